This is an optimization exercise on Yosys and OpenROAD, whose aim is small area, a short achievable clock period and few clock cycles per item, not a production implementation.
At most, simulation tests tie the RTL to the original design; equivalence was not proved.
The runs stand in the order in which they began. Some may have run side by side, so a run need not build on the results above it, and the first need not be the original design.
Some runs may be left out. An edit can pass the tests and still lose a function that they never use.
No functional check of the RTL was part of runs 1 to 11, 20, 22, 25, 29, 32, 36, 38 and 39.
Power and IR drop assume default switching activity.

<file path="design.v">
module tag (
   input          clk,
   input          csel,
   input          ssel,
   input  [237:0] b,
   input  [237:0] a,
   input  [135:0] y,
   input  [135:0] x,
   input  [6:0]   e,
   output [6:0]   u
);
   reg q1_0_0;
   reg q1_0_1;
   reg q1_0_2;
   reg q1_0_3;
   reg q1_0_4;
   reg q1_0_5;
   reg q1_0_6;
   reg q1_0_7;
   reg q1_1_0;
   reg q1_1_1;
   reg q1_1_2;
   reg q1_1_3;
   reg q1_1_4;
   reg q1_1_5;
   reg q1_1_6;
   reg q1_1_7;
   reg q1_2_0;
   reg q1_2_1;
   reg q1_2_2;
   reg q1_2_3;
   reg q1_2_4;
   reg q1_2_5;
   reg q1_2_6;
   reg q1_2_7;
   reg q1_3_0;
   reg q1_3_1;
   reg q1_3_2;
   reg q1_3_3;
   reg q1_3_4;
   reg q1_3_5;
   reg q1_3_6;
   reg q1_3_7;
   reg q1_4_0;
   reg q1_4_1;
   reg q1_4_2;
   reg q1_4_3;
   reg q1_4_4;
   reg q1_4_5;
   reg q1_4_6;
   reg q1_4_7;
   reg q1_5_0;
   reg q1_5_1;
   reg q1_5_2;
   reg q1_5_3;
   reg q1_5_4;
   reg q1_5_5;
   reg q1_5_6;
   reg q1_5_7;
   reg q1_6_0;
   reg q1_6_1;
   reg q1_6_2;
   reg q1_6_3;
   reg q1_6_4;
   reg q1_6_5;
   reg q1_6_6;
   reg q1_6_7;
   reg [6:0] ur;
   wire [6:0] c0 = csel ? a[6:0] : b[6:0];
   wire [3:0] k0 = ssel ? x[3:0] : y[3:0];
   wire [6:0] r0a = k0[0] ? {c0[5:0], c0[6]} : c0;
   wire [6:0] r0b = k0[1] ? {r0a[4:0], r0a[6:5]} : r0a;
   wire [6:0] r0c = k0[2] ? {r0b[2:0], r0b[6:3]} : r0b;
   wire [6:0] t0 = r0c ^ {7{k0[3]}};
   wire [6:0] c1 = csel ? a[13:7] : b[13:7];
   wire [3:0] k1 = ssel ? x[7:4] : y[7:4];
   wire [6:0] r1a = k1[0] ? {c1[5:0], c1[6]} : c1;
   wire [6:0] r1b = k1[1] ? {r1a[4:0], r1a[6:5]} : r1a;
   wire [6:0] r1c = k1[2] ? {r1b[2:0], r1b[6:3]} : r1b;
   wire [6:0] t1 = r1c ^ {7{k1[3]}};
   wire [6:0] c2 = csel ? a[20:14] : b[20:14];
   wire [3:0] k2 = ssel ? x[11:8] : y[11:8];
   wire [6:0] r2a = k2[0] ? {c2[5:0], c2[6]} : c2;
   wire [6:0] r2b = k2[1] ? {r2a[4:0], r2a[6:5]} : r2a;
   wire [6:0] r2c = k2[2] ? {r2b[2:0], r2b[6:3]} : r2b;
   wire [6:0] t2 = r2c ^ {7{k2[3]}};
   wire [6:0] c3 = csel ? a[27:21] : b[27:21];
   wire [3:0] k3 = ssel ? x[15:12] : y[15:12];
   wire [6:0] r3a = k3[0] ? {c3[5:0], c3[6]} : c3;
   wire [6:0] r3b = k3[1] ? {r3a[4:0], r3a[6:5]} : r3a;
   wire [6:0] r3c = k3[2] ? {r3b[2:0], r3b[6:3]} : r3b;
   wire [6:0] t3 = r3c ^ {7{k3[3]}};
   wire [6:0] c4 = csel ? a[34:28] : b[34:28];
   wire [3:0] k4 = ssel ? x[19:16] : y[19:16];
   wire [6:0] r4a = k4[0] ? {c4[5:0], c4[6]} : c4;
   wire [6:0] r4b = k4[1] ? {r4a[4:0], r4a[6:5]} : r4a;
   wire [6:0] r4c = k4[2] ? {r4b[2:0], r4b[6:3]} : r4b;
   wire [6:0] t4 = r4c ^ {7{k4[3]}};
   wire [6:0] c5 = csel ? a[41:35] : b[41:35];
   wire [3:0] k5 = ssel ? x[23:20] : y[23:20];
   wire [6:0] r5a = k5[0] ? {c5[5:0], c5[6]} : c5;
   wire [6:0] r5b = k5[1] ? {r5a[4:0], r5a[6:5]} : r5a;
   wire [6:0] r5c = k5[2] ? {r5b[2:0], r5b[6:3]} : r5b;
   wire [6:0] t5 = r5c ^ {7{k5[3]}};
   wire [6:0] c6 = csel ? a[48:42] : b[48:42];
   wire [3:0] k6 = ssel ? x[27:24] : y[27:24];
   wire [6:0] r6a = k6[0] ? {c6[5:0], c6[6]} : c6;
   wire [6:0] r6b = k6[1] ? {r6a[4:0], r6a[6:5]} : r6a;
   wire [6:0] r6c = k6[2] ? {r6b[2:0], r6b[6:3]} : r6b;
   wire [6:0] t6 = r6c ^ {7{k6[3]}};
   wire [6:0] c7 = csel ? a[55:49] : b[55:49];
   wire [3:0] k7 = ssel ? x[31:28] : y[31:28];
   wire [6:0] r7a = k7[0] ? {c7[5:0], c7[6]} : c7;
   wire [6:0] r7b = k7[1] ? {r7a[4:0], r7a[6:5]} : r7a;
   wire [6:0] r7c = k7[2] ? {r7b[2:0], r7b[6:3]} : r7b;
   wire [6:0] t7 = r7c ^ {7{k7[3]}};
   wire [6:0] c8 = csel ? a[62:56] : b[62:56];
   wire [3:0] k8 = ssel ? x[35:32] : y[35:32];
   wire [6:0] r8a = k8[0] ? {c8[5:0], c8[6]} : c8;
   wire [6:0] r8b = k8[1] ? {r8a[4:0], r8a[6:5]} : r8a;
   wire [6:0] r8c = k8[2] ? {r8b[2:0], r8b[6:3]} : r8b;
   wire [6:0] t8 = r8c ^ {7{k8[3]}};
   wire [6:0] c9 = csel ? a[69:63] : b[69:63];
   wire [3:0] k9 = ssel ? x[39:36] : y[39:36];
   wire [6:0] r9a = k9[0] ? {c9[5:0], c9[6]} : c9;
   wire [6:0] r9b = k9[1] ? {r9a[4:0], r9a[6:5]} : r9a;
   wire [6:0] r9c = k9[2] ? {r9b[2:0], r9b[6:3]} : r9b;
   wire [6:0] t9 = r9c ^ {7{k9[3]}};
   wire [6:0] c10 = csel ? a[76:70] : b[76:70];
   wire [3:0] k10 = ssel ? x[43:40] : y[43:40];
   wire [6:0] r10a = k10[0] ? {c10[5:0], c10[6]} : c10;
   wire [6:0] r10b = k10[1] ? {r10a[4:0], r10a[6:5]} : r10a;
   wire [6:0] r10c = k10[2] ? {r10b[2:0], r10b[6:3]} : r10b;
   wire [6:0] t10 = r10c ^ {7{k10[3]}};
   wire [6:0] c11 = csel ? a[83:77] : b[83:77];
   wire [3:0] k11 = ssel ? x[47:44] : y[47:44];
   wire [6:0] r11a = k11[0] ? {c11[5:0], c11[6]} : c11;
   wire [6:0] r11b = k11[1] ? {r11a[4:0], r11a[6:5]} : r11a;
   wire [6:0] r11c = k11[2] ? {r11b[2:0], r11b[6:3]} : r11b;
   wire [6:0] t11 = r11c ^ {7{k11[3]}};
   wire [6:0] c12 = csel ? a[90:84] : b[90:84];
   wire [3:0] k12 = ssel ? x[51:48] : y[51:48];
   wire [6:0] r12a = k12[0] ? {c12[5:0], c12[6]} : c12;
   wire [6:0] r12b = k12[1] ? {r12a[4:0], r12a[6:5]} : r12a;
   wire [6:0] r12c = k12[2] ? {r12b[2:0], r12b[6:3]} : r12b;
   wire [6:0] t12 = r12c ^ {7{k12[3]}};
   wire [6:0] c13 = csel ? a[97:91] : b[97:91];
   wire [3:0] k13 = ssel ? x[55:52] : y[55:52];
   wire [6:0] r13a = k13[0] ? {c13[5:0], c13[6]} : c13;
   wire [6:0] r13b = k13[1] ? {r13a[4:0], r13a[6:5]} : r13a;
   wire [6:0] r13c = k13[2] ? {r13b[2:0], r13b[6:3]} : r13b;
   wire [6:0] t13 = r13c ^ {7{k13[3]}};
   wire [6:0] c14 = csel ? a[104:98] : b[104:98];
   wire [3:0] k14 = ssel ? x[59:56] : y[59:56];
   wire [6:0] r14a = k14[0] ? {c14[5:0], c14[6]} : c14;
   wire [6:0] r14b = k14[1] ? {r14a[4:0], r14a[6:5]} : r14a;
   wire [6:0] r14c = k14[2] ? {r14b[2:0], r14b[6:3]} : r14b;
   wire [6:0] t14 = r14c ^ {7{k14[3]}};
   wire [6:0] c15 = csel ? a[111:105] : b[111:105];
   wire [3:0] k15 = ssel ? x[63:60] : y[63:60];
   wire [6:0] r15a = k15[0] ? {c15[5:0], c15[6]} : c15;
   wire [6:0] r15b = k15[1] ? {r15a[4:0], r15a[6:5]} : r15a;
   wire [6:0] r15c = k15[2] ? {r15b[2:0], r15b[6:3]} : r15b;
   wire [6:0] t15 = r15c ^ {7{k15[3]}};
   wire [6:0] c16 = csel ? a[118:112] : b[118:112];
   wire [3:0] k16 = ssel ? x[67:64] : y[67:64];
   wire [6:0] r16a = k16[0] ? {c16[5:0], c16[6]} : c16;
   wire [6:0] r16b = k16[1] ? {r16a[4:0], r16a[6:5]} : r16a;
   wire [6:0] r16c = k16[2] ? {r16b[2:0], r16b[6:3]} : r16b;
   wire [6:0] t16 = r16c ^ {7{k16[3]}};
   wire [6:0] c17 = csel ? a[125:119] : b[125:119];
   wire [3:0] k17 = ssel ? x[71:68] : y[71:68];
   wire [6:0] r17a = k17[0] ? {c17[5:0], c17[6]} : c17;
   wire [6:0] r17b = k17[1] ? {r17a[4:0], r17a[6:5]} : r17a;
   wire [6:0] r17c = k17[2] ? {r17b[2:0], r17b[6:3]} : r17b;
   wire [6:0] t17 = r17c ^ {7{k17[3]}};
   wire [6:0] c18 = csel ? a[132:126] : b[132:126];
   wire [3:0] k18 = ssel ? x[75:72] : y[75:72];
   wire [6:0] r18a = k18[0] ? {c18[5:0], c18[6]} : c18;
   wire [6:0] r18b = k18[1] ? {r18a[4:0], r18a[6:5]} : r18a;
   wire [6:0] r18c = k18[2] ? {r18b[2:0], r18b[6:3]} : r18b;
   wire [6:0] t18 = r18c ^ {7{k18[3]}};
   wire [6:0] c19 = csel ? a[139:133] : b[139:133];
   wire [3:0] k19 = ssel ? x[79:76] : y[79:76];
   wire [6:0] r19a = k19[0] ? {c19[5:0], c19[6]} : c19;
   wire [6:0] r19b = k19[1] ? {r19a[4:0], r19a[6:5]} : r19a;
   wire [6:0] r19c = k19[2] ? {r19b[2:0], r19b[6:3]} : r19b;
   wire [6:0] t19 = r19c ^ {7{k19[3]}};
   wire [6:0] c20 = csel ? a[146:140] : b[146:140];
   wire [3:0] k20 = ssel ? x[83:80] : y[83:80];
   wire [6:0] r20a = k20[0] ? {c20[5:0], c20[6]} : c20;
   wire [6:0] r20b = k20[1] ? {r20a[4:0], r20a[6:5]} : r20a;
   wire [6:0] r20c = k20[2] ? {r20b[2:0], r20b[6:3]} : r20b;
   wire [6:0] t20 = r20c ^ {7{k20[3]}};
   wire [6:0] c21 = csel ? a[153:147] : b[153:147];
   wire [3:0] k21 = ssel ? x[87:84] : y[87:84];
   wire [6:0] r21a = k21[0] ? {c21[5:0], c21[6]} : c21;
   wire [6:0] r21b = k21[1] ? {r21a[4:0], r21a[6:5]} : r21a;
   wire [6:0] r21c = k21[2] ? {r21b[2:0], r21b[6:3]} : r21b;
   wire [6:0] t21 = r21c ^ {7{k21[3]}};
   wire [6:0] c22 = csel ? a[160:154] : b[160:154];
   wire [3:0] k22 = ssel ? x[91:88] : y[91:88];
   wire [6:0] r22a = k22[0] ? {c22[5:0], c22[6]} : c22;
   wire [6:0] r22b = k22[1] ? {r22a[4:0], r22a[6:5]} : r22a;
   wire [6:0] r22c = k22[2] ? {r22b[2:0], r22b[6:3]} : r22b;
   wire [6:0] t22 = r22c ^ {7{k22[3]}};
   wire [6:0] c23 = csel ? a[167:161] : b[167:161];
   wire [3:0] k23 = ssel ? x[95:92] : y[95:92];
   wire [6:0] r23a = k23[0] ? {c23[5:0], c23[6]} : c23;
   wire [6:0] r23b = k23[1] ? {r23a[4:0], r23a[6:5]} : r23a;
   wire [6:0] r23c = k23[2] ? {r23b[2:0], r23b[6:3]} : r23b;
   wire [6:0] t23 = r23c ^ {7{k23[3]}};
   wire [6:0] c24 = csel ? a[174:168] : b[174:168];
   wire [3:0] k24 = ssel ? x[99:96] : y[99:96];
   wire [6:0] r24a = k24[0] ? {c24[5:0], c24[6]} : c24;
   wire [6:0] r24b = k24[1] ? {r24a[4:0], r24a[6:5]} : r24a;
   wire [6:0] r24c = k24[2] ? {r24b[2:0], r24b[6:3]} : r24b;
   wire [6:0] t24 = r24c ^ {7{k24[3]}};
   wire [6:0] c25 = csel ? a[181:175] : b[181:175];
   wire [3:0] k25 = ssel ? x[103:100] : y[103:100];
   wire [6:0] r25a = k25[0] ? {c25[5:0], c25[6]} : c25;
   wire [6:0] r25b = k25[1] ? {r25a[4:0], r25a[6:5]} : r25a;
   wire [6:0] r25c = k25[2] ? {r25b[2:0], r25b[6:3]} : r25b;
   wire [6:0] t25 = r25c ^ {7{k25[3]}};
   wire [6:0] c26 = csel ? a[188:182] : b[188:182];
   wire [3:0] k26 = ssel ? x[107:104] : y[107:104];
   wire [6:0] r26a = k26[0] ? {c26[5:0], c26[6]} : c26;
   wire [6:0] r26b = k26[1] ? {r26a[4:0], r26a[6:5]} : r26a;
   wire [6:0] r26c = k26[2] ? {r26b[2:0], r26b[6:3]} : r26b;
   wire [6:0] t26 = r26c ^ {7{k26[3]}};
   wire [6:0] c27 = csel ? a[195:189] : b[195:189];
   wire [3:0] k27 = ssel ? x[111:108] : y[111:108];
   wire [6:0] r27a = k27[0] ? {c27[5:0], c27[6]} : c27;
   wire [6:0] r27b = k27[1] ? {r27a[4:0], r27a[6:5]} : r27a;
   wire [6:0] r27c = k27[2] ? {r27b[2:0], r27b[6:3]} : r27b;
   wire [6:0] t27 = r27c ^ {7{k27[3]}};
   wire [6:0] c28 = csel ? a[202:196] : b[202:196];
   wire [3:0] k28 = ssel ? x[115:112] : y[115:112];
   wire [6:0] r28a = k28[0] ? {c28[5:0], c28[6]} : c28;
   wire [6:0] r28b = k28[1] ? {r28a[4:0], r28a[6:5]} : r28a;
   wire [6:0] r28c = k28[2] ? {r28b[2:0], r28b[6:3]} : r28b;
   wire [6:0] t28 = r28c ^ {7{k28[3]}};
   wire [6:0] c29 = csel ? a[209:203] : b[209:203];
   wire [3:0] k29 = ssel ? x[119:116] : y[119:116];
   wire [6:0] r29a = k29[0] ? {c29[5:0], c29[6]} : c29;
   wire [6:0] r29b = k29[1] ? {r29a[4:0], r29a[6:5]} : r29a;
   wire [6:0] r29c = k29[2] ? {r29b[2:0], r29b[6:3]} : r29b;
   wire [6:0] t29 = r29c ^ {7{k29[3]}};
   wire [6:0] c30 = csel ? a[216:210] : b[216:210];
   wire [3:0] k30 = ssel ? x[123:120] : y[123:120];
   wire [6:0] r30a = k30[0] ? {c30[5:0], c30[6]} : c30;
   wire [6:0] r30b = k30[1] ? {r30a[4:0], r30a[6:5]} : r30a;
   wire [6:0] r30c = k30[2] ? {r30b[2:0], r30b[6:3]} : r30b;
   wire [6:0] t30 = r30c ^ {7{k30[3]}};
   wire [6:0] c31 = csel ? a[223:217] : b[223:217];
   wire [3:0] k31 = ssel ? x[127:124] : y[127:124];
   wire [6:0] r31a = k31[0] ? {c31[5:0], c31[6]} : c31;
   wire [6:0] r31b = k31[1] ? {r31a[4:0], r31a[6:5]} : r31a;
   wire [6:0] r31c = k31[2] ? {r31b[2:0], r31b[6:3]} : r31b;
   wire [6:0] t31 = r31c ^ {7{k31[3]}};
   wire [6:0] c32 = csel ? a[230:224] : b[230:224];
   wire [3:0] k32 = ssel ? x[131:128] : y[131:128];
   wire [6:0] r32a = k32[0] ? {c32[5:0], c32[6]} : c32;
   wire [6:0] r32b = k32[1] ? {r32a[4:0], r32a[6:5]} : r32a;
   wire [6:0] r32c = k32[2] ? {r32b[2:0], r32b[6:3]} : r32b;
   wire [6:0] t32 = r32c ^ {7{k32[3]}};
   wire [6:0] c33 = csel ? a[237:231] : b[237:231];
   wire [3:0] k33 = ssel ? x[135:132] : y[135:132];
   wire [6:0] r33a = k33[0] ? {c33[5:0], c33[6]} : c33;
   wire [6:0] r33b = k33[1] ? {r33a[4:0], r33a[6:5]} : r33a;
   wire [6:0] r33c = k33[2] ? {r33b[2:0], r33b[6:3]} : r33b;
   wire [6:0] t33 = r33c ^ {7{k33[3]}};
   wire s1_0_0 = t0[0] ^ t1[0] ^ t2[0];
   wire o1_0_0 = (t0[0] & t1[0]) | (t0[0] & t2[0]) | (t1[0] & t2[0]);
   wire s1_0_1 = t3[0] ^ t4[0] ^ t5[0];
   wire o1_0_1 = (t3[0] & t4[0]) | (t3[0] & t5[0]) | (t4[0] & t5[0]);
   wire s1_0_2 = t6[0] ^ t7[0] ^ t8[0];
   wire o1_0_2 = (t6[0] & t7[0]) | (t6[0] & t8[0]) | (t7[0] & t8[0]);
   wire s1_0_3 = t9[0] ^ t10[0] ^ t11[0];
   wire o1_0_3 = (t9[0] & t10[0]) | (t9[0] & t11[0]) | (t10[0] & t11[0]);
   wire s1_0_4 = t12[0] ^ t13[0] ^ t14[0];
   wire o1_0_4 = (t12[0] & t13[0]) | (t12[0] & t14[0]) | (t13[0] & t14[0]);
   wire s1_0_5 = t15[0] ^ t16[0] ^ t17[0];
   wire o1_0_5 = (t15[0] & t16[0]) | (t15[0] & t17[0]) | (t16[0] & t17[0]);
   wire s1_0_6 = t18[0] ^ t19[0] ^ t20[0];
   wire o1_0_6 = (t18[0] & t19[0]) | (t18[0] & t20[0]) | (t19[0] & t20[0]);
   wire s1_0_7 = t21[0] ^ t22[0] ^ t23[0];
   wire o1_0_7 = (t21[0] & t22[0]) | (t21[0] & t23[0]) | (t22[0] & t23[0]);
   wire s1_0_8 = t24[0] ^ t25[0] ^ t26[0];
   wire o1_0_8 = (t24[0] & t25[0]) | (t24[0] & t26[0]) | (t25[0] & t26[0]);
   wire s1_0_9 = t27[0] ^ t28[0] ^ t29[0];
   wire o1_0_9 = (t27[0] & t28[0]) | (t27[0] & t29[0]) | (t28[0] & t29[0]);
   wire s1_0_10 = t30[0] ^ t31[0] ^ t32[0];
   wire o1_0_10 = (t30[0] & t31[0]) | (t30[0] & t32[0]) | (t31[0] & t32[0]);
   wire s1_1_0 = t0[1] ^ t1[1] ^ t2[1];
   wire o1_1_0 = (t0[1] & t1[1]) | (t0[1] & t2[1]) | (t1[1] & t2[1]);
   wire s1_1_1 = t3[1] ^ t4[1] ^ t5[1];
   wire o1_1_1 = (t3[1] & t4[1]) | (t3[1] & t5[1]) | (t4[1] & t5[1]);
   wire s1_1_2 = t6[1] ^ t7[1] ^ t8[1];
   wire o1_1_2 = (t6[1] & t7[1]) | (t6[1] & t8[1]) | (t7[1] & t8[1]);
   wire s1_1_3 = t9[1] ^ t10[1] ^ t11[1];
   wire o1_1_3 = (t9[1] & t10[1]) | (t9[1] & t11[1]) | (t10[1] & t11[1]);
   wire s1_1_4 = t12[1] ^ t13[1] ^ t14[1];
   wire o1_1_4 = (t12[1] & t13[1]) | (t12[1] & t14[1]) | (t13[1] & t14[1]);
   wire s1_1_5 = t15[1] ^ t16[1] ^ t17[1];
   wire o1_1_5 = (t15[1] & t16[1]) | (t15[1] & t17[1]) | (t16[1] & t17[1]);
   wire s1_1_6 = t18[1] ^ t19[1] ^ t20[1];
   wire o1_1_6 = (t18[1] & t19[1]) | (t18[1] & t20[1]) | (t19[1] & t20[1]);
   wire s1_1_7 = t21[1] ^ t22[1] ^ t23[1];
   wire o1_1_7 = (t21[1] & t22[1]) | (t21[1] & t23[1]) | (t22[1] & t23[1]);
   wire s1_1_8 = t24[1] ^ t25[1] ^ t26[1];
   wire o1_1_8 = (t24[1] & t25[1]) | (t24[1] & t26[1]) | (t25[1] & t26[1]);
   wire s1_1_9 = t27[1] ^ t28[1] ^ t29[1];
   wire o1_1_9 = (t27[1] & t28[1]) | (t27[1] & t29[1]) | (t28[1] & t29[1]);
   wire s1_1_10 = t30[1] ^ t31[1] ^ t32[1];
   wire o1_1_10 = (t30[1] & t31[1]) | (t30[1] & t32[1]) | (t31[1] & t32[1]);
   wire s1_2_0 = t0[2] ^ t1[2] ^ t2[2];
   wire o1_2_0 = (t0[2] & t1[2]) | (t0[2] & t2[2]) | (t1[2] & t2[2]);
   wire s1_2_1 = t3[2] ^ t4[2] ^ t5[2];
   wire o1_2_1 = (t3[2] & t4[2]) | (t3[2] & t5[2]) | (t4[2] & t5[2]);
   wire s1_2_2 = t6[2] ^ t7[2] ^ t8[2];
   wire o1_2_2 = (t6[2] & t7[2]) | (t6[2] & t8[2]) | (t7[2] & t8[2]);
   wire s1_2_3 = t9[2] ^ t10[2] ^ t11[2];
   wire o1_2_3 = (t9[2] & t10[2]) | (t9[2] & t11[2]) | (t10[2] & t11[2]);
   wire s1_2_4 = t12[2] ^ t13[2] ^ t14[2];
   wire o1_2_4 = (t12[2] & t13[2]) | (t12[2] & t14[2]) | (t13[2] & t14[2]);
   wire s1_2_5 = t15[2] ^ t16[2] ^ t17[2];
   wire o1_2_5 = (t15[2] & t16[2]) | (t15[2] & t17[2]) | (t16[2] & t17[2]);
   wire s1_2_6 = t18[2] ^ t19[2] ^ t20[2];
   wire o1_2_6 = (t18[2] & t19[2]) | (t18[2] & t20[2]) | (t19[2] & t20[2]);
   wire s1_2_7 = t21[2] ^ t22[2] ^ t23[2];
   wire o1_2_7 = (t21[2] & t22[2]) | (t21[2] & t23[2]) | (t22[2] & t23[2]);
   wire s1_2_8 = t24[2] ^ t25[2] ^ t26[2];
   wire o1_2_8 = (t24[2] & t25[2]) | (t24[2] & t26[2]) | (t25[2] & t26[2]);
   wire s1_2_9 = t27[2] ^ t28[2] ^ t29[2];
   wire o1_2_9 = (t27[2] & t28[2]) | (t27[2] & t29[2]) | (t28[2] & t29[2]);
   wire s1_2_10 = t30[2] ^ t31[2] ^ t32[2];
   wire o1_2_10 = (t30[2] & t31[2]) | (t30[2] & t32[2]) | (t31[2] & t32[2]);
   wire s1_3_0 = t0[3] ^ t1[3] ^ t2[3];
   wire o1_3_0 = (t0[3] & t1[3]) | (t0[3] & t2[3]) | (t1[3] & t2[3]);
   wire s1_3_1 = t3[3] ^ t4[3] ^ t5[3];
   wire o1_3_1 = (t3[3] & t4[3]) | (t3[3] & t5[3]) | (t4[3] & t5[3]);
   wire s1_3_2 = t6[3] ^ t7[3] ^ t8[3];
   wire o1_3_2 = (t6[3] & t7[3]) | (t6[3] & t8[3]) | (t7[3] & t8[3]);
   wire s1_3_3 = t9[3] ^ t10[3] ^ t11[3];
   wire o1_3_3 = (t9[3] & t10[3]) | (t9[3] & t11[3]) | (t10[3] & t11[3]);
   wire s1_3_4 = t12[3] ^ t13[3] ^ t14[3];
   wire o1_3_4 = (t12[3] & t13[3]) | (t12[3] & t14[3]) | (t13[3] & t14[3]);
   wire s1_3_5 = t15[3] ^ t16[3] ^ t17[3];
   wire o1_3_5 = (t15[3] & t16[3]) | (t15[3] & t17[3]) | (t16[3] & t17[3]);
   wire s1_3_6 = t18[3] ^ t19[3] ^ t20[3];
   wire o1_3_6 = (t18[3] & t19[3]) | (t18[3] & t20[3]) | (t19[3] & t20[3]);
   wire s1_3_7 = t21[3] ^ t22[3] ^ t23[3];
   wire o1_3_7 = (t21[3] & t22[3]) | (t21[3] & t23[3]) | (t22[3] & t23[3]);
   wire s1_3_8 = t24[3] ^ t25[3] ^ t26[3];
   wire o1_3_8 = (t24[3] & t25[3]) | (t24[3] & t26[3]) | (t25[3] & t26[3]);
   wire s1_3_9 = t27[3] ^ t28[3] ^ t29[3];
   wire o1_3_9 = (t27[3] & t28[3]) | (t27[3] & t29[3]) | (t28[3] & t29[3]);
   wire s1_3_10 = t30[3] ^ t31[3] ^ t32[3];
   wire o1_3_10 = (t30[3] & t31[3]) | (t30[3] & t32[3]) | (t31[3] & t32[3]);
   wire s1_4_0 = t0[4] ^ t1[4] ^ t2[4];
   wire o1_4_0 = (t0[4] & t1[4]) | (t0[4] & t2[4]) | (t1[4] & t2[4]);
   wire s1_4_1 = t3[4] ^ t4[4] ^ t5[4];
   wire o1_4_1 = (t3[4] & t4[4]) | (t3[4] & t5[4]) | (t4[4] & t5[4]);
   wire s1_4_2 = t6[4] ^ t7[4] ^ t8[4];
   wire o1_4_2 = (t6[4] & t7[4]) | (t6[4] & t8[4]) | (t7[4] & t8[4]);
   wire s1_4_3 = t9[4] ^ t10[4] ^ t11[4];
   wire o1_4_3 = (t9[4] & t10[4]) | (t9[4] & t11[4]) | (t10[4] & t11[4]);
   wire s1_4_4 = t12[4] ^ t13[4] ^ t14[4];
   wire o1_4_4 = (t12[4] & t13[4]) | (t12[4] & t14[4]) | (t13[4] & t14[4]);
   wire s1_4_5 = t15[4] ^ t16[4] ^ t17[4];
   wire o1_4_5 = (t15[4] & t16[4]) | (t15[4] & t17[4]) | (t16[4] & t17[4]);
   wire s1_4_6 = t18[4] ^ t19[4] ^ t20[4];
   wire o1_4_6 = (t18[4] & t19[4]) | (t18[4] & t20[4]) | (t19[4] & t20[4]);
   wire s1_4_7 = t21[4] ^ t22[4] ^ t23[4];
   wire o1_4_7 = (t21[4] & t22[4]) | (t21[4] & t23[4]) | (t22[4] & t23[4]);
   wire s1_4_8 = t24[4] ^ t25[4] ^ t26[4];
   wire o1_4_8 = (t24[4] & t25[4]) | (t24[4] & t26[4]) | (t25[4] & t26[4]);
   wire s1_4_9 = t27[4] ^ t28[4] ^ t29[4];
   wire o1_4_9 = (t27[4] & t28[4]) | (t27[4] & t29[4]) | (t28[4] & t29[4]);
   wire s1_4_10 = t30[4] ^ t31[4] ^ t32[4];
   wire o1_4_10 = (t30[4] & t31[4]) | (t30[4] & t32[4]) | (t31[4] & t32[4]);
   wire s1_5_0 = t0[5] ^ t1[5] ^ t2[5];
   wire o1_5_0 = (t0[5] & t1[5]) | (t0[5] & t2[5]) | (t1[5] & t2[5]);
   wire s1_5_1 = t3[5] ^ t4[5] ^ t5[5];
   wire o1_5_1 = (t3[5] & t4[5]) | (t3[5] & t5[5]) | (t4[5] & t5[5]);
   wire s1_5_2 = t6[5] ^ t7[5] ^ t8[5];
   wire o1_5_2 = (t6[5] & t7[5]) | (t6[5] & t8[5]) | (t7[5] & t8[5]);
   wire s1_5_3 = t9[5] ^ t10[5] ^ t11[5];
   wire o1_5_3 = (t9[5] & t10[5]) | (t9[5] & t11[5]) | (t10[5] & t11[5]);
   wire s1_5_4 = t12[5] ^ t13[5] ^ t14[5];
   wire o1_5_4 = (t12[5] & t13[5]) | (t12[5] & t14[5]) | (t13[5] & t14[5]);
   wire s1_5_5 = t15[5] ^ t16[5] ^ t17[5];
   wire o1_5_5 = (t15[5] & t16[5]) | (t15[5] & t17[5]) | (t16[5] & t17[5]);
   wire s1_5_6 = t18[5] ^ t19[5] ^ t20[5];
   wire o1_5_6 = (t18[5] & t19[5]) | (t18[5] & t20[5]) | (t19[5] & t20[5]);
   wire s1_5_7 = t21[5] ^ t22[5] ^ t23[5];
   wire o1_5_7 = (t21[5] & t22[5]) | (t21[5] & t23[5]) | (t22[5] & t23[5]);
   wire s1_5_8 = t24[5] ^ t25[5] ^ t26[5];
   wire o1_5_8 = (t24[5] & t25[5]) | (t24[5] & t26[5]) | (t25[5] & t26[5]);
   wire s1_5_9 = t27[5] ^ t28[5] ^ t29[5];
   wire o1_5_9 = (t27[5] & t28[5]) | (t27[5] & t29[5]) | (t28[5] & t29[5]);
   wire s1_5_10 = t30[5] ^ t31[5] ^ t32[5];
   wire o1_5_10 = (t30[5] & t31[5]) | (t30[5] & t32[5]) | (t31[5] & t32[5]);
   wire s1_6_0 = t0[6] ^ t1[6] ^ t2[6];
   wire o1_6_0 = (t0[6] & t1[6]) | (t0[6] & t2[6]) | (t1[6] & t2[6]);
   wire s1_6_1 = t3[6] ^ t4[6] ^ t5[6];
   wire o1_6_1 = (t3[6] & t4[6]) | (t3[6] & t5[6]) | (t4[6] & t5[6]);
   wire s1_6_2 = t6[6] ^ t7[6] ^ t8[6];
   wire o1_6_2 = (t6[6] & t7[6]) | (t6[6] & t8[6]) | (t7[6] & t8[6]);
   wire s1_6_3 = t9[6] ^ t10[6] ^ t11[6];
   wire o1_6_3 = (t9[6] & t10[6]) | (t9[6] & t11[6]) | (t10[6] & t11[6]);
   wire s1_6_4 = t12[6] ^ t13[6] ^ t14[6];
   wire o1_6_4 = (t12[6] & t13[6]) | (t12[6] & t14[6]) | (t13[6] & t14[6]);
   wire s1_6_5 = t15[6] ^ t16[6] ^ t17[6];
   wire o1_6_5 = (t15[6] & t16[6]) | (t15[6] & t17[6]) | (t16[6] & t17[6]);
   wire s1_6_6 = t18[6] ^ t19[6] ^ t20[6];
   wire o1_6_6 = (t18[6] & t19[6]) | (t18[6] & t20[6]) | (t19[6] & t20[6]);
   wire s1_6_7 = t21[6] ^ t22[6] ^ t23[6];
   wire o1_6_7 = (t21[6] & t22[6]) | (t21[6] & t23[6]) | (t22[6] & t23[6]);
   wire s1_6_8 = t24[6] ^ t25[6] ^ t26[6];
   wire o1_6_8 = (t24[6] & t25[6]) | (t24[6] & t26[6]) | (t25[6] & t26[6]);
   wire s1_6_9 = t27[6] ^ t28[6] ^ t29[6];
   wire o1_6_9 = (t27[6] & t28[6]) | (t27[6] & t29[6]) | (t28[6] & t29[6]);
   wire s1_6_10 = t30[6] ^ t31[6] ^ t32[6];
   wire o1_6_10 = (t30[6] & t31[6]) | (t30[6] & t32[6]) | (t31[6] & t32[6]);
   wire s2_0_0 = s1_0_0 ^ s1_0_1 ^ s1_0_2;
   wire o2_0_0 = (s1_0_0 & s1_0_1) | (s1_0_0 & s1_0_2) | (s1_0_1 & s1_0_2);
   wire s2_0_1 = s1_0_3 ^ s1_0_4 ^ s1_0_5;
   wire o2_0_1 = (s1_0_3 & s1_0_4) | (s1_0_3 & s1_0_5) | (s1_0_4 & s1_0_5);
   wire s2_0_2 = s1_0_6 ^ s1_0_7 ^ s1_0_8;
   wire o2_0_2 = (s1_0_6 & s1_0_7) | (s1_0_6 & s1_0_8) | (s1_0_7 & s1_0_8);
   wire s2_0_3 = s1_0_9 ^ s1_0_10 ^ t33[0];
   wire o2_0_3 = (s1_0_9 & s1_0_10) | (s1_0_9 & t33[0]) | (s1_0_10 & t33[0]);
   wire s2_0_4 = e[0] ^ o1_6_0 ^ o1_6_1;
   wire o2_0_4 = (e[0] & o1_6_0) | (e[0] & o1_6_1) | (o1_6_0 & o1_6_1);
   wire s2_0_5 = o1_6_2 ^ o1_6_3 ^ o1_6_4;
   wire o2_0_5 = (o1_6_2 & o1_6_3) | (o1_6_2 & o1_6_4) | (o1_6_3 & o1_6_4);
   wire s2_0_6 = o1_6_5 ^ o1_6_6 ^ o1_6_7;
   wire o2_0_6 = (o1_6_5 & o1_6_6) | (o1_6_5 & o1_6_7) | (o1_6_6 & o1_6_7);
   wire s2_0_7 = o1_6_8 ^ o1_6_9 ^ o1_6_10;
   wire o2_0_7 = (o1_6_8 & o1_6_9) | (o1_6_8 & o1_6_10) | (o1_6_9 & o1_6_10);
   wire s2_1_0 = o1_0_0 ^ o1_0_1 ^ o1_0_2;
   wire o2_1_0 = (o1_0_0 & o1_0_1) | (o1_0_0 & o1_0_2) | (o1_0_1 & o1_0_2);
   wire s2_1_1 = o1_0_3 ^ o1_0_4 ^ o1_0_5;
   wire o2_1_1 = (o1_0_3 & o1_0_4) | (o1_0_3 & o1_0_5) | (o1_0_4 & o1_0_5);
   wire s2_1_2 = o1_0_6 ^ o1_0_7 ^ o1_0_8;
   wire o2_1_2 = (o1_0_6 & o1_0_7) | (o1_0_6 & o1_0_8) | (o1_0_7 & o1_0_8);
   wire s2_1_3 = o1_0_9 ^ o1_0_10 ^ s1_1_0;
   wire o2_1_3 = (o1_0_9 & o1_0_10) | (o1_0_9 & s1_1_0) | (o1_0_10 & s1_1_0);
   wire s2_1_4 = s1_1_1 ^ s1_1_2 ^ s1_1_3;
   wire o2_1_4 = (s1_1_1 & s1_1_2) | (s1_1_1 & s1_1_3) | (s1_1_2 & s1_1_3);
   wire s2_1_5 = s1_1_4 ^ s1_1_5 ^ s1_1_6;
   wire o2_1_5 = (s1_1_4 & s1_1_5) | (s1_1_4 & s1_1_6) | (s1_1_5 & s1_1_6);
   wire s2_1_6 = s1_1_7 ^ s1_1_8 ^ s1_1_9;
   wire o2_1_6 = (s1_1_7 & s1_1_8) | (s1_1_7 & s1_1_9) | (s1_1_8 & s1_1_9);
   wire s2_1_7 = s1_1_10 ^ t33[1] ^ e[1];
   wire o2_1_7 = (s1_1_10 & t33[1]) | (s1_1_10 & e[1]) | (t33[1] & e[1]);
   wire s2_2_0 = o1_1_0 ^ o1_1_1 ^ o1_1_2;
   wire o2_2_0 = (o1_1_0 & o1_1_1) | (o1_1_0 & o1_1_2) | (o1_1_1 & o1_1_2);
   wire s2_2_1 = o1_1_3 ^ o1_1_4 ^ o1_1_5;
   wire o2_2_1 = (o1_1_3 & o1_1_4) | (o1_1_3 & o1_1_5) | (o1_1_4 & o1_1_5);
   wire s2_2_2 = o1_1_6 ^ o1_1_7 ^ o1_1_8;
   wire o2_2_2 = (o1_1_6 & o1_1_7) | (o1_1_6 & o1_1_8) | (o1_1_7 & o1_1_8);
   wire s2_2_3 = o1_1_9 ^ o1_1_10 ^ s1_2_0;
   wire o2_2_3 = (o1_1_9 & o1_1_10) | (o1_1_9 & s1_2_0) | (o1_1_10 & s1_2_0);
   wire s2_2_4 = s1_2_1 ^ s1_2_2 ^ s1_2_3;
   wire o2_2_4 = (s1_2_1 & s1_2_2) | (s1_2_1 & s1_2_3) | (s1_2_2 & s1_2_3);
   wire s2_2_5 = s1_2_4 ^ s1_2_5 ^ s1_2_6;
   wire o2_2_5 = (s1_2_4 & s1_2_5) | (s1_2_4 & s1_2_6) | (s1_2_5 & s1_2_6);
   wire s2_2_6 = s1_2_7 ^ s1_2_8 ^ s1_2_9;
   wire o2_2_6 = (s1_2_7 & s1_2_8) | (s1_2_7 & s1_2_9) | (s1_2_8 & s1_2_9);
   wire s2_2_7 = s1_2_10 ^ t33[2] ^ e[2];
   wire o2_2_7 = (s1_2_10 & t33[2]) | (s1_2_10 & e[2]) | (t33[2] & e[2]);
   wire s2_3_0 = o1_2_0 ^ o1_2_1 ^ o1_2_2;
   wire o2_3_0 = (o1_2_0 & o1_2_1) | (o1_2_0 & o1_2_2) | (o1_2_1 & o1_2_2);
   wire s2_3_1 = o1_2_3 ^ o1_2_4 ^ o1_2_5;
   wire o2_3_1 = (o1_2_3 & o1_2_4) | (o1_2_3 & o1_2_5) | (o1_2_4 & o1_2_5);
   wire s2_3_2 = o1_2_6 ^ o1_2_7 ^ o1_2_8;
   wire o2_3_2 = (o1_2_6 & o1_2_7) | (o1_2_6 & o1_2_8) | (o1_2_7 & o1_2_8);
   wire s2_3_3 = o1_2_9 ^ o1_2_10 ^ s1_3_0;
   wire o2_3_3 = (o1_2_9 & o1_2_10) | (o1_2_9 & s1_3_0) | (o1_2_10 & s1_3_0);
   wire s2_3_4 = s1_3_1 ^ s1_3_2 ^ s1_3_3;
   wire o2_3_4 = (s1_3_1 & s1_3_2) | (s1_3_1 & s1_3_3) | (s1_3_2 & s1_3_3);
   wire s2_3_5 = s1_3_4 ^ s1_3_5 ^ s1_3_6;
   wire o2_3_5 = (s1_3_4 & s1_3_5) | (s1_3_4 & s1_3_6) | (s1_3_5 & s1_3_6);
   wire s2_3_6 = s1_3_7 ^ s1_3_8 ^ s1_3_9;
   wire o2_3_6 = (s1_3_7 & s1_3_8) | (s1_3_7 & s1_3_9) | (s1_3_8 & s1_3_9);
   wire s2_3_7 = s1_3_10 ^ t33[3] ^ e[3];
   wire o2_3_7 = (s1_3_10 & t33[3]) | (s1_3_10 & e[3]) | (t33[3] & e[3]);
   wire s2_4_0 = o1_3_0 ^ o1_3_1 ^ o1_3_2;
   wire o2_4_0 = (o1_3_0 & o1_3_1) | (o1_3_0 & o1_3_2) | (o1_3_1 & o1_3_2);
   wire s2_4_1 = o1_3_3 ^ o1_3_4 ^ o1_3_5;
   wire o2_4_1 = (o1_3_3 & o1_3_4) | (o1_3_3 & o1_3_5) | (o1_3_4 & o1_3_5);
   wire s2_4_2 = o1_3_6 ^ o1_3_7 ^ o1_3_8;
   wire o2_4_2 = (o1_3_6 & o1_3_7) | (o1_3_6 & o1_3_8) | (o1_3_7 & o1_3_8);
   wire s2_4_3 = o1_3_9 ^ o1_3_10 ^ s1_4_0;
   wire o2_4_3 = (o1_3_9 & o1_3_10) | (o1_3_9 & s1_4_0) | (o1_3_10 & s1_4_0);
   wire s2_4_4 = s1_4_1 ^ s1_4_2 ^ s1_4_3;
   wire o2_4_4 = (s1_4_1 & s1_4_2) | (s1_4_1 & s1_4_3) | (s1_4_2 & s1_4_3);
   wire s2_4_5 = s1_4_4 ^ s1_4_5 ^ s1_4_6;
   wire o2_4_5 = (s1_4_4 & s1_4_5) | (s1_4_4 & s1_4_6) | (s1_4_5 & s1_4_6);
   wire s2_4_6 = s1_4_7 ^ s1_4_8 ^ s1_4_9;
   wire o2_4_6 = (s1_4_7 & s1_4_8) | (s1_4_7 & s1_4_9) | (s1_4_8 & s1_4_9);
   wire s2_4_7 = s1_4_10 ^ t33[4] ^ e[4];
   wire o2_4_7 = (s1_4_10 & t33[4]) | (s1_4_10 & e[4]) | (t33[4] & e[4]);
   wire s2_5_0 = o1_4_0 ^ o1_4_1 ^ o1_4_2;
   wire o2_5_0 = (o1_4_0 & o1_4_1) | (o1_4_0 & o1_4_2) | (o1_4_1 & o1_4_2);
   wire s2_5_1 = o1_4_3 ^ o1_4_4 ^ o1_4_5;
   wire o2_5_1 = (o1_4_3 & o1_4_4) | (o1_4_3 & o1_4_5) | (o1_4_4 & o1_4_5);
   wire s2_5_2 = o1_4_6 ^ o1_4_7 ^ o1_4_8;
   wire o2_5_2 = (o1_4_6 & o1_4_7) | (o1_4_6 & o1_4_8) | (o1_4_7 & o1_4_8);
   wire s2_5_3 = o1_4_9 ^ o1_4_10 ^ s1_5_0;
   wire o2_5_3 = (o1_4_9 & o1_4_10) | (o1_4_9 & s1_5_0) | (o1_4_10 & s1_5_0);
   wire s2_5_4 = s1_5_1 ^ s1_5_2 ^ s1_5_3;
   wire o2_5_4 = (s1_5_1 & s1_5_2) | (s1_5_1 & s1_5_3) | (s1_5_2 & s1_5_3);
   wire s2_5_5 = s1_5_4 ^ s1_5_5 ^ s1_5_6;
   wire o2_5_5 = (s1_5_4 & s1_5_5) | (s1_5_4 & s1_5_6) | (s1_5_5 & s1_5_6);
   wire s2_5_6 = s1_5_7 ^ s1_5_8 ^ s1_5_9;
   wire o2_5_6 = (s1_5_7 & s1_5_8) | (s1_5_7 & s1_5_9) | (s1_5_8 & s1_5_9);
   wire s2_5_7 = s1_5_10 ^ t33[5] ^ e[5];
   wire o2_5_7 = (s1_5_10 & t33[5]) | (s1_5_10 & e[5]) | (t33[5] & e[5]);
   wire s2_6_0 = o1_5_0 ^ o1_5_1 ^ o1_5_2;
   wire o2_6_0 = (o1_5_0 & o1_5_1) | (o1_5_0 & o1_5_2) | (o1_5_1 & o1_5_2);
   wire s2_6_1 = o1_5_3 ^ o1_5_4 ^ o1_5_5;
   wire o2_6_1 = (o1_5_3 & o1_5_4) | (o1_5_3 & o1_5_5) | (o1_5_4 & o1_5_5);
   wire s2_6_2 = o1_5_6 ^ o1_5_7 ^ o1_5_8;
   wire o2_6_2 = (o1_5_6 & o1_5_7) | (o1_5_6 & o1_5_8) | (o1_5_7 & o1_5_8);
   wire s2_6_3 = o1_5_9 ^ o1_5_10 ^ s1_6_0;
   wire o2_6_3 = (o1_5_9 & o1_5_10) | (o1_5_9 & s1_6_0) | (o1_5_10 & s1_6_0);
   wire s2_6_4 = s1_6_1 ^ s1_6_2 ^ s1_6_3;
   wire o2_6_4 = (s1_6_1 & s1_6_2) | (s1_6_1 & s1_6_3) | (s1_6_2 & s1_6_3);
   wire s2_6_5 = s1_6_4 ^ s1_6_5 ^ s1_6_6;
   wire o2_6_5 = (s1_6_4 & s1_6_5) | (s1_6_4 & s1_6_6) | (s1_6_5 & s1_6_6);
   wire s2_6_6 = s1_6_7 ^ s1_6_8 ^ s1_6_9;
   wire o2_6_6 = (s1_6_7 & s1_6_8) | (s1_6_7 & s1_6_9) | (s1_6_8 & s1_6_9);
   wire s2_6_7 = s1_6_10 ^ t33[6] ^ e[6];
   wire o2_6_7 = (s1_6_10 & t33[6]) | (s1_6_10 & e[6]) | (t33[6] & e[6]);
   wire s3_0_0 = s2_0_0 ^ s2_0_1 ^ s2_0_2;
   wire o3_0_0 = (s2_0_0 & s2_0_1) | (s2_0_0 & s2_0_2) | (s2_0_1 & s2_0_2);
   wire s3_0_1 = s2_0_3 ^ s2_0_4 ^ s2_0_5;
   wire o3_0_1 = (s2_0_3 & s2_0_4) | (s2_0_3 & s2_0_5) | (s2_0_4 & s2_0_5);
   wire s3_0_2 = s2_0_6 ^ s2_0_7 ^ o2_6_0;
   wire o3_0_2 = (s2_0_6 & s2_0_7) | (s2_0_6 & o2_6_0) | (s2_0_7 & o2_6_0);
   wire s3_0_3 = o2_6_1 ^ o2_6_2 ^ o2_6_3;
   wire o3_0_3 = (o2_6_1 & o2_6_2) | (o2_6_1 & o2_6_3) | (o2_6_2 & o2_6_3);
   wire s3_0_4 = o2_6_4 ^ o2_6_5 ^ o2_6_6;
   wire o3_0_4 = (o2_6_4 & o2_6_5) | (o2_6_4 & o2_6_6) | (o2_6_5 & o2_6_6);
   wire s3_1_0 = o2_0_0 ^ o2_0_1 ^ o2_0_2;
   wire o3_1_0 = (o2_0_0 & o2_0_1) | (o2_0_0 & o2_0_2) | (o2_0_1 & o2_0_2);
   wire s3_1_1 = o2_0_3 ^ o2_0_4 ^ o2_0_5;
   wire o3_1_1 = (o2_0_3 & o2_0_4) | (o2_0_3 & o2_0_5) | (o2_0_4 & o2_0_5);
   wire s3_1_2 = o2_0_6 ^ o2_0_7 ^ s2_1_0;
   wire o3_1_2 = (o2_0_6 & o2_0_7) | (o2_0_6 & s2_1_0) | (o2_0_7 & s2_1_0);
   wire s3_1_3 = s2_1_1 ^ s2_1_2 ^ s2_1_3;
   wire o3_1_3 = (s2_1_1 & s2_1_2) | (s2_1_1 & s2_1_3) | (s2_1_2 & s2_1_3);
   wire s3_1_4 = s2_1_4 ^ s2_1_5 ^ s2_1_6;
   wire o3_1_4 = (s2_1_4 & s2_1_5) | (s2_1_4 & s2_1_6) | (s2_1_5 & s2_1_6);
   wire s3_2_0 = o2_1_0 ^ o2_1_1 ^ o2_1_2;
   wire o3_2_0 = (o2_1_0 & o2_1_1) | (o2_1_0 & o2_1_2) | (o2_1_1 & o2_1_2);
   wire s3_2_1 = o2_1_3 ^ o2_1_4 ^ o2_1_5;
   wire o3_2_1 = (o2_1_3 & o2_1_4) | (o2_1_3 & o2_1_5) | (o2_1_4 & o2_1_5);
   wire s3_2_2 = o2_1_6 ^ o2_1_7 ^ s2_2_0;
   wire o3_2_2 = (o2_1_6 & o2_1_7) | (o2_1_6 & s2_2_0) | (o2_1_7 & s2_2_0);
   wire s3_2_3 = s2_2_1 ^ s2_2_2 ^ s2_2_3;
   wire o3_2_3 = (s2_2_1 & s2_2_2) | (s2_2_1 & s2_2_3) | (s2_2_2 & s2_2_3);
   wire s3_2_4 = s2_2_4 ^ s2_2_5 ^ s2_2_6;
   wire o3_2_4 = (s2_2_4 & s2_2_5) | (s2_2_4 & s2_2_6) | (s2_2_5 & s2_2_6);
   wire s3_3_0 = o2_2_0 ^ o2_2_1 ^ o2_2_2;
   wire o3_3_0 = (o2_2_0 & o2_2_1) | (o2_2_0 & o2_2_2) | (o2_2_1 & o2_2_2);
   wire s3_3_1 = o2_2_3 ^ o2_2_4 ^ o2_2_5;
   wire o3_3_1 = (o2_2_3 & o2_2_4) | (o2_2_3 & o2_2_5) | (o2_2_4 & o2_2_5);
   wire s3_3_2 = o2_2_6 ^ o2_2_7 ^ s2_3_0;
   wire o3_3_2 = (o2_2_6 & o2_2_7) | (o2_2_6 & s2_3_0) | (o2_2_7 & s2_3_0);
   wire s3_3_3 = s2_3_1 ^ s2_3_2 ^ s2_3_3;
   wire o3_3_3 = (s2_3_1 & s2_3_2) | (s2_3_1 & s2_3_3) | (s2_3_2 & s2_3_3);
   wire s3_3_4 = s2_3_4 ^ s2_3_5 ^ s2_3_6;
   wire o3_3_4 = (s2_3_4 & s2_3_5) | (s2_3_4 & s2_3_6) | (s2_3_5 & s2_3_6);
   wire s3_4_0 = o2_3_0 ^ o2_3_1 ^ o2_3_2;
   wire o3_4_0 = (o2_3_0 & o2_3_1) | (o2_3_0 & o2_3_2) | (o2_3_1 & o2_3_2);
   wire s3_4_1 = o2_3_3 ^ o2_3_4 ^ o2_3_5;
   wire o3_4_1 = (o2_3_3 & o2_3_4) | (o2_3_3 & o2_3_5) | (o2_3_4 & o2_3_5);
   wire s3_4_2 = o2_3_6 ^ o2_3_7 ^ s2_4_0;
   wire o3_4_2 = (o2_3_6 & o2_3_7) | (o2_3_6 & s2_4_0) | (o2_3_7 & s2_4_0);
   wire s3_4_3 = s2_4_1 ^ s2_4_2 ^ s2_4_3;
   wire o3_4_3 = (s2_4_1 & s2_4_2) | (s2_4_1 & s2_4_3) | (s2_4_2 & s2_4_3);
   wire s3_4_4 = s2_4_4 ^ s2_4_5 ^ s2_4_6;
   wire o3_4_4 = (s2_4_4 & s2_4_5) | (s2_4_4 & s2_4_6) | (s2_4_5 & s2_4_6);
   wire s3_5_0 = o2_4_0 ^ o2_4_1 ^ o2_4_2;
   wire o3_5_0 = (o2_4_0 & o2_4_1) | (o2_4_0 & o2_4_2) | (o2_4_1 & o2_4_2);
   wire s3_5_1 = o2_4_3 ^ o2_4_4 ^ o2_4_5;
   wire o3_5_1 = (o2_4_3 & o2_4_4) | (o2_4_3 & o2_4_5) | (o2_4_4 & o2_4_5);
   wire s3_5_2 = o2_4_6 ^ o2_4_7 ^ s2_5_0;
   wire o3_5_2 = (o2_4_6 & o2_4_7) | (o2_4_6 & s2_5_0) | (o2_4_7 & s2_5_0);
   wire s3_5_3 = s2_5_1 ^ s2_5_2 ^ s2_5_3;
   wire o3_5_3 = (s2_5_1 & s2_5_2) | (s2_5_1 & s2_5_3) | (s2_5_2 & s2_5_3);
   wire s3_5_4 = s2_5_4 ^ s2_5_5 ^ s2_5_6;
   wire o3_5_4 = (s2_5_4 & s2_5_5) | (s2_5_4 & s2_5_6) | (s2_5_5 & s2_5_6);
   wire s3_6_0 = o2_5_0 ^ o2_5_1 ^ o2_5_2;
   wire o3_6_0 = (o2_5_0 & o2_5_1) | (o2_5_0 & o2_5_2) | (o2_5_1 & o2_5_2);
   wire s3_6_1 = o2_5_3 ^ o2_5_4 ^ o2_5_5;
   wire o3_6_1 = (o2_5_3 & o2_5_4) | (o2_5_3 & o2_5_5) | (o2_5_4 & o2_5_5);
   wire s3_6_2 = o2_5_6 ^ o2_5_7 ^ s2_6_0;
   wire o3_6_2 = (o2_5_6 & o2_5_7) | (o2_5_6 & s2_6_0) | (o2_5_7 & s2_6_0);
   wire s3_6_3 = s2_6_1 ^ s2_6_2 ^ s2_6_3;
   wire o3_6_3 = (s2_6_1 & s2_6_2) | (s2_6_1 & s2_6_3) | (s2_6_2 & s2_6_3);
   wire s3_6_4 = s2_6_4 ^ s2_6_5 ^ s2_6_6;
   wire o3_6_4 = (s2_6_4 & s2_6_5) | (s2_6_4 & s2_6_6) | (s2_6_5 & s2_6_6);
   wire s4_0_0 = s3_0_0 ^ s3_0_1 ^ s3_0_2;
   wire o4_0_0 = (s3_0_0 & s3_0_1) | (s3_0_0 & s3_0_2) | (s3_0_1 & s3_0_2);
   wire s4_0_1 = s3_0_3 ^ s3_0_4 ^ o2_6_7;
   wire o4_0_1 = (s3_0_3 & s3_0_4) | (s3_0_3 & o2_6_7) | (s3_0_4 & o2_6_7);
   wire s4_0_2 = o3_6_0 ^ o3_6_1 ^ o3_6_2;
   wire o4_0_2 = (o3_6_0 & o3_6_1) | (o3_6_0 & o3_6_2) | (o3_6_1 & o3_6_2);
   wire s4_1_0 = o3_0_0 ^ o3_0_1 ^ o3_0_2;
   wire o4_1_0 = (o3_0_0 & o3_0_1) | (o3_0_0 & o3_0_2) | (o3_0_1 & o3_0_2);
   wire s4_1_1 = o3_0_3 ^ o3_0_4 ^ s3_1_0;
   wire o4_1_1 = (o3_0_3 & o3_0_4) | (o3_0_3 & s3_1_0) | (o3_0_4 & s3_1_0);
   wire s4_1_2 = s3_1_1 ^ s3_1_2 ^ s3_1_3;
   wire o4_1_2 = (s3_1_1 & s3_1_2) | (s3_1_1 & s3_1_3) | (s3_1_2 & s3_1_3);
   wire s4_2_0 = o3_1_0 ^ o3_1_1 ^ o3_1_2;
   wire o4_2_0 = (o3_1_0 & o3_1_1) | (o3_1_0 & o3_1_2) | (o3_1_1 & o3_1_2);
   wire s4_2_1 = o3_1_3 ^ o3_1_4 ^ s3_2_0;
   wire o4_2_1 = (o3_1_3 & o3_1_4) | (o3_1_3 & s3_2_0) | (o3_1_4 & s3_2_0);
   wire s4_2_2 = s3_2_1 ^ s3_2_2 ^ s3_2_3;
   wire o4_2_2 = (s3_2_1 & s3_2_2) | (s3_2_1 & s3_2_3) | (s3_2_2 & s3_2_3);
   wire s4_3_0 = o3_2_0 ^ o3_2_1 ^ o3_2_2;
   wire o4_3_0 = (o3_2_0 & o3_2_1) | (o3_2_0 & o3_2_2) | (o3_2_1 & o3_2_2);
   wire s4_3_1 = o3_2_3 ^ o3_2_4 ^ s3_3_0;
   wire o4_3_1 = (o3_2_3 & o3_2_4) | (o3_2_3 & s3_3_0) | (o3_2_4 & s3_3_0);
   wire s4_3_2 = s3_3_1 ^ s3_3_2 ^ s3_3_3;
   wire o4_3_2 = (s3_3_1 & s3_3_2) | (s3_3_1 & s3_3_3) | (s3_3_2 & s3_3_3);
   wire s4_4_0 = o3_3_0 ^ o3_3_1 ^ o3_3_2;
   wire o4_4_0 = (o3_3_0 & o3_3_1) | (o3_3_0 & o3_3_2) | (o3_3_1 & o3_3_2);
   wire s4_4_1 = o3_3_3 ^ o3_3_4 ^ s3_4_0;
   wire o4_4_1 = (o3_3_3 & o3_3_4) | (o3_3_3 & s3_4_0) | (o3_3_4 & s3_4_0);
   wire s4_4_2 = s3_4_1 ^ s3_4_2 ^ s3_4_3;
   wire o4_4_2 = (s3_4_1 & s3_4_2) | (s3_4_1 & s3_4_3) | (s3_4_2 & s3_4_3);
   wire s4_5_0 = o3_4_0 ^ o3_4_1 ^ o3_4_2;
   wire o4_5_0 = (o3_4_0 & o3_4_1) | (o3_4_0 & o3_4_2) | (o3_4_1 & o3_4_2);
   wire s4_5_1 = o3_4_3 ^ o3_4_4 ^ s3_5_0;
   wire o4_5_1 = (o3_4_3 & o3_4_4) | (o3_4_3 & s3_5_0) | (o3_4_4 & s3_5_0);
   wire s4_5_2 = s3_5_1 ^ s3_5_2 ^ s3_5_3;
   wire o4_5_2 = (s3_5_1 & s3_5_2) | (s3_5_1 & s3_5_3) | (s3_5_2 & s3_5_3);
   wire s4_6_0 = o3_5_0 ^ o3_5_1 ^ o3_5_2;
   wire o4_6_0 = (o3_5_0 & o3_5_1) | (o3_5_0 & o3_5_2) | (o3_5_1 & o3_5_2);
   wire s4_6_1 = o3_5_3 ^ o3_5_4 ^ s3_6_0;
   wire o4_6_1 = (o3_5_3 & o3_5_4) | (o3_5_3 & s3_6_0) | (o3_5_4 & s3_6_0);
   wire s4_6_2 = s3_6_1 ^ s3_6_2 ^ s3_6_3;
   wire o4_6_2 = (s3_6_1 & s3_6_2) | (s3_6_1 & s3_6_3) | (s3_6_2 & s3_6_3);
   wire s5_0_0 = q1_0_0 ^ q1_0_1 ^ q1_0_2;
   wire o5_0_0 = (q1_0_0 & q1_0_1) | (q1_0_0 & q1_0_2) | (q1_0_1 & q1_0_2);
   wire s5_0_1 = q1_0_3 ^ q1_0_4 ^ q1_0_5;
   wire o5_0_1 = (q1_0_3 & q1_0_4) | (q1_0_3 & q1_0_5) | (q1_0_4 & q1_0_5);
   wire s5_1_0 = q1_1_0 ^ q1_1_1 ^ q1_1_2;
   wire o5_1_0 = (q1_1_0 & q1_1_1) | (q1_1_0 & q1_1_2) | (q1_1_1 & q1_1_2);
   wire s5_1_1 = q1_1_3 ^ q1_1_4 ^ q1_1_5;
   wire o5_1_1 = (q1_1_3 & q1_1_4) | (q1_1_3 & q1_1_5) | (q1_1_4 & q1_1_5);
   wire s5_2_0 = q1_2_0 ^ q1_2_1 ^ q1_2_2;
   wire o5_2_0 = (q1_2_0 & q1_2_1) | (q1_2_0 & q1_2_2) | (q1_2_1 & q1_2_2);
   wire s5_2_1 = q1_2_3 ^ q1_2_4 ^ q1_2_5;
   wire o5_2_1 = (q1_2_3 & q1_2_4) | (q1_2_3 & q1_2_5) | (q1_2_4 & q1_2_5);
   wire s5_3_0 = q1_3_0 ^ q1_3_1 ^ q1_3_2;
   wire o5_3_0 = (q1_3_0 & q1_3_1) | (q1_3_0 & q1_3_2) | (q1_3_1 & q1_3_2);
   wire s5_3_1 = q1_3_3 ^ q1_3_4 ^ q1_3_5;
   wire o5_3_1 = (q1_3_3 & q1_3_4) | (q1_3_3 & q1_3_5) | (q1_3_4 & q1_3_5);
   wire s5_4_0 = q1_4_0 ^ q1_4_1 ^ q1_4_2;
   wire o5_4_0 = (q1_4_0 & q1_4_1) | (q1_4_0 & q1_4_2) | (q1_4_1 & q1_4_2);
   wire s5_4_1 = q1_4_3 ^ q1_4_4 ^ q1_4_5;
   wire o5_4_1 = (q1_4_3 & q1_4_4) | (q1_4_3 & q1_4_5) | (q1_4_4 & q1_4_5);
   wire s5_5_0 = q1_5_0 ^ q1_5_1 ^ q1_5_2;
   wire o5_5_0 = (q1_5_0 & q1_5_1) | (q1_5_0 & q1_5_2) | (q1_5_1 & q1_5_2);
   wire s5_5_1 = q1_5_3 ^ q1_5_4 ^ q1_5_5;
   wire o5_5_1 = (q1_5_3 & q1_5_4) | (q1_5_3 & q1_5_5) | (q1_5_4 & q1_5_5);
   wire s5_6_0 = q1_6_0 ^ q1_6_1 ^ q1_6_2;
   wire o5_6_0 = (q1_6_0 & q1_6_1) | (q1_6_0 & q1_6_2) | (q1_6_1 & q1_6_2);
   wire s5_6_1 = q1_6_3 ^ q1_6_4 ^ q1_6_5;
   wire o5_6_1 = (q1_6_3 & q1_6_4) | (q1_6_3 & q1_6_5) | (q1_6_4 & q1_6_5);
   wire s6_0_0 = s5_0_0 ^ s5_0_1 ^ q1_0_6;
   wire o6_0_0 = (s5_0_0 & s5_0_1) | (s5_0_0 & q1_0_6) | (s5_0_1 & q1_0_6);
   wire s6_0_1 = q1_0_7 ^ o5_6_0 ^ o5_6_1;
   wire o6_0_1 = (q1_0_7 & o5_6_0) | (q1_0_7 & o5_6_1) | (o5_6_0 & o5_6_1);
   wire s6_1_0 = o5_0_0 ^ o5_0_1 ^ s5_1_0;
   wire o6_1_0 = (o5_0_0 & o5_0_1) | (o5_0_0 & s5_1_0) | (o5_0_1 & s5_1_0);
   wire s6_1_1 = s5_1_1 ^ q1_1_6 ^ q1_1_7;
   wire o6_1_1 = (s5_1_1 & q1_1_6) | (s5_1_1 & q1_1_7) | (q1_1_6 & q1_1_7);
   wire s6_2_0 = o5_1_0 ^ o5_1_1 ^ s5_2_0;
   wire o6_2_0 = (o5_1_0 & o5_1_1) | (o5_1_0 & s5_2_0) | (o5_1_1 & s5_2_0);
   wire s6_2_1 = s5_2_1 ^ q1_2_6 ^ q1_2_7;
   wire o6_2_1 = (s5_2_1 & q1_2_6) | (s5_2_1 & q1_2_7) | (q1_2_6 & q1_2_7);
   wire s6_3_0 = o5_2_0 ^ o5_2_1 ^ s5_3_0;
   wire o6_3_0 = (o5_2_0 & o5_2_1) | (o5_2_0 & s5_3_0) | (o5_2_1 & s5_3_0);
   wire s6_3_1 = s5_3_1 ^ q1_3_6 ^ q1_3_7;
   wire o6_3_1 = (s5_3_1 & q1_3_6) | (s5_3_1 & q1_3_7) | (q1_3_6 & q1_3_7);
   wire s6_4_0 = o5_3_0 ^ o5_3_1 ^ s5_4_0;
   wire o6_4_0 = (o5_3_0 & o5_3_1) | (o5_3_0 & s5_4_0) | (o5_3_1 & s5_4_0);
   wire s6_4_1 = s5_4_1 ^ q1_4_6 ^ q1_4_7;
   wire o6_4_1 = (s5_4_1 & q1_4_6) | (s5_4_1 & q1_4_7) | (q1_4_6 & q1_4_7);
   wire s6_5_0 = o5_4_0 ^ o5_4_1 ^ s5_5_0;
   wire o6_5_0 = (o5_4_0 & o5_4_1) | (o5_4_0 & s5_5_0) | (o5_4_1 & s5_5_0);
   wire s6_5_1 = s5_5_1 ^ q1_5_6 ^ q1_5_7;
   wire o6_5_1 = (s5_5_1 & q1_5_6) | (s5_5_1 & q1_5_7) | (q1_5_6 & q1_5_7);
   wire s6_6_0 = o5_5_0 ^ o5_5_1 ^ s5_6_0;
   wire o6_6_0 = (o5_5_0 & o5_5_1) | (o5_5_0 & s5_6_0) | (o5_5_1 & s5_6_0);
   wire s6_6_1 = s5_6_1 ^ q1_6_6 ^ q1_6_7;
   wire o6_6_1 = (s5_6_1 & q1_6_6) | (s5_6_1 & q1_6_7) | (q1_6_6 & q1_6_7);
   wire s7_0_0 = s6_0_0 ^ s6_0_1 ^ o6_6_0;
   wire o7_0_0 = (s6_0_0 & s6_0_1) | (s6_0_0 & o6_6_0) | (s6_0_1 & o6_6_0);
   wire s7_1_0 = o6_0_0 ^ o6_0_1 ^ s6_1_0;
   wire o7_1_0 = (o6_0_0 & o6_0_1) | (o6_0_0 & s6_1_0) | (o6_0_1 & s6_1_0);
   wire s7_2_0 = o6_1_0 ^ o6_1_1 ^ s6_2_0;
   wire o7_2_0 = (o6_1_0 & o6_1_1) | (o6_1_0 & s6_2_0) | (o6_1_1 & s6_2_0);
   wire s7_3_0 = o6_2_0 ^ o6_2_1 ^ s6_3_0;
   wire o7_3_0 = (o6_2_0 & o6_2_1) | (o6_2_0 & s6_3_0) | (o6_2_1 & s6_3_0);
   wire s7_4_0 = o6_3_0 ^ o6_3_1 ^ s6_4_0;
   wire o7_4_0 = (o6_3_0 & o6_3_1) | (o6_3_0 & s6_4_0) | (o6_3_1 & s6_4_0);
   wire s7_5_0 = o6_4_0 ^ o6_4_1 ^ s6_5_0;
   wire o7_5_0 = (o6_4_0 & o6_4_1) | (o6_4_0 & s6_5_0) | (o6_4_1 & s6_5_0);
   wire s7_6_0 = o6_5_0 ^ o6_5_1 ^ s6_6_0;
   wire o7_6_0 = (o6_5_0 & o6_5_1) | (o6_5_0 & s6_6_0) | (o6_5_1 & s6_6_0);
   wire s8_0_0 = s7_0_0 ^ o6_6_1 ^ o7_6_0;
   wire o8_0_0 = (s7_0_0 & o6_6_1) | (s7_0_0 & o7_6_0) | (o6_6_1 & o7_6_0);
   wire s8_1_0 = o7_0_0 ^ s7_1_0 ^ s6_1_1;
   wire o8_1_0 = (o7_0_0 & s7_1_0) | (o7_0_0 & s6_1_1) | (s7_1_0 & s6_1_1);
   wire s8_2_0 = o7_1_0 ^ s7_2_0 ^ s6_2_1;
   wire o8_2_0 = (o7_1_0 & s7_2_0) | (o7_1_0 & s6_2_1) | (s7_2_0 & s6_2_1);
   wire s8_3_0 = o7_2_0 ^ s7_3_0 ^ s6_3_1;
   wire o8_3_0 = (o7_2_0 & s7_3_0) | (o7_2_0 & s6_3_1) | (s7_3_0 & s6_3_1);
   wire s8_4_0 = o7_3_0 ^ s7_4_0 ^ s6_4_1;
   wire o8_4_0 = (o7_3_0 & s7_4_0) | (o7_3_0 & s6_4_1) | (s7_4_0 & s6_4_1);
   wire s8_5_0 = o7_4_0 ^ s7_5_0 ^ s6_5_1;
   wire o8_5_0 = (o7_4_0 & s7_5_0) | (o7_4_0 & s6_5_1) | (s7_5_0 & s6_5_1);
   wire s8_6_0 = o7_5_0 ^ s7_6_0 ^ s6_6_1;
   wire o8_6_0 = (o7_5_0 & s7_6_0) | (o7_5_0 & s6_6_1) | (s7_6_0 & s6_6_1);
   wire [6:0] fa_ = {o8_5_0, o8_4_0, o8_3_0, o8_2_0, o8_1_0, o8_0_0, s8_0_0};
   wire [6:0] fb_ = {s8_6_0, s8_5_0, s8_4_0, s8_3_0, s8_2_0, s8_1_0, o8_6_0};
   wire [7:0] fs_ = {1'b0, fa_} + {1'b0, fb_};
   wire [6:0] u_sum = fs_[6:0] + {6'd0, fs_[7]};
   assign u = ur;
   always @(posedge clk) begin
      q1_0_0 <= s4_0_0;
      q1_0_1 <= s4_0_1;
      q1_0_2 <= s4_0_2;
      q1_0_3 <= o3_6_3;
      q1_0_4 <= o3_6_4;
      q1_0_5 <= o4_6_0;
      q1_0_6 <= o4_6_1;
      q1_0_7 <= o4_6_2;
      q1_1_0 <= o4_0_0;
      q1_1_1 <= o4_0_1;
      q1_1_2 <= o4_0_2;
      q1_1_3 <= s4_1_0;
      q1_1_4 <= s4_1_1;
      q1_1_5 <= s4_1_2;
      q1_1_6 <= s3_1_4;
      q1_1_7 <= s2_1_7;
      q1_2_0 <= o4_1_0;
      q1_2_1 <= o4_1_1;
      q1_2_2 <= o4_1_2;
      q1_2_3 <= s4_2_0;
      q1_2_4 <= s4_2_1;
      q1_2_5 <= s4_2_2;
      q1_2_6 <= s3_2_4;
      q1_2_7 <= s2_2_7;
      q1_3_0 <= o4_2_0;
      q1_3_1 <= o4_2_1;
      q1_3_2 <= o4_2_2;
      q1_3_3 <= s4_3_0;
      q1_3_4 <= s4_3_1;
      q1_3_5 <= s4_3_2;
      q1_3_6 <= s3_3_4;
      q1_3_7 <= s2_3_7;
      q1_4_0 <= o4_3_0;
      q1_4_1 <= o4_3_1;
      q1_4_2 <= o4_3_2;
      q1_4_3 <= s4_4_0;
      q1_4_4 <= s4_4_1;
      q1_4_5 <= s4_4_2;
      q1_4_6 <= s3_4_4;
      q1_4_7 <= s2_4_7;
      q1_5_0 <= o4_4_0;
      q1_5_1 <= o4_4_1;
      q1_5_2 <= o4_4_2;
      q1_5_3 <= s4_5_0;
      q1_5_4 <= s4_5_1;
      q1_5_5 <= s4_5_2;
      q1_5_6 <= s3_5_4;
      q1_5_7 <= s2_5_7;
      q1_6_0 <= o4_5_0;
      q1_6_1 <= o4_5_1;
      q1_6_2 <= o4_5_2;
      q1_6_3 <= s4_6_0;
      q1_6_4 <= s4_6_1;
      q1_6_5 <= s4_6_2;
      q1_6_6 <= s3_6_4;
      q1_6_7 <= s2_6_7;
      ur[0] <= u_sum[0];
      ur[1] <= u_sum[1];
      ur[2] <= u_sum[2];
      ur[3] <= u_sum[3];
      ur[4] <= u_sum[4];
      ur[5] <= u_sum[5];
      ur[6] <= u_sum[6];
   end
endmodule
module rsdp_tag (
   input          clk,
   input          rst,
   input          start,
   input          csel,
   input          ssel,
   input  [237:0] b,
   input  [237:0] a,
   input  [135:0] y,
   input  [135:0] x,
   input  [6:0]   e,
   output         ready,
   output         done,
   output [6:0]   u
);
   reg [1:0] vld;
   assign ready = 1'b1;
   assign done  = vld[1];
   tag core (
      .clk(clk), .csel(csel), .ssel(ssel),
      .b(b), .a(a), .y(y), .x(x), .e(e), .u(u)
   );
   always @(posedge clk) begin
      if (rst)
         vld <= 2'd0;
      else
         vld <= {vld[0:0], start};
   end
endmodule
</file>
<file path="run.sh">
#!/bin/bash
# synth_recipe.tcl (not shown) runs the flow's synth.tcl, then flattens the netlist and writes it again
# the make line also repeats each setting of config.mk as NAME=value (left out here)
make -C /OpenROAD-flow-scripts/flow DESIGN_CONFIG=/design/flow/config.mk WORK_HOME=/design/flow/orfs CLKGATE_MAP_FILE= SYNTH_SCRIPT=/design/flow/synth_recipe.tcl finish
</file>
<file path="config.mk">
export PLATFORM = sky130hd
export DESIGN_NAME = rsdp_tag
export DESIGN_NICKNAME = rsdp_tag
export VERILOG_FILES = /design/flow/design.v
export SDC_FILE = /design/flow/constraint.sdc
export NUM_CORES = 4
export LEC_CHECK = 0
export CAP_MARGIN = 20
export CORE_MARGIN = 2
export CORE_UTILIZATION = 35
export SLEW_MARGIN = 20
</file>
<file path="constraint.sdc">
create_clock -name core_clock -period 8.0 [get_ports {clk}]
set_input_delay 1.6000 -clock core_clock [delete_from_list [all_inputs] [get_ports {clk}]]
set_output_delay 1.6000 -clock core_clock [all_outputs]
set_load 0.01 [all_outputs]
</file>
==> results of run 1 <==
[through the flow]
step           worst slack, ps  utilization
4_1_cts                   1600        0.475
3_5_place_dp              1240        0.471
2_1_floorplan             2510            -
5_1_grt                   1220        0.476
3_3_place_gp              1310        0.471
6_report                  1580        0.476
[path summary, 6_finish.rpt]
check | to | slack [ps] | depth (start not counted)
max | core.q1_4_5 | 1580 | 13
min | vld[1] | 430 | 1
max reg2reg | core.ur[6] | 3040 | 20
min reg2reg | vld[1] | 430 | 1
[layout by cell type (no fill, tap or decap), drive strengths merged, types with 89 or more instances in the layout]
master and instances:
xor2 89, o2bb2ai 95, nor2 108, xnor2 156, fa 232, clkdlybuf4s50 765, mux2 231, o22ai 126
a221oi 160, mux2i 412, inv 358
[where the power goes]
part | total [mW] | leakage [nW] | internal (mW) | switching [mW]
logic | 12.7 | 13.2 | 5.53 | 7.20
registers | 0.859 | 0.548 | 0.777 | 0.0823
clock network | 0.444 | 0.158 | 0.276 | 0.168
[cell families after synthesis]
group	count (synthesis)	share of synthesized area
compound gates	801	0.254
other cells	1	0.000146
xor+xnor	245	0.0834
mux	643	0.270
flops	65	0.0506
simple gates	399	0.0797
buf+inv	459	0.0775
fa+ha+maj	241	0.185
[layout make-up]
| cell class | count | area share |
|---|---|---|
| clock inverter | 7 | 0.00292 |
| timing repair buffer | 804 | 0.232 |
| sequential | 65 | 0.0375 |
| clock buffer | 9 | 0.00650 |
| inverter | 356 | 0.0386 |
| tap | 959 | 0.0346 |
| multi-input combinational | 2330 | 0.648 |
| antenna | 10 | 0.000722 |
[routing by layer]
layer / global-route usage / wire length, microns / vias to the layer above
met2: 0.478 / 53200 / 1065
met1: 0.354 / 44900 / 12410
met4: 0.0491 / 2030 / 22
li1: - / - / 12123
met3: 0.0372 / 6870 / 123
met5: 0 / 148 / -
==> flow_summary.json, run 1 <==
{
  "status": "finished clean",
  "placed_cell_area_sq_mm": 0.0343,
  "tritoncts": "built",
  "fillCellCount": 6986,
  "globalRouteTotalUtil": 0.271,
  "peakVddDrop_uv": 1550,
  "relSlewSlack": 0.304,
  "cts_inserted_buffers": 9,
  "critPathMaxFanout": 105,
  "finalPower_mw": 14.0,
  "ys.flop_type": "dfxtp_1",
  "cts_setup_buffers": 0,
  "cpMostUsedCell": "fa_1",
  "synth_seq_cells": 65,
  "dieArea_sq_mm": 0.0757,
  "slew_violations": 0,
  "critPathTopFamily": "adder cells",
  "syn_area_per_cell_sq_um": 9.02,
  "path_clk_slew_ps": 60,
  "vias": 25743,
  "end_kind": "flop",
  "h-tree-depth": 3,
  "drv_cap": 0,
  "port_buffers": 767,
  "netlist_top_cells_area": "fa_1 18%, mux2i_1 14%, mux2_2 10%, xnor2_1 5.3%, inv_1 5.2%",
  "hpwl_mm": 94.7,
  "setup_violations": 0,
  "synthTopCellsByCount": "358 x mux2i_1, 356 x inv_1, 232 x fa_1",
  "crit_start": "ssel",
  "stdcell_area_sq_mm": 0.0347,
  "worst_pin_slew_ps": 1010,
  "drive_above_1_share": 0.114,
  "min-delay-start": "vld[0]",
  "slowest_stage": "buf_4",
  "dr.pass1.iters": 6,
  "clkSinkCount": 65,
  "overflow": 0,
  "drcViolationCount": 0,
  "netlist_area_sq_mm": 0.0257,
  "rsz0062_at_grt": "false",
  "cp-start-kind": "input pin",
  "p_leak_nw": 13.9,
  "dp_cells": 4513,
  "hold_violations": 0,
  "whs_ps": 435,
  "yosysTopAreaCell": "fa_1",
  "path_cells": "buf_8 -> buf_4 -> buf_4 -> nand2_1 -> o2bb2ai_1 -> a221oi_1 -> o221ai_1 -> xor2_1 -> fa_1 -> fa_1 -> fa_1 -> inv_1 -> fa_1",
  "fmax_ghz": 0.156,
  "coreArea_sq_mm": 0.0728,
  "ys_types": 60,
  "wire_per_inst_microns": 23.6,
  "fin_nets": 4567,
  "synth_most_common_cell": "mux2i_1",
  "hold_buffers": 0,
  "cp_slowest_stage_delay_ps": 650,
  "root_buffer": "clkbuf_16",
  "top_register": "core.ur",
  "ant_nets": 0,
  "multiInputGateArea_sq_mm": 0.0224,
  "clk_path_buf_depth": 2,
  "clock_skew_ps": 12.6,
  "fin_tns_setup_ps": 0,
  "synth_top_cell_area_share": 0.180,
  "drtIter0Drc": 2071,
  "die_height_microns": 275,
  "largest_register_ffs": 7,
  "grt_pass1_wl_mm": 156,
  "yosys_warnings": 2,
  "final-seq-area_sq_mm": 0.00130,
  "chipWidth_microns": 275,
  "pwr_density_cell_mw_per_mm2": 405,
  "hp-class": "flop to flop",
  "instances_no_fill": 4540,
  "grt_max_degree": 106,
  "synth_edf_count": 0,
  "finalCritPeriodShare": 0.803,
  "syn_nets": 3855,
  "postRouteWirelength_mm": 107,
  "syn_to_final_growth_pct": 34.7,
  "antenna_found_initial": 21,
  "clkLatencyLatePin_ps": 360,
  "initial_utilization": 0.353,
  "crit_type": "input pin to flop",
  "viasPerCell": 5.67,
  "layout_min_cycle_time_ps": 6420,
  "ys_seq_area_frac": 0.0506,
  "num_io_pins": 769,
  "grt_pass1_vias": 25074,
  "reg2reg_from": "core.q1_2_2",
  "reg_top3": "core.ur (7), vld (2)",
  "syn_inst": 2854,
  "worstPathRequired_ps": 8240,
  "post_cts_resized": 0,
  "rows": 99,
  "place_congestion": 0.973,
  "synthArstFlopShare": 0,
  "cp_num_buf_inv": 4,
  "arrival_ps": 6660
}
==> run 2: too many edits to list; what changed since run 1 <==
design.v: 834 -> 932 lines; modules unchanged: 0
  tag: edited, 805 -> 903 lines, not shown
  rsdp_tag: edited, 29 -> 29 lines
==> module rsdp_tag, changes in run 2 <==
@@ -14,7 +14,7 @@
    output [6:0]   u
 );
-   reg [1:0] vld;
+   reg [2:0] vld;
    assign ready = 1'b1;
-   assign done  = vld[1];
+   assign done  = vld[2];
    tag core (
       .clk(clk), .csel(csel), .ssel(ssel),
@@ -23,7 +23,7 @@
    always @(posedge clk) begin
       if (rst)
-         vld <= 2'd0;
+         vld <= 3'd0;
       else
-         vld <= {vld[0:0], start};
+         vld <= {vld[1:0], start};
    end
 endmodule
==> flow_summary.json, run 2 <==
{
  "reg2reg_from": "core.q2_1_2",
  "die_height_microns": 280,
  "vias": 26560,
  "arrival_ps": 6240,
  "viasPerCell": 5.68,
  "crit_type": "input pin to flop",
  "worstPathRequired_ps": 8290,
  "power.internal_mw": 4.86,
  "port_buffers": 767,
  "synthArstFlopShare": 0,
  "path_cells": "buf_8 -> buf_4 -> mux2i_2 -> mux2i_1 -> o22ai_1 -> a221oi_1 -> xnor2_1 -> fa_1 -> inv_1 -> fa_1 -> fa_1",
  "layout_common_cells": "765 x clkdlybuf4s50_1, 340 x mux2i_1, 274 x inv_1",
  "clkSinkCount": 115,
  "holdPathEnd": "vld[2]",
  "post_cts_resized": 0,
  "fmax_ghz": 0.168,
  "drcViolationCount": 0,
  "relSlewSlack": 0.253,
  "wire_per_inst_microns": 23.9,
  "grt_pass1_wl_mm": 163,
  "end_kind": "flop",
  "syn_inst": 2957,
  "cpMostUsedCell": "fa_1",
  "rr_worst_depth": 14,
  "ant_nets": 0,
  "tritoncts": "built",
  "synth_top_cell_area_share": 0.174,
  "dp_cells": 4628,
  "ys.flop_type": "dfxtp_1",
  "hold_path_depth": 1,
  "layout_min_cycle_time_ps": 5950,
  "power_switching_mw": 4.69,
  "syn_nets": 3958,
  "num_io_pins": 769,
  "cp_slowest_stage_delay_ps": 710,
  "fin_nets": 4670,
  "clock_power_share": 0.082,
  "pwr_density_cell_mw_per_mm2": 266,
  "place_congestion": 0.976,
  "hold_violations": 0,
  "chipWidth_microns": 280,
  "synth_seq_cells": 115,
  "clk_path_buf_depth": 2,
  "rows": 101,
  "hold_buffers": 0,
  "initial_utilization": 0.353,
  "ys_seq_area_frac": 0.0862,
  "drtIter0Drc": 2168,
  "path_clk_slew_ps": 50,
  "comb_power_share": 0.790,
  "postRouteWirelength_mm": 112,
  "critPathMaxFanout": 118,
  "grt_pass1_vias": 25928,
  "cp-start-kind": "input pin",
  "globalRouteTotalUtil": 0.273,
  "syn_area_per_cell_sq_um": 9.04,
  "finalCritPeriodShare": 0.744,
  "root_buffer": "clkbuf_16",
  "rsz0062_at_grt": "false",
  "hpwl_mm": 98.4,
  "dr.pass1.iters": 8,
  "peakVddDrop_uv": 319,
  "hp-class": "flop to flop",
  "top_register": "core.ur",
  "coreArea_sq_mm": 0.0757,
  "slowest_stage": "mux2i_2",
  "syn_to_final_growth_pct": 34.4,
  "yosysTopAreaCell": "fa_1",
  "fin_tns_setup_ps": 0,
  "cts_setup_buffers": 0,
  "yosys_warnings": 2,
  "p_leak_nw": 14.2,
  "ys_types": 68,
  "synthTopCellsByCount": "346 x mux2i_1, 274 x inv_1, 232 x fa_1",
  "h-tree-depth": 4,
  "instances_no_fill": 4676,
  "swShare": 0.491,
  "status": "finished clean",
  "worst_pin_slew_ps": 1100,
  "cts_inserted_buffers": 17,
  "dieArea_sq_mm": 0.0786,
  "clock_skew_ps": 9.70,
  "clkLatencyLatePin_ps": 410,
  "reg2reg_to": "core.ur[6]",
  "synth_edf_count": 0,
  "netlist_top_cells_area": "fa_1 17%, mux2i_1 13%, mux2_2 8.9%, dfxtp_1 8.6%, xnor2_1 4.9%",
  "antenna_found_initial": 14,
  "p_seq_frac": 0.129,
  "drv_cap": 0,
  "synth_most_common_cell": "mux2i_1",
  "slew_violations": 0,
  "min-delay-start": "vld[1]",
  "layout_commonest_cell": "clkdlybuf4s50_1",
  "largest_register_ffs": 7,
  "netlist_area_sq_mm": 0.0267,
  "overflow": 0,
  "rrSetupSlack_ps": 4140,
  "grt_max_degree": 119,
  "setup_violations": 0,
  "reg_top3": "core.ur (7), vld (3)",
  "drive_above_1_share": 0.112
}
==> run 2: worst max path at each step <==
stage	from	endpoint	slack, ps	cells after the start
finish	ssel	core.q1_1_9	2050	11
detailed placement	ssel	core.q1_1_9	1620	11
global placement	ssel	core.q1_3_9	1700	11
floorplan	ssel	core.q1_3_9	3010	11
CTS	ssel	core.q1_1_9	2060	11
global route	ssel	core.q1_4_9	1760	11
==> run 2: worst max-delay path: cells and delay by family <==
kind | cells | cell delay [ps]
xor gates and xnor gates | 1 | 220
adders and majority gates | 3 | 1540
AOI/OAI and AO/OA | 2 | 480
buffers and inverters | 3 | 1190
muxes | 2 | 1090
==> run 2: stage by stage <==
| step | area [sq um] | hold WS [ps] | setup WS [ps] | total power, mW | utilization |
|---|---|---|---|---|---|
| after CTS | 35800 | 451 | 2060 | 9.62 | 0.474 |
| after floorplan | 26700 | 414 | 3010 | 5.97 | - |
| after detailed placement | 35200 | 435 | 1620 | 8.76 | 0.466 |
| final | 35900 | 446 | 2050 | 9.55 | 0.474 |
| after global routing | 35900 | 467 | 1760 | 10.6 | 0.474 |
| after global placement | 35200 | 422 | 1700 | 8.60 | 0.465 |
==> run 2: logic make-up after synthesis <==
| family | synth area share |
|---|---|
| flip-flops | 0.0862 |
| AND/OR/NAND/NOR | 0.116 |
| XOR/XNOR | 0.0803 |
| adder cells (fa/ha/maj) | 0.178 |
| buffers and inverters | 0.0622 |
| multiplexers | 0.244 |
| other | 0.000140 |
| AO/OA/AOI/OAI | 0.233 |
==> run 2: layout make-up <==
class | instances | area (sq um)
fillers | 7286 | 39800
multi-input cells | 2466 | 22800
repair buffers | 795 | 7920
flip-flops and latches | 115 | 2300
well taps | 978 | 1220
inverters | 274 | 1030
clock buffers | 20 | 457
clock inverters | 12 | 155
diodes | 16 | 40.0
==> run 2: routing by layer <==
layer	up-vias	track usage	wire, microns
met4	4	0.0458	1600
met2	1036	0.481	56000
met1	12883	0.362	48600
met3	95	0.0292	5540
li1	12542	-	-
met5	-	0	21
==> run 2: power by group through the flow <==
stage	clock, mW	sequential, mW	combinational, mW
5_1_grt	0.817	1.26	8.49
6_report	0.780	1.23	7.54
2_1_floorplan	0	1.20	4.77
3_5_place_dp	0	1.24	7.52
4_1_cts	0.789	1.23	7.60
3_3_place_gp	0	1.24	7.37
==> run 3, diff against run 2 <==
--- a/design.v
+++ b/design.v
@@ -87,32 +87,4 @@
    reg q1_6_9;
    reg q1_6_10;
-   reg q2_0_0;
-   reg q2_0_1;
-   reg q2_0_2;
-   reg q2_0_3;
-   reg q2_1_0;
-   reg q2_1_1;
-   reg q2_1_2;
-   reg q2_1_3;
-   reg q2_2_0;
-   reg q2_2_1;
-   reg q2_2_2;
-   reg q2_2_3;
-   reg q2_3_0;
-   reg q2_3_1;
-   reg q2_3_2;
-   reg q2_3_3;
-   reg q2_4_0;
-   reg q2_4_1;
-   reg q2_4_2;
-   reg q2_4_3;
-   reg q2_5_0;
-   reg q2_5_1;
-   reg q2_5_2;
-   reg q2_5_3;
-   reg q2_6_0;
-   reg q2_6_1;
-   reg q2_6_2;
-   reg q2_6_3;
    reg [6:0] ur;
    wire [6:0] c0 = csel ? a[6:0] : b[6:0];
@@ -754,36 +726,54 @@
    wire s6_6_1 = s5_6_1 ^ q1_6_9 ^ q1_6_10;
    wire o6_6_1 = (s5_6_1 & q1_6_9) | (s5_6_1 & q1_6_10) | (q1_6_9 & q1_6_10);
-   wire s7_0_0 = q2_0_0 ^ q2_0_1 ^ q2_0_2;
-   wire o7_0_0 = (q2_0_0 & q2_0_1) | (q2_0_0 & q2_0_2) | (q2_0_1 & q2_0_2);
-   wire s7_1_0 = q2_1_0 ^ q2_1_1 ^ q2_1_2;
-   wire o7_1_0 = (q2_1_0 & q2_1_1) | (q2_1_0 & q2_1_2) | (q2_1_1 & q2_1_2);
-   wire s7_2_0 = q2_2_0 ^ q2_2_1 ^ q2_2_2;
-   wire o7_2_0 = (q2_2_0 & q2_2_1) | (q2_2_0 & q2_2_2) | (q2_2_1 & q2_2_2);
-   wire s7_3_0 = q2_3_0 ^ q2_3_1 ^ q2_3_2;
-   wire o7_3_0 = (q2_3_0 & q2_3_1) | (q2_3_0 & q2_3_2) | (q2_3_1 & q2_3_2);
-   wire s7_4_0 = q2_4_0 ^ q2_4_1 ^ q2_4_2;
-   wire o7_4_0 = (q2_4_0 & q2_4_1) | (q2_4_0 & q2_4_2) | (q2_4_1 & q2_4_2);
-   wire s7_5_0 = q2_5_0 ^ q2_5_1 ^ q2_5_2;
-   wire o7_5_0 = (q2_5_0 & q2_5_1) | (q2_5_0 & q2_5_2) | (q2_5_1 & q2_5_2);
-   wire s7_6_0 = q2_6_0 ^ q2_6_1 ^ q2_6_2;
-   wire o7_6_0 = (q2_6_0 & q2_6_1) | (q2_6_0 & q2_6_2) | (q2_6_1 & q2_6_2);
-   wire s8_0_0 = s7_0_0 ^ q2_0_3 ^ o7_6_0;
-   wire o8_0_0 = (s7_0_0 & q2_0_3) | (s7_0_0 & o7_6_0) | (q2_0_3 & o7_6_0);
-   wire s8_1_0 = o7_0_0 ^ s7_1_0 ^ q2_1_3;
-   wire o8_1_0 = (o7_0_0 & s7_1_0) | (o7_0_0 & q2_1_3) | (s7_1_0 & q2_1_3);
-   wire s8_2_0 = o7_1_0 ^ s7_2_0 ^ q2_2_3;
-   wire o8_2_0 = (o7_1_0 & s7_2_0) | (o7_1_0 & q2_2_3) | (s7_2_0 & q2_2_3);
-   wire s8_3_0 = o7_2_0 ^ s7_3_0 ^ q2_3_3;
-   wire o8_3_0 = (o7_2_0 & s7_3_0) | (o7_2_0 & q2_3_3) | (s7_3_0 & q2_3_3);
-   wire s8_4_0 = o7_3_0 ^ s7_4_0 ^ q2_4_3;
-   wire o8_4_0 = (o7_3_0 & s7_4_0) | (o7_3_0 & q2_4_3) | (s7_4_0 & q2_4_3);
-   wire s8_5_0 = o7_4_0 ^ s7_5_0 ^ q2_5_3;
-   wire o8_5_0 = (o7_4_0 & s7_5_0) | (o7_4_0 & q2_5_3) | (s7_5_0 & q2_5_3);
-   wire s8_6_0 = o7_5_0 ^ s7_6_0 ^ q2_6_3;
-   wire o8_6_0 = (o7_5_0 & s7_6_0) | (o7_5_0 & q2_6_3) | (s7_6_0 & q2_6_3);
-   wire [6:0] fa_ = {o8_5_0, o8_4_0, o8_3_0, o8_2_0, o8_1_0, o8_0_0, s8_0_0};
-   wire [6:0] fb_ = {s8_6_0, s8_5_0, s8_4_0, s8_3_0, s8_2_0, s8_1_0, o8_6_0};
-   wire [7:0] fs_ = {1'b0, fa_} + {1'b0, fb_};
-   wire [6:0] u_sum = fs_[6:0] + {6'd0, fs_[7]};
+   wire s7_0_0 = s6_0_0 ^ s6_0_1 ^ o6_6_0;
+   wire o7_0_0 = (s6_0_0 & s6_0_1) | (s6_0_0 & o6_6_0) | (s6_0_1 & o6_6_0);
+   wire s7_1_0 = o6_0_0 ^ o6_0_1 ^ s6_1_0;
+   wire o7_1_0 = (o6_0_0 & o6_0_1) | (o6_0_0 & s6_1_0) | (o6_0_1 & s6_1_0);
+   wire s7_2_0 = o6_1_0 ^ o6_1_1 ^ s6_2_0;
+   wire o7_2_0 = (o6_1_0 & o6_1_1) | (o6_1_0 & s6_2_0) | (o6_1_1 & s6_2_0);
+   wire s7_3_0 = o6_2_0 ^ o6_2_1 ^ s6_3_0;
+   wire o7_3_0 = (o6_2_0 & o6_2_1) | (o6_2_0 & s6_3_0) | (o6_2_1 & s6_3_0);
+   wire s7_4_0 = o6_3_0 ^ o6_3_1 ^ s6_4_0;
+   wire o7_4_0 = (o6_3_0 & o6_3_1) | (o6_3_0 & s6_4_0) | (o6_3_1 & s6_4_0);
+   wire s7_5_0 = o6_4_0 ^ o6_4_1 ^ s6_5_0;
+   wire o7_5_0 = (o6_4_0 & o6_4_1) | (o6_4_0 & s6_5_0) | (o6_4_1 & s6_5_0);
+   wire s7_6_0 = o6_5_0 ^ o6_5_1 ^ s6_6_0;
+   wire o7_6_0 = (o6_5_0 & o6_5_1) | (o6_5_0 & s6_6_0) | (o6_5_1 & s6_6_0);
+   wire s8_0_0 = s7_0_0 ^ o6_6_1 ^ o7_6_0;
+   wire o8_0_0 = (s7_0_0 & o6_6_1) | (s7_0_0 & o7_6_0) | (o6_6_1 & o7_6_0);
+   wire s8_1_0 = o7_0_0 ^ s7_1_0 ^ s6_1_1;
+   wire o8_1_0 = (o7_0_0 & s7_1_0) | (o7_0_0 & s6_1_1) | (s7_1_0 & s6_1_1);
+   wire s8_2_0 = o7_1_0 ^ s7_2_0 ^ s6_2_1;
+   wire o8_2_0 = (o7_1_0 & s7_2_0) | (o7_1_0 & s6_2_1) | (s7_2_0 & s6_2_1);
+   wire s8_3_0 = o7_2_0 ^ s7_3_0 ^ s6_3_1;
+   wire o8_3_0 = (o7_2_0 & s7_3_0) | (o7_2_0 & s6_3_1) | (s7_3_0 & s6_3_1);
+   wire s8_4_0 = o7_3_0 ^ s7_4_0 ^ s6_4_1;
+   wire o8_4_0 = (o7_3_0 & s7_4_0) | (o7_3_0 & s6_4_1) | (s7_4_0 & s6_4_1);
+   wire s8_5_0 = o7_4_0 ^ s7_5_0 ^ s6_5_1;
+   wire o8_5_0 = (o7_4_0 & s7_5_0) | (o7_4_0 & s6_5_1) | (s7_5_0 & s6_5_1);
+   wire s8_6_0 = o7_5_0 ^ s7_6_0 ^ s6_6_1;
+   wire o8_6_0 = (o7_5_0 & s7_6_0) | (o7_5_0 & s6_6_1) | (s7_6_0 & s6_6_1);
+   wire g0_ = s8_0_0 & o8_6_0;
+   wire p0_ = s8_0_0 ^ o8_6_0;
+   wire g1_ = o8_0_0 & s8_1_0;
+   wire p1_ = o8_0_0 ^ s8_1_0;
+   wire g2_ = o8_1_0 & s8_2_0;
+   wire p2_ = o8_1_0 ^ s8_2_0;
+   wire g3_ = o8_2_0 & s8_3_0;
+   wire p3_ = o8_2_0 ^ s8_3_0;
+   wire g4_ = o8_3_0 & s8_4_0;
+   wire p4_ = o8_3_0 ^ s8_4_0;
+   wire g5_ = o8_4_0 & s8_5_0;
+   wire p5_ = o8_4_0 ^ s8_5_0;
+   wire g6_ = o8_5_0 & s8_6_0;
+   wire p6_ = o8_5_0 ^ s8_6_0;
+   wire cy0_ = (g6_) | (p6_ & g5_) | (p6_ & p5_ & g4_) | (p6_ & p5_ & p4_ & g3_) | (p6_ & p5_ & p4_ & p3_ & g2_) | (p6_ & p5_ & p4_ & p3_ & p2_ & g1_) | (p6_ & p5_ & p4_ & p3_ & p2_ & p1_ & g0_);
+   wire cy1_ = (g0_) | (p0_ & g6_) | (p0_ & p6_ & g5_) | (p0_ & p6_ & p5_ & g4_) | (p0_ & p6_ & p5_ & p4_ & g3_) | (p0_ & p6_ & p5_ & p4_ & p3_ & g2_) | (p0_ & p6_ & p5_ & p4_ & p3_ & p2_ & g1_);
+   wire cy2_ = (g1_) | (p1_ & g0_) | (p1_ & p0_ & g6_) | (p1_ & p0_ & p6_ & g5_) | (p1_ & p0_ & p6_ & p5_ & g4_) | (p1_ & p0_ & p6_ & p5_ & p4_ & g3_) | (p1_ & p0_ & p6_ & p5_ & p4_ & p3_ & g2_);
+   wire cy3_ = (g2_) | (p2_ & g1_) | (p2_ & p1_ & g0_) | (p2_ & p1_ & p0_ & g6_) | (p2_ & p1_ & p0_ & p6_ & g5_) | (p2_ & p1_ & p0_ & p6_ & p5_ & g4_) | (p2_ & p1_ & p0_ & p6_ & p5_ & p4_ & g3_);
+   wire cy4_ = (g3_) | (p3_ & g2_) | (p3_ & p2_ & g1_) | (p3_ & p2_ & p1_ & g0_) | (p3_ & p2_ & p1_ & p0_ & g6_) | (p3_ & p2_ & p1_ & p0_ & p6_ & g5_) | (p3_ & p2_ & p1_ & p0_ & p6_ & p5_ & g4_);
+   wire cy5_ = (g4_) | (p4_ & g3_) | (p4_ & p3_ & g2_) | (p4_ & p3_ & p2_ & g1_) | (p4_ & p3_ & p2_ & p1_ & g0_) | (p4_ & p3_ & p2_ & p1_ & p0_ & g6_) | (p4_ & p3_ & p2_ & p1_ & p0_ & p6_ & g5_);
+   wire cy6_ = (g5_) | (p5_ & g4_) | (p5_ & p4_ & g3_) | (p5_ & p4_ & p3_ & g2_) | (p5_ & p4_ & p3_ & p2_ & g1_) | (p5_ & p4_ & p3_ & p2_ & p1_ & g0_) | (p5_ & p4_ & p3_ & p2_ & p1_ & p0_ & g6_);
+   wire [6:0] u_sum = {p6_ ^ cy6_, p5_ ^ cy5_, p4_ ^ cy4_, p3_ ^ cy3_, p2_ ^ cy2_, p1_ ^ cy1_, p0_ ^ cy0_};
    assign u = ur;
    always @(posedge clk) begin
@@ -865,32 +855,4 @@
       q1_6_9 <= s3_6_4;
       q1_6_10 <= s2_6_7;
-      q2_0_0 <= s6_0_0;
-      q2_0_1 <= s6_0_1;
-      q2_0_2 <= o6_6_0;
-      q2_0_3 <= o6_6_1;
-      q2_1_0 <= o6_0_0;
-      q2_1_1 <= o6_0_1;
-      q2_1_2 <= s6_1_0;
-      q2_1_3 <= s6_1_1;
-      q2_2_0 <= o6_1_0;
-      q2_2_1 <= o6_1_1;
-      q2_2_2 <= s6_2_0;
-      q2_2_3 <= s6_2_1;
-      q2_3_0 <= o6_2_0;
-      q2_3_1 <= o6_2_1;
-      q2_3_2 <= s6_3_0;
-      q2_3_3 <= s6_3_1;
-      q2_4_0 <= o6_3_0;
-      q2_4_1 <= o6_3_1;
-      q2_4_2 <= s6_4_0;
-      q2_4_3 <= s6_4_1;
-      q2_5_0 <= o6_4_0;
-      q2_5_1 <= o6_4_1;
-      q2_5_2 <= s6_5_0;
-      q2_5_3 <= s6_5_1;
-      q2_6_0 <= o6_5_0;
-      q2_6_1 <= o6_5_1;
-      q2_6_2 <= s6_6_0;
-      q2_6_3 <= s6_6_1;
       ur[0] <= u_sum[0];
       ur[1] <= u_sum[1];
@@ -917,7 +879,7 @@
    output [6:0]   u
 );
-   reg [2:0] vld;
+   reg [1:0] vld;
    assign ready = 1'b1;
-   assign done  = vld[2];
+   assign done  = vld[1];
    tag core (
       .clk(clk), .csel(csel), .ssel(ssel),
@@ -926,7 +888,7 @@
    always @(posedge clk) begin
       if (rst)
-         vld <= 3'd0;
+         vld <= 2'd0;
       else
-         vld <= {vld[1:0], start};
+         vld <= {vld[0:0], start};
    end
 endmodule
==> flow/run.sh (new file) <==
#!/bin/bash
# Standard ORFS layout (standard.sh, unchanged synthesis), with the
# port buffers that global placement inserts made from buf_1 cells instead of
# the default delay buffers. Every input and output port still gets a buffer.
set -euo pipefail
export BUFFER_PORTS_ARGS="-buffer_cell sky130_fd_sc_hd__buf_1"
bash standard.sh > orfs_make.log 2>&1
==> standard.sh (new file) <==
#!/bin/bash
# synth_recipe.tcl (not shown) runs the flow's synth.tcl, then flattens the netlist and writes it again
# the make line also repeats each setting of config.mk as NAME=value (left out here)
make -C /OpenROAD-flow-scripts/flow DESIGN_CONFIG=/design/flow/config.mk WORK_HOME=/design/flow/orfs CLKGATE_MAP_FILE= SYNTH_SCRIPT=/design/flow/synth_recipe.tcl "${@:-finish}"
removed: run.sh
==> flow_summary.json, run 3 <==
{
  "status": "finished clean",
  "syn_to_final_growth_pct": 15.2,
  "overflow": 0,
  "clkLatencyLatePin_ps": 350,
  "synth_top_cell_area_share": 0.169,
  "yosys_warnings": 2,
  "path_clk_slew_ps": 70,
  "finalPower_mw": 19.1,
  "whs_ps": 438,
  "fillCellCount": 7973,
  "drv_cap": 0,
  "min-delay-start": "vld[0]",
  "h-tree-depth": 3,
  "wire_per_inst_microns": 23.6,
  "grt_pass1_wl_mm": 167,
  "p_leak_nw": 12.1,
  "fin_ws_ps": 2160,
  "ys_seq_area_frac": 0.0629,
  "rrSetupSlack_ps": 3480,
  "viasPerCell": 5.72,
  "coreArea_sq_mm": 0.0775,
  "reg_top3": "core.ur (7), vld (2)",
  "pre_cts_slack_ps": 1790,
  "globalRouteTotalUtil": 0.270,
  "synthArstFlopShare": 0,
  "rsz0062_at_grt": "false",
  "cp-start-kind": "input pin",
  "layout_min_cycle_time_ps": 5840,
  "hold_violations": 0,
  "yosysTopAreaCell": "fa_1",
  "layout_commonest_cell": "buf_1",
  "synth_seq_cells": 86,
  "holdPathEnd": "vld[1]",
  "drcViolationCount": 0,
  "clock_skew_ps": 10.3,
  "hp-class": "flop to flop",
  "die_height_microns": 284,
  "peakVddDrop_uv": 2490,
  "setup_violations": 0,
  "ant_nets": 0,
  "finalCritPeriodShare": 0.730,
  "relSlewSlack": 0.297,
  "hold_buffers": 0,
  "grt_max_degree": 107,
  "ys.flop_type": "dfxtp_1",
  "tritoncts": "built",
  "initial_utilization": 0.353,
  "ys_types": 74,
  "arrival_ps": 6070,
  "dieArea_sq_mm": 0.0805,
  "postRouteWirelength_mm": 114,
  "syn_inst": 3052,
  "clkSinkCount": 86,
  "crit_type": "input pin to flop",
  "drive_above_1_share": 0.137,
  "drtIter0Drc": 2196,
  "worst_pin_slew_ps": 1030,
  "layout_common_cells": "765 x buf_1, 286 x mux2_2, 277 x inv_1",
  "grt_pass1_vias": 26806,
  "pwr_density_cell_mw_per_mm2": 606,
  "clk_path_buf_depth": 2,
  "syn_area_per_cell_sq_um": 8.97,
  "hold_path_depth": 1,
  "root_buffer": "clkbuf_16",
  "chipWidth_microns": 284,
  "worstPathRequired_ps": 8230,
  "cts_inserted_buffers": 9,
  "vias": 27540,
  "synthTopCellsByCount": "286 x mux2_2, 277 x inv_1, 259 x mux2i_1",
  "slew_violations": 0,
  "reg2reg_from": "core.q1_0_2",
  "dr.pass1.iters": 5,
  "port_buffers": 767,
  "synth_edf_count": 0,
  "critPathMaxFanout": 106,
  "rr_worst_depth": 13,
  "fmax_ghz": 0.171,
  "fin_tns_setup_ps": 0,
  "antenna_found_initial": 13,
  "hpwl_mm": 100,
  "cts_setup_buffers": 0,
  "fin_nets": 4757,
  "place_congestion": 0.951,
  "netlist_area_sq_mm": 0.0274,
  "rows": 102,
  "fin_util": 0.407,
  "syn_nets": 4056,
  "end_kind": "flop",
  "num_io_pins": 769,
  "synth_most_common_cell": "mux2_2",
  "reg2reg_to": "core.ur[3]",
  "post_cts_resized": 0,
  "netlist_top_cells_area": "fa_1 17%, mux2_2 12%, mux2i_1 9.5%, dfxtp_1 6.3%, xnor2_1 5.8%",
  "top_register": "core.ur",
  "largest_register_ffs": 7
}
-- run 3: critical path, stage by stage --
cell and delay, ps:
clkbuf_4 670, buf_12 470, mux2i_2 560, mux2i_1 360, o22ai_1 110, a221oi_1 310, xnor2_1 240, fa_1 590
inv_1 60, fa_1 500, fa_1 480
-- run 3: cell type report --
type	instances	area, sq um	area share
diodes	15	37.5	0.00119
clock buffers	10	239	0.00758
clock inverters	5	41.3	0.00131
multi-input cells	2577	24000	0.760
inverters	277	1040	0.0330
flip-flops and latches	86	1720	0.0546
repair buffers	802	3190	0.101
well taps	1040	1300	0.0413
-- run 3: power by group --
part	internal (mW)	total, mW	leakage (nW)	switching [mW]
clock network	0.222	0.426	0.137	0.204
logic	7.41	17.6	11.3	10.2
registers	0.942	1.05	0.725	0.112
-- run 3: kinds of logic (layout without fill, tap and decap cells) --
group | after synthesis | in the layout | share of synthesized area
AO/OA/AOI/OAI | 855 | 855 | 0.246
XOR/XNOR | 245 | 245 | 0.0784
adder cells (fa/ha/maj) | 244 | 244 | 0.175
buffers and inverters | 389 | 1094 | 0.0622
flip-flops | 86 | 86 | 0.0629
multiplexers | 613 | 613 | 0.248
other | 1 | 16 | 0.000137
AND/OR/NAND/NOR | 619 | 619 | 0.127
-- run 3: how the worst max path moves through the flow --
stage / start / to / slack (ps) / depth (start not counted)
finish: ssel / core.q1_3_9 / 2160 / 11
global route: ssel / core.q1_2_9 / 1970 / 11
CTS: ssel / core.q1_0_0 / 2160 / 11
detailed placement: ssel / core.q1_4_9 / 1790 / 10
floorplan: csel / core.q1_3_9 / 3100 / 11
global placement: ssel / core.q1_6_9 / 1770 / 10
-- run 3: metrics by stage --
stage / std cells / cell area, sq um
after floorplan: 3052 / 27400
after global placement: 4782 / 31200
after detailed placement: 4782 / 31200
after CTS: 4797 / 31500
after global routing: 4804 / 31500
final: 4812 / 31500
-- run 3: layer usage --
layer  track usage  part of all wire  vias up  wire [microns]
met5             0           0.00046        -              52
met4        0.0657             0.027        8            3030
met3        0.0342             0.063      127            7110
met2         0.465              0.48     1267           54300
met1         0.356              0.43    13283           49200
li1              -                 -    12855               -
--- run 4: outline of the changes from run 3 ---
design.v: 894 -> 1160 lines; modules unchanged: 0
  tag: edited, 865 -> 1131 lines, not shown
  rsdp_tag: edited, 29 -> 29 lines
==> module rsdp_tag, changes in run 4 <==
@@ -14,7 +14,7 @@
    output [6:0]   u
 );
-   reg [1:0] vld;
+   reg [2:0] vld;
    assign ready = 1'b1;
-   assign done  = vld[1];
+   assign done  = vld[2];
    tag core (
       .clk(clk), .csel(csel), .ssel(ssel),
@@ -23,7 +23,7 @@
    always @(posedge clk) begin
       if (rst)
-         vld <= 2'd0;
+         vld <= 3'd0;
       else
-         vld <= {vld[0:0], start};
+         vld <= {vld[1:0], start};
    end
 endmodule
==> flow_summary.json, run 4 <==
{
  "syn_nets": 4055,
  "holdPathEnd": "vld[2]",
  "rrSetupSlack_ps": 4510,
  "h-tree-depth": 1,
  "num_io_pins": 769,
  "ys_seq_area_frac": 0.150,
  "netlist_top_cells_area": "fa_1 16%, dfxtp_1 15%, mux2i_1 11%, mux2_2 8.5%, xor2_1 4.8%",
  "rr_worst_depth": 11,
  "reg_top3": "core.ur (7), vld (3)",
  "overflow": 0,
  "drv_cap": 0,
  "synth_top_cell_area_share": 0.158,
  "fin_tns_setup_ps": 0,
  "hold_violations": 0,
  "cts_setup_buffers": 0,
  "coreArea_sq_mm": 0.0833,
  "globalRouteTotalUtil": 0.250,
  "synth_most_common_cell": "mux2i_1",
  "critPathMaxFanout": 129,
  "crit_type": "input pin to flop",
  "rows": 106,
  "port_buffers": 767,
  "syn_area_per_cell_sq_um": 9.60,
  "peakVddDrop_uv": 804,
  "grt_pass1_wl_mm": 164,
  "syn_to_final_growth_pct": 16.1,
  "synthArstFlopShare": 0,
  "yosysTopAreaCell": "fa_1",
  "finalCritPeriodShare": 0.612,
  "die_height_microns": 293,
  "fin_nets": 4763,
  "chipWidth_microns": 293,
  "worst_pin_slew_ps": 948,
  "hp-class": "flop to flop",
  "ys_types": 68,
  "layout_min_cycle_time_ps": 4900,
  "slowest_stage": "mux2i_4",
  "cts_inserted_buffers": 26,
  "clock_skew_ps": 23.9,
  "status": "finished clean",
  "slew_violations": 0,
  "top_register": "core.ur",
  "viasPerCell": 5.62,
  "clkLatencyLatePin_ps": 570,
  "root_buffer": "clkbuf_16",
  "clkSinkCount": 220,
  "place_congestion": 1.01,
  "syn_inst": 3051,
  "hold_path_depth": 1,
  "antenna_found_initial": 15,
  "rsz0062_at_grt": "false",
  "synth_edf_count": 0,
  "fin_util": 0.408,
  "ys.flop_type": "dfxtp_1",
  "drtIter0Drc": 2075,
  "post_cts_resized": 0,
  "grt_max_degree": 130,
  "relSlewSlack": 0.350,
  "dieArea_sq_mm": 0.0860,
  "wire_per_inst_microns": 23.2,
  "initial_utilization": 0.352,
  "min-delay-start": "vld[1]",
  "end_kind": "flop",
  "hpwl_mm": 97.2,
  "cp_slowest_stage_delay_ps": 600,
  "path_clk_slew_ps": 70,
  "synth_seq_cells": 220,
  "postRouteWirelength_mm": 113,
  "netlist_area_sq_mm": 0.0293,
  "cp-start-kind": "input pin",
  "hold_buffers": 0,
  "drcViolationCount": 0,
  "setup_violations": 0,
  "arrival_ps": 5330,
  "grt_pass1_vias": 26442,
  "worstPathRequired_ps": 8430,
  "vias": 27375,
  "path_cells": "clkbuf_4 -> buf_12 -> mux2i_4 -> mux2i_1 -> o2bb2ai_1 -> a221oi_2 -> xor2_1 -> fa_1",
  "synthTopCellsByCount": "324 x mux2i_1, 265 x inv_1, 231 x fa_1",
  "layout_commonest_cell": "buf_1",
  "reg2reg_to": "core.ur[4]",
  "tritoncts": "built",
  "layout_common_cells": "765 x buf_1, 318 x mux2i_1, 265 x inv_1",
  "clk_path_buf_depth": 3,
  "yosys_warnings": 2,
  "reg2reg_from": "core.q2_0_2",
  "pwr_density_cell_mw_per_mm2": 399,
  "drive_above_1_share": 0.120,
  "largest_register_ffs": 7,
  "dr.pass1.iters": 8,
  "p_leak_nw": 13.2,
  "fmax_ghz": 0.204,
  "ant_nets": 0
}
-- run 4: cell types whose count changed in the layout (fill, tap and decap cells not counted), sizes merged, moves of 45 or more --
cell	delta
dfxtp	+134
o21ai	-107
nor2	-105
a21oi	+101
xnor2	-98
xor2	+98
mux2	-71
nand2	+71
mux2i	+67
or2	-61
and3b	-50
nor3b	-47
o2111ai	-45
-- run 4: worst max-delay path by stage --
stage                     from           end
after floorplan           ssel  core.q1_5_11
after global placement    ssel   core.q1_0_4
after detailed placement  ssel  core.q1_3_19
after CTS                 ssel  core.q1_3_19
after global routing      ssel   core.q1_0_8
final                     ssel   core.q1_0_4
-- run 4: layout make-up --
cell class | count | area [sq um]
Fill cell | 8348 | 49300
Multi-Input combinational cell | 2461 | 23200
Sequential cell | 220 | 4400
Timing Repair Buffer | 782 | 3060
Tap cell | 1080 | 1350
Inverter | 268 | 1010
Clock buffer | 31 | 699
Clock inverter | 16 | 263
Antenna cell | 14 | 35.0
-- run 4: stage by stage --
stage | power (mW) | instances | area [sq um] | setup WS [ps] | hold slack, ps
CTS | 13.7 | 4858 | 34000 | 3190 | 444
global placement | 12.1 | 4811 | 33000 | 2640 | 417
global route | 15.1 | 4865 | 34000 | 2990 | 451
floorplan | 9.11 | 3051 | 29300 | 4090 | 414
detailed placement | 12.2 | 4811 | 33000 | 2580 | 427
finish | 13.6 | 4872 | 34000 | 3100 | 440
-- run 4: kinds of logic after synthesis --
group                      count (synthesis)  synth area share
AOI/OAI and AO/OA                        841             0.226
other                                      1          0.000128
muxes                                    609             0.230
buffers and inverters                    370            0.0585
DFF                                      220             0.150
adders and majority gates                244             0.163
and+or+nand+nor                          521            0.0975
xor gates and xnor gates                 245            0.0733
-- run 4: layer usage --
metal	vias to the layer above	routed length, microns	track usage	part of all wire
li1	12871	-	-	-
met1	13247	49000	0.328	0.43
met2	1109	55100	0.438	0.49
met3	142	6210	0.0293	0.055
met4	6	2780	0.0586	0.025
met5	-	37	0	0.00033
-- run 4: critical path, delay by kind of cell --
family,cells,cell delay (ps)
buffers and inverters,2,1100
xor gates and xnor gates,1,490
AOI/OAI and AO/OA,2,250
adders and majority gates,1,490
muxes,2,1140
-- run 4: power by group --
group / switching [mW] / internal [mW]
combinational: 5.71 / 4.22
sequential: 0.421 / 1.85
clock: 0.534 / 0.823
total: 6.67 / 6.90
## Run 5: large edit since run 4, in outline
design.v: 1160 -> 894 lines; modules unchanged: 0
  tag: edited, 1131 -> 865 lines, not shown
  rsdp_tag: edited, 29 -> 29 lines
==> module rsdp_tag, changes in run 5 <==
@@ -14,7 +14,7 @@
    output [6:0]   u
 );
-   reg [2:0] vld;
+   reg [1:0] vld;
    assign ready = 1'b1;
-   assign done  = vld[2];
+   assign done  = vld[1];
    tag core (
       .clk(clk), .csel(csel), .ssel(ssel),
@@ -23,7 +23,7 @@
    always @(posedge clk) begin
       if (rst)
-         vld <= 3'd0;
+         vld <= 2'd0;
       else
-         vld <= {vld[1:0], start};
+         vld <= {vld[0:0], start};
    end
 endmodule
--- a/config.mk
+++ b/config.mk
@@ -8,4 +8,4 @@
 export CAP_MARGIN = 20
 export CORE_MARGIN = 2
-export CORE_UTILIZATION = 35
+export CORE_UTILIZATION = 55
 export SLEW_MARGIN = 20
==> flow_summary.json, run 5 <==
{
  "status": "stopped before the end",
  "stop_stage": "3_2_place_iop",
  "first-error": "[ERROR PPL-0024] Number of IO pins (769) exceeds maximum number of available positions (730). Increase the die perimeter from 813.96um to 1045.84um.",
  "synth_most_common_cell": "mux2i_1",
  "syn_inst": 2037,
  "syn_area_per_cell_sq_um": 10.7,
  "ys.flop_type": "dfxtp_1",
  "netlist_top_cells_area": "mux2i_1 43%, fa_1 21%, xor2_1 8.7%, dfxtp_1 7.9%, mux2_2 4.1%",
  "die_height_microns": 203,
  "yosys_warnings": 2,
  "syn_nets": 3041,
  "yosysTopAreaCell": "mux2i_1",
  "synth_seq_cells": 86,
  "synth_top_cell_area_share": 0.428,
  "synth_edf_count": 0,
  "synthTopCellsByCount": "935 x mux2i_1, 231 x fa_1, 228 x inv_1",
  "chipWidth_microns": 203,
  "initial_utilization": 0.553,
  "netlist_area_sq_mm": 0.0219,
  "rows": 73,
  "ys_types": 32,
  "synthArstFlopShare": 0,
  "ys_seq_area_frac": 0.0787
}
## run 5: changes by cell type after synthesis, moves of 49 or more
cell / delta
xnor2_1: -56
mux2_2: -142
nand2_1: -108
mux2i_1: +611
a221oi_1: -98
xor2_1: +56
a21oi_1: -155
dfxtp_1: -134
o2bb2ai_1: -68
nor2_1: -91
o22ai_1: -125
and2_1: -49
## run 5: kinds of logic after synthesis
kind of cell,Yosys count,synth area share
simple gates,12,0.00274
mux,1088,0.527
flops,86,0.0787
xor+xnor,245,0.0980
compound gates,25,0.00720
buf+inv,336,0.0671
other cells,1,0.000171
fa+ha+maj,244,0.219
==> run 6: too many edits to list; what changed since run 5 <==
design.v: 894 -> 1160 lines; modules unchanged: 0
  tag: edited, 865 -> 1131 lines, not shown
  rsdp_tag: edited, 29 -> 29 lines
==> module rsdp_tag, changes in run 6 <==
@@ -14,7 +14,7 @@
    output [6:0]   u
 );
-   reg [1:0] vld;
+   reg [2:0] vld;
    assign ready = 1'b1;
-   assign done  = vld[1];
+   assign done  = vld[2];
    tag core (
       .clk(clk), .csel(csel), .ssel(ssel),
@@ -23,7 +23,7 @@
    always @(posedge clk) begin
       if (rst)
-         vld <= 2'd0;
+         vld <= 3'd0;
       else
-         vld <= {vld[0:0], start};
+         vld <= {vld[1:0], start};
    end
 endmodule
==> flow_summary.json, run 6 <==
{
  "tritoncts": "built",
  "cp_slowest_stage_delay_ps": 510,
  "viasPerCell": 5.29,
  "reg2reg_to": "core.ur[4]",
  "slowest_stage": "mux2i_4",
  "crit_start": "ssel",
  "netlist_top_cells_area": "mux2i_1 39%, fa_1 19%, dfxtp_1 18%, xnor2_1 8.7%, mux2i_4 3.1%",
  "top_register": "core.ur",
  "critPathMaxFanout": 75,
  "place_congestion": 0.937,
  "reg2reg_from": "core.q2_0_4",
  "drv_cap": 0,
  "synth_most_common_cell": "mux2i_1",
  "fmax_ghz": 0.234,
  "yosys_warnings": 2,
  "status": "finished clean",
  "ys_types": 30,
  "h-tree-depth": 1,
  "globalRouteTotalUtil": 0.317,
  "p_seq_frac": 0.174,
  "worst_pin_slew_ps": 919,
  "rrSetupSlack_ps": 4440,
  "synth_edf_count": 0,
  "synthTopCellsByCount": "952 x mux2i_1, 243 x xnor2_1, 231 x fa_1",
  "drtIter0Drc": 804,
  "cts_setup_buffers": 0,
  "synth_seq_cells": 220,
  "cp-start-kind": "input pin",
  "ys_seq_area_frac": 0.180,
  "antenna_found_initial": 25,
  "swShare": 0.486,
  "slew_violations": 0,
  "layout_common_cells": "952 x mux2i_1, 765 x buf_1, 243 x xnor2_1",
  "die_height_microns": 215,
  "pwr_density_cell_mw_per_mm2": 463,
  "overflow": 0,
  "hold_buffers": 0,
  "crit_type": "input pin to flop",
  "rr_worst_depth": 11,
  "hp-class": "flop to flop",
  "grt_max_degree": 102,
  "syn_area_per_cell_sq_um": 11.5,
  "coreArea_sq_mm": 0.0440,
  "syn_to_final_growth_pct": 15.8,
  "grt_pass1_vias": 19604,
  "relSlewSlack": 0.387,
  "vias": 18195,
  "end_kind": "flop",
  "cp_num_buf_inv": 2,
  "port_buffers": 767,
  "clkSinkCount": 220,
  "netlist_area_sq_mm": 0.0244,
  "fin_nets": 3830,
  "post_cts_resized": 0,
  "num_io_pins": 769,
  "drcViolationCount": 0,
  "cpMostUsedCell": "mux2i_1",
  "synth_top_cell_area_share": 0.390,
  "comb_power_share": 0.748,
  "chipWidth_microns": 215,
  "ant_nets": 0,
  "drive_above_1_share": 0.0624,
  "path_cells": "clkbuf_4 -> buf_12 -> mux2i_4 -> xnor2_1 -> mux2i_1 -> mux2i_1 -> mux2i_1 -> fa_1",
  "whs_ps": 450,
  "clkLatencyLatePin_ps": 530,
  "cp.depth": 8,
  "peakVddDrop_uv": 686,
  "arrival_ps": 4680,
  "clock_power_share": 0.077,
  "rows": 77,
  "critPathTopFamily": "multiplexers",
  "syn_inst": 2129,
  "synthArstFlopShare": 0,
  "initial_utilization": 0.554,
  "layout_commonest_cell": "mux2i_1",
  "syn_nets": 3133,
  "layout_min_cycle_time_ps": 4270,
  "largest_register_ffs": 7,
  "worstPathRequired_ps": 8410,
  "wire_per_inst_microns": 21.6,
  "root_buffer": "clkbuf_16",
  "fin_util": 0.642,
  "clk_path_buf_depth": 3,
  "path_clk_slew_ps": 60,
  "power_switching_mw": 6.36,
  "crit_path_end": "core.q1_5_18",
  "postRouteWirelength_mm": 74.4,
  "fin_tns_setup_ps": 0,
  "reg_top3": "core.ur (7), vld (3)",
  "dr.pass1.iters": 5,
  "power.internal_mw": 6.74,
  "rsz0062_at_grt": "false",
  "setup_violations": 0,
  "hold_violations": 0,
  "clock_skew_ps": 27.6,
  "grt_pass1_wl_mm": 112,
  "finalCritPeriodShare": 0.534,
  "hpwl_mm": 66.8,
  "p_leak_nw": 12.8,
  "cts_inserted_buffers": 23,
  "dieArea_sq_mm": 0.0461,
  "ys.flop_type": "dfxtp_1",
  "yosysTopAreaCell": "mux2i_1"
}
[run 6: changes by cell type after synthesis, moves of 4 or more]
cell / before / now
buf_1: 5 / 11
buf_2: 67 / 76
buf_4: 11 / 4
clkbuf_1: 7 / 3
clkbuf_2: 10 / 0
dfxtp_1: 86 / 220
inv_1: 228 / 193
mux2_2: 80 / 57
mux2i_1: 935 / 952
mux2i_2: 41 / 45
xnor2_1: 27 / 243
xor2_1: 218 / 2
[run 6: worst min path at each step]
stage / end / slack (ps) / startpoint / cells after the start
2_1_floorplan: vld[1] / 410 / vld[0] / 1
3_3_place_gp: vld[2] / 430 / vld[1] / 1
3_5_place_dp: vld[1] / 440 / vld[0] / 1
4_1_cts: vld[1] / 450 / vld[0] / 1
5_1_grt: vld[1] / 460 / vld[0] / 1
6_report: vld[1] / 450 / vld[0] / 1
[run 6: layer usage]
metal | routed length (microns) | track usage | vias up
met3 | 4250 | 0.0431 | 78
met1 | 32200 | 0.419 | 8848
li1 | - | - | 8702
met4 | 1480 | 0.0537 | 8
met2 | 36400 | 0.561 | 559
met5 | 49 | 0 | -
[run 6: cell families (layout without fill, tap and decap cells)]
kind of cell / after synthesis / in the layout / synth area share
AOI/OAI and AO/OA: 27 / 27 / 0.00687
adders and majority gates: 244 / 244 / 0.196
xor gates and xnor gates: 245 / 245 / 0.0879
buffers and inverters: 294 / 1003 / 0.0529
other: 1 / 13 / 0.000154
muxes: 1088 / 1088 / 0.473
and+or+nand+nor: 10 / 10 / 0.00215
DFF: 220 / 220 / 0.180
[run 6: worst register-to-register path, cell delays in order, from the launching register on]
cell and delay, ps:
dfxtp_1 390, fa_1 480, fa_1 520, inv_1 50, fa_1 530, inv_1 60, ha_1 370, a21o_1 210
a221o_1 370, a21o_1 180, a21oi_1 170, xnor2_1 130
[run 6: power groups by stage]
stage,combinational (mW),sequential (mW),clock [mW]
floorplan,7.12,2.09,0
global placement,9.66,2.31,0
detailed placement,9.77,2.30,0
CTS,9.82,2.28,1.03
global route,11.2,2.32,1.07
finish,9.80,2.28,1.02
[run 6: area by class of cell]
type | instances | area [sq um]
multi-input combinational | 1615 | 18700
fill | 3690 | 15800
sequential | 220 | 4400
timing repair buffer | 773 | 2970
tap | 592 | 741
inverter | 193 | 724
clock buffer | 28 | 604
clock inverter | 9 | 91.3
antenna | 12 | 30.0
[run 6: per-stage QoR]
step                cell area, sq um  power (mW)  setup WS (ps)  std cells
floorplan                      24400        9.21           4360       2129
global placement               27600        12.0           3350       3393
detailed placement             27600        12.1           3270       3393
CTS                            28200        13.1           3830       3430
global route                   28300        14.6           3600       3434
finish                         28300        13.1           3730       3442
## Run 7: large edit since run 6, in outline
design.v: 1160 -> 1286 lines; modules unchanged: 1
  tag: edited, 1131 -> 1257 lines, not shown
--- a/config.mk
+++ b/config.mk
@@ -8,4 +8,4 @@
 export CAP_MARGIN = 20
 export CORE_MARGIN = 2
-export CORE_UTILIZATION = 55
+export CORE_UTILIZATION = 35
 export SLEW_MARGIN = 20
==> flow_summary.json, run 7 <==
{
  "path_clk_slew_ps": 60,
  "rr_worst_depth": 8,
  "syn_to_final_growth_pct": 18.0,
  "status": "finished clean",
  "clk_path_buf_depth": 3,
  "clock_power_share": 0.104,
  "hold_path_depth": 1,
  "hp-class": "flop to flop",
  "yosys.area_share.simple": 0.00315,
  "finalCritPeriodShare": 0.482,
  "crit_start": "core.q1_0_26",
  "layout_min_cycle_time_ps": 3860,
  "syn_area_per_cell_sq_um": 11.2,
  "rows": 101,
  "crit_type": "flop to flop",
  "grt_max_degree": 98,
  "worstPathRequired_ps": 8410,
  "fillCellCount": 7476,
  "power.internal_mw": 8.43,
  "dieArea_sq_mm": 0.0782,
  "comb_power_share": 0.748,
  "overflow": 0,
  "ys_types": 30,
  "grt_pass1_vias": 19702,
  "synth_most_common_cell": "mux2i_1",
  "fin_nets": 4068,
  "hold_violations": 0,
  "hpwl_mm": 66.3,
  "yosysTopAreaCell": "mux2i_1",
  "clock_skew_ps": 24.3,
  "rsz0062_at_grt": "false",
  "postRouteWirelength_mm": 74.6,
  "p_leak_nw": 14.5,
  "antenna_found_initial": 2,
  "slowest_stage": "fa_1",
  "p_seq_frac": 0.148,
  "coreArea_sq_mm": 0.0756,
  "route.met3.wl_mm": 3.10,
  "viasPerCell": 4.53,
  "root_buffer": "clkbuf_16",
  "yosys_warnings": 2,
  "path_cells": "fa_1 -> inv_1 -> fa_1 -> fa_1 -> inv_1 -> fa_1 -> fa_1 -> fa_1",
  "reg2reg_to": "core.q2_0_0",
  "clkSinkCount": 283,
  "met1_length_mm": 32.2,
  "wire_per_inst_microns": 18.3,
  "cpMostUsedCell": "fa_1",
  "dr.pass1.iters": 4,
  "drtIter0Drc": 540,
  "post_cts_resized": 0,
  "fin_ws_ps": 4140,
  "setup_violations": 0,
  "fin_tns_setup_ps": 0,
  "syn_inst": 2375,
  "peakVddDrop_uv": 729,
  "relSlewSlack": 0.414,
  "netlist_top_cells_area": "mux2i_1 36%, dfxtp_1 21%, fa_1 17%, xnor2_1 8.0%, mux2i_4 5.4%",
  "reg2reg_from": "core.q1_0_26",
  "power_switching_mw": 7.98,
  "wl_met2_mm": 37.6,
  "h-tree-depth": 2,
  "pre_cts_slack_ps": 3690,
  "synth_xor_area_frac": 0.0807,
  "cp_slowest_stage_delay_ps": 650,
  "reg_top3": "core.ur (7), vld (3)",
  "cp-start-kind": "flop",
  "synth_edf_count": 0,
  "post_synth_fa_ha_maj_area_fraction": 0.177,
  "clkLatencyLatePin_ps": 540,
  "initial_utilization": 0.352,
  "pwr_density_cell_mw_per_mm2": 523,
  "drv_cap": 0,
  "port_buffers": 767,
  "globalRouteTotalUtil": 0.186,
  "drcViolationCount": 0,
  "ant_nets": 0,
  "layout_commonest_cell": "mux2i_1",
  "largest_register_ffs": 7,
  "rrSetupSlack_ps": 4140,
  "end_kind": "flop",
  "cts_setup_buffers": 0,
  "place_congestion": 0.843,
  "chipWidth_microns": 280,
  "synth_top_family_by_area": "multiplexers",
  "netlist_area_sq_mm": 0.0266,
  "ys_seq_area_frac": 0.213,
  "ys.flop_type": "dfxtp_1",
  "synthArstFlopShare": 0,
  "syn_nets": 3373,
  "cts_inserted_buffers": 35,
  "fmax_ghz": 0.259,
  "swShare": 0.486,
  "top_layer": "met5",
  "muxShareOfSynthArea": 0.444,
  "num_io_pins": 769,
  "worst_pin_slew_ps": 880,
  "synth_top_cell_area_share": 0.359,
  "die_height_microns": 280,
  "top_register": "core.ur",
  "critPathMaxFanout": 1,
  "synthTopCellsByCount": "952 x mux2i_1, 371 x inv_1, 283 x dfxtp_1",
  "tritoncts": "built",
  "hold_buffers": 0,
  "grt_pass1_wl_mm": 110,
  "layout_common_cells": "952 x mux2i_1, 765 x buf_1, 371 x inv_1",
  "arrival_ps": 4270,
  "drive_above_1_share": 0.0653,
  "synth-compound-area-share": 0.00480,
  "placed_cell_area_sq_mm": 0.0301,
  "slew_violations": 0,
  "stdcell_area_sq_mm": 0.0314,
  "crit_path_end": "core.q2_0_0",
  "synth_seq_cells": 283,
  "vias": 18473
}
-- run 7: kinds of logic (layout without fill, tap and decap cells) --
kind of cell / after synthesis / count (layout)
compound gates: 20 / 20
xor+xnor: 245 / 245
fa+ha+maj: 238 / 238
buf+inv: 485 / 1204
flops: 283 / 283
mux: 1088 / 1088
other cells: 1 / 3
simple gates: 15 / 15
-- run 7: worst max-delay path, delay by kind of cell (launching register included) --
family                     cells  cell delay, ps
adders and majority gates      6            3260
buffers and inverters          2             140
DFF                            1             330
-- run 7: metrics by stage --
stage                      util  total power [mW]  instances  hold WS, ps
final                     0.415              16.4       4074          440
after detailed placement  0.399              14.9       4011          438
after floorplan               -              11.0       2375          414
after global placement    0.399              14.6       4011          416
after CTS                 0.415              16.7       4072          452
after global routing      0.415              18.5       4073          465
-- run 7: how the worst min path moves through the flow --
stage	slack, ps	startpoint	to
floorplan	410	vld[0]	vld[1]
global placement	420	vld[0]	vld[1]
detailed placement	440	vld[0]	vld[1]
CTS	450	vld[0]	vld[1]
global route	470	vld[1]	vld[2]
finish	440	vld[0]	vld[1]
-- run 7: final cells by class --
| class | instances | area, sq um | share of cell area |
|---|---|---|---|
| Antenna cell | 2 | 5.00 | 0.000160 |
| Clock buffer | 40 | 925 | 0.0295 |
| Clock inverter | 21 | 313 | 0.00997 |
| Inverter | 371 | 1390 | 0.0444 |
| Multi-Input combinational cell | 1607 | 18900 | 0.601 |
| Sequential cell | 283 | 5670 | 0.181 |
| Tap cell | 978 | 1220 | 0.0390 |
| Timing Repair Buffer | 772 | 2970 | 0.0948 |
-- run 7: layer usage --
metal / GRT usage / vias up
met5: 0 / -
met4: 0.0465 / 2
met3: 0.0238 / 74
met2: 0.334 / 437
met1: 0.235 / 8703
li1: - / 9257
-- run 7: power groups by stage --
stage	Combinational, mW	Clock [mW]	Sequential, mW
after detailed placement	12.4	0	2.46
after floorplan	8.56	0	2.39
after global routing	14.2	1.82	2.48
after global placement	12.1	0	2.46
final	12.3	1.70	2.42
after CTS	12.5	1.76	2.44
==> run 8, diff against run 7 <==
--- a/config.mk
+++ b/config.mk
@@ -9,3 +9,4 @@
 export CORE_MARGIN = 2
 export CORE_UTILIZATION = 35
+export SETUP_SLACK_MARGIN = 4.5
 export SLEW_MARGIN = 20
==> flow_summary.json, run 8 <==
{
  "finalPower_mw": 17.4,
  "yosys_warnings": 2,
  "instances_no_fill": 4076,
  "antenna_found_initial": 4,
  "fin_nets": 4067,
  "drive_above_1_share": 0.124,
  "cp-start-kind": "flop",
  "rrSetupSlack_ps": 4310,
  "clkLatencyLatePin_ps": 550,
  "globalRouteTotalUtil": 0.185,
  "synth_edf_count": 0,
  "viasPerCell": 4.53,
  "path_clk_slew_ps": 60,
  "top_layer": "met4",
  "vias": 18463,
  "tritoncts": "built",
  "drtIter0Drc": 572,
  "postRouteWirelength_mm": 74.3,
  "p_leak_nw": 14.3,
  "layout_min_cycle_time_ps": 3690,
  "ys_seq_area_frac": 0.213,
  "synthArstFlopShare": 0,
  "slew_violations": 0,
  "top_register": "core.ur",
  "end_kind": "flop",
  "grt_max_degree": 106,
  "largest_register_ffs": 7,
  "netlist_top_cells_area": "mux2i_1 36%, dfxtp_1 21%, fa_1 17%, xnor2_1 8.0%, mux2i_4 5.4%",
  "fin_tns_setup_ps": 0,
  "syn_inst": 2375,
  "worst_pin_slew_ps": 1000,
  "ys.flop_type": "dfxtp_1",
  "grt_pass1_vias": 19565,
  "clk_path_buf_depth": 3,
  "pwr_density_cell_mw_per_mm2": 553,
  "wire_per_inst_microns": 18.2,
  "die_height_microns": 280,
  "layout_common_cells": "952 x mux2i_1, 765 x buf_1, 297 x inv_1",
  "finalCritPeriodShare": 0.462,
  "netlist_area_sq_mm": 0.0266,
  "dieArea_sq_mm": 0.0782,
  "synth_top_cell_area_share": 0.359,
  "initial_utilization": 0.352,
  "synthTopCellsByCount": "952 x mux2i_1, 371 x inv_1, 283 x dfxtp_1",
  "layout_commonest_cell": "mux2i_1",
  "overflow": 0,
  "peakVddDrop_uv": 718,
  "reg2reg_from": "core.q1_2_25",
  "cts_inserted_buffers": 34,
  "crit_path_end": "core.q2_3_3",
  "syn_nets": 3373,
  "ys_types": 30,
  "place_congestion": 0.872,
  "reg_top3": "core.ur (7), vld (3)",
  "arrival_ps": 4190,
  "grt_pass1_wl_mm": 110,
  "crit_type": "flop to flop",
  "cts_setup_buffers": 0,
  "hold_violations": 0,
  "dp_cells": 4011,
  "port_buffers": 767,
  "route.met3.wl_mm": 2.82,
  "setup_violations": 0,
  "coreArea_sq_mm": 0.0756,
  "hpwl_mm": 65.9,
  "synth_most_common_cell": "mux2i_1",
  "met1_length_mm": 32.6,
  "chipWidth_microns": 280,
  "wl_met2_mm": 37.1,
  "status": "finished clean",
  "rows": 101,
  "ant_nets": 0,
  "root_buffer": "clkbuf_16",
  "syn_to_final_growth_pct": 18.6,
  "reg2reg_to": "core.q2_3_3",
  "fmax_ghz": 0.271,
  "rsz0062_at_grt": "true",
  "h-tree-depth": 2,
  "hp-class": "flop to flop",
  "clkSinkCount": 283,
  "rr_worst_depth": 10,
  "synth_seq_cells": 283,
  "clock_skew_ps": 27.8,
  "drv_cap": 0,
  "syn_area_per_cell_sq_um": 11.2,
  "num_io_pins": 769,
  "relSlewSlack": 0.330,
  "worstPathRequired_ps": 8500,
  "drcViolationCount": 0,
  "critPathMaxFanout": 1,
  "yosysTopAreaCell": "mux2i_1",
  "crit_start": "core.q1_2_25",
  "dr.pass1.iters": 4
}
[run 8: cell counts after synthesis]
No cell type changed its count.
[run 8: stage by stage]
stage | setup slack, ps | hold slack, ps | util | instance area [sq um]
CTS | 4320 | 443 | 0.416 | 31400
finish | 4310 | 439 | 0.417 | 31500
floorplan | 4510 | 414 | - | 26600
detailed placement | 3760 | 436 | 0.399 | 30100
global placement | 3750 | 420 | 0.399 | 30100
global route | 4250 | 463 | 0.417 | 31500
[run 8: area by class of cell]
| cell class | count | area, sq um |
|---|---|---|
| Multi-Input combinational cell | 1607 | 19100 |
| Clock inverter | 19 | 186 |
| Inverter | 371 | 1390 |
| Fill cell | 7470 | 44100 |
| Clock buffer | 42 | 942 |
| Sequential cell | 283 | 5710 |
| Timing Repair Buffer | 772 | 2990 |
| Antenna cell | 4 | 10.0 |
| Tap cell | 978 | 1220 |
[run 8: power breakdown]
group / switching (mW) / internal, mW
Combinational: 7.55 / 5.88
Sequential: 0.218 / 2.23
Clock: 0.658 / 0.888
[run 8: worst min path at each step]
stage / startpoint / endpoint / slack, ps / cells past startpoint
final: vld[0] / vld[1] / 440 / 1
after global routing: vld[0] / vld[1] / 460 / 1
after CTS: vld[0] / vld[1] / 440 / 1
after detailed placement: vld[0] / vld[1] / 440 / 1
after global placement: vld[0] / vld[1] / 420 / 1
after floorplan: vld[0] / vld[1] / 410 / 1
[run 8: cells by family after synthesis]
logic type	count (synthesis)	share of synthesized area
fa+ha+maj	238	0.177
mux	1088	0.444
compound gates	20	0.00480
buf+inv	485	0.0772
flops	283	0.213
other cells	1	0.000141
simple gates	15	0.00315
xor+xnor	245	0.0807
[run 8: what timing repair did]
item,CTS,global route
resized for setup,108,76
hold buffers,0,0
gates cloned,0,0
endpoints found under the setup margin,45,28
pin swaps,42,51
[run 8: critical path: stages (launching register included)]
cell and delay, ps:
dfxtp_2 320, fa_2 610, inv_2 70, fa_2 620, inv_2 50, fa_2 340, fa_1 520, inv_2 40
fa_2 540, inv_2 40, fa_2 500
[run 8: per-layer routing]
metal	up-vias	GRT usage
li1	9249	-
met1	8689	0.234
met2	446	0.329
met3	79	0.0240
met4	0	0.0502
met5	-	0
==> run 9, diff against run 8 <==
--- a/design.v
+++ b/design.v
@@ -259,28 +259,42 @@
    reg q2_0_2;
    reg q2_0_3;
+   reg q2_0_4;
+   reg q2_0_5;
    reg q2_1_0;
    reg q2_1_1;
    reg q2_1_2;
    reg q2_1_3;
+   reg q2_1_4;
+   reg q2_1_5;
    reg q2_2_0;
    reg q2_2_1;
    reg q2_2_2;
    reg q2_2_3;
+   reg q2_2_4;
+   reg q2_2_5;
    reg q2_3_0;
    reg q2_3_1;
    reg q2_3_2;
    reg q2_3_3;
+   reg q2_3_4;
+   reg q2_3_5;
    reg q2_4_0;
    reg q2_4_1;
    reg q2_4_2;
    reg q2_4_3;
+   reg q2_4_4;
+   reg q2_4_5;
    reg q2_5_0;
    reg q2_5_1;
    reg q2_5_2;
    reg q2_5_3;
+   reg q2_5_4;
+   reg q2_5_5;
    reg q2_6_0;
    reg q2_6_1;
    reg q2_6_2;
    reg q2_6_3;
+   reg q2_6_4;
+   reg q2_6_5;
    reg [6:0] ur;
    wire [6:0] c0 = csel ? a[6:0] : b[6:0];
@@ -894,60 +908,60 @@
    wire s5_6_1 = s4_6_0 ^ s4_6_1 ^ s4_6_2;
    wire o5_6_1 = (s4_6_0 & s4_6_1) | (s4_6_0 & s4_6_2) | (s4_6_1 & s4_6_2);
-   wire s6_0_0 = s5_0_0 ^ s5_0_1 ^ o4_6_1;
-   wire o6_0_0 = (s5_0_0 & s5_0_1) | (s5_0_0 & o4_6_1) | (s5_0_1 & o4_6_1);
-   wire s6_0_1 = o4_6_2 ^ o5_6_0 ^ o5_6_1;
-   wire o6_0_1 = (o4_6_2 & o5_6_0) | (o4_6_2 & o5_6_1) | (o5_6_0 & o5_6_1);
-   wire s6_1_0 = o5_0_0 ^ o5_0_1 ^ s5_1_0;
-   wire o6_1_0 = (o5_0_0 & o5_0_1) | (o5_0_0 & s5_1_0) | (o5_0_1 & s5_1_0);
-   wire s6_1_1 = s5_1_1 ^ s3_1_4 ^ s2_1_7;
-   wire o6_1_1 = (s5_1_1 & s3_1_4) | (s5_1_1 & s2_1_7) | (s3_1_4 & s2_1_7);
-   wire s6_2_0 = o5_1_0 ^ o5_1_1 ^ s5_2_0;
-   wire o6_2_0 = (o5_1_0 & o5_1_1) | (o5_1_0 & s5_2_0) | (o5_1_1 & s5_2_0);
-   wire s6_2_1 = s5_2_1 ^ s3_2_4 ^ s2_2_7;
-   wire o6_2_1 = (s5_2_1 & s3_2_4) | (s5_2_1 & s2_2_7) | (s3_2_4 & s2_2_7);
-   wire s6_3_0 = o5_2_0 ^ o5_2_1 ^ s5_3_0;
-   wire o6_3_0 = (o5_2_0 & o5_2_1) | (o5_2_0 & s5_3_0) | (o5_2_1 & s5_3_0);
-   wire s6_3_1 = s5_3_1 ^ s3_3_4 ^ s2_3_7;
-   wire o6_3_1 = (s5_3_1 & s3_3_4) | (s5_3_1 & s2_3_7) | (s3_3_4 & s2_3_7);
-   wire s6_4_0 = o5_3_0 ^ o5_3_1 ^ s5_4_0;
-   wire o6_4_0 = (o5_3_0 & o5_3_1) | (o5_3_0 & s5_4_0) | (o5_3_1 & s5_4_0);
-   wire s6_4_1 = s5_4_1 ^ s3_4_4 ^ s2_4_7;
-   wire o6_4_1 = (s5_4_1 & s3_4_4) | (s5_4_1 & s2_4_7) | (s3_4_4 & s2_4_7);
-   wire s6_5_0 = o5_4_0 ^ o5_4_1 ^ s5_5_0;
-   wire o6_5_0 = (o5_4_0 & o5_4_1) | (o5_4_0 & s5_5_0) | (o5_4_1 & s5_5_0);
-   wire s6_5_1 = s5_5_1 ^ s3_5_4 ^ s2_5_7;
-   wire o6_5_1 = (s5_5_1 & s3_5_4) | (s5_5_1 & s2_5_7) | (s3_5_4 & s2_5_7);
-   wire s6_6_0 = o5_5_0 ^ o5_5_1 ^ s5_6_0;
-   wire o6_6_0 = (o5_5_0 & o5_5_1) | (o5_5_0 & s5_6_0) | (o5_5_1 & s5_6_0);
-   wire s6_6_1 = s5_6_1 ^ s3_6_4 ^ s2_6_7;
-   wire o6_6_1 = (s5_6_1 & s3_6_4) | (s5_6_1 & s2_6_7) | (s3_6_4 & s2_6_7);
-   wire s7_0_0 = q2_0_0 ^ q2_0_1 ^ q2_0_2;
-   wire o7_0_0 = (q2_0_0 & q2_0_1) | (q2_0_0 & q2_0_2) | (q2_0_1 & q2_0_2);
-   wire s7_1_0 = q2_1_0 ^ q2_1_1 ^ q2_1_2;
-   wire o7_1_0 = (q2_1_0 & q2_1_1) | (q2_1_0 & q2_1_2) | (q2_1_1 & q2_1_2);
-   wire s7_2_0 = q2_2_0 ^ q2_2_1 ^ q2_2_2;
-   wire o7_2_0 = (q2_2_0 & q2_2_1) | (q2_2_0 & q2_2_2) | (q2_2_1 & q2_2_2);
-   wire s7_3_0 = q2_3_0 ^ q2_3_1 ^ q2_3_2;
-   wire o7_3_0 = (q2_3_0 & q2_3_1) | (q2_3_0 & q2_3_2) | (q2_3_1 & q2_3_2);
-   wire s7_4_0 = q2_4_0 ^ q2_4_1 ^ q2_4_2;
-   wire o7_4_0 = (q2_4_0 & q2_4_1) | (q2_4_0 & q2_4_2) | (q2_4_1 & q2_4_2);
-   wire s7_5_0 = q2_5_0 ^ q2_5_1 ^ q2_5_2;
-   wire o7_5_0 = (q2_5_0 & q2_5_1) | (q2_5_0 & q2_5_2) | (q2_5_1 & q2_5_2);
-   wire s7_6_0 = q2_6_0 ^ q2_6_1 ^ q2_6_2;
-   wire o7_6_0 = (q2_6_0 & q2_6_1) | (q2_6_0 & q2_6_2) | (q2_6_1 & q2_6_2);
-   wire s8_0_0 = s7_0_0 ^ q2_0_3 ^ o7_6_0;
-   wire o8_0_0 = (s7_0_0 & q2_0_3) | (s7_0_0 & o7_6_0) | (q2_0_3 & o7_6_0);
-   wire s8_1_0 = o7_0_0 ^ s7_1_0 ^ q2_1_3;
-   wire o8_1_0 = (o7_0_0 & s7_1_0) | (o7_0_0 & q2_1_3) | (s7_1_0 & q2_1_3);
-   wire s8_2_0 = o7_1_0 ^ s7_2_0 ^ q2_2_3;
-   wire o8_2_0 = (o7_1_0 & s7_2_0) | (o7_1_0 & q2_2_3) | (s7_2_0 & q2_2_3);
-   wire s8_3_0 = o7_2_0 ^ s7_3_0 ^ q2_3_3;
-   wire o8_3_0 = (o7_2_0 & s7_3_0) | (o7_2_0 & q2_3_3) | (s7_3_0 & q2_3_3);
-   wire s8_4_0 = o7_3_0 ^ s7_4_0 ^ q2_4_3;
-   wire o8_4_0 = (o7_3_0 & s7_4_0) | (o7_3_0 & q2_4_3) | (s7_4_0 & q2_4_3);
-   wire s8_5_0 = o7_4_0 ^ s7_5_0 ^ q2_5_3;
-   wire o8_5_0 = (o7_4_0 & s7_5_0) | (o7_4_0 & q2_5_3) | (s7_5_0 & q2_5_3);
-   wire s8_6_0 = o7_5_0 ^ s7_6_0 ^ q2_6_3;
-   wire o8_6_0 = (o7_5_0 & s7_6_0) | (o7_5_0 & q2_6_3) | (s7_6_0 & q2_6_3);
+   wire s6_0_0 = q2_0_0 ^ q2_0_1 ^ q2_0_2;
+   wire o6_0_0 = (q2_0_0 & q2_0_1) | (q2_0_0 & q2_0_2) | (q2_0_1 & q2_0_2);
+   wire s6_0_1 = q2_0_3 ^ q2_0_4 ^ q2_0_5;
+   wire o6_0_1 = (q2_0_3 & q2_0_4) | (q2_0_3 & q2_0_5) | (q2_0_4 & q2_0_5);
+   wire s6_1_0 = q2_1_0 ^ q2_1_1 ^ q2_1_2;
+   wire o6_1_0 = (q2_1_0 & q2_1_1) | (q2_1_0 & q2_1_2) | (q2_1_1 & q2_1_2);
+   wire s6_1_1 = q2_1_3 ^ q2_1_4 ^ q2_1_5;
+   wire o6_1_1 = (q2_1_3 & q2_1_4) | (q2_1_3 & q2_1_5) | (q2_1_4 & q2_1_5);
+   wire s6_2_0 = q2_2_0 ^ q2_2_1 ^ q2_2_2;
+   wire o6_2_0 = (q2_2_0 & q2_2_1) | (q2_2_0 & q2_2_2) | (q2_2_1 & q2_2_2);
+   wire s6_2_1 = q2_2_3 ^ q2_2_4 ^ q2_2_5;
+   wire o6_2_1 = (q2_2_3 & q2_2_4) | (q2_2_3 & q2_2_5) | (q2_2_4 & q2_2_5);
+   wire s6_3_0 = q2_3_0 ^ q2_3_1 ^ q2_3_2;
+   wire o6_3_0 = (q2_3_0 & q2_3_1) | (q2_3_0 & q2_3_2) | (q2_3_1 & q2_3_2);
+   wire s6_3_1 = q2_3_3 ^ q2_3_4 ^ q2_3_5;
+   wire o6_3_1 = (q2_3_3 & q2_3_4) | (q2_3_3 & q2_3_5) | (q2_3_4 & q2_3_5);
+   wire s6_4_0 = q2_4_0 ^ q2_4_1 ^ q2_4_2;
+   wire o6_4_0 = (q2_4_0 & q2_4_1) | (q2_4_0 & q2_4_2) | (q2_4_1 & q2_4_2);
+   wire s6_4_1 = q2_4_3 ^ q2_4_4 ^ q2_4_5;
+   wire o6_4_1 = (q2_4_3 & q2_4_4) | (q2_4_3 & q2_4_5) | (q2_4_4 & q2_4_5);
+   wire s6_5_0 = q2_5_0 ^ q2_5_1 ^ q2_5_2;
+   wire o6_5_0 = (q2_5_0 & q2_5_1) | (q2_5_0 & q2_5_2) | (q2_5_1 & q2_5_2);
+   wire s6_5_1 = q2_5_3 ^ q2_5_4 ^ q2_5_5;
+   wire o6_5_1 = (q2_5_3 & q2_5_4) | (q2_5_3 & q2_5_5) | (q2_5_4 & q2_5_5);
+   wire s6_6_0 = q2_6_0 ^ q2_6_1 ^ q2_6_2;
+   wire o6_6_0 = (q2_6_0 & q2_6_1) | (q2_6_0 & q2_6_2) | (q2_6_1 & q2_6_2);
+   wire s6_6_1 = q2_6_3 ^ q2_6_4 ^ q2_6_5;
+   wire o6_6_1 = (q2_6_3 & q2_6_4) | (q2_6_3 & q2_6_5) | (q2_6_4 & q2_6_5);
+   wire s7_0_0 = s6_0_0 ^ s6_0_1 ^ o6_6_0;
+   wire o7_0_0 = (s6_0_0 & s6_0_1) | (s6_0_0 & o6_6_0) | (s6_0_1 & o6_6_0);
+   wire s7_1_0 = o6_0_0 ^ o6_0_1 ^ s6_1_0;
+   wire o7_1_0 = (o6_0_0 & o6_0_1) | (o6_0_0 & s6_1_0) | (o6_0_1 & s6_1_0);
+   wire s7_2_0 = o6_1_0 ^ o6_1_1 ^ s6_2_0;
+   wire o7_2_0 = (o6_1_0 & o6_1_1) | (o6_1_0 & s6_2_0) | (o6_1_1 & s6_2_0);
+   wire s7_3_0 = o6_2_0 ^ o6_2_1 ^ s6_3_0;
+   wire o7_3_0 = (o6_2_0 & o6_2_1) | (o6_2_0 & s6_3_0) | (o6_2_1 & s6_3_0);
+   wire s7_4_0 = o6_3_0 ^ o6_3_1 ^ s6_4_0;
+   wire o7_4_0 = (o6_3_0 & o6_3_1) | (o6_3_0 & s6_4_0) | (o6_3_1 & s6_4_0);
+   wire s7_5_0 = o6_4_0 ^ o6_4_1 ^ s6_5_0;
+   wire o7_5_0 = (o6_4_0 & o6_4_1) | (o6_4_0 & s6_5_0) | (o6_4_1 & s6_5_0);
+   wire s7_6_0 = o6_5_0 ^ o6_5_1 ^ s6_6_0;
+   wire o7_6_0 = (o6_5_0 & o6_5_1) | (o6_5_0 & s6_6_0) | (o6_5_1 & s6_6_0);
+   wire s8_0_0 = s7_0_0 ^ o6_6_1 ^ o7_6_0;
+   wire o8_0_0 = (s7_0_0 & o6_6_1) | (s7_0_0 & o7_6_0) | (o6_6_1 & o7_6_0);
+   wire s8_1_0 = o7_0_0 ^ s7_1_0 ^ s6_1_1;
+   wire o8_1_0 = (o7_0_0 & s7_1_0) | (o7_0_0 & s6_1_1) | (s7_1_0 & s6_1_1);
+   wire s8_2_0 = o7_1_0 ^ s7_2_0 ^ s6_2_1;
+   wire o8_2_0 = (o7_1_0 & s7_2_0) | (o7_1_0 & s6_2_1) | (s7_2_0 & s6_2_1);
+   wire s8_3_0 = o7_2_0 ^ s7_3_0 ^ s6_3_1;
+   wire o8_3_0 = (o7_2_0 & s7_3_0) | (o7_2_0 & s6_3_1) | (s7_3_0 & s6_3_1);
+   wire s8_4_0 = o7_3_0 ^ s7_4_0 ^ s6_4_1;
+   wire o8_4_0 = (o7_3_0 & s7_4_0) | (o7_3_0 & s6_4_1) | (s7_4_0 & s6_4_1);
+   wire s8_5_0 = o7_4_0 ^ s7_5_0 ^ s6_5_1;
+   wire o8_5_0 = (o7_4_0 & s7_5_0) | (o7_4_0 & s6_5_1) | (s7_5_0 & s6_5_1);
+   wire s8_6_0 = o7_5_0 ^ s7_6_0 ^ s6_6_1;
+   wire o8_6_0 = (o7_5_0 & s7_6_0) | (o7_5_0 & s6_6_1) | (s7_6_0 & s6_6_1);
    wire g0_ = s8_0_0 & o8_6_0;
    wire p0_ = s8_0_0 ^ o8_6_0;
@@ -1219,32 +1233,46 @@
       q1_6_33 <= t33[6];
       q1_6_34 <= e[6];
-      q2_0_0 <= s6_0_0;
-      q2_0_1 <= s6_0_1;
-      q2_0_2 <= o6_6_0;
-      q2_0_3 <= o6_6_1;
-      q2_1_0 <= o6_0_0;
-      q2_1_1 <= o6_0_1;
-      q2_1_2 <= s6_1_0;
-      q2_1_3 <= s6_1_1;
-      q2_2_0 <= o6_1_0;
-      q2_2_1 <= o6_1_1;
-      q2_2_2 <= s6_2_0;
-      q2_2_3 <= s6_2_1;
-      q2_3_0 <= o6_2_0;
-      q2_3_1 <= o6_2_1;
-      q2_3_2 <= s6_3_0;
-      q2_3_3 <= s6_3_1;
-      q2_4_0 <= o6_3_0;
-      q2_4_1 <= o6_3_1;
-      q2_4_2 <= s6_4_0;
-      q2_4_3 <= s6_4_1;
-      q2_5_0 <= o6_4_0;
-      q2_5_1 <= o6_4_1;
-      q2_5_2 <= s6_5_0;
-      q2_5_3 <= s6_5_1;
-      q2_6_0 <= o6_5_0;
-      q2_6_1 <= o6_5_1;
-      q2_6_2 <= s6_6_0;
-      q2_6_3 <= s6_6_1;
+      q2_0_0 <= s5_0_0;
+      q2_0_1 <= s5_0_1;
+      q2_0_2 <= o4_6_1;
+      q2_0_3 <= o4_6_2;
+      q2_0_4 <= o5_6_0;
+      q2_0_5 <= o5_6_1;
+      q2_1_0 <= o5_0_0;
+      q2_1_1 <= o5_0_1;
+      q2_1_2 <= s5_1_0;
+      q2_1_3 <= s5_1_1;
+      q2_1_4 <= s3_1_4;
+      q2_1_5 <= s2_1_7;
+      q2_2_0 <= o5_1_0;
+      q2_2_1 <= o5_1_1;
+      q2_2_2 <= s5_2_0;
+      q2_2_3 <= s5_2_1;
+      q2_2_4 <= s3_2_4;
+      q2_2_5 <= s2_2_7;
+      q2_3_0 <= o5_2_0;
+      q2_3_1 <= o5_2_1;
+      q2_3_2 <= s5_3_0;
+      q2_3_3 <= s5_3_1;
+      q2_3_4 <= s3_3_4;
+      q2_3_5 <= s2_3_7;
+      q2_4_0 <= o5_3_0;
+      q2_4_1 <= o5_3_1;
+      q2_4_2 <= s5_4_0;
+      q2_4_3 <= s5_4_1;
+      q2_4_4 <= s3_4_4;
+      q2_4_5 <= s2_4_7;
+      q2_5_0 <= o5_4_0;
+      q2_5_1 <= o5_4_1;
+      q2_5_2 <= s5_5_0;
+      q2_5_3 <= s5_5_1;
+      q2_5_4 <= s3_5_4;
+      q2_5_5 <= s2_5_7;
+      q2_6_0 <= o5_5_0;
+      q2_6_1 <= o5_5_1;
+      q2_6_2 <= s5_6_0;
+      q2_6_3 <= s5_6_1;
+      q2_6_4 <= s3_6_4;
+      q2_6_5 <= s2_6_7;
       ur[0] <= u_sum[0];
       ur[1] <= u_sum[1];
==> flow_summary.json, run 9 <==
{
  "status": "finished clean",
  "syn_inst": 2350,
  "p_seq_frac": 0.157,
  "cts_inserted_buffers": 38,
  "grt_max_degree": 108,
  "ant_nets": 0,
  "whs_ps": 440,
  "ys.flop_type": "dfxtp_1",
  "hpwl_mm": 69.1,
  "h-tree-depth": 2,
  "arrival_ps": 3890,
  "place_congestion": 0.890,
  "synth_most_common_cell": "mux2i_1",
  "power.internal_mw": 8.40,
  "drive_above_1_share": 0.0673,
  "netlist_area_sq_mm": 0.0268,
  "grt_pass1_vias": 19924,
  "fin_nets": 4053,
  "syn_to_final_growth_pct": 18.2,
  "path_clk_slew_ps": 60,
  "power_switching_mw": 7.65,
  "fin_tns_setup_ps": 0,
  "wire_per_inst_microns": 19.5,
  "rows": 101,
  "fillCellCount": 7458,
  "top_register": "core.ur",
  "netlist_top_cells_area": "mux2i_1 36%, dfxtp_1 22%, fa_1 17%, xnor2_1 8.0%, mux2i_4 5.4%",
  "chipWidth_microns": 281,
  "port_buffers": 767,
  "p_leak_nw": 14.4,
  "grt_pass1_wl_mm": 114,
  "crit_type": "input pin to flop",
  "end_kind": "flop",
  "cts_setup_buffers": 0,
  "syn_nets": 3354,
  "vias": 18675,
  "postRouteWirelength_mm": 79.1,
  "layout_commonest_cell": "mux2i_1",
  "drtIter0Drc": 578,
  "hold_path_depth": 1,
  "cp-start-kind": "input pin",
  "worst_pin_slew_ps": 958,
  "synthArstFlopShare": 0,
  "cp_slowest_stage_delay_ps": 520,
  "ys_types": 32,
  "synth_edf_count": 0,
  "cpMostUsedCell": "mux2i_1",
  "antenna_found_initial": 5,
  "slew_violations": 0,
  "grt_use_met3": 0.0197,
  "dr.pass1.iters": 5,
  "worstPathRequired_ps": 8400,
  "yosysTopAreaCell": "mux2i_1",
  "path_cells": "clkbuf_4 -> buf_12 -> mux2i_4 -> xnor2_1 -> mux2i_1 -> mux2i_1 -> mux2i_1",
  "comb_power_share": 0.735,
  "initial_utilization": 0.353,
  "fin_util": 0.417,
  "clkLatencyLatePin_ps": 550,
  "clock_skew_ps": 18.8,
  "clk_path_buf_depth": 3,
  "overflow": 0,
  "ys_seq_area_frac": 0.222,
  "peakVddDrop_uv": 806,
  "viasPerCell": 4.61,
  "clock_power_share": 0.109,
  "tritoncts": "built",
  "fmax_ghz": 0.287,
  "rr_worst_depth": 11,
  "hold_violations": 0,
  "swShare": 0.477,
  "num_io_pins": 769,
  "slowest_stage": "mux2i_4",
  "reg_top3": "core.ur (7), vld (3)",
  "drv_cap": 0,
  "synth_top_cell_area_share": 0.356,
  "syn_area_per_cell_sq_um": 11.4,
  "synthTopCellsByCount": "952 x mux2i_1, 322 x inv_1, 297 x dfxtp_1",
  "critPathMaxFanout": 72,
  "setup_violations": 0,
  "clkSinkCount": 297,
  "grt_use_met2": 0.349,
  "layout_common_cells": "952 x mux2i_1, 765 x buf_1, 322 x inv_1",
  "dieArea_sq_mm": 0.0787,
  "top_usage_layer": "met2",
  "synth_seq_cells": 297,
  "layout_min_cycle_time_ps": 3490,
  "coreArea_sq_mm": 0.0758,
  "largest_register_ffs": 7,
  "hp-class": "flop to flop",
  "globalRouteTotalUtil": 0.193,
  "root_buffer": "clkbuf_16",
  "die_height_microns": 281,
  "met1_usage": 0.247,
  "relSlewSlack": 0.361,
  "finalCritPeriodShare": 0.436,
  "pwr_density_cell_mw_per_mm2": 507,
  "drcViolationCount": 0,
  "yosys_warnings": 2,
  "rsz0062_at_grt": "false"
}
[run 9: final cells by class]
| type | instances | area [sq um] | area share |
|---|---|---|---|
| clock buffers | 48 | 1060 | 0.0335 |
| well taps | 978 | 1220 | 0.0387 |
| inverters | 322 | 1210 | 0.0382 |
| clock inverters | 18 | 216 | 0.00684 |
| diodes | 2 | 5.00 | 0.000158 |
| repair buffers | 772 | 3010 | 0.0951 |
| multi-input cells | 1618 | 19000 | 0.600 |
| flip-flops and latches | 297 | 5950 | 0.188 |
[run 9: path summary, 6_finish.rpt]
kind | slack, ps | from | to
max | 4510 | ssel | core.q1_2_26
min | 440 | vld[1] | vld[2]
max reg2reg | 4600 | core.q2_0_2 | core.ur[4]
min reg2reg | 440 | vld[1] | vld[2]
[run 9: worst max-delay path, delay by kind of cell]
family / cells / cell delay, ps
buffers and inverters: 2 / 670
XOR/XNOR: 1 / 230
multiplexers: 4 / 1040
[run 9: power groups by stage]
stage	clock network [mW]	logic (mW)	registers (mW)
final	1.74	11.8	2.51
after detailed placement	0	11.8	2.54
after global routing	1.86	13.5	2.57
after global placement	0	11.6	2.55
after CTS	1.80	11.9	2.52
after floorplan	0	8.22	2.45
[run 9: metrics by stage]
stage	cells	total power [mW]	worst slack, ps	area, sq um
final	4055	16.0	4510	31600
after global routing	4055	17.9	4460	31600
after CTS	4052	16.2	4510	31600
after detailed placement	3986	14.3	3940	30300
after global placement	3986	14.2	3950	30300
after floorplan	2350	10.7	4790	26800
[run 9: kinds of logic (layout without fill, tap and decap cells)]
group / count (synthesis) / after routing / synth area share
buf+inv: 435 / 1160 / 0.0696
flops: 297 / 297 / 0.222
mux: 1088 / 1088 / 0.440
simple gates: 12 / 12 / 0.00252
compound gates: 28 / 28 / 0.00640
fa+ha+maj: 244 / 244 / 0.179
xor+xnor: 245 / 245 / 0.0801
other cells: 1 / 3 / 0.000140
[run 9: routing by layer]
layer | routed length [microns] | vias up
met5 | 13 | -
met1 | 34400 | 8932
met2 | 40300 | 436
met3 | 2900 | 66
li1 | - | 9239
met4 | 1440 | 2
[run 9: timing repair]
| action | CTS | global route |
|---|---|---|
| hold buffers | 0 | 0 |
| setup endpoints to repair | 0 | 150 |
| gates resized for setup | 0 | 7 |
==> run 10, diff against run 9 <==
--- a/config.mk
+++ b/config.mk
@@ -9,4 +9,4 @@
 export CORE_MARGIN = 2
 export CORE_UTILIZATION = 35
-export SETUP_SLACK_MARGIN = 4.5
+export SETUP_SLACK_MARGIN = 5
 export SLEW_MARGIN = 20
==> flow_summary.json, run 10 <==
{
  "worstPathRequired_ps": 8440,
  "layout_commonest_cell": "mux2i_1",
  "globalRouteTotalUtil": 0.196,
  "hold_violations": 0,
  "pwr_density_cell_mw_per_mm2": 592,
  "end_kind": "flop",
  "wire_per_inst_microns": 20.0,
  "dieArea_sq_mm": 0.0787,
  "worst_pin_slew_ps": 684,
  "fin_tns_setup_ps": 0,
  "peakVddDrop_uv": 1050,
  "cp_slowest_stage_delay_ps": 570,
  "syn_inst": 2350,
  "cp-start-kind": "flop",
  "h-tree-depth": 2,
  "syn_to_final_growth_pct": 22.3,
  "reg2reg_to": "core.ur[5]",
  "chipWidth_microns": 281,
  "stdcell_area_sq_mm": 0.0327,
  "status": "finished clean",
  "grt_pass1_wl_mm": 115,
  "hpwl_mm": 68.4,
  "rrSetupSlack_ps": 4760,
  "netlist_area_sq_mm": 0.0268,
  "drv_cap": 0,
  "slowest_stage": "fa_1",
  "reg_top3": "core.ur (7), vld (3)",
  "critPathTopFamily": "adder cells",
  "arrival_ps": 3670,
  "coreArea_sq_mm": 0.0758,
  "cp_num_buf_inv": 2,
  "antenna_found_initial": 4,
  "clock_skew_ps": 19.3,
  "holdPathEnd": "vld[2]",
  "placed_cell_area_sq_mm": 0.0303,
  "fmax_ghz": 0.309,
  "netlist_top_cells_area": "mux2i_1 36%, dfxtp_1 22%, fa_1 17%, xnor2_1 8.0%, mux2i_4 5.4%",
  "path_cells": "inv_1 -> fa_1 -> fa_2 -> fa_1 -> inv_1 -> ha_4 -> a21o_1 -> a21oi_2 -> nor2_1 -> or3_4 -> xnor2_2",
  "synth_top_cell_area_share": 0.356,
  "critPathMaxFanout": 5,
  "rsz0062_at_grt": "true",
  "initial_utilization": 0.353,
  "drive_above_1_share": 0.146,
  "vias": 18832,
  "synth_most_common_cell": "mux2i_1",
  "pre_cts_slack_ps": 3750,
  "clkSinkCount": 297,
  "min-delay-start": "vld[1]",
  "grt_pass1_vias": 19552,
  "synth_seq_cells": 297,
  "viasPerCell": 4.60,
  "synthArstFlopShare": 0,
  "port_buffers": 767,
  "finalPower_mw": 19.4,
  "fin_ws_ps": 4760,
  "finalCritPeriodShare": 0.404,
  "yosys_warnings": 2,
  "drtIter0Drc": 720,
  "layout_common_cells": "950 x mux2i_1, 765 x buf_1, 264 x dfxtp_1",
  "largest_register_ffs": 7,
  "whs_ps": 439,
  "root_buffer": "clkbuf_16",
  "reg2reg_from": "core.q2_5_0",
  "tritoncts": "built",
  "die_height_microns": 281,
  "setup_violations": 0,
  "synthTopCellsByCount": "952 x mux2i_1, 322 x inv_1, 297 x dfxtp_1",
  "ys_seq_area_frac": 0.222,
  "rr_worst_depth": 11,
  "ys.flop_type": "dfxtp_1",
  "crit_type": "flop to flop",
  "rows": 101,
  "dr.pass1.iters": 4,
  "syn_area_per_cell_sq_um": 11.4,
  "grt_max_degree": 54,
  "clkLatencyLatePin_ps": 550,
  "fin_nets": 4087,
  "top_register": "core.ur",
  "overflow": 0,
  "path_clk_slew_ps": 60,
  "num_io_pins": 769,
  "syn_nets": 3354,
  "hold_path_depth": 1,
  "drcViolationCount": 0,
  "hp-class": "flop to flop",
  "relSlewSlack": 0.535,
  "p_leak_nw": 14.7,
  "clk_path_buf_depth": 3,
  "postRouteWirelength_mm": 81.9,
  "slew_violations": 0,
  "cts_inserted_buffers": 37,
  "ant_nets": 0,
  "synth_edf_count": 0,
  "ys_types": 32,
  "layout_min_cycle_time_ps": 3240,
  "yosysTopAreaCell": "mux2i_1",
  "place_congestion": 0.857
}
==> run 10: cell counts after synthesis <==
No cell type changed its count.
==> run 10: cells by family (layout without fill, tap and decap cells) <==
group / after synthesis / in the layout / synth area share
flops: 297 / 297 / 0.222
compound gates: 28 / 28 / 0.00640
buf+inv: 435 / 1196 / 0.0696
mux: 1088 / 1088 / 0.440
xor+xnor: 245 / 245 / 0.0801
fa+ha+maj: 244 / 244 / 0.179
other cells: 1 / 3 / 0.000140
simple gates: 12 / 12 / 0.00252
==> run 10: worst max path at each step <==
stage	start	depth (start not counted)	endpoint
after CTS	core.q1_0_32	9	core.q2_0_0
after global placement	csel	7	core.q1_1_25
after global routing	core.q2_6_1	11	core.ur[5]
final	core.q2_5_0	11	core.ur[5]
after floorplan	core.q2_2_0	12	core.ur[5]
after detailed placement	csel	7	core.q1_2_18
==> run 10: area by class of cell <==
type,instances,area [sq um]
flip-flops and latches,297,5990
repair buffers,807,3520
clock inverters,14,290
well taps,978,1220
clock buffers,53,1120
fillers,7333,43100
inverters,322,1210
multi-input cells,1618,19400
diodes,2,5.00
==> run 10: through the flow <==
stage               utilization  instances
floorplan                     -       2350
global placement          0.400       3988
detailed placement        0.400       3988
CTS                       0.426       4070
global route              0.432       4091
finish                    0.432       4091
==> run 10: routing by layer <==
layer,wire length [microns],vias to the layer above,global-route usage,part of all wire
met4,1650,4,0.0428,0.020
met3,3600,91,0.0269,0.044
met5,27,-,0,0.00033
met1,36100,8914,0.253,0.44
met2,40500,502,0.346,0.49
li1,-,9321,-,-
==> run 10: what timing repair did <==
item | in CTS | in global routing
cloned | 4 | 6
pin swaps | 89 | 53
setup buffers | 11 | 13
endpoints found under the setup margin | 271 | 215
hold buffers | 0 | 0
resized for setup | 149 | 82
==> run 10: power breakdown <==
group	switching [mW]	leakage (nW)	internal (mW)	total, mW
sequential	0.258	2.51	2.27	2.53
clock	0.672	0.682	1.23	1.91
combinational	7.94	11.5	7.01	15.0
total	8.87	14.7	10.5	19.4
==> run 10: worst reg2reg max path, stage by stage, from the launching register on <==
cell	delay, ps
dfxtp_1	310
inv_1	60
fa_1	570
fa_2	460
fa_1	520
inv_1	100
ha_4	190
a21o_1	180
a21oi_2	160
nor2_1	50
or3_4	380
xnor2_2	150
--- run 11: outline of the changes from run 10 ---
design.v: 1314 -> 1290 lines; modules unchanged: 1
  tag: edited, 1285 -> 1257 lines, not shown
  fa3: new, 4 lines
==> module fa3 as of run 11 <==
module fa3 (input x, input y, input z, output s, output c);
   assign s = x ^ y ^ z;
   assign c = (x & y) | (x & z) | (y & z);
endmodule
--- a/config.mk
+++ b/config.mk
@@ -11,2 +11,4 @@
 export SETUP_SLACK_MARGIN = 5
 export SLEW_MARGIN = 20
+export SYNTH_HIERARCHICAL = 1
+export SYNTH_MINIMUM_KEEP_SIZE = 0
==> flow_summary.json, run 11 <==
{
  "clk_path_buf_depth": 3,
  "fin_tns_setup_ps": 0,
  "globalRouteTotalUtil": 0.221,
  "ys_types": 31,
  "layout_common_cells": "941 x mux2i_1, 765 x buf_1, 266 x dfxtp_1",
  "comb_power_share": 0.758,
  "cp-start-kind": "flop",
  "h-tree-depth": 2,
  "reg_top3": "core.ur (7), vld (3)",
  "rr_worst_depth": 6,
  "ys.flop_type": "dfxtp_1",
  "clock_skew_ps": 25.9,
  "place_congestion": 0.919,
  "tritoncts": "built",
  "hold_path_depth": 1,
  "status": "finished clean",
  "grt_max_degree": 64,
  "dr.pass1.iters": 4,
  "netlist_area_sq_mm": 0.0253,
  "arrival_ps": 4010,
  "hp-class": "flop to flop",
  "syn_nets": 3024,
  "largest_register_ffs": 7,
  "grt_pass1_vias": 19682,
  "p_leak_nw": 12.9,
  "port_buffers": 767,
  "worst_pin_slew_ps": 733,
  "hpwl_mm": 72.4,
  "num_io_pins": 769,
  "hold_violations": 0,
  "dieArea_sq_mm": 0.0745,
  "drcViolationCount": 0,
  "syn_area_per_cell_sq_um": 12.5,
  "power_switching_mw": 7.87,
  "clock_power_share": 0.098,
  "p_seq_frac": 0.144,
  "layout_commonest_cell": "mux2i_1",
  "drive_above_1_share": 0.144,
  "drv_cap": 0,
  "path_clk_slew_ps": 60,
  "antenna_cells": 0,
  "synthArstFlopShare": 0,
  "finalCritPeriodShare": 0.450,
  "synth_seq_cells": 283,
  "end_kind": "flop",
  "grt_pass1_wl_mm": 123,
  "swShare": 0.448,
  "crit_type": "flop to flop",
  "die_height_microns": 273,
  "drtIter0Drc": 749,
  "layout_min_cycle_time_ps": 3600,
  "vias": 18125,
  "cts_inserted_buffers": 36,
  "coreArea_sq_mm": 0.0715,
  "finalPower_mw": 17.5,
  "viasPerCell": 4.85,
  "relSlewSlack": 0.502,
  "ys_seq_area_frac": 0.224,
  "syn_inst": 2020,
  "hold_buffers": 0,
  "critPathMaxFanout": 1,
  "overflow": 0,
  "chipWidth_microns": 273,
  "rows": 98,
  "rrSetupSlack_ps": 4400,
  "slew_violations": 0,
  "peakVddDrop_uv": 710,
  "wire_per_inst_microns": 23.3,
  "netlist_top_cells_area": "mux2i_1 38%, dfxtp_1 22%, fa_1 18%, xnor2_1 8.4%, mux2i_4 5.7%",
  "root_buffer": "clkbuf_16",
  "worstPathRequired_ps": 8410,
  "clkSinkCount": 283,
  "clkLatencyLatePin_ps": 540,
  "postRouteWirelength_mm": 87.1,
  "ant_nets": 0,
  "synth_most_common_cell": "mux2i_1",
  "initial_utilization": 0.354,
  "power.internal_mw": 9.68,
  "synthTopCellsByCount": "952 x mux2i_1, 283 x dfxtp_1, 242 x xnor2_1",
  "yosys_warnings": 8,
  "synth_edf_count": 0,
  "syn_to_final_growth_pct": 23.4,
  "top_register": "core.ur",
  "rsz0062_at_grt": "true",
  "setup_violations": 0,
  "fmax_ghz": 0.278,
  "synth_top_cell_area_share": 0.376,
  "antenna_found_initial": 1,
  "pwr_density_cell_mw_per_mm2": 562,
  "yosysTopAreaCell": "mux2i_1",
  "fin_nets": 3763
}
run 11: modules after synthesis (local to each module, per instance):
| module | cells inside | times used | flops+latches | cell area [sq um] |
|---|---|---|---|---|
| tag | 1781 | 1 | 280 | 20600 |
| rsdp_tag | 8 | 1 | 3 | 90.1 |
| fa3 | 1 | 231 | 0 | 20.0 |
run 11: layout make-up:
type	count	area (sq um)
fill	6798	40200
multi-input combinational	1620	19300
sequential	283	5690
timing repair buffer	816	3760
tap	950	1190
clock buffer	40	957
clock inverter	26	320
inverter	2	7.51
run 11: power groups by stage:
| stage | clock network [mW] | logic, mW | registers [mW] |
|---|---|---|---|
| floorplan | 0 | 8.64 | 2.46 |
| global placement | 0 | 12.9 | 2.56 |
| detailed placement | 0 | 13.0 | 2.56 |
| CTS | 1.77 | 13.5 | 2.54 |
| global route | 1.82 | 15.0 | 2.58 |
| finish | 1.72 | 13.3 | 2.53 |
run 11: worst paths after layout:
kind	startpoint	endpoint
max	core.q1_3_2	core.q2_3_3
max reg2reg	core.q1_3_2	core.q2_3_3
min reg2reg	vld[0]	vld[1]
min	vld[0]	vld[1]
run 11: timing repair:
| action | 4_1_cts | 5_1_grt |
|---|---|---|
| gates cloned | 8 | 6 |
| endpoints found under the hold margin | 0 | 0 |
| pin swaps | 36 | 7 |
| endpoints found under the setup margin | 266 | 231 |
| gates resized for setup | 66 | 23 |
| setup buffers | 17 | 13 |
run 11: layer usage:
metal	wire length, microns	GRT usage	part of all wire	vias up
li1	-	-	-	8653
met1	38200	0.281	0.44	8983
met2	45200	0.408	0.52	422
met3	2880	0.0257	0.033	65
met4	855	0.0286	0.0098	2
met5	13	0	0.00015	-
run 11: kinds of logic after synthesis:
family / count (synthesis) / synth area share
AO/OA/AOI/OAI: 31 / 0.00751
buffers and inverters: 117 / 0.0264
XOR/XNOR: 245 / 0.0848
AND/OR/NAND/NOR: 11 / 0.00237
multiplexers: 1088 / 0.466
other: 1 / 0.000148
flip-flops: 283 / 0.224
adder cells (fa/ha/maj): 244 / 0.189
run 11: worst max-delay path, stage by stage (launching register included):
cell and delay (ps):
dfxtp_2 320, fa_2 640, fa_2 500, fa_1 540
fa_2 470, fa_2 580, fa_1 410
run 11: metrics by stage:
| stage | utilization | cells | hold WS (ps) | setup slack [ps] | instance area [sq um] |
|---|---|---|---|---|---|
| finish | 0.437 | 3737 | 452 | 4400 | 31200 |
| global route | 0.437 | 3737 | 469 | 4350 | 31200 |
| CTS | 0.433 | 3718 | 455 | 4380 | 31000 |
| detailed placement | 0.406 | 3627 | 441 | 3370 | 29000 |
| global placement | 0.406 | 3627 | 425 | 3620 | 29000 |
| floorplan | - | 2020 | 414 | 4700 | 25600 |
==> run 12, diff against run 11 <==
--- a/design.v
+++ b/design.v
@@ -259,28 +259,42 @@
    reg q2_0_2;
    reg q2_0_3;
+   reg q2_0_4;
+   reg q2_0_5;
    reg q2_1_0;
    reg q2_1_1;
    reg q2_1_2;
    reg q2_1_3;
+   reg q2_1_4;
+   reg q2_1_5;
    reg q2_2_0;
    reg q2_2_1;
    reg q2_2_2;
    reg q2_2_3;
+   reg q2_2_4;
+   reg q2_2_5;
    reg q2_3_0;
    reg q2_3_1;
    reg q2_3_2;
    reg q2_3_3;
+   reg q2_3_4;
+   reg q2_3_5;
    reg q2_4_0;
    reg q2_4_1;
    reg q2_4_2;
    reg q2_4_3;
+   reg q2_4_4;
+   reg q2_4_5;
    reg q2_5_0;
    reg q2_5_1;
    reg q2_5_2;
    reg q2_5_3;
+   reg q2_5_4;
+   reg q2_5_5;
    reg q2_6_0;
    reg q2_6_1;
    reg q2_6_2;
    reg q2_6_3;
+   reg q2_6_4;
+   reg q2_6_5;
    reg [6:0] ur;
    wire [6:0] c0 = csel ? a[6:0] : b[6:0];
@@ -895,59 +909,59 @@
    fa3 us5_6_1 (.x(s4_6_0), .y(s4_6_1), .z(s4_6_2), .s(s5_6_1), .c(o5_6_1));
    wire s6_0_0, o6_0_0;
-   fa3 us6_0_0 (.x(s5_0_0), .y(s5_0_1), .z(o4_6_1), .s(s6_0_0), .c(o6_0_0));
+   fa3 us6_0_0 (.x(q2_0_0), .y(q2_0_1), .z(q2_0_2), .s(s6_0_0), .c(o6_0_0));
    wire s6_0_1, o6_0_1;
-   fa3 us6_0_1 (.x(o4_6_2), .y(o5_6_0), .z(o5_6_1), .s(s6_0_1), .c(o6_0_1));
+   fa3 us6_0_1 (.x(q2_0_3), .y(q2_0_4), .z(q2_0_5), .s(s6_0_1), .c(o6_0_1));
    wire s6_1_0, o6_1_0;
-   fa3 us6_1_0 (.x(o5_0_0), .y(o5_0_1), .z(s5_1_0), .s(s6_1_0), .c(o6_1_0));
+   fa3 us6_1_0 (.x(q2_1_0), .y(q2_1_1), .z(q2_1_2), .s(s6_1_0), .c(o6_1_0));
    wire s6_1_1, o6_1_1;
-   fa3 us6_1_1 (.x(s5_1_1), .y(s3_1_4), .z(s2_1_7), .s(s6_1_1), .c(o6_1_1));
+   fa3 us6_1_1 (.x(q2_1_3), .y(q2_1_4), .z(q2_1_5), .s(s6_1_1), .c(o6_1_1));
    wire s6_2_0, o6_2_0;
-   fa3 us6_2_0 (.x(o5_1_0), .y(o5_1_1), .z(s5_2_0), .s(s6_2_0), .c(o6_2_0));
+   fa3 us6_2_0 (.x(q2_2_0), .y(q2_2_1), .z(q2_2_2), .s(s6_2_0), .c(o6_2_0));
    wire s6_2_1, o6_2_1;
-   fa3 us6_2_1 (.x(s5_2_1), .y(s3_2_4), .z(s2_2_7), .s(s6_2_1), .c(o6_2_1));
+   fa3 us6_2_1 (.x(q2_2_3), .y(q2_2_4), .z(q2_2_5), .s(s6_2_1), .c(o6_2_1));
    wire s6_3_0, o6_3_0;
-   fa3 us6_3_0 (.x(o5_2_0), .y(o5_2_1), .z(s5_3_0), .s(s6_3_0), .c(o6_3_0));
+   fa3 us6_3_0 (.x(q2_3_0), .y(q2_3_1), .z(q2_3_2), .s(s6_3_0), .c(o6_3_0));
    wire s6_3_1, o6_3_1;
-   fa3 us6_3_1 (.x(s5_3_1), .y(s3_3_4), .z(s2_3_7), .s(s6_3_1), .c(o6_3_1));
+   fa3 us6_3_1 (.x(q2_3_3), .y(q2_3_4), .z(q2_3_5), .s(s6_3_1), .c(o6_3_1));
    wire s6_4_0, o6_4_0;
-   fa3 us6_4_0 (.x(o5_3_0), .y(o5_3_1), .z(s5_4_0), .s(s6_4_0), .c(o6_4_0));
+   fa3 us6_4_0 (.x(q2_4_0), .y(q2_4_1), .z(q2_4_2), .s(s6_4_0), .c(o6_4_0));
    wire s6_4_1, o6_4_1;
-   fa3 us6_4_1 (.x(s5_4_1), .y(s3_4_4), .z(s2_4_7), .s(s6_4_1), .c(o6_4_1));
+   fa3 us6_4_1 (.x(q2_4_3), .y(q2_4_4), .z(q2_4_5), .s(s6_4_1), .c(o6_4_1));
    wire s6_5_0, o6_5_0;
-   fa3 us6_5_0 (.x(o5_4_0), .y(o5_4_1), .z(s5_5_0), .s(s6_5_0), .c(o6_5_0));
+   fa3 us6_5_0 (.x(q2_5_0), .y(q2_5_1), .z(q2_5_2), .s(s6_5_0), .c(o6_5_0));
    wire s6_5_1, o6_5_1;
-   fa3 us6_5_1 (.x(s5_5_1), .y(s3_5_4), .z(s2_5_7), .s(s6_5_1), .c(o6_5_1));
+   fa3 us6_5_1 (.x(q2_5_3), .y(q2_5_4), .z(q2_5_5), .s(s6_5_1), .c(o6_5_1));
    wire s6_6_0, o6_6_0;
-   fa3 us6_6_0 (.x(o5_5_0), .y(o5_5_1), .z(s5_6_0), .s(s6_6_0), .c(o6_6_0));
+   fa3 us6_6_0 (.x(q2_6_0), .y(q2_6_1), .z(q2_6_2), .s(s6_6_0), .c(o6_6_0));
    wire s6_6_1, o6_6_1;
-   fa3 us6_6_1 (.x(s5_6_1), .y(s3_6_4), .z(s2_6_7), .s(s6_6_1), .c(o6_6_1));
+   fa3 us6_6_1 (.x(q2_6_3), .y(q2_6_4), .z(q2_6_5), .s(s6_6_1), .c(o6_6_1));
    wire s7_0_0, o7_0_0;
-   fa3 us7_0_0 (.x(q2_0_0), .y(q2_0_1), .z(q2_0_2), .s(s7_0_0), .c(o7_0_0));
+   fa3 us7_0_0 (.x(s6_0_0), .y(s6_0_1), .z(o6_6_0), .s(s7_0_0), .c(o7_0_0));
    wire s7_1_0, o7_1_0;
-   fa3 us7_1_0 (.x(q2_1_0), .y(q2_1_1), .z(q2_1_2), .s(s7_1_0), .c(o7_1_0));
+   fa3 us7_1_0 (.x(o6_0_0), .y(o6_0_1), .z(s6_1_0), .s(s7_1_0), .c(o7_1_0));
    wire s7_2_0, o7_2_0;
-   fa3 us7_2_0 (.x(q2_2_0), .y(q2_2_1), .z(q2_2_2), .s(s7_2_0), .c(o7_2_0));
+   fa3 us7_2_0 (.x(o6_1_0), .y(o6_1_1), .z(s6_2_0), .s(s7_2_0), .c(o7_2_0));
    wire s7_3_0, o7_3_0;
-   fa3 us7_3_0 (.x(q2_3_0), .y(q2_3_1), .z(q2_3_2), .s(s7_3_0), .c(o7_3_0));
+   fa3 us7_3_0 (.x(o6_2_0), .y(o6_2_1), .z(s6_3_0), .s(s7_3_0), .c(o7_3_0));
    wire s7_4_0, o7_4_0;
-   fa3 us7_4_0 (.x(q2_4_0), .y(q2_4_1), .z(q2_4_2), .s(s7_4_0), .c(o7_4_0));
+   fa3 us7_4_0 (.x(o6_3_0), .y(o6_3_1), .z(s6_4_0), .s(s7_4_0), .c(o7_4_0));
    wire s7_5_0, o7_5_0;
-   fa3 us7_5_0 (.x(q2_5_0), .y(q2_5_1), .z(q2_5_2), .s(s7_5_0), .c(o7_5_0));
+   fa3 us7_5_0 (.x(o6_4_0), .y(o6_4_1), .z(s6_5_0), .s(s7_5_0), .c(o7_5_0));
    wire s7_6_0, o7_6_0;
-   fa3 us7_6_0 (.x(q2_6_0), .y(q2_6_1), .z(q2_6_2), .s(s7_6_0), .c(o7_6_0));
+   fa3 us7_6_0 (.x(o6_5_0), .y(o6_5_1), .z(s6_6_0), .s(s7_6_0), .c(o7_6_0));
    wire s8_0_0, o8_0_0;
-   fa3 us8_0_0 (.x(s7_0_0), .y(q2_0_3), .z(o7_6_0), .s(s8_0_0), .c(o8_0_0));
+   fa3 us8_0_0 (.x(s7_0_0), .y(o6_6_1), .z(o7_6_0), .s(s8_0_0), .c(o8_0_0));
    wire s8_1_0, o8_1_0;
-   fa3 us8_1_0 (.x(o7_0_0), .y(s7_1_0), .z(q2_1_3), .s(s8_1_0), .c(o8_1_0));
+   fa3 us8_1_0 (.x(o7_0_0), .y(s7_1_0), .z(s6_1_1), .s(s8_1_0), .c(o8_1_0));
    wire s8_2_0, o8_2_0;
-   fa3 us8_2_0 (.x(o7_1_0), .y(s7_2_0), .z(q2_2_3), .s(s8_2_0), .c(o8_2_0));
+   fa3 us8_2_0 (.x(o7_1_0), .y(s7_2_0), .z(s6_2_1), .s(s8_2_0), .c(o8_2_0));
    wire s8_3_0, o8_3_0;
-   fa3 us8_3_0 (.x(o7_2_0), .y(s7_3_0), .z(q2_3_3), .s(s8_3_0), .c(o8_3_0));
+   fa3 us8_3_0 (.x(o7_2_0), .y(s7_3_0), .z(s6_3_1), .s(s8_3_0), .c(o8_3_0));
    wire s8_4_0, o8_4_0;
-   fa3 us8_4_0 (.x(o7_3_0), .y(s7_4_0), .z(q2_4_3), .s(s8_4_0), .c(o8_4_0));
+   fa3 us8_4_0 (.x(o7_3_0), .y(s7_4_0), .z(s6_4_1), .s(s8_4_0), .c(o8_4_0));
    wire s8_5_0, o8_5_0;
-   fa3 us8_5_0 (.x(o7_4_0), .y(s7_5_0), .z(q2_5_3), .s(s8_5_0), .c(o8_5_0));
+   fa3 us8_5_0 (.x(o7_4_0), .y(s7_5_0), .z(s6_5_1), .s(s8_5_0), .c(o8_5_0));
    wire s8_6_0, o8_6_0;
-   fa3 us8_6_0 (.x(o7_5_0), .y(s7_6_0), .z(q2_6_3), .s(s8_6_0), .c(o8_6_0));
+   fa3 us8_6_0 (.x(o7_5_0), .y(s7_6_0), .z(s6_6_1), .s(s8_6_0), .c(o8_6_0));
    wire g0_ = s8_0_0 & o8_6_0;
    wire p0_ = s8_0_0 ^ o8_6_0;
@@ -1219,32 +1233,46 @@
       q1_6_33 <= t33[6];
       q1_6_34 <= e[6];
-      q2_0_0 <= s6_0_0;
-      q2_0_1 <= s6_0_1;
-      q2_0_2 <= o6_6_0;
-      q2_0_3 <= o6_6_1;
-      q2_1_0 <= o6_0_0;
-      q2_1_1 <= o6_0_1;
-      q2_1_2 <= s6_1_0;
-      q2_1_3 <= s6_1_1;
-      q2_2_0 <= o6_1_0;
-      q2_2_1 <= o6_1_1;
-      q2_2_2 <= s6_2_0;
-      q2_2_3 <= s6_2_1;
-      q2_3_0 <= o6_2_0;
-      q2_3_1 <= o6_2_1;
-      q2_3_2 <= s6_3_0;
-      q2_3_3 <= s6_3_1;
-      q2_4_0 <= o6_3_0;
-      q2_4_1 <= o6_3_1;
-      q2_4_2 <= s6_4_0;
-      q2_4_3 <= s6_4_1;
-      q2_5_0 <= o6_4_0;
-      q2_5_1 <= o6_4_1;
-      q2_5_2 <= s6_5_0;
-      q2_5_3 <= s6_5_1;
-      q2_6_0 <= o6_5_0;
-      q2_6_1 <= o6_5_1;
-      q2_6_2 <= s6_6_0;
-      q2_6_3 <= s6_6_1;
+      q2_0_0 <= s5_0_0;
+      q2_0_1 <= s5_0_1;
+      q2_0_2 <= o4_6_1;
+      q2_0_3 <= o4_6_2;
+      q2_0_4 <= o5_6_0;
+      q2_0_5 <= o5_6_1;
+      q2_1_0 <= o5_0_0;
+      q2_1_1 <= o5_0_1;
+      q2_1_2 <= s5_1_0;
+      q2_1_3 <= s5_1_1;
+      q2_1_4 <= s3_1_4;
+      q2_1_5 <= s2_1_7;
+      q2_2_0 <= o5_1_0;
+      q2_2_1 <= o5_1_1;
+      q2_2_2 <= s5_2_0;
+      q2_2_3 <= s5_2_1;
+      q2_2_4 <= s3_2_4;
+      q2_2_5 <= s2_2_7;
+      q2_3_0 <= o5_2_0;
+      q2_3_1 <= o5_2_1;
+      q2_3_2 <= s5_3_0;
+      q2_3_3 <= s5_3_1;
+      q2_3_4 <= s3_3_4;
+      q2_3_5 <= s2_3_7;
+      q2_4_0 <= o5_3_0;
+      q2_4_1 <= o5_3_1;
+      q2_4_2 <= s5_4_0;
+      q2_4_3 <= s5_4_1;
+      q2_4_4 <= s3_4_4;
+      q2_4_5 <= s2_4_7;
+      q2_5_0 <= o5_4_0;
+      q2_5_1 <= o5_4_1;
+      q2_5_2 <= s5_5_0;
+      q2_5_3 <= s5_5_1;
+      q2_5_4 <= s3_5_4;
+      q2_5_5 <= s2_5_7;
+      q2_6_0 <= o5_5_0;
+      q2_6_1 <= o5_5_1;
+      q2_6_2 <= s5_6_0;
+      q2_6_3 <= s5_6_1;
+      q2_6_4 <= s3_6_4;
+      q2_6_5 <= s2_6_7;
       ur[0] <= u_sum[0];
       ur[1] <= u_sum[1];
==> flow_summary.json, run 12 <==
{
  "rsz0062_at_grt": "true",
  "synthArstFlopShare": 0,
  "layout_commonest_cell": "mux2i_1",
  "num_io_pins": 769,
  "place_congestion": 0.964,
  "root_buffer": "clkbuf_16",
  "fin_nets": 3758,
  "synth_top_cell_area_share": 0.372,
  "clkLatencyLatePin_ps": 540,
  "hp-class": "flop to flop",
  "path_cells": "fa_2 -> fa_2 -> fa_1 -> fa_1 -> fa_2",
  "chipWidth_microns": 274,
  "viasPerCell": 4.87,
  "dp_cells": 3649,
  "yosys_warnings": 8,
  "fin_ws_ps": 4840,
  "drive_above_1_share": 0.127,
  "clkSinkCount": 297,
  "layout_min_cycle_time_ps": 3160,
  "finalCritPeriodShare": 0.395,
  "tritoncts": "built",
  "synth_most_common_cell": "mux2i_1",
  "h-tree-depth": 2,
  "hold_violations": 0,
  "clk_path_buf_depth": 3,
  "slowest_stage": "fa_2",
  "critPathMaxFanout": 1,
  "wire_per_inst_microns": 23.6,
  "worstPathRequired_ps": 8390,
  "dieArea_sq_mm": 0.0753,
  "ant_nets": 0,
  "hpwl_mm": 73.3,
  "cp-start-kind": "flop",
  "drtIter0Drc": 691,
  "synth_edf_count": 0,
  "synth_seq_cells": 297,
  "ys_types": 31,
  "die_height_microns": 274,
  "layout_common_cells": "947 x mux2i_1, 765 x buf_1, 284 x dfxtp_1",
  "cts_inserted_buffers": 38,
  "syn_nets": 3038,
  "worst_pin_slew_ps": 610,
  "syn_inst": 2034,
  "cp_slowest_stage_delay_ps": 620,
  "arrival_ps": 3540,
  "syn_to_final_growth_pct": 22.8,
  "initial_utilization": 0.352,
  "port_buffers": 767,
  "reg_top3": "core.ur (7), vld (3)",
  "largest_register_ffs": 7,
  "instances_no_fill": 3745,
  "cpMostUsedCell": "fa_2",
  "pwr_density_cell_mw_per_mm2": 588,
  "netlist_top_cells_area": "mux2i_1 37%, dfxtp_1 23%, fa_1 18%, xnor2_1 8.3%, mux2i_4 5.6%",
  "coreArea_sq_mm": 0.0727,
  "dr.pass1.iters": 5,
  "antenna_found_initial": 2,
  "end_kind": "flop",
  "netlist_area_sq_mm": 0.0256,
  "crit_type": "flop to flop",
  "fin_tns_setup_ps": 0,
  "drv_cap": 0,
  "slew_violations": 0,
  "overflow": 0,
  "status": "finished clean",
  "hold_buffers": 0,
  "globalRouteTotalUtil": 0.220,
  "syn_area_per_cell_sq_um": 12.6,
  "path_clk_slew_ps": 60,
  "grt_pass1_wl_mm": 122,
  "yosysTopAreaCell": "mux2i_1",
  "pre_cts_slack_ps": 3730,
  "p_leak_nw": 13.0,
  "clock_skew_ps": 26.2,
  "peakVddDrop_uv": 859,
  "grt_max_degree": 61,
  "grt_pass1_vias": 19959,
  "rows": 99,
  "relSlewSlack": 0.585,
  "fmax_ghz": 0.317,
  "postRouteWirelength_mm": 88.4,
  "top_register": "core.ur",
  "ys_seq_area_frac": 0.232,
  "synthTopCellsByCount": "952 x mux2i_1, 297 x dfxtp_1, 242 x xnor2_1",
  "drcViolationCount": 0,
  "setup_violations": 0,
  "vias": 18220,
  "ys.flop_type": "dfxtp_1"
}
run 12: cell count changes in the layout (fill, tap and decap cells not counted), moves of 7 or more:
cell / change
buf_4: -13
dfxtp_1: +18
ha_4: +7
a21oi_2: +8
a21oi_1: -8
fa_1: +40
ha_1: -8
fa_2: -40
run 12: final timing paths:
check | end | cells after the start | slack, ps | start
worst max-delay path | core.q2_5_3 | 5 | 4840 | core.q1_5_2
worst min-delay path | vld[1] | 1 | 450 | vld[0]
worst max register to register | core.q2_5_3 | 5 | 4840 | core.q1_5_2
worst min register to register | vld[1] | 1 | 450 | vld[0]
run 12: per-layer routing:
metal,track usage,wire (microns),vias to the layer above,part of all wire
met5,0,13,-,0.00015
met4,0.0589,2110,2,0.024
met1,0.277,37800,8977,0.43
met3,0.0327,3710,97,0.042
met2,0.391,44800,488,0.51
li1,-,-,8656,-
run 12: worst max-delay path: cells and delay by family, from the launching register on:
family | cells | cell delay [ps]
fa+ha+maj | 5 | 2630
flops | 1 | 370
run 12: kinds of logic after synthesis:
logic type,after synthesis,synth area share
other,1,0.000147
and+or+nand+nor,11,0.00235
xor gates and xnor gates,245,0.0838
muxes,1088,0.461
DFF,297,0.232
adders and majority gates,244,0.187
buffers and inverters,117,0.0262
AOI/OAI and AO/OA,31,0.00743
run 12: modules after synthesis (local to each module, per instance):
module	cells	times used	area (sq um)
rsdp_tag	8	1	90.1
fa3	1	231	20.0
tag	1795	1	20900
run 12: report_power, final:
part	leakage [nW]	switching, mW	total [mW]	internal, mW
clock network	0.705	0.695	1.95	1.25
registers	2.51	0.317	2.58	2.26
logic	9.81	7.25	13.9	6.69
total	13.0	8.26	18.5	10.2
run 12: what timing repair did:
item / CTS / global route
cloned: 5 / 8
pin swaps: 62 / 62
buffers inserted: 9 / 2
endpoints found under the setup margin: 270 / 247
gates resized for setup: 89 / 48
run 12: final cells by class:
class / count / area [sq um]
Inverter: 2 / 7.51
Tap cell: 959 / 1200
Clock inverter: 21 / 335
Fill cell: 6850 / 41300
Clock buffer: 49 / 1120
Multi-Input combinational cell: 1620 / 19300
Antenna cell: 2 / 5.00
Sequential cell: 297 / 5960
Timing Repair Buffer: 795 / 3470
run 12: metrics by stage:
stage                     power [mW]  hold slack, ps  instance area (sq um)  utilization
final                           18.5             449                  31400        0.432
after global placement          14.5             432                  29100        0.401
after global routing            20.1             460                  31400        0.432
after detailed placement        14.7             437                  29100        0.401
after CTS                       18.0             447                  31100        0.428
after floorplan                 10.7             414                  25700            -
Testbench counts for the RTL of run 12, summed over its fixed seeds: cycles 536, tags 512.
==> run 13, diff against run 12 <==
--- a/config.mk
+++ b/config.mk
@@ -9,4 +9,7 @@
 export CORE_MARGIN = 2
 export CORE_UTILIZATION = 35
+export CTS_BUF_LIST = sky130_fd_sc_hd__clkbuf_8 sky130_fd_sc_hd__clkbuf_16
+export CTS_CLUSTER_DIAMETER = 60
+export CTS_CLUSTER_SIZE = 20
 export SETUP_SLACK_MARGIN = 5
 export SLEW_MARGIN = 20
==> flow_summary.json, run 13 <==
{
  "status": "finished clean",
  "fmax_ghz": 0.318,
  "drive_above_1_share": 0.137,
  "h-tree-depth": 2,
  "syn_inst": 2034,
  "overflow": 0,
  "ant_nets": 0,
  "place_congestion": 0.964,
  "tritoncts": "built",
  "syn_to_final_growth_pct": 23.0,
  "antenna_found_initial": 2,
  "worst_pin_slew_ps": 612,
  "dp_cells": 3649,
  "end_kind": "flop",
  "hold_violations": 0,
  "route.met3.wl_mm": 3.69,
  "instances_no_fill": 3759,
  "path_clk_slew_ps": 70,
  "ys_seq_area_frac": 0.232,
  "critPathMaxFanout": 1,
  "chipWidth_microns": 274,
  "num_io_pins": 769,
  "yosysTopAreaCell": "mux2i_1",
  "drtIter0Drc": 704,
  "p_leak_nw": 13.0,
  "cts_inserted_buffers": 34,
  "cp-start-kind": "flop",
  "clock_skew_ps": 20.1,
  "top_layer": "met5",
  "wire_per_inst_microns": 23.3,
  "slew_violations": 0,
  "layout_min_cycle_time_ps": 3140,
  "top_register": "core.ur",
  "viasPerCell": 4.88,
  "ys.flop_type": "dfxtp_1",
  "netlist_top_cells_area": "mux2i_1 37%, dfxtp_1 23%, fa_1 18%, xnor2_1 8.3%, mux2i_4 5.6%",
  "grt_pass1_wl_mm": 121,
  "largest_register_ffs": 7,
  "dr.pass1.iters": 4,
  "peakVddDrop_uv": 834,
  "initial_utilization": 0.352,
  "vias": 18330,
  "synth_most_common_cell": "mux2i_1",
  "fin_tns_setup_ps": 0,
  "worstPathRequired_ps": 8480,
  "stdcell_area_sq_mm": 0.0315,
  "netlist_area_sq_mm": 0.0256,
  "synthArstFlopShare": 0,
  "arrival_ps": 3630,
  "clkSinkCount": 297,
  "hp-class": "flop to flop",
  "ys_types": 31,
  "fin_ws_ps": 4860,
  "globalRouteTotalUtil": 0.219,
  "relSlewSlack": 0.584,
  "wl_met2_mm": 44.6,
  "fin_nets": 3777,
  "synthTopCellsByCount": "952 x mux2i_1, 297 x dfxtp_1, 242 x xnor2_1",
  "syn_nets": 3038,
  "pwr_density_cell_mw_per_mm2": 603,
  "yosys_warnings": 8,
  "grt_pass1_vias": 19865,
  "syn_area_per_cell_sq_um": 12.6,
  "coreArea_sq_mm": 0.0727,
  "reg_top3": "core.ur (7), vld (3)",
  "postRouteWirelength_mm": 87.5,
  "synth_seq_cells": 297,
  "fin_util": 0.433,
  "met1_length_mm": 37.0,
  "cp_slowest_stage_delay_ps": 620,
  "die_height_microns": 274,
  "slowest_stage": "fa_2",
  "cp_num_buf_inv": 0,
  "dieArea_sq_mm": 0.0753,
  "placed_cell_area_sq_mm": 0.0291,
  "rows": 99,
  "layout_commonest_cell": "mux2i_1",
  "layout_common_cells": "945 x mux2i_1, 765 x buf_1, 283 x dfxtp_1",
  "synth_top_cell_area_share": 0.372,
  "clkLatencyLatePin_ps": 550,
  "setup_violations": 0,
  "root_buffer": "clkbuf_16",
  "drcViolationCount": 0,
  "critPathTopFamily": "adder cells",
  "grt_max_degree": 61,
  "cpMostUsedCell": "fa_2",
  "rsz0062_at_grt": "true",
  "hpwl_mm": 73.3,
  "clk_path_buf_depth": 3,
  "crit_type": "flop to flop",
  "path_cells": "fa_2 -> fa_2 -> fa_2 -> fa_2 -> fa_2",
  "finalCritPeriodShare": 0.393,
  "synth_edf_count": 0,
  "drv_cap": 0,
  "pre_cts_slack_ps": 3730,
  "port_buffers": 767
}
## run 13: cell count changes in the layout (fill, tap and decap cells not counted), moves of 5 or more
cell	before	now
buf_4	8	24
fa_1	152	143
fa_2	79	88
buf_12	3	11
clkbuf_16	49	41
bufinv_16	8	1
clkbuf_8	6	0
inv_12	0	5
## run 13: kinds of logic (layout without fill, tap and decap cells)
| group | after synthesis | in the layout | share of synthesized area |
|---|---|---|---|
| flip-flops | 297 | 297 | 0.232 |
| adder cells (fa/ha/maj) | 244 | 244 | 0.187 |
| AO/OA/AOI/OAI | 31 | 31 | 0.00743 |
| other | 1 | 3 | 0.000147 |
| XOR/XNOR | 245 | 245 | 0.0838 |
| AND/OR/NAND/NOR | 11 | 11 | 0.00235 |
| multiplexers | 1088 | 1088 | 0.461 |
| buffers and inverters | 117 | 881 | 0.0262 |
## run 13: repair_timing
item,CTS,global route
pin swaps,59,69
setup buffers,10,26
gates resized for setup,92,63
hold buffers,0,0
endpoints found under the setup margin,270,246
gates cloned,5,6
## run 13: power by group
group | switching [mW] | total, mW | leakage [nW] | internal, mW
registers | 0.318 | 2.58 | 2.51 | 2.26
clock network | 0.752 | 1.65 | 0.588 | 0.896
logic | 7.52 | 14.8 | 9.93 | 7.24
total | 8.59 | 19.0 | 13.0 | 10.4
## run 13: final timing paths
| path | end | start | slack (ps) | cells past startpoint |
|---|---|---|---|---|
| min | vld[1] | vld[0] | 450 | 1 |
| max reg2reg | core.q2_0_0 | core.q1_0_16 | 4860 | 5 |
| min reg2reg | vld[1] | vld[0] | 450 | 1 |
| max | core.q2_0_0 | core.q1_0_16 | 4860 | 5 |
## run 13: per-module statistics from Yosys, one instance, submodules excluded
module / copies in the design / cell area, sq um / cells inside
tag: 1 / 20900 / 1795
rsdp_tag: 1 / 90.1 / 8
fa3: 231 / 20.0 / 1
## run 13: cell type report
cell class / instances / area (sq um)
diodes: 2 / 5.00
clock buffers: 35 / 876
clock inverters: 26 / 327
fillers: 6859 / 41200
inverters: 2 / 10.0
multi-input cells: 1620 / 19400
flip-flops and latches: 297 / 5960
well taps: 959 / 1200
repair buffers: 818 / 3710
## run 13: routing by layer
layer,GRT usage,up-vias
met3,0.0362,100
met2,0.389,469
li1,-,8692
met5,0,-
met1,0.273,9067
met4,0.0568,2
## run 13: per-stage QoR
stage	hold slack (ps)	total power, mW
2_1_floorplan	414	10.7
5_1_grt	460	20.6
6_report	449	19.0
3_5_place_dp	437	14.7
3_3_place_gp	432	14.5
4_1_cts	446	17.8
==> run 14, diff against run 13 <==
==> flow/run.sh (replaced) <==
#!/bin/bash
# Standard ORFS layout (standard.sh, unchanged synthesis), except:
# - the port buffers that global placement inserts are buf_1 cells instead of
#   the default delay buffers (every input and output port still gets one);
# - clock tree synthesis uses clkbuf_8 leaf buffers, clusters of up to 20
#   sinks and no dummy loads, which makes a smaller clock tree.
set -euo pipefail
export BUFFER_PORTS_ARGS="-buffer_cell sky130_fd_sc_hd__buf_1"
export CTS_ARGS="-sink_clustering_enable -repair_clock_nets -dont_use_dummy_load -buf_list {sky130_fd_sc_hd__clkbuf_8 sky130_fd_sc_hd__clkbuf_16} -sink_clustering_size 20 -sink_clustering_max_diameter 60"
bash standard.sh > orfs_make.log 2>&1
--- a/config.mk
+++ b/config.mk
@@ -9,7 +9,4 @@
 export CORE_MARGIN = 2
 export CORE_UTILIZATION = 35
-export CTS_BUF_LIST = sky130_fd_sc_hd__clkbuf_8 sky130_fd_sc_hd__clkbuf_16
-export CTS_CLUSTER_DIAMETER = 60
-export CTS_CLUSTER_SIZE = 20
 export SETUP_SLACK_MARGIN = 5
 export SLEW_MARGIN = 20
==> flow_summary.json, run 14 <==
{
  "initial_utilization": 0.352,
  "hold_buffers": 0,
  "coreArea_sq_mm": 0.0727,
  "grt_pass1_vias": 19845,
  "cts_inserted_buffers": 34,
  "tritoncts": "built",
  "min-delay-start": "vld[0]",
  "ys_seq_area_frac": 0.232,
  "path_cells": "fa_2 -> fa_2 -> fa_2 -> fa_2 -> fa_2",
  "ys_types": 31,
  "h-tree-depth": 2,
  "clk_path_buf_depth": 3,
  "layout_common_cells": "944 x mux2i_1, 765 x buf_1, 282 x dfxtp_1",
  "wire_per_inst_microns": 23.6,
  "end_kind": "flop",
  "cpMostUsedCell": "fa_2",
  "layout_commonest_cell": "mux2i_1",
  "fillCellCount": 6905,
  "instances_no_fill": 3727,
  "hold_violations": 0,
  "syn_area_per_cell_sq_um": 12.6,
  "port_buffers": 767,
  "finalPower_mw": 18.2,
  "globalRouteTotalUtil": 0.221,
  "synth_seq_cells": 297,
  "hpwl_mm": 73.3,
  "post_synth_fa_ha_maj_area_fraction": 0.187,
  "slowest_stage": "fa_2",
  "die_height_microns": 274,
  "layout_min_cycle_time_ps": 3120,
  "drtIter0Drc": 690,
  "relSlewSlack": 0.588,
  "slew_violations": 0,
  "netlist_area_sq_mm": 0.0256,
  "postRouteWirelength_mm": 87.9,
  "synth_top_family_by_area": "multiplexers",
  "finalCritPeriodShare": 0.390,
  "fin_tns_setup_ps": 0,
  "drcViolationCount": 0,
  "crit_type": "flop to flop",
  "drive_above_1_share": 0.128,
  "clkSinkCount": 297,
  "path_clk_slew_ps": 70,
  "dr.pass1.iters": 4,
  "chipWidth_microns": 274,
  "pwr_density_cell_mw_per_mm2": 583,
  "p_leak_nw": 12.9,
  "ant_nets": 0,
  "synthTopCellsByCount": "952 x mux2i_1, 297 x dfxtp_1, 242 x xnor2_1",
  "synth_top_cell_area_share": 0.372,
  "largest_register_ffs": 7,
  "synth_edf_count": 0,
  "netlist_top_cells_area": "mux2i_1 37%, dfxtp_1 23%, fa_1 18%, xnor2_1 8.3%, mux2i_4 5.6%",
  "yosys.area_share.simple": 0.00235,
  "fin_nets": 3772,
  "multiInputGateArea_sq_mm": 0.0194,
  "reg2reg_to": "core.q2_5_3",
  "num_io_pins": 769,
  "rsz0062_at_grt": "true",
  "fin_ws_ps": 4880,
  "hp-class": "flop to flop",
  "syn_to_final_growth_pct": 21.6,
  "pre_cts_slack_ps": 3730,
  "synth_most_common_cell": "mux2i_1",
  "whs_ps": 445,
  "peakVddDrop_uv": 890,
  "vias": 18284,
  "syn_nets": 3038,
  "yosysTopAreaCell": "mux2i_1",
  "rr_worst_depth": 5,
  "antenna_found_initial": 2,
  "cp-start-kind": "flop",
  "rrSetupSlack_ps": 4880,
  "cp_slowest_stage_delay_ps": 630,
  "ys.flop_type": "dfxtp_1",
  "dieArea_sq_mm": 0.0753,
  "dp_cells": 3649,
  "muxShareOfSynthArea": 0.461,
  "reg2reg_from": "core.q1_5_0",
  "viasPerCell": 4.91,
  "synthArstFlopShare": 0,
  "root_buffer": "clkbuf_16",
  "syn_inst": 2034,
  "top_register": "core.ur",
  "worstPathRequired_ps": 8390,
  "final-seq-area_sq_mm": 0.00596,
  "place_congestion": 0.964,
  "grt_pass1_wl_mm": 122,
  "setup_violations": 0,
  "arrival_ps": 3510,
  "clkLatencyLatePin_ps": 540,
  "synth-compound-area-share": 0.00743,
  "hold_path_depth": 1,
  "holdPathEnd": "vld[1]",
  "clock_skew_ps": 54.4,
  "rows": 99,
  "critPathMaxFanout": 1,
  "grt_max_degree": 60,
  "reg_top3": "core.ur (7), vld (3)",
  "drv_cap": 0,
  "status": "finished clean",
  "synth_xor_area_frac": 0.0838,
  "overflow": 0,
  "worst_pin_slew_ps": 606,
  "fmax_ghz": 0.321,
  "yosys_warnings": 8
}
-- run 14: cell counts after synthesis --
Identical to the previous run, type by type.
-- run 14: cells by family after synthesis --
| kind of cell | Yosys count |
|---|---|
| muxes | 1088 |
| DFF | 297 |
| xor gates and xnor gates | 245 |
| adders and majority gates | 244 |
| buffers and inverters | 117 |
| AOI/OAI and AO/OA | 31 |
| and+or+nand+nor | 11 |
| other | 1 |
-- run 14: critical path, delay by kind of cell (launching register included) --
kind,cells,cell delay [ps]
adder cells (fa/ha/maj),5,2630
flip-flops,1,350
-- run 14: worst max-delay path by stage --
stage / startpoint / end
2_1_floorplan: csel / core.q1_0_14
3_3_place_gp: csel / core.q1_4_21
3_5_place_dp: ssel / core.q1_3_23
4_1_cts: core.q1_5_1 / core.q2_5_3
5_1_grt: core.q1_0_30 / core.q2_0_0
6_report: core.q1_5_0 / core.q2_5_3
-- run 14: per-layer routing --
metal  track usage  up-vias  part of all wire
li1              -     8659                 -
met1         0.278     9052              0.42
met2         0.392      470              0.51
met3        0.0339      101             0.042
met4        0.0579        2             0.025
met5             0        -           0.00015
-- run 14: final cells by class --
type | instances | share of cell area
tap | 959 | 0.0386
sequential | 297 | 0.192
multi-input combinational | 1620 | 0.623
inverter | 2 | 0.000322
antenna | 2 | 0.000161
timing repair buffer | 813 | 0.119
clock buffer | 34 | 0.0273
-- run 14: where the power goes --
group / switching [mW] / total, mW / internal [mW]
combinational: 7.39 / 14.3 / 6.89
sequential: 0.319 / 2.58 / 2.27
clock: 0.559 / 1.30 / 0.742
-- run 14: through the flow --
stage / area (sq um) / utilization
after floorplan: 25700 / -
after global placement: 29100 / 0.401
after detailed placement: 29100 / 0.401
after CTS: 30700 / 0.422
after global routing: 31100 / 0.428
final: 31100 / 0.428
-- run 14: Yosys stat by module (local to each module, per instance) --
module    area [sq um]  cells inside
fa3               20.0             1
rsdp_tag          90.1             8
tag              20900          1795
-- run 14: timing repair --
action	in CTS	in global routing
buffers inserted	13	17
resized for setup	99	58
endpoints found under the setup margin	270	238
pin swaps	72	62
gates cloned	7	5
==> run 15, diff against run 14 <==
==> flow/run.sh (replaced) <==
#!/bin/bash
# Standard ORFS layout (standard.sh, unchanged synthesis), except:
# - the port buffers that global placement inserts are buf_1 cells instead of
#   the default delay buffers (every input and output port still gets one);
# - clock tree synthesis uses clkbuf_8 leaf buffers, clusters of up to 24
#   sinks and no dummy loads, which makes a smaller clock tree.
set -euo pipefail
export BUFFER_PORTS_ARGS="-buffer_cell sky130_fd_sc_hd__buf_1"
export CTS_ARGS="-sink_clustering_enable -repair_clock_nets -dont_use_dummy_load -buf_list {sky130_fd_sc_hd__clkbuf_8} -sink_clustering_size 24 -sink_clustering_max_diameter 50"
bash standard.sh > orfs_make.log 2>&1
==> flow_summary.json, run 15 <==
{
  "status": "finished clean",
  "tritoncts": "built",
  "holdPathEnd": "vld[1]",
  "stdcell_area_sq_mm": 0.0308,
  "power.internal_mw": 9.53,
  "pwr_density_cell_mw_per_mm2": 573,
  "hold_violations": 0,
  "viasPerCell": 4.89,
  "comb_power_share": 0.798,
  "drcViolationCount": 0,
  "rrSetupSlack_ps": 4890,
  "hpwl_mm": 73.3,
  "synth_most_common_cell": "mux2i_1",
  "critPathMaxFanout": 1,
  "worstPathRequired_ps": 8460,
  "overflow": 0,
  "relSlewSlack": 0.588,
  "synthTopCellsByCount": "952 x mux2i_1, 297 x dfxtp_1, 242 x xnor2_1",
  "dr.pass1.iters": 5,
  "setup_violations": 0,
  "cpMostUsedCell": "fa_2",
  "drv_cap": 0,
  "chipWidth_microns": 274,
  "hp-class": "flop to flop",
  "drive_above_1_share": 0.131,
  "p_seq_frac": 0.146,
  "dieArea_sq_mm": 0.0753,
  "slowest_stage": "fa_2",
  "ys_types": 31,
  "syn_inst": 2034,
  "hold_buffers": 0,
  "arrival_ps": 3580,
  "wire_per_inst_microns": 23.4,
  "place_congestion": 0.964,
  "hold_path_depth": 1,
  "netlist_area_sq_mm": 0.0256,
  "path_clk_slew_ps": 90,
  "coreArea_sq_mm": 0.0727,
  "top_register": "core.ur",
  "netlist_top_cells_area": "mux2i_1 37%, dfxtp_1 23%, fa_1 18%, xnor2_1 8.3%, mux2i_4 5.6%",
  "cp_slowest_stage_delay_ps": 620,
  "cp-start-kind": "flop",
  "reg_top3": "core.ur (7), vld (3)",
  "globalRouteTotalUtil": 0.218,
  "clkSinkCount": 297,
  "syn_area_per_cell_sq_um": 12.6,
  "worst_pin_slew_ps": 607,
  "swShare": 0.460,
  "grt_pass1_vias": 19914,
  "reg2reg_to": "core.q2_0_0",
  "placed_cell_area_sq_mm": 0.0291,
  "yosysTopAreaCell": "mux2i_1",
  "path_cells": "fa_2 -> fa_2 -> fa_2 -> fa_2 -> fa_1",
  "clock_power_share": 0.056,
  "rr_worst_depth": 5,
  "num_io_pins": 769,
  "ys_seq_area_frac": 0.232,
  "layout_min_cycle_time_ps": 3110,
  "synth_top_cell_area_share": 0.372,
  "ys.flop_type": "dfxtp_1",
  "finalCritPeriodShare": 0.389,
  "layout_common_cells": "944 x mux2i_1, 765 x buf_1, 280 x dfxtp_1",
  "end_kind": "flop",
  "root_buffer": "clkbuf_8",
  "ant_nets": 0,
  "grt_max_degree": 61,
  "fin_tns_setup_ps": 0,
  "fmax_ghz": 0.321,
  "cp_num_buf_inv": 0,
  "syn_nets": 3038,
  "min-delay-start": "vld[0]",
  "power_switching_mw": 8.12,
  "syn_to_final_growth_pct": 20.4,
  "rsz0062_at_grt": "true",
  "h-tree-depth": 2,
  "peakVddDrop_uv": 811,
  "yosys_warnings": 8,
  "port_buffers": 767,
  "p_leak_nw": 12.7,
  "synth_edf_count": 0,
  "critPathTopFamily": "adder cells",
  "initial_utilization": 0.352,
  "largest_register_ffs": 7,
  "die_height_microns": 274,
  "synthArstFlopShare": 0,
  "synth_seq_cells": 297,
  "cts_inserted_buffers": 42,
  "reg2reg_from": "core.q1_0_16",
  "grt_pass1_wl_mm": 121,
  "clkLatencyLatePin_ps": 600,
  "clock_skew_ps": 69.6,
  "slew_violations": 0,
  "crit_type": "flop to flop",
  "layout_commonest_cell": "mux2i_1",
  "antenna_found_initial": 2,
  "drtIter0Drc": 715,
  "clk_path_buf_depth": 3,
  "postRouteWirelength_mm": 87.6,
  "vias": 18280,
  "fin_nets": 3781,
  "rows": 99
}
==> run 15: cell counts after synthesis <==
No cell type changed its count.
==> run 15: cell type report <==
type	instances	area, sq um
Inverter	2	7.51
Sequential cell	297	5970
Fill cell	6937	41900
Antenna cell	3	7.51
Timing Repair Buffer	814	3650
Clock buffer	42	578
Tap cell	959	1200
Multi-Input combinational cell	1620	19400
==> run 15: repair_timing <==
item | 4_1_cts | 5_1_grt
resized for setup | 102 | 56
endpoints found under the setup margin | 271 | 135
cloned | 5 | 6
buffers inserted | 16 | 16
pin swaps | 82 | 69
==> run 15: worst max path at each step <==
stage                         to  depth (start not counted)  slack (ps)         start
floorplan           core.q1_0_14                          8        4990          csel
global placement    core.q1_4_21                          7        3810          csel
detailed placement  core.q1_3_23                          7        3730          ssel
CTS                  core.q2_0_0                          5        4870  core.q1_0_14
global route          core.ur[4]                          9        4840   core.q2_4_0
finish               core.q2_0_0                          5        4890  core.q1_0_16
==> run 15: logic make-up after synthesis <==
group	count (synthesis)	synth area share
other cells	1	0.000147
mux	1088	0.461
buf+inv	117	0.0262
compound gates	31	0.00743
simple gates	11	0.00235
flops	297	0.232
xor+xnor	245	0.0838
fa+ha+maj	244	0.187
==> run 15: layer usage <==
metal | vias up | track usage | part of all wire
met5 | - | 0 | 0.00015
met2 | 488 | 0.388 | 0.51
li1 | 8673 | - | -
met3 | 104 | 0.0356 | 0.044
met1 | 9013 | 0.272 | 0.42
met4 | 2 | 0.0594 | 0.025
==> run 15: power by group through the flow <==
stage          Combinational [mW]  Clock [mW]  Sequential (mW)
4_1_cts                      13.5        1.04             2.59
3_5_place_dp                 12.1           0             2.61
2_1_floorplan                8.19           0             2.50
5_1_grt                      15.5        1.09             2.65
3_3_place_gp                 11.9           0             2.61
6_report                     14.1       0.984             2.59
==> run 15: modules after synthesis (local to each module, per instance) <==
module	cells inside	area, sq um
fa3	1	20.0
tag	1795	20900
rsdp_tag	8	90.1
==> run 15: through the flow <==
stage | total power [mW] | setup slack, ps | hold slack, ps | instances | utilization
final | 17.7 | 4890 | 445 | 3737 | 0.424
after global routing | 19.2 | 4840 | 456 | 3735 | 0.424
after CTS | 17.2 | 4870 | 442 | 3712 | 0.417
after detailed placement | 14.7 | 3730 | 437 | 3649 | 0.401
after global placement | 14.5 | 3810 | 432 | 3649 | 0.401
after floorplan | 10.7 | 4990 | 414 | 2034 | -
==> run 16, diff against run 15 <==
==> flow/run.sh (replaced) <==
#!/bin/bash
# Standard ORFS layout (standard.sh, unchanged synthesis), except:
# - the port buffers that global placement inserts are buf_1 cells instead of
#   the default delay buffers (every input and output port still gets one);
# - clock tree synthesis uses clkbuf_8 leaf buffers, clusters of up to 16
#   sinks and no dummy loads, which makes a smaller clock tree.
set -euo pipefail
export BUFFER_PORTS_ARGS="-buffer_cell sky130_fd_sc_hd__buf_1"
export CTS_ARGS="-sink_clustering_enable -repair_clock_nets -dont_use_dummy_load -buf_list {sky130_fd_sc_hd__clkbuf_8} -sink_clustering_size 16 -sink_clustering_max_diameter 100"
bash standard.sh > orfs_make.log 2>&1
--- a/config.mk
+++ b/config.mk
@@ -7,6 +7,6 @@
 export LEC_CHECK = 0
 export CAP_MARGIN = 20
-export CORE_MARGIN = 2
-export CORE_UTILIZATION = 35
+export CORE_AREA = 2 2 378 148
+export DIE_AREA = 0 0 380 150
 export SETUP_SLACK_MARGIN = 5
 export SLEW_MARGIN = 20
==> flow_summary.json, run 16 <==
{
  "ant_nets": 0,
  "clk_path_buf_depth": 3,
  "synthTopCellsByCount": "952 x mux2i_1, 297 x dfxtp_1, 242 x xnor2_1",
  "cpMostUsedCell": "fa_2",
  "dp_cells": 3435,
  "postRouteWirelength_mm": 70.8,
  "drv_cap": 0,
  "finalCritPeriodShare": 0.395,
  "drcViolationCount": 0,
  "rsz0062_at_grt": "true",
  "clkLatencyLatePin_ps": 620,
  "synth_seq_cells": 297,
  "cts_inserted_buffers": 22,
  "path_cells": "fa_2 -> fa_2 -> fa_2 -> fa_1 -> fa_2",
  "netlist_top_cells_area": "mux2i_1 37%, dfxtp_1 23%, fa_1 18%, xnor2_1 8.3%, mux2i_4 5.6%",
  "wire_per_inst_microns": 20.4,
  "placed_cell_area_sq_mm": 0.0289,
  "pre_cts_slack_ps": 3730,
  "hold_violations": 0,
  "synth_edf_count": 0,
  "path_clk_slew_ps": 120,
  "yosys_warnings": 8,
  "ys.flop_type": "dfxtp_1",
  "place_congestion": 0.903,
  "top_register": "core.ur",
  "viasPerCell": 5.04,
  "initial_utilization": 0.473,
  "ys_types": 31,
  "dieArea_sq_mm": 0.0570,
  "num_io_pins": 769,
  "hpwl_mm": 59.6,
  "hp-class": "flop to flop",
  "syn_nets": 3038,
  "grt_pass1_wl_mm": 101,
  "critPathTopFamily": "adder cells",
  "clkSinkCount": 297,
  "root_buffer": "clkbuf_8",
  "status": "finished clean",
  "crit_type": "flop to flop",
  "clock_skew_ps": 48.0,
  "peakVddDrop_uv": 1210,
  "pwr_density_cell_mw_per_mm2": 603,
  "cp-start-kind": "flop",
  "synth_most_common_cell": "mux2i_1",
  "reg_top3": "core.ur (7), vld (3)",
  "critPathMaxFanout": 1,
  "stdcell_area_sq_mm": 0.0299,
  "layout_common_cells": "952 x mux2i_1, 765 x buf_1, 268 x dfxtp_1",
  "p_leak_nw": 12.4,
  "finalPower_mw": 18.0,
  "largest_register_ffs": 7,
  "synth_top_cell_area_share": 0.372,
  "overflow": 0,
  "syn_to_final_growth_pct": 16.9,
  "dr.pass1.iters": 5,
  "slew_violations": 0,
  "fin_ws_ps": 4840,
  "rows": 53,
  "worst_pin_slew_ps": 659,
  "syn_area_per_cell_sq_um": 12.6,
  "coreArea_sq_mm": 0.0541,
  "synthArstFlopShare": 0,
  "instances_no_fill": 3472,
  "fin_util": 0.553,
  "tritoncts": "built",
  "die_height_microns": 150,
  "vias": 17514,
  "slowest_stage": "fa_2",
  "fmax_ghz": 0.317,
  "syn_inst": 2034,
  "chipWidth_microns": 380,
  "fillCellCount": 4793,
  "arrival_ps": 3620,
  "yosysTopAreaCell": "mux2i_1",
  "grt_max_degree": 72,
  "grt_pass1_vias": 18148,
  "setup_violations": 0,
  "port_buffers": 767,
  "ys_seq_area_frac": 0.232,
  "fin_nets": 3734,
  "drtIter0Drc": 737,
  "antenna_found_initial": 1,
  "h-tree-depth": 1,
  "netlist_area_sq_mm": 0.0256,
  "globalRouteTotalUtil": 0.235,
  "layout_commonest_cell": "mux2i_1",
  "drive_above_1_share": 0.118,
  "cp_num_buf_inv": 0,
  "worstPathRequired_ps": 8460,
  "whs_ps": 454,
  "layout_min_cycle_time_ps": 3160,
  "cp_slowest_stage_delay_ps": 640,
  "relSlewSlack": 0.552,
  "fin_tns_setup_ps": 0,
  "end_kind": "flop"
}
## run 16: cell counts after synthesis
Identical to the previous run, type by type.
## run 16: worst reg2reg max path, delay by kind of cell, from the launching register on
family / cells / cell delay (ps)
fa+ha+maj: 5 / 2680
flops: 1 / 330
## run 16: path summary, 6_finish.rpt
path                                   start     endpoint  slack [ps]  cells after the start
worst min register to register        vld[0]       vld[1]         450                      1
worst max-delay path            core.q1_0_11  core.q2_0_0        4840                      5
worst min-delay path                  vld[0]       vld[1]         450                      1
worst max register to register  core.q1_0_11  core.q2_0_0        4840                      5
## run 16: power breakdown
| part | leakage [nW] | switching (mW) | total [mW] | internal (mW) |
|---|---|---|---|---|
| Clock | 0.158 | 0.485 | 0.734 | 0.248 |
| Sequential | 2.51 | 0.325 | 2.59 | 2.27 |
| Combinational | 9.74 | 7.72 | 14.7 | 6.98 |
| Total | 12.4 | 8.53 | 18.0 | 9.50 |
## run 16: area by class of cell
class                           instances  area [sq um]  area share
Timing Repair Buffer                  787          3320       0.111
Antenna cell                            2          5.00    0.000167
Tap cell                              742           928      0.0310
Multi-Input combinational cell       1620         19400       0.647
Inverter                                2          7.51    0.000251
Clock buffer                           22           303      0.0101
Sequential cell                       297          5980       0.200
## run 16: cells by family after synthesis
logic type	synth area share
and+or+nand+nor	0.00235
DFF	0.232
muxes	0.461
adders and majority gates	0.187
buffers and inverters	0.0262
xor gates and xnor gates	0.0838
AOI/OAI and AO/OA	0.00743
other	0.000147
## run 16: metal layers
metal / part of all wire / track usage / up-vias
met5: 0.0039 / 0.0345 / -
met4: 0.012 / 0.0296 / 4
met3: 0.091 / 0.0915 / 56
met2: 0.43 / 0.354 / 449
met1: 0.47 / 0.322 / 8412
li1: - / - / 8593
## run 16: Yosys stat by module, one instance, submodules excluded
module	times used	area, sq um	flops+latches
tag	1	20900	294
rsdp_tag	1	90.1	3
fa3	231	20.0	0
## run 16: what timing repair did
| item | in CTS | in global routing |
|---|---|---|
| gates resized for setup | 120 | 46 |
| buffers inserted | 6 | 0 |
| hold buffers | 0 | 0 |
| gates cloned | 2 | 5 |
| pin swaps | 93 | 39 |
| setup endpoints to repair | 270 | 84 |
==> run 17, diff against run 16 <==
--- a/flow/run.sh
+++ b/flow/run.sh
@@ -6,4 +6,5 @@
 #   sinks and no dummy loads, which makes a smaller clock tree.
 set -euo pipefail
+export SETUP_SLACK_MARGIN=5.4
 export BUFFER_PORTS_ARGS="-buffer_cell sky130_fd_sc_hd__buf_1"
 export CTS_ARGS="-sink_clustering_enable -repair_clock_nets -dont_use_dummy_load -buf_list {sky130_fd_sc_hd__clkbuf_8} -sink_clustering_size 16 -sink_clustering_max_diameter 100"
--- a/config.mk
+++ b/config.mk
@@ -7,7 +7,6 @@
 export LEC_CHECK = 0
 export CAP_MARGIN = 20
-export CORE_AREA = 2 2 378 148
-export DIE_AREA = 0 0 380 150
-export SETUP_SLACK_MARGIN = 5
+export CORE_MARGIN = 2
+export CORE_UTILIZATION = 35
 export SLEW_MARGIN = 20
 export SYNTH_HIERARCHICAL = 1
==> flow_summary.json, run 17 <==
{
  "status": "finished clean",
  "root_buffer": "clkbuf_8",
  "finalCritPeriodShare": 0.391,
  "fin_util": 0.535,
  "slew_violations": 0,
  "synthTopCellsByCount": "952 x mux2i_1, 297 x dfxtp_1, 242 x xnor2_1",
  "grt_pass1_vias": 20478,
  "h-tree-depth": 1,
  "ys.flop_type": "dfxtp_1",
  "clock_power_share": 0.041,
  "synth-compound-area-share": 0.00743,
  "synth_most_common_cell": "mux2i_1",
  "synth_edf_count": 0,
  "synth_top_family_by_area": "multiplexers",
  "placed_cell_area_sq_mm": 0.0294,
  "rows": 99,
  "syn_area_per_cell_sq_um": 12.6,
  "drtIter0Drc": 982,
  "wire_per_inst_microns": 25.5,
  "grt_pass1_wl_mm": 132,
  "muxShareOfSynthArea": 0.461,
  "antenna_found_initial": 4,
  "reg_top3": "core.ur (7), vld (3)",
  "slowest_stage": "fa_2",
  "postRouteWirelength_mm": 97.6,
  "chipWidth_microns": 274,
  "setup_violations": 0,
  "drv_cap": 0,
  "layout_common_cells": "757 x buf_1, 572 x mux2i_1, 273 x mux2i_2",
  "worst_pin_slew_ps": 560,
  "fmax_ghz": 0.320,
  "drcViolationCount": 0,
  "initial_utilization": 0.352,
  "hold_violations": 0,
  "crit_type": "flop to flop",
  "swShare": 0.457,
  "worstPathRequired_ps": 8460,
  "syn_inst": 2034,
  "rsz0062_at_grt": "true",
  "top_register": "core.ur",
  "yosys_warnings": 8,
  "fin_tns_setup_ps": 0,
  "syn_to_final_growth_pct": 52.1,
  "dieArea_sq_mm": 0.0753,
  "critPathTopFamily": "adder cells",
  "grt_max_degree": 24,
  "cp_slowest_stage_delay_ps": 610,
  "relSlewSlack": 0.616,
  "num_io_pins": 769,
  "instances_no_fill": 3829,
  "path_cells": "fa_2 -> fa_2 -> fa_2 -> ha_4 -> a21o_1 -> a21o_1 -> a21oi_2 -> o21ai_1 -> xor2_1",
  "post_synth_fa_ha_maj_area_fraction": 0.187,
  "yosys.area_share.simple": 0.00235,
  "die_height_microns": 274,
  "p_seq_frac": 0.141,
  "port_buffers": 767,
  "finalPower_mw": 18.5,
  "peakVddDrop_uv": 821,
  "cp_num_buf_inv": 0,
  "drive_above_1_share": 0.403,
  "crit_start": "core.q2_2_0",
  "ys_types": 31,
  "layout_min_cycle_time_ps": 3130,
  "arrival_ps": 3590,
  "comb_power_share": 0.818,
  "hold_buffers": 0,
  "power.internal_mw": 10.1,
  "hp-class": "flop to flop",
  "clkLatencyLatePin_ps": 630,
  "tritoncts": "built",
  "critPathMaxFanout": 4,
  "end_kind": "flop",
  "dr.pass1.iters": 5,
  "viasPerCell": 5.06,
  "cp-start-kind": "flop",
  "netlist_area_sq_mm": 0.0256,
  "reg2reg_from": "core.q2_2_0",
  "clk_path_buf_depth": 3,
  "min-delay-start": "vld[0]",
  "ant_nets": 0,
  "rrSetupSlack_ps": 4870,
  "overflow": 0,
  "stdcell_area_sq_mm": 0.0389,
  "power_switching_mw": 8.48,
  "ys_seq_area_frac": 0.232,
  "coreArea_sq_mm": 0.0727,
  "cpMostUsedCell": "fa_2",
  "globalRouteTotalUtil": 0.242,
  "synth_xor_area_frac": 0.0838,
  "path_clk_slew_ps": 90,
  "hpwl_mm": 71.4,
  "syn_nets": 3038,
  "synth_top_cell_area_share": 0.372,
  "netlist_top_cells_area": "mux2i_1 37%, dfxtp_1 23%, fa_1 18%, xnor2_1 8.3%, mux2i_4 5.6%",
  "clkSinkCount": 297,
  "place_congestion": 0.945,
  "p_leak_nw": 14.7,
  "yosysTopAreaCell": "mux2i_1",
  "largest_register_ffs": 7,
  "cts_inserted_buffers": 24,
  "pwr_density_cell_mw_per_mm2": 476,
  "fin_nets": 3873,
  "vias": 19360,
  "layout_commonest_cell": "buf_1",
  "synth_seq_cells": 297,
  "synthArstFlopShare": 0,
  "clock_skew_ps": 79.7,
  "dp_cells": 3650
}
==> run 17: cell counts after synthesis <==
Identical to the previous run, type by type.
==> run 17: cells by family (layout without fill, tap and decap cells) <==
group	Yosys count	count (layout)
buffers and inverters	117	950
flip-flops	297	297
XOR/XNOR	245	245
AND/OR/NAND/NOR	11	11
other	1	4
AO/OA/AOI/OAI	31	31
multiplexers	1088	1088
adder cells (fa/ha/maj)	244	244
==> run 17: path summary, 6_finish.rpt <==
check,endpoint,depth (start not counted)
hold / removal,vld[1],1
setup / recovery,core.ur[0],9
hold reg to reg,vld[1],1
setup reg to reg,core.ur[0],9
==> run 17: what timing repair did <==
item | CTS | global route
endpoints found under the setup margin | 281 | 280
pin swaps | 90 | 93
cloned | 28 | 5
buffers inserted | 88 | 31
resized for setup | 641 | 499
==> run 17: per-module statistics from Yosys, one instance, submodules excluded <==
module	flip-flops and latches	cells
fa3	0	1
rsdp_tag	3	8
tag	294	1795
==> run 17: layout make-up <==
| type | count | area, sq um |
|---|---|---|
| fill | 5876 | 33800 |
| multi-input combinational | 1620 | 25600 |
| sequential | 297 | 5990 |
| timing repair buffer | 924 | 5760 |
| tap | 959 | 1200 |
| clock buffer | 24 | 330 |
| inverter | 2 | 10.0 |
| antenna | 3 | 7.51 |
==> run 17: power groups by stage <==
stage | Combinational (mW) | Sequential, mW | Clock, mW
floorplan | 8.90 | 2.52 | 0
global placement | 12.6 | 2.63 | 0
detailed placement | 12.7 | 2.63 | 0
CTS | 14.7 | 2.62 | 0.802
global route | 16.9 | 2.66 | 0.845
finish | 15.2 | 2.61 | 0.760
==> run 17: metrics by stage <==
stage	hold slack [ps]	setup WS [ps]
2_1_floorplan	414	5050
3_3_place_gp	429	3590
3_5_place_dp	445	3490
4_1_cts	465	4860
5_1_grt	473	4820
6_report	456	4870
==> run 17: routing by layer <==
layer / wire length [microns] / GRT usage / part of all wire / vias to the layer above
met5: 14 / 0 / 0.00014 / -
met2: 50500 / 0.441 / 0.52 / 595
met3: 4060 / 0.0240 / 0.042 / 112
li1: - / - / - / 8917
met4: 2080 / 0.0410 / 0.021 / 2
met1: 40900 / 0.312 / 0.42 / 9734
==> run 18, diff against run 17 <==
--- a/flow/run.sh
+++ b/flow/run.sh
@@ -6,5 +6,4 @@
 #   sinks and no dummy loads, which makes a smaller clock tree.
 set -euo pipefail
-export SETUP_SLACK_MARGIN=5.4
 export BUFFER_PORTS_ARGS="-buffer_cell sky130_fd_sc_hd__buf_1"
 export CTS_ARGS="-sink_clustering_enable -repair_clock_nets -dont_use_dummy_load -buf_list {sky130_fd_sc_hd__clkbuf_8} -sink_clustering_size 16 -sink_clustering_max_diameter 100"
--- a/config.mk
+++ b/config.mk
@@ -9,4 +9,5 @@
 export CORE_MARGIN = 2
 export CORE_UTILIZATION = 35
+export SETUP_SLACK_MARGIN = 5
 export SLEW_MARGIN = 20
 export SYNTH_HIERARCHICAL = 1
==> flow_summary.json, run 18 <==
{
  "drv_cap": 0,
  "viasPerCell": 4.89,
  "clk_path_buf_depth": 3,
  "dieArea_sq_mm": 0.0753,
  "h-tree-depth": 1,
  "top_register": "core.ur",
  "rows": 99,
  "yosysTopAreaCell": "mux2i_1",
  "yosys_warnings": 8,
  "fmax_ghz": 0.324,
  "hp-class": "flop to flop",
  "synth_most_common_cell": "mux2i_1",
  "arrival_ps": 3570,
  "syn_nets": 3038,
  "synth_top_cell_area_share": 0.372,
  "p_leak_nw": 12.5,
  "die_height_microns": 274,
  "wire_per_inst_microns": 23.6,
  "syn_to_final_growth_pct": 18.9,
  "setup_violations": 0,
  "layout_commonest_cell": "mux2i_1",
  "synthTopCellsByCount": "952 x mux2i_1, 297 x dfxtp_1, 242 x xnor2_1",
  "grt_max_degree": 61,
  "cts_inserted_buffers": 22,
  "peakVddDrop_uv": 909,
  "slew_violations": 0,
  "place_congestion": 0.964,
  "vias": 18156,
  "netlist_area_sq_mm": 0.0256,
  "cp_slowest_stage_delay_ps": 620,
  "cpMostUsedCell": "fa_2",
  "ys.flop_type": "dfxtp_1",
  "layout_common_cells": "947 x mux2i_1, 765 x buf_1, 276 x dfxtp_1",
  "drive_above_1_share": 0.123,
  "crit_start": "core.q1_0_8",
  "clkSinkCount": 297,
  "fin_util": 0.419,
  "overflow": 0,
  "ys_types": 31,
  "critPathMaxFanout": 1,
  "postRouteWirelength_mm": 87.6,
  "coreArea_sq_mm": 0.0727,
  "largest_register_ffs": 7,
  "synthArstFlopShare": 0,
  "hold_violations": 0,
  "finalCritPeriodShare": 0.386,
  "synth_edf_count": 0,
  "grt_pass1_wl_mm": 121,
  "worst_pin_slew_ps": 609,
  "crit_type": "flop to flop",
  "hpwl_mm": 73.3,
  "chipWidth_microns": 274,
  "dr.pass1.iters": 4,
  "root_buffer": "clkbuf_8",
  "fin_tns_setup_ps": 0,
  "cp-start-kind": "flop",
  "syn_area_per_cell_sq_um": 12.6,
  "fin_ws_ps": 4910,
  "syn_inst": 2034,
  "clock_skew_ps": 21.8,
  "globalRouteTotalUtil": 0.217,
  "path_clk_slew_ps": 120,
  "reg_top3": "core.ur (7), vld (3)",
  "clkLatencyLatePin_ps": 590,
  "finalPower_mw": 17.6,
  "pwr_density_cell_mw_per_mm2": 577,
  "netlist_top_cells_area": "mux2i_1 37%, dfxtp_1 23%, fa_1 18%, xnor2_1 8.3%, mux2i_4 5.6%",
  "relSlewSlack": 0.586,
  "synth_seq_cells": 297,
  "path_cells": "fa_2 -> fa_2 -> fa_2 -> fa_2 -> fa_2",
  "reg2reg_from": "core.q1_0_8",
  "slowest_stage": "fa_2",
  "end_kind": "flop",
  "fillCellCount": 6950,
  "rsz0062_at_grt": "true",
  "antenna_found_initial": 3,
  "worstPathRequired_ps": 8480,
  "ys_seq_area_frac": 0.232,
  "layout_min_cycle_time_ps": 3090,
  "drcViolationCount": 0,
  "pre_cts_slack_ps": 3730,
  "status": "finished clean",
  "grt_pass1_vias": 19692,
  "port_buffers": 767,
  "num_io_pins": 769,
  "drtIter0Drc": 690,
  "fin_nets": 3756,
  "min-delay-start": "vld[0]",
  "tritoncts": "built",
  "initial_utilization": 0.352,
  "ant_nets": 0
}
run 18: cell counts after synthesis:
No cell type changed its count.
run 18: kinds of logic after synthesis:
kind of cell	share of synthesized area
other	0.000147
AO/OA/AOI/OAI	0.00743
multiplexers	0.461
adder cells (fa/ha/maj)	0.187
AND/OR/NAND/NOR	0.00235
XOR/XNOR	0.0838
flip-flops	0.232
buffers and inverters	0.0262
run 18: path summary, 6_finish.rpt:
path                            slack [ps]  cells after the start          end
worst min-delay path                   460                      1       vld[1]
worst max-delay path                  4910                      5  core.q2_0_0
worst min register to register         460                      1       vld[1]
worst max register to register        4910                      5  core.q2_0_0
run 18: stage by stage:
| step | std cells | instance area (sq um) | hold WS [ps] |
|---|---|---|---|
| 2_1_floorplan | 2034 | 25700 | 414 |
| 3_3_place_gp | 3649 | 29100 | 432 |
| 3_5_place_dp | 3649 | 29100 | 437 |
| 4_1_cts | 3683 | 30000 | 457 |
| 5_1_grt | 3711 | 30400 | 468 |
| 6_report | 3712 | 30400 | 459 |
run 18: area by class of cell:
type                            count  area, sq um  share of cell area
Sequential cell                   297         5970               0.196
Clock buffer                       22          303             0.00995
Tap cell                          959         1200              0.0394
Antenna cell                        3         7.51            0.000247
Multi-Input combinational cell   1620        19400               0.636
Inverter                            2         7.51            0.000247
Timing Repair Buffer              809         3580               0.118
run 18: per-layer routing:
| metal | vias up | share of wire | GRT usage |
|---|---|---|---|
| met1 | 8955 | 0.43 | 0.272 |
| met3 | 84 | 0.042 | 0.0331 |
| met2 | 504 | 0.51 | 0.391 |
| met4 | 2 | 0.023 | 0.0453 |
| met5 | - | 0.00015 | 0 |
| li1 | 8611 | - | - |
run 18: what timing repair did:
action | 4_1_cts | 5_1_grt
setup endpoints to repair | 271 | 177
cloned | 4 | 7
hold buffers | 0 | 0
buffers inserted | 8 | 19
gates resized for setup | 89 | 63
pin swaps | 56 | 64
run 18: report_power, final:
part | internal, mW | total [mW] | switching (mW) | leakage [nW]
logic | 6.90 | 14.2 | 7.33 | 9.87
registers | 2.26 | 2.58 | 0.319 | 2.51
clock network | 0.248 | 0.741 | 0.493 | 0.158
run 18: per-module statistics from Yosys (local to each module, per instance):
module,cells,copies in the design,flip-flops and latches,cell area (sq um)
fa3,1,231,0,20.0
rsdp_tag,8,1,3,90.1
tag,1795,1,294,20900
run 18: critical path, delay by kind of cell (launching register included):
family / cells / cell delay, ps
adders and majority gates: 5 / 2580
DFF: 1 / 390
--- run 19: outline of the changes from run 18 ---
design.v: 1318 -> 2479 lines; modules unchanged: 2
  tag: edited, 1285 -> 2443 lines, not shown
  mxi: new, 3 lines
==> module mxi as of run 19 <==
module mxi (input a, input b, input s, input sn, output y);
   assign y = ~((a | sn) & (b | s));
endmodule
==> flow_summary.json, run 19 <==
{
  "chipWidth_microns": 247,
  "finalCritPeriodShare": 0.385,
  "die_height_microns": 247,
  "coreArea_sq_mm": 0.0587,
  "slew_violations": 0,
  "fmax_ghz": 0.325,
  "initial_utilization": 0.352,
  "relSlewSlack": 0.468,
  "clock_skew_ps": 37.0,
  "clkLatencyLatePin_ps": 590,
  "yosysTopAreaCell": "o22ai_1",
  "end_kind": "flop",
  "post_synth_fa_ha_maj_area_fraction": 0.232,
  "drtIter0Drc": 1466,
  "synth-compound-area-share": 0.339,
  "largest_register_ffs": 7,
  "postRouteWirelength_mm": 86.9,
  "reg_top3": "core.ur (7), vld (3)",
  "drcViolationCount": 0,
  "ys.flop_type": "dfxtp_1",
  "stdcell_area_sq_mm": 0.0274,
  "synth_most_common_cell": "o22ai_1",
  "yosys.area_share.simple": 0.00740,
  "reg2reg_from": "core.q1_0_27",
  "ys_types": 30,
  "crit_path_end": "core.q2_0_0",
  "ant_nets": 0,
  "viasPerCell": 5.87,
  "peakVddDrop_uv": 874,
  "dieArea_sq_mm": 0.0609,
  "grt_max_degree": 99,
  "globalRouteTotalUtil": 0.256,
  "pwr_density_cell_mw_per_mm2": 612,
  "swShare": 0.473,
  "grt_pass1_vias": 20400,
  "hpwl_mm": 67.9,
  "placed_cell_area_sq_mm": 0.0244,
  "yosys_warnings": 8,
  "synth_edf_count": 0,
  "arrival_ps": 3540,
  "fin_tns_setup_ps": 0,
  "synthArstFlopShare": 0,
  "drive_above_1_share": 0.137,
  "clkSinkCount": 297,
  "ys_seq_area_frac": 0.288,
  "critPathMaxFanout": 1,
  "layout_common_cells": "943 x o22ai_1, 765 x buf_1, 274 x dfxtp_1",
  "path_clk_slew_ps": 110,
  "tritoncts": "built",
  "netlist_top_cells_area": "o22ai_1 33%, dfxtp_1 29%, fa_1 22%, xnor2_1 10%, inv_1 2.0%",
  "hp-class": "flop to flop",
  "wire_per_inst_microns": 23.7,
  "syn_to_final_growth_pct": 32.8,
  "p_leak_nw": 8.90,
  "hold_violations": 0,
  "muxShareOfSynthArea": 0,
  "layout_min_cycle_time_ps": 3080,
  "power.internal_mw": 8.85,
  "hold_buffers": 0,
  "status": "finished clean",
  "synth_top_family_by_area": "compound AO/OA/AOI/OAI gates",
  "vias": 21553,
  "crit_type": "flop to flop",
  "h-tree-depth": 1,
  "drv_cap": 0,
  "cts_inserted_buffers": 22,
  "rr_worst_depth": 5,
  "dr.pass1.iters": 6,
  "num_io_pins": 769,
  "power_switching_mw": 7.93,
  "port_buffers": 767,
  "synth_top_cell_area_share": 0.330,
  "syn_area_per_cell_sq_um": 9.92,
  "comb_power_share": 0.816,
  "crit_start": "core.q1_0_27",
  "fin_util": 0.467,
  "clock_power_share": 0.043,
  "overflow": 0,
  "clk_path_buf_depth": 3,
  "place_congestion": 0.922,
  "reg2reg_to": "core.q2_0_0",
  "root_buffer": "clkbuf_8",
  "antenna_found_initial": 4,
  "fin_nets": 3901,
  "rows": 89,
  "setup_violations": 0,
  "grt_pass1_wl_mm": 118,
  "syn_nets": 3084,
  "p_seq_frac": 0.141,
  "top_register": "core.ur",
  "synth_xor_area_frac": 0.103,
  "rrSetupSlack_ps": 4920,
  "synth_seq_cells": 297,
  "rsz0062_at_grt": "true",
  "netlist_area_sq_mm": 0.0206,
  "worst_pin_slew_ps": 798,
  "cp-start-kind": "flop",
  "syn_inst": 2080,
  "worstPathRequired_ps": 8470,
  "synthTopCellsByCount": "1088 x o22ai_1, 297 x dfxtp_1, 243 x xnor2_1",
  "layout_commonest_cell": "o22ai_1"
}
[run 19: changes by cell type in the layout (fill, tap and decap cells not counted), sizes merged, moves of 3 or more]
cell	change
mux2i	-1020
inv	+107
xor2	-3
buf	+25
mux2	-68
o21ai	+4
clkbuf	-3
o22ai	+1088
a21o	-8
nor2	+6
[run 19: layer usage]
| layer | track usage | vias up | share of wire |
|---|---|---|---|
| li1 | - | 10048 | - |
| met1 | 0.329 | 10491 | 0.41 |
| met2 | 0.467 | 881 | 0.50 |
| met3 | 0.0263 | 133 | 0.057 |
| met4 | 0.0459 | 0 | 0.029 |
| met5 | 0 | - | 0 |
[run 19: through the flow]
step,power (mW),setup WS [ps],hold WS (ps),std cells
floorplan,9.83,3070,414,2080
global placement,12.9,3440,431,3590
detailed placement,13.0,3250,443,3590
CTS,15.5,4890,464,3623
global route,18.1,4870,468,3671
finish,16.8,4920,456,3672
[run 19: worst min path at each step]
stage | startpoint | end | slack (ps) | cells after the start
CTS | vld[0] | vld[1] | 460 | 1
detailed placement | vld[0] | vld[1] | 440 | 1
floorplan | vld[0] | vld[1] | 410 | 1
global route | vld[0] | vld[1] | 470 | 1
finish | vld[0] | vld[1] | 460 | 1
global placement | vld[0] | vld[1] | 430 | 1
[run 19: cells by family (layout without fill, tap and decap cells)]
kind of cell | count (synthesis) | count (layout)
other | 1 | 5
buffers and inverters | 148 | 963
xor gates and xnor gates | 243 | 243
and+or+nand+nor | 29 | 29
adders and majority gates | 244 | 244
AOI/OAI and AO/OA | 1118 | 1118
DFF | 297 | 297
[run 19: what timing repair did]
| action | CTS | global route |
|---|---|---|
| cloned | 5 | 7 |
| setup buffers | 6 | 38 |
| resized for setup | 202 | 199 |
| pin swaps | 59 | 72 |
| setup endpoints to repair | 266 | 261 |
[run 19: Yosys stat by module (local to each module, per instance)]
| module | cells inside | cell area (sq um) | flip-flops and latches |
|---|---|---|---|
| rsdp_tag | 8 | 90.1 | 3 |
| fa3 | 1 | 20.0 | 0 |
| tag | 753 | 9120 | 294 |
| mxi | 1 | 6.26 | 0 |
[run 19: power by group through the flow]
| stage | registers [mW] | logic, mW | clock network [mW] |
|---|---|---|---|
| finish | 2.37 | 13.7 | 0.721 |
| floorplan | 2.31 | 7.52 | 0 |
| detailed placement | 2.39 | 10.6 | 0 |
| global route | 2.41 | 14.9 | 0.805 |
| CTS | 2.37 | 12.4 | 0.755 |
| global placement | 2.39 | 10.5 | 0 |
[run 19: worst max-delay path, cell delays in order (launching register included)]
cell     delay (ps)
dfxtp_2         350
fa_2            500
fa_2            630
fa_2            480
fa_2            590
fa_1            420
[run 19: layout make-up]
type,instances,area [sq um]
Multi-Input combinational cell,1635,15800
Clock buffer,22,303
Timing Repair Buffer,830,3880
Fill cell,5508,31300
Timing Repair inverter,2,22.5
Inverter,109,439
Tap cell,773,967
Antenna cell,4,10.0
Sequential cell,297,5970
Testbench counts for the RTL of run 19, summed over its fixed seeds: cycles 536, tags 512.
==> run 20: too many edits to list; what changed since run 19 <==
design.v: 2479 -> 2325 lines; modules unchanged: 3
  tag: edited, 2443 -> 2289 lines, not shown
==> flow_summary.json, run 20 <==
{
  "status": "finished clean",
  "syn_area_per_cell_sq_um": 9.53,
  "hp-class": "flop to flop",
  "reg_top3": "core.ur (7), vld (3)",
  "ant_nets": 0,
  "postRouteWirelength_mm": 104,
  "drv_cap": 0,
  "num_io_pins": 769,
  "h-tree-depth": 1,
  "rows": 85,
  "fin_nets": 3927,
  "worst_pin_slew_ps": 739,
  "cts_inserted_buffers": 17,
  "placed_cell_area_sq_mm": 0.0227,
  "peakVddDrop_uv": 1030,
  "cp_slowest_stage_delay_ps": 460,
  "root_buffer": "clkbuf_8",
  "ys_seq_area_frac": 0.231,
  "worstPathRequired_ps": 8400,
  "layout_commonest_cell": "buf_1",
  "grt_max_degree": 89,
  "slowest_stage": "fa_1",
  "synthTopCellsByCount": "1088 x o22ai_1, 243 x xnor2_1, 231 x fa_1",
  "clkSinkCount": 220,
  "place_congestion": 0.984,
  "netlist_top_cells_area": "o22ai_1 36%, fa_1 24%, dfxtp_1 23%, xnor2_1 11%, inv_1 2.1%",
  "relSlewSlack": 0.507,
  "syn_to_final_growth_pct": 80.7,
  "dr.pass1.iters": 5,
  "netlist_area_sq_mm": 0.0191,
  "finalCritPeriodShare": 0.447,
  "p_leak_nw": 11.8,
  "dieArea_sq_mm": 0.0565,
  "cp_num_buf_inv": 4,
  "clock_skew_ps": 35.6,
  "fmax_ghz": 0.280,
  "yosys_warnings": 8,
  "tritoncts": "built",
  "critPathMaxFanout": 16,
  "stdcell_area_sq_mm": 0.0345,
  "drcViolationCount": 0,
  "ys.flop_type": "dfxtp_1",
  "rsz0062_at_grt": "true",
  "chipWidth_microns": 238,
  "hold_violations": 0,
  "cpMostUsedCell": "o22ai_2",
  "critPathTopFamily": "buffers and inverters",
  "top_register": "core.ur",
  "arrival_ps": 3980,
  "overflow": 0,
  "dp_cells": 3436,
  "slew_violations": 0,
  "yosysTopAreaCell": "o22ai_1",
  "synth_edf_count": 0,
  "synth_most_common_cell": "o22ai_1",
  "viasPerCell": 6.45,
  "pwr_density_cell_mw_per_mm2": 507,
  "wire_per_inst_microns": 28.7,
  "clk_path_buf_depth": 3,
  "whs_ps": 459,
  "drive_above_1_share": 0.480,
  "setup_violations": 0,
  "ys_types": 30,
  "syn_nets": 3007,
  "hpwl_mm": 65.8,
  "synth_top_cell_area_share": 0.356,
  "path_cells": "clkbuf_16 -> buf_12 -> bufbuf_16 -> o22ai_4 -> buf_12 -> xnor2_1 -> o22ai_2 -> o22ai_2 -> o22ai_2 -> fa_1",
  "cp.depth": 10,
  "grt_pass1_vias": 23084,
  "end_kind": "flop",
  "drtIter0Drc": 1487,
  "synthArstFlopShare": 0,
  "antenna_found_initial": 8,
  "fillCellCount": 3986,
  "globalRouteTotalUtil": 0.319,
  "instances_no_fill": 3624,
  "clkLatencyLatePin_ps": 530,
  "synth_seq_cells": 220,
  "fin_tns_setup_ps": 0,
  "layout_common_cells": "765 x buf_1, 726 x o22ai_2, 214 x dfxtp_1",
  "syn_inst": 2003,
  "vias": 23365,
  "initial_utilization": 0.354,
  "layout_min_cycle_time_ps": 3580,
  "crit_type": "input pin to flop",
  "port_buffers": 767,
  "cp-start-kind": "input pin",
  "rr_worst_depth": 9,
  "die_height_microns": 238,
  "largest_register_ffs": 7,
  "hold_path_depth": 1,
  "grt_pass1_wl_mm": 137,
  "path_clk_slew_ps": 110,
  "coreArea_sq_mm": 0.0539
}
==> run 20: cell types whose count changed after synthesis, sizes merged <==
cell | previous run | this run
dfxtp | 297 | 220
==> run 20: repair_timing <==
item / in CTS / in global routing
buffers inserted: 70 / 54
pin swaps: 165 / 173
endpoints found under the setup margin: 168 / 168
gates resized for setup: 912 / 590
cloned: 28 / 12
hold buffers: 0 / 0
==> run 20: power breakdown <==
group | total, mW | switching (mW) | internal, mW
clock network | 0.551 | 0.359 | 0.193
logic | 14.7 | 7.73 | 7.01
registers | 2.21 | 0.416 | 1.80
==> run 20: area by class of cell <==
| type | count | area (sq um) | area share |
|---|---|---|---|
| repair buffers | 939 | 5470 | 0.158 |
| diodes | 7 | 17.5 | 0.000508 |
| repair inverters | 1 | 8.76 | 0.000254 |
| multi-input cells | 1635 | 23000 | 0.668 |
| clock buffers | 17 | 234 | 0.00678 |
| well taps | 696 | 871 | 0.0252 |
| flip-flops and latches | 220 | 4410 | 0.128 |
| inverters | 109 | 448 | 0.0130 |
==> run 20: worst register-to-register path: cells and delay by family (launching register included) <==
family                   cells  cell delay (ps)
XOR/XNOR                     1              140
AO/OA/AOI/OAI                2              360
AND/OR/NAND/NOR              1              110
adder cells (fa/ha/maj)      4             1970
buffers and inverters        1              160
flip-flops                   1              340
==> run 20: cells by family (layout without fill, tap and decap cells) <==
logic type	Yosys count	after routing	synth area share
xor+xnor	243	243	0.111
flops	220	220	0.231
simple gates	29	29	0.00799
buf+inv	148	1066	0.0324
compound gates	1118	1118	0.367
fa+ha+maj	244	244	0.251
other cells	1	8	0.000196
==> run 20: final timing paths <==
path | end | startpoint | slack, ps
worst max-delay path | core.q1_4_11 | ssel | 4420
worst min register to register | vld[1] | vld[0] | 460
worst max register to register | core.ur[5] | core.q2_4_1 | 4860
worst min-delay path | vld[1] | vld[0] | 460
==> run 20: layer usage <==
| layer | up-vias | share of wire | global-route usage |
|---|---|---|---|
| li1 | 10078 | - | - |
| met1 | 11636 | 0.38 | 0.396 |
| met2 | 1293 | 0.49 | 0.573 |
| met3 | 356 | 0.075 | 0.0373 |
| met4 | 2 | 0.054 | 0.106 |
| met5 | - | 0.00012 | 0 |
==> run 20: stage by stage <==
step / total power [mW] / util / worst slack [ps]
floorplan: 9.23 / - / 2570
global placement: 12.2 / 0.421 / 2790
detailed placement: 12.3 / 0.421 / 2630
CTS: 15.1 / 0.557 / 4570
global route: 18.8 / 0.640 / 4370
finish: 17.5 / 0.640 / 4420
==> run 20: modules after synthesis (local to each module, per instance) <==
module | cells inside | copies in the design | cell area [sq um]
mxi | 1 | 1088 | 6.26
fa3 | 1 | 231 | 20.0
rsdp_tag | 8 | 1 | 90.1
tag | 676 | 1 | 7580
==> run 21, diff against run 20 <==
==> design.v: back to that of run 19 <==
--- a/config.mk
+++ b/config.mk
@@ -7,6 +7,6 @@
 export LEC_CHECK = 0
 export CAP_MARGIN = 20
-export CORE_MARGIN = 2
-export CORE_UTILIZATION = 35
+export CORE_AREA = 2 2 358 148
+export DIE_AREA = 0 0 360 150
 export SETUP_SLACK_MARGIN = 5
 export SLEW_MARGIN = 20
==> flow_summary.json, run 21 <==
{
  "status": "finished clean",
  "dr.pass1.iters": 6,
  "clkSinkCount": 297,
  "hold_violations": 0,
  "viasPerCell": 5.95,
  "stdcell_area_sq_mm": 0.0266,
  "fin_tns_setup_ps": 0,
  "globalRouteTotalUtil": 0.257,
  "relSlewSlack": 0.465,
  "critPathMaxFanout": 1,
  "initial_utilization": 0.403,
  "yosys_warnings": 8,
  "clkLatencyLatePin_ps": 590,
  "drv_cap": 0,
  "yosysTopAreaCell": "o22ai_1",
  "fin_nets": 3875,
  "crit_start": "core.q1_3_0",
  "layout_min_cycle_time_ps": 3250,
  "cp_num_buf_inv": 0,
  "cp-start-kind": "flop",
  "path_cells": "fa_2 -> fa_2 -> fa_2 -> fa_1 -> fa_2",
  "end_kind": "flop",
  "chipWidth_microns": 360,
  "antenna_found_initial": 1,
  "peakVddDrop_uv": 1130,
  "drive_above_1_share": 0.109,
  "syn_to_final_growth_pct": 28.8,
  "num_io_pins": 769,
  "ys_seq_area_frac": 0.288,
  "cpMostUsedCell": "fa_2",
  "synth_seq_cells": 297,
  "pre_cts_slack_ps": 3350,
  "vias": 21154,
  "drtIter0Drc": 1589,
  "reg2reg_from": "core.q1_3_0",
  "cts_inserted_buffers": 22,
  "layout_commonest_cell": "o22ai_1",
  "route.met3.wl_mm": 7.20,
  "synth_most_common_cell": "o22ai_1",
  "postRouteWirelength_mm": 78.8,
  "critPathTopFamily": "adder cells",
  "fin_ws_ps": 4750,
  "synth_edf_count": 0,
  "wl_met2_mm": 33.7,
  "largest_register_ffs": 7,
  "rrSetupSlack_ps": 4750,
  "overflow": 0,
  "h-tree-depth": 1,
  "crit_type": "flop to flop",
  "fmax_ghz": 0.307,
  "top_register": "core.ur",
  "worstPathRequired_ps": 8500,
  "met1_length_mm": 37.0,
  "grt_max_degree": 112,
  "ant_nets": 0,
  "die_height_microns": 150,
  "dieArea_sq_mm": 0.0540,
  "port_buffers": 767,
  "min-delay-start": "vld[1]",
  "reg_top3": "core.ur (7), vld (3)",
  "netlist_top_cells_area": "o22ai_1 33%, dfxtp_1 29%, fa_1 22%, xnor2_1 10%, inv_1 2.0%",
  "worst_pin_slew_ps": 803,
  "rr_worst_depth": 5,
  "clock_skew_ps": 55.6,
  "finalCritPeriodShare": 0.407,
  "synthArstFlopShare": 0,
  "layout_common_cells": "988 x o22ai_1, 765 x buf_1, 279 x dfxtp_1",
  "top_layer": "met4",
  "grt_pass1_wl_mm": 107,
  "arrival_ps": 3760,
  "coreArea_sq_mm": 0.0513,
  "hp-class": "flop to flop",
  "cp_slowest_stage_delay_ps": 670,
  "syn_inst": 2080,
  "slowest_stage": "fa_2",
  "rsz0062_at_grt": "true",
  "path_clk_slew_ps": 120,
  "clk_path_buf_depth": 3,
  "cp.depth": 5,
  "grt_pass1_vias": 19025,
  "crit_path_end": "core.q2_3_3",
  "hpwl_mm": 60.4,
  "root_buffer": "clkbuf_8",
  "ys_types": 30,
  "drcViolationCount": 0,
  "hold_buffers": 0,
  "place_congestion": 0.939,
  "ys.flop_type": "dfxtp_1",
  "wire_per_inst_microns": 22.2,
  "pwr_density_cell_mw_per_mm2": 659,
  "setup_violations": 0,
  "p_leak_nw": 8.49,
  "finalPower_mw": 17.5,
  "synth_top_cell_area_share": 0.330,
  "synthTopCellsByCount": "1088 x o22ai_1, 297 x dfxtp_1, 243 x xnor2_1",
  "placed_cell_area_sq_mm": 0.0242,
  "rows": 53,
  "slew_violations": 0,
  "syn_nets": 3084,
  "tritoncts": "built",
  "netlist_area_sq_mm": 0.0206,
  "reg2reg_to": "core.q2_3_3",
  "syn_area_per_cell_sq_um": 9.92
}
-- run 21: logic make-up after synthesis --
family | Yosys count | synth area share
flops | 297 | 0.288
other cells | 1 | 0.000182
xor+xnor | 243 | 0.103
simple gates | 29 | 0.00740
fa+ha+maj | 244 | 0.232
buf+inv | 148 | 0.0300
compound gates | 1118 | 0.339
-- run 21: layer usage --
layer  GRT usage  vias to the layer above
met5           0                        -
met4      0.0263                        0
li1            -                    10013
met3      0.0639                       70
met1       0.383                    10240
met2       0.386                      831
-- run 21: layout make-up --
type / instances / area (sq um)
clock buffer: 22 / 303
fill: 4752 / 24700
sequential: 297 / 5970
antenna: 1 / 2.50
tap: 687 / 860
multi-input combinational: 1635 / 15400
timing repair buffer: 804 / 3530
inverter: 109 / 442
timing repair inverter: 2 / 22.5
-- run 21: worst register-to-register path, stage by stage, from the launching register on --
cell     delay (ps)
dfxtp_2         350
fa_2            670
fa_2            500
fa_2            600
fa_1            450
fa_2            610
-- run 21: how the worst min path moves through the flow --
stage | cells past startpoint | slack [ps] | to
2_1_floorplan | 1 | 410 | vld[1]
3_3_place_gp | 1 | 420 | vld[2]
3_5_place_dp | 1 | 420 | vld[2]
4_1_cts | 1 | 450 | vld[2]
5_1_grt | 1 | 460 | vld[2]
6_report | 1 | 440 | vld[2]
-- run 21: through the flow --
| stage | hold slack [ps] | instances | util |
|---|---|---|---|
| 5_1_grt | 465 | 3557 | 0.518 |
| 3_3_place_gp | 418 | 3504 | 0.473 |
| 3_5_place_dp | 421 | 3504 | 0.473 |
| 4_1_cts | 447 | 3530 | 0.496 |
| 6_report | 443 | 3557 | 0.518 |
| 2_1_floorplan | 414 | 2080 | - |
-- run 21: per-module statistics from Yosys, one instance, submodules excluded --
module	flip-flops and latches	area (sq um)	cells inside
tag	294	9120	753
rsdp_tag	3	90.1	8
fa3	0	20.0	1
mxi	0	6.26	1
-- run 21: repair_timing --
action | CTS | global route
gates resized for setup | 188 | 155
buffers inserted | 2 | 16
cloned | 2 | 10
setup endpoints to repair | 267 | 260
pin swaps | 46 | 60
-- run 21: power breakdown --
part	internal, mW	switching, mW
Clock	0.249	0.486
Combinational	6.69	7.74
Sequential	2.11	0.256
Total	9.04	8.48
Testbench counts for the RTL of run 21, summed over its fixed seeds: cycles 536, tags 512.
--- run 22: outline of the changes from run 21 ---
design.v: 2479 -> 2465 lines; modules unchanged: 3
  tag: edited, 2443 -> 2429 lines, not shown
--- a/config.mk
+++ b/config.mk
@@ -7,6 +7,6 @@
 export LEC_CHECK = 0
 export CAP_MARGIN = 20
-export CORE_AREA = 2 2 358 148
-export DIE_AREA = 0 0 360 150
+export CORE_MARGIN = 2
+export CORE_UTILIZATION = 35
 export SETUP_SLACK_MARGIN = 5
 export SLEW_MARGIN = 20
==> flow_summary.json, run 22 <==
{
  "status": "finished clean",
  "ys.flop_type": "dfxtp_1",
  "syn_inst": 2073,
  "coreArea_sq_mm": 0.0578,
  "finalPower_mw": 14.6,
  "dieArea_sq_mm": 0.0605,
  "ant_nets": 0,
  "synth_most_common_cell": "o22ai_1",
  "chipWidth_microns": 246,
  "grt_pass1_wl_mm": 122,
  "worstPathRequired_ps": 8470,
  "postRouteWirelength_mm": 88.9,
  "hold_violations": 0,
  "drive_above_1_share": 0.162,
  "setup_violations": 0,
  "end_kind": "flop",
  "critPathTopFamily": "compound AO/OA/AOI/OAI gates",
  "fmax_ghz": 0.323,
  "finalCritPeriodShare": 0.387,
  "hold_buffers": 0,
  "hp-class": "flop to flop",
  "ys_seq_area_frac": 0.283,
  "yosys_warnings": 8,
  "die_height_microns": 246,
  "power.internal_mw": 7.86,
  "cp-start-kind": "input pin",
  "cp_slowest_stage_delay_ps": 310,
  "cpMostUsedCell": "o22ai_1",
  "clk_path_buf_depth": 3,
  "cts_inserted_buffers": 22,
  "yosysTopAreaCell": "o22ai_1",
  "clock_power_share": 0.049,
  "root_buffer": "clkbuf_8",
  "synth_top_cell_area_share": 0.332,
  "netlist_area_sq_mm": 0.0205,
  "cp_num_buf_inv": 4,
  "top_register": "core.ur",
  "syn_to_final_growth_pct": 33.6,
  "grt_pass1_vias": 20811,
  "vias": 21665,
  "syn_area_per_cell_sq_um": 9.89,
  "arrival_ps": 3570,
  "p_seq_frac": 0.157,
  "fillCellCount": 5392,
  "layout_min_cycle_time_ps": 3100,
  "drcViolationCount": 0,
  "layout_commonest_cell": "o22ai_1",
  "h-tree-depth": 1,
  "clkSinkCount": 290,
  "pwr_density_cell_mw_per_mm2": 535,
  "fin_tns_setup_ps": 0,
  "dr.pass1.iters": 5,
  "syn_nets": 3077,
  "port_buffers": 767,
  "relSlewSlack": 0.507,
  "initial_utilization": 0.355,
  "power_switching_mw": 6.78,
  "drv_cap": 0,
  "antenna_found_initial": 5,
  "hpwl_mm": 67.3,
  "path_clk_slew_ps": 100,
  "wire_per_inst_microns": 24.4,
  "slew_violations": 0,
  "fin_nets": 3876,
  "viasPerCell": 5.95,
  "ys_types": 30,
  "p_leak_nw": 8.56,
  "rows": 88,
  "reg_top3": "core.ur (7), vld (3)",
  "synthArstFlopShare": 0,
  "path_cells": "clkbuf_16 -> clkinvlp_4 -> buf_12 -> clkbuf_16 -> o22ai_1 -> xnor2_1 -> o22ai_1 -> o22ai_1 -> o22ai_1",
  "rsz0062_at_grt": "true",
  "grt_max_degree": 90,
  "synth_seq_cells": 290,
  "synthTopCellsByCount": "1088 x o22ai_1, 290 x dfxtp_1, 243 x xnor2_1",
  "critPathMaxFanout": 22,
  "crit_type": "input pin to flop",
  "clkLatencyLatePin_ps": 590,
  "comb_power_share": 0.794,
  "swShare": 0.463,
  "drtIter0Drc": 1605,
  "clock_skew_ps": 40.8,
  "worst_pin_slew_ps": 740,
  "synth_edf_count": 0,
  "place_congestion": 0.998,
  "layout_common_cells": "922 x o22ai_1, 765 x buf_1, 254 x dfxtp_1",
  "globalRouteTotalUtil": 0.263,
  "slowest_stage": "o22ai_1",
  "peakVddDrop_uv": 756,
  "num_io_pins": 769,
  "tritoncts": "built",
  "largest_register_ffs": 7,
  "overflow": 0,
  "netlist_top_cells_area": "o22ai_1 33%, dfxtp_1 28%, fa_1 23%, xnor2_1 10%, inv_1 2.0%"
}
-- run 22: cell count changes after synthesis --
cell     previous run  this run
dfxtp_1           297       290
-- run 22: routing by layer --
layer  GRT usage  wire (microns)
met2       0.462           43700
met1       0.346           37200
met3      0.0240            5460
met5           0               0
met4      0.0711            2530
-- run 22: stage by stage --
stage | instance area [sq um] | util | worst slack [ps] | instances | hold slack, ps
5_1_grt | 27400 | 0.474 | 4890 | 3639 | 488
4_1_cts | 26000 | 0.450 | 4850 | 3608 | 460
3_5_place_dp | 24300 | 0.420 | 2860 | 3573 | 444
2_1_floorplan | 20600 | - | 3070 | 2073 | 414
3_3_place_gp | 24300 | 0.420 | 2960 | 3573 | 423
6_report | 27400 | 0.474 | 4900 | 3643 | 454
-- run 22: final timing paths --
check        slack, ps  depth (start not counted)           to    startpoint
min reg2reg        450                          1       vld[2]        vld[1]
max reg2reg       4930                          6  core.q2_2_4  core.q1_4_31
max               4900                          9  core.q1_6_9          csel
min                450                          1       vld[2]        vld[1]
-- run 22: cell type report --
type | instances | area (sq um) | share of cell area
inverter | 109 | 439 | 0.0160
clock buffer | 22 | 303 | 0.0111
multi-input combinational | 1635 | 16100 | 0.587
antenna | 8 | 20.0 | 0.000731
timing repair inverter | 2 | 20.0 | 0.000731
tap | 765 | 957 | 0.0350
sequential | 290 | 5850 | 0.214
timing repair buffer | 812 | 3710 | 0.135
-- run 22: modules after synthesis, one instance, submodules excluded --
module / cell area, sq um / cells inside
fa3: 20.0 / 1
mxi: 6.26 / 1
rsdp_tag: 90.1 / 8
tag: 8980 / 746
-- run 22: power groups by stage --
stage | sequential (mW) | clock, mW | combinational [mW]
floorplan | 2.24 | 0 | 6.56
CTS | 2.29 | 0.743 | 10.6
global route | 2.34 | 0.794 | 12.8
finish | 2.30 | 0.714 | 11.6
detailed placement | 2.31 | 0 | 9.56
global placement | 2.31 | 0 | 9.36
-- run 22: kinds of logic (layout without fill, tap and decap cells) --
logic type / Yosys count / in the layout / share of synthesized area
AOI/OAI and AO/OA: 1118 / 1118 / 0.342
xor gates and xnor gates: 243 / 243 / 0.104
adders and majority gates: 244 / 244 / 0.234
buffers and inverters: 148 / 945 / 0.0302
DFF: 290 / 290 / 0.283
other: 1 / 9 / 0.000183
and+or+nand+nor: 29 / 29 / 0.00745
-- run 22: timing repair --
item / CTS / global route
buffers inserted: 6 / 15
endpoints found under the setup margin: 265 / 262
cloned: 7 / 12
resized for setup: 264 / 204
pin swaps: 72 / 96
==> run 23, diff against run 22 <==
==> design.v: back to that of run 19 <==
--- a/config.mk
+++ b/config.mk
@@ -9,5 +9,5 @@
 export CORE_MARGIN = 2
 export CORE_UTILIZATION = 35
-export SETUP_SLACK_MARGIN = 5
+export SETUP_SLACK_MARGIN = 4.4
 export SLEW_MARGIN = 20
 export SYNTH_HIERARCHICAL = 1
==> flow_summary.json, run 23 <==
{
  "clock_skew_ps": 35.9,
  "root_buffer": "clkbuf_8",
  "relSlewSlack": 0.366,
  "overflow": 0,
  "crit_type": "input pin to flop",
  "fin_tns_setup_ps": 0,
  "dieArea_sq_mm": 0.0609,
  "cp_num_buf_inv": 3,
  "yosys_warnings": 8,
  "cp.depth": 8,
  "drv_cap": 0,
  "reg2reg_from": "core.q2_4_0",
  "peakVddDrop_uv": 880,
  "hpwl_mm": 67.9,
  "arrival_ps": 3990,
  "largest_register_ffs": 7,
  "drcViolationCount": 0,
  "pre_cts_slack_ps": 3250,
  "wl_met2_mm": 40.9,
  "port_buffers": 767,
  "cts_inserted_buffers": 22,
  "slew_violations": 0,
  "ant_nets": 0,
  "grt_max_degree": 101,
  "route.met3.wl_mm": 3.60,
  "fin_ws_ps": 4440,
  "cp-start-kind": "input pin",
  "grt_pass1_vias": 20005,
  "netlist_area_sq_mm": 0.0206,
  "ys_types": 30,
  "synth_seq_cells": 297,
  "rows": 89,
  "hold_path_depth": 1,
  "synth_edf_count": 0,
  "top_register": "core.ur",
  "layout_commonest_cell": "o22ai_1",
  "syn_nets": 3084,
  "viasPerCell": 5.74,
  "fmax_ghz": 0.281,
  "hold_buffers": 0,
  "wire_per_inst_microns": 22.0,
  "p_leak_nw": 7.98,
  "synthArstFlopShare": 0,
  "synth_top_cell_area_share": 0.330,
  "postRouteWirelength_mm": 79.5,
  "rrSetupSlack_ps": 4670,
  "cp_slowest_stage_delay_ps": 730,
  "top_layer": "met4",
  "grt_pass1_wl_mm": 115,
  "fillCellCount": 5769,
  "yosysTopAreaCell": "o22ai_1",
  "hold_violations": 0,
  "slowest_stage": "o22ai_1",
  "worst_pin_slew_ps": 951,
  "pwr_density_cell_mw_per_mm2": 555,
  "coreArea_sq_mm": 0.0587,
  "dr.pass1.iters": 5,
  "critPathTopFamily": "compound AO/OA/AOI/OAI gates",
  "syn_inst": 2080,
  "synth_most_common_cell": "o22ai_1",
  "status": "finished clean",
  "path_cells": "clkbuf_4 -> inv_8 -> buf_12 -> o22ai_1 -> xnor2_1 -> o22ai_1 -> o22ai_1 -> o22ai_1",
  "synthTopCellsByCount": "1088 x o22ai_1, 297 x dfxtp_1, 243 x xnor2_1",
  "h-tree-depth": 1,
  "rr_worst_depth": 8,
  "ys_seq_area_frac": 0.288,
  "cpMostUsedCell": "o22ai_1",
  "met1_length_mm": 33.8,
  "clk_path_buf_depth": 3,
  "drtIter0Drc": 1337,
  "critPathMaxFanout": 70,
  "place_congestion": 0.922,
  "globalRouteTotalUtil": 0.247,
  "reg_top3": "core.ur (7), vld (3)",
  "initial_utilization": 0.352,
  "rsz0062_at_grt": "false",
  "reg2reg_to": "core.ur[6]",
  "netlist_top_cells_area": "o22ai_1 33%, dfxtp_1 29%, fa_1 22%, xnor2_1 10%, inv_1 2.0%",
  "drive_above_1_share": 0.0144,
  "num_io_pins": 769,
  "layout_min_cycle_time_ps": 3560,
  "syn_area_per_cell_sq_um": 9.92,
  "tritoncts": "built",
  "vias": 20750,
  "syn_to_final_growth_pct": 20.0,
  "crit_start": "ssel",
  "die_height_microns": 247,
  "clkLatencyLatePin_ps": 580,
  "worstPathRequired_ps": 8430,
  "chipWidth_microns": 247,
  "antenna_found_initial": 5,
  "fin_nets": 3845,
  "hp-class": "flop to flop",
  "ys.flop_type": "dfxtp_1",
  "clkSinkCount": 297,
  "layout_common_cells": "1085 x o22ai_1, 765 x buf_1, 297 x dfxtp_1",
  "path_clk_slew_ps": 110,
  "end_kind": "flop",
  "setup_violations": 0,
  "crit_path_end": "core.q1_3_4",
  "finalCritPeriodShare": 0.445
}
==> run 23: changes by cell type in the layout (fill, tap and decap cells not counted), moves of 16 or more <==
cell     change
buf_4       -16
dfxtp_2     -35
dfxtp_1     +43
fa_1       +162
fa_2       -162
o22ai_2    -113
o22ai_4     -50
o22ai_1    +163
==> run 23: layout make-up <==
cell class	count	area [sq um]	area share
multi-input combinational	1635	14100	0.569
sequential	297	5950	0.240
timing repair buffer	776	3020	0.122
tap	773	967	0.0391
inverter	109	420	0.0170
clock buffer	22	303	0.0122
antenna	5	12.5	0.000505
==> run 23: worst min path at each step <==
stage,startpoint,to,slack (ps)
floorplan,vld[0],vld[1],410
global placement,vld[0],vld[1],430
detailed placement,vld[0],vld[1],440
CTS,vld[0],vld[1],460
global route,vld[0],vld[1],470
finish,vld[0],vld[1],460
==> run 23: metrics by stage <==
step,hold slack (ps),total power [mW],cell area (sq um),instances,util
finish,457,13.7,24800,3617,0.422
global route,468,15.1,24800,3616,0.422
CTS,464,13.8,24700,3612,0.421
detailed placement,443,13.0,24400,3590,0.415
global placement,431,12.9,24400,3590,0.415
floorplan,414,9.83,20600,2080,-
==> run 23: cells by family after synthesis <==
group | count (synthesis) | synth area share
buffers and inverters | 148 | 0.0300
XOR/XNOR | 243 | 0.103
AO/OA/AOI/OAI | 1118 | 0.339
flip-flops | 297 | 0.288
adder cells (fa/ha/maj) | 244 | 0.232
other | 1 | 0.000182
AND/OR/NAND/NOR | 29 | 0.00740
==> run 23: where the power goes <==
group	total (mW)	switching, mW	internal, mW
sequential	2.35	0.249	2.10
clock	0.717	0.470	0.248
combinational	10.7	6.14	4.54
total	13.7	6.86	6.89
==> run 23: layer usage <==
| layer | global-route usage | vias to the layer above |
|---|---|---|
| li1 | - | 9911 |
| met1 | 0.317 | 10034 |
| met2 | 0.453 | 737 |
| met3 | 0.0237 | 68 |
| met4 | 0.0404 | 0 |
| met5 | 0 | - |
==> run 23: worst register-to-register path: stages (launching register included) <==
cell and delay [ps]:
dfxtp_1 390, fa_1 480, fa_1 510, fa_1 530, ha_1 470, a21oi_1 310, o311ai_2 140, a31oi_1 220
xnor2_1 180
==> run 23: what timing repair did <==
item                                    CTS  global route
endpoints found under the setup margin  238           233
setup buffers                             0             0
gates resized for setup                   9            13
pin swaps                                 0             0
==> run 23: Yosys stat by module, one instance, submodules excluded <==
| module | flip-flops and latches | cells inside | area (sq um) |
|---|---|---|---|
| tag | 294 | 753 | 9120 |
| rsdp_tag | 3 | 8 | 90.1 |
| fa3 | 0 | 1 | 20.0 |
| mxi | 0 | 1 | 6.26 |
Testbench counts for the RTL of run 23, summed over its fixed seeds: cycles 536, tags 512.
==> run 24, diff against run 23 <==
--- a/config.mk
+++ b/config.mk
@@ -9,5 +9,5 @@
 export CORE_MARGIN = 2
 export CORE_UTILIZATION = 35
-export SETUP_SLACK_MARGIN = 4.4
+export SETUP_SLACK_MARGIN = 4.7
 export SLEW_MARGIN = 20
 export SYNTH_HIERARCHICAL = 1
==> flow_summary.json, run 24 <==
{
  "syn_area_per_cell_sq_um": 9.92,
  "ant_nets": 0,
  "cp_num_buf_inv": 4,
  "rrSetupSlack_ps": 4820,
  "fin_util": 0.437,
  "fin_ws_ps": 4750,
  "finalCritPeriodShare": 0.406,
  "hold_violations": 0,
  "cts_inserted_buffers": 22,
  "comb_power_share": 0.784,
  "chipWidth_microns": 247,
  "vias": 21042,
  "synth_seq_cells": 297,
  "power.internal_mw": 7.20,
  "fin_tns_setup_ps": 0,
  "reg2reg_to": "core.q2_0_0",
  "synth_top_cell_area_share": 0.330,
  "pwr_density_cell_mw_per_mm2": 555,
  "globalRouteTotalUtil": 0.249,
  "top_register": "core.ur",
  "synth_xor_area_frac": 0.103,
  "dr.pass1.iters": 6,
  "fillCellCount": 5695,
  "drv_cap": 0,
  "swShare": 0.494,
  "synthArstFlopShare": 0,
  "clock_power_share": 0.050,
  "synth_edf_count": 0,
  "grt_max_degree": 99,
  "tritoncts": "built",
  "syn_nets": 3084,
  "worstPathRequired_ps": 8490,
  "root_buffer": "clkbuf_8",
  "reg2reg_from": "core.q1_0_31",
  "power_switching_mw": 7.03,
  "clock_skew_ps": 36.0,
  "netlist_area_sq_mm": 0.0206,
  "status": "finished clean",
  "layout_min_cycle_time_ps": 3250,
  "reg_top3": "core.ur (7), vld (3)",
  "path_clk_slew_ps": 110,
  "syn_to_final_growth_pct": 24.2,
  "yosysTopAreaCell": "o22ai_1",
  "grt_pass1_wl_mm": 115,
  "wire_per_inst_microns": 22.6,
  "largest_register_ffs": 7,
  "worst_pin_slew_ps": 843,
  "die_height_microns": 247,
  "ys_types": 30,
  "yosys_warnings": 8,
  "grt_pass1_vias": 20047,
  "synth_most_common_cell": "o22ai_1",
  "antenna_found_initial": 4,
  "layout_commonest_cell": "o22ai_1",
  "clkLatencyLatePin_ps": 580,
  "hold_path_depth": 1,
  "slowest_stage": "clkbuf_16",
  "min-delay-start": "vld[0]",
  "initial_utilization": 0.352,
  "arrival_ps": 3740,
  "cp-start-kind": "input pin",
  "drcViolationCount": 0,
  "muxShareOfSynthArea": 0,
  "coreArea_sq_mm": 0.0587,
  "clk_path_buf_depth": 3,
  "port_buffers": 767,
  "rr_worst_depth": 5,
  "path_cells": "clkbuf_4 -> inv_16 -> clkbuf_16 -> o22ai_2 -> inv_1 -> o22ai_1 -> o22ai_1 -> o22ai_1",
  "rows": 89,
  "post_synth_fa_ha_maj_area_fraction": 0.232,
  "hp-class": "flop to flop",
  "critPathTopFamily": "buffers and inverters",
  "synth-compound-area-share": 0.339,
  "fmax_ghz": 0.308,
  "drive_above_1_share": 0.0453,
  "synth_top_family_by_area": "compound AO/OA/AOI/OAI gates",
  "synthTopCellsByCount": "1088 x o22ai_1, 297 x dfxtp_1, 243 x xnor2_1",
  "place_congestion": 0.922,
  "dieArea_sq_mm": 0.0609,
  "cpMostUsedCell": "o22ai_1",
  "netlist_top_cells_area": "o22ai_1 33%, dfxtp_1 29%, fa_1 22%, xnor2_1 10%, inv_1 2.0%",
  "clkSinkCount": 297,
  "num_io_pins": 769,
  "crit_type": "input pin to flop",
  "fin_nets": 3852,
  "relSlewSlack": 0.438,
  "overflow": 0,
  "syn_inst": 2080,
  "rsz0062_at_grt": "false",
  "hpwl_mm": 67.9,
  "ys.flop_type": "dfxtp_1",
  "cp_slowest_stage_delay_ps": 370,
  "slew_violations": 0,
  "layout_common_cells": "1015 x o22ai_1, 765 x buf_1, 297 x dfxtp_1",
  "pre_cts_slack_ps": 3250,
  "holdPathEnd": "vld[1]",
  "p_leak_nw": 8.25,
  "end_kind": "flop",
  "setup_violations": 0,
  "p_seq_frac": 0.165,
  "drtIter0Drc": 1377,
  "postRouteWirelength_mm": 81.8,
  "peakVddDrop_uv": 911,
  "critPathMaxFanout": 72,
  "viasPerCell": 5.81,
  "yosys.area_share.simple": 0.00740,
  "ys_seq_area_frac": 0.288,
  "h-tree-depth": 1
}
==> run 24: power by group through the flow <==
stage	Combinational [mW]	Clock (mW)	Sequential [mW]
final	11.2	0.717	2.35
after global routing	12.4	0.804	2.40
after CTS	10.7	0.755	2.36
after detailed placement	10.6	0	2.39
after global placement	10.5	0	2.39
after floorplan	7.52	0	2.31
==> run 24: worst max-delay path by stage <==
stage                   endpoint        start  slack (ps)  depth (start not counted)
floorplan            core.q1_0_0         csel        3070                          6
global placement    core.q1_5_18         csel        3440                          9
detailed placement  core.q1_5_23         csel        3250                          9
CTS                 core.q1_0_31         ssel        4600                          7
global route          core.ur[6]  core.q2_1_1        4700                          8
finish              core.q1_5_16         ssel        4750                          8
==> run 24: metal layers <==
layer  global-route usage  wire [microns]  vias up
met2                0.457           41600      785
met4               0.0390            1610        0
met3               0.0247            4010       90
li1                     -               -     9950
met1                0.320           34600    10217
met5                    0               0        -
==> run 24: cells by family (layout without fill, tap and decap cells) <==
family / count (synthesis) / in the layout
fa+ha+maj: 244 / 244
compound gates: 1118 / 1118
xor+xnor: 243 / 243
simple gates: 29 / 29
buf+inv: 148 / 914
other cells: 1 / 5
flops: 297 / 297
==> run 24: timing repair <==
| item | CTS | global route |
|---|---|---|
| endpoints found under the setup margin | 239 | 243 |
| buffers inserted | 0 | 3 |
| gates cloned | 1 | 3 |
| hold buffers | 0 | 0 |
| pin swaps | 0 | 3 |
| resized for setup | 25 | 123 |
| hold endpoints to repair | 0 | 0 |
==> run 24: modules after synthesis (local to each module, per instance) <==
module	times used	cells inside	flops+latches	cell area [sq um]
mxi	1088	1	0	6.26
rsdp_tag	1	8	3	90.1
fa3	231	1	0	20.0
tag	1	753	294	9120
==> run 24: per-stage QoR <==
stage / power, mW / hold WS [ps] / cell area, sq um / std cells
2_1_floorplan: 9.83 / 414 / 20600 / 2080
3_3_place_gp: 12.9 / 431 / 24400 / 3590
3_5_place_dp: 13.0 / 443 / 24400 / 3590
4_1_cts: 13.8 / 464 / 24800 / 3613
5_1_grt: 15.6 / 468 / 25600 / 3622
6_report: 14.2 / 456 / 25600 / 3623
==> run 24: area by class of cell <==
cell class	count	area (sq um)	area share
clock buffer	22	303	0.0118
timing repair buffer	783	3220	0.125
inverter	109	429	0.0167
antenna	4	10.0	0.000390
multi-input combinational	1635	14800	0.576
sequential	297	5950	0.232
tap	773	967	0.0377
==> run 25, diff against run 24 <==
==> design.v: back to that of run 22 <==
==> flow_summary.json, run 25 <==
{
  "syn_area_per_cell_sq_um": 9.89,
  "reg2reg_from": "core.q1_4_12",
  "cts_inserted_buffers": 22,
  "power_switching_mw": 6.02,
  "finalCritPeriodShare": 0.422,
  "synthTopCellsByCount": "1088 x o22ai_1, 290 x dfxtp_1, 243 x xnor2_1",
  "worstPathRequired_ps": 8480,
  "h-tree-depth": 1,
  "clk_path_buf_depth": 3,
  "arrival_ps": 3860,
  "dp_cells": 3575,
  "ys.flop_type": "dfxtp_1",
  "power.internal_mw": 6.50,
  "synth_seq_cells": 290,
  "chipWidth_microns": 246,
  "hold_path_depth": 1,
  "fin_util": 0.435,
  "comb_power_share": 0.763,
  "syn_to_final_growth_pct": 22.6,
  "postRouteWirelength_mm": 81.3,
  "path_clk_slew_ps": 100,
  "relSlewSlack": 0.346,
  "slew_violations": 0,
  "syn_inst": 2073,
  "synth_edf_count": 0,
  "dr.pass1.iters": 6,
  "grt_pass1_vias": 20230,
  "syn_nets": 3077,
  "rrSetupSlack_ps": 4780,
  "drv_cap": 0,
  "grt_max_degree": 112,
  "peakVddDrop_uv": 566,
  "status": "finished clean",
  "worst_pin_slew_ps": 981,
  "grt_pass1_wl_mm": 117,
  "top_register": "core.ur",
  "pre_cts_slack_ps": 3430,
  "fin_tns_setup_ps": 0,
  "clkSinkCount": 290,
  "netlist_area_sq_mm": 0.0205,
  "critPathMaxFanout": 88,
  "fin_ws_ps": 4620,
  "p_leak_nw": 8.04,
  "cpMostUsedCell": "o22ai_1",
  "cp-start-kind": "input pin",
  "globalRouteTotalUtil": 0.253,
  "antenna_found_initial": 7,
  "overflow": 0,
  "pwr_density_cell_mw_per_mm2": 498,
  "hp-class": "flop to flop",
  "hold_buffers": 0,
  "clock_skew_ps": 75.4,
  "crit_type": "input pin to flop",
  "ys_types": 30,
  "yosys_warnings": 8,
  "vias": 20945,
  "layout_common_cells": "1037 x o22ai_1, 765 x buf_1, 289 x dfxtp_1",
  "clock_power_share": 0.056,
  "reg_top3": "core.ur (7), vld (3)",
  "end_kind": "flop",
  "fillCellCount": 5643,
  "ys_seq_area_frac": 0.283,
  "netlist_top_cells_area": "o22ai_1 33%, dfxtp_1 28%, fa_1 23%, xnor2_1 10%, inv_1 2.0%",
  "cp_slowest_stage_delay_ps": 460,
  "rsz0062_at_grt": "true",
  "hpwl_mm": 67.9,
  "fin_nets": 3840,
  "synthArstFlopShare": 0,
  "layout_commonest_cell": "o22ai_1",
  "holdPathEnd": "vld[1]",
  "stdcell_area_sq_mm": 0.0251,
  "instances_no_fill": 3604,
  "root_buffer": "clkbuf_8",
  "coreArea_sq_mm": 0.0578,
  "rr_worst_depth": 6,
  "setup_violations": 0,
  "tritoncts": "built",
  "ant_nets": 0,
  "viasPerCell": 5.81,
  "drive_above_1_share": 0.0501,
  "placed_cell_area_sq_mm": 0.0242,
  "drtIter0Drc": 1330,
  "path_cells": "clkbuf_4 -> inv_16 -> buf_6 -> o22ai_2 -> xnor2_1 -> o22ai_1 -> o22ai_1 -> o22ai_1",
  "reg2reg_to": "core.q2_1_4",
  "rows": 88,
  "drcViolationCount": 0,
  "yosysTopAreaCell": "o22ai_1",
  "initial_utilization": 0.355,
  "wire_per_inst_microns": 22.6,
  "swShare": 0.481,
  "fmax_ghz": 0.296,
  "dieArea_sq_mm": 0.0605,
  "p_seq_frac": 0.181,
  "largest_register_ffs": 7,
  "slowest_stage": "o22ai_2",
  "synth_top_cell_area_share": 0.332,
  "hold_violations": 0,
  "clkLatencyLatePin_ps": 600,
  "port_buffers": 767,
  "min-delay-start": "vld[0]",
  "die_height_microns": 246,
  "num_io_pins": 769,
  "layout_min_cycle_time_ps": 3380,
  "synth_most_common_cell": "o22ai_1",
  "place_congestion": 0.949
}
[run 25: what timing repair did]
action / 4_1_cts / 5_1_grt
buffers inserted: 1 / 0
gates cloned: 1 / 0
endpoints found under the hold margin: 0 / 0
gates resized for setup: 61 / 65
endpoints found under the setup margin: 252 / 182
pin swaps: 4 / 5
[run 25: worst max-delay path: cells and delay by family]
kind                      cells  cell delay, ps
buffers and inverters         3             790
xor gates and xnor gates      1             200
AOI/OAI and AO/OA             4            1130
[run 25: cell families (layout without fill, tap and decap cells)]
logic type	Yosys count	after routing	synth area share
buffers and inverters	148	909	0.0302
adders and majority gates	244	244	0.234
xor gates and xnor gates	243	243	0.104
DFF	290	290	0.283
other	1	6	0.000183
AOI/OAI and AO/OA	1118	1118	0.342
and+or+nand+nor	29	29	0.00745
[run 25: cell type report]
class                      count  area (sq um)  share of cell area
antenna                        5          12.5            0.000498
clock buffer                  22           303              0.0120
inverter                     109           429              0.0171
multi-input combinational   1635         14600               0.579
sequential                   290          5810               0.231
tap                          765           957              0.0381
timing repair buffer         778          3070               0.122
[run 25: worst max-delay path by stage]
stage	start	end	slack [ps]
2_1_floorplan	csel	core.q1_0_0	3070
3_3_place_gp	csel	core.q1_1_10	3540
3_5_place_dp	csel	core.q1_1_10	3430
4_1_cts	core.q1_3_12	core.q2_0_4	4700
5_1_grt	ssel	core.q1_3_23	4560
6_report	ssel	core.q1_1_3	4620
[run 25: stage by stage]
step                      hold slack (ps)  power, mW
after floorplan                       414       8.68
after global placement                428       11.6
after detailed placement              437       11.6
after CTS                             460       12.4
after global routing                  468       13.8
final                                 461       12.5
[run 25: power groups by stage]
stage          combinational [mW]  clock [mW]  sequential [mW]
6_report                     9.55       0.704             2.27
4_1_cts                      9.35       0.743             2.28
3_5_place_dp                 9.26           0             2.30
3_3_place_gp                 9.26           0             2.30
2_1_floorplan                6.44           0             2.24
5_1_grt                      10.7       0.788             2.31
[run 25: routing by layer]
layer | track usage | vias to the layer above | wire, microns
li1 | - | 9919 | -
met1 | 0.334 | 10189 | 35000
met2 | 0.451 | 757 | 41000
met3 | 0.0227 | 80 | 3770
met4 | 0.0476 | 0 | 1590
met5 | 0 | - | 0
[run 25: per-module statistics from Yosys, one instance, submodules excluded]
module    cells  flops+latches  area (sq um)
rsdp_tag      8              3          90.1
tag         746            287          8980
fa3           1              0          20.0
mxi           1              0          6.26
==> run 26, diff against run 25 <==
==> design.v: back to that of run 19 <==
--- a/config.mk
+++ b/config.mk
@@ -9,5 +9,5 @@
 export CORE_MARGIN = 2
 export CORE_UTILIZATION = 35
-export SETUP_SLACK_MARGIN = 4.7
+export SETUP_SLACK_MARGIN = 4.85
 export SLEW_MARGIN = 20
 export SYNTH_HIERARCHICAL = 1
==> flow_summary.json, run 26 <==
{
  "instances_no_fill": 3628,
  "dp_cells": 3590,
  "wire_per_inst_microns": 22.9,
  "top_register": "core.ur",
  "worst_pin_slew_ps": 781,
  "status": "finished clean",
  "crit_type": "input pin to flop",
  "peakVddDrop_uv": 955,
  "path_cells": "buf_6 -> buf_12 -> o22ai_4 -> xnor2_1 -> o22ai_1 -> o22ai_1 -> o22ai_1",
  "syn_nets": 3084,
  "drv_cap": 0,
  "cp_num_buf_inv": 2,
  "hold_violations": 0,
  "clk_path_buf_depth": 3,
  "worstPathRequired_ps": 8430,
  "synth_seq_cells": 297,
  "rows": 89,
  "drive_above_1_share": 0.0726,
  "layout_min_cycle_time_ps": 3200,
  "overflow": 0,
  "path_clk_slew_ps": 110,
  "ys_seq_area_frac": 0.288,
  "largest_register_ffs": 7,
  "synth_most_common_cell": "o22ai_1",
  "chipWidth_microns": 247,
  "clock_skew_ps": 35.0,
  "relSlewSlack": 0.479,
  "h-tree-depth": 1,
  "tritoncts": "built",
  "cp.depth": 7,
  "hp-class": "flop to flop",
  "yosysTopAreaCell": "o22ai_1",
  "grt_pass1_vias": 20149,
  "reg_top3": "core.ur (7), vld (3)",
  "num_io_pins": 769,
  "coreArea_sq_mm": 0.0587,
  "cpMostUsedCell": "o22ai_1",
  "hold_path_depth": 1,
  "fin_tns_setup_ps": 0,
  "grt_max_degree": 99,
  "syn_area_per_cell_sq_um": 9.92,
  "netlist_top_cells_area": "o22ai_1 33%, dfxtp_1 29%, fa_1 22%, xnor2_1 10%, inv_1 2.0%",
  "pwr_density_cell_mw_per_mm2": 585,
  "port_buffers": 767,
  "postRouteWirelength_mm": 82.9,
  "pre_cts_slack_ps": 3250,
  "synthArstFlopShare": 0,
  "netlist_area_sq_mm": 0.0206,
  "fin_ws_ps": 4800,
  "place_congestion": 0.922,
  "ys_types": 30,
  "critPathTopFamily": "compound AO/OA/AOI/OAI gates",
  "critPathMaxFanout": 66,
  "clkLatencyLatePin_ps": 580,
  "globalRouteTotalUtil": 0.251,
  "antenna_found_initial": 5,
  "layout_commonest_cell": "o22ai_1",
  "slowest_stage": "buf_12",
  "end_kind": "flop",
  "fin_nets": 3856,
  "synth_edf_count": 0,
  "initial_utilization": 0.352,
  "rsz0062_at_grt": "true",
  "root_buffer": "clkbuf_8",
  "fin_util": 0.446,
  "arrival_ps": 3630,
  "drtIter0Drc": 1329,
  "layout_common_cells": "980 x o22ai_1, 765 x buf_1, 296 x dfxtp_1",
  "drcViolationCount": 0,
  "syn_to_final_growth_pct": 26.7,
  "cp-start-kind": "input pin",
  "clkSinkCount": 297,
  "vias": 21160,
  "rr_worst_depth": 5,
  "p_leak_nw": 8.41,
  "cts_inserted_buffers": 22,
  "yosys_warnings": 8,
  "slew_violations": 0,
  "hold_buffers": 0,
  "ant_nets": 0,
  "dr.pass1.iters": 5,
  "synthTopCellsByCount": "1088 x o22ai_1, 297 x dfxtp_1, 243 x xnor2_1",
  "dieArea_sq_mm": 0.0609,
  "ys.flop_type": "dfxtp_1",
  "fmax_ghz": 0.312,
  "synth_top_cell_area_share": 0.330,
  "hpwl_mm": 67.9,
  "die_height_microns": 247,
  "grt_pass1_wl_mm": 117,
  "setup_violations": 0,
  "finalCritPeriodShare": 0.400,
  "cp_slowest_stage_delay_ps": 360,
  "viasPerCell": 5.83,
  "syn_inst": 2080
}
==> run 26: cell types whose count changed in the layout (fill, tap and decap cells not counted), moves of 8 or more <==
cell     change
o22ai_4     +26
xnor2_2      +8
o22ai_1     -57
fa_2        -21
xnor2_1      -8
fa_1        +21
o22ai_2     +31
==> run 26: path summary, 6_finish.rpt <==
path	from	endpoint	slack (ps)
max	ssel	core.q1_4_31	4800
min	vld[0]	vld[1]	460
max reg2reg	core.q1_3_2	core.q2_3_3	4870
min reg2reg	vld[0]	vld[1]	460
==> run 26: timing repair <==
item / 4_1_cts / 5_1_grt
setup buffers: 0 / 6
gates resized for setup: 85 / 152
cloned: 2 / 3
pin swaps: 3 / 18
endpoints found under the setup margin: 248 / 249
==> run 26: power breakdown <==
| group | switching [mW] | leakage, nW | internal, mW |
|---|---|---|---|
| sequential | 0.251 | 2.50 | 2.10 |
| combinational | 6.63 | 5.75 | 5.61 |
| clock | 0.470 | 0.158 | 0.248 |
==> run 26: cell families after synthesis <==
family                     synth area share
AOI/OAI and AO/OA                     0.339
xor gates and xnor gates              0.103
adders and majority gates             0.232
buffers and inverters                0.0300
DFF                                   0.288
other                              0.000182
and+or+nand+nor                     0.00740
==> run 26: Yosys stat by module (local to each module, per instance) <==
module    cells  copies in the design
fa3           1                   231
tag         753                     1
mxi           1                  1088
rsdp_tag      8                     1
==> run 26: layer usage <==
layer | vias up | track usage | wire [microns]
met5 | - | 0 | 0
met4 | 0 | 0.0392 | 1510
met3 | 81 | 0.0251 | 4140
met2 | 814 | 0.461 | 42500
met1 | 10306 | 0.324 | 34800
li1 | 9959 | - | -
==> run 26: worst register-to-register path, delay by kind of cell, from the launching register on <==
family	cells	cell delay, ps
adders and majority gates	5	2660
DFF	1	340
==> run 26: layout make-up <==
| type | count | area [sq um] |
|---|---|---|
| Antenna cell | 5 | 12.5 |
| Clock buffer | 22 | 303 |
| Fill cell | 5619 | 32500 |
| Inverter | 109 | 439 |
| Multi-Input combinational cell | 1635 | 15200 |
| Sequential cell | 297 | 5950 |
| Tap cell | 773 | 967 |
| Timing Repair Buffer | 786 | 3260 |
| Timing Repair inverter | 1 | 11.3 |
==> run 26: through the flow <==
stage | hold slack, ps | instance area [sq um] | power [mW]
after detailed placement | 443 | 24400 | 13.0
after global routing | 468 | 26200 | 16.7
after floorplan | 414 | 20600 | 9.83
after global placement | 431 | 24400 | 12.9
after CTS | 464 | 25200 | 14.4
final | 457 | 26200 | 15.3
Testbench counts for the RTL of run 26, summed over its fixed seeds: cycles 536, tags 512.
==> run 27, diff against run 26 <==
--- a/config.mk
+++ b/config.mk
@@ -9,5 +9,6 @@
 export CORE_MARGIN = 2
 export CORE_UTILIZATION = 35
-export SETUP_SLACK_MARGIN = 4.85
+export PLACE_DENSITY = 0.75
+export SETUP_SLACK_MARGIN = 4.7
 export SLEW_MARGIN = 20
 export SYNTH_HIERARCHICAL = 1
==> flow_summary.json, run 27 <==
{
  "status": "finished clean",
  "final-seq-area_sq_mm": 0.00595,
  "hold_violations": 0,
  "grt_pass1_vias": 18757,
  "syn_area_per_cell_sq_um": 9.92,
  "holdPathEnd": "vld[2]",
  "setup_violations": 0,
  "placed_cell_area_sq_mm": 0.0244,
  "vias": 20771,
  "netlist_area_sq_mm": 0.0206,
  "drcViolationCount": 0,
  "cpMostUsedCell": "o22ai_1",
  "clkLatencyLatePin_ps": 620,
  "multiInputGateArea_sq_mm": 0.0142,
  "yosys.area_share.simple": 0.00740,
  "viasPerCell": 5.74,
  "ant_nets": 0,
  "fin_util": 0.425,
  "fmax_ghz": 0.301,
  "ys_types": 30,
  "h-tree-depth": 1,
  "die_height_microns": 247,
  "hold_path_depth": 1,
  "layout_common_cells": "1068 x o22ai_1, 765 x buf_1, 296 x dfxtp_1",
  "place_congestion": 0.925,
  "synth_most_common_cell": "o22ai_1",
  "rrSetupSlack_ps": 4750,
  "ys_seq_area_frac": 0.288,
  "coreArea_sq_mm": 0.0587,
  "relSlewSlack": 0.391,
  "reg2reg_from": "core.q1_6_1",
  "p_leak_nw": 8.03,
  "fin_tns_setup_ps": 0,
  "slowest_stage": "o22ai_1",
  "ys.flop_type": "dfxtp_1",
  "drv_cap": 0,
  "chipWidth_microns": 247,
  "netlist_top_cells_area": "o22ai_1 33%, dfxtp_1 29%, fa_1 22%, xnor2_1 10%, inv_1 2.0%",
  "fillCellCount": 5665,
  "arrival_ps": 3850,
  "min-delay-start": "vld[1]",
  "grt_max_degree": 150,
  "syn_nets": 3084,
  "layout_commonest_cell": "o22ai_1",
  "hp-class": "flop to flop",
  "reg_top3": "core.ur (7), vld (3)",
  "cts_setup_buffers": 0,
  "stdcell_area_sq_mm": 0.0249,
  "worst_pin_slew_ps": 914,
  "num_io_pins": 769,
  "root_buffer": "clkbuf_8",
  "synthTopCellsByCount": "1088 x o22ai_1, 297 x dfxtp_1, 243 x xnor2_1",
  "largest_register_ffs": 7,
  "cp_num_buf_inv": 2,
  "end_kind": "flop",
  "dieArea_sq_mm": 0.0609,
  "pwr_density_cell_mw_per_mm2": 555,
  "yosys_warnings": 8,
  "initial_utilization": 0.352,
  "cp-start-kind": "input pin",
  "synth-compound-area-share": 0.339,
  "post_synth_fa_ha_maj_area_fraction": 0.232,
  "critPathTopFamily": "compound AO/OA/AOI/OAI gates",
  "whs_ps": 446,
  "drive_above_1_share": 0.0226,
  "overflow": 0,
  "synth_top_cell_area_share": 0.330,
  "synth_edf_count": 0,
  "synth_top_family_by_area": "compound AO/OA/AOI/OAI gates",
  "finalCritPeriodShare": 0.415,
  "path_clk_slew_ps": 90,
  "rsz0062_at_grt": "true",
  "synthArstFlopShare": 0,
  "peakVddDrop_uv": 906,
  "cts_inserted_buffers": 22,
  "slew_violations": 0,
  "globalRouteTotalUtil": 0.240,
  "fin_nets": 3844,
  "wire_per_inst_microns": 21.6,
  "tritoncts": "built",
  "hpwl_mm": 64.8,
  "clk_path_buf_depth": 3,
  "dr.pass1.iters": 6,
  "crit_type": "input pin to flop",
  "syn_inst": 2080,
  "synth_seq_cells": 297,
  "rows": 89,
  "port_buffers": 767,
  "synth_xor_area_frac": 0.103,
  "worstPathRequired_ps": 8530,
  "drtIter0Drc": 1522,
  "critPathMaxFanout": 66,
  "clkSinkCount": 297,
  "clock_skew_ps": 62.4,
  "antenna_found_initial": 7,
  "yosysTopAreaCell": "o22ai_1",
  "top_register": "core.ur",
  "reg2reg_to": "core.q2_6_3",
  "layout_min_cycle_time_ps": 3320,
  "rr_worst_depth": 5,
  "muxShareOfSynthArea": 0,
  "path_cells": "clkbuf_4 -> clkbuf_8 -> o22ai_1 -> xnor2_1 -> o22ai_1 -> o22ai_1 -> o22ai_1",
  "grt_pass1_wl_mm": 110,
  "postRouteWirelength_mm": 78.0,
  "syn_to_final_growth_pct": 20.8,
  "cp_slowest_stage_delay_ps": 770
}
run 27: kinds of logic after synthesis:
group	Yosys count
compound gates	1118
flops	297
fa+ha+maj	244
xor+xnor	243
buf+inv	148
simple gates	29
other cells	1
run 27: timing repair:
action,CTS,global route
gates resized for setup,13,29
hold buffers,0,0
endpoints found under the setup margin,196,236
pin swaps,0,1
gates cloned,1,0
run 27: per-module statistics from Yosys (local to each module, per instance):
| module | times used | cell area [sq um] | cells inside |
|---|---|---|---|
| tag | 1 | 9120 | 753 |
| rsdp_tag | 1 | 90.1 | 8 |
| mxi | 1088 | 6.26 | 1 |
| fa3 | 231 | 20.0 | 1 |
run 27: worst max path at each step:
stage,cells past startpoint,to,startpoint
2_1_floorplan,6,core.q1_0_0,csel
3_3_place_gp,8,core.q1_2_27,ssel
3_5_place_dp,8,core.q1_2_27,ssel
4_1_cts,8,core.q1_0_19,csel
5_1_grt,8,core.q1_2_27,ssel
6_report,7,core.q1_4_16,ssel
run 27: per-layer routing:
metal / up-vias / share of wire / GRT usage
li1: 9939 / - / -
met1: 9867 / 0.42 / 0.317
met2: 869 / 0.49 / 0.417
met3: 94 / 0.063 / 0.0334
met4: 2 / 0.023 / 0.0501
met5: - / 0.00013 / 0
run 27: worst register-to-register path, stage by stage (launching register included):
cell and delay, ps:
dfxtp_1 330, fa_1 750, fa_1 520, fa_1 520, fa_1 550, fa_1 420
run 27: final cells by class:
type | instances | share of cell area
antenna | 9 | 0.000903
clock buffer | 22 | 0.0121
inverter | 109 | 0.0169
timing repair buffer | 775 | 0.122
tap | 773 | 0.0388
multi-input combinational | 1635 | 0.571
sequential | 297 | 0.239
run 27: power breakdown:
group / leakage [nW] / total, mW / internal [mW] / switching, mW
clock: 0.158 / 0.732 / 0.247 / 0.485
sequential: 2.50 / 2.36 / 2.10 / 0.263
combinational: 5.37 / 10.8 / 4.75 / 6.01
run 27: metrics by stage:
stage	worst slack, ps	cells	power [mW]
2_1_floorplan	3070	2080	9.83
4_1_cts	4700	3611	13.4
5_1_grt	4580	3615	15.1
3_3_place_gp	3510	3588	12.4
3_5_place_dp	3470	3588	12.6
6_report	4680	3620	13.8
==> run 28, diff against run 27 <==
--- a/config.mk
+++ b/config.mk
@@ -10,5 +10,5 @@
 export CORE_UTILIZATION = 35
 export PLACE_DENSITY = 0.75
-export SETUP_SLACK_MARGIN = 4.7
+export SETUP_SLACK_MARGIN = 5
 export SLEW_MARGIN = 20
 export SYNTH_HIERARCHICAL = 1
==> flow_summary.json, run 28 <==
{
  "drive_above_1_share": 0.185,
  "setup_violations": 0,
  "yosysTopAreaCell": "o22ai_1",
  "crit_type": "flop to flop",
  "hp-class": "flop to flop",
  "syn_to_final_growth_pct": 37.0,
  "rows": 89,
  "root_buffer": "clkbuf_8",
  "dp_cells": 3588,
  "clkSinkCount": 297,
  "coreArea_sq_mm": 0.0587,
  "status": "finished clean",
  "cts_inserted_buffers": 22,
  "syn_nets": 3084,
  "synthArstFlopShare": 0,
  "synth_top_cell_area_share": 0.330,
  "synth_most_common_cell": "o22ai_1",
  "fin_nets": 3880,
  "top_register": "core.ur",
  "netlist_area_sq_mm": 0.0206,
  "clock_skew_ps": 63.4,
  "critPathMaxFanout": 6,
  "path_clk_slew_ps": 110,
  "num_io_pins": 769,
  "synth_seq_cells": 297,
  "antenna_found_initial": 8,
  "whs_ps": 444,
  "min-delay-start": "vld[1]",
  "worstPathRequired_ps": 8490,
  "grt_pass1_wl_mm": 113,
  "reg_top3": "core.ur (7), vld (3)",
  "viasPerCell": 6.03,
  "layout_common_cells": "765 x buf_1, 756 x o22ai_1, 286 x o22ai_2",
  "overflow": 0,
  "h-tree-depth": 1,
  "postRouteWirelength_mm": 92.6,
  "hold_violations": 0,
  "synthTopCellsByCount": "1088 x o22ai_1, 297 x dfxtp_1, 243 x xnor2_1",
  "layout_min_cycle_time_ps": 3150,
  "rr_worst_depth": 9,
  "place_congestion": 0.925,
  "hold_path_depth": 1,
  "pwr_density_cell_mw_per_mm2": 572,
  "clkLatencyLatePin_ps": 620,
  "globalRouteTotalUtil": 0.248,
  "ys.flop_type": "dfxtp_1",
  "die_height_microns": 247,
  "relSlewSlack": 0.456,
  "ant_nets": 0,
  "vias": 22050,
  "initial_utilization": 0.352,
  "fin_util": 0.482,
  "chipWidth_microns": 247,
  "grt_pass1_vias": 19121,
  "hpwl_mm": 64.8,
  "wire_per_inst_microns": 25.3,
  "cp-start-kind": "flop",
  "rrSetupSlack_ps": 4850,
  "slew_violations": 0,
  "p_leak_nw": 9.16,
  "finalPower_mw": 16.2,
  "drv_cap": 0,
  "netlist_top_cells_area": "o22ai_1 33%, dfxtp_1 29%, fa_1 22%, xnor2_1 10%, inv_1 2.0%",
  "holdPathEnd": "vld[2]",
  "tritoncts": "built",
  "reg2reg_to": "core.ur[6]",
  "fmax_ghz": 0.318,
  "syn_inst": 2080,
  "drtIter0Drc": 1642,
  "dieArea_sq_mm": 0.0609,
  "grt_max_degree": 150,
  "dr.pass1.iters": 6,
  "finalCritPeriodShare": 0.393,
  "yosys_warnings": 8,
  "rsz0062_at_grt": "true",
  "peakVddDrop_uv": 1030,
  "drcViolationCount": 0,
  "reg2reg_from": "core.q2_4_1",
  "largest_register_ffs": 7,
  "syn_area_per_cell_sq_um": 9.92,
  "synth_edf_count": 0,
  "fin_tns_setup_ps": 0,
  "worst_pin_slew_ps": 816,
  "ys_seq_area_frac": 0.288,
  "end_kind": "flop",
  "arrival_ps": 3640,
  "instances_no_fill": 3656,
  "ys_types": 30,
  "layout_commonest_cell": "buf_1",
  "port_buffers": 767,
  "clk_path_buf_depth": 3
}
## run 28: cell types whose count changed in the layout (fill, tap and decap cells not counted), moves of 24 or more
| cell | before | now |
|---|---|---|
| o22ai_1 | 1068 | 756 |
| o22ai_2 | 20 | 286 |
| fa_1 | 231 | 160 |
| fa_2 | 0 | 71 |
| o22ai_4 | 0 | 46 |
| dfxtp_1 | 296 | 271 |
| dfxtp_2 | 1 | 25 |
## run 28: final cells by class
type / instances / area, sq um
fillers: 5304 / 30400
multi-input cells: 1635 / 16900
flip-flops and latches: 297 / 5980
repair buffers: 809 / 3610
well taps: 773 / 967
inverters: 109 / 439
clock buffers: 22 / 303
repair inverters: 2 / 22.5
diodes: 9 / 22.5
## run 28: routing by layer
metal	track usage	wire, microns	vias up
met1	0.327	36100	10606
met4	0.0569	4420	2
li1	-	-	10025
met5	0	12	-
met2	0.430	44700	1189
met3	0.0345	7330	228
## run 28: stage by stage
stage | cell area [sq um] | worst slack, ps
after floorplan | 20600 | 3070
after global placement | 24400 | 3510
after detailed placement | 24400 | 3470
after CTS | 25600 | 4850
after global routing | 28300 | 4800
final | 28300 | 4850
## run 28: worst max-delay path by stage
stage	from	endpoint	slack [ps]	cells past startpoint
after floorplan	csel	core.q1_0_0	3070	6
after global placement	ssel	core.q1_2_27	3510	8
after detailed placement	ssel	core.q1_2_27	3470	8
after CTS	ssel	core.q1_2_30	4850	8
after global routing	core.q2_5_0	core.ur[3]	4800	8
final	core.q2_4_1	core.ur[6]	4850	9
## run 28: per-module statistics from Yosys, one instance, submodules excluded
| module | times used | cells inside | cell area, sq um |
|---|---|---|---|
| fa3 | 231 | 1 | 20.0 |
| tag | 1 | 753 | 9120 |
| mxi | 1088 | 1 | 6.26 |
| rsdp_tag | 1 | 8 | 90.1 |
## run 28: timing repair
action                                  4_1_cts  5_1_grt
resized for setup                           177      377
endpoints found under the setup margin      268      260
pin swaps                                    63       74
hold buffers                                  0        0
endpoints found under the hold margin         0        0
gates cloned                                  3       15
buffers inserted                             10        9
## run 28: cells by family after synthesis
logic type	count (synthesis)	share of synthesized area
AND/OR/NAND/NOR	29	0.00740
adder cells (fa/ha/maj)	244	0.232
buffers and inverters	148	0.0300
XOR/XNOR	243	0.103
AO/OA/AOI/OAI	1118	0.339
flip-flops	297	0.288
other	1	0.000182
## run 28: worst max-delay path, stage by stage, from the launching register on
cell and delay (ps):
dfxtp_2 340, fa_1 540, fa_2 600, fa_2 470, buf_6 140, ha_4 260
a21oi_4 160, o311ai_2 130, a31oi_2 200, xnor2_1 170
## run 28: where the power goes
| part | internal (mW) | switching, mW | leakage [nW] |
|---|---|---|---|
| clock | 0.247 | 0.490 | 0.158 |
| sequential | 2.11 | 0.274 | 2.51 |
| combinational | 6.18 | 6.87 | 6.50 |
==> run 29: too many edits to list; what changed since run 28 <==
design.v: 2479 -> 2584 lines; modules unchanged: 3
  tag: edited, 2443 -> 2545 lines, not shown
  mxp: new, 3 lines
==> module mxp as of run 29 <==
module mxp (input a, input b, input s, input sn, output y);
   assign y = (a & s) | (b & sn);
endmodule
--- a/config.mk
+++ b/config.mk
@@ -9,6 +9,5 @@
 export CORE_MARGIN = 2
 export CORE_UTILIZATION = 35
-export PLACE_DENSITY = 0.75
-export SETUP_SLACK_MARGIN = 5
+export SETUP_SLACK_MARGIN = 4.7
 export SLEW_MARGIN = 20
 export SYNTH_HIERARCHICAL = 1
==> flow_summary.json, run 29 <==
{
  "finalPower_mw": 14.6,
  "layout_commonest_cell": "o22ai_1",
  "drtIter0Drc": 1366,
  "clkSinkCount": 297,
  "dieArea_sq_mm": 0.0624,
  "synth_edf_count": 0,
  "die_height_microns": 250,
  "synthTopCellsByCount": "1088 x o22ai_1, 297 x dfxtp_1, 243 x xnor2_1",
  "pwr_density_cell_mw_per_mm2": 564,
  "stdcell_area_sq_mm": 0.0259,
  "h-tree-depth": 1,
  "placed_cell_area_sq_mm": 0.0249,
  "synthArstFlopShare": 0,
  "arrival_ps": 3850,
  "path_clk_slew_ps": 100,
  "dr.pass1.iters": 7,
  "top_register": "core.ur",
  "ant_nets": 0,
  "hold_violations": 0,
  "rrSetupSlack_ps": 4750,
  "cp-start-kind": "input pin",
  "reg_top3": "core.ur (7), vld (3)",
  "layout_common_cells": "1042 x o22ai_1, 765 x buf_1, 296 x dfxtp_1",
  "syn_inst": 2080,
  "fin_nets": 3851,
  "relSlewSlack": 0.435,
  "chipWidth_microns": 250,
  "critPathMaxFanout": 47,
  "layout_min_cycle_time_ps": 3350,
  "worst_pin_slew_ps": 848,
  "ys.flop_type": "dfxtp_1",
  "end_kind": "flop",
  "drv_cap": 0,
  "crit_type": "input pin to flop",
  "place_congestion": 0.978,
  "num_io_pins": 769,
  "netlist_area_sq_mm": 0.0212,
  "globalRouteTotalUtil": 0.260,
  "fmax_ghz": 0.298,
  "p_leak_nw": 8.02,
  "postRouteWirelength_mm": 85.9,
  "synth_most_common_cell": "o22ai_1",
  "port_buffers": 767,
  "drcViolationCount": 0,
  "cts_inserted_buffers": 22,
  "root_buffer": "clkbuf_8",
  "peakVddDrop_uv": 754,
  "largest_register_ffs": 7,
  "synth_top_cell_area_share": 0.322,
  "fin_tns_setup_ps": 0,
  "viasPerCell": 6.06,
  "finalCritPeriodShare": 0.419,
  "tritoncts": "built",
  "grt_pass1_wl_mm": 126,
  "yosys_warnings": 8,
  "syn_to_final_growth_pct": 22.5,
  "syn_nets": 3084,
  "antenna_found_initial": 7,
  "rsz0062_at_grt": "true",
  "setup_violations": 0,
  "ys_seq_area_frac": 0.281,
  "drive_above_1_share": 0.0366,
  "overflow": 0,
  "worstPathRequired_ps": 8490,
  "slew_violations": 0,
  "hp-class": "flop to flop",
  "initial_utilization": 0.352,
  "yosysTopAreaCell": "o22ai_1",
  "grt_max_degree": 110,
  "hpwl_mm": 71.4,
  "status": "finished clean",
  "ys_types": 31,
  "hold_buffers": 0,
  "syn_area_per_cell_sq_um": 10.2,
  "fillCellCount": 5874,
  "vias": 21985,
  "synth_seq_cells": 297,
  "netlist_top_cells_area": "o22ai_1 32%, dfxtp_1 28%, fa_1 22%, xnor2_1 10%, a22o_1 4.2%",
  "clkLatencyLatePin_ps": 600,
  "rows": 90,
  "coreArea_sq_mm": 0.0600,
  "clk_path_buf_depth": 3,
  "wire_per_inst_microns": 23.7,
  "grt_pass1_vias": 21485,
  "clock_skew_ps": 40.0
}
==> run 29: cell count changes after synthesis, sizes merged <==
cell	before	now
inv	109	7
a22o	0	102
==> run 29: final timing paths <==
path	start	endpoint	cells after the start
setup / recovery	ssel	core.q1_0_14	8
hold / removal	vld[0]	vld[1]	1
setup reg to reg	core.q1_6_1	core.q2_6_3	5
hold reg to reg	vld[0]	vld[1]	1
==> run 29: what timing repair did <==
action	in CTS	in global routing
gates cloned	1	1
resized for setup	52	67
endpoints found under the setup margin	239	238
pin swaps	1	1
buffers inserted	2	0
==> run 29: Yosys stat by module (local to each module, per instance) <==
module	area [sq um]	cells	copies in the design	flops+latches
mxp	8.76	1	102	0
mxi	6.26	1	1088	0
tag	8740	651	1	294
rsdp_tag	90.1	8	1	3
fa3	20.0	1	231	0
==> run 29: power by group <==
| group | leakage, nW | total (mW) | switching (mW) | internal (mW) |
|---|---|---|---|---|
| sequential | 2.51 | 2.40 | 0.263 | 2.14 |
| clock | 0.158 | 0.726 | 0.479 | 0.247 |
| combinational | 5.36 | 11.5 | 6.44 | 5.04 |
| total | 8.02 | 14.6 | 7.19 | 7.43 |
==> run 29: critical path, cell delays in order <==
cell	delay, ps
clkbuf_16	220
clkinvlp_4	170
buf_6	230
o22ai_1	700
xnor2_1	230
o22ai_1	270
o22ai_1	130
o22ai_1	250
==> run 29: kinds of logic (layout without fill, tap and decap cells) <==
| family | Yosys count | count (layout) | synth area share |
|---|---|---|---|
| adder cells (fa/ha/maj) | 244 | 244 | 0.226 |
| AND/OR/NAND/NOR | 29 | 29 | 0.00722 |
| AO/OA/AOI/OAI | 1220 | 1220 | 0.373 |
| flip-flops | 297 | 297 | 0.281 |
| other | 1 | 2 | 0.000177 |
| buffers and inverters | 46 | 811 | 0.0112 |
| XOR/XNOR | 243 | 243 | 0.101 |
==> run 29: final cells by class <==
cell class                      count  area, sq um  share of cell area
Antenna cell                        1         2.50           0.0000966
Sequential cell                   297         5950               0.229
Timing Repair inverter              1         5.00            0.000193
Clock buffer                       22          303              0.0117
Multi-Input combinational cell   1737        15500               0.597
Inverter                            7         33.8             0.00130
Timing Repair Buffer              781         3160               0.122
Tap cell                          782          978              0.0378
==> run 29: metrics by stage <==
step	setup slack (ps)	instances	hold slack, ps	utilization
after floorplan	2830	2080	414	-
after global placement	3260	3601	429	0.415
after detailed placement	3060	3601	434	0.415
after CTS	4700	3626	458	0.425
after global routing	4580	3627	476	0.432
final	4650	3628	449	0.432
==> run 29: metal layers <==
metal | part of all wire | track usage | vias up
met5 | 0.00059 | 0 | -
met4 | 0.022 | 0.0497 | 8
met3 | 0.044 | 0.0292 | 101
met2 | 0.52 | 0.485 | 817
met1 | 0.41 | 0.323 | 10800
li1 | - | - | 10259
==> run 30, diff against run 29 <==
==> design.v: back to that of run 19 <==
--- a/config.mk
+++ b/config.mk
@@ -6,9 +6,9 @@
 export NUM_CORES = 4
 export LEC_CHECK = 0
-export CAP_MARGIN = 20
+export CAP_MARGIN = 0
 export CORE_MARGIN = 2
 export CORE_UTILIZATION = 35
 export SETUP_SLACK_MARGIN = 4.7
-export SLEW_MARGIN = 20
+export SLEW_MARGIN = 0
 export SYNTH_HIERARCHICAL = 1
 export SYNTH_MINIMUM_KEEP_SIZE = 0
==> flow_summary.json, run 30 <==
{
  "status": "finished clean",
  "layout_min_cycle_time_ps": 3250,
  "slew_violations": 0,
  "port_buffers": 767,
  "path_clk_slew_ps": 110,
  "worstPathRequired_ps": 8490,
  "viasPerCell": 5.81,
  "postRouteWirelength_mm": 81.8,
  "fin_tns_setup_ps": 0,
  "clock_skew_ps": 36.0,
  "drcViolationCount": 0,
  "netlist_area_sq_mm": 0.0206,
  "ys.flop_type": "dfxtp_1",
  "netlist_top_cells_area": "o22ai_1 33%, dfxtp_1 29%, fa_1 22%, xnor2_1 10%, inv_1 2.0%",
  "slowest_stage": "clkbuf_16",
  "rows": 89,
  "coreArea_sq_mm": 0.0587,
  "min-delay-start": "vld[0]",
  "arrival_ps": 3740,
  "clkLatencyLatePin_ps": 580,
  "p_leak_nw": 8.25,
  "hpwl_mm": 67.9,
  "grt_pass1_wl_mm": 115,
  "reg2reg_to": "core.q2_0_0",
  "ys_types": 30,
  "worst_pin_slew_ps": 843,
  "clkSinkCount": 297,
  "grt_max_degree": 99,
  "vias": 21042,
  "yosys_warnings": 8,
  "ant_nets": 0,
  "antenna_found_initial": 4,
  "cp_slowest_stage_delay_ps": 370,
  "place_congestion": 0.922,
  "critPathTopFamily": "buffers and inverters",
  "globalRouteTotalUtil": 0.249,
  "clk_path_buf_depth": 3,
  "synth_top_cell_area_share": 0.330,
  "finalCritPeriodShare": 0.406,
  "grt_pass1_vias": 20047,
  "whs_ps": 456,
  "layout_commonest_cell": "o22ai_1",
  "synth_edf_count": 0,
  "num_io_pins": 769,
  "cp-start-kind": "input pin",
  "die_height_microns": 247,
  "path_cells": "clkbuf_4 -> inv_16 -> clkbuf_16 -> o22ai_2 -> inv_1 -> o22ai_1 -> o22ai_1 -> o22ai_1",
  "critPathMaxFanout": 72,
  "synthTopCellsByCount": "1088 x o22ai_1, 297 x dfxtp_1, 243 x xnor2_1",
  "yosysTopAreaCell": "o22ai_1",
  "synth_most_common_cell": "o22ai_1",
  "wire_per_inst_microns": 22.6,
  "ys_seq_area_frac": 0.288,
  "hold_violations": 0,
  "root_buffer": "clkbuf_8",
  "syn_inst": 2080,
  "crit_type": "input pin to flop",
  "reg_top3": "core.ur (7), vld (3)",
  "layout_common_cells": "1015 x o22ai_1, 765 x buf_1, 297 x dfxtp_1",
  "cts_inserted_buffers": 22,
  "rsz0062_at_grt": "false",
  "setup_violations": 0,
  "dr.pass1.iters": 6,
  "reg2reg_from": "core.q1_0_31",
  "dieArea_sq_mm": 0.0609,
  "hp-class": "flop to flop",
  "hold_path_depth": 1,
  "holdPathEnd": "vld[1]",
  "overflow": 0,
  "syn_to_final_growth_pct": 24.2,
  "relSlewSlack": 0.438,
  "cpMostUsedCell": "o22ai_1",
  "top_register": "core.ur",
  "rrSetupSlack_ps": 4820,
  "synthArstFlopShare": 0,
  "fmax_ghz": 0.308,
  "h-tree-depth": 1,
  "fin_nets": 3852,
  "peakVddDrop_uv": 911,
  "rr_worst_depth": 5,
  "hold_buffers": 0,
  "largest_register_ffs": 7,
  "drv_cap": 0,
  "drtIter0Drc": 1377,
  "syn_area_per_cell_sq_um": 9.92,
  "tritoncts": "built",
  "syn_nets": 3084,
  "initial_utilization": 0.352,
  "chipWidth_microns": 247,
  "synth_seq_cells": 297,
  "drive_above_1_share": 0.0453,
  "end_kind": "flop",
  "cp_num_buf_inv": 4,
  "pwr_density_cell_mw_per_mm2": 555
}
[run 30: cell types whose count changed in the layout (fill, tap and decap cells not counted), sizes merged]
cell      change
diode         +3
a22o        -102
clkbuf        +1
buf           +1
inv         +103
clkinvlp      -2
[run 30: per-stage QoR]
step,power (mW),util,setup slack (ps),std cells,cell area [sq um]
after floorplan,9.83,-,3070,2080,20600
after global placement,12.9,0.415,3440,3590,24400
after detailed placement,13.0,0.415,3250,3590,24400
after CTS,13.8,0.423,4600,3613,24800
after global routing,15.6,0.437,4700,3622,25600
final,14.2,0.437,4750,3623,25600
[run 30: power breakdown]
| part | internal (mW) | switching [mW] | total [mW] |
|---|---|---|---|
| Combinational | 4.85 | 6.31 | 11.2 |
| Clock | 0.247 | 0.470 | 0.717 |
| Sequential | 2.10 | 0.248 | 2.35 |
| Total | 7.20 | 7.03 | 14.2 |
[run 30: Yosys stat by module, one instance, submodules excluded]
module | times used | flops+latches
mxi | 1088 | 0
rsdp_tag | 1 | 3
tag | 1 | 294
fa3 | 231 | 0
[run 30: cell families after synthesis]
kind of cell | Yosys count | share of synthesized area
other | 1 | 0.000182
XOR/XNOR | 243 | 0.103
AND/OR/NAND/NOR | 29 | 0.00740
buffers and inverters | 148 | 0.0300
AO/OA/AOI/OAI | 1118 | 0.339
flip-flops | 297 | 0.288
adder cells (fa/ha/maj) | 244 | 0.232
[run 30: cell type report]
type / instances / area [sq um]
timing repair buffer: 783 / 3220
antenna: 4 / 10.0
fill: 5695 / 33000
sequential: 297 / 5950
inverter: 109 / 429
multi-input combinational: 1635 / 14800
tap: 773 / 967
clock buffer: 22 / 303
[run 30: worst max path at each step]
| stage | to | slack, ps | depth (start not counted) | from |
|---|---|---|---|---|
| 2_1_floorplan | core.q1_0_0 | 3070 | 6 | csel |
| 3_3_place_gp | core.q1_5_18 | 3440 | 9 | csel |
| 3_5_place_dp | core.q1_5_23 | 3250 | 9 | csel |
| 4_1_cts | core.q1_0_31 | 4600 | 7 | ssel |
| 5_1_grt | core.ur[6] | 4700 | 8 | core.q2_1_1 |
| 6_report | core.q1_5_16 | 4750 | 8 | ssel |
[run 30: what timing repair did]
action	4_1_cts	5_1_grt
pin swaps	0	3
setup buffers	0	3
setup endpoints to repair	239	243
resized for setup	25	123
gates cloned	1	3
[run 30: worst reg2reg max path: cells and delay by family (launching register included)]
family                   cells  cell delay [ps]
flip-flops                   1              330
adder cells (fa/ha/maj)      5             2740
[run 30: layer usage]
layer | routed length (microns) | GRT usage | vias up | part of all wire
met3 | 4010 | 0.0247 | 90 | 0.049
met4 | 1610 | 0.0390 | 0 | 0.020
met2 | 41600 | 0.457 | 785 | 0.51
met5 | 0 | 0 | - | 0
met1 | 34600 | 0.320 | 10217 | 0.42
li1 | - | - | 9950 | -
Testbench counts for the RTL of run 30, summed over its fixed seeds: cycles 536, tags 512.
==> run 31, diff against run 30 <==
--- a/config.mk
+++ b/config.mk
@@ -6,9 +6,10 @@
 export NUM_CORES = 4
 export LEC_CHECK = 0
-export CAP_MARGIN = 0
+export CAP_MARGIN = 20
 export CORE_MARGIN = 2
 export CORE_UTILIZATION = 35
+export GPL_ROUTABILITY_DRIVEN = 0
 export SETUP_SLACK_MARGIN = 4.7
-export SLEW_MARGIN = 0
+export SLEW_MARGIN = 20
 export SYNTH_HIERARCHICAL = 1
 export SYNTH_MINIMUM_KEEP_SIZE = 0
==> flow_summary.json, run 31 <==
{
  "fin_ws_ps": 4760,
  "grt_max_degree": 105,
  "setup_violations": 0,
  "largest_register_ffs": 7,
  "fin_nets": 3847,
  "overflow": 0,
  "drv_cap": 0,
  "initial_utilization": 0.352,
  "worst_pin_slew_ps": 820,
  "slew_violations": 0,
  "slowest_stage": "o22ai_1",
  "yosys_warnings": 8,
  "reg2reg_from": "core.q1_0_31",
  "crit_start": "ssel",
  "num_io_pins": 769,
  "netlist_area_sq_mm": 0.0206,
  "finalPower_mw": 13.9,
  "rrSetupSlack_ps": 4790,
  "finalCritPeriodShare": 0.405,
  "port_buffers": 767,
  "pre_cts_slack_ps": 3430,
  "end_kind": "flop",
  "viasPerCell": 5.84,
  "h-tree-depth": 1,
  "path_cells": "buf_4 -> inv_16 -> o22ai_1 -> xnor2_1 -> o22ai_1 -> o22ai_1 -> o22ai_1",
  "clock_skew_ps": 46.2,
  "whs_ps": 450,
  "ant_nets": 0,
  "reg2reg_to": "core.q2_0_0",
  "wire_per_inst_microns": 21.9,
  "path_clk_slew_ps": 110,
  "fmax_ghz": 0.308,
  "worstPathRequired_ps": 8480,
  "power.internal_mw": 7.04,
  "netlist_top_cells_area": "o22ai_1 33%, dfxtp_1 29%, fa_1 22%, xnor2_1 10%, inv_1 2.0%",
  "cts_inserted_buffers": 22,
  "fin_tns_setup_ps": 0,
  "die_height_microns": 247,
  "cpMostUsedCell": "o22ai_1",
  "syn_area_per_cell_sq_um": 9.92,
  "grt_pass1_vias": 19880,
  "cp_num_buf_inv": 2,
  "drive_above_1_share": 0.0394,
  "critPathTopFamily": "compound AO/OA/AOI/OAI gates",
  "antenna_found_initial": 4,
  "drtIter0Drc": 1401,
  "tritoncts": "built",
  "clk_path_buf_depth": 3,
  "p_leak_nw": 8.17,
  "cp-start-kind": "input pin",
  "root_buffer": "clkbuf_8",
  "chipWidth_microns": 247,
  "dieArea_sq_mm": 0.0609,
  "ys.flop_type": "dfxtp_1",
  "pwr_density_cell_mw_per_mm2": 547,
  "arrival_ps": 3730,
  "synthArstFlopShare": 0,
  "synth_edf_count": 0,
  "rr_worst_depth": 5,
  "ys_seq_area_frac": 0.288,
  "relSlewSlack": 0.453,
  "syn_inst": 2080,
  "dr.pass1.iters": 5,
  "swShare": 0.492,
  "clock_power_share": 0.052,
  "layout_commonest_cell": "o22ai_1",
  "cp.depth": 7,
  "synthTopCellsByCount": "1088 x o22ai_1, 297 x dfxtp_1, 243 x xnor2_1",
  "vias": 21122,
  "synth_seq_cells": 297,
  "crit_path_end": "core.q1_3_24",
  "comb_power_share": 0.778,
  "yosysTopAreaCell": "o22ai_1",
  "power_switching_mw": 6.83,
  "peakVddDrop_uv": 945,
  "coreArea_sq_mm": 0.0587,
  "status": "finished clean",
  "cp_slowest_stage_delay_ps": 690,
  "clkLatencyLatePin_ps": 600,
  "reg_top3": "core.ur (7), vld (3)",
  "hold_violations": 0,
  "postRouteWirelength_mm": 79.2,
  "hold_buffers": 0,
  "top_register": "core.ur",
  "p_seq_frac": 0.170,
  "grt_pass1_wl_mm": 112,
  "syn_nets": 3084,
  "crit_type": "input pin to flop",
  "critPathMaxFanout": 70,
  "drcViolationCount": 0,
  "syn_to_final_growth_pct": 22.8,
  "layout_min_cycle_time_ps": 3240,
  "hpwl_mm": 66.4,
  "clkSinkCount": 297,
  "rsz0062_at_grt": "true",
  "ys_types": 30,
  "globalRouteTotalUtil": 0.239,
  "synth_top_cell_area_share": 0.330,
  "fillCellCount": 5652,
  "hp-class": "flop to flop",
  "rows": 89,
  "layout_common_cells": "1022 x o22ai_1, 765 x buf_1, 297 x dfxtp_1",
  "synth_most_common_cell": "o22ai_1"
}
run 31: cell types whose count changed in the layout (fill, tap and decap cells not counted), sizes merged:
cell	previous run	this run
buf	779	774
run 31: area by class of cell:
cell class	instances	area (sq um)	share of cell area
Antenna cell	4	10.0	0.000395
Clock buffer	22	303	0.0119
Sequential cell	297	5950	0.234
Multi-Input combinational cell	1635	14600	0.576
Inverter	109	429	0.0169
Timing Repair Buffer	778	3110	0.123
Tap cell	773	967	0.0381
run 31: per-layer routing:
| layer | share of wire | up-vias | GRT usage |
|---|---|---|---|
| met5 | 0 | - | 0 |
| met4 | 0.017 | 0 | 0.0310 |
| met3 | 0.049 | 84 | 0.0208 |
| met2 | 0.51 | 833 | 0.442 |
| met1 | 0.42 | 10258 | 0.310 |
| li1 | - | 9947 | - |
run 31: worst min path at each step:
stage | to | cells after the start | slack, ps | from
2_1_floorplan | vld[1] | 1 | 410 | vld[0]
3_3_place_gp | vld[2] | 1 | 430 | vld[1]
3_5_place_dp | vld[2] | 1 | 430 | vld[1]
4_1_cts | vld[2] | 1 | 460 | vld[1]
5_1_grt | vld[2] | 1 | 470 | vld[1]
6_report | vld[2] | 1 | 450 | vld[1]
run 31: per-stage QoR:
stage	utilization	area, sq um	instances
4_1_cts	0.422	24800	3612
2_1_floorplan	-	20600	2080
5_1_grt	0.432	25300	3614
6_report	0.432	25400	3618
3_5_place_dp	0.415	24400	3590
3_3_place_gp	0.415	24400	3590
run 31: modules after synthesis, one instance, submodules excluded:
module    area (sq um)  cells inside
tag               9120           753
mxi               6.26             1
rsdp_tag          90.1             8
fa3               20.0             1
run 31: power by group through the flow:
stage	combinational [mW]	clock [mW]	sequential [mW]
after detailed placement	10.4	0	2.40
after global placement	10.1	0	2.40
final	10.8	0.718	2.35
after floorplan	7.52	0	2.31
after CTS	10.5	0.756	2.37
after global routing	11.8	0.805	2.40
run 31: timing repair:
| action | 4_1_cts | 5_1_grt |
|---|---|---|
| buffers inserted | 0 | 0 |
| gates resized for setup | 19 | 96 |
| setup endpoints to repair | 227 | 194 |
| gates cloned | 0 | 2 |
run 31: cell families after synthesis:
group           after synthesis  synth area share
buf+inv                     148            0.0300
xor+xnor                    243             0.103
compound gates             1118             0.339
simple gates                 29           0.00740
fa+ha+maj                   244             0.232
flops                       297             0.288
other cells                   1          0.000182
==> run 32, diff against run 31 <==
==> design.v: back to that of run 22 <==
==> flow_summary.json, run 32 <==
{
  "placed_cell_area_sq_mm": 0.0242,
  "synthTopCellsByCount": "1088 x o22ai_1, 290 x dfxtp_1, 243 x xnor2_1",
  "hold_violations": 0,
  "syn_nets": 3077,
  "drcViolationCount": 0,
  "critPathTopFamily": "compound AO/OA/AOI/OAI gates",
  "clkSinkCount": 290,
  "fin_tns_setup_ps": 0,
  "chipWidth_microns": 246,
  "antenna_found_initial": 11,
  "largest_register_ffs": 7,
  "synth_top_cell_area_share": 0.332,
  "root_buffer": "clkbuf_8",
  "grt_pass1_vias": 20548,
  "ant_nets": 0,
  "critPathMaxFanout": 80,
  "num_io_pins": 769,
  "multiInputGateArea_sq_mm": 0.0145,
  "cpMostUsedCell": "o22ai_1",
  "syn_to_final_growth_pct": 22.8,
  "dp_cells": 3571,
  "synthArstFlopShare": 0,
  "whs_ps": 459,
  "instances_no_fill": 3607,
  "grt_max_degree": 176,
  "slowest_stage": "o22ai_1",
  "cp_slowest_stage_delay_ps": 740,
  "wire_per_inst_microns": 23.0,
  "yosysTopAreaCell": "o22ai_1",
  "worst_pin_slew_ps": 893,
  "globalRouteTotalUtil": 0.253,
  "h-tree-depth": 1,
  "tritoncts": "built",
  "port_buffers": 767,
  "dieArea_sq_mm": 0.0605,
  "fmax_ghz": 0.295,
  "postRouteWirelength_mm": 83.0,
  "drive_above_1_share": 0.0480,
  "initial_utilization": 0.355,
  "cp_num_buf_inv": 3,
  "grt_pass1_wl_mm": 117,
  "end_kind": "flop",
  "fin_nets": 3840,
  "clock_skew_ps": 109,
  "dr.pass1.iters": 5,
  "syn_area_per_cell_sq_um": 9.89,
  "stdcell_area_sq_mm": 0.0252,
  "finalCritPeriodShare": 0.424,
  "status": "finished clean",
  "fillCellCount": 5621,
  "hpwl_mm": 68.0,
  "coreArea_sq_mm": 0.0578,
  "ys_types": 30,
  "arrival_ps": 3920,
  "relSlewSlack": 0.405,
  "crit_type": "input pin to flop",
  "layout_commonest_cell": "o22ai_1",
  "layout_common_cells": "1047 x o22ai_1, 765 x buf_1, 288 x dfxtp_1",
  "path_clk_slew_ps": 100,
  "drv_cap": 0,
  "rsz0062_at_grt": "true",
  "hp-class": "flop to flop",
  "fin_util": 0.436,
  "overflow": 0,
  "peakVddDrop_uv": 546,
  "reg_top3": "core.ur (7), vld (3)",
  "synth_seq_cells": 290,
  "slew_violations": 0,
  "hold_buffers": 0,
  "cp-start-kind": "input pin",
  "viasPerCell": 5.87,
  "worstPathRequired_ps": 8530,
  "p_leak_nw": 8.03,
  "syn_inst": 2073,
  "synth_edf_count": 0,
  "drtIter0Drc": 1448,
  "rows": 88,
  "vias": 21191,
  "top_register": "core.ur",
  "die_height_microns": 246,
  "setup_violations": 0,
  "synth_most_common_cell": "o22ai_1",
  "clkLatencyLatePin_ps": 630,
  "clk_path_buf_depth": 3,
  "layout_min_cycle_time_ps": 3390,
  "yosys_warnings": 8,
  "path_cells": "clkbuf_8 -> inv_16 -> o22ai_1 -> inv_1 -> o22ai_1 -> o22ai_1 -> o22ai_1",
  "ys.flop_type": "dfxtp_1",
  "netlist_top_cells_area": "o22ai_1 33%, dfxtp_1 28%, fa_1 23%, xnor2_1 10%, inv_1 2.0%",
  "final-seq-area_sq_mm": 0.00581,
  "ys_seq_area_frac": 0.283,
  "netlist_area_sq_mm": 0.0205,
  "cts_inserted_buffers": 22,
  "pwr_density_cell_mw_per_mm2": 509
}
## run 32: cell families (layout without fill, tap and decap cells)
kind of cell	after synthesis	count (layout)	synth area share
compound gates	1118	1118	0.342
xor+xnor	243	243	0.104
fa+ha+maj	244	244	0.234
buf+inv	148	909	0.0302
flops	290	290	0.283
other cells	1	9	0.000183
simple gates	29	29	0.00745
## run 32: what timing repair did
action,4_1_cts,5_1_grt
setup endpoints to repair,249,209
pin swaps,7,8
setup buffers,2,0
cloned,1,3
gates resized for setup,73,48
## run 32: per-layer routing
metal	routed length, microns	up-vias	share of wire	track usage
met2	41400	882	0.50	0.451
met3	4760	104	0.057	0.0292
met1	34500	10277	0.42	0.323
li1	-	9928	-	-
met4	2310	0	0.028	0.0683
met5	0	-	0	0
## run 32: final cells by class
type	count	area share
antenna	8	0.000795
clock buffer	22	0.0120
inverter	109	0.0170
multi-input combinational	1635	0.577
sequential	290	0.231
tap	765	0.0380
timing repair buffer	778	0.125
## run 32: report_power, final
part	total, mW	internal, mW	switching (mW)
registers	2.27	2.04	0.232
logic	9.85	4.37	5.48
clock network	0.706	0.247	0.459
total	12.8	6.65	6.17
## run 32: stage by stage
step / setup WS, ps / power [mW]
2_1_floorplan: 3070 / 8.68
3_3_place_gp: 3380 / 11.3
3_5_place_dp: 3270 / 11.6
4_1_cts: 4700 / 12.5
5_1_grt: 4610 / 14.0
6_report: 4610 / 12.8
## run 32: final timing paths
path / from / endpoint / slack [ps] / cells past startpoint
setup reg to reg: core.q1_2_23 / core.q2_0_4 / 4770 / 6
hold / removal: vld[1] / vld[2] / 460 / 1
setup / recovery: ssel / core.q1_4_21 / 4610 / 7
hold reg to reg: vld[1] / vld[2] / 460 / 1
## run 32: Yosys stat by module (local to each module, per instance)
module	copies in the design	cells
tag	1	746
rsdp_tag	1	8
fa3	231	1
mxi	1088	1
==> run 33, diff against run 32 <==
==> design.v: back to that of run 19 <==
--- a/config.mk
+++ b/config.mk
@@ -10,5 +10,5 @@
 export CORE_UTILIZATION = 35
 export GPL_ROUTABILITY_DRIVEN = 0
-export SETUP_SLACK_MARGIN = 4.7
+export SETUP_SLACK_MARGIN = 5
 export SLEW_MARGIN = 20
 export SYNTH_HIERARCHICAL = 1
==> flow_summary.json, run 33 <==
{
  "min-delay-start": "vld[1]",
  "fmax_ghz": 0.324,
  "rsz0062_at_grt": "true",
  "instances_no_fill": 3633,
  "syn_nets": 3084,
  "globalRouteTotalUtil": 0.245,
  "chipWidth_microns": 247,
  "tritoncts": "built",
  "wire_per_inst_microns": 22.7,
  "layout_min_cycle_time_ps": 3090,
  "synthArstFlopShare": 0,
  "cpMostUsedCell": "fa_1",
  "top_register": "core.ur",
  "hold_path_depth": 1,
  "worstPathRequired_ps": 8460,
  "arrival_ps": 3550,
  "die_height_microns": 247,
  "cts_inserted_buffers": 22,
  "grt_pass1_vias": 20247,
  "holdPathEnd": "vld[2]",
  "yosys_warnings": 8,
  "worst_pin_slew_ps": 690,
  "drv_cap": 0,
  "dp_cells": 3590,
  "cp_slowest_stage_delay_ps": 630,
  "clkLatencyLatePin_ps": 600,
  "layout_commonest_cell": "o22ai_1",
  "clkSinkCount": 297,
  "reg2reg_from": "core.q1_0_27",
  "critPathTopFamily": "adder cells",
  "stdcell_area_sq_mm": 0.0267,
  "cp-start-kind": "flop",
  "ys_seq_area_frac": 0.288,
  "h-tree-depth": 1,
  "ant_nets": 0,
  "netlist_area_sq_mm": 0.0206,
  "fin_nets": 3864,
  "rows": 89,
  "fillCellCount": 5507,
  "dr.pass1.iters": 5,
  "relSlewSlack": 0.540,
  "status": "finished clean",
  "rrSetupSlack_ps": 4910,
  "drtIter0Drc": 1396,
  "largest_register_ffs": 7,
  "drive_above_1_share": 0.109,
  "path_cells": "fa_2 -> fa_2 -> fa_1 -> fa_1 -> fa_1",
  "syn_inst": 2080,
  "ys_types": 30,
  "end_kind": "flop",
  "hpwl_mm": 66.4,
  "layout_common_cells": "949 x o22ai_1, 765 x buf_1, 277 x dfxtp_1",
  "ys.flop_type": "dfxtp_1",
  "fin_ws_ps": 4910,
  "reg2reg_to": "core.q2_0_0",
  "dieArea_sq_mm": 0.0609,
  "path_clk_slew_ps": 110,
  "grt_max_degree": 105,
  "cp_num_buf_inv": 0,
  "critPathMaxFanout": 1,
  "synth_seq_cells": 297,
  "hold_violations": 0,
  "netlist_top_cells_area": "o22ai_1 33%, dfxtp_1 29%, fa_1 22%, xnor2_1 10%, inv_1 2.0%",
  "placed_cell_area_sq_mm": 0.0244,
  "slew_violations": 0,
  "clock_skew_ps": 45.4,
  "hp-class": "flop to flop",
  "synth_edf_count": 0,
  "root_buffer": "clkbuf_8",
  "num_io_pins": 769,
  "slowest_stage": "fa_2",
  "yosysTopAreaCell": "o22ai_1",
  "syn_to_final_growth_pct": 29.6,
  "port_buffers": 767,
  "p_leak_nw": 8.56,
  "clk_path_buf_depth": 3,
  "coreArea_sq_mm": 0.0587,
  "viasPerCell": 5.89,
  "finalCritPeriodShare": 0.386,
  "syn_area_per_cell_sq_um": 9.92,
  "initial_utilization": 0.352,
  "postRouteWirelength_mm": 82.5,
  "synth_most_common_cell": "o22ai_1",
  "peakVddDrop_uv": 1070,
  "synthTopCellsByCount": "1088 x o22ai_1, 297 x dfxtp_1, 243 x xnor2_1",
  "synth_top_cell_area_share": 0.330,
  "setup_violations": 0,
  "overflow": 0,
  "rr_worst_depth": 5,
  "pre_cts_slack_ps": 3430,
  "drcViolationCount": 0,
  "antenna_found_initial": 5,
  "fin_tns_setup_ps": 0,
  "vias": 21407,
  "whs_ps": 450,
  "pwr_density_cell_mw_per_mm2": 596,
  "crit_type": "flop to flop",
  "reg_top3": "core.ur (7), vld (3)",
  "grt_pass1_wl_mm": 114
}
-- run 33: layout make-up --
class | count | area [sq um] | share of cell area
tap | 773 | 967 | 0.0362
timing repair buffer | 793 | 3400 | 0.127
sequential | 297 | 5970 | 0.223
antenna | 2 | 5.00 | 0.000187
timing repair inverter | 2 | 22.5 | 0.000842
clock buffer | 22 | 303 | 0.0113
inverter | 109 | 439 | 0.0164
multi-input combinational | 1635 | 15600 | 0.585
-- run 33: cell families after synthesis --
logic type               synth area share
adder cells (fa/ha/maj)             0.232
buffers and inverters              0.0300
AO/OA/AOI/OAI                       0.339
AND/OR/NAND/NOR                   0.00740
other                            0.000182
XOR/XNOR                            0.103
flip-flops                          0.288
-- run 33: worst max-delay path by stage --
| stage | startpoint | slack (ps) | cells past startpoint | end |
|---|---|---|---|---|
| 2_1_floorplan | csel | 3070 | 6 | core.q1_0_0 |
| 3_3_place_gp | ssel | 3540 | 8 | core.q1_6_21 |
| 3_5_place_dp | ssel | 3430 | 8 | core.q1_5_21 |
| 4_1_cts | core.q1_0_27 | 4890 | 5 | core.q2_0_0 |
| 5_1_grt | core.q1_0_27 | 4840 | 5 | core.q2_0_0 |
| 6_report | core.q1_0_27 | 4910 | 5 | core.q2_0_0 |
-- run 33: stage by stage --
stage | power, mW | utilization
after floorplan | 9.83 | -
after global placement | 12.5 | 0.415
after detailed placement | 12.8 | 0.415
after CTS | 15.0 | 0.438
after global routing | 17.2 | 0.456
final | 15.9 | 0.456
-- run 33: what timing repair did --
action,CTS,global route
endpoints found under the setup margin,265,256
pin swaps,61,34
hold buffers,0,0
buffers inserted,5,5
cloned,3,6
endpoints found under the hold margin,0,0
resized for setup,195,149
-- run 33: report_power, final --
part / internal [mW] / switching (mW) / total, mW
clock: 0.247 / 0.472 / 0.719
combinational: 6.05 / 6.80 / 12.9
sequential: 2.11 / 0.261 / 2.37
-- run 33: metal layers --
layer,GRT usage,part of all wire
met5,0,0.00011
met3,0.0202,0.052
met1,0.316,0.41
met2,0.447,0.51
met4,0.0510,0.028
-- run 33: per-module statistics from Yosys, one instance, submodules excluded --
module,times used,cell area [sq um],cells inside
rsdp_tag,1,90.1,8
mxi,1088,6.26,1
fa3,231,20.0,1
tag,1,9120,753
Testbench counts for the RTL of run 33, summed over its fixed seeds: cycles 536, tags 512.
==> run 34, diff against run 33 <==
--- a/config.mk
+++ b/config.mk
@@ -10,5 +10,5 @@
 export CORE_UTILIZATION = 35
 export GPL_ROUTABILITY_DRIVEN = 0
-export SETUP_SLACK_MARGIN = 5
+export SETUP_SLACK_MARGIN = 4.95
 export SLEW_MARGIN = 20
 export SYNTH_HIERARCHICAL = 1
==> flow_summary.json, run 34 <==
{
  "antenna_found_initial": 4,
  "rsz0062_at_grt": "true",
  "dp_cells": 3590,
  "netlist_area_sq_mm": 0.0206,
  "synth_top_cell_area_share": 0.330,
  "yosysTopAreaCell": "o22ai_1",
  "hp-class": "flop to flop",
  "end_kind": "flop",
  "swShare": 0.476,
  "dr.pass1.iters": 6,
  "placed_cell_area_sq_mm": 0.0244,
  "yosys_warnings": 8,
  "relSlewSlack": 0.487,
  "power_switching_mw": 7.90,
  "synth_edf_count": 0,
  "ys_types": 30,
  "reg_top3": "core.ur (7), vld (3)",
  "worst_pin_slew_ps": 769,
  "clk_path_buf_depth": 3,
  "synth_most_common_cell": "o22ai_1",
  "slew_violations": 0,
  "wire_per_inst_microns": 22.2,
  "initial_utilization": 0.352,
  "fin_tns_setup_ps": 0,
  "largest_register_ffs": 7,
  "arrival_ps": 3560,
  "clkLatencyLatePin_ps": 600,
  "overflow": 0,
  "layout_min_cycle_time_ps": 3130,
  "finalCritPeriodShare": 0.391,
  "instances_no_fill": 3625,
  "cts_inserted_buffers": 22,
  "fin_util": 0.446,
  "syn_area_per_cell_sq_um": 9.92,
  "syn_inst": 2080,
  "clock_skew_ps": 46.8,
  "comb_power_share": 0.814,
  "drtIter0Drc": 1330,
  "cp-start-kind": "input pin",
  "power.internal_mw": 8.68,
  "p_leak_nw": 8.37,
  "stdcell_area_sq_mm": 0.0262,
  "hold_buffers": 0,
  "vias": 21203,
  "h-tree-depth": 1,
  "pre_cts_slack_ps": 3430,
  "clkSinkCount": 297,
  "synthTopCellsByCount": "1088 x o22ai_1, 297 x dfxtp_1, 243 x xnor2_1",
  "root_buffer": "clkbuf_8",
  "fmax_ghz": 0.319,
  "ys_seq_area_frac": 0.288,
  "worstPathRequired_ps": 8430,
  "fin_ws_ps": 4870,
  "peakVddDrop_uv": 1160,
  "p_seq_frac": 0.143,
  "die_height_microns": 247,
  "chipWidth_microns": 247,
  "grt_pass1_wl_mm": 113,
  "hpwl_mm": 66.4,
  "status": "finished clean",
  "synth_seq_cells": 297,
  "hold_violations": 0,
  "crit_type": "input pin to flop",
  "clock_power_share": 0.043,
  "critPathMaxFanout": 63,
  "dieArea_sq_mm": 0.0609,
  "num_io_pins": 769,
  "drive_above_1_share": 0.0922,
  "synthArstFlopShare": 0,
  "ant_nets": 0,
  "syn_to_final_growth_pct": 26.9,
  "port_buffers": 767,
  "viasPerCell": 5.85,
  "top_register": "core.ur",
  "rows": 89,
  "grt_max_degree": 105,
  "path_clk_slew_ps": 110,
  "globalRouteTotalUtil": 0.243,
  "tritoncts": "built",
  "drv_cap": 0,
  "layout_common_cells": "989 x o22ai_1, 765 x buf_1, 279 x dfxtp_1",
  "grt_pass1_vias": 20095,
  "netlist_top_cells_area": "o22ai_1 33%, dfxtp_1 29%, fa_1 22%, xnor2_1 10%, inv_1 2.0%",
  "postRouteWirelength_mm": 80.6,
  "drcViolationCount": 0,
  "ys.flop_type": "dfxtp_1",
  "syn_nets": 3084,
  "coreArea_sq_mm": 0.0587,
  "fin_nets": 3857,
  "layout_commonest_cell": "o22ai_1",
  "pwr_density_cell_mw_per_mm2": 633,
  "setup_violations": 0
}
-- run 34: cell counts after synthesis --
Identical to the previous run, type by type.
-- run 34: per-stage QoR --
stage,hold WS [ps],total power [mW]
2_1_floorplan,414,9.83
3_3_place_gp,429,12.5
3_5_place_dp,432,12.8
4_1_cts,458,14.8
5_1_grt,472,17.8
6_report,450,16.6
-- run 34: cell families after synthesis --
group,Yosys count,synth area share
compound gates,1118,0.339
flops,297,0.288
fa+ha+maj,244,0.232
xor+xnor,243,0.103
buf+inv,148,0.0300
simple gates,29,0.00740
other cells,1,0.000182
-- run 34: area by class of cell --
cell class | instances | area (sq um)
multi-input cells | 1635 | 15200
fillers | 5583 | 32500
well taps | 773 | 967
diodes | 1 | 2.50
inverters | 109 | 429
flip-flops and latches | 297 | 5970
clock buffers | 22 | 303
repair buffers | 788 | 3270
-- run 34: timing repair --
item	CTS	global route
setup endpoints to repair	258	250
gates cloned	1	3
pin swaps	44	63
resized for setup	162	119
setup buffers	3	5
-- run 34: worst max-delay path, cell delays in order --
cell and delay (ps):
clkbuf_8 250, buf_12 350, o22ai_2 330, xnor2_1 320, o22ai_1 140, o22ai_1 240
o22ai_1 130
-- run 34: metal layers --
layer  wire, microns  GRT usage  share of wire  up-vias
met5               0          0              0        -
met4            1730     0.0429          0.022        0
met3            3830     0.0203          0.047      101
met2           41100      0.446           0.51      839
met1           33900      0.314           0.42    10299
li1                -          -              -     9964
-- run 34: power by group through the flow --
stage,logic (mW),clock network [mW],registers [mW]
3_3_place_gp,10.1,0,2.40
5_1_grt,14.6,0.805,2.42
2_1_floorplan,7.52,0,2.31
6_report,13.5,0.717,2.37
3_5_place_dp,10.4,0,2.40
4_1_cts,11.6,0.756,2.38
-- run 34: modules after synthesis, one instance, submodules excluded --
module    copies in the design  cells inside  cell area [sq um]
mxi                       1088             1               6.26
fa3                        231             1               20.0
tag                          1           753               9120
rsdp_tag                     1             8               90.1
-- run 34: final timing paths --
path / from / slack (ps) / to / cells past startpoint
worst max register to register: core.q2_3_0 / 4890 / core.ur[6] / 9
worst min-delay path: vld[1] / 450 / vld[2] / 1
worst min register to register: vld[1] / 450 / vld[2] / 1
worst max-delay path: ssel / 4870 / core.q1_6_13 / 7
==> run 35, diff against run 34 <==
--- a/config.mk
+++ b/config.mk
@@ -10,5 +10,5 @@
 export CORE_UTILIZATION = 35
 export GPL_ROUTABILITY_DRIVEN = 0
-export SETUP_SLACK_MARGIN = 4.95
+export SETUP_SLACK_MARGIN = 4.85
 export SLEW_MARGIN = 20
 export SYNTH_HIERARCHICAL = 1
==> flow_summary.json, run 35 <==
{
  "relSlewSlack": 0.470,
  "antenna_found_initial": 5,
  "reg_top3": "core.ur (7), vld (3)",
  "syn_nets": 3084,
  "syn_to_final_growth_pct": 24.1,
  "synth_most_common_cell": "o22ai_1",
  "synth_seq_cells": 297,
  "chipWidth_microns": 247,
  "critPathMaxFanout": 63,
  "path_clk_slew_ps": 110,
  "yosysTopAreaCell": "o22ai_1",
  "reg2reg_from": "core.q1_0_31",
  "layout_min_cycle_time_ps": 3150,
  "finalCritPeriodShare": 0.394,
  "root_buffer": "clkbuf_8",
  "synth_top_cell_area_share": 0.330,
  "synthArstFlopShare": 0,
  "layout_commonest_cell": "o22ai_1",
  "die_height_microns": 247,
  "clkLatencyLatePin_ps": 610,
  "p_seq_frac": 0.157,
  "worst_pin_slew_ps": 795,
  "status": "finished clean",
  "hold_violations": 0,
  "crit_start": "csel",
  "cpMostUsedCell": "o22ai_1",
  "power.internal_mw": 7.82,
  "syn_area_per_cell_sq_um": 9.92,
  "fmax_ghz": 0.317,
  "met1_length_mm": 33.7,
  "syn_inst": 2080,
  "synthTopCellsByCount": "1088 x o22ai_1, 297 x dfxtp_1, 243 x xnor2_1",
  "path_cells": "buf_8 -> clkinvlp_4 -> buf_12 -> clkbuf_16 -> o22ai_1 -> xnor2_1 -> o22ai_1 -> o22ai_1 -> o22ai_1",
  "tritoncts": "built",
  "ys_types": 30,
  "setup_violations": 0,
  "wl_met2_mm": 40.9,
  "slowest_stage": "o22ai_1",
  "comb_power_share": 0.795,
  "instances_no_fill": 3616,
  "cp_num_buf_inv": 4,
  "hp-class": "flop to flop",
  "route.met3.wl_mm": 3.81,
  "slew_violations": 0,
  "cp_slowest_stage_delay_ps": 280,
  "fillCellCount": 5652,
  "top_layer": "met4",
  "rrSetupSlack_ps": 4900,
  "ys_seq_area_frac": 0.288,
  "ys.flop_type": "dfxtp_1",
  "postRouteWirelength_mm": 79.5,
  "cp.depth": 9,
  "hpwl_mm": 66.4,
  "clk_path_buf_depth": 3,
  "fin_nets": 3848,
  "initial_utilization": 0.352,
  "critPathTopFamily": "buffers and inverters",
  "wire_per_inst_microns": 22.0,
  "crit_path_end": "core.q1_4_9",
  "coreArea_sq_mm": 0.0587,
  "rsz0062_at_grt": "true",
  "clock_power_share": 0.048,
  "rr_worst_depth": 5,
  "h-tree-depth": 1,
  "largest_register_ffs": 7,
  "p_leak_nw": 8.21,
  "drive_above_1_share": 0.0577,
  "grt_max_degree": 105,
  "drcViolationCount": 0,
  "dr.pass1.iters": 5,
  "grt_pass1_vias": 19990,
  "swShare": 0.480,
  "peakVddDrop_uv": 1080,
  "hold_buffers": 0,
  "drv_cap": 0,
  "dp_cells": 3590,
  "netlist_area_sq_mm": 0.0206,
  "port_buffers": 767,
  "netlist_top_cells_area": "o22ai_1 33%, dfxtp_1 29%, fa_1 22%, xnor2_1 10%, inv_1 2.0%",
  "clkSinkCount": 297,
  "drtIter0Drc": 1397,
  "num_io_pins": 769,
  "globalRouteTotalUtil": 0.241,
  "pwr_density_cell_mw_per_mm2": 588,
  "fin_tns_setup_ps": 0,
  "viasPerCell": 5.84,
  "arrival_ps": 3600,
  "vias": 21127,
  "crit_type": "input pin to flop",
  "cp-start-kind": "input pin",
  "grt_pass1_wl_mm": 112,
  "yosys_warnings": 8,
  "clock_skew_ps": 46.2,
  "synth_edf_count": 0,
  "ant_nets": 0,
  "cts_inserted_buffers": 22,
  "reg2reg_to": "core.q2_0_0",
  "worstPathRequired_ps": 8450,
  "power_switching_mw": 7.23,
  "dieArea_sq_mm": 0.0609,
  "layout_common_cells": "1009 x o22ai_1, 765 x buf_1, 292 x dfxtp_1",
  "top_register": "core.ur",
  "overflow": 0,
  "end_kind": "flop",
  "rows": 89
}
## run 35: how the worst min path moves through the flow
stage	start	endpoint	depth (start not counted)
after global placement	vld[1]	vld[2]	1
after CTS	vld[1]	vld[2]	1
final	vld[1]	vld[2]	1
after global routing	vld[1]	vld[2]	1
after floorplan	vld[0]	vld[1]	1
after detailed placement	vld[1]	vld[2]	1
## run 35: kinds of logic after synthesis
kind of cell,Yosys count,synth area share
AO/OA/AOI/OAI,1118,0.339
flip-flops,297,0.288
adder cells (fa/ha/maj),244,0.232
XOR/XNOR,243,0.103
buffers and inverters,148,0.0300
AND/OR/NAND/NOR,29,0.00740
other,1,0.000182
## run 35: what timing repair did
action                     4_1_cts  5_1_grt
setup buffers                    0        1
setup endpoints to repair      247      248
gates resized for setup         77      102
gates cloned                     0        2
pin swaps                        2       17
## run 35: power groups by stage
stage	combinational (mW)	clock [mW]	sequential, mW
after CTS	10.9	0.756	2.37
after global placement	10.1	0	2.40
final	12.0	0.719	2.36
after detailed placement	10.4	0	2.40
after floorplan	7.52	0	2.31
after global routing	13.1	0.805	2.41
## run 35: metal layers
metal  vias up  track usage
li1       9930            -
met1     10288        0.311
met2       826        0.445
met3        83       0.0200
met4         0       0.0312
met5         -            0
## run 35: layout make-up
| cell class | instances | area [sq um] | area share |
|---|---|---|---|
| Inverter | 109 | 429 | 0.0168 |
| Tap cell | 773 | 967 | 0.0378 |
| Timing Repair Buffer | 779 | 3130 | 0.122 |
| Antenna cell | 1 | 2.50 | 0.0000977 |
| Clock buffer | 22 | 303 | 0.0118 |
| Multi-Input combinational cell | 1635 | 14800 | 0.579 |
| Sequential cell | 297 | 5950 | 0.232 |
## run 35: modules after synthesis, one instance, submodules excluded
module | flip-flops and latches | area [sq um] | times used
tag | 294 | 9120 | 1
rsdp_tag | 3 | 90.1 | 1
fa3 | 0 | 20.0 | 231
mxi | 0 | 6.26 | 1088
## run 35: worst reg2reg max path, delay by kind of cell (launching register included)
kind       cells  cell delay (ps)
fa+ha+maj      5             2650
flops          1              350
## run 35: per-stage QoR
| step | worst slack, ps | cell area (sq um) | total power, mW | utilization | hold WS [ps] |
|---|---|---|---|---|---|
| 6_report | 4850 | 25600 | 15.0 | 0.436 | 450 |
| 5_1_grt | 4830 | 25600 | 16.3 | 0.436 | 472 |
| 4_1_cts | 4770 | 25100 | 14.0 | 0.427 | 458 |
| 3_5_place_dp | 3430 | 24400 | 12.8 | 0.415 | 432 |
| 3_3_place_gp | 3540 | 24400 | 12.5 | 0.415 | 429 |
| 2_1_floorplan | 3070 | 20600 | 9.83 | - | 414 |
## Run 36: large edit since run 35, in outline
design.v: 2479 -> 2188 lines; modules unchanged: 3
  tag: edited, 2443 -> 2135 lines, not shown
  selc: new, 10 lines, not shown
  sels: new, 7 lines
==> module sels as of run 36 <==
module sels (input [3:0] a, input [3:0] b, input s, output [3:0] yn);
   wire sn = ~s;
   mxi u0 (.a(a[0]), .b(b[0]), .s(s), .sn(sn), .y(yn[0]));
   mxi u1 (.a(a[1]), .b(b[1]), .s(s), .sn(sn), .y(yn[1]));
   mxi u2 (.a(a[2]), .b(b[2]), .s(s), .sn(sn), .y(yn[2]));
   mxi u3 (.a(a[3]), .b(b[3]), .s(s), .sn(sn), .y(yn[3]));
endmodule
==> flow_summary.json, run 36 <==
{
  "fillCellCount": 5736,
  "yosysTopAreaCell": "o22ai_1",
  "wire_per_inst_microns": 22.2,
  "postRouteWirelength_mm": 82.0,
  "largest_register_ffs": 7,
  "vias": 21564,
  "grt_pass1_vias": 20558,
  "coreArea_sq_mm": 0.0589,
  "synthTopCellsByCount": "1089 x o22ai_1, 297 x dfxtp_1, 242 x xnor2_1",
  "ys.flop_type": "dfxtp_1",
  "synthArstFlopShare": 0,
  "netlist_top_cells_area": "o22ai_1 33%, dfxtp_1 29%, fa_1 22%, xnor2_1 10%, inv_1 3.2%",
  "rsz0062_at_grt": "true",
  "cp-start-kind": "input pin",
  "yosys_warnings": 8,
  "ys_seq_area_frac": 0.285,
  "fmax_ghz": 0.319,
  "globalRouteTotalUtil": 0.244,
  "port_buffers": 767,
  "stdcell_area_sq_mm": 0.0258,
  "slew_violations": 0,
  "cp.depth": 8,
  "reg_top3": "core.ur (7), vld (3)",
  "ys_types": 36,
  "fin_util": 0.438,
  "dr.pass1.iters": 6,
  "ant_nets": 0,
  "p_seq_frac": 0.159,
  "cp_num_buf_inv": 3,
  "instances_no_fill": 3689,
  "antenna_found_initial": 7,
  "worstPathRequired_ps": 8440,
  "swShare": 0.477,
  "synth_edf_count": 0,
  "clock_power_share": 0.048,
  "synth_top_cell_area_share": 0.327,
  "hp-class": "flop to flop",
  "netlist_area_sq_mm": 0.0208,
  "drtIter0Drc": 1591,
  "layout_min_cycle_time_ps": 3140,
  "crit_type": "input pin to flop",
  "drcViolationCount": 0,
  "fin_nets": 3915,
  "placed_cell_area_sq_mm": 0.0246,
  "worst_pin_slew_ps": 847,
  "clkSinkCount": 297,
  "pwr_density_cell_mw_per_mm2": 575,
  "fin_tns_setup_ps": 0,
  "end_kind": "flop",
  "status": "finished clean",
  "syn_area_per_cell_sq_um": 9.72,
  "top_register": "core.ur",
  "hold_violations": 0,
  "arrival_ps": 3580,
  "layout_commonest_cell": "o22ai_1",
  "synth_most_common_cell": "o22ai_1",
  "drv_cap": 0,
  "root_buffer": "clkbuf_8",
  "tritoncts": "built",
  "whs_ps": 455,
  "layout_common_cells": "1024 x o22ai_1, 765 x buf_1, 294 x dfxtp_1",
  "overflow": 0,
  "dieArea_sq_mm": 0.0615,
  "cpMostUsedCell": "o22ai_1",
  "hold_path_depth": 1,
  "path_clk_slew_ps": 100,
  "syn_nets": 3149,
  "critPathMaxFanout": 58,
  "grt_pass1_wl_mm": 114,
  "critPathTopFamily": "compound AO/OA/AOI/OAI gates",
  "rr_worst_depth": 8,
  "grt_max_degree": 80,
  "h-tree-depth": 1,
  "die_height_microns": 248,
  "drive_above_1_share": 0.0461,
  "hpwl_mm": 67.9,
  "syn_to_final_growth_pct": 23.8,
  "comb_power_share": 0.794,
  "initial_utilization": 0.354,
  "cp_slowest_stage_delay_ps": 370,
  "cts_inserted_buffers": 22,
  "power_switching_mw": 7.08,
  "dp_cells": 3651,
  "clk_path_buf_depth": 3,
  "viasPerCell": 5.85,
  "peakVddDrop_uv": 938,
  "num_io_pins": 769,
  "rows": 89,
  "relSlewSlack": 0.435,
  "syn_inst": 2145,
  "setup_violations": 0,
  "path_cells": "clkbuf_16 -> buf_16 -> clkinvlp_4 -> o22ai_1 -> xnor2_1 -> o22ai_1 -> o22ai_1 -> o22ai_1",
  "finalCritPeriodShare": 0.392,
  "slowest_stage": "o22ai_1",
  "p_leak_nw": 8.57,
  "power.internal_mw": 7.76,
  "chipWidth_microns": 248,
  "clkLatencyLatePin_ps": 590,
  "synth_seq_cells": 297,
  "clock_skew_ps": 35.1
}
-- run 36: changes by cell type after synthesis, sizes merged, moves of 3 or more --
cell    change
clkbuf     +34
nand3       -3
buf        -34
inv        +67
nor2        -3
a21oi       -5
-- run 36: logic make-up (layout without fill, tap and decap cells) --
group,Yosys count,after routing,share of synthesized area
flip-flops,297,297,0.285
buffers and inverters,215,979,0.0394
AO/OA/AOI/OAI,1119,1119,0.337
adder cells (fa/ha/maj),244,244,0.230
XOR/XNOR,242,242,0.102
other,1,8,0.000180
AND/OR/NAND/NOR,27,27,0.00708
-- run 36: layer usage --
metal,global-route usage,up-vias,part of all wire
met5,0,-,0
li1,-,10071,-
met3,0.0333,137,0.064
met4,0.0821,0,0.033
met2,0.436,1010,0.50
met1,0.303,10346,0.40
-- run 36: worst paths after layout --
check,start,end,slack [ps]
setup / recovery,csel,core.q1_1_2,4860
hold / removal,vld[1],vld[2],450
setup reg to reg,core.q2_3_0,core.ur[6],4860
hold reg to reg,vld[1],vld[2],450
-- run 36: cell type report --
class / instances / area [sq um] / area share
multi-input combinational: 1633 / 14700 / 0.570
sequential: 297 / 5950 / 0.231
timing repair buffer: 781 / 3180 / 0.123
tap: 773 / 967 / 0.0375
inverter: 176 / 668 / 0.0259
clock buffer: 22 / 303 / 0.0117
antenna: 7 / 17.5 / 0.000679
-- run 36: repair_timing --
item                                    in CTS  in global routing
pin swaps                                    8                 19
setup buffers                                2                  2
cloned                                       2                  3
endpoints found under the setup margin     247                206
gates resized for setup                     72                 57
hold buffers                                 0                  0
-- run 36: worst reg2reg max path: stages (launching register included) --
cell      delay (ps)
dfxtp_2          340
fa_1             550
fa_2             480
fa_2             640
ha_4             240
a211oi_4         210
nor2_1            80
or3_1            300
o211ai_1         190
-- run 36: through the flow --
stage | setup WS, ps | power, mW
2_1_floorplan | 4980 | 9.81
3_3_place_gp | 3750 | 12.4
3_5_place_dp | 3590 | 12.8
4_1_cts | 4830 | 14.3
5_1_grt | 4700 | 16.2
6_report | 4860 | 14.8
-- run 36: power groups by stage --
stage | registers (mW) | logic, mW | clock network (mW)
after floorplan | 2.31 | 7.50 | 0
after global placement | 2.40 | 10.0 | 0
after detailed placement | 2.40 | 10.4 | 0
after CTS | 2.36 | 11.2 | 0.745
after global routing | 2.40 | 13.0 | 0.793
final | 2.36 | 11.8 | 0.708
-- run 36: modules after synthesis, one instance, submodules excluded --
module	cells inside	copies in the design	cell area [sq um]	flip-flops and latches
tag	750	1	9070	294
rsdp_tag	8	1	90.1	3
fa3	1	231	20.0	0
mxi	1	1088	6.26	0
selc	1	34	3.75	0
sels	1	34	3.75	0
==> run 37, diff against run 36 <==
==> design.v: back to that of run 19 <==
--- a/config.mk
+++ b/config.mk
@@ -8,5 +8,5 @@
 export CAP_MARGIN = 20
 export CORE_MARGIN = 2
-export CORE_UTILIZATION = 35
+export CORE_UTILIZATION = 39
 export GPL_ROUTABILITY_DRIVEN = 0
 export SETUP_SLACK_MARGIN = 4.85
==> flow_summary.json, run 37 <==
{
  "status": "finished clean",
  "end_kind": "flop",
  "syn_to_final_growth_pct": 22.5,
  "dp_cells": 3503,
  "globalRouteTotalUtil": 0.267,
  "coreArea_sq_mm": 0.0524,
  "fmax_ghz": 0.307,
  "hold_violations": 0,
  "synth_edf_count": 0,
  "grt_max_degree": 118,
  "rsz0062_at_grt": "true",
  "viasPerCell": 5.98,
  "layout_commonest_cell": "o22ai_1",
  "syn_area_per_cell_sq_um": 9.92,
  "layout_common_cells": "1034 x o22ai_1, 765 x buf_1, 296 x dfxtp_1",
  "grt_pass1_wl_mm": 112,
  "layout_min_cycle_time_ps": 3250,
  "port_buffers": 767,
  "postRouteWirelength_mm": 78.7,
  "relSlewSlack": 0.417,
  "tritoncts": "built",
  "vias": 21134,
  "instances_no_fill": 3535,
  "die_height_microns": 234,
  "wire_per_inst_microns": 22.3,
  "synth_most_common_cell": "o22ai_1",
  "fin_tns_setup_ps": 0,
  "finalCritPeriodShare": 0.407,
  "critPathMaxFanout": 66,
  "ys_seq_area_frac": 0.288,
  "ys_types": 30,
  "slew_violations": 0,
  "synth_top_cell_area_share": 0.330,
  "yosysTopAreaCell": "o22ai_1",
  "worst_pin_slew_ps": 875,
  "rows": 84,
  "peakVddDrop_uv": 1150,
  "dieArea_sq_mm": 0.0548,
  "syn_inst": 2080,
  "p_leak_nw": 8.20,
  "antenna_found_initial": 7,
  "clkSinkCount": 297,
  "clkLatencyLatePin_ps": 580,
  "yosys_warnings": 8,
  "synthTopCellsByCount": "1088 x o22ai_1, 297 x dfxtp_1, 243 x xnor2_1",
  "arrival_ps": 3680,
  "h-tree-depth": 1,
  "num_io_pins": 769,
  "worstPathRequired_ps": 8430,
  "grt_pass1_vias": 19869,
  "drive_above_1_share": 0.0464,
  "hpwl_mm": 65.3,
  "synthArstFlopShare": 0,
  "crit_type": "input pin to flop",
  "fin_nets": 3851,
  "netlist_area_sq_mm": 0.0206,
  "chipWidth_microns": 234,
  "clk_path_buf_depth": 3,
  "path_clk_slew_ps": 100,
  "hp-class": "flop to flop",
  "largest_register_ffs": 7,
  "top_register": "core.ur",
  "syn_nets": 3084,
  "pwr_density_cell_mw_per_mm2": 579,
  "dr.pass1.iters": 6,
  "ant_nets": 0,
  "root_buffer": "clkbuf_8",
  "netlist_top_cells_area": "o22ai_1 33%, dfxtp_1 29%, fa_1 22%, xnor2_1 10%, inv_1 2.0%",
  "drv_cap": 0,
  "cp-start-kind": "input pin",
  "synth_seq_cells": 297,
  "drcViolationCount": 0,
  "overflow": 0,
  "reg_top3": "core.ur (7), vld (3)",
  "finalPower_mw": 14.6,
  "clock_skew_ps": 24.6,
  "initial_utilization": 0.394,
  "setup_violations": 0,
  "ys.flop_type": "dfxtp_1",
  "cts_inserted_buffers": 22,
  "drtIter0Drc": 1437
}
## run 37: cell count changes in the layout (fill, tap and decap cells not counted), moves of 3 or more
cell | before | now
o22ai_4 | 12 | 1
nor2_1 | 4 | 7
inv_1 | 174 | 107
xnor2_2 | 0 | 8
o22ai_1 | 1024 | 1034
nor3_1 | 4 | 1
a21oi_1 | 5 | 11
diode_2 | 7 | 2
nand3_1 | 1 | 4
xnor2_1 | 242 | 235
## run 37: cell type report
type	instances	area [sq um]
Inverter	109	425
Fill cell	4974	27200
Sequential cell	297	5950
Antenna cell	2	5.00
Multi-Input combinational cell	1635	14600
Tap cell	688	861
Timing Repair inverter	1	5.00
Clock buffer	22	303
Timing Repair Buffer	781	3110
## run 37: Yosys stat by module, one instance, submodules excluded
module | times used | area (sq um) | flip-flops and latches
tag | 1 | 9120 | 294
mxi | 1088 | 6.26 | 0
fa3 | 231 | 20.0 | 0
rsdp_tag | 1 | 90.1 | 3
## run 37: routing by layer
layer,part of all wire,global-route usage,up-vias
met5,0.00070,0,-
met2,0.51,0.485,870
met1,0.42,0.347,10221
met4,0.015,0.0326,10
li1,-,-,9940
met3,0.061,0.0336,93
## run 37: per-stage QoR
stage | worst slack, ps | hold WS [ps] | instance area [sq um] | util
4_1_cts | 4850 | 456 | 24800 | 0.473
5_1_grt | 4730 | 475 | 25300 | 0.482
2_1_floorplan | 3070 | 414 | 20600 | -
3_3_place_gp | 3340 | 429 | 24200 | 0.462
6_report | 4750 | 450 | 25300 | 0.482
3_5_place_dp | 3180 | 439 | 24200 | 0.462
## run 37: repair_timing
action,4_1_cts,5_1_grt
pin swaps,3,5
endpoints found under the setup margin,247,232
hold buffers,0,0
resized for setup,53,70
cloned,1,2
setup buffers,2,3
hold endpoints to repair,0,0
## run 37: logic make-up (layout without fill, tap and decap cells)
kind of cell             Yosys count  in the layout  synth area share
flip-flops                       297            297             0.288
AND/OR/NAND/NOR                   29             29           0.00740
other                              1              3          0.000182
AO/OA/AOI/OAI                   1118           1118             0.339
XOR/XNOR                         243            243             0.103
buffers and inverters            148            913            0.0300
adder cells (fa/ha/maj)          244            244             0.232
## run 37: worst paths after layout
check	from	end	slack [ps]	cells after the start
setup / recovery	ssel	core.q1_1_15	4750	7
hold / removal	vld[1]	vld[2]	450	1
setup reg to reg	core.q1_2_13	core.q2_3_3	4890	5
hold reg to reg	vld[1]	vld[2]	450	1
## run 37: critical path, cell delays in order
cell and delay, ps:
clkbuf_4 170, buf_8 210, o22ai_1 700, xnor2_1 230
o22ai_1 150, o22ai_1 380, o22ai_1 140
## run 37: power breakdown
group	switching (mW)	leakage (nW)	total, mW	internal, mW
clock network	0.463	0.158	0.711	0.248
registers	0.247	2.50	2.35	2.10
logic	6.36	5.54	11.6	5.23
Testbench counts for the RTL of run 37, summed over its fixed seeds: cycles 536, tags 512.
## Run 38: large edit since run 37, in outline
design.v: 2479 -> 2480 lines; modules unchanged: 3
  tag: edited, 2443 -> 2441 lines, not shown
  mxs: new, 3 lines
==> module mxs as of run 38 <==
module mxs (input a, input b, input s, output y);
   assign y = ~(s ? a : b);
endmodule
--- a/config.mk
+++ b/config.mk
@@ -8,5 +8,5 @@
 export CAP_MARGIN = 20
 export CORE_MARGIN = 2
-export CORE_UTILIZATION = 39
+export CORE_UTILIZATION = 35
 export GPL_ROUTABILITY_DRIVEN = 0
 export SETUP_SLACK_MARGIN = 4.85
==> flow_summary.json, run 38 <==
{
  "rsz0062_at_grt": "true",
  "grt_max_degree": 121,
  "ys_types": 37,
  "clkSinkCount": 297,
  "critPathTopFamily": "adder cells",
  "drtIter0Drc": 1246,
  "dieArea_sq_mm": 0.0649,
  "holdPathEnd": "vld[2]",
  "reg_top3": "core.ur (7), vld (3)",
  "hpwl_mm": 66.8,
  "finalCritPeriodShare": 0.388,
  "viasPerCell": 5.44,
  "largest_register_ffs": 7,
  "hp-class": "flop to flop",
  "setup_violations": 0,
  "slowest_stage": "fa_1",
  "dr.pass1.iters": 6,
  "grt_pass1_wl_mm": 113,
  "finalPower_mw": 15.0,
  "h-tree-depth": 1,
  "port_buffers": 767,
  "netlist_top_cells_area": "dfxtp_1 27%, fa_1 21%, o22ai_1 20%, mux2i_1 17%, xnor2_1 9.6%",
  "fin_ws_ps": 4900,
  "min-delay-start": "vld[1]",
  "path_clk_slew_ps": 100,
  "power_switching_mw": 7.15,
  "syn_to_final_growth_pct": 23.7,
  "cpMostUsedCell": "fa_1",
  "layout_commonest_cell": "buf_1",
  "fmax_ghz": 0.322,
  "wire_per_inst_microns": 21.7,
  "cts_inserted_buffers": 23,
  "p_leak_nw": 9.74,
  "drcViolationCount": 0,
  "synth_seq_cells": 297,
  "top_register": "core.ur",
  "netlist_area_sq_mm": 0.0220,
  "syn_inst": 2077,
  "syn_area_per_cell_sq_um": 10.6,
  "pre_cts_slack_ps": 3500,
  "arrival_ps": 3620,
  "worst_pin_slew_ps": 809,
  "layout_common_cells": "765 x buf_1, 715 x o22ai_1, 295 x dfxtp_1",
  "clkLatencyLatePin_ps": 590,
  "initial_utilization": 0.355,
  "die_height_microns": 255,
  "synth_top_cell_area_share": 0.270,
  "comb_power_share": 0.795,
  "overflow": 0,
  "yosys_warnings": 8,
  "grt_pass1_vias": 19926,
  "globalRouteTotalUtil": 0.229,
  "drv_cap": 0,
  "postRouteWirelength_mm": 79.9,
  "relSlewSlack": 0.445,
  "coreArea_sq_mm": 0.0619,
  "clock_power_share": 0.048,
  "rows": 91,
  "yosysTopAreaCell": "dfxtp_1",
  "synth_edf_count": 0,
  "worstPathRequired_ps": 8510,
  "synthTopCellsByCount": "715 x o22ai_1, 374 x mux2i_1, 297 x dfxtp_1",
  "status": "finished clean",
  "chipWidth_microns": 255,
  "ys.flop_type": "dfxtp_1",
  "critPathMaxFanout": 12,
  "cp-start-kind": "flop",
  "clock_skew_ps": 52.2,
  "pwr_density_cell_mw_per_mm2": 552,
  "clk_path_buf_depth": 3,
  "reg2reg_from": "core.q2_5_1",
  "reg2reg_to": "core.ur[5]",
  "vias": 20026,
  "peakVddDrop_uv": 1040,
  "whs_ps": 448,
  "rr_worst_depth": 8,
  "synth_most_common_cell": "o22ai_1",
  "swShare": 0.476,
  "path_cells": "fa_1 -> fa_1 -> fa_1 -> ha_4 -> or4b_1 -> o22ai_1 -> a311oi_1 -> o211ai_1",
  "crit_type": "flop to flop",
  "cp_num_buf_inv": 0,
  "hold_violations": 0,
  "end_kind": "flop",
  "fin_nets": 3845,
  "cp_slowest_stage_delay_ps": 560,
  "fin_tns_setup_ps": 0,
  "power.internal_mw": 7.88,
  "drive_above_1_share": 0.0592,
  "antenna_found_initial": 3,
  "fin_util": 0.439,
  "fillCellCount": 5926,
  "ant_nets": 0,
  "p_seq_frac": 0.157,
  "hold_path_depth": 1,
  "tritoncts": "built",
  "root_buffer": "clkbuf_8",
  "slew_violations": 0,
  "layout_min_cycle_time_ps": 3100,
  "synthArstFlopShare": 0,
  "syn_nets": 3081,
  "rrSetupSlack_ps": 4900,
  "ys_seq_area_frac": 0.270,
  "num_io_pins": 769
}
-- run 38: area by class of cell --
type	count	area, sq um	share of cell area
repair buffers	778	3130	0.115
multi-input cells	1633	16400	0.601
inverters	108	405	0.0149
diodes	3	7.51	0.000276
well taps	837	1050	0.0385
flip-flops and latches	297	5950	0.219
clock buffers	23	317	0.0116
-- run 38: through the flow --
step           instance area (sq um)  instances
2_1_floorplan                  22000       2077
3_3_place_gp                   25800       3647
3_5_place_dp                   25800       3647
4_1_cts                        26800       3671
5_1_grt                        27200       3679
6_report                       27200       3679
-- run 38: logic make-up after synthesis --
logic type | share of synthesized area
buffers and inverters | 0.0258
muxes | 0.170
and+or+nand+nor | 0.00671
AOI/OAI and AO/OA | 0.213
adders and majority gates | 0.218
xor gates and xnor gates | 0.0964
other | 0.000170
DFF | 0.270
-- run 38: worst reg2reg max path, stage by stage, from the launching register on --
cell      delay, ps
dfxtp_1         330
fa_1            560
fa_1            460
fa_1            560
ha_4            370
or4b_1          480
o22ai_1         130
a311oi_1         60
o211ai_1        100
-- run 38: modules after synthesis (local to each module, per instance) --
module | copies in the design | cell area [sq um]
mxs | 374 | 10.0
fa3 | 231 | 20.0
tag | 1 | 9070
rsdp_tag | 1 | 90.1
mxi | 714 | 6.26
-- run 38: what timing repair did --
item | 4_1_cts | 5_1_grt
cloned | 1 | 3
endpoints found under the setup margin | 247 | 254
resized for setup | 125 | 67
pin swaps | 3 | 20
setup buffers | 0 | 2
hold buffers | 0 | 0
-- run 38: power groups by stage --
stage                     registers [mW]  clock network (mW)  logic (mW)
final                               2.36               0.729        11.9
after global routing                2.40               0.814        13.2
after CTS                           2.36               0.766        10.9
after detailed placement            2.39                   0        10.4
after global placement              2.39                   0        10.0
after floorplan                     2.31                   0        7.47
-- run 38: worst max-delay path by stage --
stage	from	to	slack, ps	depth (start not counted)
final	core.q2_5_1	core.ur[5]	4900	8
after detailed placement	ssel	core.q1_1_8	3500	7
after global placement	ssel	core.q1_0_8	3580	7
after global routing	core.q2_5_0	core.ur[5]	4790	8
after CTS	csel	core.q1_2_13	4720	7
after floorplan	core.q2_3_1	core.ur[5]	4980	9
-- run 38: per-layer routing --
layer / global-route usage / wire length (microns)
met1: 0.285 / 33000
met2: 0.425 / 41600
met3: 0.0244 / 3630
met4: 0.0453 / 1690
met5: 0 / 0
==> run 39, diff against run 38 <==
--- a/config.mk
+++ b/config.mk
@@ -10,5 +10,5 @@
 export CORE_UTILIZATION = 35
 export GPL_ROUTABILITY_DRIVEN = 0
-export SETUP_SLACK_MARGIN = 4.85
+export SETUP_SLACK_MARGIN = 5
 export SLEW_MARGIN = 20
 export SYNTH_HIERARCHICAL = 1
==> flow_summary.json, run 39 <==
{
  "fmax_ghz": 0.324,
  "synth_edf_count": 0,
  "ys_seq_area_frac": 0.270,
  "hpwl_mm": 66.6,
  "cp_slowest_stage_delay_ps": 660,
  "top_register": "core.ur",
  "cts_inserted_buffers": 23,
  "arrival_ps": 3560,
  "port_buffers": 767,
  "hold_buffers": 0,
  "finalCritPeriodShare": 0.386,
  "drv_cap": 0,
  "hold_violations": 0,
  "path_clk_slew_ps": 100,
  "slowest_stage": "fa_2",
  "clkLatencyLatePin_ps": 610,
  "synth_seq_cells": 297,
  "path_cells": "fa_2 -> fa_1 -> fa_1 -> fa_2 -> fa_1",
  "fin_util": 0.448,
  "netlist_top_cells_area": "dfxtp_1 27%, fa_1 21%, o22ai_1 20%, mux2i_1 17%, xnor2_1 9.6%",
  "reg_top3": "core.ur (7), vld (3)",
  "yosys_warnings": 8,
  "worstPathRequired_ps": 8480,
  "die_height_microns": 255,
  "coreArea_sq_mm": 0.0619,
  "grt_pass1_wl_mm": 115,
  "synthTopCellsByCount": "715 x o22ai_1, 374 x mux2i_1, 297 x dfxtp_1",
  "layout_common_cells": "765 x buf_1, 714 x o22ai_1, 285 x mux2i_1",
  "antenna_found_initial": 5,
  "ant_nets": 0,
  "ys_types": 37,
  "h-tree-depth": 1,
  "rrSetupSlack_ps": 4910,
  "clkSinkCount": 297,
  "overflow": 0,
  "synth_top_cell_area_share": 0.270,
  "peakVddDrop_uv": 922,
  "p_leak_nw": 9.83,
  "stdcell_area_sq_mm": 0.0277,
  "chipWidth_microns": 255,
  "viasPerCell": 5.49,
  "whs_ps": 440,
  "dieArea_sq_mm": 0.0649,
  "fin_tns_setup_ps": 0,
  "tritoncts": "built",
  "instances_no_fill": 3699,
  "largest_register_ffs": 7,
  "setup_violations": 0,
  "relSlewSlack": 0.517,
  "grt_pass1_vias": 20386,
  "hp-class": "flop to flop",
  "fin_nets": 3864,
  "worst_pin_slew_ps": 705,
  "pwr_density_cell_mw_per_mm2": 554,
  "netlist_area_sq_mm": 0.0220,
  "drive_above_1_share": 0.0934,
  "crit_type": "flop to flop",
  "wire_per_inst_microns": 22.2,
  "globalRouteTotalUtil": 0.235,
  "postRouteWirelength_mm": 82.1,
  "synth_most_common_cell": "o22ai_1",
  "clk_path_buf_depth": 3,
  "rows": 91,
  "clock_skew_ps": 48.3,
  "syn_inst": 2077,
  "synthArstFlopShare": 0,
  "dr.pass1.iters": 8,
  "vias": 20310,
  "syn_to_final_growth_pct": 26.1,
  "initial_utilization": 0.355,
  "drcViolationCount": 0,
  "slew_violations": 0,
  "status": "finished clean",
  "syn_area_per_cell_sq_um": 10.6,
  "drtIter0Drc": 1331,
  "layout_min_cycle_time_ps": 3090,
  "ys.flop_type": "dfxtp_1",
  "end_kind": "flop",
  "syn_nets": 3081,
  "yosysTopAreaCell": "dfxtp_1",
  "num_io_pins": 769,
  "rsz0062_at_grt": "true",
  "placed_cell_area_sq_mm": 0.0258,
  "root_buffer": "clkbuf_8",
  "grt_max_degree": 53,
  "cpMostUsedCell": "fa_1",
  "cp-start-kind": "flop",
  "layout_commonest_cell": "buf_1",
  "dp_cells": 3646,
  "critPathMaxFanout": 1
}
[run 39: logic make-up after synthesis]
group | after synthesis | synth area share
buf+inv | 147 | 0.0258
compound gates | 745 | 0.213
simple gates | 27 | 0.00671
other cells | 1 | 0.000170
xor+xnor | 242 | 0.0964
fa+ha+maj | 244 | 0.218
mux | 374 | 0.170
flops | 297 | 0.270
[run 39: through the flow]
stage	worst slack (ps)	power, mW
final	4910	15.4
after global routing	4820	16.7
after floorplan	5000	9.79
after detailed placement	3320	12.8
after CTS	4930	14.7
after global placement	3400	12.4
[run 39: critical path: cells and delay by family, from the launching register on]
family                   cells  cell delay (ps)
adder cells (fa/ha/maj)      5             2620
flip-flops                   1              340
[run 39: power breakdown]
group          internal [mW]  switching (mW)  leakage, nW  total [mW]
logic                   5.79            6.47         7.16        12.3
clock network          0.258           0.489        0.165       0.746
registers               2.10           0.262         2.51        2.37
total                   8.15            7.22         9.83        15.4
[run 39: layout make-up]
| class | count | area (sq um) |
|---|---|---|
| Fill cell | 5861 | 34200 |
| Multi-Input combinational cell | 1633 | 16600 |
| Sequential cell | 297 | 5980 |
| Timing Repair Buffer | 797 | 3410 |
| Tap cell | 837 | 1050 |
| Inverter | 108 | 405 |
| Clock buffer | 23 | 317 |
| Antenna cell | 4 | 10.0 |
[run 39: final timing paths]
kind / end / depth (start not counted) / from
hold reg to reg: vld[2] / 1 / vld[1]
setup / recovery: core.q2_3_3 / 5 / core.q1_3_1
hold / removal: vld[2] / 1 / vld[1]
setup reg to reg: core.q2_3_3 / 5 / core.q1_3_1
[run 39: routing by layer]
layer	track usage	vias up	routed length, microns
met5	0	-	8
met2	0.429	775	41800
li1	-	9602	-
met4	0.0583	2	2550
met3	0.0230	112	4010
met1	0.295	9819	33700
[run 39: Yosys stat by module, one instance, submodules excluded]
module / copies in the design / area (sq um) / flops+latches / cells inside
fa3: 231 / 20.0 / 0 / 1
mxs: 374 / 10.0 / 0 / 1
rsdp_tag: 1 / 90.1 / 3 / 8
tag: 1 / 9070 / 294 / 750
mxi: 714 / 6.26 / 0 / 1
[run 39: repair_timing]
item | in CTS | in global routing
resized for setup | 210 | 73
pin swaps | 67 | 41
endpoints found under the setup margin | 267 | 246
cloned | 4 | 6
buffers inserted | 9 | 7
==> run 40, diff against run 39 <==
==> design.v: back to that of run 19 <==
==> flow/run.sh (replaced) <==
#!/bin/bash
# Standard ORFS layout (standard.sh, unchanged synthesis), except:
# - the port buffers that global placement inserts are buf_1 cells instead of
#   the default delay buffers (every input and output port still gets one);
# - clock tree synthesis uses clkbuf_8 leaf buffers, clusters of up to 24
#   sinks and no dummy loads, which makes a smaller clock tree.
set -euo pipefail
export BUFFER_PORTS_ARGS="-buffer_cell sky130_fd_sc_hd__buf_1"
export CTS_ARGS="-sink_clustering_enable -repair_clock_nets -dont_use_dummy_load -buf_list {sky130_fd_sc_hd__clkbuf_8} -sink_clustering_size 24 -sink_clustering_max_diameter 50"
bash standard.sh > orfs_make.log 2>&1
--- a/config.mk
+++ b/config.mk
@@ -10,5 +10,5 @@
 export CORE_UTILIZATION = 35
 export GPL_ROUTABILITY_DRIVEN = 0
-export SETUP_SLACK_MARGIN = 5
+export SETUP_SLACK_MARGIN = 4.85
 export SLEW_MARGIN = 20
 export SYNTH_HIERARCHICAL = 1
==> flow_summary.json, run 40 <==
{
  "antenna_found_initial": 4,
  "pwr_density_cell_mw_per_mm2": 568,
  "hp-class": "flop to flop",
  "tritoncts": "built",
  "finalCritPeriodShare": 0.398,
  "yosysTopAreaCell": "o22ai_1",
  "yosys_warnings": 8,
  "clock_power_share": 0.056,
  "holdPathEnd": "vld[2]",
  "wire_per_inst_microns": 21.8,
  "ant_nets": 0,
  "crit_type": "input pin to flop",
  "rsz0062_at_grt": "true",
  "coreArea_sq_mm": 0.0587,
  "vias": 21177,
  "hpwl_mm": 66.4,
  "syn_area_per_cell_sq_um": 9.92,
  "grt_max_degree": 105,
  "synth_top_cell_area_share": 0.330,
  "fin_ws_ps": 4810,
  "comb_power_share": 0.782,
  "status": "finished clean",
  "power.internal_mw": 7.55,
  "dieArea_sq_mm": 0.0609,
  "dr.pass1.iters": 5,
  "ys.flop_type": "dfxtp_1",
  "clock_skew_ps": 112,
  "cp-start-kind": "input pin",
  "relSlewSlack": 0.468,
  "postRouteWirelength_mm": 79.1,
  "clkLatencyLatePin_ps": 680,
  "ys_types": 30,
  "rows": 89,
  "ys_seq_area_frac": 0.288,
  "p_leak_nw": 8.23,
  "setup_violations": 0,
  "h-tree-depth": 1,
  "syn_nets": 3084,
  "fin_util": 0.436,
  "peakVddDrop_uv": 1570,
  "drtIter0Drc": 1512,
  "worstPathRequired_ps": 8470,
  "hold_violations": 0,
  "synth_edf_count": 0,
  "netlist_top_cells_area": "o22ai_1 33%, dfxtp_1 29%, fa_1 22%, xnor2_1 10%, inv_1 2.0%",
  "grt_pass1_vias": 20056,
  "grt_pass1_wl_mm": 111,
  "synth_seq_cells": 297,
  "rr_worst_depth": 5,
  "overflow": 0,
  "worst_pin_slew_ps": 798,
  "fmax_ghz": 0.314,
  "arrival_ps": 3660,
  "chipWidth_microns": 247,
  "path_clk_slew_ps": 90,
  "power_switching_mw": 7.00,
  "globalRouteTotalUtil": 0.239,
  "layout_common_cells": "1022 x o22ai_1, 765 x buf_1, 294 x dfxtp_1",
  "fin_nets": 3856,
  "end_kind": "flop",
  "synth_most_common_cell": "o22ai_1",
  "cts_setup_buffers": 0,
  "reg2reg_to": "core.q2_4_3",
  "clk_path_buf_depth": 3,
  "whs_ps": 433,
  "initial_utilization": 0.352,
  "layout_min_cycle_time_ps": 3190,
  "slew_violations": 0,
  "netlist_area_sq_mm": 0.0206,
  "hold_path_depth": 1,
  "p_seq_frac": 0.162,
  "synthTopCellsByCount": "1088 x o22ai_1, 297 x dfxtp_1, 243 x xnor2_1",
  "top_register": "core.ur",
  "drv_cap": 0,
  "fillCellCount": 5641,
  "layout_commonest_cell": "o22ai_1",
  "num_io_pins": 769,
  "largest_register_ffs": 7,
  "min-delay-start": "vld[1]",
  "rrSetupSlack_ps": 4900,
  "viasPerCell": 5.84,
  "drcViolationCount": 0,
  "syn_to_final_growth_pct": 24.0,
  "fin_tns_setup_ps": 0,
  "placed_cell_area_sq_mm": 0.0244,
  "drive_above_1_share": 0.0565,
  "swShare": 0.481,
  "reg_top3": "core.ur (7), vld (3)",
  "root_buffer": "clkbuf_8",
  "synthArstFlopShare": 0,
  "pre_cts_slack_ps": 3430,
  "die_height_microns": 247,
  "critPathMaxFanout": 70,
  "syn_inst": 2080,
  "reg2reg_from": "core.q1_3_22",
  "hold_buffers": 0,
  "port_buffers": 767,
  "cts_inserted_buffers": 31,
  "stdcell_area_sq_mm": 0.0256,
  "clkSinkCount": 297
}
[run 40: changes by cell type after synthesis, sizes merged, moves of 5 or more]
cell	before	now
mux2i	374	0
o22ai	715	1088
buf	5	39
clkbuf	34	0
a21oi	7	12
[run 40: power by group through the flow]
stage          clock network, mW  logic [mW]  registers [mW]
2_1_floorplan                  0        7.52            2.31
3_3_place_gp                   0        10.1            2.40
3_5_place_dp                   0        10.4            2.40
4_1_cts                    0.849        10.6            2.37
5_1_grt                    0.901        12.5            2.41
6_report                   0.816        11.4            2.36
[run 40: worst max-delay path by stage]
stage / startpoint / to / slack [ps] / depth (start not counted)
6_report: ssel / core.q1_5_9 / 4810 / 8
5_1_grt: csel / core.q1_6_14 / 4750 / 9
4_1_cts: ssel / core.q1_0_3 / 4740 / 8
3_5_place_dp: ssel / core.q1_5_21 / 3430 / 8
3_3_place_gp: ssel / core.q1_6_21 / 3540 / 8
2_1_floorplan: csel / core.q1_0_0 / 3070 / 6
[run 40: layer usage]
layer  routed length (microns)  vias to the layer above  GRT usage
li1                          -                     9956          -
met4                      1350                        0     0.0349
met2                     40500                      893      0.442
met1                     33100                    10235      0.305
met5                         0                        -          0
met3                      4120                       93     0.0257
[run 40: kinds of logic (layout without fill, tap and decap cells)]
family | after synthesis | after routing | synth area share
compound gates | 1118 | 1118 | 0.339
xor+xnor | 243 | 243 | 0.103
fa+ha+maj | 244 | 244 | 0.232
buf+inv | 148 | 918 | 0.0300
flops | 297 | 297 | 0.288
other cells | 1 | 3 | 0.000182
simple gates | 29 | 29 | 0.00740
[run 40: through the flow]
stage | instances | power (mW)
final | 3625 | 14.6
after global routing | 3623 | 15.8
after CTS | 3621 | 13.8
after detailed placement | 3590 | 12.8
after global placement | 3590 | 12.5
after floorplan | 2080 | 9.83
[run 40: per-module statistics from Yosys, one instance, submodules excluded]
module / flops+latches / cells inside / times used
fa3: 0 / 1 / 231
mxi: 0 / 1 / 1088
rsdp_tag: 3 / 8 / 1
tag: 294 / 753 / 1
[run 40: what timing repair did]
item                                   in CTS  in global routing
gates cloned                                0                  2
pin swaps                                   3                 20
endpoints found under the hold margin       0                  0
gates resized for setup                    61                 98
setup endpoints to repair                 248                251
[run 40: cell type report]
cell class	instances	area, sq um	area share
Multi-Input combinational cell	1635	14700	0.574
Sequential cell	297	5950	0.232
Timing Repair Buffer	778	3120	0.122
Tap cell	773	967	0.0378
Inverter	109	429	0.0168
Clock buffer	31	427	0.0167
Antenna cell	2	5.00	0.000196
[run 40: critical path, cell delays in order]
cell and delay [ps]:
buf_6 240, inv_16 140, buf_16 270, o22ai_2 460, xnor2_1 230, o22ai_1 170
o22ai_1 290, o22ai_1 130
Testbench counts for the RTL of run 40, summed over its fixed seeds: cycles 536, tags 512.
==> run 41, diff against run 40 <==
==> flow/run.sh (replaced) <==
#!/bin/bash
# Standard ORFS layout (standard.sh, unchanged synthesis), except:
# - the port buffers that global placement inserts are buf_1 cells instead of
#   the default delay buffers (every input and output port still gets one);
# - clock tree synthesis uses clkbuf_8 leaf buffers, clusters of up to 16
#   sinks and no dummy loads, which makes a smaller clock tree.
set -euo pipefail
export BUFFER_PORTS_ARGS="-buffer_cell sky130_fd_sc_hd__buf_1"
export CTS_ARGS="-sink_clustering_enable -repair_clock_nets -dont_use_dummy_load -buf_list {sky130_fd_sc_hd__clkbuf_8} -sink_clustering_size 16 -sink_clustering_max_diameter 100"
bash standard.sh > orfs_make.log 2>&1
--- a/config.mk
+++ b/config.mk
@@ -10,4 +10,5 @@
 export CORE_UTILIZATION = 35
 export GPL_ROUTABILITY_DRIVEN = 0
+export PLACE_DENSITY = 0.7
 export SETUP_SLACK_MARGIN = 4.85
 export SLEW_MARGIN = 20
==> flow_summary.json, run 41 <==
{
  "cts_inserted_buffers": 22,
  "slew_violations": 0,
  "globalRouteTotalUtil": 0.243,
  "layout_commonest_cell": "o22ai_1",
  "grt_pass1_wl_mm": 111,
  "grt_pass1_vias": 19043,
  "syn_nets": 3084,
  "relSlewSlack": 0.403,
  "synthArstFlopShare": 0,
  "status": "finished clean",
  "hold_path_depth": 1,
  "tritoncts": "built",
  "netlist_top_cells_area": "o22ai_1 33%, dfxtp_1 29%, fa_1 22%, xnor2_1 10%, inv_1 2.0%",
  "rr_worst_depth": 8,
  "hold_buffers": 0,
  "setup_violations": 0,
  "ys_seq_area_frac": 0.288,
  "worstPathRequired_ps": 8540,
  "top_usage_layer": "met2",
  "finalCritPeriodShare": 0.407,
  "drive_above_1_share": 0.0479,
  "grt_use_met2": 0.412,
  "swShare": 0.479,
  "min-delay-start": "vld[0]",
  "p_seq_frac": 0.157,
  "layout_common_cells": "1049 x o22ai_1, 765 x buf_1, 288 x dfxtp_1",
  "pwr_density_cell_mw_per_mm2": 596,
  "synthTopCellsByCount": "1088 x o22ai_1, 297 x dfxtp_1, 243 x xnor2_1",
  "clkSinkCount": 297,
  "peakVddDrop_uv": 988,
  "drcViolationCount": 0,
  "fillCellCount": 5711,
  "fin_tns_setup_ps": 0,
  "chipWidth_microns": 247,
  "fin_nets": 3848,
  "ys.flop_type": "dfxtp_1",
  "drv_cap": 0,
  "clock_power_share": 0.048,
  "clk_path_buf_depth": 3,
  "clock_skew_ps": 61.0,
  "power.internal_mw": 7.86,
  "end_kind": "flop",
  "largest_register_ffs": 7,
  "viasPerCell": 5.71,
  "finalPower_mw": 15.1,
  "slowest_stage": "o22ai_1",
  "coreArea_sq_mm": 0.0587,
  "clkLatencyLatePin_ps": 610,
  "layout_min_cycle_time_ps": 3260,
  "rsz0062_at_grt": "true",
  "fmax_ghz": 0.307,
  "synth_seq_cells": 297,
  "stdcell_area_sq_mm": 0.0253,
  "dieArea_sq_mm": 0.0609,
  "syn_to_final_growth_pct": 22.7,
  "p_leak_nw": 8.09,
  "cp_slowest_stage_delay_ps": 550,
  "power_switching_mw": 7.23,
  "path_cells": "clkbuf_4 -> inv_16 -> buf_16 -> o22ai_1 -> inv_1 -> o22ai_1 -> o22ai_1 -> o22ai_1",
  "drtIter0Drc": 1566,
  "synth_most_common_cell": "o22ai_1",
  "grt_use_met3": 0.0470,
  "h-tree-depth": 1,
  "yosys_warnings": 8,
  "worst_pin_slew_ps": 896,
  "placed_cell_area_sq_mm": 0.0244,
  "arrival_ps": 3800,
  "met1_usage": 0.309,
  "syn_area_per_cell_sq_um": 9.92,
  "fin_util": 0.431,
  "hold_violations": 0,
  "die_height_microns": 247,
  "antenna_found_initial": 13,
  "ant_nets": 0,
  "path_clk_slew_ps": 110,
  "crit_type": "input pin to flop",
  "num_io_pins": 769,
  "reg2reg_from": "core.q2_4_1",
  "rows": 89,
  "crit_start": "ssel",
  "root_buffer": "clkbuf_8",
  "initial_utilization": 0.352,
  "vias": 20726,
  "synth_edf_count": 0,
  "cp-start-kind": "input pin",
  "syn_inst": 2080,
  "comb_power_share": 0.795,
  "postRouteWirelength_mm": 79.7,
  "dr.pass1.iters": 5,
  "wire_per_inst_microns": 22.0,
  "ys_types": 30,
  "top_register": "core.ur",
  "port_buffers": 767,
  "grt_max_degree": 118,
  "reg_top3": "core.ur (7), vld (3)",
  "critPathMaxFanout": 60,
  "hp-class": "flop to flop",
  "cpMostUsedCell": "o22ai_1",
  "synth_top_cell_area_share": 0.330,
  "yosysTopAreaCell": "o22ai_1",
  "hpwl_mm": 66.7,
  "overflow": 0,
  "netlist_area_sq_mm": 0.0206
}
[run 41: cell counts after synthesis]
Identical to the previous run, type by type.
[run 41: kinds of logic (layout without fill, tap and decap cells)]
logic type	Yosys count	count (layout)	synth area share
other	1	13	0.000182
xor gates and xnor gates	243	243	0.103
and+or+nand+nor	29	29	0.00740
AOI/OAI and AO/OA	1118	1118	0.339
DFF	297	297	0.288
adders and majority gates	244	244	0.232
buffers and inverters	148	910	0.0300
[run 41: through the flow]
step	instances	setup slack (ps)	hold slack [ps]
6_report	3627	4740	451
5_1_grt	3626	4640	465
4_1_cts	3613	4790	460
3_5_place_dp	3589	3370	433
3_3_place_gp	3589	3450	417
2_1_floorplan	2080	3070	414
[run 41: power by group through the flow]
stage / clock, mW / sequential, mW / combinational [mW]
after floorplan: 0 / 2.31 / 7.52
after global placement: 0 / 2.40 / 10.0
after detailed placement: 0 / 2.41 / 10.2
after CTS: 0.766 / 2.38 / 11.2
after global routing: 0.811 / 2.42 / 13.2
final: 0.724 / 2.37 / 12.0
[run 41: worst paths after layout]
| kind | to | slack [ps] |
|---|---|---|
| max | core.q1_0_20 | 4740 |
| min | vld[1] | 450 |
| max reg2reg | core.ur[4] | 4890 |
| min reg2reg | vld[1] | 450 |
[run 41: final cells by class]
cell class	count	area (sq um)	share of cell area
clock buffer	22	303	0.0120
timing repair inverter	1	5.00	0.000198
tap	773	967	0.0382
sequential	297	5960	0.235
multi-input combinational	1635	14500	0.575
inverter	109	429	0.0169
timing repair buffer	778	3080	0.122
antenna	12	30.0	0.00119
[run 41: what timing repair did]
item / CTS / global route
buffers inserted: 1 / 1
cloned: 1 / 1
setup endpoints to repair: 243 / 244
gates resized for setup: 84 / 50
pin swaps: 19 / 18
[run 41: Yosys stat by module, one instance, submodules excluded]
module | area [sq um] | cells | copies in the design
tag | 9120 | 753 | 1
rsdp_tag | 90.1 | 8 | 1
fa3 | 20.0 | 1 | 231
mxi | 6.26 | 1 | 1088
[run 41: worst max-delay path, delay by kind of cell]
family                 cells  cell delay, ps
buffers and inverters      4             940
AOI/OAI and AO/OA          4            1170
[run 41: metal layers]
metal | share of wire | vias to the layer above
li1 | - | 9930
met4 | 0.034 | 4
met2 | 0.49 | 905
met5 | 0.00030 | -
met3 | 0.073 | 117
met1 | 0.41 | 9770

## separate check: timing with driven ports
The flow's constraints put no driver on any port. The routed layouts listed below were extracted and timed again, unchanged, in two steps.
Step 1, drivers: a clkbuf_16 drives clk and a buf_2 each remaining input, both assumed.
Step 2 adds t to the input delays and takes it off the output delays; t is the mean of the earliest and latest rising clock arrival at the registers after step 1. Input paths then give back, and output paths get back, about the clock's delay inside the block.
Slacks: ideal ports / drivers / drivers and shift; pairs: ideal ports / drivers.
| run | shift t [ns] | setup WS [ns] | hold slack, ns | worst setup path after step 2 | pins driven straight from the clock port |
|---|---|---|---|---|---|
| run 1 | 0.390 | 1.579 / 1.562 / 1.172 | 0.435 / 0.435 / 0.435 | input to register | 1 |
| run 2 | 0.452 | 2.047 / 2.043 / 1.591 | 0.446 / 0.446 / 0.446 | input to register | 1 |
| run 3 | 0.386 | 2.157 / 2.165 / 1.779 | 0.438 / 0.438 / 0.438 | input to register | 1 |
| run 4 | 0.623 | 3.100 / 3.131 / 2.508 | 0.440 / 0.440 / 0.440 | input to register | 1 |
| run 6 | 0.572 | 3.728 / 3.753 / 3.181 | 0.450 / 0.450 / 0.450 | input to register | 1 |
| run 7 | 0.595 | 4.141 / 4.141 / 3.723 | 0.440 / 0.440 / 0.440 | input to register | 1 |
| run 8 | 0.599 | 4.306 / 4.306 / 4.076 | 0.439 / 0.439 / 0.439 | input to register | 1 |
| run 9 | 0.592 | 4.512 / 4.546 / 3.954 | 0.440 / 0.440 / 0.440 | input to register | 1 |
| run 10 | 0.603 | 4.764 / 4.764 / 4.268 | 0.439 / 0.439 / 0.439 | input to register | 1 |
| run 11 | 0.588 | 4.400 / 4.400 / 4.400 | 0.452 / 0.452 / 0.452 | register to register | 1 |
| run 12 | 0.588 | 4.844 / 4.844 / 4.421 | 0.449 / 0.449 / 0.449 | input to register | 1 |
| run 13 | 0.591 | 4.855 / 4.855 / 4.393 | 0.449 / 0.449 / 0.449 | input to register | 1 |
| run 14 | 0.573 | 4.880 / 4.880 / 4.451 | 0.445 / 0.445 / 0.445 | input to register | 1 |
| run 15 | 0.623 | 4.887 / 4.887 / 4.394 | 0.445 / 0.445 / 0.445 | input to register | 1 |
| run 16 | 0.656 | 4.841 / 4.841 / 4.399 | 0.454 / 0.454 / 0.454 | input to register | 1 |
| run 17 | 0.645 | 4.873 / 4.873 / 4.360 | 0.456 / 0.456 / 0.456 | input to register | 1 |
| run 18 | 0.640 | 4.910 / 4.910 / 4.359 | 0.459 / 0.459 / 0.459 | input to register | 1 |
| run 19 | 0.629 | 4.922 / 4.892 / 4.263 | 0.456 / 0.456 / 0.456 | input to register | 1 |
| run 20 | 0.554 | 4.422 / 4.321 / 3.767 | 0.459 / 0.459 / 0.459 | input to register | 1 |
| run 21 | 0.619 | 4.747 / 4.747 / 4.377 | 0.443 / 0.443 / 0.443 | input to register | 1 |
| run 22 | 0.623 | 4.903 / 4.780 / 4.157 | 0.454 / 0.454 / 0.454 | input to register | 1 |
| run 23 | 0.621 | 4.440 / 4.473 / 3.852 | 0.457 / 0.457 / 0.457 | input to register | 1 |
| run 24 | 0.623 | 4.751 / 4.786 / 4.163 | 0.456 / 0.456 / 0.456 | input to register | 1 |
| run 25 | 0.619 | 4.621 / 4.650 / 4.031 | 0.461 / 0.461 / 0.461 | input to register | 1 |
| run 26 | 0.623 | 4.797 / 4.816 / 4.193 | 0.457 / 0.457 / 0.457 | input to register | 1 |
| run 27 | 0.637 | 4.679 / 4.708 / 4.071 | 0.446 / 0.446 / 0.446 | input to register | 1 |
| run 28 | 0.647 | 4.855 / 4.822 / 4.175 | 0.444 / 0.444 / 0.444 | input to register | 1 |
| run 29 | 0.638 | 4.646 / 4.643 / 4.005 | 0.449 / 0.449 / 0.449 | input to register | 1 |
| run 30 | 0.623 | 4.751 / 4.786 / 4.163 | 0.456 / 0.456 / 0.456 | input to register | 1 |
| run 31 | 0.627 | 4.757 / 4.781 / 4.154 | 0.450 / 0.450 / 0.450 | input to register | 1 |
| run 32 | 0.629 | 4.606 / 4.628 / 3.999 | 0.459 / 0.459 / 0.459 | input to register | 1 |
| run 33 | 0.637 | 4.911 / 4.903 / 4.267 | 0.450 / 0.450 / 0.450 | input to register | 1 |
| run 34 | 0.633 | 4.869 / 4.889 / 4.256 | 0.450 / 0.450 / 0.450 | input to register | 1 |
| run 35 | 0.639 | 4.848 / 4.852 / 4.213 | 0.450 / 0.450 / 0.450 | input to register | 1 |
| run 36 | 0.627 | 4.860 / 4.834 / 4.208 | 0.455 / 0.455 / 0.455 | input to register | 1 |
| run 37 | 0.623 | 4.748 / 4.751 / 4.128 | 0.450 / 0.450 / 0.450 | input to register | 1 |
| run 38 | 0.627 | 4.897 / 4.897 / 4.312 | 0.448 / 0.448 / 0.448 | input to register | 1 |
| run 39 | 0.643 | 4.913 / 4.886 / 4.243 | 0.440 / 0.440 / 0.440 | input to register | 1 |
| run 40 | 0.676 | 4.813 / 4.828 / 4.152 | 0.433 / 0.433 / 0.433 | input to register | 1 |
| run 41 | 0.635 | 4.742 / 4.773 / 4.139 | 0.451 / 0.451 / 0.451 | input to register | 1 |
After both steps setup and hold are still met in every run listed. The setup slack of run 22, which loses most, moves by -0.123 ns with the drivers and by -0.746 ns with both steps.
